This design comes from an exercise in tuning for small area on the open sky130 flow, not from production work.
RTL that was checked went through simulation tests only; none was proved equivalent to the original.
Order is by start time. A run may have started before the one above it ended, and the first run may already hold edits.
Some runs may be left out. An edit can pass the tests and still lose a function that they never use.
The RTL of runs 1 to 7, 9 to 13, 17 and 19 to 24 was laid out without a check of its function.

==> flow/design.v <==
module fsm_engine (
    input  wire        clk,
    input  wire        rst,
    input  wire [3:0]  sensor_in,
    output reg  [2:0]  action_out
);
    typedef enum logic [1:0] {
        IDLE  = 2'b00,
        WALK  = 2'b01,
        TURN  = 2'b10,
        STOP  = 2'b11
    } state_t;
    state_t state, next_state;
    always_ff @(posedge clk or posedge rst) begin
        if (rst)
            state <= IDLE;
        else
            state <= next_state;
    end
    always_comb begin
        case (state)
            IDLE:  next_state = sensor_in[0] ? WALK : IDLE;
            WALK:  next_state = sensor_in[1] ? TURN : WALK;
            TURN:  next_state = sensor_in[2] ? STOP : TURN;
            STOP:  next_state = IDLE;
            default: next_state = IDLE;
        endcase
    end
    always_comb begin
        case (state)
            IDLE:  action_out = 3'b000;
            WALK:  action_out = 3'b001;
            TURN:  action_out = 3'b010;
            STOP:  action_out = 3'b100;
            default: action_out = 3'b000;
        endcase
    end
endmodule
module pid_controller (
    input  wire             clk,
    input  wire             rst,
    input  wire signed [15:0] ref_in,
    input  wire signed [15:0] y,
    output reg  signed [15:0] u_out
);
    parameter signed [15:0] Kp = 16'sd2;
    parameter signed [15:0] Ki = 16'sd1;
    parameter signed [15:0] Kd = 16'sd1;
    reg signed [15:0] e, e_prev, integ, deriv;
    always @(posedge clk or posedge rst) begin
        if (rst) begin
            e      <= 0;
            e_prev <= 0;
            integ  <= 0;
            deriv  <= 0;
            u_out  <= 0;
        end else begin
            e      <= ref_in - y;
            integ  <= integ + e;
            deriv  <= e - e_prev;
            u_out  <= Kp*e + Ki*integ + Kd*deriv;
            e_prev <= e;
        end
    end
endmodule
module soc_top (
    input  wire        clk,
    input  wire        rst,
    input  wire [3:0]  sensor_in,
    input  wire [15:0] y_feedback,
    output wire [15:0] actuator_out
);
    wire [2:0] action_out;
    wire [15:0] ref_val;
    fsm_engine fsm_inst (
        .clk(clk),
        .rst(rst),
        .sensor_in(sensor_in),
        .action_out(action_out)
    );
    assign ref_val = (action_out == 3'b001) ? 16'd1000 :    
                 (action_out == 3'b010) ? -16'd500 :    
                 16'd0;                                 
    pid_controller pid_inst (
        .clk(clk),
        .rst(rst),
        .ref_in(ref_val),
        .y(y_feedback),
        .u_out(actuator_out)
    );
endmodule
==> flow/run.sh <==
#!/bin/bash
# synth_recipe.tcl (not shown) runs the flow's synth.tcl, then flattens the netlist and writes it again
# the make line also repeats each setting of config.mk as NAME=value (left out here)
make -C /OpenROAD-flow-scripts/flow DESIGN_CONFIG=/design/flow/config.mk WORK_HOME=/design/flow/orfs CLKGATE_MAP_FILE= SYNTH_SCRIPT=/design/flow/synth_recipe.tcl finish
==> flow/config.mk <==
export PLATFORM = sky130hd
export DESIGN_NAME = soc_top
export DESIGN_NICKNAME = soc_top
export VERILOG_FILES = /design/flow/design.v
export SDC_FILE = /design/flow/constraint.sdc
export NUM_CORES = 4
export LEC_CHECK = 0
export CAP_MARGIN = 20
export CORE_MARGIN = 2
export CORE_UTILIZATION = 40
export SLEW_MARGIN = 20
==> flow/constraint.sdc <==
create_clock -name core_clock -period 3.0 [get_ports {clk}]
set_input_delay 0.6000 -clock core_clock [delete_from_list [all_inputs] [get_ports {clk}]]
set_output_delay 0.6000 -clock core_clock [all_outputs]
set_load 0.01 [all_outputs]
==> results of run 1 <==
worst register-to-register path, stage by stage (launching register included):
cell and delay (ns):
dfrtp_1 0.40, inv_1 0.07, fa_1 0.49, inv_1 0.04
ha_1 0.21, fa_1 0.42, a21oi_2 0.16, o21ai_1 0.12
a211oi_1 0.34, o21a_1 0.20, o21ai_1 0.08, xor2_1 0.16
metal layers:
layer  track usage, %  up-vias  share of wire, %  wire (um)
met4            8.110        0               2.7        263
met5                0        -                 0          0
met1            18.29     1739                46       4455
met2            24.39       73                47       4549
met3            2.395       21               3.8        369
li1                 -     1896                 -          -
Yosys cell counts (7+ instances only):
master / instances
xor2_1: 24
a21o_1: 16
nand2_1: 29
nand2b_1: 8
xnor2_1: 25
o21ai_1: 7
a21oi_1: 36
and3_1: 7
fa_1: 17
inv_1: 50
nand3_1: 14
ha_1: 63
o21a_1: 8
dfrtp_1: 82
nor2_1: 32
o21ai_0: 16
cells in the final DEF, fill, tap and decap left out, drive strengths merged, types with 7 or more instances in the layout:
cell type / synthesis / layout
dfrtp: 82 / 82
nor2: 32 / 32
ha: 63 / 63
o21a: 8 / 8
a21o: 16 / 16
a21oi: 40 / 40
and3: 7 / 7
a31oi: 7 / 7
xor2: 24 / 24
nand3: 14 / 14
clkdlybuf4s50: 0 / 36
nand2b: 8 / 8
nand2: 29 / 29
o21ai: 25 / 25
xnor2: 25 / 25
fa: 17 / 17
clkbuf: 3 / 10
inv: 50 / 49
logic make-up after synthesis:
kind of cell | Yosys count
compound gates | 128
fa+ha+maj | 80
mux | 1
simple gates | 122
xor+xnor | 49
buf+inv | 53
flops | 82
path summary, 6_finish.rpt:
check                                  startpoint             endpoint  slack [ns]  cells after the start
worst max-delay path            pid_inst.integ[1]   pid_inst.u_out[13]        0.18                     11
worst min-delay path                pid_inst.e[0]   pid_inst.e_prev[0]        0.42                      0
worst max register to register  pid_inst.integ[1]   pid_inst.u_out[13]        0.18                     11
worst min register to register      pid_inst.e[0]   pid_inst.e_prev[0]        0.42                      0
max in group asynchronous                     rst  pid_inst.e_prev[11]        1.99                      3
min in group asynchronous                     rst    pid_inst.integ[2]        0.67                      3
metrics by stage:
stage / area (sq um) / cells / util [%]
after CTS: 6188 / 743 / 47.29
after global routing: 6192 / 743 / 47.32
final: 6192 / 743 / 47.32
after floorplan: 5311 / 515 / -
after global placement: 5917 / 727 / 45.22
after detailed placement: 5917 / 727 / 45.22
sequential cells by signal (all words and copies together), names as in the netlist, named ones only:
register / cells
pid_inst.e_prev: 16
pid_inst.e: 16
pid_inst.u_out: 16
fsm_inst.state: 1
pid_inst.deriv: 16
pid_inst.integ: 16
cell type report:
type	instances	area, sq um	area share, %
clock inverters	6	32.53	0.5254
well taps	176	220.2	3.556
multi-input cells	380	3064	49.48
repair buffers	39	395.4	6.385
flip-flops and latches	82	2052	33.14
clock buffers	10	239.0	3.859
inverters	50	188.9	3.051
==> results.tsv, run 1 <==
metric	value	unit
# hold bufs at CTS	0	
post-route ant nets	0	
Setup violations, final	0	
#FFs+latches synth	82	
WHS	0.4165	ns
crit-path cells	inv_1 -> fa_1 -> inv_1 -> ha_1 -> fa_1 -> a21oi_2 -> o21ai_1 -> a211oi_1 -> o21a_1 -> o21ai_1 -> xor2_1	
first-pass GRT wire length	16500	um
post-cts resize count	0	
Distinct cells, synth	54	
CP max-delay cell	fa_1	
total CTS buffers	9	
RePlAce Congestion	0.8667	
Worst Path Arrival	3.04	ns
Port Buffers	36	
clock-pin slew of the registers on the worst-case setup and hold paths	0.06	ns
CP Launch Type	register	
DRC	0	
Post-synth top flop	dfrtp_1	
row cnt	42	
Via density	5.019	
initial antenna violation count	0	
htree depth	3	
Routed WL per cell	12.97	um
die area	14220	sq um
Slew headroom	64.89	%
adder-cell share of the synthesized area	21.25	%
pre-CTS WS	0.09274	ns
Critical Path RT	3.22	ns
Clk Latency, worst-skew pair	0.34	ns
Simple-Gate Fraction of Synth Area	11.83	%
Post-Syn Nets	617	
mux cell area share after synthesis	0.1885	%
core area	13090	sq um
CTS tree	done	
Die Ht	119.2	um
vias in the first global route	3732	
DIE WIDTH	119.2	um
DP HPWL	7450	um
CP Capture Type	register	
total of max-cap violations	0	
largest family of logic cells by synthesized area	adder cells	
Global Route Usage Sum	14.71	%
synthesized area	5311	sq um
Compound-Gate Fraction of Synth Area	16.28	%
RSZ-0062 raised after global routing	false	
pin count of the biggest net entering global routing	83	
clk_skew	0.006683	ns
clock buffer depth	2	
fin worst setup slack	0.1842	ns
Post-synth EDFFs	0	
Iter 0 DRT Violations	188	
Final period util	93.86	%
actual transition at the worst max-transition pin	0.5210	ns
worst min-delay path class	reg2reg	
setup TNS	0	ns
Buf/Inv on CP	2	
Final nets	664	
Remaining Overflow, GRT	0	
Final Max Tran Viols	0	
async set-or-reset flop fraction in the synthesized netlist	100.0	%
crit-path max FO	3	
status	finished clean	
f_max	0.3551	GHz
layout cells sized above 1	5.644	%
Syn Area/Cell	10.31	sq um
post-CTS setup buffer count	0	
Post-Synth XOR/XNOR Area	8.080	%
Filler cells	1220	
number of diodes	0	
Period minus WS final	2.816	ns
Ports	38	
share of the synthesized area in the top cell type	38.63	%
sequential fraction of the synthesis area	38.63	%
max incr delay on CP	0.49	ns
Area Overhead vs Synth	16.58	%
Initial DRT Pass Iterations	5	
Syn. warnings	2	
cell family with most CP delay	adder cells	
via count	3729	
WS Path Type	reg2reg	
Final Hold Viols	0	
main area contributors after synthesis	dfrtp_1 (39%), ha_1 (15%), fa_1 (6.4%), xnor2_1 (4.1%), xor2_1 (4.0%)	
Synth area leader	dfrtp_1	
Synth Instances	515	
# clock sinks	82	
final WL	9637	um
CTS Root Cell	clkbuf_16	
Starting Density	40.59	%
Power of run 1 is not shown: default switching activity piles up to over one toggle a cycle in this logic, so the estimate is an artifact.
==> run 2: changes to the inputs <==
--- a/flow/design.v
+++ b/flow/design.v
@@ -44,21 +44,64 @@
     output reg  signed [15:0] u_out
 );
-    parameter signed [15:0] Kp = 16'sd2;
-    parameter signed [15:0] Ki = 16'sd1;
-    parameter signed [15:0] Kd = 16'sd1;
-    reg signed [15:0] e, e_prev, integ, deriv;
+    reg [15:0] e, t3, t2, t1;
+    wire [15:0] e_d, t2_d, u_d;
+    wire [16:0] ce;
+    assign ce[0] = 1'b1;
+    genvar i;
+    generate
+        for (i = 0; i < 16; i = i + 1) begin : g_e
+            wire a = ref_in[i];
+            wire b = ~y[i];
+            assign e_d[i]  = a ^ b ^ ce[i];
+            assign ce[i+1] = (a & b) | (ce[i] & (a ^ b));
+        end
+    endgenerate
+    wire [16:0] ct;
+    assign t2_d[0] = t3[0];
+    assign ct[1] = 1'b1;
+    generate
+        for (i = 1; i < 16; i = i + 1) begin : g_t
+            wire a = t3[i];
+            wire b = ~e[i-1];
+            assign t2_d[i] = a ^ b ^ ct[i];
+            assign ct[i+1] = (a & b) | (ct[i] & (a ^ b));
+        end
+    endgenerate
+    wire [15:0] s, c;
+    assign s[0] = u_out[0] ^ t1[0];
+    assign c[0] = 1'b0;
+    generate
+        for (i = 1; i < 16; i = i + 1) begin : g_csa
+            wire a = u_out[i];
+            wire b = t1[i];
+            wire d = e[i-1];
+            assign s[i] = a ^ b ^ d;
+            assign c[i] = (a & b) | (d & (a ^ b));
+        end
+    endgenerate
+    wire [16:0] cu;
+    assign u_d[0] = s[0];
+    assign cu[1] = u_out[0] & t1[0];
+    generate
+        for (i = 1; i < 16; i = i + 1) begin : g_u
+            wire a = s[i];
+            wire b = c[i-1];
+            assign u_d[i] = a ^ b ^ cu[i];
+            assign cu[i+1] = (a & b) | (cu[i] & (a ^ b));
+        end
+    endgenerate
     always @(posedge clk or posedge rst) begin
         if (rst) begin
-            e      <= 0;
-            e_prev <= 0;
-            integ  <= 0;
-            deriv  <= 0;
-            u_out  <= 0;
+            e     <= 16'd0;
+            t3    <= 16'd0;
+            t2    <= 16'd0;
+            t1    <= 16'd0;
+            u_out <= 16'sd0;
         end else begin
-            e      <= ref_in - y;
-            integ  <= integ + e;
-            deriv  <= e - e_prev;
-            u_out  <= Kp*e + Ki*integ + Kd*deriv;
-            e_prev <= e;
+            e     <= e_d;
+            t3    <= e;
+            t2    <= t2_d;
+            t1    <= t2;
+            u_out <= u_d;
         end
     end
==> results.tsv, run 2 <==
metric	value	unit	change
vias in the first global route	1897		-49%
worst min-delay path class	reg2reg		
setup TNS	-38.73	ns	-38.73 ns
WHS	0.3464	ns	-0.07016 ns
# clock sinks	82		unchanged
CTS tree	done		
Global Route Usage Sum	11.50	%	-3.2 points
synthesized area	3641	sq um	-31%
clock buffer depth	2		unchanged
status	finished with violations		
most frequent cells in the layout	dfrtp_1 (82), fa_2 (38), inv_1 (35), clkdlybuf4s50_1 (33), buf_4 (17)		
total CTS buffers	9		unchanged
total of max-cap violations	0		unchanged
Final Hold Viols	0		unchanged
CP Capture Type	register		
Die Ht	99.41	um	-17%
share of the synthesized area in the top cell type	56.36	%	+18 points
most common cell after layout, fill and taps aside	dfrtp_1		
met2 usage	16.74	%	-7.7 points
initial antenna violation count	0		unchanged
Syn. warnings	2		unchanged
Port Buffers	36		unchanged
first-pass GRT wire length	8528	um	-48%
post-route ant nets	0		unchanged
core area	8763	sq um	-33%
Remaining Overflow, GRT	0		unchanged
Period minus WS final	6.025	ns	+3.209 ns
htree depth	3		unchanged
Critical Path RT	3.23	ns	about the same
Distinct cells, synth	14		-74%
RePlAce Congestion	0.7742		-11%
main area contributors after synthesis	dfrtp_1 (56%), fa_1 (29%), inv_1 (5.6%), ha_1 (3.4%), buf_4 (3.1%)		
DRC	0		unchanged
actual transition at the worst max-transition pin	0.4175	ns	-0.1034 ns
via count	1592		-57%
GR Layer Usage met3	2.881	%	+0.49 points
async set-or-reset flop fraction in the synthesized netlist	100.0	%	unchanged
Initial DRT Pass Iterations	3		-2
DIE WIDTH	99.41	um	-17%
Ports	38		unchanged
Area Overhead vs Synth	24.78	%	
crit-path max FO	2		-1
GRT Max-Usage Layer	met2		
pin count of the biggest net entering global routing	43		-48%
f_max	0.1660	GHz	-53%
met1 GRT Util	16.04	%	-2.2 points
Fail Reasons	negative setup slack		
clk_skew	0.01223	ns	+0.005550 ns
Worst Path Arrival	6.26	ns	+3.22 ns
clock-pin slew of the registers on the worst-case setup and hold paths	0.09	ns	+0.03 ns
Post-synth top flop	dfrtp_1		
Clk Latency, worst-skew pair	0.34	ns	about the same
fin worst setup slack	-3.025	ns	-3.209 ns
# hold bufs at CTS	0		unchanged
sequential fraction of the synthesis area	56.36	%	+18 points
die area	9881	sq um	-30%
Setup violations, final	27		+27
CP Launch Type	register		
layout cells sized above 1	35.46	%	+30 points
WS Path Type	reg2reg		
Synth area leader	dfrtp_1		
Final nets	361		-46%
DP HPWL	3730	um	-50%
CTS Root Cell	clkbuf_8		
Post-synth EDFFs	0		unchanged
row cnt	34		-19%
most instantiated library cell after synthesis	dfrtp_1		
Syn Area/Cell	16.11	sq um	+56%
Routed WL per cell	11.80	um	-9.0%
final WL	4602	um	-52%
Final period util	200.8	%	+110 points
Final Max Tran Viols	0		unchanged
Via density	4.082		-19%
Post-Syn Nets	310		-50%
number of diodes	0		unchanged
Iter 0 DRT Violations	26		-86%
Starting Density	41.55	%	+0.96 points
RSZ-0062 raised after global routing	true		
Synth Instances	226		-56%
Slew headroom	72.13	%	+7.2 points
top post-synthesis cells by count	dfrtp_1 (82), inv_1 (54), fa_1 (52)		
#FFs+latches synth	82		unchanged
run 2: metrics by stage:
step	utilization (%)	area (sq um)	instances	setup WS (ns)
2_1_floorplan	-	3799	226	-2.855
3_3_place_gp	49.33	4323	372	-2.944
3_5_place_dp	49.33	4323	372	-3.020
4_1_cts	51.51	4514	389	-3.049
5_1_grt	51.84	4543	390	-3.199
6_report	51.84	4543	390	-3.025
run 2: final cells by class:
cell class / count / area (sq um)
clock inverter: 7 / 58.81
multi-input combinational: 75 / 1436
timing repair buffer: 55 / 513.0
sequential: 82 / 2052
clock buffer: 9 / 123.9
fill: 742 / 4220
inverter: 54 / 224.0
tap: 108 / 135.1
run 2: path summary, 6_finish.rpt:
path | startpoint | end | depth (start not counted) | slack, ns
min in group asynchronous | rst | pid_inst.t3[0] | 2 | 0.55
setup / recovery | pid_inst.e[0] | pid_inst.u_out[15] | 17 | -3.02
hold reg to reg | pid_inst.t2[5] | pid_inst.t1[5] | 0 | 0.35
max in group asynchronous | rst | pid_inst.t2[5] | 3 | 1.86
hold / removal | pid_inst.t2[5] | pid_inst.t1[5] | 0 | 0.35
setup reg to reg | pid_inst.e[0] | pid_inst.u_out[15] | 17 | -3.02
run 2: metal layers:
layer / wire length (um) / up-vias
met5: 0 / -
met1: 2189 / 819
met2: 2158 / 33
met4: 61 / 0
met3: 192 / 4
li1: - / 736
run 2: timing repair:
action                     in CTS  in global routing
resized for setup               9                 12
buffers inserted                1                  1
setup endpoints to repair      28                 27
run 2: worst max-delay path, stage by stage, from the launching register on:
cell     delay (ns)
dfrtp_1        0.42
fa_1           0.47
ha_2           0.19
fa_2           0.34
fa_2           0.35
fa_2           0.34
fa_2           0.34
fa_2           0.34
fa_2           0.36
fa_2           0.35
fa_2           0.35
fa_2           0.34
fa_2           0.35
fa_2           0.35
fa_2           0.34
fa_2           0.33
xnor3_1        0.19
xnor2_1        0.14
run 2: cells by family after synthesis:
family                     Yosys count  share of synthesized area [%]
adders and majority gates           62                          32.03
DFF                                 82                          56.36
buffers and inverters               69                          8.660
AOI/OAI and AO/OA                    2                         0.3093
xor gates and xnor gates             7                          2.062
and+or+nand+nor                      4                         0.5842
Power of run 2 is not shown: the default activity estimate is doubtful for this run.
==> run 3: changes to the inputs <==
--- a/flow/design.v
+++ b/flow/design.v
@@ -45,50 +45,4 @@
 );
     reg [15:0] e, t3, t2, t1;
-    wire [15:0] e_d, t2_d, u_d;
-    wire [16:0] ce;
-    assign ce[0] = 1'b1;
-    genvar i;
-    generate
-        for (i = 0; i < 16; i = i + 1) begin : g_e
-            wire a = ref_in[i];
-            wire b = ~y[i];
-            assign e_d[i]  = a ^ b ^ ce[i];
-            assign ce[i+1] = (a & b) | (ce[i] & (a ^ b));
-        end
-    endgenerate
-    wire [16:0] ct;
-    assign t2_d[0] = t3[0];
-    assign ct[1] = 1'b1;
-    generate
-        for (i = 1; i < 16; i = i + 1) begin : g_t
-            wire a = t3[i];
-            wire b = ~e[i-1];
-            assign t2_d[i] = a ^ b ^ ct[i];
-            assign ct[i+1] = (a & b) | (ct[i] & (a ^ b));
-        end
-    endgenerate
-    wire [15:0] s, c;
-    assign s[0] = u_out[0] ^ t1[0];
-    assign c[0] = 1'b0;
-    generate
-        for (i = 1; i < 16; i = i + 1) begin : g_csa
-            wire a = u_out[i];
-            wire b = t1[i];
-            wire d = e[i-1];
-            assign s[i] = a ^ b ^ d;
-            assign c[i] = (a & b) | (d & (a ^ b));
-        end
-    endgenerate
-    wire [16:0] cu;
-    assign u_d[0] = s[0];
-    assign cu[1] = u_out[0] & t1[0];
-    generate
-        for (i = 1; i < 16; i = i + 1) begin : g_u
-            wire a = s[i];
-            wire b = c[i-1];
-            assign u_d[i] = a ^ b ^ cu[i];
-            assign cu[i+1] = (a & b) | (cu[i] & (a ^ b));
-        end
-    endgenerate
     always @(posedge clk or posedge rst) begin
         if (rst) begin
@@ -99,9 +53,9 @@
             u_out <= 16'sd0;
         end else begin
-            e     <= e_d;
+            e     <= ref_in - y;
             t3    <= e;
-            t2    <= t2_d;
+            t2    <= t3 - {e[14:0], 1'b0};
             t1    <= t2;
-            u_out <= u_d;
+            u_out <= u_out + t1 + {e[14:0], 1'b0};
         end
     end
==> results.tsv, run 3 <==
metric	value	unit	change
max incr delay on CP	0.47	ns	about the same
share of the synthesized area in the top cell type	43.50	%	-13 points
RePlAce Congestion	0.8432		+8.9%
Syn. warnings	2		unchanged
Setup violations, final	0		-100%
status	finished clean		
cell family with most CP delay	adder cells		
via count	3170		+99%
Synth Instances	432		+91%
Global Route Usage Sum	14.65	%	+3.1 points
Port Buffers	36		unchanged
crit-path max FO	3		+1
clock buffer depth	2		unchanged
top post-synthesis cells by count	dfrtp_1 (82), inv_1 (48), ha_1 (47)		
most frequent cells in the layout	dfrtp_1 (82), inv_1 (47), ha_1 (47), clkdlybuf4s50_1 (36), a21oi_1 (31)		
Via density	5.080		+24%
# hold bufs at CTS	0		unchanged
DRC	0		unchanged
f_max	0.3502	GHz	+110%
Final Hold Viols	0		unchanged
most instantiated library cell after synthesis	dfrtp_1		
main area contributors after synthesis	dfrtp_1 (44%), ha_1 (12%), fa_1 (6.8%), inv_1 (3.8%), a21oi_1 (3.3%)		
FF/Latch Area	2052	sq um	unchanged
Syn Area/Cell	10.92	sq um	-32%
layout cells sized above 1	6.237	%	-29 points
Post-synth top flop	dfrtp_1		
clk_skew	0.004506	ns	-0.007727 ns
Remaining Overflow, GRT	0		unchanged
CTS tree	done		
Multi-input gate area	2465	sq um	+72%
Final Max Tran Viols	0		unchanged
Final period util	95.19	%	-110 points
RSZ-0062 raised after global routing	false		
Area Overhead vs Synth	17.56	%	
clock-pin slew of the registers on the worst-case setup and hold paths	0.06	ns	-0.03 ns
setup TNS	0	ns	+38.73 ns
Die Ht	112.6	um	+13%
Iter 0 DRT Violations	178		+580%
sequential fraction of the synthesis area	43.50	%	-13 points
Post-Syn Nets	517		+67%
Initial DRT Pass Iterations	4		+1
Period minus WS final	2.856	ns	-3.169 ns
core area	11470	sq um	+31%
Critical Path RT	3.25	ns	+0.02 ns
actual transition at the worst max-transition pin	0.6704	ns	+0.2529 ns
post-CTS setup buffer count	0		-1
total CTS buffers	9		unchanged
# clock sinks	82		unchanged
Worst Path Arrival	3.10	ns	-3.16 ns
Final nets	562		+56%
Slew headroom	55.03	%	-17 points
post-cts resize count	0		-9
total of max-cap violations	0		unchanged
pin count of the biggest net entering global routing	37		-14%
Clk Latency, worst-skew pair	0.33	ns	about the same
die area	12680	sq um	+28%
final WL	8345	um	+81%
CP max-delay cell	fa_1		
Ports	38		unchanged
crit-path cells	inv_1 -> fa_1 -> inv_1 -> ha_1 -> fa_1 -> a21o_2 -> a221oi_2 -> o21bai_2 -> a311oi_2 -> xnor2_1		
DIE WIDTH	112.6	um	+13%
first-pass GRT wire length	14730	um	+73%
Post-synth EDFFs	0		unchanged
Routed WL per cell	13.37	um	+13%
#FFs+latches synth	82		unchanged
Starting Density	41.13	%	-0.41 points
number of diodes	0		unchanged
initial antenna violation count	0		unchanged
Buf/Inv on CP	2		+2
Synth area leader	dfrtp_1		
most common cell after layout, fill and taps aside	dfrtp_1		
CP Capture Type	register		
row cnt	39		+15%
Filler cells	1023		+38%
htree depth	3		unchanged
Distinct cells, synth	53		+39
CTS Root Cell	clkbuf_16		
CP Launch Type	register		
Finished Core Util	48.36	%	-3.5 points
synthesized area	4717	sq um	+30%
async set-or-reset flop fraction in the synthesized netlist	100.0	%	unchanged
WS Path Type	reg2reg		
worst min-delay path class	reg2reg		
DP HPWL	6570	um	+76%
post-route ant nets	0		unchanged
vias in the first global route	3183		+68%
run 3: layout make-up:
type / instances / share of cell area [%]
repair buffers: 39 / 6.904
flip-flops and latches: 82 / 37.00
clock inverters: 5 / 1.015
well taps: 143 / 3.227
clock buffers: 10 / 4.129
inverters: 48 / 3.272
multi-input cells: 297 / 44.45
run 3: final timing paths:
check	slack, ns	start	cells after the start	end
min reg2reg	0.34	pid_inst.t2[0]	0	pid_inst.t1[0]
max	0.14	pid_inst.e[0]	10	pid_inst.u_out[13]
max in group asynchronous	1.66	rst	3	pid_inst.u_out[15]
min	0.34	pid_inst.t2[0]	0	pid_inst.t1[0]
max reg2reg	0.14	pid_inst.e[0]	10	pid_inst.u_out[13]
min in group asynchronous	0.64	rst	2	fsm_inst.state[0]
run 3: per-layer routing:
metal / wire, um / track usage [%] / up-vias
met4: 218 / 6.829 / 0
li1: - / - / 1608
met2: 3998 / 24.11 / 57
met5: 0 / 0 / -
met1: 3791 / 18.43 / 1489
met3: 337 / 3.240 / 16
run 3: worst reg2reg max path, cell delays in order (launching register included):
cell and delay [ns]:
dfrtp_1 0.38, inv_1 0.08, fa_1 0.47, inv_1 0.04, ha_1 0.23, fa_1 0.42, a21o_2 0.23, a221oi_2 0.31
o21bai_2 0.14, a311oi_2 0.31, xnor2_1 0.16
run 3: logic make-up (layout without fill, tap and decap cells):
group           Yosys count  after routing  share of synthesized area [%]
mux                       2              2                         0.4244
flops                    82             82                          43.50
fa+ha+maj                63             63                          19.26
xor+xnor                 32             32                          5.942
buf+inv                  53            102                          4.244
compound gates          115            115                          17.43
simple gates             85             85                          9.205
run 3: metrics by stage:
| step | hold slack [ns] | setup slack [ns] | instance area [sq um] | cells |
|---|---|---|---|---|
| after floorplan | 0.3312 | 0.2857 | 4717 | 432 |
| after detailed placement | 0.3347 | 0.1810 | 5260 | 609 |
| final | 0.3435 | 0.1443 | 5545 | 624 |
| after global placement | 0.3315 | 0.1835 | 5260 | 609 |
| after global routing | 0.3511 | 0.009958 | 5545 | 624 |
| after CTS | 0.3456 | 0.1504 | 5545 | 624 |
Power of run 3 is not shown: default switching activity piles up to over one toggle a cycle in this logic, so the estimate is an artifact.
==> run 4: changes to the inputs <==
--- a/flow/config.mk
+++ b/flow/config.mk
@@ -9,3 +9,4 @@
 export CORE_MARGIN = 2
 export CORE_UTILIZATION = 40
+export CTS_BUF_LIST = sky130_fd_sc_hd__clkbuf_4
 export SLEW_MARGIN = 20
==> results.tsv, run 4 <==
metric	value	unit	change
clock buffer depth	2		unchanged
Final Hold Viols	0		unchanged
Syn Area/Cell	10.92	sq um	unchanged
Synth area leader	dfrtp_1		
DIE WIDTH	112.6	um	unchanged
Syn. warnings	2		unchanged
most common cell after layout, fill and taps aside	dfrtp_1		
clk_skew	0.01323	ns	+0.008720 ns
Distinct cells, synth	53		unchanged
layout cells sized above 1	6.445	%	+0.21 points
post-cts resize count	0		unchanged
DRC	0		unchanged
Area Overhead vs Synth	14.59	%	
core area	11470	sq um	unchanged
clock-pin slew of the registers on the worst-case setup and hold paths	0.13	ns	+0.07 ns
pin count of the biggest net entering global routing	37		unchanged
Die Ht	112.6	um	unchanged
# hold bufs at CTS	0		unchanged
RePlAce Congestion	0.8432		unchanged
Post-Syn Nets	517		unchanged
CP max-delay cell	fa_1		
Post-synth EDFFs	0		unchanged
Worst Path Arrival	3.18	ns	+0.08 ns
status	finished clean		
Clk Latency, worst-skew pair	0.43	ns	+0.10 ns
WS Path Type	reg2reg		
Iter 0 DRT Violations	136		-24%
async set-or-reset flop fraction in the synthesized netlist	100.0	%	unchanged
# clock sinks	82		unchanged
Final nets	562		unchanged
#FFs+latches synth	82		unchanged
Slew headroom	55.60	%	+0.56 points
Routed WL per cell	13.27	um	-0.78%
initial antenna violation count	1		+1
most frequent cells in the layout	dfrtp_1 (82), inv_1 (47), ha_1 (47), clkdlybuf4s50_1 (36), a21oi_1 (31)		
sequential fraction of the synthesis area	43.50	%	unchanged
worst min-delay path class	reg2reg		
DP HPWL	6570	um	unchanged
CP Launch Type	register		
Critical Path RT	3.36	ns	+0.11 ns
Via density	5.067		-0.25%
cell family with most CP delay	adder cells		
CTS Root Cell	clkbuf_4		
Remaining Overflow, GRT	0		unchanged
most instantiated library cell after synthesis	dfrtp_1		
synthesized area	4717	sq um	unchanged
die area	12680	sq um	unchanged
row cnt	39		unchanged
Final period util	94.11	%	-1.1 points
total CTS buffers	9		unchanged
top post-synthesis cells by count	dfrtp_1 (82), inv_1 (48), ha_1 (47)		
Setup violations, final	0		unchanged
htree depth	3		unchanged
total of max-cap violations	0		unchanged
Global Route Usage Sum	14.48	%	-0.17 points
Synth Instances	432		unchanged
RSZ-0062 raised after global routing	false		
max incr delay on CP	0.52	ns	+0.05 ns
Post-synth top flop	dfrtp_1		
Initial DRT Pass Iterations	4		unchanged
main area contributors after synthesis	dfrtp_1 (44%), ha_1 (12%), fa_1 (6.8%), inv_1 (3.8%), a21oi_1 (3.3%)		
CP Capture Type	register		
share of the synthesized area in the top cell type	43.50	%	unchanged
via count	3167		-0.095%
actual transition at the worst max-transition pin	0.6621	ns	-0.008384 ns
final WL	8293	um	-0.62%
post-CTS setup buffer count	0		unchanged
CTS tree	done		
post-route ant nets	0		unchanged
crit-path cells	inv_1 -> fa_1 -> inv_1 -> ha_1 -> fa_1 -> a21o_2 -> a221oi_4 -> o21bai_2 -> a311oi_2 -> xnor2_1		
setup TNS	0	ns	unchanged
Port Buffers	36		unchanged
Buf/Inv on CP	2		unchanged
Ports	38		unchanged
Period minus WS final	2.823	ns	-0.03248 ns
crit-path max FO	3		unchanged
first-pass GRT wire length	14510	um	-1.5%
Final Max Tran Viols	0		unchanged
f_max	0.3542	GHz	+1.2%
Starting Density	41.13	%	unchanged
vias in the first global route	3165		-0.57%
worst reg-to-reg setup slack	0.18	ns	+0.03 ns
[run 4: cell counts after synthesis]
No cell type changed its count.
[run 4: metal layers]
metal / track usage, % / wire length (um)
met2: 23.43 / 3903
met4: 7.886 / 261
met5: 0 / 0
met1: 18.75 / 3846
met3: 2.160 / 281
[run 4: layout make-up]
cell class / instances / area [sq um]
Fill cell: 1039 / 6062
Antenna cell: 1 / 2.502
Tap cell: 143 / 178.9
Multi-Input combinational cell: 297 / 2476
Inverter: 48 / 181.4
Sequential cell: 82 / 2052
Clock inverter: 5 / 56.30
Clock buffer: 10 / 75.07
Timing Repair Buffer: 39 / 382.9
[run 4: worst reg2reg max path: stages (launching register included)]
cell and delay (ns):
dfrtp_1 0.36, inv_1 0.06, fa_1 0.52, inv_1 0.04, ha_1 0.23, fa_1 0.42
a21o_2 0.24, a221oi_4 0.27, o21bai_2 0.14, a311oi_2 0.31, xnor2_1 0.16
[run 4: worst paths after layout]
check / from / cells past startpoint / to
max reg2reg: pid_inst.u_out[1] / 10 / pid_inst.u_out[13]
max in group asynchronous: rst / 3 / pid_inst.t3[15]
min in group asynchronous: rst / 2 / pid_inst.t1[1]
min reg2reg: pid_inst.t2[0] / 0 / pid_inst.t1[0]
max: pid_inst.u_out[1] / 10 / pid_inst.u_out[13]
min: pid_inst.t2[0] / 0 / pid_inst.t1[0]
[run 4: logic make-up after synthesis]
kind of cell / Yosys count / share of synthesized area [%]
flip-flops: 82 / 43.50
AO/OA/AOI/OAI: 115 / 17.43
multiplexers: 2 / 0.4244
adder cells (fa/ha/maj): 63 / 19.26
buffers and inverters: 53 / 4.244
AND/OR/NAND/NOR: 85 / 9.205
XOR/XNOR: 32 / 5.942
[run 4: through the flow]
step                      setup slack, ns  hold slack [ns]  instance area (sq um)  cells  utilization (%)
after floorplan                    0.2857           0.3312                   4717    432                -
after global placement             0.1835           0.3315                   5260    609            45.87
after detailed placement           0.1810           0.3347                   5260    609            45.87
after CTS                          0.1296           0.3546                   5391    624            47.02
after global routing              0.03039           0.3681                   5405    625            47.14
final                              0.1768           0.3528                   5405    625            47.14
Power of run 4 is left out for the same reason.
==> run 5: changes to the inputs <==
--- a/flow/design.v
+++ b/flow/design.v
@@ -44,18 +44,187 @@
     output reg  signed [15:0] u_out
 );
-    reg [15:0] e, t3, t2, t1;
+    reg [15:0] e, e1, e2, e3;
+    wire [15:0] e_d;
+    assign e_d = {ref_in[15], ref_in[14], ref_in[13], ref_in[12], ref_in[11], ref_in[10], ref_in[9], ref_in[8], ref_in[7], ref_in[6], ref_in[5], ref_in[4], ref_in[3], ref_in[2], ref_in[1], ref_in[0]} + {~y[15], ~y[14], ~y[13], ~y[12], ~y[11], ~y[10], ~y[9], ~y[8], ~y[7], ~y[6], ~y[5], ~y[4], ~y[3], ~y[2], ~y[1], ~y[0]} + 1'b1;
+    wire [15:0] s1, c1;
+    assign s1[0] = 1'b0 ^ 1'b1 ^ e3[0];
+    assign c1[0] = (1'b0 & 1'b1) | (e3[0] & (1'b0 ^ 1'b1));
+    assign s1[1] = e[0] ^ ~e2[0] ^ e3[1];
+    assign c1[1] = (e[0] & ~e2[0]) | (e3[1] & (e[0] ^ ~e2[0]));
+    assign s1[2] = e[1] ^ ~e2[1] ^ e3[2];
+    assign c1[2] = (e[1] & ~e2[1]) | (e3[2] & (e[1] ^ ~e2[1]));
+    assign s1[3] = e[2] ^ ~e2[2] ^ e3[3];
+    assign c1[3] = (e[2] & ~e2[2]) | (e3[3] & (e[2] ^ ~e2[2]));
+    assign s1[4] = e[3] ^ ~e2[3] ^ e3[4];
+    assign c1[4] = (e[3] & ~e2[3]) | (e3[4] & (e[3] ^ ~e2[3]));
+    assign s1[5] = e[4] ^ ~e2[4] ^ e3[5];
+    assign c1[5] = (e[4] & ~e2[4]) | (e3[5] & (e[4] ^ ~e2[4]));
+    assign s1[6] = e[5] ^ ~e2[5] ^ e3[6];
+    assign c1[6] = (e[5] & ~e2[5]) | (e3[6] & (e[5] ^ ~e2[5]));
+    assign s1[7] = e[6] ^ ~e2[6] ^ e3[7];
+    assign c1[7] = (e[6] & ~e2[6]) | (e3[7] & (e[6] ^ ~e2[6]));
+    assign s1[8] = e[7] ^ ~e2[7] ^ e3[8];
+    assign c1[8] = (e[7] & ~e2[7]) | (e3[8] & (e[7] ^ ~e2[7]));
+    assign s1[9] = e[8] ^ ~e2[8] ^ e3[9];
+    assign c1[9] = (e[8] & ~e2[8]) | (e3[9] & (e[8] ^ ~e2[8]));
+    assign s1[10] = e[9] ^ ~e2[9] ^ e3[10];
+    assign c1[10] = (e[9] & ~e2[9]) | (e3[10] & (e[9] ^ ~e2[9]));
+    assign s1[11] = e[10] ^ ~e2[10] ^ e3[11];
+    assign c1[11] = (e[10] & ~e2[10]) | (e3[11] & (e[10] ^ ~e2[10]));
+    assign s1[12] = e[11] ^ ~e2[11] ^ e3[12];
+    assign c1[12] = (e[11] & ~e2[11]) | (e3[12] & (e[11] ^ ~e2[11]));
+    assign s1[13] = e[12] ^ ~e2[12] ^ e3[13];
+    assign c1[13] = (e[12] & ~e2[12]) | (e3[13] & (e[12] ^ ~e2[12]));
+    assign s1[14] = e[13] ^ ~e2[13] ^ e3[14];
+    assign c1[14] = (e[13] & ~e2[13]) | (e3[14] & (e[13] ^ ~e2[13]));
+    assign s1[15] = e[14] ^ ~e2[14] ^ e3[15];
+    assign c1[15] = (e[14] & ~e2[14]) | (e3[15] & (e[14] ^ ~e2[14]));
+    wire [15:0] s2, c2;
+    assign s2[0] = u_out[0] ^ s1[0] ^ 1'b1;
+    assign c2[0] = (u_out[0] & s1[0]) | (1'b1 & (u_out[0] ^ s1[0]));
+    assign s2[1] = u_out[1] ^ s1[1] ^ c1[0];
+    assign c2[1] = (u_out[1] & s1[1]) | (c1[0] & (u_out[1] ^ s1[1]));
+    assign s2[2] = u_out[2] ^ s1[2] ^ c1[1];
+    assign c2[2] = (u_out[2] & s1[2]) | (c1[1] & (u_out[2] ^ s1[2]));
+    assign s2[3] = u_out[3] ^ s1[3] ^ c1[2];
+    assign c2[3] = (u_out[3] & s1[3]) | (c1[2] & (u_out[3] ^ s1[3]));
+    assign s2[4] = u_out[4] ^ s1[4] ^ c1[3];
+    assign c2[4] = (u_out[4] & s1[4]) | (c1[3] & (u_out[4] ^ s1[4]));
+    assign s2[5] = u_out[5] ^ s1[5] ^ c1[4];
+    assign c2[5] = (u_out[5] & s1[5]) | (c1[4] & (u_out[5] ^ s1[5]));
+    assign s2[6] = u_out[6] ^ s1[6] ^ c1[5];
+    assign c2[6] = (u_out[6] & s1[6]) | (c1[5] & (u_out[6] ^ s1[6]));
+    assign s2[7] = u_out[7] ^ s1[7] ^ c1[6];
+    assign c2[7] = (u_out[7] & s1[7]) | (c1[6] & (u_out[7] ^ s1[7]));
+    assign s2[8] = u_out[8] ^ s1[8] ^ c1[7];
+    assign c2[8] = (u_out[8] & s1[8]) | (c1[7] & (u_out[8] ^ s1[8]));
+    assign s2[9] = u_out[9] ^ s1[9] ^ c1[8];
+    assign c2[9] = (u_out[9] & s1[9]) | (c1[8] & (u_out[9] ^ s1[9]));
+    assign s2[10] = u_out[10] ^ s1[10] ^ c1[9];
+    assign c2[10] = (u_out[10] & s1[10]) | (c1[9] & (u_out[10] ^ s1[10]));
+    assign s2[11] = u_out[11] ^ s1[11] ^ c1[10];
+    assign c2[11] = (u_out[11] & s1[11]) | (c1[10] & (u_out[11] ^ s1[11]));
+    assign s2[12] = u_out[12] ^ s1[12] ^ c1[11];
+    assign c2[12] = (u_out[12] & s1[12]) | (c1[11] & (u_out[12] ^ s1[12]));
+    assign s2[13] = u_out[13] ^ s1[13] ^ c1[12];
+    assign c2[13] = (u_out[13] & s1[13]) | (c1[12] & (u_out[13] ^ s1[13]));
+    assign s2[14] = u_out[14] ^ s1[14] ^ c1[13];
+    assign c2[14] = (u_out[14] & s1[14]) | (c1[13] & (u_out[14] ^ s1[14]));
+    assign s2[15] = u_out[15] ^ s1[15] ^ c1[14];
+    assign c2[15] = (u_out[15] & s1[15]) | (c1[14] & (u_out[15] ^ s1[15]));
+    wire [15:0] u_d;
+    wire u_d_p0 = s2[0] ^ 1'b0;
+    wire u_d_g0 = (s2[0] & 1'b0) | (1'b0 & u_d_p0);
+    wire u_d_p1 = s2[1] ^ c2[0];
+    wire u_d_g1 = s2[1] & c2[0];
+    wire u_d_p2 = s2[2] ^ c2[1];
+    wire u_d_g2 = s2[2] & c2[1];
+    wire u_d_p3 = s2[3] ^ c2[2];
+    wire u_d_g3 = s2[3] & c2[2];
+    wire u_d_p4 = s2[4] ^ c2[3];
+    wire u_d_g4 = s2[4] & c2[3];
+    wire u_d_p5 = s2[5] ^ c2[4];
+    wire u_d_g5 = s2[5] & c2[4];
+    wire u_d_p6 = s2[6] ^ c2[5];
+    wire u_d_g6 = s2[6] & c2[5];
+    wire u_d_p7 = s2[7] ^ c2[6];
+    wire u_d_g7 = s2[7] & c2[6];
+    wire u_d_p8 = s2[8] ^ c2[7];
+    wire u_d_g8 = s2[8] & c2[7];
+    wire u_d_p9 = s2[9] ^ c2[8];
+    wire u_d_g9 = s2[9] & c2[8];
+    wire u_d_p10 = s2[10] ^ c2[9];
+    wire u_d_g10 = s2[10] & c2[9];
+    wire u_d_p11 = s2[11] ^ c2[10];
+    wire u_d_g11 = s2[11] & c2[10];
+    wire u_d_p12 = s2[12] ^ c2[11];
+    wire u_d_g12 = s2[12] & c2[11];
+    wire u_d_p13 = s2[13] ^ c2[12];
+    wire u_d_g13 = s2[13] & c2[12];
+    wire u_d_p14 = s2[14] ^ c2[13];
+    wire u_d_g14 = s2[14] & c2[13];
+    wire u_d_p15 = s2[15] ^ c2[14];
+    wire u_d_g15 = s2[15] & c2[14];
+    wire u_d_G0_1 = u_d_g1 | (u_d_p1 & u_d_g0);
+    wire u_d_P0_1 = u_d_p1 & u_d_p0;
+    wire u_d_G0_3 = u_d_g3 | (u_d_p3 & u_d_g2);
+    wire u_d_P0_3 = u_d_p3 & u_d_p2;
+    wire u_d_G0_5 = u_d_g5 | (u_d_p5 & u_d_g4);
+    wire u_d_P0_5 = u_d_p5 & u_d_p4;
+    wire u_d_G0_7 = u_d_g7 | (u_d_p7 & u_d_g6);
+    wire u_d_P0_7 = u_d_p7 & u_d_p6;
+    wire u_d_G0_9 = u_d_g9 | (u_d_p9 & u_d_g8);
+    wire u_d_P0_9 = u_d_p9 & u_d_p8;
+    wire u_d_G0_11 = u_d_g11 | (u_d_p11 & u_d_g10);
+    wire u_d_P0_11 = u_d_p11 & u_d_p10;
+    wire u_d_G0_13 = u_d_g13 | (u_d_p13 & u_d_g12);
+    wire u_d_P0_13 = u_d_p13 & u_d_p12;
+    wire u_d_G0_15 = u_d_g15 | (u_d_p15 & u_d_g14);
+    wire u_d_P0_15 = u_d_p15 & u_d_p14;
+    wire u_d_G1_3 = u_d_G0_3 | (u_d_P0_3 & u_d_G0_1);
+    wire u_d_P1_3 = u_d_P0_3 & u_d_P0_1;
+    wire u_d_G1_7 = u_d_G0_7 | (u_d_P0_7 & u_d_G0_5);
+    wire u_d_P1_7 = u_d_P0_7 & u_d_P0_5;
+    wire u_d_G1_11 = u_d_G0_11 | (u_d_P0_11 & u_d_G0_9);
+    wire u_d_P1_11 = u_d_P0_11 & u_d_P0_9;
+    wire u_d_G1_15 = u_d_G0_15 | (u_d_P0_15 & u_d_G0_13);
+    wire u_d_P1_15 = u_d_P0_15 & u_d_P0_13;
+    wire u_d_G2_7 = u_d_G1_7 | (u_d_P1_7 & u_d_G1_3);
+    wire u_d_P2_7 = u_d_P1_7 & u_d_P1_3;
+    wire u_d_G2_15 = u_d_G1_15 | (u_d_P1_15 & u_d_G1_11);
+    wire u_d_P2_15 = u_d_P1_15 & u_d_P1_11;
+    wire u_d_G3_15 = u_d_G2_15 | (u_d_P2_15 & u_d_G2_7);
+    wire u_d_P3_15 = u_d_P2_15 & u_d_P2_7;
+    wire u_d_G4_11 = u_d_G1_11 | (u_d_P1_11 & u_d_G2_7);
+    wire u_d_P4_11 = u_d_P1_11 & u_d_P2_7;
+    wire u_d_G5_5 = u_d_G0_5 | (u_d_P0_5 & u_d_G1_3);
+    wire u_d_P5_5 = u_d_P0_5 & u_d_P1_3;
+    wire u_d_G5_9 = u_d_G0_9 | (u_d_P0_9 & u_d_G2_7);
+    wire u_d_P5_9 = u_d_P0_9 & u_d_P2_7;
+    wire u_d_G5_13 = u_d_G0_13 | (u_d_P0_13 & u_d_G4_11);
+    wire u_d_P5_13 = u_d_P0_13 & u_d_P4_11;
+    wire u_d_G6_2 = u_d_g2 | (u_d_p2 & u_d_G0_1);
+    wire u_d_P6_2 = u_d_p2 & u_d_P0_1;
+    wire u_d_G6_4 = u_d_g4 | (u_d_p4 & u_d_G1_3);
+    wire u_d_P6_4 = u_d_p4 & u_d_P1_3;
+    wire u_d_G6_6 = u_d_g6 | (u_d_p6 & u_d_G5_5);
+    wire u_d_P6_6 = u_d_p6 & u_d_P5_5;
+    wire u_d_G6_8 = u_d_g8 | (u_d_p8 & u_d_G2_7);
+    wire u_d_P6_8 = u_d_p8 & u_d_P2_7;
+    wire u_d_G6_10 = u_d_g10 | (u_d_p10 & u_d_G5_9);
+    wire u_d_P6_10 = u_d_p10 & u_d_P5_9;
+    wire u_d_G6_12 = u_d_g12 | (u_d_p12 & u_d_G4_11);
+    wire u_d_P6_12 = u_d_p12 & u_d_P4_11;
+    wire u_d_G6_14 = u_d_g14 | (u_d_p14 & u_d_G5_13);
+    wire u_d_P6_14 = u_d_p14 & u_d_P5_13;
+    assign u_d[0] = u_d_p0 ^ 1'b0;
+    assign u_d[1] = u_d_p1 ^ u_d_g0;
+    assign u_d[2] = u_d_p2 ^ u_d_G0_1;
+    assign u_d[3] = u_d_p3 ^ u_d_G6_2;
+    assign u_d[4] = u_d_p4 ^ u_d_G1_3;
+    assign u_d[5] = u_d_p5 ^ u_d_G6_4;
+    assign u_d[6] = u_d_p6 ^ u_d_G5_5;
+    assign u_d[7] = u_d_p7 ^ u_d_G6_6;
+    assign u_d[8] = u_d_p8 ^ u_d_G2_7;
+    assign u_d[9] = u_d_p9 ^ u_d_G6_8;
+    assign u_d[10] = u_d_p10 ^ u_d_G5_9;
+    assign u_d[11] = u_d_p11 ^ u_d_G6_10;
+    assign u_d[12] = u_d_p12 ^ u_d_G4_11;
+    assign u_d[13] = u_d_p13 ^ u_d_G6_12;
+    assign u_d[14] = u_d_p14 ^ u_d_G5_13;
+    assign u_d[15] = u_d_p15 ^ u_d_G6_14;
     always @(posedge clk or posedge rst) begin
         if (rst) begin
             e     <= 16'd0;
-            t3    <= 16'd0;
-            t2    <= 16'd0;
-            t1    <= 16'd0;
+            e1    <= 16'd0;
+            e2    <= 16'd0;
+            e3    <= 16'd0;
             u_out <= 16'sd0;
         end else begin
-            e     <= ref_in - y;
-            t3    <= e;
-            t2    <= t3 - {e[14:0], 1'b0};
-            t1    <= t2;
-            u_out <= u_out + t1 + {e[14:0], 1'b0};
+            e     <= e_d;
+            e1    <= e;
+            e2    <= e1;
+            e3    <= e2;
+            u_out <= u_d;
         end
     end
--- a/flow/config.mk
+++ b/flow/config.mk
@@ -9,4 +9,3 @@
 export CORE_MARGIN = 2
 export CORE_UTILIZATION = 40
-export CTS_BUF_LIST = sky130_fd_sc_hd__clkbuf_4
 export SLEW_MARGIN = 20
==> results.tsv, run 5 <==
metric	value	unit	change
total CTS buffers	9		unchanged
Global Route Usage Sum	12.64	%	-1.8 points
fin worst setup slack	-0.3171	ns	-0.4939 ns
crit-path max FO	2		-1
Remaining Overflow, GRT	0		unchanged
Critical Path RT	3.23	ns	-0.13 ns
via count	2477		-22%
main area contributors after synthesis	dfrtp_1 (49%), fa_1 (17%), ha_1 (9.5%), inv_1 (8.1%), xnor2_1 (2.7%)		
sequential fraction of the synthesis area	48.54	%	+5.0 points
#FFs+latches synth	82		unchanged
FF/Latch Area	2052	sq um	unchanged
Final nets	501		-11%
Distinct cells, synth	38		-28%
Starting Density	41.14	%	about the same
layout cells sized above 1	13.19	%	+6.7 points
DIE WIDTH	106.8	um	-5.1%
die area	11410	sq um	-10%
htree depth	3		unchanged
RePlAce Congestion	0.7932		-5.9%
Post-synth top flop	dfrtp_1		
Port Buffers	36		unchanged
WS Path Type	reg2reg		
met2 wire length	3038	um	-22%
clock buffer depth	2		unchanged
clk_skew	0.008775	ns	-0.004451 ns
Ports	38		unchanged
clock-pin slew of the registers on the worst-case setup and hold paths	0.09	ns	-0.04 ns
CP Capture Type	register		
post-route ant nets	0		unchanged
Via density	4.479		-12%
initial antenna violation count	0		-1
Setup violations, final	4		+4
cell family with most CP delay	adder cells		
crit-path cells	fa_1 -> inv_1 -> fa_1 -> ha_4 -> a211oi_4 -> o31ai_1 -> a31oi_2 -> o21ai_2 -> a31o_2 -> fa_2 -> xnor2_2 -> xnor2_1		
worst min-delay path class	reg2reg		
Area after DPL	4885	sq um	-7.1%
Initial DRT Pass Iterations	4		unchanged
Iter 0 DRT Violations	62		-54%
Slew headroom	64.74	%	+9.1 points
top post-synthesis cells by count	inv_1 (91), dfrtp_1 (82), fa_1 (35)		
Max Used Layer	met4		
Post-synth EDFFs	0		unchanged
most frequent cells in the layout	inv_1 (89), dfrtp_1 (82), clkdlybuf4s50_1 (36), fa_1 (32), ha_1 (26)		
Final period util	110.6	%	+16 points
DP HPWL	4859	um	-26%
Synth area leader	dfrtp_1		
Syn. warnings	2		unchanged
# hold bufs at CTS	0		unchanged
CTS Root Cell	clkbuf_8		
Area Overhead vs Synth	23.56	%	
Syn Area/Cell	12.15	sq um	+11%
Period minus WS final	3.317	ns	+0.4939 ns
Final Max Tran Viols	0		unchanged
Multi-input gate area	1957	sq um	-21%
number of diodes	0		-1
final WL	6439	um	-22%
synthesized area	4228	sq um	-10%
Clk Latency, worst-skew pair	0.34	ns	-0.09 ns
first-pass GRT wire length	11120	um	-23%
Fail Reasons	negative setup slack		
most common cell after layout, fill and taps aside	inv_1		
CP max-delay cell	fa_1		
actual transition at the worst max-transition pin	0.5283	ns	-0.1338 ns
pin count of the biggest net entering global routing	56		+51%
CTS tree	done		
routed wl met3	188	um	-33%
total of max-cap violations	0		unchanged
Worst Path Arrival	3.55	ns	+0.37 ns
RSZ-0062 raised after global routing	true		
Filler cells	926		-11%
Final Hold Viols	0		unchanged
share of the synthesized area in the top cell type	48.54	%	+5.0 points
core area	10280	sq um	-10%
max incr delay on CP	0.53	ns	about the same
post-route cell area	5224	sq um	-3.4%
WHS	0.3402	ns	-0.01257 ns
CP Launch Type	register		
CP most frequent cell	fa_1		
Die Ht	106.8	um	-5.1%
DRC	0		unchanged
Post-Syn Nets	437		-15%
Buf/Inv on CP	1		-1
f_max	0.3015	GHz	-15%
# clock sinks	82		unchanged
Routed WL per cell	11.64	um	-12%
row cnt	37		-5.1%
vias in the first global route	2530		-20%
status	finished with violations		
most instantiated library cell after synthesis	inv_1		
async set-or-reset flop fraction in the synthesized netlist	100.0	%	unchanged
Synth Instances	348		-19%
DRT met1 WL	3101	um	-19%
run 5: kinds of logic (layout without fill, tap and decap cells):
group                      count (synthesis)  after routing  share of synthesized area, %
buffers and inverters                     92            161                         8.198
DFF                                       82             82                         48.54
adders and majority gates                 67             67                         26.04
AOI/OAI and AO/OA                         50             50                         7.754
and+or+nand+nor                           31             31                         4.055
xor gates and xnor gates                  25             25                         5.179
muxes                                      1              1                        0.2368
run 5: worst register-to-register path: cells and delay by family, from the launching register on:
family          cells  cell delay [ns]
flops               1             0.40
buf+inv             1             0.05
compound gates      5             0.89
fa+ha+maj           4             1.60
xor+xnor            2             0.26
run 5: layout make-up:
class | count | share of cell area, %
sequential | 82 | 39.28
multi-input combinational | 174 | 37.46
timing repair buffer | 54 | 9.725
inverter | 91 | 6.563
tap | 136 | 3.257
clock buffer | 10 | 2.443
clock inverter | 6 | 1.269
run 5: final timing paths:
check / slack (ns) / startpoint / depth (start not counted) / to
worst max register to register: -0.32 / pid_inst.e2[1] / 12 / pid_inst.u_out[15]
min in group asynchronous: 0.60 / rst / 2 / pid_inst.e3[14]
max in group asynchronous: 1.75 / rst / 3 / pid_inst.e1[11]
worst max-delay path: -0.32 / pid_inst.e2[1] / 12 / pid_inst.u_out[15]
worst min register to register: 0.34 / pid_inst.e1[11] / 0 / pid_inst.e2[11]
worst min-delay path: 0.34 / pid_inst.e1[11] / 0 / pid_inst.e2[11]
run 5: per-stage QoR:
stage | std cells | util, % | setup TNS, ns | setup slack (ns)
after CTS | 551 | 50.33 | -0.6710 | -0.3662
after global placement | 532 | 47.53 | -1.121 | -0.4772
after floorplan | 348 | - | -0.3288 | -0.2324
after detailed placement | 532 | 47.53 | -1.287 | -0.4974
after global routing | 553 | 50.83 | -1.250 | -0.4639
final | 553 | 50.83 | -0.6681 | -0.3171
run 5: repair_timing:
action,4_1_cts,5_1_grt
endpoints found under the setup margin,6,8
gates resized for setup,12,5
pin swaps,5,6
buffers inserted,3,2
run 5: layer usage:
layer,vias up,track usage [%]
met2,45,19.24
met1,1207,17.17
met4,0,6.308
met3,6,2.796
met5,-,0
li1,1219,-
Power of run 5 is left out for the same reason.
==> run 6: changes to the inputs <==
--- a/flow/design.v
+++ b/flow/design.v
@@ -162,56 +162,68 @@
     wire u_d_G0_15 = u_d_g15 | (u_d_p15 & u_d_g14);
     wire u_d_P0_15 = u_d_p15 & u_d_p14;
+    wire u_d_G1_2 = u_d_g2 | (u_d_p2 & u_d_G0_1);
+    wire u_d_P1_2 = u_d_p2 & u_d_P0_1;
     wire u_d_G1_3 = u_d_G0_3 | (u_d_P0_3 & u_d_G0_1);
     wire u_d_P1_3 = u_d_P0_3 & u_d_P0_1;
+    wire u_d_G1_6 = u_d_g6 | (u_d_p6 & u_d_G0_5);
+    wire u_d_P1_6 = u_d_p6 & u_d_P0_5;
     wire u_d_G1_7 = u_d_G0_7 | (u_d_P0_7 & u_d_G0_5);
     wire u_d_P1_7 = u_d_P0_7 & u_d_P0_5;
+    wire u_d_G1_10 = u_d_g10 | (u_d_p10 & u_d_G0_9);
+    wire u_d_P1_10 = u_d_p10 & u_d_P0_9;
     wire u_d_G1_11 = u_d_G0_11 | (u_d_P0_11 & u_d_G0_9);
     wire u_d_P1_11 = u_d_P0_11 & u_d_P0_9;
+    wire u_d_G1_14 = u_d_g14 | (u_d_p14 & u_d_G0_13);
+    wire u_d_P1_14 = u_d_p14 & u_d_P0_13;
     wire u_d_G1_15 = u_d_G0_15 | (u_d_P0_15 & u_d_G0_13);
     wire u_d_P1_15 = u_d_P0_15 & u_d_P0_13;
+    wire u_d_G2_4 = u_d_g4 | (u_d_p4 & u_d_G1_3);
+    wire u_d_P2_4 = u_d_p4 & u_d_P1_3;
+    wire u_d_G2_5 = u_d_G0_5 | (u_d_P0_5 & u_d_G1_3);
+    wire u_d_P2_5 = u_d_P0_5 & u_d_P1_3;
+    wire u_d_G2_6 = u_d_G1_6 | (u_d_P1_6 & u_d_G1_3);
+    wire u_d_P2_6 = u_d_P1_6 & u_d_P1_3;
     wire u_d_G2_7 = u_d_G1_7 | (u_d_P1_7 & u_d_G1_3);
     wire u_d_P2_7 = u_d_P1_7 & u_d_P1_3;
+    wire u_d_G2_12 = u_d_g12 | (u_d_p12 & u_d_G1_11);
+    wire u_d_P2_12 = u_d_p12 & u_d_P1_11;
+    wire u_d_G2_13 = u_d_G0_13 | (u_d_P0_13 & u_d_G1_11);
+    wire u_d_P2_13 = u_d_P0_13 & u_d_P1_11;
+    wire u_d_G2_14 = u_d_G1_14 | (u_d_P1_14 & u_d_G1_11);
+    wire u_d_P2_14 = u_d_P1_14 & u_d_P1_11;
     wire u_d_G2_15 = u_d_G1_15 | (u_d_P1_15 & u_d_G1_11);
     wire u_d_P2_15 = u_d_P1_15 & u_d_P1_11;
+    wire u_d_G3_8 = u_d_g8 | (u_d_p8 & u_d_G2_7);
+    wire u_d_P3_8 = u_d_p8 & u_d_P2_7;
+    wire u_d_G3_9 = u_d_G0_9 | (u_d_P0_9 & u_d_G2_7);
+    wire u_d_P3_9 = u_d_P0_9 & u_d_P2_7;
+    wire u_d_G3_10 = u_d_G1_10 | (u_d_P1_10 & u_d_G2_7);
+    wire u_d_P3_10 = u_d_P1_10 & u_d_P2_7;
+    wire u_d_G3_11 = u_d_G1_11 | (u_d_P1_11 & u_d_G2_7);
+    wire u_d_P3_11 = u_d_P1_11 & u_d_P2_7;
+    wire u_d_G3_12 = u_d_G2_12 | (u_d_P2_12 & u_d_G2_7);
+    wire u_d_P3_12 = u_d_P2_12 & u_d_P2_7;
+    wire u_d_G3_13 = u_d_G2_13 | (u_d_P2_13 & u_d_G2_7);
+    wire u_d_P3_13 = u_d_P2_13 & u_d_P2_7;
+    wire u_d_G3_14 = u_d_G2_14 | (u_d_P2_14 & u_d_G2_7);
+    wire u_d_P3_14 = u_d_P2_14 & u_d_P2_7;
     wire u_d_G3_15 = u_d_G2_15 | (u_d_P2_15 & u_d_G2_7);
     wire u_d_P3_15 = u_d_P2_15 & u_d_P2_7;
-    wire u_d_G4_11 = u_d_G1_11 | (u_d_P1_11 & u_d_G2_7);
-    wire u_d_P4_11 = u_d_P1_11 & u_d_P2_7;
-    wire u_d_G5_5 = u_d_G0_5 | (u_d_P0_5 & u_d_G1_3);
-    wire u_d_P5_5 = u_d_P0_5 & u_d_P1_3;
-    wire u_d_G5_9 = u_d_G0_9 | (u_d_P0_9 & u_d_G2_7);
-    wire u_d_P5_9 = u_d_P0_9 & u_d_P2_7;
-    wire u_d_G5_13 = u_d_G0_13 | (u_d_P0_13 & u_d_G4_11);
-    wire u_d_P5_13 = u_d_P0_13 & u_d_P4_11;
-    wire u_d_G6_2 = u_d_g2 | (u_d_p2 & u_d_G0_1);
-    wire u_d_P6_2 = u_d_p2 & u_d_P0_1;
-    wire u_d_G6_4 = u_d_g4 | (u_d_p4 & u_d_G1_3);
-    wire u_d_P6_4 = u_d_p4 & u_d_P1_3;
-    wire u_d_G6_6 = u_d_g6 | (u_d_p6 & u_d_G5_5);
-    wire u_d_P6_6 = u_d_p6 & u_d_P5_5;
-    wire u_d_G6_8 = u_d_g8 | (u_d_p8 & u_d_G2_7);
-    wire u_d_P6_8 = u_d_p8 & u_d_P2_7;
-    wire u_d_G6_10 = u_d_g10 | (u_d_p10 & u_d_G5_9);
-    wire u_d_P6_10 = u_d_p10 & u_d_P5_9;
-    wire u_d_G6_12 = u_d_g12 | (u_d_p12 & u_d_G4_11);
-    wire u_d_P6_12 = u_d_p12 & u_d_P4_11;
-    wire u_d_G6_14 = u_d_g14 | (u_d_p14 & u_d_G5_13);
-    wire u_d_P6_14 = u_d_p14 & u_d_P5_13;
     assign u_d[0] = u_d_p0 ^ 1'b0;
     assign u_d[1] = u_d_p1 ^ u_d_g0;
     assign u_d[2] = u_d_p2 ^ u_d_G0_1;
-    assign u_d[3] = u_d_p3 ^ u_d_G6_2;
+    assign u_d[3] = u_d_p3 ^ u_d_G1_2;
     assign u_d[4] = u_d_p4 ^ u_d_G1_3;
-    assign u_d[5] = u_d_p5 ^ u_d_G6_4;
-    assign u_d[6] = u_d_p6 ^ u_d_G5_5;
-    assign u_d[7] = u_d_p7 ^ u_d_G6_6;
+    assign u_d[5] = u_d_p5 ^ u_d_G2_4;
+    assign u_d[6] = u_d_p6 ^ u_d_G2_5;
+    assign u_d[7] = u_d_p7 ^ u_d_G2_6;
     assign u_d[8] = u_d_p8 ^ u_d_G2_7;
-    assign u_d[9] = u_d_p9 ^ u_d_G6_8;
-    assign u_d[10] = u_d_p10 ^ u_d_G5_9;
-    assign u_d[11] = u_d_p11 ^ u_d_G6_10;
-    assign u_d[12] = u_d_p12 ^ u_d_G4_11;
-    assign u_d[13] = u_d_p13 ^ u_d_G6_12;
-    assign u_d[14] = u_d_p14 ^ u_d_G5_13;
-    assign u_d[15] = u_d_p15 ^ u_d_G6_14;
+    assign u_d[9] = u_d_p9 ^ u_d_G3_8;
+    assign u_d[10] = u_d_p10 ^ u_d_G3_9;
+    assign u_d[11] = u_d_p11 ^ u_d_G3_10;
+    assign u_d[12] = u_d_p12 ^ u_d_G3_11;
+    assign u_d[13] = u_d_p13 ^ u_d_G3_12;
+    assign u_d[14] = u_d_p14 ^ u_d_G3_13;
+    assign u_d[15] = u_d_p15 ^ u_d_G3_14;
     always @(posedge clk or posedge rst) begin
         if (rst) begin
==> flow/flow/run.sh (new file) <==
#!/bin/bash
# Own layout flow: the standard layout (standard.sh, unchanged synthesis)
# with two changes: the port buffers are sky130_fd_sc_hd__buf_1 instead of
# the cell buffer_ports picks by default, and CTS runs without dummy loads.
set -euo pipefail
CTS="-sink_clustering_enable -repair_clock_nets -dont_use_dummy_load"
bash standard.sh "BUFFER_PORTS_ARGS=-buffer_cell sky130_fd_sc_hd__buf_1" "CTS_ARGS=$CTS" finish > make_finish.log 2>&1
==> flow/standard.sh (new file) <==
#!/bin/bash
# synth_recipe.tcl (not shown) runs the flow's synth.tcl, then flattens the netlist and writes it again
# the make line also repeats each setting of config.mk as NAME=value (left out here)
make -C /OpenROAD-flow-scripts/flow DESIGN_CONFIG=/design/flow/config.mk WORK_HOME=/design/flow/orfs CLKGATE_MAP_FILE= SYNTH_SCRIPT=/design/flow/synth_recipe.tcl "${@:-finish}"
removed: flow/run.sh
==> results.tsv, run 6 <==
metric	value	unit	change
final WL	6913	um	+7.4%
f_max	0.3304	GHz	+9.6%
Port Buffers	36		unchanged
total of max-cap violations	0		unchanged
Clk Latency, worst-skew pair	0.35	ns	about the same
Post-synth EDFFs	0		unchanged
# hold bufs at CTS	0		unchanged
worst min-delay path class	in2async		
CTS Root Cell	clkbuf_8		
CP Launch Type	register		
Critical R2R Launch	pid_inst.e3[2]		
sequential fraction of the synthesis area	48.56	%	about the same
initial antenna violation count	0		unchanged
htree depth	3		unchanged
setup TNS	-0.02690	ns	+0.6412 ns
Worst Path Arrival	3.31	ns	-0.24 ns
worst reg-to-reg setup slack	-0.03	ns	+0.29 ns
Routed WL per cell	12.71	um	+9.1%
via count	2480		+0.12%
RSZ-0062 raised after global routing	true		
clock buffer depth	2		unchanged
WS Path Type	reg2reg		
Final Max Tran Viols	0		unchanged
Starting Density	41.11	%	about the same
top post-synthesis cells by count	inv_1 (90), dfrtp_1 (82), ha_1 (33)		
Iter 0 DRT Violations	67		+8.1%
Via density	4.559		+1.8%
Setup violations, final	1		-3
worst r2r path cells	12		unchanged
Die Ht	106.8	um	about the same
clock-pin slew of the registers on the worst-case setup and hold paths	0.08	ns	about the same
Slew headroom	69.44	%	+4.7 points
async set-or-reset flop fraction in the synthesized netlist	100.0	%	unchanged
crit-path max FO	2		unchanged
Remaining Overflow, GRT	0		unchanged
DP HPWL	5195	um	+6.9%
synthesized area	4225	sq um	about the same
Synth Instances	353		+1.4%
Global Route Usage Sum	13.85	%	+1.2 points
total CTS buffers	9		unchanged
# clock sinks	82		unchanged
Final nets	496		-1.0%
met2 wire length	3527	um	+16%
routed wl met3	247	um	+31%
first-pass GRT wire length	12140	um	+9.3%
Ports	38		unchanged
pin count of the biggest net entering global routing	83		+48%
pre-CTS WS	-0.2134	ns	+0.2841 ns
CP Capture Type	register		
Synth area leader	dfrtp_1		
DRC	0		unchanged
DRT met1 WL	3024	um	-2.5%
core area	10280	sq um	unchanged
Max Used Layer	met4		
Initial DRT Pass Iterations	4		unchanged
Fail Reasons	negative setup slack		
Distinct cells, synth	41		+7.9%
most instantiated library cell after synthesis	inv_1		
status	finished with violations		
Area Overhead vs Synth	14.95	%	
share of the synthesized area in the top cell type	48.56	%	about the same
Critical Path RT	3.29	ns	+0.06 ns
Final Hold Viols	0		unchanged
Multi-input gate area	1949	sq um	-0.38%
vias in the first global route	2658		+5.1%
fin worst setup slack	-0.02690	ns	+0.2902 ns
most common cell after layout, fill and taps aside	inv_1		
layout cells sized above 1	10.78	%	-2.4 points
die area	11400	sq um	about the same
post-route ant nets	0		unchanged
Final period util	100.9	%	-9.7 points
Period minus WS final	3.027	ns	-0.2902 ns
Finished Core Util	47.26	%	-3.6 points
DIE WIDTH	106.8	um	about the same
row cnt	37		unchanged
RePlAce Congestion	0.8506		+7.2%
most frequent cells in the layout	inv_1 (85), dfrtp_1 (82), buf_1 (36), fa_1 (30), ha_1 (29)		
Syn. warnings	2		unchanged
clk_skew	0.02126	ns	+0.01248 ns
Post-Syn Nets	439		+0.46%
CTS tree	done		
main area contributors after synthesis	dfrtp_1 (49%), fa_1 (15%), ha_1 (9.8%), inv_1 (8.0%), xnor2_1 (3.3%)		
number of diodes	0		unchanged
Syn Area/Cell	11.97	sq um	-1.5%
R2R Path End	pid_inst.u_out[8]		
Filler cells	954		+3.0%
actual transition at the worst max-transition pin	0.4585	ns	-0.06981 ns
#FFs+latches synth	82		unchanged
Post-synth top flop	dfrtp_1		
FF/Latch Area	2052	sq um	unchanged
-- run 6: cell count changes after synthesis, moves of 2 or more --
cell / previous run / this run
a21oi_1: 13 / 18
fa_1: 35 / 31
nand2_1: 5 / 9
o21a_1: 4 / 1
xnor2_1: 13 / 16
a21o_2: 2 / 0
nor3_1: 2 / 4
o211ai_1: 4 / 2
or3_1: 0 / 2
or4_1: 2 / 0
xor2_1: 12 / 10
-- run 6: metal layers --
layer / GRT usage, % / up-vias
met5: 0 / -
met4: 4.638 / 0
met3: 3.708 / 12
met2: 23.07 / 46
met1: 17.57 / 1206
li1: - / 1216
-- run 6: how the worst max path moves through the flow --
stage,from,to,slack (ns),cells after the start
floorplan,pid_inst.e3[2],pid_inst.u_out[8],0.009,12
detailed placement,pid_inst.e3[2],pid_inst.u_out[8],-0.21,12
global route,pid_inst.e2[4],pid_inst.u_out[9],-0.20,11
global placement,pid_inst.e2[1],pid_inst.u_out[8],-0.16,11
CTS,pid_inst.e[2],pid_inst.u_out[8],-0.02,12
finish,pid_inst.e3[2],pid_inst.u_out[8],-0.03,12
-- run 6: logic make-up (layout without fill, tap and decap cells) --
family	Yosys count	in the layout	share of synthesized area (%)
AO/OA/AOI/OAI	56	56	8.884
adder cells (fa/ha/maj)	64	64	24.46
XOR/XNOR	27	27	5.922
AND/OR/NAND/NOR	34	34	4.175
flip-flops	82	82	48.56
buffers and inverters	90	145	7.995
-- run 6: cell type report --
cell class,count,area share (%)
multi-input combinational,181,40.13
tap,136,3.503
clock buffer,9,2.550
sequential,82,42.25
timing repair buffer,46,4.585
inverter,90,6.981
-- run 6: repair_timing --
action                                  in CTS  in global routing
cloned                                       0                  0
gates resized for setup                      9                 13
pin swaps                                    7                  7
buffers inserted                             3                  0
endpoints found under the setup margin       7                  6
-- run 6: critical path, stage by stage (launching register included) --
cell and delay (ns):
dfrtp_1 0.35, inv_2 0.04, fa_1 0.54, inv_2 0.04, fa_2 0.57, ha_4 0.21, a211oi_4 0.26, o21ai_2 0.12
a21oi_2 0.18, nor2b_1 0.06, nor2_1 0.11, fa_1 0.42, inv_1 0.06
-- run 6: metrics by stage --
stage | instances | cell area [sq um] | hold slack (ns)
3_3_place_gp | 532 | 4597 | 0.3316
3_5_place_dp | 532 | 4597 | 0.3347
4_1_cts | 544 | 4800 | 0.3271
5_1_grt | 544 | 4857 | 0.3328
6_report | 544 | 4857 | 0.2811
2_1_floorplan | 353 | 4225 | 0.3312
Power of run 6 is left out for the same reason.
==> run 7: changes to the inputs <==
==> flow/design.v (replaced) <==
module fsm_engine (
    input  wire        clk,
    input  wire        rst,
    input  wire [3:0]  sensor_in,
    output reg  [2:0]  action_out
);
    typedef enum logic [1:0] {
        IDLE  = 2'b00,
        WALK  = 2'b01,
        TURN  = 2'b10,
        STOP  = 2'b11
    } state_t;
    state_t state, next_state;
    always_ff @(posedge clk or posedge rst) begin
        if (rst)
            state <= IDLE;
        else
            state <= next_state;
    end
    always_comb begin
        case (state)
            IDLE:  next_state = sensor_in[0] ? WALK : IDLE;
            WALK:  next_state = sensor_in[1] ? TURN : WALK;
            TURN:  next_state = sensor_in[2] ? STOP : TURN;
            STOP:  next_state = IDLE;
            default: next_state = IDLE;
        endcase
    end
    always_comb begin
        case (state)
            IDLE:  action_out = 3'b000;
            WALK:  action_out = 3'b001;
            TURN:  action_out = 3'b010;
            STOP:  action_out = 3'b100;
            default: action_out = 3'b000;
        endcase
    end
endmodule
module pid_controller (
    input  wire             clk,
    input  wire             rst,
    input  wire signed [15:0] ref_in,
    input  wire signed [15:0] y,
    output reg  signed [15:0] u_out
);
    reg [15:0] ne, ne1, ne2, jb;
    wire [15:0] ne_d = y - ref_in;
    wire [15:0] jb_d = jb + ne2;
    wire [15:0] s1, c1;
    assign s1[0] = jb[0];
    assign c1[0] = 1'b0;
    assign s1[1] = ne[0] ^ ne1[0] ^ jb[1];
    assign c1[1] = (ne[0] & ne1[0]) | (jb[1] & (ne[0] ^ ne1[0]));
    assign s1[2] = ne[1] ^ ne1[1] ^ jb[2];
    assign c1[2] = (ne[1] & ne1[1]) | (jb[2] & (ne[1] ^ ne1[1]));
    assign s1[3] = ne[2] ^ ne1[2] ^ jb[3];
    assign c1[3] = (ne[2] & ne1[2]) | (jb[3] & (ne[2] ^ ne1[2]));
    assign s1[4] = ne[3] ^ ne1[3] ^ jb[4];
    assign c1[4] = (ne[3] & ne1[3]) | (jb[4] & (ne[3] ^ ne1[3]));
    assign s1[5] = ne[4] ^ ne1[4] ^ jb[5];
    assign c1[5] = (ne[4] & ne1[4]) | (jb[5] & (ne[4] ^ ne1[4]));
    assign s1[6] = ne[5] ^ ne1[5] ^ jb[6];
    assign c1[6] = (ne[5] & ne1[5]) | (jb[6] & (ne[5] ^ ne1[5]));
    assign s1[7] = ne[6] ^ ne1[6] ^ jb[7];
    assign c1[7] = (ne[6] & ne1[6]) | (jb[7] & (ne[6] ^ ne1[6]));
    assign s1[8] = ne[7] ^ ne1[7] ^ jb[8];
    assign c1[8] = (ne[7] & ne1[7]) | (jb[8] & (ne[7] ^ ne1[7]));
    assign s1[9] = ne[8] ^ ne1[8] ^ jb[9];
    assign c1[9] = (ne[8] & ne1[8]) | (jb[9] & (ne[8] ^ ne1[8]));
    assign s1[10] = ne[9] ^ ne1[9] ^ jb[10];
    assign c1[10] = (ne[9] & ne1[9]) | (jb[10] & (ne[9] ^ ne1[9]));
    assign s1[11] = ne[10] ^ ne1[10] ^ jb[11];
    assign c1[11] = (ne[10] & ne1[10]) | (jb[11] & (ne[10] ^ ne1[10]));
    assign s1[12] = ne[11] ^ ne1[11] ^ jb[12];
    assign c1[12] = (ne[11] & ne1[11]) | (jb[12] & (ne[11] ^ ne1[11]));
    assign s1[13] = ne[12] ^ ne1[12] ^ jb[13];
    assign c1[13] = (ne[12] & ne1[12]) | (jb[13] & (ne[12] ^ ne1[12]));
    assign s1[14] = ne[13] ^ ne1[13] ^ jb[14];
    assign c1[14] = (ne[13] & ne1[13]) | (jb[14] & (ne[13] ^ ne1[13]));
    assign s1[15] = ne[14] ^ ne1[14] ^ jb[15];
    assign c1[15] = (ne[14] & ne1[14]) | (jb[15] & (ne[14] ^ ne1[14]));
    wire [15:0] u_s;
    assign u_s = {s1[15], s1[14], s1[13], s1[12], s1[11], s1[10], s1[9], s1[8], s1[7], s1[6], s1[5], s1[4], s1[3], s1[2], s1[1], s1[0]} + {c1[14], c1[13], c1[12], c1[11], c1[10], c1[9], c1[8], c1[7], c1[6], c1[5], c1[4], c1[3], c1[2], c1[1], c1[0], 1'b0} + 1'b0;
    always @(posedge clk or posedge rst) begin
        if (rst) begin
            ne    <= 16'd0;
            ne1   <= 16'd0;
            ne2   <= 16'd0;
            jb    <= 16'hffff;
            u_out <= 16'sd0;
        end else begin
            ne    <= ne_d;
            ne1   <= ne;
            ne2   <= ne1;
            jb    <= jb_d;
            u_out <= ~u_s;
        end
    end
endmodule
module soc_top (
    input  wire        clk,
    input  wire        rst,
    input  wire [3:0]  sensor_in,
    input  wire [15:0] y_feedback,
    output wire [15:0] actuator_out
);
    wire [2:0] action_out;
    wire [15:0] ref_val;
    fsm_engine fsm_inst (
        .clk(clk),
        .rst(rst),
        .sensor_in(sensor_in),
        .action_out(action_out)
    );
    assign ref_val = (action_out == 3'b001) ? 16'd1000 :    
                 (action_out == 3'b010) ? -16'd500 :    
                 16'd0;                                 
    pid_controller pid_inst (
        .clk(clk),
        .rst(rst),
        .ref_in(ref_val),
        .y(y_feedback),
        .u_out(actuator_out)
    );
endmodule
==> flow/run.sh (new file) <==
#!/bin/bash
# synth_recipe.tcl (not shown) runs the flow's synth.tcl, then flattens the netlist and writes it again
# the make line also repeats each setting of config.mk as NAME=value (left out here)
make -C /OpenROAD-flow-scripts/flow DESIGN_CONFIG=/design/flow/config.mk WORK_HOME=/design/flow/orfs CLKGATE_MAP_FILE= SYNTH_SCRIPT=/design/flow/synth_recipe.tcl finish
removed: flow/flow/run.sh
removed: flow/standard.sh
==> results.tsv, run 7 <==
metric	value	unit	change
status	finished clean		
most common cell after layout, fill and taps aside	dfrtp_1		
Port Buffers	36		unchanged
f_max	0.3511	GHz	+6.3%
layout cells sized above 1	11.61	%	+0.83 points
Final nets	501		+1.0%
core area	10750	sq um	+4.6%
Distinct cells, synth	51		+24%
Global Route Usage Sum	14.57	%	+0.72 points
#FFs+latches synth	82		unchanged
synthesized area	4379	sq um	+3.6%
first-pass GRT wire length	13220	um	+8.9%
DP HPWL	5904	um	+14%
CP Capture Type	register		
Post-synth EDFFs	0		unchanged
final std cells w/o fill	562		+3.3%
pin count of the biggest net entering global routing	47		-43%
top post-synthesis cells by count	dfrtp_1 (66), ha_1 (45), a21oi_1 (27)		
htree depth	3		unchanged
die area	11800	sq um	+3.5%
Via density	5.048		+11%
row cnt	38		+2.7%
Finished Core Util	47.58	%	+0.32 points
Final Hold Viols	0		unchanged
Setup violations, final	0		-1
Iter 0 DRT Violations	188		+180%
clock-pin slew of the registers on the worst-case setup and hold paths	0.08	ns	about the same
main area contributors after synthesis	dfrtp_1 (38%), ha_1 (13%), dfstp_2 (9.6%), fa_1 (7.8%), xnor2_1 (5.0%)		
via count	2837		+14%
Worst Path Arrival	3.12	ns	-0.19 ns
Period minus WS final	2.848	ns	-0.1788 ns
final WL	7610	um	+10%
RePlAce Congestion	0.8315		-2.2%
CTS tree	done		
Syn. warnings	2		unchanged
clk_skew	0.007640	ns	-0.01362 ns
vias in the first global route	2842		+6.9%
Synth area leader	dfrtp_1		
Slew headroom	58.66	%	-11 points
# hold bufs at CTS	0		unchanged
Syn Area/Cell	11.77	sq um	-1.7%
Synth Instances	372		+5.4%
worst min-delay path class	reg2reg		
Area after DPL	4918	sq um	+7.0%
post-route cell area	5112	sq um	+5.3%
Routed WL per cell	13.54	um	+6.6%
DIE WIDTH	108.6	um	+1.7%
Area Overhead vs Synth	16.74	%	
Clk Latency, worst-skew pair	0.36	ns	about the same
actual transition at the worst max-transition pin	0.6194	ns	+0.1609 ns
Remaining Overflow, GRT	0		unchanged
Placed Cells incl. Taps	545		+2.4%
Post-Syn Nets	456		+3.9%
total CTS buffers	9		unchanged
initial antenna violation count	0		unchanged
Starting Density	40.75	%	-0.36 points
Final Max Tran Viols	0		unchanged
Critical Path RT	3.27	ns	-0.02 ns
number of diodes	0		unchanged
CP Launch Type	register		
Ports	38		unchanged
CTS Root Cell	clkbuf_8		
sequential fraction of the synthesis area	47.31	%	-1.2 points
most instantiated library cell after synthesis	dfrtp_1		
async set-or-reset flop fraction in the synthesized netlist	100.0	%	unchanged
Initial DRT Pass Iterations	4		unchanged
clock buffer depth	2		unchanged
crit-path max FO	3		+1
Die Ht	108.6	um	+1.7%
# clock sinks	82		unchanged
WS Path Type	reg2reg		
Post-synth top flop	dfrtp_1		
setup TNS	0	ns	+0.02690 ns
post-route ant nets	0		unchanged
Final period util	94.94	%	-6.0 points
most frequent cells in the layout	dfrtp_1 (66), ha_1 (45), clkdlybuf4s50_1 (36), a21oi_1 (27)		
total of max-cap violations	0		unchanged
DRC	0		unchanged
share of the synthesized area in the top cell type	37.71	%	-11 points
run 7: cell types whose count changed after synthesis, sizes merged, moves of 11 or more:
cell / before / now
nor2: 7 / 18
fa: 31 / 17
dfrtp: 82 / 66
inv: 90 / 26
ha: 33 / 45
dfstp: 0 / 16
a21oi: 18 / 29
run 7: timing repair:
| item | in CTS | in global routing |
|---|---|---|
| setup endpoints to repair | 0 | 1 |
| gates resized for setup | 0 | 3 |
| buffers inserted | 0 | 1 |
run 7: through the flow:
| step | hold slack, ns | setup slack, ns |
|---|---|---|
| 2_1_floorplan | 0.3312 | 0.3180 |
| 3_3_place_gp | 0.3345 | 0.1540 |
| 3_5_place_dp | 0.3411 | 0.1138 |
| 4_1_cts | 0.3586 | 0.09124 |
| 5_1_grt | 0.3614 | -0.01687 |
| 6_report | 0.3543 | 0.1518 |
run 7: routing by layer:
| layer | track usage [%] | routed length (um) | vias to the layer above |
|---|---|---|---|
| li1 | - | - | 1390 |
| met1 | 19.77 | 3656 | 1363 |
| met2 | 22.41 | 3437 | 71 |
| met3 | 3.945 | 369 | 13 |
| met4 | 5.495 | 145 | 0 |
| met5 | 0 | 0 | - |
run 7: path summary, 6_finish.rpt:
check                           startpoint            endpoint  slack, ns  cells after the start
hold / removal             pid_inst.ne[15]    pid_inst.ne1[15]       0.35                      0
max in group asynchronous              rst     pid_inst.jb[11]       1.68                      3
min in group asynchronous              rst           async pin       0.62                      2
setup / recovery            pid_inst.jb[1]  pid_inst.u_out[14]       0.15                     12
hold reg to reg            pid_inst.ne[15]    pid_inst.ne1[15]       0.35                      0
setup reg to reg            pid_inst.jb[1]  pid_inst.u_out[14]       0.15                     12
run 7: worst max-delay path, stage by stage (launching register included):
cell	delay (ns)
dfstp_2	0.57
inv_1	0.06
fa_1	0.41
inv_1	0.06
ha_1	0.17
inv_1	0.06
fa_1	0.41
nor2b_2	0.15
o211ai_1	0.11
a21oi_1	0.22
o21ai_2	0.10
and4b_1	0.22
a311oi_2	0.23
run 7: kinds of logic (layout without fill, tap and decap cells):
kind of cell	after synthesis	count (layout)	synth area share (%)
DFF	82	82	47.31
AOI/OAI and AO/OA	94	94	14.51
buffers and inverters	30	80	2.629
adders and majority gates	62	62	20.63
and+or+nand+nor	68	68	7.714
xor gates and xnor gates	36	36	7.200
run 7: final cells by class:
cell class	instances	area, sq um
fill	1014	5633
multi-input combinational	260	2205
sequential	82	2072
timing repair buffer	38	387.9
tap	140	175.2
clock buffer	13	158.9
inverter	26	98.84
clock inverter	3	15.01
Power of run 7 is left out for the same reason.
==> run 8: changes to the inputs <==
--- a/flow/design.v
+++ b/flow/design.v
@@ -45,5 +45,117 @@
 );
     reg [15:0] ne, ne1, ne2, jb;
-    wire [15:0] ne_d = y - ref_in;
+    wire [15:0] ne_d;
+    wire ne_d_p0 = y[0] ^ ~ref_in[0];
+    wire ne_d_g0 = (y[0] & ~ref_in[0]) | (1'b1 & ne_d_p0);
+    wire ne_d_p1 = y[1] ^ ~ref_in[1];
+    wire ne_d_g1 = y[1] & ~ref_in[1];
+    wire ne_d_p2 = y[2] ^ ~ref_in[2];
+    wire ne_d_g2 = y[2] & ~ref_in[2];
+    wire ne_d_p3 = y[3] ^ ~ref_in[3];
+    wire ne_d_g3 = y[3] & ~ref_in[3];
+    wire ne_d_p4 = y[4] ^ ~ref_in[4];
+    wire ne_d_g4 = y[4] & ~ref_in[4];
+    wire ne_d_p5 = y[5] ^ ~ref_in[5];
+    wire ne_d_g5 = y[5] & ~ref_in[5];
+    wire ne_d_p6 = y[6] ^ ~ref_in[6];
+    wire ne_d_g6 = y[6] & ~ref_in[6];
+    wire ne_d_p7 = y[7] ^ ~ref_in[7];
+    wire ne_d_g7 = y[7] & ~ref_in[7];
+    wire ne_d_p8 = y[8] ^ ~ref_in[8];
+    wire ne_d_g8 = y[8] & ~ref_in[8];
+    wire ne_d_p9 = y[9] ^ ~ref_in[9];
+    wire ne_d_g9 = y[9] & ~ref_in[9];
+    wire ne_d_p10 = y[10] ^ ~ref_in[10];
+    wire ne_d_g10 = y[10] & ~ref_in[10];
+    wire ne_d_p11 = y[11] ^ ~ref_in[11];
+    wire ne_d_g11 = y[11] & ~ref_in[11];
+    wire ne_d_p12 = y[12] ^ ~ref_in[12];
+    wire ne_d_g12 = y[12] & ~ref_in[12];
+    wire ne_d_p13 = y[13] ^ ~ref_in[13];
+    wire ne_d_g13 = y[13] & ~ref_in[13];
+    wire ne_d_p14 = y[14] ^ ~ref_in[14];
+    wire ne_d_g14 = y[14] & ~ref_in[14];
+    wire ne_d_p15 = y[15] ^ ~ref_in[15];
+    wire ne_d_g15 = y[15] & ~ref_in[15];
+    wire ne_d_G0_1 = ne_d_g1 | (ne_d_p1 & ne_d_g0);
+    wire ne_d_P0_1 = ne_d_p1 & ne_d_p0;
+    wire ne_d_G0_3 = ne_d_g3 | (ne_d_p3 & ne_d_g2);
+    wire ne_d_P0_3 = ne_d_p3 & ne_d_p2;
+    wire ne_d_G0_5 = ne_d_g5 | (ne_d_p5 & ne_d_g4);
+    wire ne_d_P0_5 = ne_d_p5 & ne_d_p4;
+    wire ne_d_G0_7 = ne_d_g7 | (ne_d_p7 & ne_d_g6);
+    wire ne_d_P0_7 = ne_d_p7 & ne_d_p6;
+    wire ne_d_G0_9 = ne_d_g9 | (ne_d_p9 & ne_d_g8);
+    wire ne_d_P0_9 = ne_d_p9 & ne_d_p8;
+    wire ne_d_G0_11 = ne_d_g11 | (ne_d_p11 & ne_d_g10);
+    wire ne_d_P0_11 = ne_d_p11 & ne_d_p10;
+    wire ne_d_G0_13 = ne_d_g13 | (ne_d_p13 & ne_d_g12);
+    wire ne_d_P0_13 = ne_d_p13 & ne_d_p12;
+    wire ne_d_G0_15 = ne_d_g15 | (ne_d_p15 & ne_d_g14);
+    wire ne_d_P0_15 = ne_d_p15 & ne_d_p14;
+    wire ne_d_G1_2 = ne_d_g2 | (ne_d_p2 & ne_d_G0_1);
+    wire ne_d_P1_2 = ne_d_p2 & ne_d_P0_1;
+    wire ne_d_G1_3 = ne_d_G0_3 | (ne_d_P0_3 & ne_d_G0_1);
+    wire ne_d_P1_3 = ne_d_P0_3 & ne_d_P0_1;
+    wire ne_d_G1_6 = ne_d_g6 | (ne_d_p6 & ne_d_G0_5);
+    wire ne_d_P1_6 = ne_d_p6 & ne_d_P0_5;
+    wire ne_d_G1_7 = ne_d_G0_7 | (ne_d_P0_7 & ne_d_G0_5);
+    wire ne_d_P1_7 = ne_d_P0_7 & ne_d_P0_5;
+    wire ne_d_G1_10 = ne_d_g10 | (ne_d_p10 & ne_d_G0_9);
+    wire ne_d_P1_10 = ne_d_p10 & ne_d_P0_9;
+    wire ne_d_G1_11 = ne_d_G0_11 | (ne_d_P0_11 & ne_d_G0_9);
+    wire ne_d_P1_11 = ne_d_P0_11 & ne_d_P0_9;
+    wire ne_d_G1_14 = ne_d_g14 | (ne_d_p14 & ne_d_G0_13);
+    wire ne_d_P1_14 = ne_d_p14 & ne_d_P0_13;
+    wire ne_d_G1_15 = ne_d_G0_15 | (ne_d_P0_15 & ne_d_G0_13);
+    wire ne_d_P1_15 = ne_d_P0_15 & ne_d_P0_13;
+    wire ne_d_G2_4 = ne_d_g4 | (ne_d_p4 & ne_d_G1_3);
+    wire ne_d_P2_4 = ne_d_p4 & ne_d_P1_3;
+    wire ne_d_G2_5 = ne_d_G0_5 | (ne_d_P0_5 & ne_d_G1_3);
+    wire ne_d_P2_5 = ne_d_P0_5 & ne_d_P1_3;
+    wire ne_d_G2_6 = ne_d_G1_6 | (ne_d_P1_6 & ne_d_G1_3);
+    wire ne_d_P2_6 = ne_d_P1_6 & ne_d_P1_3;
+    wire ne_d_G2_7 = ne_d_G1_7 | (ne_d_P1_7 & ne_d_G1_3);
+    wire ne_d_P2_7 = ne_d_P1_7 & ne_d_P1_3;
+    wire ne_d_G2_12 = ne_d_g12 | (ne_d_p12 & ne_d_G1_11);
+    wire ne_d_P2_12 = ne_d_p12 & ne_d_P1_11;
+    wire ne_d_G2_13 = ne_d_G0_13 | (ne_d_P0_13 & ne_d_G1_11);
+    wire ne_d_P2_13 = ne_d_P0_13 & ne_d_P1_11;
+    wire ne_d_G2_14 = ne_d_G1_14 | (ne_d_P1_14 & ne_d_G1_11);
+    wire ne_d_P2_14 = ne_d_P1_14 & ne_d_P1_11;
+    wire ne_d_G2_15 = ne_d_G1_15 | (ne_d_P1_15 & ne_d_G1_11);
+    wire ne_d_P2_15 = ne_d_P1_15 & ne_d_P1_11;
+    wire ne_d_G3_8 = ne_d_g8 | (ne_d_p8 & ne_d_G2_7);
+    wire ne_d_P3_8 = ne_d_p8 & ne_d_P2_7;
+    wire ne_d_G3_9 = ne_d_G0_9 | (ne_d_P0_9 & ne_d_G2_7);
+    wire ne_d_P3_9 = ne_d_P0_9 & ne_d_P2_7;
+    wire ne_d_G3_10 = ne_d_G1_10 | (ne_d_P1_10 & ne_d_G2_7);
+    wire ne_d_P3_10 = ne_d_P1_10 & ne_d_P2_7;
+    wire ne_d_G3_11 = ne_d_G1_11 | (ne_d_P1_11 & ne_d_G2_7);
+    wire ne_d_P3_11 = ne_d_P1_11 & ne_d_P2_7;
+    wire ne_d_G3_12 = ne_d_G2_12 | (ne_d_P2_12 & ne_d_G2_7);
+    wire ne_d_P3_12 = ne_d_P2_12 & ne_d_P2_7;
+    wire ne_d_G3_13 = ne_d_G2_13 | (ne_d_P2_13 & ne_d_G2_7);
+    wire ne_d_P3_13 = ne_d_P2_13 & ne_d_P2_7;
+    wire ne_d_G3_14 = ne_d_G2_14 | (ne_d_P2_14 & ne_d_G2_7);
+    wire ne_d_P3_14 = ne_d_P2_14 & ne_d_P2_7;
+    wire ne_d_G3_15 = ne_d_G2_15 | (ne_d_P2_15 & ne_d_G2_7);
+    wire ne_d_P3_15 = ne_d_P2_15 & ne_d_P2_7;
+    assign ne_d[0] = ne_d_p0 ^ 1'b1;
+    assign ne_d[1] = ne_d_p1 ^ ne_d_g0;
+    assign ne_d[2] = ne_d_p2 ^ ne_d_G0_1;
+    assign ne_d[3] = ne_d_p3 ^ ne_d_G1_2;
+    assign ne_d[4] = ne_d_p4 ^ ne_d_G1_3;
+    assign ne_d[5] = ne_d_p5 ^ ne_d_G2_4;
+    assign ne_d[6] = ne_d_p6 ^ ne_d_G2_5;
+    assign ne_d[7] = ne_d_p7 ^ ne_d_G2_6;
+    assign ne_d[8] = ne_d_p8 ^ ne_d_G2_7;
+    assign ne_d[9] = ne_d_p9 ^ ne_d_G3_8;
+    assign ne_d[10] = ne_d_p10 ^ ne_d_G3_9;
+    assign ne_d[11] = ne_d_p11 ^ ne_d_G3_10;
+    assign ne_d[12] = ne_d_p12 ^ ne_d_G3_11;
+    assign ne_d[13] = ne_d_p13 ^ ne_d_G3_12;
+    assign ne_d[14] = ne_d_p14 ^ ne_d_G3_13;
+    assign ne_d[15] = ne_d_p15 ^ ne_d_G3_14;
     wire [15:0] jb_d = jb + ne2;
     wire [15:0] s1, c1;
@@ -81,5 +193,116 @@
     assign c1[15] = (ne[14] & ne1[14]) | (jb[15] & (ne[14] ^ ne1[14]));
     wire [15:0] u_s;
-    assign u_s = {s1[15], s1[14], s1[13], s1[12], s1[11], s1[10], s1[9], s1[8], s1[7], s1[6], s1[5], s1[4], s1[3], s1[2], s1[1], s1[0]} + {c1[14], c1[13], c1[12], c1[11], c1[10], c1[9], c1[8], c1[7], c1[6], c1[5], c1[4], c1[3], c1[2], c1[1], c1[0], 1'b0} + 1'b0;
+    wire u_s_p0 = s1[0] ^ 1'b0;
+    wire u_s_g0 = (s1[0] & 1'b0) | (1'b0 & u_s_p0);
+    wire u_s_p1 = s1[1] ^ c1[0];
+    wire u_s_g1 = s1[1] & c1[0];
+    wire u_s_p2 = s1[2] ^ c1[1];
+    wire u_s_g2 = s1[2] & c1[1];
+    wire u_s_p3 = s1[3] ^ c1[2];
+    wire u_s_g3 = s1[3] & c1[2];
+    wire u_s_p4 = s1[4] ^ c1[3];
+    wire u_s_g4 = s1[4] & c1[3];
+    wire u_s_p5 = s1[5] ^ c1[4];
+    wire u_s_g5 = s1[5] & c1[4];
+    wire u_s_p6 = s1[6] ^ c1[5];
+    wire u_s_g6 = s1[6] & c1[5];
+    wire u_s_p7 = s1[7] ^ c1[6];
+    wire u_s_g7 = s1[7] & c1[6];
+    wire u_s_p8 = s1[8] ^ c1[7];
+    wire u_s_g8 = s1[8] & c1[7];
+    wire u_s_p9 = s1[9] ^ c1[8];
+    wire u_s_g9 = s1[9] & c1[8];
+    wire u_s_p10 = s1[10] ^ c1[9];
+    wire u_s_g10 = s1[10] & c1[9];
+    wire u_s_p11 = s1[11] ^ c1[10];
+    wire u_s_g11 = s1[11] & c1[10];
+    wire u_s_p12 = s1[12] ^ c1[11];
+    wire u_s_g12 = s1[12] & c1[11];
+    wire u_s_p13 = s1[13] ^ c1[12];
+    wire u_s_g13 = s1[13] & c1[12];
+    wire u_s_p14 = s1[14] ^ c1[13];
+    wire u_s_g14 = s1[14] & c1[13];
+    wire u_s_p15 = s1[15] ^ c1[14];
+    wire u_s_g15 = s1[15] & c1[14];
+    wire u_s_G0_1 = u_s_g1 | (u_s_p1 & u_s_g0);
+    wire u_s_P0_1 = u_s_p1 & u_s_p0;
+    wire u_s_G0_3 = u_s_g3 | (u_s_p3 & u_s_g2);
+    wire u_s_P0_3 = u_s_p3 & u_s_p2;
+    wire u_s_G0_5 = u_s_g5 | (u_s_p5 & u_s_g4);
+    wire u_s_P0_5 = u_s_p5 & u_s_p4;
+    wire u_s_G0_7 = u_s_g7 | (u_s_p7 & u_s_g6);
+    wire u_s_P0_7 = u_s_p7 & u_s_p6;
+    wire u_s_G0_9 = u_s_g9 | (u_s_p9 & u_s_g8);
+    wire u_s_P0_9 = u_s_p9 & u_s_p8;
+    wire u_s_G0_11 = u_s_g11 | (u_s_p11 & u_s_g10);
+    wire u_s_P0_11 = u_s_p11 & u_s_p10;
+    wire u_s_G0_13 = u_s_g13 | (u_s_p13 & u_s_g12);
+    wire u_s_P0_13 = u_s_p13 & u_s_p12;
+    wire u_s_G0_15 = u_s_g15 | (u_s_p15 & u_s_g14);
+    wire u_s_P0_15 = u_s_p15 & u_s_p14;
+    wire u_s_G1_2 = u_s_g2 | (u_s_p2 & u_s_G0_1);
+    wire u_s_P1_2 = u_s_p2 & u_s_P0_1;
+    wire u_s_G1_3 = u_s_G0_3 | (u_s_P0_3 & u_s_G0_1);
+    wire u_s_P1_3 = u_s_P0_3 & u_s_P0_1;
+    wire u_s_G1_6 = u_s_g6 | (u_s_p6 & u_s_G0_5);
+    wire u_s_P1_6 = u_s_p6 & u_s_P0_5;
+    wire u_s_G1_7 = u_s_G0_7 | (u_s_P0_7 & u_s_G0_5);
+    wire u_s_P1_7 = u_s_P0_7 & u_s_P0_5;
+    wire u_s_G1_10 = u_s_g10 | (u_s_p10 & u_s_G0_9);
+    wire u_s_P1_10 = u_s_p10 & u_s_P0_9;
+    wire u_s_G1_11 = u_s_G0_11 | (u_s_P0_11 & u_s_G0_9);
+    wire u_s_P1_11 = u_s_P0_11 & u_s_P0_9;
+    wire u_s_G1_14 = u_s_g14 | (u_s_p14 & u_s_G0_13);
+    wire u_s_P1_14 = u_s_p14 & u_s_P0_13;
+    wire u_s_G1_15 = u_s_G0_15 | (u_s_P0_15 & u_s_G0_13);
+    wire u_s_P1_15 = u_s_P0_15 & u_s_P0_13;
+    wire u_s_G2_4 = u_s_g4 | (u_s_p4 & u_s_G1_3);
+    wire u_s_P2_4 = u_s_p4 & u_s_P1_3;
+    wire u_s_G2_5 = u_s_G0_5 | (u_s_P0_5 & u_s_G1_3);
+    wire u_s_P2_5 = u_s_P0_5 & u_s_P1_3;
+    wire u_s_G2_6 = u_s_G1_6 | (u_s_P1_6 & u_s_G1_3);
+    wire u_s_P2_6 = u_s_P1_6 & u_s_P1_3;
+    wire u_s_G2_7 = u_s_G1_7 | (u_s_P1_7 & u_s_G1_3);
+    wire u_s_P2_7 = u_s_P1_7 & u_s_P1_3;
+    wire u_s_G2_12 = u_s_g12 | (u_s_p12 & u_s_G1_11);
+    wire u_s_P2_12 = u_s_p12 & u_s_P1_11;
+    wire u_s_G2_13 = u_s_G0_13 | (u_s_P0_13 & u_s_G1_11);
+    wire u_s_P2_13 = u_s_P0_13 & u_s_P1_11;
+    wire u_s_G2_14 = u_s_G1_14 | (u_s_P1_14 & u_s_G1_11);
+    wire u_s_P2_14 = u_s_P1_14 & u_s_P1_11;
+    wire u_s_G2_15 = u_s_G1_15 | (u_s_P1_15 & u_s_G1_11);
+    wire u_s_P2_15 = u_s_P1_15 & u_s_P1_11;
+    wire u_s_G3_8 = u_s_g8 | (u_s_p8 & u_s_G2_7);
+    wire u_s_P3_8 = u_s_p8 & u_s_P2_7;
+    wire u_s_G3_9 = u_s_G0_9 | (u_s_P0_9 & u_s_G2_7);
+    wire u_s_P3_9 = u_s_P0_9 & u_s_P2_7;
+    wire u_s_G3_10 = u_s_G1_10 | (u_s_P1_10 & u_s_G2_7);
+    wire u_s_P3_10 = u_s_P1_10 & u_s_P2_7;
+    wire u_s_G3_11 = u_s_G1_11 | (u_s_P1_11 & u_s_G2_7);
+    wire u_s_P3_11 = u_s_P1_11 & u_s_P2_7;
+    wire u_s_G3_12 = u_s_G2_12 | (u_s_P2_12 & u_s_G2_7);
+    wire u_s_P3_12 = u_s_P2_12 & u_s_P2_7;
+    wire u_s_G3_13 = u_s_G2_13 | (u_s_P2_13 & u_s_G2_7);
+    wire u_s_P3_13 = u_s_P2_13 & u_s_P2_7;
+    wire u_s_G3_14 = u_s_G2_14 | (u_s_P2_14 & u_s_G2_7);
+    wire u_s_P3_14 = u_s_P2_14 & u_s_P2_7;
+    wire u_s_G3_15 = u_s_G2_15 | (u_s_P2_15 & u_s_G2_7);
+    wire u_s_P3_15 = u_s_P2_15 & u_s_P2_7;
+    assign u_s[0] = u_s_p0 ^ 1'b0;
+    assign u_s[1] = u_s_p1 ^ u_s_g0;
+    assign u_s[2] = u_s_p2 ^ u_s_G0_1;
+    assign u_s[3] = u_s_p3 ^ u_s_G1_2;
+    assign u_s[4] = u_s_p4 ^ u_s_G1_3;
+    assign u_s[5] = u_s_p5 ^ u_s_G2_4;
+    assign u_s[6] = u_s_p6 ^ u_s_G2_5;
+    assign u_s[7] = u_s_p7 ^ u_s_G2_6;
+    assign u_s[8] = u_s_p8 ^ u_s_G2_7;
+    assign u_s[9] = u_s_p9 ^ u_s_G3_8;
+    assign u_s[10] = u_s_p10 ^ u_s_G3_9;
+    assign u_s[11] = u_s_p11 ^ u_s_G3_10;
+    assign u_s[12] = u_s_p12 ^ u_s_G3_11;
+    assign u_s[13] = u_s_p13 ^ u_s_G3_12;
+    assign u_s[14] = u_s_p14 ^ u_s_G3_13;
+    assign u_s[15] = u_s_p15 ^ u_s_G3_14;
     always @(posedge clk or posedge rst) begin
         if (rst) begin
==> results.tsv, run 8 <==
metric	value	unit	change
Port Buffers	36		unchanged
Post-synth top flop	dfrtp_1		
DIE WIDTH	107.3	um	-1.2%
Global Route Usage Sum	14.35	%	-0.22 points
worst reg-to-reg setup slack	0.14	ns	about the same
WS Path Type	reg2reg		
Distinct cells, synth	47		-7.8%
Syn Area/Cell	12.37	sq um	+5.1%
top post-synthesis cells by count	dfrtp_1 (66), ha_1 (46), inv_1 (31)		
async set-or-reset flop fraction in the synthesized netlist	100.0	%	unchanged
worst setup path startpoint	pid_inst.jb[2]		
Area Overhead vs Synth	19.32	%	
Finished Core Util	49.33	%	+1.7 points
Worst Path Arrival	3.08	ns	-0.04 ns
crit-path max FO	4		+1
core area	10320	sq um	-3.9%
Post-synth EDFFs	0		unchanged
Synth area leader	dfrtp_1		
Slew headroom	57.44	%	-1.2 points
via count	2605		-8.2%
max incr delay on CP	0.55	ns	-0.02 ns
clock buffer depth	2		unchanged
Clk Latency, worst-skew pair	0.36	ns	about the same
post-route ant nets	0		unchanged
actual transition at the worst max-transition pin	0.6376	ns	+0.01820 ns
first-pass GRT wire length	12630	um	-4.4%
Setup violations, final	0		unchanged
Critical R2R Launch	pid_inst.jb[2]		
worst setup path endpoint	pid_inst.u_out[8]		
Buf/Inv on CP	2		-1
Final Hold Viols	0		unchanged
Die Ht	107.3	um	-1.2%
final WL	7138	um	-6.2%
Post-Syn Nets	432		-5.3%
pin count of the biggest net entering global routing	48		+2.1%
number of diodes	0		unchanged
total CTS buffers	9		unchanged
Initial DRT Pass Iterations	4		unchanged
total of max-cap violations	0		unchanged
setup TNS	0	ns	unchanged
Routed WL per cell	13.29	um	-1.8%
row cnt	37		-2.6%
Remaining Overflow, GRT	0		unchanged
layout cells sized above 1	11.97	%	+0.36 points
status	finished clean		
Ports	38		unchanged
clk_skew	0.007721	ns	+0.00008102 ns
Synth Instances	345		-7.3%
Final period util	95.36	%	+0.42 points
f_max	0.3496	GHz	-0.44%
Via density	4.851		-3.9%
most frequent cells in the layout	dfrtp_1 (66), ha_1 (46), clkdlybuf4s50_1 (36), inv_1 (30)		
DP HPWL	5494	um	-6.9%
most common cell after layout, fill and taps aside	dfrtp_1		
RSZ-0062 raised after global routing	false		
Critical Path RT	3.22	ns	-0.05 ns
sequential fraction of the synthesis area	48.55	%	+1.2 points
CP max-delay cell	dfstp_2		
CTS tree	done		
initial antenna violation count	0		unchanged
DRC	0		unchanged
Iter 0 DRT Violations	63		-66%
# clock sinks	82		unchanged
#FFs+latches synth	82		unchanged
clock-pin slew of the registers on the worst-case setup and hold paths	0.08	ns	about the same
die area	11510	sq um	-2.4%
Final Max Tran Viols	0		unchanged
R2R Path End	pid_inst.u_out[8]		
critical path depth	10		-2
main area contributors after synthesis	dfrtp_1 (39%), ha_1 (13%), dfstp_2 (9.9%), fa_1 (8.9%), xnor2_1 (3.5%)		
CP Launch Type	register		
htree depth	3		unchanged
most instantiated library cell after synthesis	dfrtp_1		
CP Capture Type	register		
Final nets	483		-3.6%
vias in the first global route	2758		-3.0%
worst min-delay path class	reg2reg		
share of the synthesized area in the top cell type	38.70	%	+0.98 points
Period minus WS final	2.861	ns	+0.01262 ns
Starting Density	41.34	%	+0.59 points
worst r2r path cells	10		-2
cell family with most CP delay	adder cells		
synthesized area	4268	sq um	-2.5%
crit-path cells	fa_1 -> ha_1 -> inv_1 -> fa_2 -> nor2b_1 -> o31a_1 -> nor2_2 -> inv_1 -> a21oi_1 -> fa_1		
Syn. warnings	2		unchanged
RePlAce Congestion	0.8032		-3.4%
CTS Root Cell	clkbuf_8		
==> run 8: cell count changes after synthesis, moves of 3 or more <==
cell | previous run | this run
inv_1 | 26 | 31
nand2_1 | 16 | 5
a21o_1 | 11 | 5
xor2_1 | 11 | 15
nor2_1 | 18 | 21
o21ai_0 | 16 | 19
a21oi_1 | 27 | 20
nand4_1 | 6 | 2
xnor2_1 | 25 | 17
==> run 8: kinds of logic (layout without fill, tap and decap cells) <==
kind of cell / count (synthesis) / count (layout) / share of synthesized area (%)
fa+ha+maj: 65 / 65 / 22.40
compound gates: 79 / 79 / 13.10
xor+xnor: 32 / 32 / 6.567
buf+inv: 31 / 87 / 2.726
flops: 82 / 82 / 48.55
simple gates: 56 / 56 / 6.655
==> run 8: how the worst min path moves through the flow <==
| stage | start | to | slack (ns) | cells past startpoint |
|---|---|---|---|---|
| after floorplan | pid_inst.ne[15] | pid_inst.ne1[15] | 0.33 | 0 |
| after global placement | pid_inst.ne1[15] | pid_inst.ne2[15] | 0.33 | 0 |
| after detailed placement | pid_inst.ne1[15] | pid_inst.ne2[15] | 0.35 | 0 |
| after CTS | pid_inst.ne1[15] | pid_inst.ne2[15] | 0.37 | 0 |
| after global routing | pid_inst.ne1[15] | pid_inst.ne2[15] | 0.37 | 0 |
| final | pid_inst.ne1[15] | pid_inst.ne2[15] | 0.36 | 0 |
==> run 8: final cells by class <==
class,count,area [sq um]
flip-flops and latches,82,2072
fillers,917,5231
multi-input cells,232,2088
well taps,136,170.2
repair buffers,40,402.9
inverters,31,117.6
clock buffers,9,123.9
clock inverters,7,117.6
==> run 8: per-stage QoR <==
step                cells  setup WS (ns)  cell area (sq um)  hold WS (ns)
finish                537         0.1392               5092        0.3628
global route          537        0.02541               5092        0.3711
CTS                   536        0.05873               5076        0.3701
detailed placement    520        0.09083               4835        0.3498
global placement      520        0.09917               4835        0.3326
floorplan             345         0.3180               4268        0.3312
==> run 8: layer usage <==
metal	share of wire, %	global-route usage, %
met1	47	18.57
met2	46	21.70
met3	3.8	3.450
met4	3.1	8.905
met5	0	0
==> run 8: repair_timing <==
action	4_1_cts	5_1_grt
setup buffers	0	1
hold buffers	0	0
gates resized for setup	0	4
endpoints found under the setup margin	0	2
endpoints found under the hold margin	0	0
Power of run 8 is left out for the same reason.
==> run 9: changes to the inputs <==
--- a/flow/design.v
+++ b/flow/design.v
@@ -46,12 +46,14 @@
     reg [15:0] ne, ne1, ne2, jb;
     wire [15:0] ne_d;
-    wire ne_d_p0 = y[0] ^ ~ref_in[0];
-    wire ne_d_g0 = (y[0] & ~ref_in[0]) | (1'b1 & ne_d_p0);
-    wire ne_d_p1 = y[1] ^ ~ref_in[1];
-    wire ne_d_g1 = y[1] & ~ref_in[1];
-    wire ne_d_p2 = y[2] ^ ~ref_in[2];
-    wire ne_d_g2 = y[2] & ~ref_in[2];
-    wire ne_d_p3 = y[3] ^ ~ref_in[3];
-    wire ne_d_g3 = y[3] & ~ref_in[3];
+    wire [4:0] ne_d_c;
+    assign ne_d_c[0] = 1'b1;
+    assign ne_d[0] = y[0] ^ ~ref_in[0] ^ ne_d_c[0];
+    assign ne_d_c[1] = (y[0] & ~ref_in[0]) | (ne_d_c[0] & (y[0] ^ ~ref_in[0]));
+    assign ne_d[1] = y[1] ^ ~ref_in[1] ^ ne_d_c[1];
+    assign ne_d_c[2] = (y[1] & ~ref_in[1]) | (ne_d_c[1] & (y[1] ^ ~ref_in[1]));
+    assign ne_d[2] = y[2] ^ ~ref_in[2] ^ ne_d_c[2];
+    assign ne_d_c[3] = (y[2] & ~ref_in[2]) | (ne_d_c[2] & (y[2] ^ ~ref_in[2]));
+    assign ne_d[3] = y[3] ^ ~ref_in[3] ^ ne_d_c[3];
+    assign ne_d_c[4] = (y[3] & ~ref_in[3]) | (ne_d_c[3] & (y[3] ^ ~ref_in[3]));
     wire ne_d_p4 = y[4] ^ ~ref_in[4];
     wire ne_d_g4 = y[4] & ~ref_in[4];
@@ -78,38 +80,30 @@
     wire ne_d_p15 = y[15] ^ ~ref_in[15];
     wire ne_d_g15 = y[15] & ~ref_in[15];
-    wire ne_d_G0_1 = ne_d_g1 | (ne_d_p1 & ne_d_g0);
-    wire ne_d_P0_1 = ne_d_p1 & ne_d_p0;
-    wire ne_d_G0_3 = ne_d_g3 | (ne_d_p3 & ne_d_g2);
-    wire ne_d_P0_3 = ne_d_p3 & ne_d_p2;
-    wire ne_d_G0_5 = ne_d_g5 | (ne_d_p5 & ne_d_g4);
-    wire ne_d_P0_5 = ne_d_p5 & ne_d_p4;
-    wire ne_d_G0_7 = ne_d_g7 | (ne_d_p7 & ne_d_g6);
-    wire ne_d_P0_7 = ne_d_p7 & ne_d_p6;
-    wire ne_d_G0_9 = ne_d_g9 | (ne_d_p9 & ne_d_g8);
-    wire ne_d_P0_9 = ne_d_p9 & ne_d_p8;
-    wire ne_d_G0_11 = ne_d_g11 | (ne_d_p11 & ne_d_g10);
-    wire ne_d_P0_11 = ne_d_p11 & ne_d_p10;
-    wire ne_d_G0_13 = ne_d_g13 | (ne_d_p13 & ne_d_g12);
-    wire ne_d_P0_13 = ne_d_p13 & ne_d_p12;
-    wire ne_d_G0_15 = ne_d_g15 | (ne_d_p15 & ne_d_g14);
-    wire ne_d_P0_15 = ne_d_p15 & ne_d_p14;
-    wire ne_d_G1_2 = ne_d_g2 | (ne_d_p2 & ne_d_G0_1);
-    wire ne_d_P1_2 = ne_d_p2 & ne_d_P0_1;
+    wire ne_d_G0_1 = ne_d_g5 | (ne_d_p5 & ne_d_g4);
+    wire ne_d_P0_1 = ne_d_p5 & ne_d_p4;
+    wire ne_d_G0_3 = ne_d_g7 | (ne_d_p7 & ne_d_g6);
+    wire ne_d_P0_3 = ne_d_p7 & ne_d_p6;
+    wire ne_d_G0_5 = ne_d_g9 | (ne_d_p9 & ne_d_g8);
+    wire ne_d_P0_5 = ne_d_p9 & ne_d_p8;
+    wire ne_d_G0_7 = ne_d_g11 | (ne_d_p11 & ne_d_g10);
+    wire ne_d_P0_7 = ne_d_p11 & ne_d_p10;
+    wire ne_d_G0_9 = ne_d_g13 | (ne_d_p13 & ne_d_g12);
+    wire ne_d_P0_9 = ne_d_p13 & ne_d_p12;
+    wire ne_d_G0_11 = ne_d_g15 | (ne_d_p15 & ne_d_g14);
+    wire ne_d_P0_11 = ne_d_p15 & ne_d_p14;
+    wire ne_d_G1_2 = ne_d_g6 | (ne_d_p6 & ne_d_G0_1);
+    wire ne_d_P1_2 = ne_d_p6 & ne_d_P0_1;
     wire ne_d_G1_3 = ne_d_G0_3 | (ne_d_P0_3 & ne_d_G0_1);
     wire ne_d_P1_3 = ne_d_P0_3 & ne_d_P0_1;
-    wire ne_d_G1_6 = ne_d_g6 | (ne_d_p6 & ne_d_G0_5);
-    wire ne_d_P1_6 = ne_d_p6 & ne_d_P0_5;
+    wire ne_d_G1_6 = ne_d_g10 | (ne_d_p10 & ne_d_G0_5);
+    wire ne_d_P1_6 = ne_d_p10 & ne_d_P0_5;
     wire ne_d_G1_7 = ne_d_G0_7 | (ne_d_P0_7 & ne_d_G0_5);
     wire ne_d_P1_7 = ne_d_P0_7 & ne_d_P0_5;
-    wire ne_d_G1_10 = ne_d_g10 | (ne_d_p10 & ne_d_G0_9);
-    wire ne_d_P1_10 = ne_d_p10 & ne_d_P0_9;
+    wire ne_d_G1_10 = ne_d_g14 | (ne_d_p14 & ne_d_G0_9);
+    wire ne_d_P1_10 = ne_d_p14 & ne_d_P0_9;
     wire ne_d_G1_11 = ne_d_G0_11 | (ne_d_P0_11 & ne_d_G0_9);
     wire ne_d_P1_11 = ne_d_P0_11 & ne_d_P0_9;
-    wire ne_d_G1_14 = ne_d_g14 | (ne_d_p14 & ne_d_G0_13);
-    wire ne_d_P1_14 = ne_d_p14 & ne_d_P0_13;
-    wire ne_d_G1_15 = ne_d_G0_15 | (ne_d_P0_15 & ne_d_G0_13);
-    wire ne_d_P1_15 = ne_d_P0_15 & ne_d_P0_13;
-    wire ne_d_G2_4 = ne_d_g4 | (ne_d_p4 & ne_d_G1_3);
-    wire ne_d_P2_4 = ne_d_p4 & ne_d_P1_3;
+    wire ne_d_G2_4 = ne_d_g8 | (ne_d_p8 & ne_d_G1_3);
+    wire ne_d_P2_4 = ne_d_p8 & ne_d_P1_3;
     wire ne_d_G2_5 = ne_d_G0_5 | (ne_d_P0_5 & ne_d_G1_3);
     wire ne_d_P2_5 = ne_d_P0_5 & ne_d_P1_3;
@@ -118,14 +112,6 @@
     wire ne_d_G2_7 = ne_d_G1_7 | (ne_d_P1_7 & ne_d_G1_3);
     wire ne_d_P2_7 = ne_d_P1_7 & ne_d_P1_3;
-    wire ne_d_G2_12 = ne_d_g12 | (ne_d_p12 & ne_d_G1_11);
-    wire ne_d_P2_12 = ne_d_p12 & ne_d_P1_11;
-    wire ne_d_G2_13 = ne_d_G0_13 | (ne_d_P0_13 & ne_d_G1_11);
-    wire ne_d_P2_13 = ne_d_P0_13 & ne_d_P1_11;
-    wire ne_d_G2_14 = ne_d_G1_14 | (ne_d_P1_14 & ne_d_G1_11);
-    wire ne_d_P2_14 = ne_d_P1_14 & ne_d_P1_11;
-    wire ne_d_G2_15 = ne_d_G1_15 | (ne_d_P1_15 & ne_d_G1_11);
-    wire ne_d_P2_15 = ne_d_P1_15 & ne_d_P1_11;
-    wire ne_d_G3_8 = ne_d_g8 | (ne_d_p8 & ne_d_G2_7);
-    wire ne_d_P3_8 = ne_d_p8 & ne_d_P2_7;
+    wire ne_d_G3_8 = ne_d_g12 | (ne_d_p12 & ne_d_G2_7);
+    wire ne_d_P3_8 = ne_d_p12 & ne_d_P2_7;
     wire ne_d_G3_9 = ne_d_G0_9 | (ne_d_P0_9 & ne_d_G2_7);
     wire ne_d_P3_9 = ne_d_P0_9 & ne_d_P2_7;
@@ -134,28 +120,16 @@
     wire ne_d_G3_11 = ne_d_G1_11 | (ne_d_P1_11 & ne_d_G2_7);
     wire ne_d_P3_11 = ne_d_P1_11 & ne_d_P2_7;
-    wire ne_d_G3_12 = ne_d_G2_12 | (ne_d_P2_12 & ne_d_G2_7);
-    wire ne_d_P3_12 = ne_d_P2_12 & ne_d_P2_7;
-    wire ne_d_G3_13 = ne_d_G2_13 | (ne_d_P2_13 & ne_d_G2_7);
-    wire ne_d_P3_13 = ne_d_P2_13 & ne_d_P2_7;
-    wire ne_d_G3_14 = ne_d_G2_14 | (ne_d_P2_14 & ne_d_G2_7);
-    wire ne_d_P3_14 = ne_d_P2_14 & ne_d_P2_7;
-    wire ne_d_G3_15 = ne_d_G2_15 | (ne_d_P2_15 & ne_d_G2_7);
-    wire ne_d_P3_15 = ne_d_P2_15 & ne_d_P2_7;
-    assign ne_d[0] = ne_d_p0 ^ 1'b1;
-    assign ne_d[1] = ne_d_p1 ^ ne_d_g0;
-    assign ne_d[2] = ne_d_p2 ^ ne_d_G0_1;
-    assign ne_d[3] = ne_d_p3 ^ ne_d_G1_2;
-    assign ne_d[4] = ne_d_p4 ^ ne_d_G1_3;
-    assign ne_d[5] = ne_d_p5 ^ ne_d_G2_4;
-    assign ne_d[6] = ne_d_p6 ^ ne_d_G2_5;
-    assign ne_d[7] = ne_d_p7 ^ ne_d_G2_6;
-    assign ne_d[8] = ne_d_p8 ^ ne_d_G2_7;
-    assign ne_d[9] = ne_d_p9 ^ ne_d_G3_8;
-    assign ne_d[10] = ne_d_p10 ^ ne_d_G3_9;
-    assign ne_d[11] = ne_d_p11 ^ ne_d_G3_10;
-    assign ne_d[12] = ne_d_p12 ^ ne_d_G3_11;
-    assign ne_d[13] = ne_d_p13 ^ ne_d_G3_12;
-    assign ne_d[14] = ne_d_p14 ^ ne_d_G3_13;
-    assign ne_d[15] = ne_d_p15 ^ ne_d_G3_14;
+    assign ne_d[4] = ne_d_p4 ^ ne_d_c[4];
+    assign ne_d[5] = ne_d_p5 ^ (ne_d_g4 | (ne_d_p4 & ne_d_c[4]));
+    assign ne_d[6] = ne_d_p6 ^ (ne_d_G0_1 | (ne_d_P0_1 & ne_d_c[4]));
+    assign ne_d[7] = ne_d_p7 ^ (ne_d_G1_2 | (ne_d_P1_2 & ne_d_c[4]));
+    assign ne_d[8] = ne_d_p8 ^ (ne_d_G1_3 | (ne_d_P1_3 & ne_d_c[4]));
+    assign ne_d[9] = ne_d_p9 ^ (ne_d_G2_4 | (ne_d_P2_4 & ne_d_c[4]));
+    assign ne_d[10] = ne_d_p10 ^ (ne_d_G2_5 | (ne_d_P2_5 & ne_d_c[4]));
+    assign ne_d[11] = ne_d_p11 ^ (ne_d_G2_6 | (ne_d_P2_6 & ne_d_c[4]));
+    assign ne_d[12] = ne_d_p12 ^ (ne_d_G2_7 | (ne_d_P2_7 & ne_d_c[4]));
+    assign ne_d[13] = ne_d_p13 ^ (ne_d_G3_8 | (ne_d_P3_8 & ne_d_c[4]));
+    assign ne_d[14] = ne_d_p14 ^ (ne_d_G3_9 | (ne_d_P3_9 & ne_d_c[4]));
+    assign ne_d[15] = ne_d_p15 ^ (ne_d_G3_10 | (ne_d_P3_10 & ne_d_c[4]));
     wire [15:0] jb_d = jb + ne2;
     wire [15:0] s1, c1;
==> flow/flow/run.sh (new file) <==
#!/bin/bash
# Own layout flow: the standard layout (standard.sh, unchanged synthesis)
# with two changes: the port buffers are sky130_fd_sc_hd__buf_1 instead of
# the cell buffer_ports picks by default, and CTS runs without dummy loads.
set -euo pipefail
CTS="-sink_clustering_enable -repair_clock_nets -dont_use_dummy_load -buf_list \"sky130_fd_sc_hd__clkbuf_4 sky130_fd_sc_hd__clkbuf_8\""
bash standard.sh "BUFFER_PORTS_ARGS=-buffer_cell sky130_fd_sc_hd__buf_1" "CTS_ARGS=$CTS" finish > make_finish.log 2>&1
==> flow/standard.sh (new file) <==
#!/bin/bash
# synth_recipe.tcl (not shown) runs the flow's synth.tcl, then flattens the netlist and writes it again
# the make line also repeats each setting of config.mk as NAME=value (left out here)
make -C /OpenROAD-flow-scripts/flow DESIGN_CONFIG=/design/flow/config.mk WORK_HOME=/design/flow/orfs CLKGATE_MAP_FILE= SYNTH_SCRIPT=/design/flow/synth_recipe.tcl "${@:-finish}"
--- a/flow/config.mk
+++ b/flow/config.mk
@@ -8,4 +8,4 @@
 export CAP_MARGIN = 20
 export CORE_MARGIN = 2
-export CORE_UTILIZATION = 40
+export CORE_UTILIZATION = 65
 export SLEW_MARGIN = 20
removed: flow/run.sh
==> results.tsv, run 9 <==
metric	value	unit	change
async set-or-reset flop fraction in the synthesized netlist	100.0	%	unchanged
main area contributors after synthesis	dfrtp_1 (40%), ha_1 (13%), dfstp_2 (10%), fa_1 (9.1%), xnor2_1 (3.8%)		
DIE WIDTH	84.09	um	-22%
Post-Syn Nets	426		-1.4%
most instantiated library cell after synthesis	dfrtp_1		
Syn Area/Cell	12.23	sq um	-1.2%
Synth area leader	dfrtp_1		
Port Buffers	36		unchanged
RePlAce Congestion	0.7925		-1.3%
Post-synth top flop	dfrtp_1		
status	did not finish		
share of the synthesized area in the top cell type	39.62	%	+0.92 points
Synth Instances	341		-1.2%
DP HPWL	5162	um	-6.0%
Die Ht	84.09	um	-22%
failing step	clock tree synthesis (4_1_cts)		
sequential fraction of the synthesis area	49.70	%	+1.2 points
pre-CTS WS	-0.1019	ns	-0.1928 ns
Syn. warnings	2		unchanged
Ports	38		unchanged
synthesized area	4169	sq um	-2.3%
#FFs+latches synth	82		unchanged
Starting Density	66.41	%	+25 points
row cnt	29		-22%
Post-synth EDFFs	0		unchanged
Error	[ERROR STA-0564] clock_tree_synthesis positional arguments not supported.		
top post-synthesis cells by count	dfrtp_1 (66), ha_1 (44), inv_1 (33)		
Distinct cells, synth	45		-4.3%
-- run 9: changes by cell type after synthesis, sizes merged, moves of 3 or more --
| cell | change |
|---|---|
| o21ai | -3 |
| xor2 | -4 |
| nand2 | +5 |
| a21oi | -3 |
-- run 9: cell families after synthesis --
kind of cell	after synthesis	synth area share, %
flip-flops	82	49.70
AO/OA/AOI/OAI	74	11.58
adder cells (fa/ha/maj)	63	22.33
AND/OR/NAND/NOR	58	7.113
buffers and inverters	35	3.181
XOR/XNOR	29	6.092
-- run 9: through the flow --
stage / cell area [sq um] / cells / hold WS [ns]
after detailed placement: 4423 / 456 / 0.3373
after global placement: 4423 / 456 / 0.3328
after floorplan: 4169 / 341 / 0.3312
-- run 9: how the worst min path moves through the flow --
stage                           from                to  slack (ns)  cells past startpoint
global placement    pid_inst.ne1[15]  pid_inst.ne2[15]        0.33                      0
floorplan            pid_inst.ne[15]  pid_inst.ne1[15]        0.33                      0
detailed placement   pid_inst.ne[15]  pid_inst.ne1[15]        0.34                      0
==> run 10: changes to the inputs <==
--- a/flow/design.v
+++ b/flow/design.v
@@ -132,5 +132,91 @@
     assign ne_d[14] = ne_d_p14 ^ (ne_d_G3_9 | (ne_d_P3_9 & ne_d_c[4]));
     assign ne_d[15] = ne_d_p15 ^ (ne_d_G3_10 | (ne_d_P3_10 & ne_d_c[4]));
-    wire [15:0] jb_d = jb + ne2;
+    wire [15:0] jb_d;
+    wire [4:0] jb_d_c;
+    assign jb_d_c[0] = 1'b0;
+    assign jb_d[0] = jb[0] ^ ne2[0] ^ jb_d_c[0];
+    assign jb_d_c[1] = (jb[0] & ne2[0]) | (jb_d_c[0] & (jb[0] ^ ne2[0]));
+    assign jb_d[1] = jb[1] ^ ne2[1] ^ jb_d_c[1];
+    assign jb_d_c[2] = (jb[1] & ne2[1]) | (jb_d_c[1] & (jb[1] ^ ne2[1]));
+    assign jb_d[2] = jb[2] ^ ne2[2] ^ jb_d_c[2];
+    assign jb_d_c[3] = (jb[2] & ne2[2]) | (jb_d_c[2] & (jb[2] ^ ne2[2]));
+    assign jb_d[3] = jb[3] ^ ne2[3] ^ jb_d_c[3];
+    assign jb_d_c[4] = (jb[3] & ne2[3]) | (jb_d_c[3] & (jb[3] ^ ne2[3]));
+    wire jb_d_p4 = jb[4] ^ ne2[4];
+    wire jb_d_g4 = jb[4] & ne2[4];
+    wire jb_d_p5 = jb[5] ^ ne2[5];
+    wire jb_d_g5 = jb[5] & ne2[5];
+    wire jb_d_p6 = jb[6] ^ ne2[6];
+    wire jb_d_g6 = jb[6] & ne2[6];
+    wire jb_d_p7 = jb[7] ^ ne2[7];
+    wire jb_d_g7 = jb[7] & ne2[7];
+    wire jb_d_p8 = jb[8] ^ ne2[8];
+    wire jb_d_g8 = jb[8] & ne2[8];
+    wire jb_d_p9 = jb[9] ^ ne2[9];
+    wire jb_d_g9 = jb[9] & ne2[9];
+    wire jb_d_p10 = jb[10] ^ ne2[10];
+    wire jb_d_g10 = jb[10] & ne2[10];
+    wire jb_d_p11 = jb[11] ^ ne2[11];
+    wire jb_d_g11 = jb[11] & ne2[11];
+    wire jb_d_p12 = jb[12] ^ ne2[12];
+    wire jb_d_g12 = jb[12] & ne2[12];
+    wire jb_d_p13 = jb[13] ^ ne2[13];
+    wire jb_d_g13 = jb[13] & ne2[13];
+    wire jb_d_p14 = jb[14] ^ ne2[14];
+    wire jb_d_g14 = jb[14] & ne2[14];
+    wire jb_d_p15 = jb[15] ^ ne2[15];
+    wire jb_d_g15 = jb[15] & ne2[15];
+    wire jb_d_G0_1 = jb_d_g5 | (jb_d_p5 & jb_d_g4);
+    wire jb_d_P0_1 = jb_d_p5 & jb_d_p4;
+    wire jb_d_G0_3 = jb_d_g7 | (jb_d_p7 & jb_d_g6);
+    wire jb_d_P0_3 = jb_d_p7 & jb_d_p6;
+    wire jb_d_G0_5 = jb_d_g9 | (jb_d_p9 & jb_d_g8);
+    wire jb_d_P0_5 = jb_d_p9 & jb_d_p8;
+    wire jb_d_G0_7 = jb_d_g11 | (jb_d_p11 & jb_d_g10);
+    wire jb_d_P0_7 = jb_d_p11 & jb_d_p10;
+    wire jb_d_G0_9 = jb_d_g13 | (jb_d_p13 & jb_d_g12);
+    wire jb_d_P0_9 = jb_d_p13 & jb_d_p12;
+    wire jb_d_G0_11 = jb_d_g15 | (jb_d_p15 & jb_d_g14);
+    wire jb_d_P0_11 = jb_d_p15 & jb_d_p14;
+    wire jb_d_G1_2 = jb_d_g6 | (jb_d_p6 & jb_d_G0_1);
+    wire jb_d_P1_2 = jb_d_p6 & jb_d_P0_1;
+    wire jb_d_G1_3 = jb_d_G0_3 | (jb_d_P0_3 & jb_d_G0_1);
+    wire jb_d_P1_3 = jb_d_P0_3 & jb_d_P0_1;
+    wire jb_d_G1_6 = jb_d_g10 | (jb_d_p10 & jb_d_G0_5);
+    wire jb_d_P1_6 = jb_d_p10 & jb_d_P0_5;
+    wire jb_d_G1_7 = jb_d_G0_7 | (jb_d_P0_7 & jb_d_G0_5);
+    wire jb_d_P1_7 = jb_d_P0_7 & jb_d_P0_5;
+    wire jb_d_G1_10 = jb_d_g14 | (jb_d_p14 & jb_d_G0_9);
+    wire jb_d_P1_10 = jb_d_p14 & jb_d_P0_9;
+    wire jb_d_G1_11 = jb_d_G0_11 | (jb_d_P0_11 & jb_d_G0_9);
+    wire jb_d_P1_11 = jb_d_P0_11 & jb_d_P0_9;
+    wire jb_d_G2_4 = jb_d_g8 | (jb_d_p8 & jb_d_G1_3);
+    wire jb_d_P2_4 = jb_d_p8 & jb_d_P1_3;
+    wire jb_d_G2_5 = jb_d_G0_5 | (jb_d_P0_5 & jb_d_G1_3);
+    wire jb_d_P2_5 = jb_d_P0_5 & jb_d_P1_3;
+    wire jb_d_G2_6 = jb_d_G1_6 | (jb_d_P1_6 & jb_d_G1_3);
+    wire jb_d_P2_6 = jb_d_P1_6 & jb_d_P1_3;
+    wire jb_d_G2_7 = jb_d_G1_7 | (jb_d_P1_7 & jb_d_G1_3);
+    wire jb_d_P2_7 = jb_d_P1_7 & jb_d_P1_3;
+    wire jb_d_G3_8 = jb_d_g12 | (jb_d_p12 & jb_d_G2_7);
+    wire jb_d_P3_8 = jb_d_p12 & jb_d_P2_7;
+    wire jb_d_G3_9 = jb_d_G0_9 | (jb_d_P0_9 & jb_d_G2_7);
+    wire jb_d_P3_9 = jb_d_P0_9 & jb_d_P2_7;
+    wire jb_d_G3_10 = jb_d_G1_10 | (jb_d_P1_10 & jb_d_G2_7);
+    wire jb_d_P3_10 = jb_d_P1_10 & jb_d_P2_7;
+    wire jb_d_G3_11 = jb_d_G1_11 | (jb_d_P1_11 & jb_d_G2_7);
+    wire jb_d_P3_11 = jb_d_P1_11 & jb_d_P2_7;
+    assign jb_d[4] = jb_d_p4 ^ jb_d_c[4];
+    assign jb_d[5] = jb_d_p5 ^ (jb_d_g4 | (jb_d_p4 & jb_d_c[4]));
+    assign jb_d[6] = jb_d_p6 ^ (jb_d_G0_1 | (jb_d_P0_1 & jb_d_c[4]));
+    assign jb_d[7] = jb_d_p7 ^ (jb_d_G1_2 | (jb_d_P1_2 & jb_d_c[4]));
+    assign jb_d[8] = jb_d_p8 ^ (jb_d_G1_3 | (jb_d_P1_3 & jb_d_c[4]));
+    assign jb_d[9] = jb_d_p9 ^ (jb_d_G2_4 | (jb_d_P2_4 & jb_d_c[4]));
+    assign jb_d[10] = jb_d_p10 ^ (jb_d_G2_5 | (jb_d_P2_5 & jb_d_c[4]));
+    assign jb_d[11] = jb_d_p11 ^ (jb_d_G2_6 | (jb_d_P2_6 & jb_d_c[4]));
+    assign jb_d[12] = jb_d_p12 ^ (jb_d_G2_7 | (jb_d_P2_7 & jb_d_c[4]));
+    assign jb_d[13] = jb_d_p13 ^ (jb_d_G3_8 | (jb_d_P3_8 & jb_d_c[4]));
+    assign jb_d[14] = jb_d_p14 ^ (jb_d_G3_9 | (jb_d_P3_9 & jb_d_c[4]));
+    assign jb_d[15] = jb_d_p15 ^ (jb_d_G3_10 | (jb_d_P3_10 & jb_d_c[4]));
     wire [15:0] s1, c1;
     assign s1[0] = jb[0];
==> flow/flow/run.sh (replaced) <==
#!/bin/bash
# Own layout flow. It is the standard layout (standard.sh) with these
# changes:
#  - synthesis: the standard flow's own synthesis script (synth_recipe.tcl, so the same
#    passes, register names and flattening) except that ABC maps the logic
#    with flow/abc.script, an area-leaning script, in place of ORFS's
#    delay-driven abc_speed.script;
#  - the port buffers are sky130_fd_sc_hd__buf_1 (buffer_ports -buffer_cell);
#  - CTS uses sky130_fd_sc_hd__clkbuf_4 and no dummy loads.
# Every tool's output goes to a log file in this folder (make_*.log) and,
# as usual, to orfs/logs/.
set -euo pipefail
HERE=$(pwd)
sed "s#source \$::env(SCRIPTS_DIR)/synth.tcl#source $HERE/synth_orfs.tcl#" synth_recipe.tcl > synth_custom.tcl
grep -q "source $HERE/synth_orfs.tcl" synth_custom.tcl
sed "/synth_preamble.tcl/a set abc_args [lreplace \$abc_args 1 1 $HERE/flow/abc.script]" "$FLOW_HOME/scripts/synth.tcl" > synth_orfs.tcl
grep -q "flow/abc.script" synth_orfs.tcl
CTS="-sink_clustering_enable -repair_clock_nets -dont_use_dummy_load -buf_list sky130_fd_sc_hd__clkbuf_8"
bash standard.sh "SYNTH_SCRIPT=$HERE/synth_custom.tcl" \
  "BUFFER_PORTS_ARGS=-buffer_cell sky130_fd_sc_hd__buf_1" \
  "CTS_ARGS=$CTS" finish > make_finish.log 2>&1
==> flow/flow/abc.script (new file) <==
&get -n
&st
&dch
&nf
&st
&syn2
&dch
&nf
&st
&syn2
&dch
&nf
&put
buffer -c
topo
stime -c
upsize -c
dnsize -c
==> results.tsv, run 10 <==
metric	value	unit	change
status	finished with violations		
Fail Reasons	negative setup slack		
most frequent cells in the layout	dfrtp_1 (66), buf_4 (51), ha_1 (36), buf_1 (36)		
worst setup path startpoint	pid_inst.jb[0]		
Initial DRT Pass Iterations	4		
#FFs+latches synth	82		unchanged
row cnt	27		-6.9%
DP HPWL	4607	um	-11%
Post-synth top flop	dfrtp_1		
DRC	0		
clock buffer depth	2		
pin count of the biggest net entering global routing	49		
Via density	5.175		
RSZ-0062 raised after global routing	true		
Iter 0 DRT Violations	116		
Post-synth EDFFs	0		unchanged
htree depth	3		
Final Max Tran Viols	0		
main area contributors after synthesis	dfrtp_1 (44%), ha_1 (14%), fa_1 (12%), dfstp_2 (11%), o21a_1 (3.8%)		
core area	5540	sq um	
DIE WIDTH	80.07	um	-4.8%
top post-synthesis cells by count	dfrtp_1 (66), ha_1 (41), inv_1 (26)		
clk_skew	0.01216	ns	
Syn Area/Cell	13.78	sq um	+13%
initial antenna violation count	0		
Worst Path Arrival	4.06	ns	
number of diodes	0		
Die Ht	80.07	um	-4.8%
CTS tree	done		
CTS Root Cell	clkbuf_8		
Clk Latency, worst-skew pair	0.34	ns	
Final period util	126.5	%	
Distinct cells, synth	25		-44%
layout cells sized above 1	32.17	%	
sequential fraction of the synthesis area	55.09	%	+5.4 points
Slew headroom	52.25	%	
RePlAce Congestion	0.7830		-1.2%
total CTS buffers	9		
Syn. warnings	2		unchanged
share of the synthesized area in the top cell type	43.91	%	+4.3 points
Hold Crit Start	pid_inst.ne[15]		
actual transition at the worst max-transition pin	0.7152	ns	
synthesized area	3761	sq um	-9.8%
total of max-cap violations	0		
async set-or-reset flop fraction in the synthesized netlist	100.0	%	unchanged
Remaining Overflow, GRT	0		
Routed WL per cell	15.11	um	
Period minus WS final	3.796	ns	
die area	6410	sq um	
first-pass GRT wire length	11060	um	
Setup violations, final	12		
Global Route Usage Sum	23.55	%	
via count	2303		
post-route ant nets	0		
Synth Instances	273		-20%
# clock sinks	82		
Starting Density	67.89	%	+1.5 points
final WL	6722	um	
vias in the first global route	2462		
f_max	0.2635	GHz	
CP Launch Type	register		
crit-path max FO	2		
Synth area leader	dfrtp_1		
Final nets	460		
fin worst setup slack	-0.7958	ns	
Critical R2R Launch	pid_inst.jb[0]		
Critical Path RT	3.26	ns	
Final Hold Viols	0		
Post-Syn Nets	358		-16%
worst min-delay path class	reg2reg		
most common cell after layout, fill and taps aside	dfrtp_1		
WS Path Type	reg2reg		
Port Buffers	36		unchanged
Finished Core Util	84.44	%	
Area Overhead vs Synth	24.38	%	
CP Capture Type	register		
clock-pin slew of the registers on the worst-case setup and hold paths	0.06	ns	
Ports	38		unchanged
most instantiated library cell after synthesis	dfrtp_1		
# hold bufs at CTS	0		
## run 10: path summary, 6_finish.rpt
kind / to / slack, ns / cells past startpoint
max in group asynchronous: pid_inst.jb[15] / 1.89 / 3
min in group asynchronous: pid_inst.u_out[10] / 0.36 / 2
worst max-delay path: pid_inst.jb[15] / -0.80 / 16
worst min register to register: pid_inst.ne1[15] / 0.35 / 0
worst max register to register: pid_inst.jb[15] / -0.80 / 16
worst min-delay path: pid_inst.ne1[15] / 0.35 / 0
## run 10: cell families (layout without fill, tap and decap cells)
logic type | Yosys count | count (layout) | share of synthesized area (%)
adders and majority gates | 63 | 63 | 25.35
buffers and inverters | 26 | 126 | 2.595
DFF | 82 | 82 | 55.09
and+or+nand+nor | 52 | 52 | 6.520
xor gates and xnor gates | 17 | 17 | 3.959
AOI/OAI and AO/OA | 33 | 33 | 6.487
## run 10: layer usage
layer	part of all wire [%]	global-route usage [%]	vias to the layer above
li1	-	-	1100
met1	44	30.97	1137
met2	50	38.92	55
met3	4.2	6.742	11
met4	1.6	6.102	0
met5	0	0	-
## run 10: cell type report
cell class	count	area, sq um
well taps	72	90.09
multi-input cells	165	1720
flip-flops and latches	82	2072
repair buffers	91	571.8
inverters	26	100.1
fillers	291	862.1
clock buffers	9	123.9
## run 10: through the flow
stage | setup TNS (ns) | area (sq um) | hold slack, ns | worst slack (ns) | cells
floorplan | -2.235 | 3797 | 0.3312 | -0.6534 | 273
global placement | -3.672 | 4275 | 0.3334 | -0.6292 | 413
detailed placement | -4.352 | 4275 | 0.3370 | -0.6958 | 413
CTS | -4.113 | 4627 | 0.3351 | -0.6882 | 445
global route | -6.870 | 4678 | 0.3333 | -0.9286 | 445
finish | -4.651 | 4678 | 0.3497 | -0.7958 | 445
## run 10: repair_timing
item	4_1_cts	5_1_grt
endpoints found under the hold margin	0	0
endpoints found under the setup margin	13	18
resized for setup	13	14
gates cloned	0	0
pin swaps	14	14
setup buffers	24	8
## run 10: worst max-delay path: stages, from the launching register on
cell	delay, ns
dfstp_2	0.37
ha_2	0.17
fa_2	0.34
fa_2	0.36
fa_2	0.36
a21o_1	0.19
a21oi_2	0.17
nor2b_2	0.07
o21a_1	0.19
o21a_1	0.20
o21a_1	0.20
o21a_1	0.20
o311a_1	0.30
o21a_1	0.21
o21a_1	0.19
nor2_2	0.09
xnor2_1	0.12
Power of run 10 is left out for the same reason.
==> run 11: changes to the inputs <==
--- a/flow/design.v
+++ b/flow/design.v
@@ -133,5 +133,5 @@
     assign ne_d[15] = ne_d_p15 ^ (ne_d_G3_10 | (ne_d_P3_10 & ne_d_c[4]));
     wire [15:0] jb_d;
-    wire [4:0] jb_d_c;
+    wire [5:0] jb_d_c;
     assign jb_d_c[0] = 1'b0;
     assign jb_d[0] = jb[0] ^ ne2[0] ^ jb_d_c[0];
@@ -143,6 +143,6 @@
     assign jb_d[3] = jb[3] ^ ne2[3] ^ jb_d_c[3];
     assign jb_d_c[4] = (jb[3] & ne2[3]) | (jb_d_c[3] & (jb[3] ^ ne2[3]));
-    wire jb_d_p4 = jb[4] ^ ne2[4];
-    wire jb_d_g4 = jb[4] & ne2[4];
+    assign jb_d[4] = jb[4] ^ ne2[4] ^ jb_d_c[4];
+    assign jb_d_c[5] = (jb[4] & ne2[4]) | (jb_d_c[4] & (jb[4] ^ ne2[4]));
     wire jb_d_p5 = jb[5] ^ ne2[5];
     wire jb_d_g5 = jb[5] & ne2[5];
@@ -167,30 +167,26 @@
     wire jb_d_p15 = jb[15] ^ ne2[15];
     wire jb_d_g15 = jb[15] & ne2[15];
-    wire jb_d_G0_1 = jb_d_g5 | (jb_d_p5 & jb_d_g4);
-    wire jb_d_P0_1 = jb_d_p5 & jb_d_p4;
-    wire jb_d_G0_3 = jb_d_g7 | (jb_d_p7 & jb_d_g6);
-    wire jb_d_P0_3 = jb_d_p7 & jb_d_p6;
-    wire jb_d_G0_5 = jb_d_g9 | (jb_d_p9 & jb_d_g8);
-    wire jb_d_P0_5 = jb_d_p9 & jb_d_p8;
-    wire jb_d_G0_7 = jb_d_g11 | (jb_d_p11 & jb_d_g10);
-    wire jb_d_P0_7 = jb_d_p11 & jb_d_p10;
-    wire jb_d_G0_9 = jb_d_g13 | (jb_d_p13 & jb_d_g12);
-    wire jb_d_P0_9 = jb_d_p13 & jb_d_p12;
-    wire jb_d_G0_11 = jb_d_g15 | (jb_d_p15 & jb_d_g14);
-    wire jb_d_P0_11 = jb_d_p15 & jb_d_p14;
-    wire jb_d_G1_2 = jb_d_g6 | (jb_d_p6 & jb_d_G0_1);
-    wire jb_d_P1_2 = jb_d_p6 & jb_d_P0_1;
+    wire jb_d_G0_1 = jb_d_g6 | (jb_d_p6 & jb_d_g5);
+    wire jb_d_P0_1 = jb_d_p6 & jb_d_p5;
+    wire jb_d_G0_3 = jb_d_g8 | (jb_d_p8 & jb_d_g7);
+    wire jb_d_P0_3 = jb_d_p8 & jb_d_p7;
+    wire jb_d_G0_5 = jb_d_g10 | (jb_d_p10 & jb_d_g9);
+    wire jb_d_P0_5 = jb_d_p10 & jb_d_p9;
+    wire jb_d_G0_7 = jb_d_g12 | (jb_d_p12 & jb_d_g11);
+    wire jb_d_P0_7 = jb_d_p12 & jb_d_p11;
+    wire jb_d_G0_9 = jb_d_g14 | (jb_d_p14 & jb_d_g13);
+    wire jb_d_P0_9 = jb_d_p14 & jb_d_p13;
+    wire jb_d_G1_2 = jb_d_g7 | (jb_d_p7 & jb_d_G0_1);
+    wire jb_d_P1_2 = jb_d_p7 & jb_d_P0_1;
     wire jb_d_G1_3 = jb_d_G0_3 | (jb_d_P0_3 & jb_d_G0_1);
     wire jb_d_P1_3 = jb_d_P0_3 & jb_d_P0_1;
-    wire jb_d_G1_6 = jb_d_g10 | (jb_d_p10 & jb_d_G0_5);
-    wire jb_d_P1_6 = jb_d_p10 & jb_d_P0_5;
+    wire jb_d_G1_6 = jb_d_g11 | (jb_d_p11 & jb_d_G0_5);
+    wire jb_d_P1_6 = jb_d_p11 & jb_d_P0_5;
     wire jb_d_G1_7 = jb_d_G0_7 | (jb_d_P0_7 & jb_d_G0_5);
     wire jb_d_P1_7 = jb_d_P0_7 & jb_d_P0_5;
-    wire jb_d_G1_10 = jb_d_g14 | (jb_d_p14 & jb_d_G0_9);
-    wire jb_d_P1_10 = jb_d_p14 & jb_d_P0_9;
-    wire jb_d_G1_11 = jb_d_G0_11 | (jb_d_P0_11 & jb_d_G0_9);
-    wire jb_d_P1_11 = jb_d_P0_11 & jb_d_P0_9;
-    wire jb_d_G2_4 = jb_d_g8 | (jb_d_p8 & jb_d_G1_3);
-    wire jb_d_P2_4 = jb_d_p8 & jb_d_P1_3;
+    wire jb_d_G1_10 = jb_d_g15 | (jb_d_p15 & jb_d_G0_9);
+    wire jb_d_P1_10 = jb_d_p15 & jb_d_P0_9;
+    wire jb_d_G2_4 = jb_d_g9 | (jb_d_p9 & jb_d_G1_3);
+    wire jb_d_P2_4 = jb_d_p9 & jb_d_P1_3;
     wire jb_d_G2_5 = jb_d_G0_5 | (jb_d_P0_5 & jb_d_G1_3);
     wire jb_d_P2_5 = jb_d_P0_5 & jb_d_P1_3;
@@ -199,24 +195,21 @@
     wire jb_d_G2_7 = jb_d_G1_7 | (jb_d_P1_7 & jb_d_G1_3);
     wire jb_d_P2_7 = jb_d_P1_7 & jb_d_P1_3;
-    wire jb_d_G3_8 = jb_d_g12 | (jb_d_p12 & jb_d_G2_7);
-    wire jb_d_P3_8 = jb_d_p12 & jb_d_P2_7;
+    wire jb_d_G3_8 = jb_d_g13 | (jb_d_p13 & jb_d_G2_7);
+    wire jb_d_P3_8 = jb_d_p13 & jb_d_P2_7;
     wire jb_d_G3_9 = jb_d_G0_9 | (jb_d_P0_9 & jb_d_G2_7);
     wire jb_d_P3_9 = jb_d_P0_9 & jb_d_P2_7;
     wire jb_d_G3_10 = jb_d_G1_10 | (jb_d_P1_10 & jb_d_G2_7);
     wire jb_d_P3_10 = jb_d_P1_10 & jb_d_P2_7;
-    wire jb_d_G3_11 = jb_d_G1_11 | (jb_d_P1_11 & jb_d_G2_7);
-    wire jb_d_P3_11 = jb_d_P1_11 & jb_d_P2_7;
-    assign jb_d[4] = jb_d_p4 ^ jb_d_c[4];
-    assign jb_d[5] = jb_d_p5 ^ (jb_d_g4 | (jb_d_p4 & jb_d_c[4]));
-    assign jb_d[6] = jb_d_p6 ^ (jb_d_G0_1 | (jb_d_P0_1 & jb_d_c[4]));
-    assign jb_d[7] = jb_d_p7 ^ (jb_d_G1_2 | (jb_d_P1_2 & jb_d_c[4]));
-    assign jb_d[8] = jb_d_p8 ^ (jb_d_G1_3 | (jb_d_P1_3 & jb_d_c[4]));
-    assign jb_d[9] = jb_d_p9 ^ (jb_d_G2_4 | (jb_d_P2_4 & jb_d_c[4]));
-    assign jb_d[10] = jb_d_p10 ^ (jb_d_G2_5 | (jb_d_P2_5 & jb_d_c[4]));
-    assign jb_d[11] = jb_d_p11 ^ (jb_d_G2_6 | (jb_d_P2_6 & jb_d_c[4]));
-    assign jb_d[12] = jb_d_p12 ^ (jb_d_G2_7 | (jb_d_P2_7 & jb_d_c[4]));
-    assign jb_d[13] = jb_d_p13 ^ (jb_d_G3_8 | (jb_d_P3_8 & jb_d_c[4]));
-    assign jb_d[14] = jb_d_p14 ^ (jb_d_G3_9 | (jb_d_P3_9 & jb_d_c[4]));
-    assign jb_d[15] = jb_d_p15 ^ (jb_d_G3_10 | (jb_d_P3_10 & jb_d_c[4]));
+    assign jb_d[5] = jb_d_p5 ^ jb_d_c[5];
+    assign jb_d[6] = jb_d_p6 ^ (jb_d_g5 | (jb_d_p5 & jb_d_c[5]));
+    assign jb_d[7] = jb_d_p7 ^ (jb_d_G0_1 | (jb_d_P0_1 & jb_d_c[5]));
+    assign jb_d[8] = jb_d_p8 ^ (jb_d_G1_2 | (jb_d_P1_2 & jb_d_c[5]));
+    assign jb_d[9] = jb_d_p9 ^ (jb_d_G1_3 | (jb_d_P1_3 & jb_d_c[5]));
+    assign jb_d[10] = jb_d_p10 ^ (jb_d_G2_4 | (jb_d_P2_4 & jb_d_c[5]));
+    assign jb_d[11] = jb_d_p11 ^ (jb_d_G2_5 | (jb_d_P2_5 & jb_d_c[5]));
+    assign jb_d[12] = jb_d_p12 ^ (jb_d_G2_6 | (jb_d_P2_6 & jb_d_c[5]));
+    assign jb_d[13] = jb_d_p13 ^ (jb_d_G2_7 | (jb_d_P2_7 & jb_d_c[5]));
+    assign jb_d[14] = jb_d_p14 ^ (jb_d_G3_8 | (jb_d_P3_8 & jb_d_c[5]));
+    assign jb_d[15] = jb_d_p15 ^ (jb_d_G3_9 | (jb_d_P3_9 & jb_d_c[5]));
     wire [15:0] s1, c1;
     assign s1[0] = jb[0];
@@ -253,10 +246,12 @@
     assign c1[15] = (ne[14] & ne1[14]) | (jb[15] & (ne[14] ^ ne1[14]));
     wire [15:0] u_s;
-    wire u_s_p0 = s1[0] ^ 1'b0;
-    wire u_s_g0 = (s1[0] & 1'b0) | (1'b0 & u_s_p0);
-    wire u_s_p1 = s1[1] ^ c1[0];
-    wire u_s_g1 = s1[1] & c1[0];
-    wire u_s_p2 = s1[2] ^ c1[1];
-    wire u_s_g2 = s1[2] & c1[1];
+    wire [3:0] u_s_c;
+    assign u_s_c[0] = 1'b0;
+    assign u_s[0] = s1[0] ^ 1'b0 ^ u_s_c[0];
+    assign u_s_c[1] = (s1[0] & 1'b0) | (u_s_c[0] & (s1[0] ^ 1'b0));
+    assign u_s[1] = s1[1] ^ c1[0] ^ u_s_c[1];
+    assign u_s_c[2] = (s1[1] & c1[0]) | (u_s_c[1] & (s1[1] ^ c1[0]));
+    assign u_s[2] = s1[2] ^ c1[1] ^ u_s_c[2];
+    assign u_s_c[3] = (s1[2] & c1[1]) | (u_s_c[2] & (s1[2] ^ c1[1]));
     wire u_s_p3 = s1[3] ^ c1[2];
     wire u_s_g3 = s1[3] & c1[2];
@@ -285,38 +280,30 @@
     wire u_s_p15 = s1[15] ^ c1[14];
     wire u_s_g15 = s1[15] & c1[14];
-    wire u_s_G0_1 = u_s_g1 | (u_s_p1 & u_s_g0);
-    wire u_s_P0_1 = u_s_p1 & u_s_p0;
-    wire u_s_G0_3 = u_s_g3 | (u_s_p3 & u_s_g2);
-    wire u_s_P0_3 = u_s_p3 & u_s_p2;
-    wire u_s_G0_5 = u_s_g5 | (u_s_p5 & u_s_g4);
-    wire u_s_P0_5 = u_s_p5 & u_s_p4;
-    wire u_s_G0_7 = u_s_g7 | (u_s_p7 & u_s_g6);
-    wire u_s_P0_7 = u_s_p7 & u_s_p6;
-    wire u_s_G0_9 = u_s_g9 | (u_s_p9 & u_s_g8);
-    wire u_s_P0_9 = u_s_p9 & u_s_p8;
-    wire u_s_G0_11 = u_s_g11 | (u_s_p11 & u_s_g10);
-    wire u_s_P0_11 = u_s_p11 & u_s_p10;
-    wire u_s_G0_13 = u_s_g13 | (u_s_p13 & u_s_g12);
-    wire u_s_P0_13 = u_s_p13 & u_s_p12;
-    wire u_s_G0_15 = u_s_g15 | (u_s_p15 & u_s_g14);
-    wire u_s_P0_15 = u_s_p15 & u_s_p14;
-    wire u_s_G1_2 = u_s_g2 | (u_s_p2 & u_s_G0_1);
-    wire u_s_P1_2 = u_s_p2 & u_s_P0_1;
+    wire u_s_G0_1 = u_s_g4 | (u_s_p4 & u_s_g3);
+    wire u_s_P0_1 = u_s_p4 & u_s_p3;
+    wire u_s_G0_3 = u_s_g6 | (u_s_p6 & u_s_g5);
+    wire u_s_P0_3 = u_s_p6 & u_s_p5;
+    wire u_s_G0_5 = u_s_g8 | (u_s_p8 & u_s_g7);
+    wire u_s_P0_5 = u_s_p8 & u_s_p7;
+    wire u_s_G0_7 = u_s_g10 | (u_s_p10 & u_s_g9);
+    wire u_s_P0_7 = u_s_p10 & u_s_p9;
+    wire u_s_G0_9 = u_s_g12 | (u_s_p12 & u_s_g11);
+    wire u_s_P0_9 = u_s_p12 & u_s_p11;
+    wire u_s_G0_11 = u_s_g14 | (u_s_p14 & u_s_g13);
+    wire u_s_P0_11 = u_s_p14 & u_s_p13;
+    wire u_s_G1_2 = u_s_g5 | (u_s_p5 & u_s_G0_1);
+    wire u_s_P1_2 = u_s_p5 & u_s_P0_1;
     wire u_s_G1_3 = u_s_G0_3 | (u_s_P0_3 & u_s_G0_1);
     wire u_s_P1_3 = u_s_P0_3 & u_s_P0_1;
-    wire u_s_G1_6 = u_s_g6 | (u_s_p6 & u_s_G0_5);
-    wire u_s_P1_6 = u_s_p6 & u_s_P0_5;
+    wire u_s_G1_6 = u_s_g9 | (u_s_p9 & u_s_G0_5);
+    wire u_s_P1_6 = u_s_p9 & u_s_P0_5;
     wire u_s_G1_7 = u_s_G0_7 | (u_s_P0_7 & u_s_G0_5);
     wire u_s_P1_7 = u_s_P0_7 & u_s_P0_5;
-    wire u_s_G1_10 = u_s_g10 | (u_s_p10 & u_s_G0_9);
-    wire u_s_P1_10 = u_s_p10 & u_s_P0_9;
+    wire u_s_G1_10 = u_s_g13 | (u_s_p13 & u_s_G0_9);
+    wire u_s_P1_10 = u_s_p13 & u_s_P0_9;
     wire u_s_G1_11 = u_s_G0_11 | (u_s_P0_11 & u_s_G0_9);
     wire u_s_P1_11 = u_s_P0_11 & u_s_P0_9;
-    wire u_s_G1_14 = u_s_g14 | (u_s_p14 & u_s_G0_13);
-    wire u_s_P1_14 = u_s_p14 & u_s_P0_13;
-    wire u_s_G1_15 = u_s_G0_15 | (u_s_P0_15 & u_s_G0_13);
-    wire u_s_P1_15 = u_s_P0_15 & u_s_P0_13;
-    wire u_s_G2_4 = u_s_g4 | (u_s_p4 & u_s_G1_3);
-    wire u_s_P2_4 = u_s_p4 & u_s_P1_3;
+    wire u_s_G2_4 = u_s_g7 | (u_s_p7 & u_s_G1_3);
+    wire u_s_P2_4 = u_s_p7 & u_s_P1_3;
     wire u_s_G2_5 = u_s_G0_5 | (u_s_P0_5 & u_s_G1_3);
     wire u_s_P2_5 = u_s_P0_5 & u_s_P1_3;
@@ -325,14 +312,8 @@
     wire u_s_G2_7 = u_s_G1_7 | (u_s_P1_7 & u_s_G1_3);
     wire u_s_P2_7 = u_s_P1_7 & u_s_P1_3;
-    wire u_s_G2_12 = u_s_g12 | (u_s_p12 & u_s_G1_11);
-    wire u_s_P2_12 = u_s_p12 & u_s_P1_11;
-    wire u_s_G2_13 = u_s_G0_13 | (u_s_P0_13 & u_s_G1_11);
-    wire u_s_P2_13 = u_s_P0_13 & u_s_P1_11;
-    wire u_s_G2_14 = u_s_G1_14 | (u_s_P1_14 & u_s_G1_11);
-    wire u_s_P2_14 = u_s_P1_14 & u_s_P1_11;
-    wire u_s_G2_15 = u_s_G1_15 | (u_s_P1_15 & u_s_G1_11);
-    wire u_s_P2_15 = u_s_P1_15 & u_s_P1_11;
-    wire u_s_G3_8 = u_s_g8 | (u_s_p8 & u_s_G2_7);
-    wire u_s_P3_8 = u_s_p8 & u_s_P2_7;
+    wire u_s_G2_12 = u_s_g15 | (u_s_p15 & u_s_G1_11);
+    wire u_s_P2_12 = u_s_p15 & u_s_P1_11;
+    wire u_s_G3_8 = u_s_g11 | (u_s_p11 & u_s_G2_7);
+    wire u_s_P3_8 = u_s_p11 & u_s_P2_7;
     wire u_s_G3_9 = u_s_G0_9 | (u_s_P0_9 & u_s_G2_7);
     wire u_s_P3_9 = u_s_P0_9 & u_s_P2_7;
@@ -343,26 +324,17 @@
     wire u_s_G3_12 = u_s_G2_12 | (u_s_P2_12 & u_s_G2_7);
     wire u_s_P3_12 = u_s_P2_12 & u_s_P2_7;
-    wire u_s_G3_13 = u_s_G2_13 | (u_s_P2_13 & u_s_G2_7);
-    wire u_s_P3_13 = u_s_P2_13 & u_s_P2_7;
-    wire u_s_G3_14 = u_s_G2_14 | (u_s_P2_14 & u_s_G2_7);
-    wire u_s_P3_14 = u_s_P2_14 & u_s_P2_7;
-    wire u_s_G3_15 = u_s_G2_15 | (u_s_P2_15 & u_s_G2_7);
-    wire u_s_P3_15 = u_s_P2_15 & u_s_P2_7;
-    assign u_s[0] = u_s_p0 ^ 1'b0;
-    assign u_s[1] = u_s_p1 ^ u_s_g0;
-    assign u_s[2] = u_s_p2 ^ u_s_G0_1;
-    assign u_s[3] = u_s_p3 ^ u_s_G1_2;
-    assign u_s[4] = u_s_p4 ^ u_s_G1_3;
-    assign u_s[5] = u_s_p5 ^ u_s_G2_4;
-    assign u_s[6] = u_s_p6 ^ u_s_G2_5;
-    assign u_s[7] = u_s_p7 ^ u_s_G2_6;
-    assign u_s[8] = u_s_p8 ^ u_s_G2_7;
-    assign u_s[9] = u_s_p9 ^ u_s_G3_8;
-    assign u_s[10] = u_s_p10 ^ u_s_G3_9;
-    assign u_s[11] = u_s_p11 ^ u_s_G3_10;
-    assign u_s[12] = u_s_p12 ^ u_s_G3_11;
-    assign u_s[13] = u_s_p13 ^ u_s_G3_12;
-    assign u_s[14] = u_s_p14 ^ u_s_G3_13;
-    assign u_s[15] = u_s_p15 ^ u_s_G3_14;
+    assign u_s[3] = u_s_p3 ^ u_s_c[3];
+    assign u_s[4] = u_s_p4 ^ (u_s_g3 | (u_s_p3 & u_s_c[3]));
+    assign u_s[5] = u_s_p5 ^ (u_s_G0_1 | (u_s_P0_1 & u_s_c[3]));
+    assign u_s[6] = u_s_p6 ^ (u_s_G1_2 | (u_s_P1_2 & u_s_c[3]));
+    assign u_s[7] = u_s_p7 ^ (u_s_G1_3 | (u_s_P1_3 & u_s_c[3]));
+    assign u_s[8] = u_s_p8 ^ (u_s_G2_4 | (u_s_P2_4 & u_s_c[3]));
+    assign u_s[9] = u_s_p9 ^ (u_s_G2_5 | (u_s_P2_5 & u_s_c[3]));
+    assign u_s[10] = u_s_p10 ^ (u_s_G2_6 | (u_s_P2_6 & u_s_c[3]));
+    assign u_s[11] = u_s_p11 ^ (u_s_G2_7 | (u_s_P2_7 & u_s_c[3]));
+    assign u_s[12] = u_s_p12 ^ (u_s_G3_8 | (u_s_P3_8 & u_s_c[3]));
+    assign u_s[13] = u_s_p13 ^ (u_s_G3_9 | (u_s_P3_9 & u_s_c[3]));
+    assign u_s[14] = u_s_p14 ^ (u_s_G3_10 | (u_s_P3_10 & u_s_c[3]));
+    assign u_s[15] = u_s_p15 ^ (u_s_G3_11 | (u_s_P3_11 & u_s_c[3]));
     always @(posedge clk or posedge rst) begin
         if (rst) begin
==> flow/flow/run.sh (replaced) <==
#!/bin/bash
# Own layout flow: the standard layout (standard.sh, unchanged synthesis)
# with two changes: the port buffers are sky130_fd_sc_hd__buf_1 instead of
# the cell buffer_ports picks by default, and CTS runs without dummy loads.
set -euo pipefail
CTS="-sink_clustering_enable -repair_clock_nets -dont_use_dummy_load -buf_list {sky130_fd_sc_hd__clkbuf_4 sky130_fd_sc_hd__clkbuf_8} -root_buf sky130_fd_sc_hd__clkbuf_4 -sink_buffer_max_cap_derate 0.01"
bash standard.sh "BUFFER_PORTS_ARGS=-buffer_cell sky130_fd_sc_hd__buf_1" "CTS_ARGS=$CTS" finish > make_finish.log 2>&1
--- a/flow/config.mk
+++ b/flow/config.mk
@@ -8,4 +8,4 @@
 export CAP_MARGIN = 20
 export CORE_MARGIN = 2
-export CORE_UTILIZATION = 65
+export CORE_UTILIZATION = 60
 export SLEW_MARGIN = 20
removed: flow/flow/abc.script
==> results.tsv, run 11 <==
metric	value	unit	change
Simple-Gate Fraction of Synth Area	5.654	%	-0.87 points
number of diodes	0		unchanged
Critical Path RT	3.36	ns	+0.10 ns
Syn. warnings	2		unchanged
WHS	0.1259	ns	-0.2238 ns
synthesized area	3939	sq um	+4.7%
share of the synthesized area in the top cell type	41.93	%	-2.0 points
met1 GRT Util	25.90	%	-5.1 points
top post-synthesis cells by count	dfrtp_1 (66), ha_1 (41), inv_1 (25)		
die area	7228	sq um	+13%
Post-synth EDFFs	0		unchanged
Syn Area/Cell	13.58	sq um	-1.4%
post-route cell area	4384	sq um	-6.3%
Post-Syn Nets	374		+4.5%
# hold bufs at CTS	0		unchanged
GR Layer Usage met3	3.696	%	-3.0 points
Synth area leader	dfrtp_1		
htree depth	3		unchanged
Synth Instances	290		+6.2%
Starting Density	62.03	%	-5.9 points
Initial DRT Pass Iterations	5		+1
worst reg-to-reg setup slack	-0.29	ns	+0.51 ns
DIE WIDTH	85.02	um	+6.2%
worst min-delay path class	in2async		
row cnt	29		+7.4%
#FFs+latches synth	82		unchanged
Via density	5.152		-0.46%
initial antenna violation count	0		unchanged
Setup violations, final	6		-6
via count	2174		-5.6%
Area after DPL	4234	sq um	-0.97%
Distinct cells, synth	36		+44%
Clk Latency, worst-skew pair	0.41	ns	+0.07 ns
CTS Root Cell	clkbuf_4		
Final Hold Viols	0		unchanged
status	finished with violations		
Post-synth top flop	dfrtp_1		
Period minus WS final	3.290	ns	-0.5056 ns
Compound-Gate Fraction of Synth Area	8.767	%	+2.3 points
worst r2r path cells	12		-4
first-pass GRT wire length	10040	um	-9.2%
RePlAce Congestion	0.7631		-2.5%
largest family of logic cells by synthesized area	adder cells		
met2 usage	26.35	%	-13 points
clock-pin slew of the registers on the worst-case setup and hold paths	0.12	ns	+0.06 ns
pre-CTS WS	-0.3343	ns	+0.3615 ns
Final nets	431		-6.3%
CP Capture Type	register		
adder-cell share of the synthesized area	23.70	%	-1.7 points
f_max	0.3039	GHz	+15%
async set-or-reset flop fraction in the synthesized netlist	100.0	%	unchanged
most common cell after layout, fill and taps aside	dfrtp_1		
DP HPWL	4330	um	-6.0%
main area contributors after synthesis	dfrtp_1 (42%), ha_1 (13%), dfstp_2 (11%), fa_1 (11%), xnor2_1 (4.4%)		
RSZ-0062 raised after global routing	true		
WS Path Type	reg2reg		
clk_skew	0.03199	ns	+0.01983 ns
Die Ht	85.02	um	+6.2%
crit-path max FO	2		unchanged
DRC	0		unchanged
most instantiated library cell after synthesis	dfrtp_1		
R2R Path End	pid_inst.jb[15]		
Worst Path Arrival	3.65	ns	-0.41 ns
Slew headroom	73.10	%	+21 points
mux cell area share after synthesis	0	%	unchanged
GRT Max-Usage Layer	met2		
clock buffer depth	2		unchanged
fin worst setup slack	-0.2902	ns	+0.5056 ns
Ports	38		unchanged
Critical R2R Launch	pid_inst.jb[0]		
sequential fraction of the synthesis area	52.60	%	-2.5 points
setup TNS	-1.183	ns	+3.468 ns
total of max-cap violations	0		unchanged
Remaining Overflow, GRT	0		unchanged
actual transition at the worst max-transition pin	0.4030	ns	-0.3122 ns
pin count of the biggest net entering global routing	61		+24%
Area Overhead vs Synth	11.31	%	
post-route ant nets	0		unchanged
core area	6350	sq um	+15%
CP Launch Type	register		
Iter 0 DRT Violations	70		-40%
Port Buffers	36		unchanged
Fail Reasons	negative setup slack		
CTS tree	done		
vias in the first global route	2243		-8.9%
Routed WL per cell	13.43	um	-11%
Final Max Tran Viols	0		unchanged
Post-Synth XOR/XNOR Area	6.893	%	+2.9 points
Final period util	109.7	%	-17 points
Filler cells	484		+66%
Global Route Usage Sum	18.16	%	-5.4 points
total CTS buffers	9		unchanged
# clock sinks	82		unchanged
final WL	5666	um	-16%
layout cells sized above 1	17.97	%	-14 points
most frequent cells in the layout	dfrtp_1 (66), ha_1 (39), buf_1 (36), inv_1 (24), xnor2_1 (19)		
-- run 11: metal layers --
layer	up-vias	wire (um)
met2	46	2454
li1	1082	-
met1	1034	2847
met5	-	0
met4	0	133
met3	12	231
-- run 11: how the worst max path moves through the flow --
stage                    startpoint              end  slack [ns]  cells after the start
floorplan            pid_inst.jb[0]  pid_inst.jb[15]       -0.21                     12
global placement     pid_inst.jb[0]  pid_inst.jb[15]       -0.27                     12
detailed placement   pid_inst.jb[0]  pid_inst.jb[15]       -0.33                     12
CTS                  pid_inst.jb[0]  pid_inst.jb[15]       -0.33                     12
global route        pid_inst.ne2[0]  pid_inst.jb[15]       -0.38                     12
finish               pid_inst.jb[0]  pid_inst.jb[15]       -0.29                     12
-- run 11: cells by family after synthesis --
family | after synthesis
xor+xnor | 31
fa+ha+maj | 62
compound gates | 46
buf+inv | 25
simple gates | 44
flops | 82
-- run 11: through the flow --
stage	instances	utilization [%]
after floorplan	290	-
after global placement	408	66.68
after detailed placement	408	66.68
after CTS	418	67.92
after global routing	422	69.04
final	422	69.04
-- run 11: layout make-up --
cell class	instances	area (sq um)	area share, %
inverter	25	95.09	2.169
tap	77	96.34	2.197
clock buffer	9	67.56	1.541
sequential	82	2072	47.26
timing repair buffer	46	226.5	5.166
multi-input combinational	183	1827	41.67
-- run 11: worst max-delay path, cell delays in order, from the launching register on --
cell and delay (ns):
dfstp_2 0.38, ha_2 0.18, fa_2 0.34, fa_2 0.35
fa_2 0.35, fa_2 0.34, a21o_1 0.17, a21o_1 0.21
a21oi_4 0.19, a21oi_2 0.08, or3_4 0.35, a31oi_4 0.19
xnor2_2 0.12
-- run 11: repair_timing --
item                                    CTS  global route
buffers inserted                          1             4
gates resized for setup                   1             8
pin swaps                                 3             9
endpoints found under the setup margin    6             8
Power of run 11 is left out for the same reason.
==> run 12: changes to the inputs <==
==> flow/flow/run.sh (replaced) <==
#!/bin/bash
# Own layout flow: the standard layout (standard.sh, unchanged synthesis)
# with two changes: the port buffers are sky130_fd_sc_hd__buf_1 instead of
# the cell buffer_ports picks by default, and CTS runs without dummy loads.
set -euo pipefail
CTS="-sink_clustering_enable -repair_clock_nets -dont_use_dummy_load -buf_list sky130_fd_sc_hd__clkbuf_8 -root_buf sky130_fd_sc_hd__clkbuf_4"
bash standard.sh "BUFFER_PORTS_ARGS=-buffer_cell sky130_fd_sc_hd__buf_1" "CTS_ARGS=$CTS" finish > make_finish.log 2>&1
==> results.tsv, run 12 <==
metric	value	unit	change
clock buffer depth	2		unchanged
Post-synth EDFFs	0		unchanged
Syn. warnings	2		unchanged
layout cells sized above 1	17.97	%	unchanged
CP max-delay cell	dfstp_2		
actual transition at the worst max-transition pin	0.4030	ns	unchanged
Via density	5.152		unchanged
first-pass GRT wire length	10040	um	unchanged
number of diodes	0		unchanged
Routed WL per cell	13.43	um	unchanged
Worst Path Arrival	3.65	ns	about the same
Final Max Tran Viols	0		unchanged
core area	6350	sq um	unchanged
final WL	5666	um	unchanged
Remaining Overflow, GRT	0		unchanged
sequential fraction of the synthesis area	52.60	%	unchanged
vias in the first global route	2243		unchanged
fin worst setup slack	-0.2902	ns	unchanged
WHS	0.1259	ns	unchanged
most instantiated library cell after synthesis	dfrtp_1		
top post-synthesis cells by count	dfrtp_1 (66), ha_1 (41), inv_1 (25)		
worst r2r path cells	12		unchanged
Die Ht	85.02	um	unchanged
main area contributors after synthesis	dfrtp_1 (42%), ha_1 (13%), dfstp_2 (11%), fa_1 (11%), xnor2_1 (4.4%)		
htree depth	3		unchanged
DRC	0		unchanged
#FFs+latches synth	82		unchanged
Post-synth top flop	dfrtp_1		
share of the synthesized area in the top cell type	41.93	%	unchanged
worst min-delay path class	in2async		
Distinct cells, synth	36		unchanged
CP Launch Type	register		
via count	2174		unchanged
R2R Path End	pid_inst.jb[15]		
most frequent cells in the layout	dfrtp_1 (66), ha_1 (39), buf_1 (36), inv_1 (24), xnor2_1 (19)		
row cnt	29		unchanged
RePlAce Congestion	0.7631		unchanged
Buf/Inv on CP	0		unchanged
Syn Area/Cell	13.58	sq um	unchanged
cell family with most CP delay	adder cells		
status	finished with violations		
DP HPWL	4330	um	unchanged
CP most frequent cell	fa_2		
worst reg-to-reg setup slack	-0.29	ns	about the same
critical path depth	12		unchanged
WS Path Type	reg2reg		
Period minus WS final	3.290	ns	unchanged
worst setup path endpoint	pid_inst.jb[15]		
Final period util	109.7	%	unchanged
post-route ant nets	0		unchanged
Clk Latency, worst-skew pair	0.41	ns	about the same
Port Buffers	36		unchanged
synthesized area	3939	sq um	unchanged
Synth Instances	290		unchanged
f_max	0.3039	GHz	unchanged
die area	7228	sq um	unchanged
async set-or-reset flop fraction in the synthesized netlist	100.0	%	unchanged
Slew headroom	73.10	%	unchanged
Final Hold Viols	0		unchanged
clock-pin slew of the registers on the worst-case setup and hold paths	0.12	ns	about the same
initial antenna violation count	0		unchanged
crit-path cells	ha_2 -> fa_2 -> fa_2 -> fa_2 -> fa_2 -> a21o_1 -> a21o_1 -> a21oi_4 -> a21oi_2 -> or3_4 -> a31oi_4 -> xnor2_2		
crit-path max FO	2		unchanged
pin count of the biggest net entering global routing	61		unchanged
worst setup path startpoint	pid_inst.jb[0]		
Critical R2R Launch	pid_inst.jb[0]		
Fail Reasons	negative setup slack		
RSZ-0062 raised after global routing	true		
Global Route Usage Sum	18.16	%	unchanged
most common cell after layout, fill and taps aside	dfrtp_1		
CTS tree	done		
total of max-cap violations	0		unchanged
Synth area leader	dfrtp_1		
Starting Density	62.03	%	unchanged
clk_skew	0.03199	ns	unchanged
Iter 0 DRT Violations	70		unchanged
DIE WIDTH	85.02	um	unchanged
Area Overhead vs Synth	11.31	%	unchanged
CTS Root Cell	clkbuf_4		
Final nets	431		unchanged
Post-Syn Nets	374		unchanged
# clock sinks	82		unchanged
Initial DRT Pass Iterations	5		unchanged
# hold bufs at CTS	0		unchanged
Ports	38		unchanged
Setup violations, final	6		unchanged
max incr delay on CP	0.38	ns	about the same
total CTS buffers	9		unchanged
CP Capture Type	register		
Critical Path RT	3.36	ns	about the same
run 12: layout make-up:
type / count / area [sq um]
clock buffers: 9 / 67.56
inverters: 25 / 95.09
fillers: 484 / 1966
repair buffers: 46 / 226.5
flip-flops and latches: 82 / 2072
well taps: 77 / 96.34
multi-input cells: 183 / 1827
run 12: how the worst min path moves through the flow:
stage / startpoint / endpoint / slack (ns) / depth (start not counted)
after floorplan: pid_inst.ne[15] / pid_inst.ne1[15] / 0.33 / 0
after global placement: pid_inst.ne[15] / pid_inst.ne1[15] / 0.34 / 0
after detailed placement: pid_inst.ne1[15] / pid_inst.ne2[15] / 0.34 / 0
after CTS: rst / pid_inst.ne2[13] / 0.1 / 2
after global routing: rst / pid_inst.ne2[13] / 0.12 / 2
final: rst / pid_inst.ne[14] / 0.13 / 2
run 12: kinds of logic (layout without fill, tap and decap cells):
logic type | after synthesis | in the layout | share of synthesized area (%)
adder cells (fa/ha/maj) | 62 | 62 | 23.70
flip-flops | 82 | 82 | 52.60
AND/OR/NAND/NOR | 44 | 44 | 5.654
XOR/XNOR | 31 | 31 | 6.893
buffers and inverters | 25 | 80 | 2.382
AO/OA/AOI/OAI | 46 | 46 | 8.768
run 12: per-stage QoR:
step | setup WS [ns] | setup TNS (ns) | std cells | utilization, % | cell area, sq um
floorplan | -0.2058 | -0.2775 | 290 | - | 3951
global placement | -0.2719 | -0.6644 | 408 | 66.68 | 4234
detailed placement | -0.3343 | -0.8978 | 408 | 66.68 | 4234
CTS | -0.3252 | -0.9859 | 418 | 67.92 | 4313
global route | -0.3837 | -1.750 | 422 | 69.04 | 4384
finish | -0.2902 | -1.183 | 422 | 69.04 | 4384
run 12: timing repair:
action / CTS / global route
setup buffers: 1 / 4
endpoints found under the hold margin: 0 / 0
pin swaps: 3 / 9
resized for setup: 1 / 8
endpoints found under the setup margin: 6 / 8
run 12: layer usage:
layer	GRT usage, %	vias to the layer above	wire length (um)
li1	-	1082	-
met1	25.90	1034	2847
met2	26.35	46	2454
met3	3.696	12	231
met4	9.957	0	133
met5	0	-	0
Power of run 12 is left out for the same reason.
==> run 13: changes to the inputs <==
==> flow/design.v: back to that of run 10 <==
==> flow/flow/run.sh (replaced) <==
#!/bin/bash
# Own layout flow: the standard layout (standard.sh, unchanged synthesis)
# with two changes: the port buffers are sky130_fd_sc_hd__buf_1 instead of
# the cell buffer_ports picks by default, and CTS uses clkbuf_4 (root) and
# clkbuf_8 (sinks) without dummy loads.
set -euo pipefail
CTS="-sink_clustering_enable -repair_clock_nets -dont_use_dummy_load -buf_list {sky130_fd_sc_hd__clkbuf_4 sky130_fd_sc_hd__clkbuf_8} -root_buf sky130_fd_sc_hd__clkbuf_4 -sink_buffer_max_cap_derate 0.01"
bash standard.sh "BUFFER_PORTS_ARGS=-buffer_cell sky130_fd_sc_hd__buf_1" "CTS_ARGS=$CTS" finish > make_finish.log 2>&1
--- a/flow/config.mk
+++ b/flow/config.mk
@@ -6,6 +6,6 @@
 export NUM_CORES = 4
 export LEC_CHECK = 0
-export CAP_MARGIN = 20
+export CAP_MARGIN = 10
 export CORE_MARGIN = 2
 export CORE_UTILIZATION = 60
-export SLEW_MARGIN = 20
+export SLEW_MARGIN = 10
==> results.tsv, run 13 <==
metric	value	unit	change
most instantiated library cell after synthesis	dfrtp_1		
crit-path max FO	4		+2
top post-synthesis cells by count	dfrtp_1 (66), ha_1 (41), inv_1 (24)		
actual transition at the worst max-transition pin	0.5039	ns	+0.1008 ns
CP max-delay cell	dfstp_2		
vias in the first global route	2355		+5.0%
Placed Cells incl. Taps	424		+3.9%
CP Capture Type	register		
Final nets	449		+4.2%
Distinct cells, synth	39		+8.3%
Multi-input gate area	1886	sq um	+3.2%
Final period util	97.37	%	-12 points
sequential fraction of the synthesis area	52.04	%	-0.56 points
Worst Path Arrival	3.21	ns	-0.44 ns
post-route ant nets	0		unchanged
Setup violations, final	0		-6
first-pass GRT wire length	10610	um	+5.6%
Die Ht	85.46	um	+0.52%
DP HPWL	4632	um	+7.0%
Post-Synth XOR/XNOR Area	6.380	%	-0.51 points
worst setup path startpoint	pid_inst.jb[2]		
worst r2r path cells	10		-2
critical path depth	10		-2
pin count of the biggest net entering global routing	32		-48%
crit-path cells	fa_1 -> ha_1 -> inv_1 -> fa_2 -> nor2b_4 -> o2111a_1 -> or4b_4 -> a311oi_4 -> nand4b_1 -> nand4_1		
RSZ-0062 raised after global routing	true		
via count	2323		+6.9%
cell family with most CP delay	adder cells		
Initial DRT Pass Iterations	4		-1
async set-or-reset flop fraction in the synthesized netlist	100.0	%	unchanged
Syn Area/Cell	13.18	sq um	-2.9%
RePlAce Congestion	0.7711		+1.0%
f_max	0.3423	GHz	+13%
Port Buffers	36		unchanged
Simple-Gate Fraction of Synth Area	6.945	%	+1.3 points
Synth Instances	302		+4.1%
Filler cells	480		-0.83%
Routed WL per cell	13.56	um	+0.98%
Via density	5.292		+2.7%
CTS Root Cell	clkbuf_4		
Post-synth top flop	dfrtp_1		
R2R Path End	pid_inst.u_out[15]		
clock buffer depth	2		unchanged
Synth area leader	dfrtp_1		
worst reg-to-reg setup slack	0.08	ns	+0.37 ns
CP Launch Type	register		
Global Route Usage Sum	19.02	%	+0.86 points
Critical R2R Launch	pid_inst.jb[2]		
share of the synthesized area in the top cell type	41.48	%	-0.45 points
total CTS buffers	9		unchanged
max incr delay on CP	0.56	ns	+0.18 ns
DIE WIDTH	85.46	um	+0.52%
Post-synth EDFFs	0		unchanged
initial antenna violation count	0		unchanged
total of max-cap violations	0		unchanged
largest family of logic cells by synthesized area	adder cells		
Syn. warnings	2		unchanged
worst setup path endpoint	pid_inst.u_out[15]		
Remaining Overflow, GRT	0		unchanged
clock-pin slew of the registers on the worst-case setup and hold paths	0.11	ns	about the same
mux cell area share after synthesis	0	%	unchanged
adder-cell share of the synthesized area	23.95	%	+0.25 points
Period minus WS final	2.921	ns	-0.3692 ns
row cnt	29		unchanged
CTS tree	done		
WHS	0.1717	ns	+0.04580 ns
clk_skew	0.02882	ns	-0.003171 ns
Compound-Gate Fraction of Synth Area	8.422	%	-0.35 points
htree depth	3		unchanged
Final Hold Viols	0		unchanged
FF/Latch Area	2072	sq um	unchanged
Iter 0 DRT Violations	36		-49%
Final Max Tran Viols	0		unchanged
Clk Latency, worst-skew pair	0.42	ns	about the same
#FFs+latches synth	82		unchanged
core area	6386	sq um	+0.57%
Post-Syn Nets	387		+3.5%
layout cells sized above 1	15.75	%	-2.2 points
Slew headroom	66.37	%	-6.7 points
Ports	38		unchanged
# clock sinks	82		unchanged
number of diodes	0		unchanged
final WL	5952	um	+5.0%
Area Overhead vs Synth	12.04	%	
most common cell after layout, fill and taps aside	dfrtp_1		
most frequent cells in the layout	dfrtp_1 (66), ha_1 (41), buf_1 (36), inv_1 (23), fa_1 (18)		
Buf/Inv on CP	1		+1
die area	7303	sq um	+1.0%
status	finished clean		
synthesized area	3981	sq um	+1.1%
Critical Path RT	3.29	ns	-0.07 ns
DRC	0		unchanged
setup TNS	0	ns	+1.183 ns
final std cells w/o fill	439		+4.0%
WS Path Type	reg2reg		
worst min-delay path class	in2async		
main area contributors after synthesis	dfrtp_1 (41%), ha_1 (13%), fa_1 (11%), dfstp_2 (11%), xnor2_1 (3.5%)		
Starting Density	62.34	%	+0.31 points
==> run 13: cell count changes in the layout (fill, tap and decap cells not counted), sizes merged, moves of 3 or more <==
cell and change:
xnor2 -4, buf +5, a21oi +5, nand3 +3
or2 -7, nor2 +4, o21a +3, o21ai -4
==> run 13: repair_timing <==
item | in CTS | in global routing
buffers inserted | 5 | 1
endpoints found under the setup margin | 8 | 6
gates resized for setup | 7 | 5
pin swaps | 5 | 7
hold buffers | 0 | 0
==> run 13: metrics by stage <==
stage	utilization, %	worst slack [ns]	instance area, sq um
2_1_floorplan	-	0.01903	3994
3_3_place_gp	67.24	-0.09985	4294
3_5_place_dp	67.24	-0.1768	4294
4_1_cts	69.34	0.006299	4428
5_1_grt	69.85	-0.04919	4461
6_report	69.85	0.07901	4461
==> run 13: kinds of logic (layout without fill, tap and decap cells) <==
| family | count (synthesis) | after routing |
|---|---|---|
| compound gates | 51 | 51 |
| flops | 82 | 82 |
| xor+xnor | 29 | 29 |
| simple gates | 53 | 53 |
| buf+inv | 24 | 84 |
| fa+ha+maj | 63 | 63 |
==> run 13: layout make-up <==
type | count | area share, %
clock buffer | 9 | 1.515
timing repair buffer | 51 | 5.554
multi-input combinational | 196 | 42.27
sequential | 82 | 46.45
inverter | 24 | 2.048
tap | 77 | 2.160
==> run 13: worst min path at each step <==
stage                     startpoint  slack, ns                to
finish                           rst       0.17   pid_inst.ne[13]
global route                     rst       0.19  pid_inst.ne1[14]
CTS                              rst       0.17   pid_inst.ne[14]
detailed placement   pid_inst.ne[15]       0.34  pid_inst.ne1[15]
global placement    pid_inst.ne1[15]       0.33  pid_inst.ne2[15]
floorplan            pid_inst.ne[15]       0.33  pid_inst.ne1[15]
==> run 13: worst reg2reg max path, stage by stage, from the launching register on <==
cell,delay [ns]
dfstp_2,0.56
fa_1,0.39
ha_1,0.20
inv_1,0.06
fa_2,0.22
nor2b_4,0.05
o2111a_1,0.24
or4b_4,0.50
a311oi_4,0.35
nand4b_1,0.16
nand4_1,0.08
==> run 13: per-layer routing <==
layer / vias up / wire length (um) / global-route usage (%)
li1: 1151 / - / -
met1: 1120 / 2981 / 27.45
met2: 43 / 2648 / 28.05
met3: 9 / 228 / 3.891
met4: 0 / 94 / 8.658
met5: - / 0 / 0
Power of run 13 is left out for the same reason.
==> run 14: changes to the inputs <==
--- a/flow/design.v
+++ b/flow/design.v
@@ -45,39 +45,41 @@
 );
     reg [15:0] ne, ne1, ne2, jb;
+    wire walk = (ref_in == 16'd1000);
+    wire turn = (ref_in == 16'hfe0c);
     wire [15:0] ne_d;
     wire [4:0] ne_d_c;
-    assign ne_d_c[0] = 1'b1;
-    assign ne_d[0] = y[0] ^ ~ref_in[0] ^ ne_d_c[0];
-    assign ne_d_c[1] = (y[0] & ~ref_in[0]) | (ne_d_c[0] & (y[0] ^ ~ref_in[0]));
-    assign ne_d[1] = y[1] ^ ~ref_in[1] ^ ne_d_c[1];
-    assign ne_d_c[2] = (y[1] & ~ref_in[1]) | (ne_d_c[1] & (y[1] ^ ~ref_in[1]));
-    assign ne_d[2] = y[2] ^ ~ref_in[2] ^ ne_d_c[2];
-    assign ne_d_c[3] = (y[2] & ~ref_in[2]) | (ne_d_c[2] & (y[2] ^ ~ref_in[2]));
-    assign ne_d[3] = y[3] ^ ~ref_in[3] ^ ne_d_c[3];
-    assign ne_d_c[4] = (y[3] & ~ref_in[3]) | (ne_d_c[3] & (y[3] ^ ~ref_in[3]));
-    wire ne_d_p4 = y[4] ^ ~ref_in[4];
-    wire ne_d_g4 = y[4] & ~ref_in[4];
-    wire ne_d_p5 = y[5] ^ ~ref_in[5];
-    wire ne_d_g5 = y[5] & ~ref_in[5];
-    wire ne_d_p6 = y[6] ^ ~ref_in[6];
-    wire ne_d_g6 = y[6] & ~ref_in[6];
-    wire ne_d_p7 = y[7] ^ ~ref_in[7];
-    wire ne_d_g7 = y[7] & ~ref_in[7];
-    wire ne_d_p8 = y[8] ^ ~ref_in[8];
-    wire ne_d_g8 = y[8] & ~ref_in[8];
-    wire ne_d_p9 = y[9] ^ ~ref_in[9];
-    wire ne_d_g9 = y[9] & ~ref_in[9];
-    wire ne_d_p10 = y[10] ^ ~ref_in[10];
-    wire ne_d_g10 = y[10] & ~ref_in[10];
-    wire ne_d_p11 = y[11] ^ ~ref_in[11];
-    wire ne_d_g11 = y[11] & ~ref_in[11];
-    wire ne_d_p12 = y[12] ^ ~ref_in[12];
-    wire ne_d_g12 = y[12] & ~ref_in[12];
-    wire ne_d_p13 = y[13] ^ ~ref_in[13];
-    wire ne_d_g13 = y[13] & ~ref_in[13];
-    wire ne_d_p14 = y[14] ^ ~ref_in[14];
-    wire ne_d_g14 = y[14] & ~ref_in[14];
-    wire ne_d_p15 = y[15] ^ ~ref_in[15];
-    wire ne_d_g15 = y[15] & ~ref_in[15];
+    assign ne_d_c[0] = 1'b0;
+    assign ne_d[0] = y[0] ^ 1'b0 ^ ne_d_c[0];
+    assign ne_d_c[1] = (y[0] & 1'b0) | (ne_d_c[0] & (y[0] ^ 1'b0));
+    assign ne_d[1] = y[1] ^ 1'b0 ^ ne_d_c[1];
+    assign ne_d_c[2] = (y[1] & 1'b0) | (ne_d_c[1] & (y[1] ^ 1'b0));
+    assign ne_d[2] = y[2] ^ turn ^ ne_d_c[2];
+    assign ne_d_c[3] = (y[2] & turn) | (ne_d_c[2] & (y[2] ^ turn));
+    assign ne_d[3] = y[3] ^ walk ^ ne_d_c[3];
+    assign ne_d_c[4] = (y[3] & walk) | (ne_d_c[3] & (y[3] ^ walk));
+    wire ne_d_p4 = y[4] ^ (walk | turn);
+    wire ne_d_g4 = y[4] & (walk | turn);
+    wire ne_d_p5 = y[5] ^ turn;
+    wire ne_d_g5 = y[5] & turn;
+    wire ne_d_p6 = y[6] ^ turn;
+    wire ne_d_g6 = y[6] & turn;
+    wire ne_d_p7 = y[7] ^ turn;
+    wire ne_d_g7 = y[7] & turn;
+    wire ne_d_p8 = y[8] ^ turn;
+    wire ne_d_g8 = y[8] & turn;
+    wire ne_d_p9 = y[9] ^ 1'b0;
+    wire ne_d_g9 = y[9] & 1'b0;
+    wire ne_d_p10 = y[10] ^ walk;
+    wire ne_d_g10 = y[10] & walk;
+    wire ne_d_p11 = y[11] ^ walk;
+    wire ne_d_g11 = y[11] & walk;
+    wire ne_d_p12 = y[12] ^ walk;
+    wire ne_d_g12 = y[12] & walk;
+    wire ne_d_p13 = y[13] ^ walk;
+    wire ne_d_g13 = y[13] & walk;
+    wire ne_d_p14 = y[14] ^ walk;
+    wire ne_d_g14 = y[14] & walk;
+    wire ne_d_p15 = y[15] ^ walk;
+    wire ne_d_g15 = y[15] & walk;
     wire ne_d_G0_1 = ne_d_g5 | (ne_d_p5 & ne_d_g4);
     wire ne_d_P0_1 = ne_d_p5 & ne_d_p4;
@@ -253,10 +255,12 @@
     assign c1[15] = (ne[14] & ne1[14]) | (jb[15] & (ne[14] ^ ne1[14]));
     wire [15:0] u_s;
-    wire u_s_p0 = s1[0] ^ 1'b0;
-    wire u_s_g0 = (s1[0] & 1'b0) | (1'b0 & u_s_p0);
-    wire u_s_p1 = s1[1] ^ c1[0];
-    wire u_s_g1 = s1[1] & c1[0];
-    wire u_s_p2 = s1[2] ^ c1[1];
-    wire u_s_g2 = s1[2] & c1[1];
+    wire [3:0] u_s_c;
+    assign u_s_c[0] = 1'b0;
+    assign u_s[0] = s1[0] ^ 1'b0 ^ u_s_c[0];
+    assign u_s_c[1] = (s1[0] & 1'b0) | (u_s_c[0] & (s1[0] ^ 1'b0));
+    assign u_s[1] = s1[1] ^ c1[0] ^ u_s_c[1];
+    assign u_s_c[2] = (s1[1] & c1[0]) | (u_s_c[1] & (s1[1] ^ c1[0]));
+    assign u_s[2] = s1[2] ^ c1[1] ^ u_s_c[2];
+    assign u_s_c[3] = (s1[2] & c1[1]) | (u_s_c[2] & (s1[2] ^ c1[1]));
     wire u_s_p3 = s1[3] ^ c1[2];
     wire u_s_g3 = s1[3] & c1[2];
@@ -285,38 +289,30 @@
     wire u_s_p15 = s1[15] ^ c1[14];
     wire u_s_g15 = s1[15] & c1[14];
-    wire u_s_G0_1 = u_s_g1 | (u_s_p1 & u_s_g0);
-    wire u_s_P0_1 = u_s_p1 & u_s_p0;
-    wire u_s_G0_3 = u_s_g3 | (u_s_p3 & u_s_g2);
-    wire u_s_P0_3 = u_s_p3 & u_s_p2;
-    wire u_s_G0_5 = u_s_g5 | (u_s_p5 & u_s_g4);
-    wire u_s_P0_5 = u_s_p5 & u_s_p4;
-    wire u_s_G0_7 = u_s_g7 | (u_s_p7 & u_s_g6);
-    wire u_s_P0_7 = u_s_p7 & u_s_p6;
-    wire u_s_G0_9 = u_s_g9 | (u_s_p9 & u_s_g8);
-    wire u_s_P0_9 = u_s_p9 & u_s_p8;
-    wire u_s_G0_11 = u_s_g11 | (u_s_p11 & u_s_g10);
-    wire u_s_P0_11 = u_s_p11 & u_s_p10;
-    wire u_s_G0_13 = u_s_g13 | (u_s_p13 & u_s_g12);
-    wire u_s_P0_13 = u_s_p13 & u_s_p12;
-    wire u_s_G0_15 = u_s_g15 | (u_s_p15 & u_s_g14);
-    wire u_s_P0_15 = u_s_p15 & u_s_p14;
-    wire u_s_G1_2 = u_s_g2 | (u_s_p2 & u_s_G0_1);
-    wire u_s_P1_2 = u_s_p2 & u_s_P0_1;
+    wire u_s_G0_1 = u_s_g4 | (u_s_p4 & u_s_g3);
+    wire u_s_P0_1 = u_s_p4 & u_s_p3;
+    wire u_s_G0_3 = u_s_g6 | (u_s_p6 & u_s_g5);
+    wire u_s_P0_3 = u_s_p6 & u_s_p5;
+    wire u_s_G0_5 = u_s_g8 | (u_s_p8 & u_s_g7);
+    wire u_s_P0_5 = u_s_p8 & u_s_p7;
+    wire u_s_G0_7 = u_s_g10 | (u_s_p10 & u_s_g9);
+    wire u_s_P0_7 = u_s_p10 & u_s_p9;
+    wire u_s_G0_9 = u_s_g12 | (u_s_p12 & u_s_g11);
+    wire u_s_P0_9 = u_s_p12 & u_s_p11;
+    wire u_s_G0_11 = u_s_g14 | (u_s_p14 & u_s_g13);
+    wire u_s_P0_11 = u_s_p14 & u_s_p13;
+    wire u_s_G1_2 = u_s_g5 | (u_s_p5 & u_s_G0_1);
+    wire u_s_P1_2 = u_s_p5 & u_s_P0_1;
     wire u_s_G1_3 = u_s_G0_3 | (u_s_P0_3 & u_s_G0_1);
     wire u_s_P1_3 = u_s_P0_3 & u_s_P0_1;
-    wire u_s_G1_6 = u_s_g6 | (u_s_p6 & u_s_G0_5);
-    wire u_s_P1_6 = u_s_p6 & u_s_P0_5;
+    wire u_s_G1_6 = u_s_g9 | (u_s_p9 & u_s_G0_5);
+    wire u_s_P1_6 = u_s_p9 & u_s_P0_5;
     wire u_s_G1_7 = u_s_G0_7 | (u_s_P0_7 & u_s_G0_5);
     wire u_s_P1_7 = u_s_P0_7 & u_s_P0_5;
-    wire u_s_G1_10 = u_s_g10 | (u_s_p10 & u_s_G0_9);
-    wire u_s_P1_10 = u_s_p10 & u_s_P0_9;
+    wire u_s_G1_10 = u_s_g13 | (u_s_p13 & u_s_G0_9);
+    wire u_s_P1_10 = u_s_p13 & u_s_P0_9;
     wire u_s_G1_11 = u_s_G0_11 | (u_s_P0_11 & u_s_G0_9);
     wire u_s_P1_11 = u_s_P0_11 & u_s_P0_9;
-    wire u_s_G1_14 = u_s_g14 | (u_s_p14 & u_s_G0_13);
-    wire u_s_P1_14 = u_s_p14 & u_s_P0_13;
-    wire u_s_G1_15 = u_s_G0_15 | (u_s_P0_15 & u_s_G0_13);
-    wire u_s_P1_15 = u_s_P0_15 & u_s_P0_13;
-    wire u_s_G2_4 = u_s_g4 | (u_s_p4 & u_s_G1_3);
-    wire u_s_P2_4 = u_s_p4 & u_s_P1_3;
+    wire u_s_G2_4 = u_s_g7 | (u_s_p7 & u_s_G1_3);
+    wire u_s_P2_4 = u_s_p7 & u_s_P1_3;
     wire u_s_G2_5 = u_s_G0_5 | (u_s_P0_5 & u_s_G1_3);
     wire u_s_P2_5 = u_s_P0_5 & u_s_P1_3;
@@ -325,14 +321,8 @@
     wire u_s_G2_7 = u_s_G1_7 | (u_s_P1_7 & u_s_G1_3);
     wire u_s_P2_7 = u_s_P1_7 & u_s_P1_3;
-    wire u_s_G2_12 = u_s_g12 | (u_s_p12 & u_s_G1_11);
-    wire u_s_P2_12 = u_s_p12 & u_s_P1_11;
-    wire u_s_G2_13 = u_s_G0_13 | (u_s_P0_13 & u_s_G1_11);
-    wire u_s_P2_13 = u_s_P0_13 & u_s_P1_11;
-    wire u_s_G2_14 = u_s_G1_14 | (u_s_P1_14 & u_s_G1_11);
-    wire u_s_P2_14 = u_s_P1_14 & u_s_P1_11;
-    wire u_s_G2_15 = u_s_G1_15 | (u_s_P1_15 & u_s_G1_11);
-    wire u_s_P2_15 = u_s_P1_15 & u_s_P1_11;
-    wire u_s_G3_8 = u_s_g8 | (u_s_p8 & u_s_G2_7);
-    wire u_s_P3_8 = u_s_p8 & u_s_P2_7;
+    wire u_s_G2_12 = u_s_g15 | (u_s_p15 & u_s_G1_11);
+    wire u_s_P2_12 = u_s_p15 & u_s_P1_11;
+    wire u_s_G3_8 = u_s_g11 | (u_s_p11 & u_s_G2_7);
+    wire u_s_P3_8 = u_s_p11 & u_s_P2_7;
     wire u_s_G3_9 = u_s_G0_9 | (u_s_P0_9 & u_s_G2_7);
     wire u_s_P3_9 = u_s_P0_9 & u_s_P2_7;
@@ -343,26 +333,17 @@
     wire u_s_G3_12 = u_s_G2_12 | (u_s_P2_12 & u_s_G2_7);
     wire u_s_P3_12 = u_s_P2_12 & u_s_P2_7;
-    wire u_s_G3_13 = u_s_G2_13 | (u_s_P2_13 & u_s_G2_7);
-    wire u_s_P3_13 = u_s_P2_13 & u_s_P2_7;
-    wire u_s_G3_14 = u_s_G2_14 | (u_s_P2_14 & u_s_G2_7);
-    wire u_s_P3_14 = u_s_P2_14 & u_s_P2_7;
-    wire u_s_G3_15 = u_s_G2_15 | (u_s_P2_15 & u_s_G2_7);
-    wire u_s_P3_15 = u_s_P2_15 & u_s_P2_7;
-    assign u_s[0] = u_s_p0 ^ 1'b0;
-    assign u_s[1] = u_s_p1 ^ u_s_g0;
-    assign u_s[2] = u_s_p2 ^ u_s_G0_1;
-    assign u_s[3] = u_s_p3 ^ u_s_G1_2;
-    assign u_s[4] = u_s_p4 ^ u_s_G1_3;
-    assign u_s[5] = u_s_p5 ^ u_s_G2_4;
-    assign u_s[6] = u_s_p6 ^ u_s_G2_5;
-    assign u_s[7] = u_s_p7 ^ u_s_G2_6;
-    assign u_s[8] = u_s_p8 ^ u_s_G2_7;
-    assign u_s[9] = u_s_p9 ^ u_s_G3_8;
-    assign u_s[10] = u_s_p10 ^ u_s_G3_9;
-    assign u_s[11] = u_s_p11 ^ u_s_G3_10;
-    assign u_s[12] = u_s_p12 ^ u_s_G3_11;
-    assign u_s[13] = u_s_p13 ^ u_s_G3_12;
-    assign u_s[14] = u_s_p14 ^ u_s_G3_13;
-    assign u_s[15] = u_s_p15 ^ u_s_G3_14;
+    assign u_s[3] = u_s_p3 ^ u_s_c[3];
+    assign u_s[4] = u_s_p4 ^ (u_s_g3 | (u_s_p3 & u_s_c[3]));
+    assign u_s[5] = u_s_p5 ^ (u_s_G0_1 | (u_s_P0_1 & u_s_c[3]));
+    assign u_s[6] = u_s_p6 ^ (u_s_G1_2 | (u_s_P1_2 & u_s_c[3]));
+    assign u_s[7] = u_s_p7 ^ (u_s_G1_3 | (u_s_P1_3 & u_s_c[3]));
+    assign u_s[8] = u_s_p8 ^ (u_s_G2_4 | (u_s_P2_4 & u_s_c[3]));
+    assign u_s[9] = u_s_p9 ^ (u_s_G2_5 | (u_s_P2_5 & u_s_c[3]));
+    assign u_s[10] = u_s_p10 ^ (u_s_G2_6 | (u_s_P2_6 & u_s_c[3]));
+    assign u_s[11] = u_s_p11 ^ (u_s_G2_7 | (u_s_P2_7 & u_s_c[3]));
+    assign u_s[12] = u_s_p12 ^ (u_s_G3_8 | (u_s_P3_8 & u_s_c[3]));
+    assign u_s[13] = u_s_p13 ^ (u_s_G3_9 | (u_s_P3_9 & u_s_c[3]));
+    assign u_s[14] = u_s_p14 ^ (u_s_G3_10 | (u_s_P3_10 & u_s_c[3]));
+    assign u_s[15] = u_s_p15 ^ (u_s_G3_11 | (u_s_P3_11 & u_s_c[3]));
     always @(posedge clk or posedge rst) begin
         if (rst) begin
==> results.tsv, run 14 <==
metric	value	unit	change
status	finished clean		
CTS Root Cell	clkbuf_4		
Syn. warnings	2		unchanged
Area Overhead vs Synth	8.816	%	
Setup violations, final	0		unchanged
clock buffer depth	2		unchanged
DP HPWL	4717	um	+1.8%
crit-path cells	ha_1 -> fa_2 -> fa_2 -> fa_2 -> a21oi_2 -> nand4b_1 -> a21oi_2 -> o21a_4 -> a311o_1 -> xnor2_1		
Worst Path Arrival	3.20	ns	about the same
Post-Syn Nets	387		unchanged
vias in the first global route	2321		-1.4%
final WL	5931	um	-0.35%
Iter 0 DRT Violations	82		+130%
R2R Path End	pid_inst.jb[15]		
post-route cell area	4324	sq um	-3.1%
via count	2232		-3.9%
# clock sinks	82		unchanged
Slew headroom	55.66	%	-11 points
async set-or-reset flop fraction in the synthesized netlist	100.0	%	unchanged
Final nets	437		-2.7%
share of the synthesized area in the top cell type	41.56	%	+0.078 points
Routed WL per cell	13.86	um	+2.2%
number of diodes	0		unchanged
Via density	5.215		-1.4%
htree depth	3		unchanged
clock-pin slew of the registers on the worst-case setup and hold paths	0.12	ns	about the same
row cnt	29		unchanged
CP max-delay cell	dfstp_2		
# hold bufs at CTS	0		unchanged
Post-synth EDFFs	0		unchanged
CP most frequent cell	fa_2		
Post-synth top flop	dfrtp_1		
most instantiated library cell after synthesis	dfrtp_1		
Remaining Overflow, GRT	0		unchanged
RePlAce Congestion	0.7694		-0.22%
CP Launch Type	register		
Starting Density	62.23	%	-0.12 points
actual transition at the worst max-transition pin	0.6651	ns	+0.1612 ns
Buf/Inv on CP	0		-1
Synth area leader	dfrtp_1		
sequential fraction of the synthesis area	52.14	%	+0.098 points
Synth Instances	303		+0.33%
Port Buffers	36		unchanged
WS Path Type	reg2reg		
total CTS buffers	9		unchanged
clk_skew	0.02986	ns	+0.001045 ns
critical path depth	10		unchanged
fin worst setup slack	0.1321	ns	+0.05310 ns
Global Route Usage Sum	19.02	%	about the same
most frequent cells in the layout	dfrtp_1 (66), ha_1 (41), buf_1 (36), inv_1 (24), xnor2_1 (24)		
Period minus WS final	2.868	ns	-0.05310 ns
Initial DRT Pass Iterations	4		unchanged
post-route ant nets	0		unchanged
synthesized area	3974	sq um	-0.19%
worst r2r path cells	10		unchanged
RSZ-0062 raised after global routing	false		
max incr delay on CP	0.39	ns	-0.17 ns
Distinct cells, synth	39		unchanged
total of max-cap violations	0		unchanged
pre-CTS WS	-0.1154	ns	+0.06140 ns
top post-synthesis cells by count	dfrtp_1 (66), ha_1 (41), inv_1 (25)		
Final Hold Viols	0		unchanged
cell family with most CP delay	adder cells		
Final Max Tran Viols	0		unchanged
Final period util	95.60	%	-1.8 points
main area contributors after synthesis	dfrtp_1 (42%), ha_1 (13%), dfstp_2 (11%), fa_1 (11%), xnor2_1 (5.3%)		
layout cells sized above 1	11.11	%	-4.6 points
pin count of the biggest net entering global routing	44		+38%
crit-path max FO	3		-1
most common cell after layout, fill and taps aside	dfrtp_1		
worst min-delay path class	in2async		
f_max	0.3487	GHz	+1.9%
core area	6386	sq um	unchanged
Die Ht	85.38	um	about the same
die area	7290	sq um	-0.19%
DIE WIDTH	85.38	um	about the same
Area after DPL	4250	sq um	-1.0%
#FFs+latches synth	82		unchanged
first-pass GRT wire length	10570	um	-0.33%
Critical R2R Launch	pid_inst.jb[0]		
Critical Path RT	3.34	ns	+0.05 ns
DRC	0		unchanged
CTS tree	done		
worst reg-to-reg setup slack	0.13	ns	+0.05 ns
Syn Area/Cell	13.11	sq um	-0.52%
initial antenna violation count	0		unchanged
Ports	38		unchanged
CP Capture Type	register		
Clk Latency, worst-skew pair	0.40	ns	-0.02 ns
run 14: cell types whose count changed in the layout (fill, tap and decap cells not counted), moves of 4 or more:
cell / delta
o21a_1: -6
o21ai_0: +5
xor2_1: -4
buf_4: -12
xnor2_1: +8
run 14: repair_timing:
action,in CTS,in global routing
endpoints found under the setup margin,5,1
gates resized for setup,2,0
pin swaps,2,1
setup buffers,0,0
endpoints found under the hold margin,0,0
run 14: layout make-up:
class,count,area (sq um)
well taps,77,96.34
flip-flops and latches,82,2072
fillers,507,2062
clock buffers,9,67.56
multi-input cells,195,1815
inverters,25,95.09
repair buffers,40,177.7
run 14: per-stage QoR:
stage          TNS [ns]  util [%]  instances  hold WS (ns)
6_report              0     67.71        428        0.2237
5_1_grt               0     67.71        428        0.2610
4_1_cts               0     67.71        428        0.2397
3_5_place_dp    -0.1232     66.56        419        0.3373
3_3_place_gp   -0.04307     66.56        419        0.3343
2_1_floorplan         0         -        303        0.3312
run 14: worst max path at each step:
stage / from / endpoint
after floorplan: pid_inst.jb[0] / pid_inst.jb[15]
after global placement: pid_inst.jb[0] / pid_inst.jb[15]
after detailed placement: pid_inst.jb[0] / pid_inst.jb[15]
after CTS: pid_inst.jb[0] / pid_inst.jb[15]
after global routing: pid_inst.jb[0] / pid_inst.jb[15]
final: pid_inst.jb[0] / pid_inst.jb[15]
run 14: cell families (layout without fill, tap and decap cells):
group           Yosys count  count (layout)  share of synthesized area [%]
mux                       1               1                         0.2519
simple gates             47              47                          5.700
xor+xnor                 33              33                          7.273
compound gates           52              52                          8.691
buf+inv                  26              74                          2.456
fa+ha+maj                62              62                          23.49
flops                    82              82                          52.14
run 14: layer usage:
layer	routed length (um)	GRT usage [%]	vias to the layer above
li1	-	-	1117
met1	2880	26.10	1062
met2	2713	28.98	41
met3	213	4.669	12
met4	123	8.658	0
met5	0	0	-
Power of run 14 is left out for the same reason.
==> run 15: changes to the inputs <==
--- a/flow/config.mk
+++ b/flow/config.mk
@@ -6,6 +6,6 @@
 export NUM_CORES = 4
 export LEC_CHECK = 0
-export CAP_MARGIN = 10
+export CAP_MARGIN = 0
 export CORE_MARGIN = 2
 export CORE_UTILIZATION = 60
-export SLEW_MARGIN = 10
+export SLEW_MARGIN = 0
==> results.tsv, run 15 <==
metric	value	unit	change
Multi-input gate area	1815	sq um	unchanged
Starting Density	62.23	%	unchanged
die area	7290	sq um	unchanged
Post-synth top flop	dfrtp_1		
Die Ht	85.38	um	unchanged
Final Max Tran Viols	0		unchanged
DIE WIDTH	85.38	um	unchanged
status	finished clean		
f_max	0.3487	GHz	unchanged
clk_skew	0.02986	ns	unchanged
Area Overhead vs Synth	8.816	%	unchanged
Synth Instances	303		unchanged
Final period util	95.60	%	unchanged
actual transition at the worst max-transition pin	0.6651	ns	unchanged
worst reg-to-reg setup slack	0.13	ns	about the same
synthesized area	3974	sq um	unchanged
CTS tree	done		
core area	6386	sq um	unchanged
total of max-cap violations	0		unchanged
Via density	5.215		unchanged
RePlAce Congestion	0.7694		unchanged
clock-pin slew of the registers on the worst-case setup and hold paths	0.12	ns	about the same
most common cell after layout, fill and taps aside	dfrtp_1		
Slew headroom	55.66	%	unchanged
Remaining Overflow, GRT	0		unchanged
# clock sinks	82		unchanged
most instantiated library cell after synthesis	dfrtp_1		
sequential fraction of the synthesis area	52.14	%	unchanged
final WL	5931	um	unchanged
clock buffer depth	2		unchanged
Ports	38		unchanged
post-CTS setup buffer count	0		unchanged
DP HPWL	4717	um	unchanged
main area contributors after synthesis	dfrtp_1 (42%), ha_1 (13%), dfstp_2 (11%), fa_1 (11%), xnor2_1 (5.3%)		
CTS Root Cell	clkbuf_4		
vias in the first global route	2321		unchanged
top post-synthesis cells by count	dfrtp_1 (66), ha_1 (41), inv_1 (25)		
first-pass GRT wire length	10570	um	unchanged
post-route cell area	4324	sq um	unchanged
Routed WL per cell	13.86	um	unchanged
Synth area leader	dfrtp_1		
CP Capture Type	register		
WS Path Type	reg2reg		
total CTS buffers	9		unchanged
Distinct cells, synth	39		unchanged
RSZ-0062 raised after global routing	false		
#FFs+latches synth	82		unchanged
share of the synthesized area in the top cell type	41.56	%	unchanged
max incr delay on CP	0.39	ns	about the same
Final nets	437		unchanged
Global Route Usage Sum	19.02	%	unchanged
Post-Syn Nets	387		unchanged
async set-or-reset flop fraction in the synthesized netlist	100.0	%	unchanged
Post-synth EDFFs	0		unchanged
via count	2232		unchanged
# hold bufs at CTS	0		unchanged
cell family with most CP delay	adder cells		
Setup violations, final	0		unchanged
Clk Latency, worst-skew pair	0.40	ns	about the same
Initial DRT Pass Iterations	4		unchanged
Iter 0 DRT Violations	82		unchanged
Port Buffers	36		unchanged
Syn. warnings	2		unchanged
number of diodes	0		unchanged
CP max-delay cell	dfstp_2		
setup TNS	0	ns	unchanged
Filler cells	507		unchanged
FF/Latch Area	2072	sq um	unchanged
Syn Area/Cell	13.11	sq um	unchanged
htree depth	3		unchanged
Critical Path RT	3.34	ns	about the same
post-route ant nets	0		unchanged
crit-path cells	ha_1 -> fa_2 -> fa_2 -> fa_2 -> a21oi_2 -> nand4b_1 -> a21oi_2 -> o21a_4 -> a311o_1 -> xnor2_1		
worst min-delay path class	in2async		
CP Launch Type	register		
initial antenna violation count	0		unchanged
crit-path max FO	3		unchanged
Worst Path Arrival	3.20	ns	about the same
layout cells sized above 1	11.11	%	unchanged
CP most frequent cell	fa_2		
row cnt	29		unchanged
DRC	0		unchanged
Period minus WS final	2.868	ns	unchanged
Buf/Inv on CP	0		unchanged
most frequent cells in the layout	dfrtp_1 (66), ha_1 (41), buf_1 (36), inv_1 (24), xnor2_1 (24)		
Final Hold Viols	0		unchanged
pin count of the biggest net entering global routing	44		unchanged
Area after DPL	4250	sq um	unchanged
[run 15: metrics by stage]
step | worst slack [ns] | util (%) | hold slack, ns | instances
floorplan | 0.05646 | - | 0.3312 | 303
global placement | -0.04307 | 66.56 | 0.3343 | 419
detailed placement | -0.1154 | 66.56 | 0.3373 | 419
CTS | 0.03817 | 67.71 | 0.2397 | 428
global route | 0.03336 | 67.71 | 0.2610 | 428
finish | 0.1321 | 67.71 | 0.2237 | 428
[run 15: area by class of cell]
class                   instances  area share (%)
flip-flops and latches         82           47.92
multi-input cells             195           41.98
repair buffers                 40           4.109
well taps                      77           2.228
inverters                      25           2.199
clock buffers                   9           1.562
[run 15: path summary, 6_finish.rpt]
path	from	end	cells after the start
max	pid_inst.jb[0]	pid_inst.jb[15]	10
min	rst	pid_inst.u_out[14]	2
max reg2reg	pid_inst.jb[0]	pid_inst.jb[15]	10
min reg2reg	pid_inst.ne1[15]	pid_inst.ne2[15]	0
max in group asynchronous	rst	pid_inst.jb[8]	3
min in group core_clock	y_feedback[0]	pid_inst.ne[0]	1
[run 15: kinds of logic (layout without fill, tap and decap cells)]
logic type	Yosys count	after routing	synth area share, %
DFF	82	82	52.14
adders and majority gates	62	62	23.49
xor gates and xnor gates	33	33	7.273
and+or+nand+nor	47	47	5.700
AOI/OAI and AO/OA	52	52	8.691
muxes	1	1	0.2519
buffers and inverters	26	74	2.456
[run 15: what timing repair did]
item | in CTS | in global routing
setup endpoints to repair | 5 | 1
gates resized for setup | 2 | 0
pin swaps | 2 | 1
[run 15: metal layers]
metal  global-route usage, %  part of all wire [%]  vias up  routed length (um)
li1                        -                     -     1117                   -
met1                   26.10                    49     1062                2880
met2                   28.98                    46       41                2713
met3                   4.669                   3.6       12                 213
met4                   8.658                   2.1        0                 123
met5                       0                     0        -                   0
Power of run 15 is left out for the same reason.
==> run 16: changes to the inputs <==
--- a/flow/flow/run.sh
+++ b/flow/flow/run.sh
@@ -6,3 +6,3 @@
 set -euo pipefail
 CTS="-sink_clustering_enable -repair_clock_nets -dont_use_dummy_load -buf_list {sky130_fd_sc_hd__clkbuf_4 sky130_fd_sc_hd__clkbuf_8} -root_buf sky130_fd_sc_hd__clkbuf_4 -sink_buffer_max_cap_derate 0.01"
-bash standard.sh "BUFFER_PORTS_ARGS=-buffer_cell sky130_fd_sc_hd__buf_1" "CTS_ARGS=$CTS" finish > make_finish.log 2>&1
+bash standard.sh "BUFFER_PORTS_ARGS=-buffer_cell sky130_fd_sc_hd__buf_1" "CTS_ARGS=$CTS" RECOVER_POWER=100 finish > make_finish.log 2>&1
--- a/flow/config.mk
+++ b/flow/config.mk
@@ -6,6 +6,6 @@
 export NUM_CORES = 4
 export LEC_CHECK = 0
-export CAP_MARGIN = 0
+export CAP_MARGIN = 10
 export CORE_MARGIN = 2
 export CORE_UTILIZATION = 60
-export SLEW_MARGIN = 0
+export SLEW_MARGIN = 10
==> results.tsv, run 16 <==
metric	value	unit	change
status	finished with violations		
Fail Reasons	max-capacitance violations, max-slew violations		
CP most frequent cell	fa_2		
RePlAce Congestion	0.7694		unchanged
crit-path cells	ha_1 -> fa_2 -> fa_2 -> fa_2 -> a21oi_2 -> nand4b_1 -> a21oi_2 -> o21a_4 -> a311o_1 -> xnor2_1		
share of the synthesized area in the top cell type	41.56	%	unchanged
Final Hold Viols	0		unchanged
Filler cells	508		+0.20%
CTS tree	done		
CP Capture Type	register		
main area contributors after synthesis	dfrtp_1 (42%), ha_1 (13%), dfstp_2 (11%), fa_1 (11%), xnor2_1 (5.3%)		
Routed WL per cell	13.89	um	+0.24%
number of diodes	0		unchanged
post-route ant nets	0		unchanged
#FFs+latches synth	82		unchanged
Period minus WS final	2.880	ns	+0.01206 ns
Area Overhead vs Synth	8.344	%	
synthesized area	3974	sq um	unchanged
Iter 0 DRT Violations	88		+7.3%
Synth Instances	303		unchanged
async set-or-reset flop fraction in the synthesized netlist	100.0	%	unchanged
post-CTS setup buffer count	0		unchanged
cell family with most CP delay	adder cells		
total of max-cap violations	1		+1
most instantiated library cell after synthesis	dfrtp_1		
worst r2r path cells	10		unchanged
first-pass GRT wire length	10570	um	unchanged
f_max	0.3472	GHz	-0.42%
initial antenna violation count	0		unchanged
Initial DRT Pass Iterations	4		unchanged
Synth area leader	dfrtp_1		
Via density	5.234		+0.36%
Die Ht	85.38	um	unchanged
setup TNS	0	ns	unchanged
Clk Latency, worst-skew pair	0.40	ns	about the same
critical path depth	10		unchanged
Post-synth top flop	dfrtp_1		
RSZ-0062 raised after global routing	false		
hold depth	1		
Slew headroom	-8.489	%	-64 points
CP max-delay cell	dfstp_1		
WS Path Type	reg2reg		
CP Launch Type	register		
total CTS buffers	9		unchanged
# clock sinks	82		unchanged
die area	7290	sq um	unchanged
Syn. warnings	2		unchanged
Post-Syn Nets	387		unchanged
CTS Root Cell	clkbuf_4		
Syn Area/Cell	13.11	sq um	unchanged
crit-path max FO	3		unchanged
Ports	38		unchanged
sequential fraction of the synthesis area	52.14	%	unchanged
Post-synth EDFFs	0		unchanged
Global Route Usage Sum	19.02	%	unchanged
Critical Path RT	3.33	ns	about the same
via count	2240		+0.36%
clock-pin slew of the registers on the worst-case setup and hold paths	0.11	ns	about the same
top post-synthesis cells by count	dfrtp_1 (66), ha_1 (41), inv_1 (25)		
Final nets	437		unchanged
core area	6386	sq um	unchanged
clock buffer depth	2		unchanged
most common cell after layout, fill and taps aside	dfrtp_1		
clk_skew	0.02983	ns	-0.00003710 ns
Port Buffers	36		unchanged
WHS	0.2856	ns	+0.06191 ns
actual transition at the worst max-transition pin	1.618	ns	+0.9534 ns
Remaining Overflow, GRT	0		unchanged
layout cells sized above 1	9.687	%	-1.4 points
most frequent cells in the layout	dfrtp_1 (66), ha_1 (41), buf_1 (36), inv_1 (24), xnor2_1 (24)		
Buf/Inv on CP	0		unchanged
worst min-delay path class	in2reg		
htree depth	3		unchanged
max incr delay on CP	0.39	ns	about the same
Final period util	96.00	%	+0.40 points
DIE WIDTH	85.38	um	unchanged
DP HPWL	4717	um	unchanged
DRC	0		unchanged
vias in the first global route	2321		unchanged
pin count of the biggest net entering global routing	44		unchanged
row cnt	29		unchanged
Starting Density	62.23	%	unchanged
Distinct cells, synth	39		unchanged
Worst Path Arrival	3.21	ns	about the same
final WL	5945	um	+0.24%
Setup violations, final	0		unchanged
Final Max Tran Viols	41		+41
## run 16: cell counts after synthesis
No cell type changed its count.
## run 16: final timing paths
check                                 start            endpoint  slack, ns
min in group asynchronous               rst  pid_inst.u_out[14]       0.54
setup reg to reg             pid_inst.jb[0]     pid_inst.jb[15]       0.12
hold reg to reg            pid_inst.ne1[15]    pid_inst.ne2[15]       0.36
max in group asynchronous               rst      pid_inst.ne[1]       0.81
setup / recovery             pid_inst.jb[0]     pid_inst.jb[15]       0.12
hold / removal                y_feedback[0]      pid_inst.ne[0]       0.29
## run 16: cell families (layout without fill, tap and decap cells)
group / count (synthesis) / count (layout) / share of synthesized area, %
flops: 82 / 82 / 52.14
compound gates: 52 / 52 / 8.691
simple gates: 47 / 47 / 5.700
mux: 1 / 1 / 0.2519
buf+inv: 26 / 74 / 2.456
fa+ha+maj: 62 / 62 / 23.49
xor+xnor: 33 / 33 / 7.273
## run 16: timing repair
action                                  4_1_cts  5_1_grt
gates resized for setup                       2        0
hold buffers                                  0        0
pin swaps                                     2        1
endpoints found under the setup margin        5        1
## run 16: metrics by stage
| step | util, % | cell area, sq um | setup slack, ns | cells |
|---|---|---|---|---|
| after floorplan | - | 3979 | 0.05646 | 303 |
| after global placement | 66.56 | 4250 | -0.04307 | 419 |
| after detailed placement | 66.56 | 4250 | -0.1154 | 419 |
| after CTS | 67.71 | 4324 | 0.03817 | 428 |
| after global routing | 67.42 | 4305 | 0.02066 | 428 |
| final | 67.42 | 4305 | 0.1201 | 428 |
## run 16: worst reg2reg max path, stage by stage, from the launching register on
cell	delay [ns]
dfstp_1	0.39
ha_1	0.21
fa_2	0.36
fa_2	0.36
fa_2	0.36
a21oi_2	0.15
nand4b_1	0.19
a21oi_2	0.09
o21a_4	0.20
a311o_1	0.36
xnor2_1	0.16
## run 16: layout make-up
type,count,area (sq um),area share [%]
clock buffer,9,67.56,1.569
inverter,25,95.09,2.209
multi-input combinational,195,1815,42.17
sequential,82,2072,48.13
tap,77,96.34,2.238
timing repair buffer,40,158.9,3.691
## run 16: layer usage
metal | up-vias | track usage, % | wire length (um)
met5 | - | 0 | 0
met4 | 0 | 8.658 | 125
met3 | 13 | 4.669 | 212
met2 | 41 | 28.98 | 2718
met1 | 1069 | 26.10 | 2887
li1 | 1117 | - | -
Power of run 16 is left out for the same reason.
==> run 17: changes to the inputs <==
--- a/flow/design.v
+++ b/flow/design.v
@@ -48,5 +48,5 @@
     wire turn = (ref_in == 16'hfe0c);
     wire [15:0] ne_d;
-    wire [4:0] ne_d_c;
+    wire [5:0] ne_d_c;
     assign ne_d_c[0] = 1'b0;
     assign ne_d[0] = y[0] ^ 1'b0 ^ ne_d_c[0];
@@ -58,6 +58,6 @@
     assign ne_d[3] = y[3] ^ walk ^ ne_d_c[3];
     assign ne_d_c[4] = (y[3] & walk) | (ne_d_c[3] & (y[3] ^ walk));
-    wire ne_d_p4 = y[4] ^ (walk | turn);
-    wire ne_d_g4 = y[4] & (walk | turn);
+    assign ne_d[4] = y[4] ^ (walk | turn) ^ ne_d_c[4];
+    assign ne_d_c[5] = (y[4] & (walk | turn)) | (ne_d_c[4] & (y[4] ^ (walk | turn)));
     wire ne_d_p5 = y[5] ^ turn;
     wire ne_d_g5 = y[5] & turn;
@@ -82,30 +82,26 @@
     wire ne_d_p15 = y[15] ^ walk;
     wire ne_d_g15 = y[15] & walk;
-    wire ne_d_G0_1 = ne_d_g5 | (ne_d_p5 & ne_d_g4);
-    wire ne_d_P0_1 = ne_d_p5 & ne_d_p4;
-    wire ne_d_G0_3 = ne_d_g7 | (ne_d_p7 & ne_d_g6);
-    wire ne_d_P0_3 = ne_d_p7 & ne_d_p6;
-    wire ne_d_G0_5 = ne_d_g9 | (ne_d_p9 & ne_d_g8);
-    wire ne_d_P0_5 = ne_d_p9 & ne_d_p8;
-    wire ne_d_G0_7 = ne_d_g11 | (ne_d_p11 & ne_d_g10);
-    wire ne_d_P0_7 = ne_d_p11 & ne_d_p10;
-    wire ne_d_G0_9 = ne_d_g13 | (ne_d_p13 & ne_d_g12);
-    wire ne_d_P0_9 = ne_d_p13 & ne_d_p12;
-    wire ne_d_G0_11 = ne_d_g15 | (ne_d_p15 & ne_d_g14);
-    wire ne_d_P0_11 = ne_d_p15 & ne_d_p14;
-    wire ne_d_G1_2 = ne_d_g6 | (ne_d_p6 & ne_d_G0_1);
-    wire ne_d_P1_2 = ne_d_p6 & ne_d_P0_1;
+    wire ne_d_G0_1 = ne_d_g6 | (ne_d_p6 & ne_d_g5);
+    wire ne_d_P0_1 = ne_d_p6 & ne_d_p5;
+    wire ne_d_G0_3 = ne_d_g8 | (ne_d_p8 & ne_d_g7);
+    wire ne_d_P0_3 = ne_d_p8 & ne_d_p7;
+    wire ne_d_G0_5 = ne_d_g10 | (ne_d_p10 & ne_d_g9);
+    wire ne_d_P0_5 = ne_d_p10 & ne_d_p9;
+    wire ne_d_G0_7 = ne_d_g12 | (ne_d_p12 & ne_d_g11);
+    wire ne_d_P0_7 = ne_d_p12 & ne_d_p11;
+    wire ne_d_G0_9 = ne_d_g14 | (ne_d_p14 & ne_d_g13);
+    wire ne_d_P0_9 = ne_d_p14 & ne_d_p13;
+    wire ne_d_G1_2 = ne_d_g7 | (ne_d_p7 & ne_d_G0_1);
+    wire ne_d_P1_2 = ne_d_p7 & ne_d_P0_1;
     wire ne_d_G1_3 = ne_d_G0_3 | (ne_d_P0_3 & ne_d_G0_1);
     wire ne_d_P1_3 = ne_d_P0_3 & ne_d_P0_1;
-    wire ne_d_G1_6 = ne_d_g10 | (ne_d_p10 & ne_d_G0_5);
-    wire ne_d_P1_6 = ne_d_p10 & ne_d_P0_5;
+    wire ne_d_G1_6 = ne_d_g11 | (ne_d_p11 & ne_d_G0_5);
+    wire ne_d_P1_6 = ne_d_p11 & ne_d_P0_5;
     wire ne_d_G1_7 = ne_d_G0_7 | (ne_d_P0_7 & ne_d_G0_5);
     wire ne_d_P1_7 = ne_d_P0_7 & ne_d_P0_5;
-    wire ne_d_G1_10 = ne_d_g14 | (ne_d_p14 & ne_d_G0_9);
-    wire ne_d_P1_10 = ne_d_p14 & ne_d_P0_9;
-    wire ne_d_G1_11 = ne_d_G0_11 | (ne_d_P0_11 & ne_d_G0_9);
-    wire ne_d_P1_11 = ne_d_P0_11 & ne_d_P0_9;
-    wire ne_d_G2_4 = ne_d_g8 | (ne_d_p8 & ne_d_G1_3);
-    wire ne_d_P2_4 = ne_d_p8 & ne_d_P1_3;
+    wire ne_d_G1_10 = ne_d_g15 | (ne_d_p15 & ne_d_G0_9);
+    wire ne_d_P1_10 = ne_d_p15 & ne_d_P0_9;
+    wire ne_d_G2_4 = ne_d_g9 | (ne_d_p9 & ne_d_G1_3);
+    wire ne_d_P2_4 = ne_d_p9 & ne_d_P1_3;
     wire ne_d_G2_5 = ne_d_G0_5 | (ne_d_P0_5 & ne_d_G1_3);
     wire ne_d_P2_5 = ne_d_P0_5 & ne_d_P1_3;
@@ -114,24 +110,21 @@
     wire ne_d_G2_7 = ne_d_G1_7 | (ne_d_P1_7 & ne_d_G1_3);
     wire ne_d_P2_7 = ne_d_P1_7 & ne_d_P1_3;
-    wire ne_d_G3_8 = ne_d_g12 | (ne_d_p12 & ne_d_G2_7);
-    wire ne_d_P3_8 = ne_d_p12 & ne_d_P2_7;
+    wire ne_d_G3_8 = ne_d_g13 | (ne_d_p13 & ne_d_G2_7);
+    wire ne_d_P3_8 = ne_d_p13 & ne_d_P2_7;
     wire ne_d_G3_9 = ne_d_G0_9 | (ne_d_P0_9 & ne_d_G2_7);
     wire ne_d_P3_9 = ne_d_P0_9 & ne_d_P2_7;
     wire ne_d_G3_10 = ne_d_G1_10 | (ne_d_P1_10 & ne_d_G2_7);
     wire ne_d_P3_10 = ne_d_P1_10 & ne_d_P2_7;
-    wire ne_d_G3_11 = ne_d_G1_11 | (ne_d_P1_11 & ne_d_G2_7);
-    wire ne_d_P3_11 = ne_d_P1_11 & ne_d_P2_7;
-    assign ne_d[4] = ne_d_p4 ^ ne_d_c[4];
-    assign ne_d[5] = ne_d_p5 ^ (ne_d_g4 | (ne_d_p4 & ne_d_c[4]));
-    assign ne_d[6] = ne_d_p6 ^ (ne_d_G0_1 | (ne_d_P0_1 & ne_d_c[4]));
-    assign ne_d[7] = ne_d_p7 ^ (ne_d_G1_2 | (ne_d_P1_2 & ne_d_c[4]));
-    assign ne_d[8] = ne_d_p8 ^ (ne_d_G1_3 | (ne_d_P1_3 & ne_d_c[4]));
-    assign ne_d[9] = ne_d_p9 ^ (ne_d_G2_4 | (ne_d_P2_4 & ne_d_c[4]));
-    assign ne_d[10] = ne_d_p10 ^ (ne_d_G2_5 | (ne_d_P2_5 & ne_d_c[4]));
-    assign ne_d[11] = ne_d_p11 ^ (ne_d_G2_6 | (ne_d_P2_6 & ne_d_c[4]));
-    assign ne_d[12] = ne_d_p12 ^ (ne_d_G2_7 | (ne_d_P2_7 & ne_d_c[4]));
-    assign ne_d[13] = ne_d_p13 ^ (ne_d_G3_8 | (ne_d_P3_8 & ne_d_c[4]));
-    assign ne_d[14] = ne_d_p14 ^ (ne_d_G3_9 | (ne_d_P3_9 & ne_d_c[4]));
-    assign ne_d[15] = ne_d_p15 ^ (ne_d_G3_10 | (ne_d_P3_10 & ne_d_c[4]));
+    assign ne_d[5] = ne_d_p5 ^ ne_d_c[5];
+    assign ne_d[6] = ne_d_p6 ^ (ne_d_g5 | (ne_d_p5 & ne_d_c[5]));
+    assign ne_d[7] = ne_d_p7 ^ (ne_d_G0_1 | (ne_d_P0_1 & ne_d_c[5]));
+    assign ne_d[8] = ne_d_p8 ^ (ne_d_G1_2 | (ne_d_P1_2 & ne_d_c[5]));
+    assign ne_d[9] = ne_d_p9 ^ (ne_d_G1_3 | (ne_d_P1_3 & ne_d_c[5]));
+    assign ne_d[10] = ne_d_p10 ^ (ne_d_G2_4 | (ne_d_P2_4 & ne_d_c[5]));
+    assign ne_d[11] = ne_d_p11 ^ (ne_d_G2_5 | (ne_d_P2_5 & ne_d_c[5]));
+    assign ne_d[12] = ne_d_p12 ^ (ne_d_G2_6 | (ne_d_P2_6 & ne_d_c[5]));
+    assign ne_d[13] = ne_d_p13 ^ (ne_d_G2_7 | (ne_d_P2_7 & ne_d_c[5]));
+    assign ne_d[14] = ne_d_p14 ^ (ne_d_G3_8 | (ne_d_P3_8 & ne_d_c[5]));
+    assign ne_d[15] = ne_d_p15 ^ (ne_d_G3_9 | (ne_d_P3_9 & ne_d_c[5]));
     wire [15:0] jb_d;
     wire [4:0] jb_d_c;
@@ -181,44 +174,40 @@
     wire jb_d_G0_11 = jb_d_g15 | (jb_d_p15 & jb_d_g14);
     wire jb_d_P0_11 = jb_d_p15 & jb_d_p14;
-    wire jb_d_G1_2 = jb_d_g6 | (jb_d_p6 & jb_d_G0_1);
-    wire jb_d_P1_2 = jb_d_p6 & jb_d_P0_1;
     wire jb_d_G1_3 = jb_d_G0_3 | (jb_d_P0_3 & jb_d_G0_1);
     wire jb_d_P1_3 = jb_d_P0_3 & jb_d_P0_1;
-    wire jb_d_G1_6 = jb_d_g10 | (jb_d_p10 & jb_d_G0_5);
-    wire jb_d_P1_6 = jb_d_p10 & jb_d_P0_5;
     wire jb_d_G1_7 = jb_d_G0_7 | (jb_d_P0_7 & jb_d_G0_5);
     wire jb_d_P1_7 = jb_d_P0_7 & jb_d_P0_5;
-    wire jb_d_G1_10 = jb_d_g14 | (jb_d_p14 & jb_d_G0_9);
-    wire jb_d_P1_10 = jb_d_p14 & jb_d_P0_9;
     wire jb_d_G1_11 = jb_d_G0_11 | (jb_d_P0_11 & jb_d_G0_9);
     wire jb_d_P1_11 = jb_d_P0_11 & jb_d_P0_9;
-    wire jb_d_G2_4 = jb_d_g8 | (jb_d_p8 & jb_d_G1_3);
-    wire jb_d_P2_4 = jb_d_p8 & jb_d_P1_3;
-    wire jb_d_G2_5 = jb_d_G0_5 | (jb_d_P0_5 & jb_d_G1_3);
-    wire jb_d_P2_5 = jb_d_P0_5 & jb_d_P1_3;
-    wire jb_d_G2_6 = jb_d_G1_6 | (jb_d_P1_6 & jb_d_G1_3);
-    wire jb_d_P2_6 = jb_d_P1_6 & jb_d_P1_3;
     wire jb_d_G2_7 = jb_d_G1_7 | (jb_d_P1_7 & jb_d_G1_3);
     wire jb_d_P2_7 = jb_d_P1_7 & jb_d_P1_3;
-    wire jb_d_G3_8 = jb_d_g12 | (jb_d_p12 & jb_d_G2_7);
-    wire jb_d_P3_8 = jb_d_p12 & jb_d_P2_7;
-    wire jb_d_G3_9 = jb_d_G0_9 | (jb_d_P0_9 & jb_d_G2_7);
-    wire jb_d_P3_9 = jb_d_P0_9 & jb_d_P2_7;
-    wire jb_d_G3_10 = jb_d_G1_10 | (jb_d_P1_10 & jb_d_G2_7);
-    wire jb_d_P3_10 = jb_d_P1_10 & jb_d_P2_7;
     wire jb_d_G3_11 = jb_d_G1_11 | (jb_d_P1_11 & jb_d_G2_7);
     wire jb_d_P3_11 = jb_d_P1_11 & jb_d_P2_7;
+    wire jb_d_G4_5 = jb_d_G0_5 | (jb_d_P0_5 & jb_d_G1_3);
+    wire jb_d_P4_5 = jb_d_P0_5 & jb_d_P1_3;
+    wire jb_d_G4_9 = jb_d_G0_9 | (jb_d_P0_9 & jb_d_G2_7);
+    wire jb_d_P4_9 = jb_d_P0_9 & jb_d_P2_7;
+    wire jb_d_G5_2 = jb_d_g6 | (jb_d_p6 & jb_d_G0_1);
+    wire jb_d_P5_2 = jb_d_p6 & jb_d_P0_1;
+    wire jb_d_G5_4 = jb_d_g8 | (jb_d_p8 & jb_d_G1_3);
+    wire jb_d_P5_4 = jb_d_p8 & jb_d_P1_3;
+    wire jb_d_G5_6 = jb_d_g10 | (jb_d_p10 & jb_d_G4_5);
+    wire jb_d_P5_6 = jb_d_p10 & jb_d_P4_5;
+    wire jb_d_G5_8 = jb_d_g12 | (jb_d_p12 & jb_d_G2_7);
+    wire jb_d_P5_8 = jb_d_p12 & jb_d_P2_7;
+    wire jb_d_G5_10 = jb_d_g14 | (jb_d_p14 & jb_d_G4_9);
+    wire jb_d_P5_10 = jb_d_p14 & jb_d_P4_9;
     assign jb_d[4] = jb_d_p4 ^ jb_d_c[4];
     assign jb_d[5] = jb_d_p5 ^ (jb_d_g4 | (jb_d_p4 & jb_d_c[4]));
     assign jb_d[6] = jb_d_p6 ^ (jb_d_G0_1 | (jb_d_P0_1 & jb_d_c[4]));
-    assign jb_d[7] = jb_d_p7 ^ (jb_d_G1_2 | (jb_d_P1_2 & jb_d_c[4]));
+    assign jb_d[7] = jb_d_p7 ^ (jb_d_G5_2 | (jb_d_P5_2 & jb_d_c[4]));
     assign jb_d[8] = jb_d_p8 ^ (jb_d_G1_3 | (jb_d_P1_3 & jb_d_c[4]));
-    assign jb_d[9] = jb_d_p9 ^ (jb_d_G2_4 | (jb_d_P2_4 & jb_d_c[4]));
-    assign jb_d[10] = jb_d_p10 ^ (jb_d_G2_5 | (jb_d_P2_5 & jb_d_c[4]));
-    assign jb_d[11] = jb_d_p11 ^ (jb_d_G2_6 | (jb_d_P2_6 & jb_d_c[4]));
+    assign jb_d[9] = jb_d_p9 ^ (jb_d_G5_4 | (jb_d_P5_4 & jb_d_c[4]));
+    assign jb_d[10] = jb_d_p10 ^ (jb_d_G4_5 | (jb_d_P4_5 & jb_d_c[4]));
+    assign jb_d[11] = jb_d_p11 ^ (jb_d_G5_6 | (jb_d_P5_6 & jb_d_c[4]));
     assign jb_d[12] = jb_d_p12 ^ (jb_d_G2_7 | (jb_d_P2_7 & jb_d_c[4]));
-    assign jb_d[13] = jb_d_p13 ^ (jb_d_G3_8 | (jb_d_P3_8 & jb_d_c[4]));
-    assign jb_d[14] = jb_d_p14 ^ (jb_d_G3_9 | (jb_d_P3_9 & jb_d_c[4]));
-    assign jb_d[15] = jb_d_p15 ^ (jb_d_G3_10 | (jb_d_P3_10 & jb_d_c[4]));
+    assign jb_d[13] = jb_d_p13 ^ (jb_d_G5_8 | (jb_d_P5_8 & jb_d_c[4]));
+    assign jb_d[14] = jb_d_p14 ^ (jb_d_G4_9 | (jb_d_P4_9 & jb_d_c[4]));
+    assign jb_d[15] = jb_d_p15 ^ (jb_d_G5_10 | (jb_d_P5_10 & jb_d_c[4]));
     wire [15:0] s1, c1;
     assign s1[0] = jb[0];
@@ -301,48 +290,42 @@
     wire u_s_G0_11 = u_s_g14 | (u_s_p14 & u_s_g13);
     wire u_s_P0_11 = u_s_p14 & u_s_p13;
-    wire u_s_G1_2 = u_s_g5 | (u_s_p5 & u_s_G0_1);
-    wire u_s_P1_2 = u_s_p5 & u_s_P0_1;
     wire u_s_G1_3 = u_s_G0_3 | (u_s_P0_3 & u_s_G0_1);
     wire u_s_P1_3 = u_s_P0_3 & u_s_P0_1;
-    wire u_s_G1_6 = u_s_g9 | (u_s_p9 & u_s_G0_5);
-    wire u_s_P1_6 = u_s_p9 & u_s_P0_5;
     wire u_s_G1_7 = u_s_G0_7 | (u_s_P0_7 & u_s_G0_5);
     wire u_s_P1_7 = u_s_P0_7 & u_s_P0_5;
-    wire u_s_G1_10 = u_s_g13 | (u_s_p13 & u_s_G0_9);
-    wire u_s_P1_10 = u_s_p13 & u_s_P0_9;
     wire u_s_G1_11 = u_s_G0_11 | (u_s_P0_11 & u_s_G0_9);
     wire u_s_P1_11 = u_s_P0_11 & u_s_P0_9;
-    wire u_s_G2_4 = u_s_g7 | (u_s_p7 & u_s_G1_3);
-    wire u_s_P2_4 = u_s_p7 & u_s_P1_3;
-    wire u_s_G2_5 = u_s_G0_5 | (u_s_P0_5 & u_s_G1_3);
-    wire u_s_P2_5 = u_s_P0_5 & u_s_P1_3;
-    wire u_s_G2_6 = u_s_G1_6 | (u_s_P1_6 & u_s_G1_3);
-    wire u_s_P2_6 = u_s_P1_6 & u_s_P1_3;
     wire u_s_G2_7 = u_s_G1_7 | (u_s_P1_7 & u_s_G1_3);
     wire u_s_P2_7 = u_s_P1_7 & u_s_P1_3;
-    wire u_s_G2_12 = u_s_g15 | (u_s_p15 & u_s_G1_11);
-    wire u_s_P2_12 = u_s_p15 & u_s_P1_11;
-    wire u_s_G3_8 = u_s_g11 | (u_s_p11 & u_s_G2_7);
-    wire u_s_P3_8 = u_s_p11 & u_s_P2_7;
-    wire u_s_G3_9 = u_s_G0_9 | (u_s_P0_9 & u_s_G2_7);
-    wire u_s_P3_9 = u_s_P0_9 & u_s_P2_7;
-    wire u_s_G3_10 = u_s_G1_10 | (u_s_P1_10 & u_s_G2_7);
-    wire u_s_P3_10 = u_s_P1_10 & u_s_P2_7;
     wire u_s_G3_11 = u_s_G1_11 | (u_s_P1_11 & u_s_G2_7);
     wire u_s_P3_11 = u_s_P1_11 & u_s_P2_7;
-    wire u_s_G3_12 = u_s_G2_12 | (u_s_P2_12 & u_s_G2_7);
-    wire u_s_P3_12 = u_s_P2_12 & u_s_P2_7;
+    wire u_s_G4_5 = u_s_G0_5 | (u_s_P0_5 & u_s_G1_3);
+    wire u_s_P4_5 = u_s_P0_5 & u_s_P1_3;
+    wire u_s_G4_9 = u_s_G0_9 | (u_s_P0_9 & u_s_G2_7);
+    wire u_s_P4_9 = u_s_P0_9 & u_s_P2_7;
+    wire u_s_G5_2 = u_s_g5 | (u_s_p5 & u_s_G0_1);
+    wire u_s_P5_2 = u_s_p5 & u_s_P0_1;
+    wire u_s_G5_4 = u_s_g7 | (u_s_p7 & u_s_G1_3);
+    wire u_s_P5_4 = u_s_p7 & u_s_P1_3;
+    wire u_s_G5_6 = u_s_g9 | (u_s_p9 & u_s_G4_5);
+    wire u_s_P5_6 = u_s_p9 & u_s_P4_5;
+    wire u_s_G5_8 = u_s_g11 | (u_s_p11 & u_s_G2_7);
+    wire u_s_P5_8 = u_s_p11 & u_s_P2_7;
+    wire u_s_G5_10 = u_s_g13 | (u_s_p13 & u_s_G4_9);
+    wire u_s_P5_10 = u_s_p13 & u_s_P4_9;
+    wire u_s_G5_12 = u_s_g15 | (u_s_p15 & u_s_G3_11);
+    wire u_s_P5_12 = u_s_p15 & u_s_P3_11;
     assign u_s[3] = u_s_p3 ^ u_s_c[3];
     assign u_s[4] = u_s_p4 ^ (u_s_g3 | (u_s_p3 & u_s_c[3]));
     assign u_s[5] = u_s_p5 ^ (u_s_G0_1 | (u_s_P0_1 & u_s_c[3]));
-    assign u_s[6] = u_s_p6 ^ (u_s_G1_2 | (u_s_P1_2 & u_s_c[3]));
+    assign u_s[6] = u_s_p6 ^ (u_s_G5_2 | (u_s_P5_2 & u_s_c[3]));
     assign u_s[7] = u_s_p7 ^ (u_s_G1_3 | (u_s_P1_3 & u_s_c[3]));
-    assign u_s[8] = u_s_p8 ^ (u_s_G2_4 | (u_s_P2_4 & u_s_c[3]));
-    assign u_s[9] = u_s_p9 ^ (u_s_G2_5 | (u_s_P2_5 & u_s_c[3]));
-    assign u_s[10] = u_s_p10 ^ (u_s_G2_6 | (u_s_P2_6 & u_s_c[3]));
+    assign u_s[8] = u_s_p8 ^ (u_s_G5_4 | (u_s_P5_4 & u_s_c[3]));
+    assign u_s[9] = u_s_p9 ^ (u_s_G4_5 | (u_s_P4_5 & u_s_c[3]));
+    assign u_s[10] = u_s_p10 ^ (u_s_G5_6 | (u_s_P5_6 & u_s_c[3]));
     assign u_s[11] = u_s_p11 ^ (u_s_G2_7 | (u_s_P2_7 & u_s_c[3]));
-    assign u_s[12] = u_s_p12 ^ (u_s_G3_8 | (u_s_P3_8 & u_s_c[3]));
-    assign u_s[13] = u_s_p13 ^ (u_s_G3_9 | (u_s_P3_9 & u_s_c[3]));
-    assign u_s[14] = u_s_p14 ^ (u_s_G3_10 | (u_s_P3_10 & u_s_c[3]));
+    assign u_s[12] = u_s_p12 ^ (u_s_G5_8 | (u_s_P5_8 & u_s_c[3]));
+    assign u_s[13] = u_s_p13 ^ (u_s_G4_9 | (u_s_P4_9 & u_s_c[3]));
+    assign u_s[14] = u_s_p14 ^ (u_s_G5_10 | (u_s_P5_10 & u_s_c[3]));
     assign u_s[15] = u_s_p15 ^ (u_s_G3_11 | (u_s_P3_11 & u_s_c[3]));
     always @(posedge clk or posedge rst) begin
--- a/flow/flow/run.sh
+++ b/flow/flow/run.sh
@@ -6,3 +6,3 @@
 set -euo pipefail
 CTS="-sink_clustering_enable -repair_clock_nets -dont_use_dummy_load -buf_list {sky130_fd_sc_hd__clkbuf_4 sky130_fd_sc_hd__clkbuf_8} -root_buf sky130_fd_sc_hd__clkbuf_4 -sink_buffer_max_cap_derate 0.01"
-bash standard.sh "BUFFER_PORTS_ARGS=-buffer_cell sky130_fd_sc_hd__buf_1" "CTS_ARGS=$CTS" RECOVER_POWER=100 finish > make_finish.log 2>&1
+bash standard.sh "BUFFER_PORTS_ARGS=-buffer_cell sky130_fd_sc_hd__buf_1" "CTS_ARGS=$CTS" finish > make_finish.log 2>&1
==> results.tsv, run 17 <==
metric	value	unit	change
Fail Reasons	negative setup slack		
CP Capture Type	register		
Port Buffers	36		unchanged
Simple-Gate Fraction of Synth Area	5.506	%	-0.19 points
CTS tree	done		
first-pass GRT wire length	10290	um	-2.6%
clock-pin slew of the registers on the worst-case setup and hold paths	0.12	ns	about the same
Final Max Tran Viols	0		-100%
share of the synthesized area in the top cell type	42.25	%	+0.69 points
DRT met1 WL	2730	um	-5.4%
Post-Syn Nets	377		-2.6%
layout cells sized above 1	16.95	%	+7.3 points
Syn Area/Cell	13.34	sq um	+1.7%
Via density	5.101		-2.5%
CP most frequent cell	fa_2		
initial antenna violation count	0		unchanged
Slew headroom	77.52	%	+86 points
Routed WL per cell	13.23	um	-4.7%
total CTS buffers	9		unchanged
max incr delay on CP	0.41	ns	+0.02 ns
routed wl met3	265	um	+25%
Synth area leader	dfrtp_1		
# hold bufs at CTS	0		unchanged
Max Used Layer	met4		
worst min-delay path class	in2async		
most common cell after layout, fill and taps aside	dfrtp_1		
Filler cells	495		-2.6%
actual transition at the worst max-transition pin	0.3352	ns	-1.283 ns
die area	7176	sq um	-1.6%
adder-cell share of the synthesized area	24.07	%	+0.58 points
clock buffer depth	2		unchanged
final WL	5623	um	-5.4%
main area contributors after synthesis	dfrtp_1 (42%), ha_1 (13%), fa_1 (11%), dfstp_2 (11%), xnor2_1 (5.2%)		
Final period util	101.8	%	+5.8 points
sequential fraction of the synthesis area	53.01	%	+0.87 points
Worst Path Arrival	3.37	ns	+0.16 ns
via count	2168		-3.2%
RePlAce Congestion	0.7931		+3.1%
R2R Path End	pid_inst.jb[15]		
Starting Density	61.91	%	-0.32 points
# clock sinks	82		unchanged
#FFs+latches synth	82		unchanged
Critical Path RT	3.32	ns	about the same
largest family of logic cells by synthesized area	adder cells		
number of diodes	0		unchanged
worst reg-to-reg setup slack	-0.05	ns	-0.17 ns
Syn. warnings	2		unchanged
RSZ-0062 raised after global routing	true		
core area	6314	sq um	-1.1%
Area after DPL	4213	sq um	-0.88%
Setup violations, final	2		+2
pin count of the biggest net entering global routing	66		+50%
htree depth	3		unchanged
total of max-cap violations	0		-1
Initial DRT Pass Iterations	4		unchanged
f_max	0.3275	GHz	-5.7%
worst r2r path cells	13		+3
Area Overhead vs Synth	12.10	%	
Compound-Gate Fraction of Synth Area	6.914	%	-1.8 points
synthesized area	3909	sq um	-1.6%
crit-path cells	ha_4 -> inv_2 -> fa_2 -> inv_2 -> fa_2 -> fa_2 -> a21oi_2 -> nor2b_2 -> a31o_2 -> o41a_1 -> a41o_1 -> o41ai_2 -> xnor2_1		
Post-synth top flop	dfrtp_1		
fin worst setup slack	-0.05360	ns	-0.1736 ns
cell family with most CP delay	compound AO/OA/AOI/OAI gates		
mux cell area share after synthesis	0	%	-0.25 points
Post-Synth XOR/XNOR Area	7.618	%	+0.35 points
async set-or-reset flop fraction in the synthesized netlist	100.0	%	unchanged
vias in the first global route	2281		-1.7%
clk_skew	0.02780	ns	-0.002027 ns
DP HPWL	4393	um	-6.9%
status	finished with violations		
CTS Root Cell	clkbuf_4		
Buf/Inv on CP	2		+2
post-route cell area	4382	sq um	+1.8%
Period minus WS final	3.054	ns	+0.1736 ns
post-route ant nets	0		unchanged
met2 wire length	2582	um	-5.0%
Post-synth EDFFs	0		unchanged
Synth Instances	293		-3.3%
Ports	38		unchanged
most frequent cells in the layout	dfrtp_1 (66), ha_1 (38), buf_1 (36), inv_1 (27), xnor2_1 (22)		
CP max-delay cell	dfrtp_1		
row cnt	29		unchanged
crit-path max FO	2		-1
most instantiated library cell after synthesis	dfrtp_1		
Final Hold Viols	0		unchanged
Clk Latency, worst-skew pair	0.40	ns	about the same
top post-synthesis cells by count	dfrtp_1 (66), ha_1 (40), inv_1 (30)		
DRC	0		unchanged
Critical R2R Launch	pid_inst.ne2[0]		
DIE WIDTH	84.71	um	-0.78%
Iter 0 DRT Violations	85		-3.4%
Final nets	434		-0.69%
Global Route Usage Sum	18.52	%	-0.50 points
Remaining Overflow, GRT	0		unchanged
WS Path Type	reg2reg		
worst setup path startpoint	pid_inst.ne2[0]		
CP Launch Type	register		
Die Ht	84.71	um	-0.78%
Distinct cells, synth	30		-23%
run 17: per-stage QoR:
| stage | setup TNS, ns | util (%) | setup slack [ns] | instances | hold slack, ns |
|---|---|---|---|---|---|
| finish | -0.08107 | 69.40 | -0.05360 | 425 | 0.1019 |
| global route | -0.4485 | 69.40 | -0.1769 | 425 | 0.09527 |
| CTS | -0.1638 | 68.47 | -0.08673 | 423 | 0.08402 |
| detailed placement | -0.4645 | 66.73 | -0.1761 | 412 | 0.3434 |
| global placement | -0.2303 | 66.73 | -0.1370 | 412 | 0.3349 |
| floorplan | 0 | - | 0.002877 | 293 | 0.3312 |
run 17: what timing repair did:
action | in CTS | in global routing
endpoints found under the setup margin | 6 | 9
buffers inserted | 2 | 2
pin swaps | 4 | 3
resized for setup | 6 | 11
run 17: area by class of cell:
class	instances	area [sq um]	area share (%)
repair buffers	46	222.7	5.083
flip-flops and latches	82	2072	47.29
clock buffers	9	67.56	1.542
inverters	30	113.9	2.599
multi-input cells	181	1809	41.29
well taps	77	96.34	2.199
run 17: worst max-delay path by stage:
| stage | cells after the start | to |
|---|---|---|
| after floorplan | 13 | pid_inst.jb[15] |
| after global placement | 13 | pid_inst.jb[15] |
| after detailed placement | 13 | pid_inst.jb[15] |
| after CTS | 13 | pid_inst.jb[15] |
| after global routing | 13 | pid_inst.jb[15] |
| final | 13 | pid_inst.jb[15] |
run 17: layer usage:
metal	vias to the layer above	GRT usage, %
met1	1040	26.20
met5	-	0
met4	0	4.329
met2	47	28.70
li1	1077	-
met3	4	5.605
run 17: worst register-to-register path: cells and delay by family, from the launching register on:
kind / cells / cell delay [ns]
adder cells (fa/ha/maj): 4 / 1.04
AO/OA/AOI/OAI: 5 / 1.20
XOR/XNOR: 1 / 0.17
buffers and inverters: 2 / 0.09
AND/OR/NAND/NOR: 1 / 0.06
flip-flops: 1 / 0.41
run 17: logic make-up after synthesis:
logic type / count (synthesis)
xor gates and xnor gates: 34
DFF: 82
and+or+nand+nor: 44
adders and majority gates: 62
AOI/OAI and AO/OA: 41
buffers and inverters: 30
Power of run 17 is left out for the same reason.
==> run 18: changes to the inputs <==
==> flow/design.v: back to that of run 14 <==
--- a/flow/config.mk
+++ b/flow/config.mk
@@ -9,3 +9,4 @@
 export CORE_MARGIN = 2
 export CORE_UTILIZATION = 60
+export PLACE_DENSITY = 0.8
 export SLEW_MARGIN = 10
==> results.tsv, run 18 <==
metric	value	unit	change
status	finished clean		
Filler cells	476		-3.8%
post-route ant nets	0		unchanged
Synth Instances	303		+3.4%
actual transition at the worst max-transition pin	0.6481	ns	+0.3129 ns
vias in the first global route	2189		-4.0%
clk_skew	0.01136	ns	-0.01644 ns
pre-CTS WS	-0.1114	ns	+0.06466 ns
Port Buffers	36		unchanged
Synth area leader	dfrtp_1		
fin worst setup slack	0.1000	ns	+0.1536 ns
total CTS buffers	9		unchanged
Remaining Overflow, GRT	0		unchanged
DRC	0		unchanged
htree depth	3		unchanged
Syn. warnings	2		unchanged
number of diodes	0		unchanged
crit-path max FO	3		+1
final WL	5920	um	+5.3%
#FFs+latches synth	82		unchanged
async set-or-reset flop fraction in the synthesized netlist	100.0	%	unchanged
DIE WIDTH	85.38	um	+0.79%
clock-pin slew of the registers on the worst-case setup and hold paths	0.11	ns	about the same
Post-synth EDFFs	0		unchanged
pin count of the biggest net entering global routing	47		-29%
clock buffer depth	2		unchanged
Worst Path Arrival	3.23	ns	-0.14 ns
die area	7290	sq um	+1.6%
Via density	5.276		+3.4%
Slew headroom	56.74	%	-21 points
Final nets	437		+0.69%
sequential fraction of the synthesis area	52.14	%	-0.87 points
Starting Density	62.23	%	+0.32 points
DP HPWL	4637	um	+5.6%
via count	2258		+4.2%
post-route cell area	4324	sq um	-1.3%
Post-synth top flop	dfrtp_1		
total of max-cap violations	0		unchanged
layout cells sized above 1	11.11	%	-5.8 points
Period minus WS final	2.900	ns	-0.1536 ns
share of the synthesized area in the top cell type	41.56	%	-0.69 points
Initial DRT Pass Iterations	4		unchanged
Syn Area/Cell	13.11	sq um	-1.7%
most frequent cells in the layout	dfrtp_1 (66), ha_1 (41), buf_1 (36), inv_1 (24), xnor2_1 (24)		
Area after DPL	4243	sq um	+0.71%
Iter 0 DRT Violations	68		-20%
initial antenna violation count	0		unchanged
Finished Core Util	67.71	%	-1.7 points
CTS Root Cell	clkbuf_4		
WS Path Type	reg2reg		
row cnt	29		unchanged
Ports	38		unchanged
Final period util	96.67	%	-5.1 points
Routed WL per cell	13.83	um	+4.5%
Final Max Tran Viols	0		unchanged
worst min-delay path class	in2async		
Distinct cells, synth	39		+30%
Area Overhead vs Synth	8.816	%	
f_max	0.3448	GHz	+5.3%
RSZ-0062 raised after global routing	false		
RePlAce Congestion	0.7970		+0.49%
Final Hold Viols	0		unchanged
final std cells w/o fill	428		+0.71%
CP Capture Type	register		
# clock sinks	82		unchanged
Global Route Usage Sum	18.35	%	-0.17 points
synthesized area	3974	sq um	+1.7%
CP Launch Type	register		
Clk Latency, worst-skew pair	0.40	ns	about the same
main area contributors after synthesis	dfrtp_1 (42%), ha_1 (13%), dfstp_2 (11%), fa_1 (11%), xnor2_1 (5.3%)		
most instantiated library cell after synthesis	dfrtp_1		
most common cell after layout, fill and taps aside	dfrtp_1		
core area	6386	sq um	+1.1%
CTS tree	done		
Placed Cells incl. Taps	418		+1.5%
Setup violations, final	0		-2
Die Ht	85.38	um	+0.79%
first-pass GRT wire length	10090	um	-2.0%
top post-synthesis cells by count	dfrtp_1 (66), ha_1 (41), inv_1 (25)		
Post-Syn Nets	387		+2.7%
Critical Path RT	3.33	ns	about the same
-- run 18: path summary, 6_finish.rpt --
path	from	end	slack, ns	cells after the start
max	pid_inst.jb[0]	pid_inst.jb[15]	0.10	10
min	rst	pid_inst.u_out[6]	0.24	2
max reg2reg	pid_inst.jb[0]	pid_inst.jb[15]	0.10	10
min reg2reg	pid_inst.ne[15]	pid_inst.ne1[15]	0.36	0
max in group asynchronous	rst	pid_inst.jb[6]	2.07	3
min in group core_clock	y_feedback[1]	pid_inst.ne[1]	0.29	1
-- run 18: timing repair --
| item | CTS | global route |
|---|---|---|
| hold buffers | 0 | 0 |
| buffers inserted | 0 | 1 |
| gates cloned | 0 | 0 |
| endpoints found under the hold margin | 0 | 0 |
| endpoints found under the setup margin | 3 | 2 |
| pin swaps | 1 | 3 |
| resized for setup | 2 | 0 |
-- run 18: kinds of logic (layout without fill, tap and decap cells) --
kind of cell	after synthesis	after routing	synth area share, %
simple gates	47	47	5.700
fa+ha+maj	62	62	23.49
flops	82	82	52.14
mux	1	1	0.2519
compound gates	52	52	8.691
buf+inv	26	74	2.456
xor+xnor	33	33	7.273
-- run 18: per-layer routing --
layer / GRT usage [%] / routed length [um]
met3: 3.502 / 210
met4: 8.225 / 90
met2: 27.84 / 2749
met5: 0 / 0
met1: 26.03 / 2868
-- run 18: area by class of cell --
class	count	area (sq um)	area share, %
repair buffers	40	177.7	4.109
inverters	25	95.09	2.199
multi-input cells	195	1815	41.98
flip-flops and latches	82	2072	47.92
clock buffers	9	67.56	1.562
well taps	77	96.34	2.228
-- run 18: through the flow --
stage	hold slack [ns]	TNS, ns
floorplan	0.3312	0
global placement	0.3350	-0.04387
detailed placement	0.3427	-0.1292
CTS	0.2305	0
global route	0.2599	0
finish	0.2397	0
-- run 18: critical path, stage by stage, from the launching register on --
cell	delay (ns)
dfstp_2	0.38
ha_1	0.20
fa_2	0.34
fa_2	0.36
fa_2	0.40
a21oi_2	0.14
nand4b_1	0.20
a21oi_2	0.10
o21a_4	0.20
a311o_1	0.35
xnor2_1	0.17
Power of run 18 is left out for the same reason.
==> run 19: changes to the inputs <==
--- a/flow/design.v
+++ b/flow/design.v
@@ -48,5 +48,5 @@
     wire turn = (ref_in == 16'hfe0c);
     wire [15:0] ne_d;
-    wire [4:0] ne_d_c;
+    wire [5:0] ne_d_c;
     assign ne_d_c[0] = 1'b0;
     assign ne_d[0] = y[0] ^ 1'b0 ^ ne_d_c[0];
@@ -58,6 +58,6 @@
     assign ne_d[3] = y[3] ^ walk ^ ne_d_c[3];
     assign ne_d_c[4] = (y[3] & walk) | (ne_d_c[3] & (y[3] ^ walk));
-    wire ne_d_p4 = y[4] ^ (walk | turn);
-    wire ne_d_g4 = y[4] & (walk | turn);
+    assign ne_d[4] = y[4] ^ (walk | turn) ^ ne_d_c[4];
+    assign ne_d_c[5] = (y[4] & (walk | turn)) | (ne_d_c[4] & (y[4] ^ (walk | turn)));
     wire ne_d_p5 = y[5] ^ turn;
     wire ne_d_g5 = y[5] & turn;
@@ -82,30 +82,26 @@
     wire ne_d_p15 = y[15] ^ walk;
     wire ne_d_g15 = y[15] & walk;
-    wire ne_d_G0_1 = ne_d_g5 | (ne_d_p5 & ne_d_g4);
-    wire ne_d_P0_1 = ne_d_p5 & ne_d_p4;
-    wire ne_d_G0_3 = ne_d_g7 | (ne_d_p7 & ne_d_g6);
-    wire ne_d_P0_3 = ne_d_p7 & ne_d_p6;
-    wire ne_d_G0_5 = ne_d_g9 | (ne_d_p9 & ne_d_g8);
-    wire ne_d_P0_5 = ne_d_p9 & ne_d_p8;
-    wire ne_d_G0_7 = ne_d_g11 | (ne_d_p11 & ne_d_g10);
-    wire ne_d_P0_7 = ne_d_p11 & ne_d_p10;
-    wire ne_d_G0_9 = ne_d_g13 | (ne_d_p13 & ne_d_g12);
-    wire ne_d_P0_9 = ne_d_p13 & ne_d_p12;
-    wire ne_d_G0_11 = ne_d_g15 | (ne_d_p15 & ne_d_g14);
-    wire ne_d_P0_11 = ne_d_p15 & ne_d_p14;
-    wire ne_d_G1_2 = ne_d_g6 | (ne_d_p6 & ne_d_G0_1);
-    wire ne_d_P1_2 = ne_d_p6 & ne_d_P0_1;
+    wire ne_d_G0_1 = ne_d_g6 | (ne_d_p6 & ne_d_g5);
+    wire ne_d_P0_1 = ne_d_p6 & ne_d_p5;
+    wire ne_d_G0_3 = ne_d_g8 | (ne_d_p8 & ne_d_g7);
+    wire ne_d_P0_3 = ne_d_p8 & ne_d_p7;
+    wire ne_d_G0_5 = ne_d_g10 | (ne_d_p10 & ne_d_g9);
+    wire ne_d_P0_5 = ne_d_p10 & ne_d_p9;
+    wire ne_d_G0_7 = ne_d_g12 | (ne_d_p12 & ne_d_g11);
+    wire ne_d_P0_7 = ne_d_p12 & ne_d_p11;
+    wire ne_d_G0_9 = ne_d_g14 | (ne_d_p14 & ne_d_g13);
+    wire ne_d_P0_9 = ne_d_p14 & ne_d_p13;
+    wire ne_d_G1_2 = ne_d_g7 | (ne_d_p7 & ne_d_G0_1);
+    wire ne_d_P1_2 = ne_d_p7 & ne_d_P0_1;
     wire ne_d_G1_3 = ne_d_G0_3 | (ne_d_P0_3 & ne_d_G0_1);
     wire ne_d_P1_3 = ne_d_P0_3 & ne_d_P0_1;
-    wire ne_d_G1_6 = ne_d_g10 | (ne_d_p10 & ne_d_G0_5);
-    wire ne_d_P1_6 = ne_d_p10 & ne_d_P0_5;
+    wire ne_d_G1_6 = ne_d_g11 | (ne_d_p11 & ne_d_G0_5);
+    wire ne_d_P1_6 = ne_d_p11 & ne_d_P0_5;
     wire ne_d_G1_7 = ne_d_G0_7 | (ne_d_P0_7 & ne_d_G0_5);
     wire ne_d_P1_7 = ne_d_P0_7 & ne_d_P0_5;
-    wire ne_d_G1_10 = ne_d_g14 | (ne_d_p14 & ne_d_G0_9);
-    wire ne_d_P1_10 = ne_d_p14 & ne_d_P0_9;
-    wire ne_d_G1_11 = ne_d_G0_11 | (ne_d_P0_11 & ne_d_G0_9);
-    wire ne_d_P1_11 = ne_d_P0_11 & ne_d_P0_9;
-    wire ne_d_G2_4 = ne_d_g8 | (ne_d_p8 & ne_d_G1_3);
-    wire ne_d_P2_4 = ne_d_p8 & ne_d_P1_3;
+    wire ne_d_G1_10 = ne_d_g15 | (ne_d_p15 & ne_d_G0_9);
+    wire ne_d_P1_10 = ne_d_p15 & ne_d_P0_9;
+    wire ne_d_G2_4 = ne_d_g9 | (ne_d_p9 & ne_d_G1_3);
+    wire ne_d_P2_4 = ne_d_p9 & ne_d_P1_3;
     wire ne_d_G2_5 = ne_d_G0_5 | (ne_d_P0_5 & ne_d_G1_3);
     wire ne_d_P2_5 = ne_d_P0_5 & ne_d_P1_3;
@@ -114,24 +110,21 @@
     wire ne_d_G2_7 = ne_d_G1_7 | (ne_d_P1_7 & ne_d_G1_3);
     wire ne_d_P2_7 = ne_d_P1_7 & ne_d_P1_3;
-    wire ne_d_G3_8 = ne_d_g12 | (ne_d_p12 & ne_d_G2_7);
-    wire ne_d_P3_8 = ne_d_p12 & ne_d_P2_7;
+    wire ne_d_G3_8 = ne_d_g13 | (ne_d_p13 & ne_d_G2_7);
+    wire ne_d_P3_8 = ne_d_p13 & ne_d_P2_7;
     wire ne_d_G3_9 = ne_d_G0_9 | (ne_d_P0_9 & ne_d_G2_7);
     wire ne_d_P3_9 = ne_d_P0_9 & ne_d_P2_7;
     wire ne_d_G3_10 = ne_d_G1_10 | (ne_d_P1_10 & ne_d_G2_7);
     wire ne_d_P3_10 = ne_d_P1_10 & ne_d_P2_7;
-    wire ne_d_G3_11 = ne_d_G1_11 | (ne_d_P1_11 & ne_d_G2_7);
-    wire ne_d_P3_11 = ne_d_P1_11 & ne_d_P2_7;
-    assign ne_d[4] = ne_d_p4 ^ ne_d_c[4];
-    assign ne_d[5] = ne_d_p5 ^ (ne_d_g4 | (ne_d_p4 & ne_d_c[4]));
-    assign ne_d[6] = ne_d_p6 ^ (ne_d_G0_1 | (ne_d_P0_1 & ne_d_c[4]));
-    assign ne_d[7] = ne_d_p7 ^ (ne_d_G1_2 | (ne_d_P1_2 & ne_d_c[4]));
-    assign ne_d[8] = ne_d_p8 ^ (ne_d_G1_3 | (ne_d_P1_3 & ne_d_c[4]));
-    assign ne_d[9] = ne_d_p9 ^ (ne_d_G2_4 | (ne_d_P2_4 & ne_d_c[4]));
-    assign ne_d[10] = ne_d_p10 ^ (ne_d_G2_5 | (ne_d_P2_5 & ne_d_c[4]));
-    assign ne_d[11] = ne_d_p11 ^ (ne_d_G2_6 | (ne_d_P2_6 & ne_d_c[4]));
-    assign ne_d[12] = ne_d_p12 ^ (ne_d_G2_7 | (ne_d_P2_7 & ne_d_c[4]));
-    assign ne_d[13] = ne_d_p13 ^ (ne_d_G3_8 | (ne_d_P3_8 & ne_d_c[4]));
-    assign ne_d[14] = ne_d_p14 ^ (ne_d_G3_9 | (ne_d_P3_9 & ne_d_c[4]));
-    assign ne_d[15] = ne_d_p15 ^ (ne_d_G3_10 | (ne_d_P3_10 & ne_d_c[4]));
+    assign ne_d[5] = ne_d_p5 ^ ne_d_c[5];
+    assign ne_d[6] = ne_d_p6 ^ (ne_d_g5 | (ne_d_p5 & ne_d_c[5]));
+    assign ne_d[7] = ne_d_p7 ^ (ne_d_G0_1 | (ne_d_P0_1 & ne_d_c[5]));
+    assign ne_d[8] = ne_d_p8 ^ (ne_d_G1_2 | (ne_d_P1_2 & ne_d_c[5]));
+    assign ne_d[9] = ne_d_p9 ^ (ne_d_G1_3 | (ne_d_P1_3 & ne_d_c[5]));
+    assign ne_d[10] = ne_d_p10 ^ (ne_d_G2_4 | (ne_d_P2_4 & ne_d_c[5]));
+    assign ne_d[11] = ne_d_p11 ^ (ne_d_G2_5 | (ne_d_P2_5 & ne_d_c[5]));
+    assign ne_d[12] = ne_d_p12 ^ (ne_d_G2_6 | (ne_d_P2_6 & ne_d_c[5]));
+    assign ne_d[13] = ne_d_p13 ^ (ne_d_G2_7 | (ne_d_P2_7 & ne_d_c[5]));
+    assign ne_d[14] = ne_d_p14 ^ (ne_d_G3_8 | (ne_d_P3_8 & ne_d_c[5]));
+    assign ne_d[15] = ne_d_p15 ^ (ne_d_G3_9 | (ne_d_P3_9 & ne_d_c[5]));
     wire [15:0] jb_d;
     wire [4:0] jb_d_c;
--- a/flow/config.mk
+++ b/flow/config.mk
@@ -9,4 +9,3 @@
 export CORE_MARGIN = 2
 export CORE_UTILIZATION = 60
-export PLACE_DENSITY = 0.8
 export SLEW_MARGIN = 10
==> results.tsv, run 19 <==
metric	value	unit	change
synthesized area	4009	sq um	+0.88%
# clock sinks	82		unchanged
pin count of the biggest net entering global routing	48		+2.1%
Final Hold Viols	0		unchanged
total CTS buffers	9		unchanged
Iter 0 DRT Violations	68		unchanged
final WL	5951	um	+0.52%
Syn Area/Cell	13.19	sq um	+0.55%
R2R Path End	pid_inst.jb[14]		
Critical Path RT	3.34	ns	about the same
actual transition at the worst max-transition pin	0.6003	ns	-0.04786 ns
worst min-delay path class	in2async		
async set-or-reset flop fraction in the synthesized netlist	100.0	%	unchanged
Period minus WS final	2.942	ns	+0.04218 ns
worst reg-to-reg setup slack	0.06	ns	-0.04 ns
first-pass GRT wire length	10830	um	+7.4%
Port Buffers	36		unchanged
Remaining Overflow, GRT	0		unchanged
final std cells w/o fill	434		+1.4%
Placed Cells incl. Taps	423		+1.2%
Area Overhead vs Synth	9.988	%	
Synth Instances	304		+0.33%
Global Route Usage Sum	19.42	%	+1.1 points
CP Capture Type	register		
initial antenna violation count	0		unchanged
adder-cell share of the synthesized area	23.47	%	about the same
Synth area leader	dfrtp_1		
share of the synthesized area in the top cell type	41.20	%	-0.36 points
main area contributors after synthesis	dfrtp_1 (41%), ha_1 (12%), fa_1 (11%), dfstp_2 (10%), xnor2_1 (4.2%)		
WHS	0.2114	ns	-0.02836 ns
post-route ant nets	0		unchanged
mux cell area share after synthesis	0.2497	%	-0.0022 points
via count	2358		+4.4%
vias in the first global route	2391		+9.2%
DIE WIDTH	85.74	um	+0.42%
row cnt	29		unchanged
clock-pin slew of the registers on the worst-case setup and hold paths	0.12	ns	about the same
Post-Synth XOR/XNOR Area	6.554	%	-0.72 points
clock buffer depth	2		unchanged
sequential fraction of the synthesis area	51.69	%	-0.46 points
Setup violations, final	0		unchanged
Simple-Gate Fraction of Synth Area	6.554	%	+0.86 points
Die Ht	85.74	um	+0.42%
#FFs+latches synth	82		unchanged
Via density	5.433		+3.0%
Final nets	443		+1.4%
most common cell after layout, fill and taps aside	dfrtp_1		
Distinct cells, synth	42		+7.7%
number of diodes	0		unchanged
Slew headroom	59.94	%	+3.2 points
pre-CTS WS	-0.07986	ns	+0.03156 ns
DRC	0		unchanged
htree depth	3		unchanged
worst setup path endpoint	pid_inst.jb[14]		
clk_skew	0.03257	ns	+0.02121 ns
Clk Latency, worst-skew pair	0.41	ns	about the same
Critical R2R Launch	pid_inst.jb[0]		
f_max	0.3399	GHz	-1.4%
Starting Density	62.42	%	+0.19 points
most frequent cells in the layout	dfrtp_1 (66), ha_1 (39), buf_1 (36), inv_1 (22)		
RSZ-0062 raised after global routing	true		
largest family of logic cells by synthesized area	adder cells		
top post-synthesis cells by count	dfrtp_1 (66), ha_1 (40), inv_1 (23)		
RePlAce Congestion	0.8193		+2.8%
DP HPWL	4654	um	+0.36%
core area	6422	sq um	+0.57%
crit-path max FO	5		+2
Routed WL per cell	13.71	um	-0.87%
Final period util	98.07	%	+1.4 points
Post-synth EDFFs	0		unchanged
Syn. warnings	2		unchanged
Worst Path Arrival	3.29	ns	+0.06 ns
worst setup path startpoint	pid_inst.jb[0]		
status	finished clean		
worst r2r path cells	10		unchanged
Compound-Gate Fraction of Synth Area	9.332	%	+0.64 points
CP Launch Type	register		
most instantiated library cell after synthesis	dfrtp_1		
WS Path Type	reg2reg		
layout cells sized above 1	13.45	%	+2.3 points
Ports	38		unchanged
Final Max Tran Viols	0		unchanged
die area	7351	sq um	+0.85%
Post-synth top flop	dfrtp_1		
Initial DRT Pass Iterations	18		+14
CTS tree	done		
CTS Root Cell	clkbuf_4		
total of max-cap violations	0		unchanged
# hold bufs at CTS	0		unchanged
Post-Syn Nets	388		+0.26%
fin worst setup slack	0.05786	ns	-0.04218 ns
==> run 19: how the worst min path moves through the flow <==
| stage | depth (start not counted) | to | slack, ns | from |
|---|---|---|---|---|
| final | 2 | pid_inst.ne2[4] | 0.21 | rst |
| after global routing | 2 | pid_inst.ne2[4] | 0.23 | rst |
| after CTS | 2 | pid_inst.ne2[4] | 0.21 | rst |
| after detailed placement | 0 | pid_inst.ne1[15] | 0.34 | pid_inst.ne[15] |
| after global placement | 0 | pid_inst.ne1[15] | 0.33 | pid_inst.ne[15] |
| after floorplan | 0 | pid_inst.ne1[15] | 0.33 | pid_inst.ne[15] |
==> run 19: final cells by class <==
class	instances	area, sq um
Tap cell	77	96.34
Inverter	23	87.58
Timing Repair Buffer	44	207.7
Sequential cell	82	2072
Clock buffer	9	67.56
Fill cell	476	2013
Multi-Input combinational cell	199	1878
==> run 19: through the flow <==
step | TNS [ns] | util (%) | cell area (sq um)
floorplan | 0 | - | 4014
global placement | -0.2145 | 67.02 | 4304
detailed placement | -0.2673 | 67.02 | 4304
CTS | 0 | 68.23 | 4382
global route | -0.07727 | 68.65 | 4409
finish | 0 | 68.65 | 4409
==> run 19: cell families after synthesis <==
family | Yosys count
xor gates and xnor gates | 30
DFF | 82
adders and majority gates | 62
buffers and inverters | 23
muxes | 1
and+or+nand+nor | 52
AOI/OAI and AO/OA | 54
==> run 19: metal layers <==
metal / track usage (%) / vias up / wire length (um)
li1: - / 1142 / -
met1: 26.86 / 1147 / 2884
met3: 4.909 / 12 / 210
met5: 0 / - / 0
met2: 29.83 / 57 / 2720
met4: 7.792 / 0 / 135
==> run 19: what timing repair did <==
action / in CTS / in global routing
gates cloned: 0 / 0
endpoints found under the setup margin: 4 / 5
pin swaps: 2 / 10
setup buffers: 0 / 2
gates resized for setup: 3 / 3
==> run 19: critical path, stage by stage (launching register included) <==
cell	delay, ns
dfstp_2	0.38
ha_2	0.17
fa_2	0.34
fa_2	0.40
fa_2	0.35
a21oi_2	0.14
nand4b_1	0.18
a21boi_2	0.08
a221o_2	0.41
o31ai_4	0.30
xnor2_2	0.15
Power of run 19 is left out for the same reason.
==> run 20: changes to the inputs <==
--- a/flow/design.v
+++ b/flow/design.v
@@ -48,5 +48,5 @@
     wire turn = (ref_in == 16'hfe0c);
     wire [15:0] ne_d;
-    wire [5:0] ne_d_c;
+    wire [4:0] ne_d_c;
     assign ne_d_c[0] = 1'b0;
     assign ne_d[0] = y[0] ^ 1'b0 ^ ne_d_c[0];
@@ -58,6 +58,6 @@
     assign ne_d[3] = y[3] ^ walk ^ ne_d_c[3];
     assign ne_d_c[4] = (y[3] & walk) | (ne_d_c[3] & (y[3] ^ walk));
-    assign ne_d[4] = y[4] ^ (walk | turn) ^ ne_d_c[4];
-    assign ne_d_c[5] = (y[4] & (walk | turn)) | (ne_d_c[4] & (y[4] ^ (walk | turn)));
+    wire ne_d_p4 = y[4] ^ (walk | turn);
+    wire ne_d_g4 = y[4] & (walk | turn);
     wire ne_d_p5 = y[5] ^ turn;
     wire ne_d_g5 = y[5] & turn;
@@ -82,26 +82,30 @@
     wire ne_d_p15 = y[15] ^ walk;
     wire ne_d_g15 = y[15] & walk;
-    wire ne_d_G0_1 = ne_d_g6 | (ne_d_p6 & ne_d_g5);
-    wire ne_d_P0_1 = ne_d_p6 & ne_d_p5;
-    wire ne_d_G0_3 = ne_d_g8 | (ne_d_p8 & ne_d_g7);
-    wire ne_d_P0_3 = ne_d_p8 & ne_d_p7;
-    wire ne_d_G0_5 = ne_d_g10 | (ne_d_p10 & ne_d_g9);
-    wire ne_d_P0_5 = ne_d_p10 & ne_d_p9;
-    wire ne_d_G0_7 = ne_d_g12 | (ne_d_p12 & ne_d_g11);
-    wire ne_d_P0_7 = ne_d_p12 & ne_d_p11;
-    wire ne_d_G0_9 = ne_d_g14 | (ne_d_p14 & ne_d_g13);
-    wire ne_d_P0_9 = ne_d_p14 & ne_d_p13;
-    wire ne_d_G1_2 = ne_d_g7 | (ne_d_p7 & ne_d_G0_1);
-    wire ne_d_P1_2 = ne_d_p7 & ne_d_P0_1;
+    wire ne_d_G0_1 = ne_d_g5 | (ne_d_p5 & ne_d_g4);
+    wire ne_d_P0_1 = ne_d_p5 & ne_d_p4;
+    wire ne_d_G0_3 = ne_d_g7 | (ne_d_p7 & ne_d_g6);
+    wire ne_d_P0_3 = ne_d_p7 & ne_d_p6;
+    wire ne_d_G0_5 = ne_d_g9 | (ne_d_p9 & ne_d_g8);
+    wire ne_d_P0_5 = ne_d_p9 & ne_d_p8;
+    wire ne_d_G0_7 = ne_d_g11 | (ne_d_p11 & ne_d_g10);
+    wire ne_d_P0_7 = ne_d_p11 & ne_d_p10;
+    wire ne_d_G0_9 = ne_d_g13 | (ne_d_p13 & ne_d_g12);
+    wire ne_d_P0_9 = ne_d_p13 & ne_d_p12;
+    wire ne_d_G0_11 = ne_d_g15 | (ne_d_p15 & ne_d_g14);
+    wire ne_d_P0_11 = ne_d_p15 & ne_d_p14;
+    wire ne_d_G1_2 = ne_d_g6 | (ne_d_p6 & ne_d_G0_1);
+    wire ne_d_P1_2 = ne_d_p6 & ne_d_P0_1;
     wire ne_d_G1_3 = ne_d_G0_3 | (ne_d_P0_3 & ne_d_G0_1);
     wire ne_d_P1_3 = ne_d_P0_3 & ne_d_P0_1;
-    wire ne_d_G1_6 = ne_d_g11 | (ne_d_p11 & ne_d_G0_5);
-    wire ne_d_P1_6 = ne_d_p11 & ne_d_P0_5;
+    wire ne_d_G1_6 = ne_d_g10 | (ne_d_p10 & ne_d_G0_5);
+    wire ne_d_P1_6 = ne_d_p10 & ne_d_P0_5;
     wire ne_d_G1_7 = ne_d_G0_7 | (ne_d_P0_7 & ne_d_G0_5);
     wire ne_d_P1_7 = ne_d_P0_7 & ne_d_P0_5;
-    wire ne_d_G1_10 = ne_d_g15 | (ne_d_p15 & ne_d_G0_9);
-    wire ne_d_P1_10 = ne_d_p15 & ne_d_P0_9;
-    wire ne_d_G2_4 = ne_d_g9 | (ne_d_p9 & ne_d_G1_3);
-    wire ne_d_P2_4 = ne_d_p9 & ne_d_P1_3;
+    wire ne_d_G1_10 = ne_d_g14 | (ne_d_p14 & ne_d_G0_9);
+    wire ne_d_P1_10 = ne_d_p14 & ne_d_P0_9;
+    wire ne_d_G1_11 = ne_d_G0_11 | (ne_d_P0_11 & ne_d_G0_9);
+    wire ne_d_P1_11 = ne_d_P0_11 & ne_d_P0_9;
+    wire ne_d_G2_4 = ne_d_g8 | (ne_d_p8 & ne_d_G1_3);
+    wire ne_d_P2_4 = ne_d_p8 & ne_d_P1_3;
     wire ne_d_G2_5 = ne_d_G0_5 | (ne_d_P0_5 & ne_d_G1_3);
     wire ne_d_P2_5 = ne_d_P0_5 & ne_d_P1_3;
@@ -110,21 +114,24 @@
     wire ne_d_G2_7 = ne_d_G1_7 | (ne_d_P1_7 & ne_d_G1_3);
     wire ne_d_P2_7 = ne_d_P1_7 & ne_d_P1_3;
-    wire ne_d_G3_8 = ne_d_g13 | (ne_d_p13 & ne_d_G2_7);
-    wire ne_d_P3_8 = ne_d_p13 & ne_d_P2_7;
+    wire ne_d_G3_8 = ne_d_g12 | (ne_d_p12 & ne_d_G2_7);
+    wire ne_d_P3_8 = ne_d_p12 & ne_d_P2_7;
     wire ne_d_G3_9 = ne_d_G0_9 | (ne_d_P0_9 & ne_d_G2_7);
     wire ne_d_P3_9 = ne_d_P0_9 & ne_d_P2_7;
     wire ne_d_G3_10 = ne_d_G1_10 | (ne_d_P1_10 & ne_d_G2_7);
     wire ne_d_P3_10 = ne_d_P1_10 & ne_d_P2_7;
-    assign ne_d[5] = ne_d_p5 ^ ne_d_c[5];
-    assign ne_d[6] = ne_d_p6 ^ (ne_d_g5 | (ne_d_p5 & ne_d_c[5]));
-    assign ne_d[7] = ne_d_p7 ^ (ne_d_G0_1 | (ne_d_P0_1 & ne_d_c[5]));
-    assign ne_d[8] = ne_d_p8 ^ (ne_d_G1_2 | (ne_d_P1_2 & ne_d_c[5]));
-    assign ne_d[9] = ne_d_p9 ^ (ne_d_G1_3 | (ne_d_P1_3 & ne_d_c[5]));
-    assign ne_d[10] = ne_d_p10 ^ (ne_d_G2_4 | (ne_d_P2_4 & ne_d_c[5]));
-    assign ne_d[11] = ne_d_p11 ^ (ne_d_G2_5 | (ne_d_P2_5 & ne_d_c[5]));
-    assign ne_d[12] = ne_d_p12 ^ (ne_d_G2_6 | (ne_d_P2_6 & ne_d_c[5]));
-    assign ne_d[13] = ne_d_p13 ^ (ne_d_G2_7 | (ne_d_P2_7 & ne_d_c[5]));
-    assign ne_d[14] = ne_d_p14 ^ (ne_d_G3_8 | (ne_d_P3_8 & ne_d_c[5]));
-    assign ne_d[15] = ne_d_p15 ^ (ne_d_G3_9 | (ne_d_P3_9 & ne_d_c[5]));
+    wire ne_d_G3_11 = ne_d_G1_11 | (ne_d_P1_11 & ne_d_G2_7);
+    wire ne_d_P3_11 = ne_d_P1_11 & ne_d_P2_7;
+    assign ne_d[4] = ne_d_p4 ^ ne_d_c[4];
+    assign ne_d[5] = ne_d_p5 ^ (ne_d_g4 | (ne_d_p4 & ne_d_c[4]));
+    assign ne_d[6] = ne_d_p6 ^ (ne_d_G0_1 | (ne_d_P0_1 & ne_d_c[4]));
+    assign ne_d[7] = ne_d_p7 ^ (ne_d_G1_2 | (ne_d_P1_2 & ne_d_c[4]));
+    assign ne_d[8] = ne_d_p8 ^ (ne_d_G1_3 | (ne_d_P1_3 & ne_d_c[4]));
+    assign ne_d[9] = ne_d_p9 ^ (ne_d_G2_4 | (ne_d_P2_4 & ne_d_c[4]));
+    assign ne_d[10] = ne_d_p10 ^ (ne_d_G2_5 | (ne_d_P2_5 & ne_d_c[4]));
+    assign ne_d[11] = ne_d_p11 ^ (ne_d_G2_6 | (ne_d_P2_6 & ne_d_c[4]));
+    assign ne_d[12] = ne_d_p12 ^ (ne_d_G2_7 | (ne_d_P2_7 & ne_d_c[4]));
+    assign ne_d[13] = ne_d_p13 ^ (ne_d_G3_8 | (ne_d_P3_8 & ne_d_c[4]));
+    assign ne_d[14] = ne_d_p14 ^ (ne_d_G3_9 | (ne_d_P3_9 & ne_d_c[4]));
+    assign ne_d[15] = ne_d_p15 ^ (ne_d_G3_10 | (ne_d_P3_10 & ne_d_c[4]));
     wire [15:0] jb_d;
     wire [4:0] jb_d_c;
@@ -248,5 +255,5 @@
     assign c1[15] = (ne[14] & ne1[14]) | (jb[15] & (ne[14] ^ ne1[14]));
     wire [15:0] u_s;
-    wire [3:0] u_s_c;
+    wire [2:0] u_s_c;
     assign u_s_c[0] = 1'b0;
     assign u_s[0] = s1[0] ^ 1'b0 ^ u_s_c[0];
@@ -254,6 +261,6 @@
     assign u_s[1] = s1[1] ^ c1[0] ^ u_s_c[1];
     assign u_s_c[2] = (s1[1] & c1[0]) | (u_s_c[1] & (s1[1] ^ c1[0]));
-    assign u_s[2] = s1[2] ^ c1[1] ^ u_s_c[2];
-    assign u_s_c[3] = (s1[2] & c1[1]) | (u_s_c[2] & (s1[2] ^ c1[1]));
+    wire u_s_p2 = s1[2] ^ c1[1];
+    wire u_s_g2 = s1[2] & c1[1];
     wire u_s_p3 = s1[3] ^ c1[2];
     wire u_s_g3 = s1[3] & c1[2];
@@ -282,30 +289,32 @@
     wire u_s_p15 = s1[15] ^ c1[14];
     wire u_s_g15 = s1[15] & c1[14];
-    wire u_s_G0_1 = u_s_g4 | (u_s_p4 & u_s_g3);
-    wire u_s_P0_1 = u_s_p4 & u_s_p3;
-    wire u_s_G0_3 = u_s_g6 | (u_s_p6 & u_s_g5);
-    wire u_s_P0_3 = u_s_p6 & u_s_p5;
-    wire u_s_G0_5 = u_s_g8 | (u_s_p8 & u_s_g7);
-    wire u_s_P0_5 = u_s_p8 & u_s_p7;
-    wire u_s_G0_7 = u_s_g10 | (u_s_p10 & u_s_g9);
-    wire u_s_P0_7 = u_s_p10 & u_s_p9;
-    wire u_s_G0_9 = u_s_g12 | (u_s_p12 & u_s_g11);
-    wire u_s_P0_9 = u_s_p12 & u_s_p11;
-    wire u_s_G0_11 = u_s_g14 | (u_s_p14 & u_s_g13);
-    wire u_s_P0_11 = u_s_p14 & u_s_p13;
-    wire u_s_G1_2 = u_s_g5 | (u_s_p5 & u_s_G0_1);
-    wire u_s_P1_2 = u_s_p5 & u_s_P0_1;
+    wire u_s_G0_1 = u_s_g3 | (u_s_p3 & u_s_g2);
+    wire u_s_P0_1 = u_s_p3 & u_s_p2;
+    wire u_s_G0_3 = u_s_g5 | (u_s_p5 & u_s_g4);
+    wire u_s_P0_3 = u_s_p5 & u_s_p4;
+    wire u_s_G0_5 = u_s_g7 | (u_s_p7 & u_s_g6);
+    wire u_s_P0_5 = u_s_p7 & u_s_p6;
+    wire u_s_G0_7 = u_s_g9 | (u_s_p9 & u_s_g8);
+    wire u_s_P0_7 = u_s_p9 & u_s_p8;
+    wire u_s_G0_9 = u_s_g11 | (u_s_p11 & u_s_g10);
+    wire u_s_P0_9 = u_s_p11 & u_s_p10;
+    wire u_s_G0_11 = u_s_g13 | (u_s_p13 & u_s_g12);
+    wire u_s_P0_11 = u_s_p13 & u_s_p12;
+    wire u_s_G0_13 = u_s_g15 | (u_s_p15 & u_s_g14);
+    wire u_s_P0_13 = u_s_p15 & u_s_p14;
+    wire u_s_G1_2 = u_s_g4 | (u_s_p4 & u_s_G0_1);
+    wire u_s_P1_2 = u_s_p4 & u_s_P0_1;
     wire u_s_G1_3 = u_s_G0_3 | (u_s_P0_3 & u_s_G0_1);
     wire u_s_P1_3 = u_s_P0_3 & u_s_P0_1;
-    wire u_s_G1_6 = u_s_g9 | (u_s_p9 & u_s_G0_5);
-    wire u_s_P1_6 = u_s_p9 & u_s_P0_5;
+    wire u_s_G1_6 = u_s_g8 | (u_s_p8 & u_s_G0_5);
+    wire u_s_P1_6 = u_s_p8 & u_s_P0_5;
     wire u_s_G1_7 = u_s_G0_7 | (u_s_P0_7 & u_s_G0_5);
     wire u_s_P1_7 = u_s_P0_7 & u_s_P0_5;
-    wire u_s_G1_10 = u_s_g13 | (u_s_p13 & u_s_G0_9);
-    wire u_s_P1_10 = u_s_p13 & u_s_P0_9;
+    wire u_s_G1_10 = u_s_g12 | (u_s_p12 & u_s_G0_9);
+    wire u_s_P1_10 = u_s_p12 & u_s_P0_9;
     wire u_s_G1_11 = u_s_G0_11 | (u_s_P0_11 & u_s_G0_9);
     wire u_s_P1_11 = u_s_P0_11 & u_s_P0_9;
-    wire u_s_G2_4 = u_s_g7 | (u_s_p7 & u_s_G1_3);
-    wire u_s_P2_4 = u_s_p7 & u_s_P1_3;
+    wire u_s_G2_4 = u_s_g6 | (u_s_p6 & u_s_G1_3);
+    wire u_s_P2_4 = u_s_p6 & u_s_P1_3;
     wire u_s_G2_5 = u_s_G0_5 | (u_s_P0_5 & u_s_G1_3);
     wire u_s_P2_5 = u_s_P0_5 & u_s_P1_3;
@@ -314,8 +323,10 @@
     wire u_s_G2_7 = u_s_G1_7 | (u_s_P1_7 & u_s_G1_3);
     wire u_s_P2_7 = u_s_P1_7 & u_s_P1_3;
-    wire u_s_G2_12 = u_s_g15 | (u_s_p15 & u_s_G1_11);
-    wire u_s_P2_12 = u_s_p15 & u_s_P1_11;
-    wire u_s_G3_8 = u_s_g11 | (u_s_p11 & u_s_G2_7);
-    wire u_s_P3_8 = u_s_p11 & u_s_P2_7;
+    wire u_s_G2_12 = u_s_g14 | (u_s_p14 & u_s_G1_11);
+    wire u_s_P2_12 = u_s_p14 & u_s_P1_11;
+    wire u_s_G2_13 = u_s_G0_13 | (u_s_P0_13 & u_s_G1_11);
+    wire u_s_P2_13 = u_s_P0_13 & u_s_P1_11;
+    wire u_s_G3_8 = u_s_g10 | (u_s_p10 & u_s_G2_7);
+    wire u_s_P3_8 = u_s_p10 & u_s_P2_7;
     wire u_s_G3_9 = u_s_G0_9 | (u_s_P0_9 & u_s_G2_7);
     wire u_s_P3_9 = u_s_P0_9 & u_s_P2_7;
@@ -326,17 +337,20 @@
     wire u_s_G3_12 = u_s_G2_12 | (u_s_P2_12 & u_s_G2_7);
     wire u_s_P3_12 = u_s_P2_12 & u_s_P2_7;
-    assign u_s[3] = u_s_p3 ^ u_s_c[3];
-    assign u_s[4] = u_s_p4 ^ (u_s_g3 | (u_s_p3 & u_s_c[3]));
-    assign u_s[5] = u_s_p5 ^ (u_s_G0_1 | (u_s_P0_1 & u_s_c[3]));
-    assign u_s[6] = u_s_p6 ^ (u_s_G1_2 | (u_s_P1_2 & u_s_c[3]));
-    assign u_s[7] = u_s_p7 ^ (u_s_G1_3 | (u_s_P1_3 & u_s_c[3]));
-    assign u_s[8] = u_s_p8 ^ (u_s_G2_4 | (u_s_P2_4 & u_s_c[3]));
-    assign u_s[9] = u_s_p9 ^ (u_s_G2_5 | (u_s_P2_5 & u_s_c[3]));
-    assign u_s[10] = u_s_p10 ^ (u_s_G2_6 | (u_s_P2_6 & u_s_c[3]));
-    assign u_s[11] = u_s_p11 ^ (u_s_G2_7 | (u_s_P2_7 & u_s_c[3]));
-    assign u_s[12] = u_s_p12 ^ (u_s_G3_8 | (u_s_P3_8 & u_s_c[3]));
-    assign u_s[13] = u_s_p13 ^ (u_s_G3_9 | (u_s_P3_9 & u_s_c[3]));
-    assign u_s[14] = u_s_p14 ^ (u_s_G3_10 | (u_s_P3_10 & u_s_c[3]));
-    assign u_s[15] = u_s_p15 ^ (u_s_G3_11 | (u_s_P3_11 & u_s_c[3]));
+    wire u_s_G3_13 = u_s_G2_13 | (u_s_P2_13 & u_s_G2_7);
+    wire u_s_P3_13 = u_s_P2_13 & u_s_P2_7;
+    assign u_s[2] = u_s_p2 ^ u_s_c[2];
+    assign u_s[3] = u_s_p3 ^ (u_s_g2 | (u_s_p2 & u_s_c[2]));
+    assign u_s[4] = u_s_p4 ^ (u_s_G0_1 | (u_s_P0_1 & u_s_c[2]));
+    assign u_s[5] = u_s_p5 ^ (u_s_G1_2 | (u_s_P1_2 & u_s_c[2]));
+    assign u_s[6] = u_s_p6 ^ (u_s_G1_3 | (u_s_P1_3 & u_s_c[2]));
+    assign u_s[7] = u_s_p7 ^ (u_s_G2_4 | (u_s_P2_4 & u_s_c[2]));
+    assign u_s[8] = u_s_p8 ^ (u_s_G2_5 | (u_s_P2_5 & u_s_c[2]));
+    assign u_s[9] = u_s_p9 ^ (u_s_G2_6 | (u_s_P2_6 & u_s_c[2]));
+    assign u_s[10] = u_s_p10 ^ (u_s_G2_7 | (u_s_P2_7 & u_s_c[2]));
+    assign u_s[11] = u_s_p11 ^ (u_s_G3_8 | (u_s_P3_8 & u_s_c[2]));
+    assign u_s[12] = u_s_p12 ^ (u_s_G3_9 | (u_s_P3_9 & u_s_c[2]));
+    assign u_s[13] = u_s_p13 ^ (u_s_G3_10 | (u_s_P3_10 & u_s_c[2]));
+    assign u_s[14] = u_s_p14 ^ (u_s_G3_11 | (u_s_P3_11 & u_s_c[2]));
+    assign u_s[15] = u_s_p15 ^ (u_s_G3_12 | (u_s_P3_12 & u_s_c[2]));
     always @(posedge clk or posedge rst) begin
         if (rst) begin
==> results.tsv, run 20 <==
metric	value	unit	change
status	finished clean		
worst reg-to-reg setup slack	0.06	ns	about the same
Slew headroom	62.02	%	+2.1 points
Buf/Inv on CP	0		unchanged
Critical Path RT	3.34	ns	about the same
CP Capture Type	register		
main area contributors after synthesis	dfrtp_1 (42%), ha_1 (13%), fa_1 (12%), dfstp_2 (11%), xnor2_1 (4.4%)		
Clk Latency, worst-skew pair	0.41	ns	about the same
crit-path max FO	3		-2
htree depth	3		unchanged
mux cell area share after synthesis	0	%	-0.25 points
core area	6386	sq um	-0.57%
Distinct cells, synth	37		-12%
die area	7297	sq um	-0.75%
Final Max Tran Viols	0		unchanged
vias in the first global route	2225		-6.9%
worst setup path startpoint	pid_inst.jb[0]		
CP max-delay cell	fa_2		
f_max	0.3405	GHz	+0.19%
R2R Path End	pid_inst.jb[15]		
most frequent cells in the layout	dfrtp_1 (66), ha_1 (40), buf_1 (36), inv_1 (28), fa_1 (21)		
share of the synthesized area in the top cell type	41.52	%	+0.32 points
RSZ-0062 raised after global routing	true		
worst r2r path cells	10		unchanged
# hold bufs at CTS	0		unchanged
CP most frequent cell	fa_2		
Initial DRT Pass Iterations	4		-14
Ports	38		unchanged
Syn. warnings	2		unchanged
initial antenna violation count	0		unchanged
Starting Density	62.28	%	-0.14 points
actual transition at the worst max-transition pin	0.5690	ns	-0.03123 ns
DRC	0		unchanged
Compound-Gate Fraction of Synth Area	8.273	%	-1.1 points
Global Route Usage Sum	18.10	%	-1.3 points
layout cells sized above 1	10.95	%	-2.5 points
CTS Root Cell	clkbuf_4		
most common cell after layout, fill and taps aside	dfrtp_1		
CTS tree	done		
DIE WIDTH	85.42	um	-0.37%
async set-or-reset flop fraction in the synthesized netlist	100.0	%	unchanged
Routed WL per cell	13.33	um	-2.8%
Final period util	97.89	%	-0.18 points
crit-path cells	ha_1 -> fa_2 -> fa_2 -> fa_2 -> a21oi_2 -> nand4b_1 -> a21oi_1 -> o21a_1 -> a311o_1 -> xnor2_1		
Remaining Overflow, GRT	0		unchanged
total CTS buffers	9		unchanged
via count	2209		-6.3%
Period minus WS final	2.937	ns	-0.005536 ns
Worst Path Arrival	3.28	ns	about the same
total of max-cap violations	0		unchanged
sequential fraction of the synthesis area	52.09	%	+0.41 points
most instantiated library cell after synthesis	dfrtp_1		
number of diodes	0		unchanged
Post-Syn Nets	385		-0.77%
Port Buffers	36		unchanged
Final Hold Viols	0		unchanged
Filler cells	460		-3.4%
Syn Area/Cell	13.30	sq um	+0.88%
final WL	5652	um	-5.0%
post-route ant nets	0		unchanged
clock-pin slew of the registers on the worst-case setup and hold paths	0.12	ns	about the same
Post-Synth XOR/XNOR Area	6.826	%	+0.27 points
Final nets	435		-1.8%
max incr delay on CP	0.40	ns	about the same
Setup violations, final	0		unchanged
FF/Latch Area	2072	sq um	unchanged
Die Ht	85.42	um	-0.37%
cell family with most CP delay	adder cells		
Post-synth EDFFs	0		unchanged
Post-synth top flop	dfrtp_1		
final std cells w/o fill	424		-2.3%
Simple-Gate Fraction of Synth Area	5.411	%	-1.1 points
first-pass GRT wire length	10120	um	-6.6%
row cnt	29		unchanged
largest family of logic cells by synthesized area	adder cells		
Synth area leader	dfrtp_1		
worst min-delay path class	in2async		
top post-synthesis cells by count	dfrtp_1 (66), ha_1 (40), inv_1 (29)		
pin count of the biggest net entering global routing	50		+4.2%
Iter 0 DRT Violations	34		-50%
clk_skew	0.02106	ns	-0.01151 ns
# clock sinks	82		unchanged
Placed Cells incl. Taps	415		-1.9%
WS Path Type	reg2reg		
clock buffer depth	2		unchanged
adder-cell share of the synthesized area	24.66	%	+1.2 points
Critical R2R Launch	pid_inst.jb[0]		
#FFs+latches synth	82		unchanged
Synth Instances	299		-1.6%
Multi-input gate area	1812	sq um	-3.5%
DP HPWL	4432	um	-4.8%
Via density	5.210		-4.1%
CP Launch Type	register		
Area Overhead vs Synth	8.808	%	
RePlAce Congestion	0.7357		-10%
synthesized area	3978	sq um	-0.78%
post-CTS setup buffer count	0		unchanged
==> run 20: worst max path at each step <==
| stage | endpoint | cells after the start |
|---|---|---|
| finish | pid_inst.jb[15] | 10 |
| global route | pid_inst.jb[15] | 10 |
| CTS | pid_inst.jb[15] | 10 |
| detailed placement | pid_inst.jb[15] | 10 |
| global placement | pid_inst.jb[15] | 10 |
| floorplan | pid_inst.jb[15] | 10 |
==> run 20: worst register-to-register path: cells and delay by family, from the launching register on <==
kind            cells  cell delay (ns)
flops               1             0.38
simple gates        1             0.18
fa+ha+maj           4             1.36
compound gates      4             0.80
xor+xnor            1             0.15
==> run 20: final cells by class <==
class,instances,share of cell area [%]
timing repair buffer,39,3.932
tap,77,2.226
clock buffer,9,1.561
inverter,29,2.544
sequential,82,47.88
multi-input combinational,188,41.86
==> run 20: cells by family after synthesis <==
family	count (synthesis)
xor+xnor	31
flops	82
buf+inv	29
fa+ha+maj	64
compound gates	51
simple gates	42
==> run 20: layer usage <==
layer / track usage [%] / vias to the layer above / wire length, um
met3: 3.891 / 10 / 220
met1: 26.76 / 1055 / 2837
met5: 0 / - / 0
met4: 8.514 / 0 / 114
met2: 25.78 / 45 / 2480
li1: - / 1099 / -
==> run 20: what timing repair did <==
item / 4_1_cts / 5_1_grt
hold endpoints to repair: 0 / 0
gates resized for setup: 2 / 1
endpoints found under the setup margin: 3 / 3
pin swaps: 3 / 1
==> run 20: metrics by stage <==
stage,utilization (%),setup TNS [ns],setup slack (ns),instance area [sq um],hold WS (ns)
global route,67.77,-0.07449,-0.06439,4328,0.2310
CTS,67.71,0,0.01791,4324,0.2000
floorplan,-,0,0.04552,3983,0.3312
global placement,66.56,-0.04609,-0.04609,4250,0.3331
finish,67.77,0,0.06340,4328,0.1976
detailed placement,66.56,-0.1442,-0.1307,4250,0.3347
Power of run 20 is left out for the same reason.
==> run 21: changes to the inputs <==
--- a/flow/design.v
+++ b/flow/design.v
@@ -181,44 +181,40 @@
     wire jb_d_G0_11 = jb_d_g15 | (jb_d_p15 & jb_d_g14);
     wire jb_d_P0_11 = jb_d_p15 & jb_d_p14;
-    wire jb_d_G1_2 = jb_d_g6 | (jb_d_p6 & jb_d_G0_1);
-    wire jb_d_P1_2 = jb_d_p6 & jb_d_P0_1;
     wire jb_d_G1_3 = jb_d_G0_3 | (jb_d_P0_3 & jb_d_G0_1);
     wire jb_d_P1_3 = jb_d_P0_3 & jb_d_P0_1;
-    wire jb_d_G1_6 = jb_d_g10 | (jb_d_p10 & jb_d_G0_5);
-    wire jb_d_P1_6 = jb_d_p10 & jb_d_P0_5;
     wire jb_d_G1_7 = jb_d_G0_7 | (jb_d_P0_7 & jb_d_G0_5);
     wire jb_d_P1_7 = jb_d_P0_7 & jb_d_P0_5;
-    wire jb_d_G1_10 = jb_d_g14 | (jb_d_p14 & jb_d_G0_9);
-    wire jb_d_P1_10 = jb_d_p14 & jb_d_P0_9;
     wire jb_d_G1_11 = jb_d_G0_11 | (jb_d_P0_11 & jb_d_G0_9);
     wire jb_d_P1_11 = jb_d_P0_11 & jb_d_P0_9;
-    wire jb_d_G2_4 = jb_d_g8 | (jb_d_p8 & jb_d_G1_3);
-    wire jb_d_P2_4 = jb_d_p8 & jb_d_P1_3;
-    wire jb_d_G2_5 = jb_d_G0_5 | (jb_d_P0_5 & jb_d_G1_3);
-    wire jb_d_P2_5 = jb_d_P0_5 & jb_d_P1_3;
-    wire jb_d_G2_6 = jb_d_G1_6 | (jb_d_P1_6 & jb_d_G1_3);
-    wire jb_d_P2_6 = jb_d_P1_6 & jb_d_P1_3;
     wire jb_d_G2_7 = jb_d_G1_7 | (jb_d_P1_7 & jb_d_G1_3);
     wire jb_d_P2_7 = jb_d_P1_7 & jb_d_P1_3;
-    wire jb_d_G3_8 = jb_d_g12 | (jb_d_p12 & jb_d_G2_7);
-    wire jb_d_P3_8 = jb_d_p12 & jb_d_P2_7;
-    wire jb_d_G3_9 = jb_d_G0_9 | (jb_d_P0_9 & jb_d_G2_7);
-    wire jb_d_P3_9 = jb_d_P0_9 & jb_d_P2_7;
-    wire jb_d_G3_10 = jb_d_G1_10 | (jb_d_P1_10 & jb_d_G2_7);
-    wire jb_d_P3_10 = jb_d_P1_10 & jb_d_P2_7;
     wire jb_d_G3_11 = jb_d_G1_11 | (jb_d_P1_11 & jb_d_G2_7);
     wire jb_d_P3_11 = jb_d_P1_11 & jb_d_P2_7;
+    wire jb_d_G4_5 = jb_d_G0_5 | (jb_d_P0_5 & jb_d_G1_3);
+    wire jb_d_P4_5 = jb_d_P0_5 & jb_d_P1_3;
+    wire jb_d_G4_9 = jb_d_G0_9 | (jb_d_P0_9 & jb_d_G2_7);
+    wire jb_d_P4_9 = jb_d_P0_9 & jb_d_P2_7;
+    wire jb_d_G5_2 = jb_d_g6 | (jb_d_p6 & jb_d_G0_1);
+    wire jb_d_P5_2 = jb_d_p6 & jb_d_P0_1;
+    wire jb_d_G5_4 = jb_d_g8 | (jb_d_p8 & jb_d_G1_3);
+    wire jb_d_P5_4 = jb_d_p8 & jb_d_P1_3;
+    wire jb_d_G5_6 = jb_d_g10 | (jb_d_p10 & jb_d_G4_5);
+    wire jb_d_P5_6 = jb_d_p10 & jb_d_P4_5;
+    wire jb_d_G5_8 = jb_d_g12 | (jb_d_p12 & jb_d_G2_7);
+    wire jb_d_P5_8 = jb_d_p12 & jb_d_P2_7;
+    wire jb_d_G5_10 = jb_d_g14 | (jb_d_p14 & jb_d_G4_9);
+    wire jb_d_P5_10 = jb_d_p14 & jb_d_P4_9;
     assign jb_d[4] = jb_d_p4 ^ jb_d_c[4];
     assign jb_d[5] = jb_d_p5 ^ (jb_d_g4 | (jb_d_p4 & jb_d_c[4]));
     assign jb_d[6] = jb_d_p6 ^ (jb_d_G0_1 | (jb_d_P0_1 & jb_d_c[4]));
-    assign jb_d[7] = jb_d_p7 ^ (jb_d_G1_2 | (jb_d_P1_2 & jb_d_c[4]));
+    assign jb_d[7] = jb_d_p7 ^ (jb_d_G5_2 | (jb_d_P5_2 & jb_d_c[4]));
     assign jb_d[8] = jb_d_p8 ^ (jb_d_G1_3 | (jb_d_P1_3 & jb_d_c[4]));
-    assign jb_d[9] = jb_d_p9 ^ (jb_d_G2_4 | (jb_d_P2_4 & jb_d_c[4]));
-    assign jb_d[10] = jb_d_p10 ^ (jb_d_G2_5 | (jb_d_P2_5 & jb_d_c[4]));
-    assign jb_d[11] = jb_d_p11 ^ (jb_d_G2_6 | (jb_d_P2_6 & jb_d_c[4]));
+    assign jb_d[9] = jb_d_p9 ^ (jb_d_G5_4 | (jb_d_P5_4 & jb_d_c[4]));
+    assign jb_d[10] = jb_d_p10 ^ (jb_d_G4_5 | (jb_d_P4_5 & jb_d_c[4]));
+    assign jb_d[11] = jb_d_p11 ^ (jb_d_G5_6 | (jb_d_P5_6 & jb_d_c[4]));
     assign jb_d[12] = jb_d_p12 ^ (jb_d_G2_7 | (jb_d_P2_7 & jb_d_c[4]));
-    assign jb_d[13] = jb_d_p13 ^ (jb_d_G3_8 | (jb_d_P3_8 & jb_d_c[4]));
-    assign jb_d[14] = jb_d_p14 ^ (jb_d_G3_9 | (jb_d_P3_9 & jb_d_c[4]));
-    assign jb_d[15] = jb_d_p15 ^ (jb_d_G3_10 | (jb_d_P3_10 & jb_d_c[4]));
+    assign jb_d[13] = jb_d_p13 ^ (jb_d_G5_8 | (jb_d_P5_8 & jb_d_c[4]));
+    assign jb_d[14] = jb_d_p14 ^ (jb_d_G4_9 | (jb_d_P4_9 & jb_d_c[4]));
+    assign jb_d[15] = jb_d_p15 ^ (jb_d_G5_10 | (jb_d_P5_10 & jb_d_c[4]));
     wire [15:0] s1, c1;
     assign s1[0] = jb[0];
@@ -255,5 +251,5 @@
     assign c1[15] = (ne[14] & ne1[14]) | (jb[15] & (ne[14] ^ ne1[14]));
     wire [15:0] u_s;
-    wire [2:0] u_s_c;
+    wire [3:0] u_s_c;
     assign u_s_c[0] = 1'b0;
     assign u_s[0] = s1[0] ^ 1'b0 ^ u_s_c[0];
@@ -261,6 +257,6 @@
     assign u_s[1] = s1[1] ^ c1[0] ^ u_s_c[1];
     assign u_s_c[2] = (s1[1] & c1[0]) | (u_s_c[1] & (s1[1] ^ c1[0]));
-    wire u_s_p2 = s1[2] ^ c1[1];
-    wire u_s_g2 = s1[2] & c1[1];
+    assign u_s[2] = s1[2] ^ c1[1] ^ u_s_c[2];
+    assign u_s_c[3] = (s1[2] & c1[1]) | (u_s_c[2] & (s1[2] ^ c1[1]));
     wire u_s_p3 = s1[3] ^ c1[2];
     wire u_s_g3 = s1[3] & c1[2];
@@ -289,32 +285,30 @@
     wire u_s_p15 = s1[15] ^ c1[14];
     wire u_s_g15 = s1[15] & c1[14];
-    wire u_s_G0_1 = u_s_g3 | (u_s_p3 & u_s_g2);
-    wire u_s_P0_1 = u_s_p3 & u_s_p2;
-    wire u_s_G0_3 = u_s_g5 | (u_s_p5 & u_s_g4);
-    wire u_s_P0_3 = u_s_p5 & u_s_p4;
-    wire u_s_G0_5 = u_s_g7 | (u_s_p7 & u_s_g6);
-    wire u_s_P0_5 = u_s_p7 & u_s_p6;
-    wire u_s_G0_7 = u_s_g9 | (u_s_p9 & u_s_g8);
-    wire u_s_P0_7 = u_s_p9 & u_s_p8;
-    wire u_s_G0_9 = u_s_g11 | (u_s_p11 & u_s_g10);
-    wire u_s_P0_9 = u_s_p11 & u_s_p10;
-    wire u_s_G0_11 = u_s_g13 | (u_s_p13 & u_s_g12);
-    wire u_s_P0_11 = u_s_p13 & u_s_p12;
-    wire u_s_G0_13 = u_s_g15 | (u_s_p15 & u_s_g14);
-    wire u_s_P0_13 = u_s_p15 & u_s_p14;
-    wire u_s_G1_2 = u_s_g4 | (u_s_p4 & u_s_G0_1);
-    wire u_s_P1_2 = u_s_p4 & u_s_P0_1;
+    wire u_s_G0_1 = u_s_g4 | (u_s_p4 & u_s_g3);
+    wire u_s_P0_1 = u_s_p4 & u_s_p3;
+    wire u_s_G0_3 = u_s_g6 | (u_s_p6 & u_s_g5);
+    wire u_s_P0_3 = u_s_p6 & u_s_p5;
+    wire u_s_G0_5 = u_s_g8 | (u_s_p8 & u_s_g7);
+    wire u_s_P0_5 = u_s_p8 & u_s_p7;
+    wire u_s_G0_7 = u_s_g10 | (u_s_p10 & u_s_g9);
+    wire u_s_P0_7 = u_s_p10 & u_s_p9;
+    wire u_s_G0_9 = u_s_g12 | (u_s_p12 & u_s_g11);
+    wire u_s_P0_9 = u_s_p12 & u_s_p11;
+    wire u_s_G0_11 = u_s_g14 | (u_s_p14 & u_s_g13);
+    wire u_s_P0_11 = u_s_p14 & u_s_p13;
+    wire u_s_G1_2 = u_s_g5 | (u_s_p5 & u_s_G0_1);
+    wire u_s_P1_2 = u_s_p5 & u_s_P0_1;
     wire u_s_G1_3 = u_s_G0_3 | (u_s_P0_3 & u_s_G0_1);
     wire u_s_P1_3 = u_s_P0_3 & u_s_P0_1;
-    wire u_s_G1_6 = u_s_g8 | (u_s_p8 & u_s_G0_5);
-    wire u_s_P1_6 = u_s_p8 & u_s_P0_5;
+    wire u_s_G1_6 = u_s_g9 | (u_s_p9 & u_s_G0_5);
+    wire u_s_P1_6 = u_s_p9 & u_s_P0_5;
     wire u_s_G1_7 = u_s_G0_7 | (u_s_P0_7 & u_s_G0_5);
     wire u_s_P1_7 = u_s_P0_7 & u_s_P0_5;
-    wire u_s_G1_10 = u_s_g12 | (u_s_p12 & u_s_G0_9);
-    wire u_s_P1_10 = u_s_p12 & u_s_P0_9;
+    wire u_s_G1_10 = u_s_g13 | (u_s_p13 & u_s_G0_9);
+    wire u_s_P1_10 = u_s_p13 & u_s_P0_9;
     wire u_s_G1_11 = u_s_G0_11 | (u_s_P0_11 & u_s_G0_9);
     wire u_s_P1_11 = u_s_P0_11 & u_s_P0_9;
-    wire u_s_G2_4 = u_s_g6 | (u_s_p6 & u_s_G1_3);
-    wire u_s_P2_4 = u_s_p6 & u_s_P1_3;
+    wire u_s_G2_4 = u_s_g7 | (u_s_p7 & u_s_G1_3);
+    wire u_s_P2_4 = u_s_p7 & u_s_P1_3;
     wire u_s_G2_5 = u_s_G0_5 | (u_s_P0_5 & u_s_G1_3);
     wire u_s_P2_5 = u_s_P0_5 & u_s_P1_3;
@@ -323,10 +317,8 @@
     wire u_s_G2_7 = u_s_G1_7 | (u_s_P1_7 & u_s_G1_3);
     wire u_s_P2_7 = u_s_P1_7 & u_s_P1_3;
-    wire u_s_G2_12 = u_s_g14 | (u_s_p14 & u_s_G1_11);
-    wire u_s_P2_12 = u_s_p14 & u_s_P1_11;
-    wire u_s_G2_13 = u_s_G0_13 | (u_s_P0_13 & u_s_G1_11);
-    wire u_s_P2_13 = u_s_P0_13 & u_s_P1_11;
-    wire u_s_G3_8 = u_s_g10 | (u_s_p10 & u_s_G2_7);
-    wire u_s_P3_8 = u_s_p10 & u_s_P2_7;
+    wire u_s_G2_12 = u_s_g15 | (u_s_p15 & u_s_G1_11);
+    wire u_s_P2_12 = u_s_p15 & u_s_P1_11;
+    wire u_s_G3_8 = u_s_g11 | (u_s_p11 & u_s_G2_7);
+    wire u_s_P3_8 = u_s_p11 & u_s_P2_7;
     wire u_s_G3_9 = u_s_G0_9 | (u_s_P0_9 & u_s_G2_7);
     wire u_s_P3_9 = u_s_P0_9 & u_s_P2_7;
@@ -337,20 +329,17 @@
     wire u_s_G3_12 = u_s_G2_12 | (u_s_P2_12 & u_s_G2_7);
     wire u_s_P3_12 = u_s_P2_12 & u_s_P2_7;
-    wire u_s_G3_13 = u_s_G2_13 | (u_s_P2_13 & u_s_G2_7);
-    wire u_s_P3_13 = u_s_P2_13 & u_s_P2_7;
-    assign u_s[2] = u_s_p2 ^ u_s_c[2];
-    assign u_s[3] = u_s_p3 ^ (u_s_g2 | (u_s_p2 & u_s_c[2]));
-    assign u_s[4] = u_s_p4 ^ (u_s_G0_1 | (u_s_P0_1 & u_s_c[2]));
-    assign u_s[5] = u_s_p5 ^ (u_s_G1_2 | (u_s_P1_2 & u_s_c[2]));
-    assign u_s[6] = u_s_p6 ^ (u_s_G1_3 | (u_s_P1_3 & u_s_c[2]));
-    assign u_s[7] = u_s_p7 ^ (u_s_G2_4 | (u_s_P2_4 & u_s_c[2]));
-    assign u_s[8] = u_s_p8 ^ (u_s_G2_5 | (u_s_P2_5 & u_s_c[2]));
-    assign u_s[9] = u_s_p9 ^ (u_s_G2_6 | (u_s_P2_6 & u_s_c[2]));
-    assign u_s[10] = u_s_p10 ^ (u_s_G2_7 | (u_s_P2_7 & u_s_c[2]));
-    assign u_s[11] = u_s_p11 ^ (u_s_G3_8 | (u_s_P3_8 & u_s_c[2]));
-    assign u_s[12] = u_s_p12 ^ (u_s_G3_9 | (u_s_P3_9 & u_s_c[2]));
-    assign u_s[13] = u_s_p13 ^ (u_s_G3_10 | (u_s_P3_10 & u_s_c[2]));
-    assign u_s[14] = u_s_p14 ^ (u_s_G3_11 | (u_s_P3_11 & u_s_c[2]));
-    assign u_s[15] = u_s_p15 ^ (u_s_G3_12 | (u_s_P3_12 & u_s_c[2]));
+    assign u_s[3] = u_s_p3 ^ u_s_c[3];
+    assign u_s[4] = u_s_p4 ^ (u_s_g3 | (u_s_p3 & u_s_c[3]));
+    assign u_s[5] = u_s_p5 ^ (u_s_G0_1 | (u_s_P0_1 & u_s_c[3]));
+    assign u_s[6] = u_s_p6 ^ (u_s_G1_2 | (u_s_P1_2 & u_s_c[3]));
+    assign u_s[7] = u_s_p7 ^ (u_s_G1_3 | (u_s_P1_3 & u_s_c[3]));
+    assign u_s[8] = u_s_p8 ^ (u_s_G2_4 | (u_s_P2_4 & u_s_c[3]));
+    assign u_s[9] = u_s_p9 ^ (u_s_G2_5 | (u_s_P2_5 & u_s_c[3]));
+    assign u_s[10] = u_s_p10 ^ (u_s_G2_6 | (u_s_P2_6 & u_s_c[3]));
+    assign u_s[11] = u_s_p11 ^ (u_s_G2_7 | (u_s_P2_7 & u_s_c[3]));
+    assign u_s[12] = u_s_p12 ^ (u_s_G3_8 | (u_s_P3_8 & u_s_c[3]));
+    assign u_s[13] = u_s_p13 ^ (u_s_G3_9 | (u_s_P3_9 & u_s_c[3]));
+    assign u_s[14] = u_s_p14 ^ (u_s_G3_10 | (u_s_P3_10 & u_s_c[3]));
+    assign u_s[15] = u_s_p15 ^ (u_s_G3_11 | (u_s_P3_11 & u_s_c[3]));
     always @(posedge clk or posedge rst) begin
         if (rst) begin
==> results.tsv, run 21 <==
metric	value	unit	change
status	finished clean		
clk_skew	0.03363	ns	+0.01257 ns
row cnt	29		unchanged
first-pass GRT wire length	10980	um	+8.5%
Distinct cells, synth	40		+8.1%
clock-pin slew of the registers on the worst-case setup and hold paths	0.13	ns	about the same
# hold bufs at CTS	0		unchanged
clock buffer depth	2		unchanged
WS Path Type	reg2reg		
pin count of the biggest net entering global routing	44		-12%
Synth area leader	dfrtp_1		
final WL	6026	um	+6.6%
# clock sinks	82		unchanged
CP Capture Type	register		
Synth Instances	303		+1.3%
DRC	0		unchanged
Post-synth EDFFs	0		unchanged
Final Hold Viols	0		unchanged
Ports	38		unchanged
worst r2r path cells	10		unchanged
total CTS buffers	9		unchanged
Placed Cells incl. Taps	421		+1.4%
R2R Path End	pid_inst.jb[15]		
DP HPWL	4717	um	+6.4%
Buf/Inv on CP	0		unchanged
layout cells sized above 1	12.43	%	+1.5 points
Setup violations, final	0		unchanged
Initial DRT Pass Iterations	18		+14
share of the synthesized area in the top cell type	41.10	%	-0.43 points
Post-Syn Nets	387		+0.52%
synthesized area	4019	sq um	+1.0%
f_max	0.3560	GHz	+4.6%
total of max-cap violations	0		unchanged
Port Buffers	36		unchanged
most frequent cells in the layout	dfrtp_1 (66), ha_1 (41), buf_1 (36), inv_1 (20), xnor2_1 (19)		
Critical R2R Launch	pid_inst.jb[0]		
actual transition at the worst max-transition pin	0.7254	ns	+0.1564 ns
most instantiated library cell after synthesis	dfrtp_1		
CP max-delay cell	fa_2		
number of diodes	0		unchanged
Worst Path Arrival	3.15	ns	-0.13 ns
Iter 0 DRT Violations	93		+170%
#FFs+latches synth	82		unchanged
max incr delay on CP	0.40	ns	about the same
worst reg-to-reg setup slack	0.19	ns	+0.13 ns
Starting Density	62.58	%	+0.29 points
sequential fraction of the synthesis area	51.56	%	-0.54 points
DIE WIDTH	85.84	um	+0.49%
Critical Path RT	3.34	ns	about the same
final std cells w/o fill	431		+1.7%
CP Launch Type	register		
vias in the first global route	2348		+5.5%
Area Overhead vs Synth	9.184	%	
Routed WL per cell	13.98	um	+4.9%
async set-or-reset flop fraction in the synthesized netlist	100.0	%	unchanged
die area	7369	sq um	+0.99%
Syn. warnings	2		unchanged
top post-synthesis cells by count	dfrtp_1 (66), ha_1 (41), fa_1 (21), inv_1 (21), xnor2_1 (19)		
crit-path cells	ha_1 -> fa_2 -> fa_2 -> fa_2 -> a21oi_2 -> nand4b_1 -> and4bb_1 -> o21bai_2 -> o31a_1 -> xnor2_1		
Slew headroom	51.58	%	-10 points
Final nets	440		+1.1%
Period minus WS final	2.809	ns	-0.1279 ns
Final period util	93.62	%	-4.3 points
CTS Root Cell	clkbuf_4		
RSZ-0062 raised after global routing	false		
post-route ant nets	0		unchanged
Final Max Tran Viols	0		unchanged
core area	6422	sq um	+0.57%
cell family with most CP delay	adder cells		
Clk Latency, worst-skew pair	0.43	ns	+0.02 ns
htree depth	3		unchanged
Die Ht	85.84	um	+0.49%
initial antenna violation count	0		unchanged
CTS tree	done		
Syn Area/Cell	13.26	sq um	-0.30%
Post-synth top flop	dfrtp_1		
worst min-delay path class	in2async		
most common cell after layout, fill and taps aside	dfrtp_1		
CP most frequent cell	fa_2		
Via density	5.353		+2.7%
crit-path max FO	3		unchanged
RePlAce Congestion	0.7649		+4.0%
Remaining Overflow, GRT	0		unchanged
via count	2307		+4.4%
main area contributors after synthesis	dfrtp_1 (41%), ha_1 (13%), dfstp_2 (10%), fa_1 (10%), xnor2_1 (4.1%)		
Global Route Usage Sum	19.77	%	+1.7 points
==> run 21: layer usage <==
layer | global-route usage (%) | routed length, um | vias to the layer above
met5 | 0 | 0 | -
met4 | 6.061 | 104 | 0
met3 | 6.930 | 254 | 10
met2 | 29.33 | 2768 | 48
met1 | 27.84 | 2899 | 1107
li1 | - | - | 1142
==> run 21: metrics by stage <==
step	TNS [ns]	hold WS, ns	worst slack [ns]	utilization (%)	cell area [sq um]
2_1_floorplan	0	0.3312	0.05766	-	4019
3_3_place_gp	-0.1855	0.3355	-0.09062	66.98	4302
3_5_place_dp	-0.3316	0.3362	-0.1308	66.98	4302
4_1_cts	0	0.2329	0.03662	68.21	4380
5_1_grt	0	0.2515	0.02054	68.32	4388
6_report	0	0.2444	0.1913	68.32	4388
==> run 21: repair_timing <==
action,4_1_cts,5_1_grt
setup endpoints to repair,6,5
gates resized for setup,4,0
setup buffers,0,1
pin swaps,0,5
==> run 21: worst max-delay path by stage <==
| stage | startpoint | to | slack [ns] | cells after the start |
|---|---|---|---|---|
| 6_report | pid_inst.jb[0] | pid_inst.jb[15] | 0.19 | 10 |
| 5_1_grt | pid_inst.jb[0] | pid_inst.jb[15] | 0.02 | 10 |
| 4_1_cts | pid_inst.jb[0] | pid_inst.jb[15] | 0.04 | 10 |
| 3_5_place_dp | pid_inst.jb[0] | pid_inst.jb[15] | -0.13 | 10 |
| 3_3_place_gp | pid_inst.jb[0] | pid_inst.jb[15] | -0.09 | 10 |
| 2_1_floorplan | pid_inst.jb[0] | pid_inst.jb[15] | 0.06 | 10 |
==> run 21: kinds of logic (layout without fill, tap and decap cells) <==
family                   Yosys count  after routing  synth area share, %
AND/OR/NAND/NOR                   47             47                5.854
XOR/XNOR                          34             34                7.410
buffers and inverters             21             72                1.962
flip-flops                        82             82                51.56
adder cells (fa/ha/maj)           62             62                23.23
AO/OA/AOI/OAI                     57             57                9.994
==> run 21: area by class of cell <==
cell class | count | area, sq um
Timing Repair Buffer | 42 | 192.7
Sequential cell | 82 | 2072
Clock buffer | 9 | 67.56
Multi-Input combinational cell | 200 | 1879
Inverter | 21 | 80.08
Tap cell | 77 | 96.34
Fill cell | 501 | 2034
==> run 21: worst register-to-register path: stages (launching register included) <==
cell and delay [ns]:
dfstp_2 0.39, ha_1 0.20, fa_2 0.35, fa_2 0.36, fa_2 0.40, a21oi_2 0.14, nand4b_1 0.17, and4bb_1 0.23
o21bai_2 0.09, o31a_1 0.25, xnor2_1 0.15
Power of run 21 is left out for the same reason.
==> run 22: changes to the inputs <==
--- a/flow/design.v
+++ b/flow/design.v
@@ -181,40 +181,44 @@
     wire jb_d_G0_11 = jb_d_g15 | (jb_d_p15 & jb_d_g14);
     wire jb_d_P0_11 = jb_d_p15 & jb_d_p14;
+    wire jb_d_G1_2 = jb_d_g6 | (jb_d_p6 & jb_d_G0_1);
+    wire jb_d_P1_2 = jb_d_p6 & jb_d_P0_1;
     wire jb_d_G1_3 = jb_d_G0_3 | (jb_d_P0_3 & jb_d_G0_1);
     wire jb_d_P1_3 = jb_d_P0_3 & jb_d_P0_1;
+    wire jb_d_G1_6 = jb_d_g10 | (jb_d_p10 & jb_d_G0_5);
+    wire jb_d_P1_6 = jb_d_p10 & jb_d_P0_5;
     wire jb_d_G1_7 = jb_d_G0_7 | (jb_d_P0_7 & jb_d_G0_5);
     wire jb_d_P1_7 = jb_d_P0_7 & jb_d_P0_5;
+    wire jb_d_G1_10 = jb_d_g14 | (jb_d_p14 & jb_d_G0_9);
+    wire jb_d_P1_10 = jb_d_p14 & jb_d_P0_9;
     wire jb_d_G1_11 = jb_d_G0_11 | (jb_d_P0_11 & jb_d_G0_9);
     wire jb_d_P1_11 = jb_d_P0_11 & jb_d_P0_9;
+    wire jb_d_G2_4 = jb_d_g8 | (jb_d_p8 & jb_d_G1_3);
+    wire jb_d_P2_4 = jb_d_p8 & jb_d_P1_3;
+    wire jb_d_G2_5 = jb_d_G0_5 | (jb_d_P0_5 & jb_d_G1_3);
+    wire jb_d_P2_5 = jb_d_P0_5 & jb_d_P1_3;
+    wire jb_d_G2_6 = jb_d_G1_6 | (jb_d_P1_6 & jb_d_G1_3);
+    wire jb_d_P2_6 = jb_d_P1_6 & jb_d_P1_3;
     wire jb_d_G2_7 = jb_d_G1_7 | (jb_d_P1_7 & jb_d_G1_3);
     wire jb_d_P2_7 = jb_d_P1_7 & jb_d_P1_3;
+    wire jb_d_G3_8 = jb_d_g12 | (jb_d_p12 & jb_d_G2_7);
+    wire jb_d_P3_8 = jb_d_p12 & jb_d_P2_7;
+    wire jb_d_G3_9 = jb_d_G0_9 | (jb_d_P0_9 & jb_d_G2_7);
+    wire jb_d_P3_9 = jb_d_P0_9 & jb_d_P2_7;
+    wire jb_d_G3_10 = jb_d_G1_10 | (jb_d_P1_10 & jb_d_G2_7);
+    wire jb_d_P3_10 = jb_d_P1_10 & jb_d_P2_7;
     wire jb_d_G3_11 = jb_d_G1_11 | (jb_d_P1_11 & jb_d_G2_7);
     wire jb_d_P3_11 = jb_d_P1_11 & jb_d_P2_7;
-    wire jb_d_G4_5 = jb_d_G0_5 | (jb_d_P0_5 & jb_d_G1_3);
-    wire jb_d_P4_5 = jb_d_P0_5 & jb_d_P1_3;
-    wire jb_d_G4_9 = jb_d_G0_9 | (jb_d_P0_9 & jb_d_G2_7);
-    wire jb_d_P4_9 = jb_d_P0_9 & jb_d_P2_7;
-    wire jb_d_G5_2 = jb_d_g6 | (jb_d_p6 & jb_d_G0_1);
-    wire jb_d_P5_2 = jb_d_p6 & jb_d_P0_1;
-    wire jb_d_G5_4 = jb_d_g8 | (jb_d_p8 & jb_d_G1_3);
-    wire jb_d_P5_4 = jb_d_p8 & jb_d_P1_3;
-    wire jb_d_G5_6 = jb_d_g10 | (jb_d_p10 & jb_d_G4_5);
-    wire jb_d_P5_6 = jb_d_p10 & jb_d_P4_5;
-    wire jb_d_G5_8 = jb_d_g12 | (jb_d_p12 & jb_d_G2_7);
-    wire jb_d_P5_8 = jb_d_p12 & jb_d_P2_7;
-    wire jb_d_G5_10 = jb_d_g14 | (jb_d_p14 & jb_d_G4_9);
-    wire jb_d_P5_10 = jb_d_p14 & jb_d_P4_9;
     assign jb_d[4] = jb_d_p4 ^ jb_d_c[4];
     assign jb_d[5] = jb_d_p5 ^ (jb_d_g4 | (jb_d_p4 & jb_d_c[4]));
     assign jb_d[6] = jb_d_p6 ^ (jb_d_G0_1 | (jb_d_P0_1 & jb_d_c[4]));
-    assign jb_d[7] = jb_d_p7 ^ (jb_d_G5_2 | (jb_d_P5_2 & jb_d_c[4]));
+    assign jb_d[7] = jb_d_p7 ^ (jb_d_G1_2 | (jb_d_P1_2 & jb_d_c[4]));
     assign jb_d[8] = jb_d_p8 ^ (jb_d_G1_3 | (jb_d_P1_3 & jb_d_c[4]));
-    assign jb_d[9] = jb_d_p9 ^ (jb_d_G5_4 | (jb_d_P5_4 & jb_d_c[4]));
-    assign jb_d[10] = jb_d_p10 ^ (jb_d_G4_5 | (jb_d_P4_5 & jb_d_c[4]));
-    assign jb_d[11] = jb_d_p11 ^ (jb_d_G5_6 | (jb_d_P5_6 & jb_d_c[4]));
+    assign jb_d[9] = jb_d_p9 ^ (jb_d_G2_4 | (jb_d_P2_4 & jb_d_c[4]));
+    assign jb_d[10] = jb_d_p10 ^ (jb_d_G2_5 | (jb_d_P2_5 & jb_d_c[4]));
+    assign jb_d[11] = jb_d_p11 ^ (jb_d_G2_6 | (jb_d_P2_6 & jb_d_c[4]));
     assign jb_d[12] = jb_d_p12 ^ (jb_d_G2_7 | (jb_d_P2_7 & jb_d_c[4]));
-    assign jb_d[13] = jb_d_p13 ^ (jb_d_G5_8 | (jb_d_P5_8 & jb_d_c[4]));
-    assign jb_d[14] = jb_d_p14 ^ (jb_d_G4_9 | (jb_d_P4_9 & jb_d_c[4]));
-    assign jb_d[15] = jb_d_p15 ^ (jb_d_G5_10 | (jb_d_P5_10 & jb_d_c[4]));
+    assign jb_d[13] = jb_d_p13 ^ (jb_d_G3_8 | (jb_d_P3_8 & jb_d_c[4]));
+    assign jb_d[14] = jb_d_p14 ^ (jb_d_G3_9 | (jb_d_P3_9 & jb_d_c[4]));
+    assign jb_d[15] = jb_d_p15 ^ (jb_d_G3_10 | (jb_d_P3_10 & jb_d_c[4]));
     wire [15:0] s1, c1;
     assign s1[0] = jb[0];
@@ -297,48 +301,42 @@
     wire u_s_G0_11 = u_s_g14 | (u_s_p14 & u_s_g13);
     wire u_s_P0_11 = u_s_p14 & u_s_p13;
-    wire u_s_G1_2 = u_s_g5 | (u_s_p5 & u_s_G0_1);
-    wire u_s_P1_2 = u_s_p5 & u_s_P0_1;
     wire u_s_G1_3 = u_s_G0_3 | (u_s_P0_3 & u_s_G0_1);
     wire u_s_P1_3 = u_s_P0_3 & u_s_P0_1;
-    wire u_s_G1_6 = u_s_g9 | (u_s_p9 & u_s_G0_5);
-    wire u_s_P1_6 = u_s_p9 & u_s_P0_5;
     wire u_s_G1_7 = u_s_G0_7 | (u_s_P0_7 & u_s_G0_5);
     wire u_s_P1_7 = u_s_P0_7 & u_s_P0_5;
-    wire u_s_G1_10 = u_s_g13 | (u_s_p13 & u_s_G0_9);
-    wire u_s_P1_10 = u_s_p13 & u_s_P0_9;
     wire u_s_G1_11 = u_s_G0_11 | (u_s_P0_11 & u_s_G0_9);
     wire u_s_P1_11 = u_s_P0_11 & u_s_P0_9;
-    wire u_s_G2_4 = u_s_g7 | (u_s_p7 & u_s_G1_3);
-    wire u_s_P2_4 = u_s_p7 & u_s_P1_3;
-    wire u_s_G2_5 = u_s_G0_5 | (u_s_P0_5 & u_s_G1_3);
-    wire u_s_P2_5 = u_s_P0_5 & u_s_P1_3;
-    wire u_s_G2_6 = u_s_G1_6 | (u_s_P1_6 & u_s_G1_3);
-    wire u_s_P2_6 = u_s_P1_6 & u_s_P1_3;
     wire u_s_G2_7 = u_s_G1_7 | (u_s_P1_7 & u_s_G1_3);
     wire u_s_P2_7 = u_s_P1_7 & u_s_P1_3;
-    wire u_s_G2_12 = u_s_g15 | (u_s_p15 & u_s_G1_11);
-    wire u_s_P2_12 = u_s_p15 & u_s_P1_11;
-    wire u_s_G3_8 = u_s_g11 | (u_s_p11 & u_s_G2_7);
-    wire u_s_P3_8 = u_s_p11 & u_s_P2_7;
-    wire u_s_G3_9 = u_s_G0_9 | (u_s_P0_9 & u_s_G2_7);
-    wire u_s_P3_9 = u_s_P0_9 & u_s_P2_7;
-    wire u_s_G3_10 = u_s_G1_10 | (u_s_P1_10 & u_s_G2_7);
-    wire u_s_P3_10 = u_s_P1_10 & u_s_P2_7;
     wire u_s_G3_11 = u_s_G1_11 | (u_s_P1_11 & u_s_G2_7);
     wire u_s_P3_11 = u_s_P1_11 & u_s_P2_7;
-    wire u_s_G3_12 = u_s_G2_12 | (u_s_P2_12 & u_s_G2_7);
-    wire u_s_P3_12 = u_s_P2_12 & u_s_P2_7;
+    wire u_s_G4_5 = u_s_G0_5 | (u_s_P0_5 & u_s_G1_3);
+    wire u_s_P4_5 = u_s_P0_5 & u_s_P1_3;
+    wire u_s_G4_9 = u_s_G0_9 | (u_s_P0_9 & u_s_G2_7);
+    wire u_s_P4_9 = u_s_P0_9 & u_s_P2_7;
+    wire u_s_G5_2 = u_s_g5 | (u_s_p5 & u_s_G0_1);
+    wire u_s_P5_2 = u_s_p5 & u_s_P0_1;
+    wire u_s_G5_4 = u_s_g7 | (u_s_p7 & u_s_G1_3);
+    wire u_s_P5_4 = u_s_p7 & u_s_P1_3;
+    wire u_s_G5_6 = u_s_g9 | (u_s_p9 & u_s_G4_5);
+    wire u_s_P5_6 = u_s_p9 & u_s_P4_5;
+    wire u_s_G5_8 = u_s_g11 | (u_s_p11 & u_s_G2_7);
+    wire u_s_P5_8 = u_s_p11 & u_s_P2_7;
+    wire u_s_G5_10 = u_s_g13 | (u_s_p13 & u_s_G4_9);
+    wire u_s_P5_10 = u_s_p13 & u_s_P4_9;
+    wire u_s_G5_12 = u_s_g15 | (u_s_p15 & u_s_G3_11);
+    wire u_s_P5_12 = u_s_p15 & u_s_P3_11;
     assign u_s[3] = u_s_p3 ^ u_s_c[3];
     assign u_s[4] = u_s_p4 ^ (u_s_g3 | (u_s_p3 & u_s_c[3]));
     assign u_s[5] = u_s_p5 ^ (u_s_G0_1 | (u_s_P0_1 & u_s_c[3]));
-    assign u_s[6] = u_s_p6 ^ (u_s_G1_2 | (u_s_P1_2 & u_s_c[3]));
+    assign u_s[6] = u_s_p6 ^ (u_s_G5_2 | (u_s_P5_2 & u_s_c[3]));
     assign u_s[7] = u_s_p7 ^ (u_s_G1_3 | (u_s_P1_3 & u_s_c[3]));
-    assign u_s[8] = u_s_p8 ^ (u_s_G2_4 | (u_s_P2_4 & u_s_c[3]));
-    assign u_s[9] = u_s_p9 ^ (u_s_G2_5 | (u_s_P2_5 & u_s_c[3]));
-    assign u_s[10] = u_s_p10 ^ (u_s_G2_6 | (u_s_P2_6 & u_s_c[3]));
+    assign u_s[8] = u_s_p8 ^ (u_s_G5_4 | (u_s_P5_4 & u_s_c[3]));
+    assign u_s[9] = u_s_p9 ^ (u_s_G4_5 | (u_s_P4_5 & u_s_c[3]));
+    assign u_s[10] = u_s_p10 ^ (u_s_G5_6 | (u_s_P5_6 & u_s_c[3]));
     assign u_s[11] = u_s_p11 ^ (u_s_G2_7 | (u_s_P2_7 & u_s_c[3]));
-    assign u_s[12] = u_s_p12 ^ (u_s_G3_8 | (u_s_P3_8 & u_s_c[3]));
-    assign u_s[13] = u_s_p13 ^ (u_s_G3_9 | (u_s_P3_9 & u_s_c[3]));
-    assign u_s[14] = u_s_p14 ^ (u_s_G3_10 | (u_s_P3_10 & u_s_c[3]));
+    assign u_s[12] = u_s_p12 ^ (u_s_G5_8 | (u_s_P5_8 & u_s_c[3]));
+    assign u_s[13] = u_s_p13 ^ (u_s_G4_9 | (u_s_P4_9 & u_s_c[3]));
+    assign u_s[14] = u_s_p14 ^ (u_s_G5_10 | (u_s_P5_10 & u_s_c[3]));
     assign u_s[15] = u_s_p15 ^ (u_s_G3_11 | (u_s_P3_11 & u_s_c[3]));
     always @(posedge clk or posedge rst) begin
==> results.tsv, run 22 <==
metric	value	unit	change
Routed WL per cell	13.34	um	-4.6%
Global Route Usage Sum	19.04	%	-0.74 points
post-CTS setup buffer count	0		unchanged
pre-CTS WS	0.01682	ns	+0.1477 ns
CP max-delay cell	fa_1		
Clk Latency, worst-skew pair	0.42	ns	about the same
Die Ht	86.14	um	+0.34%
# hold bufs at CTS	0		unchanged
Synth area leader	dfrtp_1		
CTS tree	done		
total of max-cap violations	0		unchanged
Distinct cells, synth	46		+15%
Initial DRT Pass Iterations	4		-14
pin count of the biggest net entering global routing	50		+14%
post-cts resize count	0		-4
met2 usage	30.09	%	+0.76 points
Iter 0 DRT Violations	66		-29%
Starting Density	63.02	%	+0.45 points
GRT Max-Usage Layer	met2		
cell family with most CP delay	adder cells		
Filler cells	508		+1.4%
Synth Instances	302		-0.33%
WS Path Type	reg2reg		
Syn. warnings	2		unchanged
Slew headroom	48.92	%	-2.7 points
Period minus WS final	2.834	ns	+0.02501 ns
Buf/Inv on CP	2		+2
Remaining Overflow, GRT	0		unchanged
# clock sinks	82		unchanged
sequential fraction of the synthesis area	51.19	%	-0.37 points
Setup violations, final	0		unchanged
core area	6422	sq um	unchanged
Final Max Tran Viols	0		unchanged
Post-synth EDFFs	0		unchanged
CP Launch Type	register		
via count	2276		-1.3%
top post-synthesis cells by count	dfrtp_1 (66), ha_1 (41), inv_1 (26)		
Final period util	94.46	%	+0.83 points
total CTS buffers	9		unchanged
DRC	0		unchanged
Finished Core Util	68.65	%	+0.33 points
status	finished clean		
die area	7419	sq um	+0.69%
clk_skew	0.03065	ns	-0.002979 ns
max incr delay on CP	0.45	ns	+0.05 ns
most frequent cells in the layout	dfrtp_1 (66), ha_1 (41), buf_1 (36), inv_1 (25), fa_1 (20)		
most instantiated library cell after synthesis	dfrtp_1		
Area Overhead vs Synth	8.934	%	
setup TNS	0	ns	unchanged
Via density	5.293		-1.1%
htree depth	3		unchanged
RePlAce Congestion	0.7484		-2.2%
CP Capture Type	register		
layout cells sized above 1	13.03	%	+0.60 points
synthesized area	4048	sq um	+0.72%
Post-synth top flop	dfrtp_1		
main area contributors after synthesis	dfrtp_1 (41%), ha_1 (13%), dfstp_2 (10%), fa_1 (10%), xnor2_1 (4.1%)		
Final nets	439		-0.23%
most common cell after layout, fill and taps aside	dfrtp_1		
row cnt	29		unchanged
CTS Root Cell	clkbuf_4		
f_max	0.3529	GHz	-0.88%
DIE WIDTH	86.14	um	+0.34%
RSZ-0062 raised after global routing	false		
initial antenna violation count	0		unchanged
Syn Area/Cell	13.40	sq um	+1.0%
worst min-delay path class	in2async		
clock-pin slew of the registers on the worst-case setup and hold paths	0.12	ns	about the same
Worst Path Arrival	3.20	ns	+0.05 ns
final WL	5736	um	-4.8%
share of the synthesized area in the top cell type	40.80	%	-0.29 points
Port Buffers	36		unchanged
Critical Path RT	3.36	ns	+0.02 ns
crit-path cells	ha_1 -> inv_1 -> fa_1 -> inv_1 -> fa_2 -> fa_1 -> a21o_1 -> nand4_1 -> and2_4 -> a21oi_2 -> o21a_1 -> o32a_1		
#FFs+latches synth	82		unchanged
post-route ant nets	0		unchanged
met1 GRT Util	25.82	%	-2.0 points
crit-path max FO	4		+1
fin worst setup slack	0.1663	ns	-0.02501 ns
first-pass GRT wire length	10780	um	-1.8%
Post-Syn Nets	386		-0.26%
actual transition at the worst max-transition pin	0.7653	ns	+0.03990 ns
number of diodes	0		unchanged
clock buffer depth	2		unchanged
async set-or-reset flop fraction in the synthesized netlist	100.0	%	unchanged
Final Hold Viols	0		unchanged
Ports	38		unchanged
DP HPWL	4636	um	-1.7%
vias in the first global route	2423		+3.2%
GR Layer Usage met3	4.139	%	-2.8 points
-- run 22: cell type report --
cell class                 instances  area, sq um  share of cell area (%)
clock buffer                       9        67.56                   1.532
inverter                          26        98.84                   2.242
tap                               77        96.34                   2.185
sequential                        82         2072                   46.99
timing repair buffer              42        180.2                   4.086
multi-input combinational        194         1894                   42.96
-- run 22: kinds of logic after synthesis --
family,Yosys count,synth area share [%]
buffers and inverters,26,2.411
xor gates and xnor gates,32,6.924
AOI/OAI and AO/OA,49,9.273
DFF,82,51.19
and+or+nand+nor,51,7.141
adders and majority gates,62,23.06
-- run 22: path summary, 6_finish.rpt --
path,depth (start not counted),slack (ns),start,endpoint
worst max-delay path,12,0.17,pid_inst.jb[0],pid_inst.jb[14]
worst min register to register,0,0.37,pid_inst.ne1[15],pid_inst.ne2[15]
min in group core_clock,1,0.29,y_feedback[1],pid_inst.ne[1]
worst min-delay path,2,0.27,rst,pid_inst.ne[9]
max in group asynchronous,3,2.00,rst,pid_inst.jb[15]
worst max register to register,12,0.17,pid_inst.jb[0],pid_inst.jb[14]
-- run 22: per-layer routing --
layer	vias up	part of all wire, %
met4	0	2.0
met5	-	0
met2	36	47
met3	10	2.9
li1	1141	-
met1	1089	48
-- run 22: worst reg2reg max path, stage by stage (launching register included) --
cell	delay, ns
dfstp_2	0.38
ha_1	0.18
inv_1	0.07
fa_1	0.16
inv_1	0.06
fa_2	0.41
fa_1	0.45
a21o_1	0.21
nand4_1	0.12
and2_4	0.18
a21oi_2	0.07
o21a_1	0.20
o32a_1	0.28
-- run 22: stage by stage --
stage | cells | instance area (sq um) | hold slack, ns
after floorplan | 302 | 4048 | 0.3312
after CTS | 430 | 4393 | 0.2709
after global placement | 421 | 4325 | 0.3320
final | 430 | 4409 | 0.2689
after global routing | 430 | 4409 | 0.2669
after detailed placement | 421 | 4325 | 0.3451
Power of run 22 is left out for the same reason.
==> run 23: changes to the inputs <==
--- a/flow/design.v
+++ b/flow/design.v
@@ -181,44 +181,40 @@
     wire jb_d_G0_11 = jb_d_g15 | (jb_d_p15 & jb_d_g14);
     wire jb_d_P0_11 = jb_d_p15 & jb_d_p14;
-    wire jb_d_G1_2 = jb_d_g6 | (jb_d_p6 & jb_d_G0_1);
-    wire jb_d_P1_2 = jb_d_p6 & jb_d_P0_1;
     wire jb_d_G1_3 = jb_d_G0_3 | (jb_d_P0_3 & jb_d_G0_1);
     wire jb_d_P1_3 = jb_d_P0_3 & jb_d_P0_1;
-    wire jb_d_G1_6 = jb_d_g10 | (jb_d_p10 & jb_d_G0_5);
-    wire jb_d_P1_6 = jb_d_p10 & jb_d_P0_5;
     wire jb_d_G1_7 = jb_d_G0_7 | (jb_d_P0_7 & jb_d_G0_5);
     wire jb_d_P1_7 = jb_d_P0_7 & jb_d_P0_5;
-    wire jb_d_G1_10 = jb_d_g14 | (jb_d_p14 & jb_d_G0_9);
-    wire jb_d_P1_10 = jb_d_p14 & jb_d_P0_9;
     wire jb_d_G1_11 = jb_d_G0_11 | (jb_d_P0_11 & jb_d_G0_9);
     wire jb_d_P1_11 = jb_d_P0_11 & jb_d_P0_9;
-    wire jb_d_G2_4 = jb_d_g8 | (jb_d_p8 & jb_d_G1_3);
-    wire jb_d_P2_4 = jb_d_p8 & jb_d_P1_3;
-    wire jb_d_G2_5 = jb_d_G0_5 | (jb_d_P0_5 & jb_d_G1_3);
-    wire jb_d_P2_5 = jb_d_P0_5 & jb_d_P1_3;
-    wire jb_d_G2_6 = jb_d_G1_6 | (jb_d_P1_6 & jb_d_G1_3);
-    wire jb_d_P2_6 = jb_d_P1_6 & jb_d_P1_3;
     wire jb_d_G2_7 = jb_d_G1_7 | (jb_d_P1_7 & jb_d_G1_3);
     wire jb_d_P2_7 = jb_d_P1_7 & jb_d_P1_3;
-    wire jb_d_G3_8 = jb_d_g12 | (jb_d_p12 & jb_d_G2_7);
-    wire jb_d_P3_8 = jb_d_p12 & jb_d_P2_7;
-    wire jb_d_G3_9 = jb_d_G0_9 | (jb_d_P0_9 & jb_d_G2_7);
-    wire jb_d_P3_9 = jb_d_P0_9 & jb_d_P2_7;
-    wire jb_d_G3_10 = jb_d_G1_10 | (jb_d_P1_10 & jb_d_G2_7);
-    wire jb_d_P3_10 = jb_d_P1_10 & jb_d_P2_7;
     wire jb_d_G3_11 = jb_d_G1_11 | (jb_d_P1_11 & jb_d_G2_7);
     wire jb_d_P3_11 = jb_d_P1_11 & jb_d_P2_7;
+    wire jb_d_G4_5 = jb_d_G0_5 | (jb_d_P0_5 & jb_d_G1_3);
+    wire jb_d_P4_5 = jb_d_P0_5 & jb_d_P1_3;
+    wire jb_d_G4_9 = jb_d_G0_9 | (jb_d_P0_9 & jb_d_G2_7);
+    wire jb_d_P4_9 = jb_d_P0_9 & jb_d_P2_7;
+    wire jb_d_G5_2 = jb_d_g6 | (jb_d_p6 & jb_d_G0_1);
+    wire jb_d_P5_2 = jb_d_p6 & jb_d_P0_1;
+    wire jb_d_G5_4 = jb_d_g8 | (jb_d_p8 & jb_d_G1_3);
+    wire jb_d_P5_4 = jb_d_p8 & jb_d_P1_3;
+    wire jb_d_G5_6 = jb_d_g10 | (jb_d_p10 & jb_d_G4_5);
+    wire jb_d_P5_6 = jb_d_p10 & jb_d_P4_5;
+    wire jb_d_G5_8 = jb_d_g12 | (jb_d_p12 & jb_d_G2_7);
+    wire jb_d_P5_8 = jb_d_p12 & jb_d_P2_7;
+    wire jb_d_G5_10 = jb_d_g14 | (jb_d_p14 & jb_d_G4_9);
+    wire jb_d_P5_10 = jb_d_p14 & jb_d_P4_9;
     assign jb_d[4] = jb_d_p4 ^ jb_d_c[4];
     assign jb_d[5] = jb_d_p5 ^ (jb_d_g4 | (jb_d_p4 & jb_d_c[4]));
     assign jb_d[6] = jb_d_p6 ^ (jb_d_G0_1 | (jb_d_P0_1 & jb_d_c[4]));
-    assign jb_d[7] = jb_d_p7 ^ (jb_d_G1_2 | (jb_d_P1_2 & jb_d_c[4]));
+    assign jb_d[7] = jb_d_p7 ^ (jb_d_G5_2 | (jb_d_P5_2 & jb_d_c[4]));
     assign jb_d[8] = jb_d_p8 ^ (jb_d_G1_3 | (jb_d_P1_3 & jb_d_c[4]));
-    assign jb_d[9] = jb_d_p9 ^ (jb_d_G2_4 | (jb_d_P2_4 & jb_d_c[4]));
-    assign jb_d[10] = jb_d_p10 ^ (jb_d_G2_5 | (jb_d_P2_5 & jb_d_c[4]));
-    assign jb_d[11] = jb_d_p11 ^ (jb_d_G2_6 | (jb_d_P2_6 & jb_d_c[4]));
+    assign jb_d[9] = jb_d_p9 ^ (jb_d_G5_4 | (jb_d_P5_4 & jb_d_c[4]));
+    assign jb_d[10] = jb_d_p10 ^ (jb_d_G4_5 | (jb_d_P4_5 & jb_d_c[4]));
+    assign jb_d[11] = jb_d_p11 ^ (jb_d_G5_6 | (jb_d_P5_6 & jb_d_c[4]));
     assign jb_d[12] = jb_d_p12 ^ (jb_d_G2_7 | (jb_d_P2_7 & jb_d_c[4]));
-    assign jb_d[13] = jb_d_p13 ^ (jb_d_G3_8 | (jb_d_P3_8 & jb_d_c[4]));
-    assign jb_d[14] = jb_d_p14 ^ (jb_d_G3_9 | (jb_d_P3_9 & jb_d_c[4]));
-    assign jb_d[15] = jb_d_p15 ^ (jb_d_G3_10 | (jb_d_P3_10 & jb_d_c[4]));
+    assign jb_d[13] = jb_d_p13 ^ (jb_d_G5_8 | (jb_d_P5_8 & jb_d_c[4]));
+    assign jb_d[14] = jb_d_p14 ^ (jb_d_G4_9 | (jb_d_P4_9 & jb_d_c[4]));
+    assign jb_d[15] = jb_d_p15 ^ (jb_d_G5_10 | (jb_d_P5_10 & jb_d_c[4]));
     wire [15:0] s1, c1;
     assign s1[0] = jb[0];
==> results.tsv, run 23 <==
metric	value	unit	change
initial antenna violation count	0		unchanged
Post-Syn Nets	414		+7.3%
Die Ht	87.30	um	+1.3%
Distinct cells, synth	48		+4.3%
row cnt	30		+3.4%
worst reg-to-reg setup slack	0.13	ns	-0.04 ns
most frequent cells in the layout	dfrtp_1 (66), ha_1 (40), buf_1 (36), inv_1 (24), xnor2_1 (20)		
Post-synth EDFFs	0		unchanged
Finished Core Util	67.11	%	-1.5 points
CP Capture Type	register		
Clk Latency, worst-skew pair	0.42	ns	about the same
Setup violations, final	0		unchanged
Synth Instances	330		+9.3%
post-CTS setup buffer count	0		unchanged
pre-CTS WS	-0.04859	ns	-0.06541 ns
sequential fraction of the synthesis area	49.77	%	-1.4 points
crit-path max FO	2		-2
worst setup path endpoint	pid_inst.jb[15]		
# hold bufs at CTS	0		unchanged
top post-synthesis cells by count	dfrtp_1 (66), ha_1 (41), inv_1 (27)		
Slew headroom	58.03	%	+9.1 points
total CTS buffers	9		unchanged
worst r2r path cells	11		-1
WS Path Type	reg2reg		
Filler cells	542		+6.7%
Remaining Overflow, GRT	0		unchanged
Starting Density	61.61	%	-1.4 points
R2R Path End	pid_inst.jb[15]		
Global Route Usage Sum	19.06	%	+0.025 points
Final Max Tran Viols	0		unchanged
post-route ant nets	0		unchanged
clock buffer depth	2		unchanged
Worst Path Arrival	3.22	ns	+0.02 ns
share of the synthesized area in the top cell type	39.68	%	-1.1 points
clock-pin slew of the registers on the worst-case setup and hold paths	0.12	ns	about the same
Period minus WS final	2.874	ns	+0.04038 ns
WHS	0.2142	ns	-0.05468 ns
actual transition at the worst max-transition pin	0.6289	ns	-0.1364 ns
vias in the first global route	2465		+1.7%
CP Launch Type	register		
Critical R2R Launch	pid_inst.jb[0]		
Final nets	467		+6.4%
Initial DRT Pass Iterations	4		unchanged
RSZ-0062 raised after global routing	true		
Syn Area/Cell	12.61	sq um	-5.9%
Post-synth top flop	dfrtp_1		
Via density	5.386		+1.8%
clk_skew	0.04275	ns	+0.01210 ns
synthesized area	4163	sq um	+2.8%
via count	2483		+9.1%
die area	7620	sq um	+2.7%
#FFs+latches synth	82		unchanged
Area Overhead vs Synth	8.927	%	about the same
layout cells sized above 1	13.91	%	+0.88 points
most common cell after layout, fill and taps aside	dfrtp_1		
worst min-delay path class	in2async		
most instantiated library cell after synthesis	dfrtp_1		
total of max-cap violations	0		unchanged
first-pass GRT wire length	11070	um	+2.6%
Syn. warnings	2		unchanged
Port Buffers	36		unchanged
number of diodes	0		unchanged
RePlAce Congestion	0.8228		+9.9%
async set-or-reset flop fraction in the synthesized netlist	100.0	%	unchanged
pin count of the biggest net entering global routing	48		-4.0%
worst setup path startpoint	pid_inst.jb[0]		
status	finished clean		
CTS Root Cell	clkbuf_4		
DIE WIDTH	87.30	um	+1.3%
setup TNS	0	ns	unchanged
CTS tree	done		
Final Hold Viols	0		unchanged
Iter 0 DRT Violations	53		-20%
final WL	6214	um	+8.3%
Synth area leader	dfrtp_1		
Final period util	95.80	%	+1.3 points
Routed WL per cell	13.48	um	+1.0%
htree depth	3		unchanged
core area	6756	sq um	+5.2%
fin worst setup slack	0.1259	ns	-0.04038 ns
Critical Path RT	3.35	ns	about the same
Ports	38		unchanged
DRC	0		unchanged
# clock sinks	82		unchanged
DP HPWL	4843	um	+4.5%
f_max	0.3479	GHz	-1.4%
main area contributors after synthesis	dfrtp_1 (40%), ha_1 (12%), dfstp_2 (10%), fa_1 (10%), xnor2_1 (4.2%)		
run 23: logic make-up after synthesis:
logic type | count (synthesis) | synth area share, %
flops | 82 | 49.77
buf+inv | 27 | 2.435
xor+xnor | 27 | 5.681
simple gates | 64 | 7.785
compound gates | 68 | 11.90
fa+ha+maj | 62 | 22.42
run 23: area by class of cell:
type                       instances  area, sq um  area share [%]
timing repair buffer              42        192.7           4.249
tap                               80        100.1           2.208
clock buffer                       9        67.56           1.490
sequential                        82         2072           45.70
inverter                          27        102.6           2.263
multi-input combinational        221         1999           44.09
run 23: per-stage QoR:
step                area (sq um)  std cells
floorplan                   4168        330
global placement            4462        452
detailed placement          4462        452
CTS                         4529        461
global route                4534        461
finish                      4534        461
run 23: worst min path at each step:
stage / startpoint / endpoint / slack [ns]
after global routing: rst / pid_inst.ne2[2] / 0.22
after floorplan: pid_inst.ne[15] / pid_inst.ne1[15] / 0.33
after CTS: rst / pid_inst.u_out[1] / 0.21
final: rst / pid_inst.ne1[3] / 0.21
after global placement: pid_inst.ne[15] / pid_inst.ne1[15] / 0.34
after detailed placement: pid_inst.ne[15] / pid_inst.ne1[15] / 0.34
run 23: per-layer routing:
layer | GRT usage, % | part of all wire, % | vias to the layer above
met2 | 27.07 | 45 | 48
met4 | 7.972 | 1.4 | 0
li1 | - | - | 1246
met1 | 28.28 | 50 | 1181
met3 | 4.360 | 3.4 | 8
met5 | 0 | 0 | -
run 23: what timing repair did:
item | in CTS | in global routing
endpoints found under the setup margin | 1 | 2
cloned | 0 | 0
pin swaps | 4 | 7
gates resized for setup | 0 | 5
run 23: worst max-delay path, stage by stage (launching register included):
cell      delay, ns
dfstp_2        0.39
ha_2           0.17
inv_2          0.05
fa_2           0.19
inv_2          0.04
fa_2           0.36
fa_2           0.37
a211o_1        0.31
a21oi_4        0.21
o211ai_4       0.08
or4_1          0.45
and3b_1        0.17
Power of run 23 is left out for the same reason.
==> run 24: changes to the inputs <==
--- a/flow/design.v
+++ b/flow/design.v
@@ -94,44 +94,40 @@
     wire ne_d_G0_11 = ne_d_g15 | (ne_d_p15 & ne_d_g14);
     wire ne_d_P0_11 = ne_d_p15 & ne_d_p14;
-    wire ne_d_G1_2 = ne_d_g6 | (ne_d_p6 & ne_d_G0_1);
-    wire ne_d_P1_2 = ne_d_p6 & ne_d_P0_1;
     wire ne_d_G1_3 = ne_d_G0_3 | (ne_d_P0_3 & ne_d_G0_1);
     wire ne_d_P1_3 = ne_d_P0_3 & ne_d_P0_1;
-    wire ne_d_G1_6 = ne_d_g10 | (ne_d_p10 & ne_d_G0_5);
-    wire ne_d_P1_6 = ne_d_p10 & ne_d_P0_5;
     wire ne_d_G1_7 = ne_d_G0_7 | (ne_d_P0_7 & ne_d_G0_5);
     wire ne_d_P1_7 = ne_d_P0_7 & ne_d_P0_5;
-    wire ne_d_G1_10 = ne_d_g14 | (ne_d_p14 & ne_d_G0_9);
-    wire ne_d_P1_10 = ne_d_p14 & ne_d_P0_9;
     wire ne_d_G1_11 = ne_d_G0_11 | (ne_d_P0_11 & ne_d_G0_9);
     wire ne_d_P1_11 = ne_d_P0_11 & ne_d_P0_9;
-    wire ne_d_G2_4 = ne_d_g8 | (ne_d_p8 & ne_d_G1_3);
-    wire ne_d_P2_4 = ne_d_p8 & ne_d_P1_3;
-    wire ne_d_G2_5 = ne_d_G0_5 | (ne_d_P0_5 & ne_d_G1_3);
-    wire ne_d_P2_5 = ne_d_P0_5 & ne_d_P1_3;
-    wire ne_d_G2_6 = ne_d_G1_6 | (ne_d_P1_6 & ne_d_G1_3);
-    wire ne_d_P2_6 = ne_d_P1_6 & ne_d_P1_3;
     wire ne_d_G2_7 = ne_d_G1_7 | (ne_d_P1_7 & ne_d_G1_3);
     wire ne_d_P2_7 = ne_d_P1_7 & ne_d_P1_3;
-    wire ne_d_G3_8 = ne_d_g12 | (ne_d_p12 & ne_d_G2_7);
-    wire ne_d_P3_8 = ne_d_p12 & ne_d_P2_7;
-    wire ne_d_G3_9 = ne_d_G0_9 | (ne_d_P0_9 & ne_d_G2_7);
-    wire ne_d_P3_9 = ne_d_P0_9 & ne_d_P2_7;
-    wire ne_d_G3_10 = ne_d_G1_10 | (ne_d_P1_10 & ne_d_G2_7);
-    wire ne_d_P3_10 = ne_d_P1_10 & ne_d_P2_7;
     wire ne_d_G3_11 = ne_d_G1_11 | (ne_d_P1_11 & ne_d_G2_7);
     wire ne_d_P3_11 = ne_d_P1_11 & ne_d_P2_7;
+    wire ne_d_G4_5 = ne_d_G0_5 | (ne_d_P0_5 & ne_d_G1_3);
+    wire ne_d_P4_5 = ne_d_P0_5 & ne_d_P1_3;
+    wire ne_d_G4_9 = ne_d_G0_9 | (ne_d_P0_9 & ne_d_G2_7);
+    wire ne_d_P4_9 = ne_d_P0_9 & ne_d_P2_7;
+    wire ne_d_G5_2 = ne_d_g6 | (ne_d_p6 & ne_d_G0_1);
+    wire ne_d_P5_2 = ne_d_p6 & ne_d_P0_1;
+    wire ne_d_G5_4 = ne_d_g8 | (ne_d_p8 & ne_d_G1_3);
+    wire ne_d_P5_4 = ne_d_p8 & ne_d_P1_3;
+    wire ne_d_G5_6 = ne_d_g10 | (ne_d_p10 & ne_d_G4_5);
+    wire ne_d_P5_6 = ne_d_p10 & ne_d_P4_5;
+    wire ne_d_G5_8 = ne_d_g12 | (ne_d_p12 & ne_d_G2_7);
+    wire ne_d_P5_8 = ne_d_p12 & ne_d_P2_7;
+    wire ne_d_G5_10 = ne_d_g14 | (ne_d_p14 & ne_d_G4_9);
+    wire ne_d_P5_10 = ne_d_p14 & ne_d_P4_9;
     assign ne_d[4] = ne_d_p4 ^ ne_d_c[4];
     assign ne_d[5] = ne_d_p5 ^ (ne_d_g4 | (ne_d_p4 & ne_d_c[4]));
     assign ne_d[6] = ne_d_p6 ^ (ne_d_G0_1 | (ne_d_P0_1 & ne_d_c[4]));
-    assign ne_d[7] = ne_d_p7 ^ (ne_d_G1_2 | (ne_d_P1_2 & ne_d_c[4]));
+    assign ne_d[7] = ne_d_p7 ^ (ne_d_G5_2 | (ne_d_P5_2 & ne_d_c[4]));
     assign ne_d[8] = ne_d_p8 ^ (ne_d_G1_3 | (ne_d_P1_3 & ne_d_c[4]));
-    assign ne_d[9] = ne_d_p9 ^ (ne_d_G2_4 | (ne_d_P2_4 & ne_d_c[4]));
-    assign ne_d[10] = ne_d_p10 ^ (ne_d_G2_5 | (ne_d_P2_5 & ne_d_c[4]));
-    assign ne_d[11] = ne_d_p11 ^ (ne_d_G2_6 | (ne_d_P2_6 & ne_d_c[4]));
+    assign ne_d[9] = ne_d_p9 ^ (ne_d_G5_4 | (ne_d_P5_4 & ne_d_c[4]));
+    assign ne_d[10] = ne_d_p10 ^ (ne_d_G4_5 | (ne_d_P4_5 & ne_d_c[4]));
+    assign ne_d[11] = ne_d_p11 ^ (ne_d_G5_6 | (ne_d_P5_6 & ne_d_c[4]));
     assign ne_d[12] = ne_d_p12 ^ (ne_d_G2_7 | (ne_d_P2_7 & ne_d_c[4]));
-    assign ne_d[13] = ne_d_p13 ^ (ne_d_G3_8 | (ne_d_P3_8 & ne_d_c[4]));
-    assign ne_d[14] = ne_d_p14 ^ (ne_d_G3_9 | (ne_d_P3_9 & ne_d_c[4]));
-    assign ne_d[15] = ne_d_p15 ^ (ne_d_G3_10 | (ne_d_P3_10 & ne_d_c[4]));
+    assign ne_d[13] = ne_d_p13 ^ (ne_d_G5_8 | (ne_d_P5_8 & ne_d_c[4]));
+    assign ne_d[14] = ne_d_p14 ^ (ne_d_G4_9 | (ne_d_P4_9 & ne_d_c[4]));
+    assign ne_d[15] = ne_d_p15 ^ (ne_d_G5_10 | (ne_d_P5_10 & ne_d_c[4]));
     wire [15:0] jb_d;
     wire [4:0] jb_d_c;
@@ -181,40 +177,44 @@
     wire jb_d_G0_11 = jb_d_g15 | (jb_d_p15 & jb_d_g14);
     wire jb_d_P0_11 = jb_d_p15 & jb_d_p14;
+    wire jb_d_G1_2 = jb_d_g6 | (jb_d_p6 & jb_d_G0_1);
+    wire jb_d_P1_2 = jb_d_p6 & jb_d_P0_1;
     wire jb_d_G1_3 = jb_d_G0_3 | (jb_d_P0_3 & jb_d_G0_1);
     wire jb_d_P1_3 = jb_d_P0_3 & jb_d_P0_1;
+    wire jb_d_G1_6 = jb_d_g10 | (jb_d_p10 & jb_d_G0_5);
+    wire jb_d_P1_6 = jb_d_p10 & jb_d_P0_5;
     wire jb_d_G1_7 = jb_d_G0_7 | (jb_d_P0_7 & jb_d_G0_5);
     wire jb_d_P1_7 = jb_d_P0_7 & jb_d_P0_5;
+    wire jb_d_G1_10 = jb_d_g14 | (jb_d_p14 & jb_d_G0_9);
+    wire jb_d_P1_10 = jb_d_p14 & jb_d_P0_9;
     wire jb_d_G1_11 = jb_d_G0_11 | (jb_d_P0_11 & jb_d_G0_9);
     wire jb_d_P1_11 = jb_d_P0_11 & jb_d_P0_9;
+    wire jb_d_G2_4 = jb_d_g8 | (jb_d_p8 & jb_d_G1_3);
+    wire jb_d_P2_4 = jb_d_p8 & jb_d_P1_3;
+    wire jb_d_G2_5 = jb_d_G0_5 | (jb_d_P0_5 & jb_d_G1_3);
+    wire jb_d_P2_5 = jb_d_P0_5 & jb_d_P1_3;
+    wire jb_d_G2_6 = jb_d_G1_6 | (jb_d_P1_6 & jb_d_G1_3);
+    wire jb_d_P2_6 = jb_d_P1_6 & jb_d_P1_3;
     wire jb_d_G2_7 = jb_d_G1_7 | (jb_d_P1_7 & jb_d_G1_3);
     wire jb_d_P2_7 = jb_d_P1_7 & jb_d_P1_3;
+    wire jb_d_G3_8 = jb_d_g12 | (jb_d_p12 & jb_d_G2_7);
+    wire jb_d_P3_8 = jb_d_p12 & jb_d_P2_7;
+    wire jb_d_G3_9 = jb_d_G0_9 | (jb_d_P0_9 & jb_d_G2_7);
+    wire jb_d_P3_9 = jb_d_P0_9 & jb_d_P2_7;
+    wire jb_d_G3_10 = jb_d_G1_10 | (jb_d_P1_10 & jb_d_G2_7);
+    wire jb_d_P3_10 = jb_d_P1_10 & jb_d_P2_7;
     wire jb_d_G3_11 = jb_d_G1_11 | (jb_d_P1_11 & jb_d_G2_7);
     wire jb_d_P3_11 = jb_d_P1_11 & jb_d_P2_7;
-    wire jb_d_G4_5 = jb_d_G0_5 | (jb_d_P0_5 & jb_d_G1_3);
-    wire jb_d_P4_5 = jb_d_P0_5 & jb_d_P1_3;
-    wire jb_d_G4_9 = jb_d_G0_9 | (jb_d_P0_9 & jb_d_G2_7);
-    wire jb_d_P4_9 = jb_d_P0_9 & jb_d_P2_7;
-    wire jb_d_G5_2 = jb_d_g6 | (jb_d_p6 & jb_d_G0_1);
-    wire jb_d_P5_2 = jb_d_p6 & jb_d_P0_1;
-    wire jb_d_G5_4 = jb_d_g8 | (jb_d_p8 & jb_d_G1_3);
-    wire jb_d_P5_4 = jb_d_p8 & jb_d_P1_3;
-    wire jb_d_G5_6 = jb_d_g10 | (jb_d_p10 & jb_d_G4_5);
-    wire jb_d_P5_6 = jb_d_p10 & jb_d_P4_5;
-    wire jb_d_G5_8 = jb_d_g12 | (jb_d_p12 & jb_d_G2_7);
-    wire jb_d_P5_8 = jb_d_p12 & jb_d_P2_7;
-    wire jb_d_G5_10 = jb_d_g14 | (jb_d_p14 & jb_d_G4_9);
-    wire jb_d_P5_10 = jb_d_p14 & jb_d_P4_9;
     assign jb_d[4] = jb_d_p4 ^ jb_d_c[4];
     assign jb_d[5] = jb_d_p5 ^ (jb_d_g4 | (jb_d_p4 & jb_d_c[4]));
     assign jb_d[6] = jb_d_p6 ^ (jb_d_G0_1 | (jb_d_P0_1 & jb_d_c[4]));
-    assign jb_d[7] = jb_d_p7 ^ (jb_d_G5_2 | (jb_d_P5_2 & jb_d_c[4]));
+    assign jb_d[7] = jb_d_p7 ^ (jb_d_G1_2 | (jb_d_P1_2 & jb_d_c[4]));
     assign jb_d[8] = jb_d_p8 ^ (jb_d_G1_3 | (jb_d_P1_3 & jb_d_c[4]));
-    assign jb_d[9] = jb_d_p9 ^ (jb_d_G5_4 | (jb_d_P5_4 & jb_d_c[4]));
-    assign jb_d[10] = jb_d_p10 ^ (jb_d_G4_5 | (jb_d_P4_5 & jb_d_c[4]));
-    assign jb_d[11] = jb_d_p11 ^ (jb_d_G5_6 | (jb_d_P5_6 & jb_d_c[4]));
+    assign jb_d[9] = jb_d_p9 ^ (jb_d_G2_4 | (jb_d_P2_4 & jb_d_c[4]));
+    assign jb_d[10] = jb_d_p10 ^ (jb_d_G2_5 | (jb_d_P2_5 & jb_d_c[4]));
+    assign jb_d[11] = jb_d_p11 ^ (jb_d_G2_6 | (jb_d_P2_6 & jb_d_c[4]));
     assign jb_d[12] = jb_d_p12 ^ (jb_d_G2_7 | (jb_d_P2_7 & jb_d_c[4]));
-    assign jb_d[13] = jb_d_p13 ^ (jb_d_G5_8 | (jb_d_P5_8 & jb_d_c[4]));
-    assign jb_d[14] = jb_d_p14 ^ (jb_d_G4_9 | (jb_d_P4_9 & jb_d_c[4]));
-    assign jb_d[15] = jb_d_p15 ^ (jb_d_G5_10 | (jb_d_P5_10 & jb_d_c[4]));
+    assign jb_d[13] = jb_d_p13 ^ (jb_d_G3_8 | (jb_d_P3_8 & jb_d_c[4]));
+    assign jb_d[14] = jb_d_p14 ^ (jb_d_G3_9 | (jb_d_P3_9 & jb_d_c[4]));
+    assign jb_d[15] = jb_d_p15 ^ (jb_d_G3_10 | (jb_d_P3_10 & jb_d_c[4]));
     wire [15:0] s1, c1;
     assign s1[0] = jb[0];
@@ -297,42 +297,48 @@
     wire u_s_G0_11 = u_s_g14 | (u_s_p14 & u_s_g13);
     wire u_s_P0_11 = u_s_p14 & u_s_p13;
+    wire u_s_G1_2 = u_s_g5 | (u_s_p5 & u_s_G0_1);
+    wire u_s_P1_2 = u_s_p5 & u_s_P0_1;
     wire u_s_G1_3 = u_s_G0_3 | (u_s_P0_3 & u_s_G0_1);
     wire u_s_P1_3 = u_s_P0_3 & u_s_P0_1;
+    wire u_s_G1_6 = u_s_g9 | (u_s_p9 & u_s_G0_5);
+    wire u_s_P1_6 = u_s_p9 & u_s_P0_5;
     wire u_s_G1_7 = u_s_G0_7 | (u_s_P0_7 & u_s_G0_5);
     wire u_s_P1_7 = u_s_P0_7 & u_s_P0_5;
+    wire u_s_G1_10 = u_s_g13 | (u_s_p13 & u_s_G0_9);
+    wire u_s_P1_10 = u_s_p13 & u_s_P0_9;
     wire u_s_G1_11 = u_s_G0_11 | (u_s_P0_11 & u_s_G0_9);
     wire u_s_P1_11 = u_s_P0_11 & u_s_P0_9;
+    wire u_s_G2_4 = u_s_g7 | (u_s_p7 & u_s_G1_3);
+    wire u_s_P2_4 = u_s_p7 & u_s_P1_3;
+    wire u_s_G2_5 = u_s_G0_5 | (u_s_P0_5 & u_s_G1_3);
+    wire u_s_P2_5 = u_s_P0_5 & u_s_P1_3;
+    wire u_s_G2_6 = u_s_G1_6 | (u_s_P1_6 & u_s_G1_3);
+    wire u_s_P2_6 = u_s_P1_6 & u_s_P1_3;
     wire u_s_G2_7 = u_s_G1_7 | (u_s_P1_7 & u_s_G1_3);
     wire u_s_P2_7 = u_s_P1_7 & u_s_P1_3;
+    wire u_s_G2_12 = u_s_g15 | (u_s_p15 & u_s_G1_11);
+    wire u_s_P2_12 = u_s_p15 & u_s_P1_11;
+    wire u_s_G3_8 = u_s_g11 | (u_s_p11 & u_s_G2_7);
+    wire u_s_P3_8 = u_s_p11 & u_s_P2_7;
+    wire u_s_G3_9 = u_s_G0_9 | (u_s_P0_9 & u_s_G2_7);
+    wire u_s_P3_9 = u_s_P0_9 & u_s_P2_7;
+    wire u_s_G3_10 = u_s_G1_10 | (u_s_P1_10 & u_s_G2_7);
+    wire u_s_P3_10 = u_s_P1_10 & u_s_P2_7;
     wire u_s_G3_11 = u_s_G1_11 | (u_s_P1_11 & u_s_G2_7);
     wire u_s_P3_11 = u_s_P1_11 & u_s_P2_7;
-    wire u_s_G4_5 = u_s_G0_5 | (u_s_P0_5 & u_s_G1_3);
-    wire u_s_P4_5 = u_s_P0_5 & u_s_P1_3;
-    wire u_s_G4_9 = u_s_G0_9 | (u_s_P0_9 & u_s_G2_7);
-    wire u_s_P4_9 = u_s_P0_9 & u_s_P2_7;
-    wire u_s_G5_2 = u_s_g5 | (u_s_p5 & u_s_G0_1);
-    wire u_s_P5_2 = u_s_p5 & u_s_P0_1;
-    wire u_s_G5_4 = u_s_g7 | (u_s_p7 & u_s_G1_3);
-    wire u_s_P5_4 = u_s_p7 & u_s_P1_3;
-    wire u_s_G5_6 = u_s_g9 | (u_s_p9 & u_s_G4_5);
-    wire u_s_P5_6 = u_s_p9 & u_s_P4_5;
-    wire u_s_G5_8 = u_s_g11 | (u_s_p11 & u_s_G2_7);
-    wire u_s_P5_8 = u_s_p11 & u_s_P2_7;
-    wire u_s_G5_10 = u_s_g13 | (u_s_p13 & u_s_G4_9);
-    wire u_s_P5_10 = u_s_p13 & u_s_P4_9;
-    wire u_s_G5_12 = u_s_g15 | (u_s_p15 & u_s_G3_11);
-    wire u_s_P5_12 = u_s_p15 & u_s_P3_11;
+    wire u_s_G3_12 = u_s_G2_12 | (u_s_P2_12 & u_s_G2_7);
+    wire u_s_P3_12 = u_s_P2_12 & u_s_P2_7;
     assign u_s[3] = u_s_p3 ^ u_s_c[3];
     assign u_s[4] = u_s_p4 ^ (u_s_g3 | (u_s_p3 & u_s_c[3]));
     assign u_s[5] = u_s_p5 ^ (u_s_G0_1 | (u_s_P0_1 & u_s_c[3]));
-    assign u_s[6] = u_s_p6 ^ (u_s_G5_2 | (u_s_P5_2 & u_s_c[3]));
+    assign u_s[6] = u_s_p6 ^ (u_s_G1_2 | (u_s_P1_2 & u_s_c[3]));
     assign u_s[7] = u_s_p7 ^ (u_s_G1_3 | (u_s_P1_3 & u_s_c[3]));
-    assign u_s[8] = u_s_p8 ^ (u_s_G5_4 | (u_s_P5_4 & u_s_c[3]));
-    assign u_s[9] = u_s_p9 ^ (u_s_G4_5 | (u_s_P4_5 & u_s_c[3]));
-    assign u_s[10] = u_s_p10 ^ (u_s_G5_6 | (u_s_P5_6 & u_s_c[3]));
+    assign u_s[8] = u_s_p8 ^ (u_s_G2_4 | (u_s_P2_4 & u_s_c[3]));
+    assign u_s[9] = u_s_p9 ^ (u_s_G2_5 | (u_s_P2_5 & u_s_c[3]));
+    assign u_s[10] = u_s_p10 ^ (u_s_G2_6 | (u_s_P2_6 & u_s_c[3]));
     assign u_s[11] = u_s_p11 ^ (u_s_G2_7 | (u_s_P2_7 & u_s_c[3]));
-    assign u_s[12] = u_s_p12 ^ (u_s_G5_8 | (u_s_P5_8 & u_s_c[3]));
-    assign u_s[13] = u_s_p13 ^ (u_s_G4_9 | (u_s_P4_9 & u_s_c[3]));
-    assign u_s[14] = u_s_p14 ^ (u_s_G5_10 | (u_s_P5_10 & u_s_c[3]));
+    assign u_s[12] = u_s_p12 ^ (u_s_G3_8 | (u_s_P3_8 & u_s_c[3]));
+    assign u_s[13] = u_s_p13 ^ (u_s_G3_9 | (u_s_P3_9 & u_s_c[3]));
+    assign u_s[14] = u_s_p14 ^ (u_s_G3_10 | (u_s_P3_10 & u_s_c[3]));
     assign u_s[15] = u_s_p15 ^ (u_s_G3_11 | (u_s_P3_11 & u_s_c[3]));
     always @(posedge clk or posedge rst) begin
==> results.tsv, run 24 <==
metric	value	unit	change
htree depth	3		unchanged
setup TNS	0	ns	unchanged
Syn Area/Cell	13.18	sq um	+4.5%
Final nets	435		-6.9%
die area	7347	sq um	-3.6%
Ports	38		unchanged
clk_skew	0.03173	ns	-0.01102 ns
WS Path Type	reg2reg		
CP Capture Type	register		
Iter 0 DRT Violations	74		+40%
status	finished clean		
via count	2230		-10%
# hold bufs at CTS	0		unchanged
Post-synth EDFFs	0		unchanged
Hold Crit Start	y_feedback[1]		
number of diodes	0		unchanged
initial antenna violation count	0		unchanged
Initial DRT Pass Iterations	4		unchanged
Area Overhead vs Synth	8.994	%	about the same
#FFs+latches synth	82		unchanged
Final Hold Viols	0		unchanged
Hold Path Sink	pid_inst.ne[1]		
Area after DPL	4278	sq um	-4.1%
Placed Cells incl. Taps	420		-7.1%
R2R Path End	pid_inst.jb[10]		
core area	6386	sq um	-5.5%
Via density	5.186		-3.7%
share of the synthesized area in the top cell type	41.22	%	+1.5 points
CTS Root Cell	clkbuf_4		
Die Ht	85.72	um	-1.8%
Global Route Usage Sum	18.16	%	-0.90 points
Slew headroom	43.74	%	-14 points
Final period util	94.11	%	-1.7 points
worst r2r path cells	11		unchanged
sequential fraction of the synthesis area	51.72	%	+1.9 points
WHS	0.3063	ns	+0.09213 ns
Critical Path RT	3.34	ns	about the same
vias in the first global route	2277		-7.6%
top post-synthesis cells by count	dfrtp_1 (66), ha_1 (37), inv_1 (24), xnor2_1 (24), fa_1 (21)		
final std cells w/o fill	430		-6.7%
Final Max Tran Viols	0		unchanged
Period minus WS final	2.823	ns	-0.05070 ns
post-route cell area	4367	sq um	-3.7%
Post-Syn Nets	384		-7.2%
Starting Density	62.74	%	+1.1 points
DRC	0		unchanged
most instantiated library cell after synthesis	dfrtp_1		
most common cell after layout, fill and taps aside	dfrtp_1		
first-pass GRT wire length	10210	um	-7.7%
Routed WL per cell	13.31	um	-1.3%
Synth Instances	304		-7.9%
Critical R2R Launch	pid_inst.jb[0]		
Worst Path Arrival	3.16	ns	-0.06 ns
hold depth	1		
post-route ant nets	0		unchanged
f_max	0.3542	GHz	+1.8%
total CTS buffers	9		unchanged
Clk Latency, worst-skew pair	0.41	ns	about the same
Post-synth top flop	dfrtp_1		
CP Launch Type	register		
# clock sinks	82		unchanged
total of max-cap violations	0		unchanged
final WL	5722	um	-7.9%
row cnt	29		-3.3%
Remaining Overflow, GRT	0		unchanged
crit-path max FO	3		+1
actual transition at the worst max-transition pin	0.8440	ns	+0.2151 ns
DIE WIDTH	85.72	um	-1.8%
main area contributors after synthesis	dfrtp_1 (41%), ha_1 (12%), dfstp_2 (10%), fa_1 (10%), xnor2_1 (5.2%)		
Synth area leader	dfrtp_1		
clock-pin slew of the registers on the worst-case setup and hold paths	0.10	ns	-0.02 ns
synthesized area	4006	sq um	-3.8%
pin count of the biggest net entering global routing	51		+6.3%
Syn. warnings	2		unchanged
CTS tree	done		
worst min-delay path class	in2reg		
DP HPWL	4516	um	-6.8%
Setup violations, final	0		unchanged
Port Buffers	36		unchanged
most frequent cells in the layout	dfrtp_1 (66), ha_1 (36), buf_1 (36), xnor2_1 (24), inv_1 (23)		
clock buffer depth	2		unchanged
RePlAce Congestion	0.7755		-5.7%
async set-or-reset flop fraction in the synthesized netlist	100.0	%	unchanged
worst reg-to-reg setup slack	0.18	ns	+0.05 ns
RSZ-0062 raised after global routing	false		
Distinct cells, synth	40		-17%
layout cells sized above 1	12.46	%	-1.4 points
-- run 24: worst max-delay path by stage --
stage | to | cells after the start | startpoint
final | pid_inst.jb[10] | 11 | pid_inst.jb[0]
after global routing | pid_inst.u_out[15] | 8 | pid_inst.jb[3]
after CTS | pid_inst.jb[10] | 11 | pid_inst.jb[0]
after detailed placement | pid_inst.jb[15] | 10 | pid_inst.jb[0]
after global placement | pid_inst.jb[15] | 10 | pid_inst.jb[0]
after floorplan | pid_inst.jb[15] | 10 | pid_inst.jb[0]
-- run 24: repair_timing --
action	CTS	global route
gates resized for setup	2	3
setup buffers	0	1
endpoints found under the setup margin	6	5
pin swaps	4	7
cloned	0	0
-- run 24: layer usage --
metal  up-vias  track usage, %  share of wire, %
met3         8           3.850               3.7
met1      1053           25.54                50
met5         -               0                 0
met4         0           9.235               1.8
met2        44           26.99                45
li1       1125               -                 -
-- run 24: final cells by class --
class | instances | area, sq um
multi-input cells | 197 | 1854
well taps | 77 | 96.34
repair buffers | 41 | 185.2
flip-flops and latches | 82 | 2072
inverters | 24 | 91.34
clock buffers | 9 | 67.56
fillers | 496 | 2019
-- run 24: cells by family (layout without fill, tap and decap cells) --
logic type	Yosys count	after routing	synth area share (%)
xor+xnor	37	37	8.089
simple gates	50	50	6.059
flops	82	82	51.72
compound gates	51	51	9.494
buf+inv	25	74	2.342
mux	1	1	0.2499
fa+ha+maj	58	58	22.05
-- run 24: per-stage QoR --
stage	setup WS, ns	util (%)
final	0.1766	68.38
after floorplan	0.02671	-
after global placement	-0.07989	66.99
after detailed placement	-0.1471	66.99
after CTS	0.009433	68.12
after global routing	0.02122	68.38
-- run 24: critical path, cell delays in order (launching register included) --
cell,delay (ns)
dfstp_2,0.38
ha_2,0.19
fa_2,0.36
fa_2,0.36
fa_2,0.39
a21o_1,0.19
a31oi_1,0.18
o21a_1,0.20
buf_4,0.14
nor2b_1,0.05
o21ai_1,0.18
o31a_1,0.16
Power of run 24 is left out for the same reason.
==> run 25: changes to the inputs <==
==> flow/design.v: back to that of run 14 <==
--- a/flow/config.mk
+++ b/flow/config.mk
@@ -8,4 +8,4 @@
 export CAP_MARGIN = 10
 export CORE_MARGIN = 2
-export CORE_UTILIZATION = 60
+export CORE_UTILIZATION = 55
 export SLEW_MARGIN = 10
==> results.tsv, run 25 <==
metric	value	unit	change
DP HPWL	4606	um	+2.0%
Placed Cells incl. Taps	440		+4.8%
DRC	0		unchanged
vias in the first global route	2243		-1.5%
CTS Root Cell	clkbuf_4		
worst min-delay path class	in2async		
Clk Latency, worst-skew pair	0.41	ns	about the same
share of the synthesized area in the top cell type	41.56	%	+0.34 points
status	finished clean		
Critical Path RT	3.34	ns	about the same
Post-Syn Nets	387		+0.78%
CP Capture Type	register		
final WL	5889	um	+2.9%
Port Buffers	36		unchanged
Initial DRT Pass Iterations	4		unchanged
async set-or-reset flop fraction in the synthesized netlist	100.0	%	unchanged
layout cells sized above 1	11.61	%	-0.85 points
most common cell after layout, fill and taps aside	dfrtp_1		
pin count of the biggest net entering global routing	49		-3.9%
FF/Latch Area	2072	sq um	unchanged
Setup violations, final	0		unchanged
Routed WL per cell	13.12	um	-1.4%
Starting Density	57.54	%	-5.2 points
Die Ht	89	um	+3.8%
Critical R2R Launch	pid_inst.ne2[0]		
worst reg-to-reg setup slack	0.16	ns	-0.02 ns
Syn Area/Cell	13.11	sq um	-0.48%
clk_skew	0.02672	ns	-0.005016 ns
most frequent cells in the layout	dfrtp_1 (66), ha_1 (41), buf_1 (36), inv_1 (24), xnor2_1 (24)		
Synth area leader	dfrtp_1		
CP Launch Type	register		
Filler cells	589		+19%
crit-path max FO	3		unchanged
sequential fraction of the synthesis area	52.14	%	+0.42 points
core area	6907	sq um	+8.2%
Ports	38		unchanged
row cnt	30		+3.4%
Slew headroom	60.86	%	+17 points
#FFs+latches synth	82		unchanged
R2R Path End	pid_inst.jb[15]		
Syn. warnings	2		unchanged
Remaining Overflow, GRT	0		unchanged
actual transition at the worst max-transition pin	0.5864	ns	-0.2576 ns
main area contributors after synthesis	dfrtp_1 (42%), ha_1 (13%), dfstp_2 (11%), fa_1 (11%), xnor2_1 (5.3%)		
total CTS buffers	9		unchanged
Final period util	94.82	%	+0.70 points
die area	7921	sq um	+7.8%
Final Max Tran Viols	0		unchanged
Global Route Usage Sum	17.79	%	-0.37 points
clock buffer depth	2		unchanged
post-route ant nets	0		unchanged
via count	2251		+0.94%
WS Path Type	reg2reg		
Multi-input gate area	1815	sq um	-2.1%
Worst Path Arrival	3.19	ns	+0.03 ns
# clock sinks	82		unchanged
number of diodes	0		unchanged
worst r2r path cells	10		-1
f_max	0.3516	GHz	-0.74%
clock-pin slew of the registers on the worst-case setup and hold paths	0.12	ns	+0.02 ns
Post-synth top flop	dfrtp_1		
htree depth	3		unchanged
top post-synthesis cells by count	dfrtp_1 (66), ha_1 (41), inv_1 (25)		
initial antenna violation count	0		unchanged
Iter 0 DRT Violations	91		+23%
synthesized area	3974	sq um	-0.81%
Post-synth EDFFs	0		unchanged
Final nets	439		+0.92%
Distinct cells, synth	39		-2.5%
Via density	5.013		-3.3%
most instantiated library cell after synthesis	dfrtp_1		
CTS tree	done		
# hold bufs at CTS	0		unchanged
Synth Instances	303		-0.33%
final std cells w/o fill	449		+4.4%
total of max-cap violations	0		unchanged
WHS	0.2127	ns	-0.09361 ns
first-pass GRT wire length	10420	um	+2.0%
Area Overhead vs Synth	9.792	%	
RSZ-0062 raised after global routing	true		
DIE WIDTH	89	um	+3.8%
Period minus WS final	2.845	ns	+0.02110 ns
Final Hold Viols	0		unchanged
RePlAce Congestion	0.7631		-1.6%
-- run 25: changes by cell type in the layout (fill, tap and decap cells not counted), moves of 3 or more --
cell     change
a21oi_2      +3
ha_1         +5
nor2_1       +4
nor2b_1      +5
nor3_1       -4
o21a_1       -3
o21ai_0      +6
o21ai_2      -3
or2_1        -4
xor2_1       -4
-- run 25: final cells by class --
cell class              instances  share of cell area (%)
clock buffers                   9                   1.549
repair buffers                 42                   4.416
multi-input cells             195                   41.61
well taps                      96                   2.753
inverters                      25                   2.180
flip-flops and latches         82                   47.49
-- run 25: critical path: stages (launching register included) --
cell and delay, ns:
dfrtp_1 0.39, ha_1 0.19, fa_2 0.35, fa_2 0.35
fa_2 0.35, a21oi_2 0.15, nand4b_1 0.19, a21oi_2 0.09
o21a_4 0.20, a311o_1 0.35, xnor2_1 0.17
-- run 25: routing by layer --
layer  vias up  wire (um)  share of wire [%]  GRT usage [%]
met1      1081       2963                 50          25.92
met3         9        194                3.3          3.786
met5         -          0                  0              0
met2        36       2641                 45          25.78
li1       1125          -                  -              -
met4         0         90                1.5          8.141
-- run 25: worst max-delay path by stage --
stage	endpoint	from	depth (start not counted)	slack (ns)
after global placement	pid_inst.jb[15]	pid_inst.jb[0]	10	-0.05
final	pid_inst.jb[15]	pid_inst.ne2[0]	10	0.16
after detailed placement	pid_inst.jb[15]	pid_inst.jb[0]	10	-0.11
after global routing	pid_inst.jb[15]	pid_inst.ne2[0]	10	-0.001
after floorplan	pid_inst.jb[15]	pid_inst.jb[0]	10	0.06
after CTS	pid_inst.jb[15]	pid_inst.ne2[0]	10	0.002
-- run 25: kinds of logic (layout without fill, tap and decap cells) --
kind of cell | after synthesis | count (layout) | share of synthesized area [%]
simple gates | 47 | 47 | 5.700
buf+inv | 26 | 76 | 2.456
mux | 1 | 1 | 0.2519
fa+ha+maj | 62 | 62 | 23.49
compound gates | 52 | 52 | 8.691
flops | 82 | 82 | 52.14
xor+xnor | 33 | 33 | 7.273
-- run 25: per-stage QoR --
step	instance area, sq um	utilization [%]	TNS, ns	worst slack, ns
2_1_floorplan	3979	-	0	0.05646
3_3_place_gp	4289	62.10	-0.05147	-0.05147
3_5_place_dp	4289	62.10	-0.1457	-0.1093
4_1_cts	4363	63.17	0	0.001965
5_1_grt	4363	63.17	-0.001331	-0.001331
6_report	4363	63.17	0	0.1555
-- run 25: what timing repair did --
item | in CTS | in global routing
resized for setup | 2 | 1
endpoints found under the hold margin | 0 | 0
pin swaps | 1 | 4
buffers inserted | 0 | 0
endpoints found under the setup margin | 4 | 5
Power of run 25 is left out for the same reason.

==> separate check: timing with driven ports <==
The flow's constraints put no driver on any port. The routed layouts listed below were extracted and timed again, unchanged, in two steps. Step 1: set_driving_cell puts a clkbuf_16 on clk and a buf_2 on each other input, an assumption about the parent block. Step 2 also shifts input and output timing later by t, the mid clock arrival at the registers, as if the neighbouring blocks saw the same clock. Three values: no drivers, after step 1, after step 2; two values: the first two.
| run | t, ns | slack for setup (ns) | latest minus earliest clock arrival (ns) | worst data-port slew with drivers (ns) | cell pins on the clock port's net |
|---|---|---|---|---|---|
| run 1 | 0.372 | 0.184 / 0.184 / 0.105 | 0.007 / 0.007 | 0.03 | 1 |
| run 2 | 0.368 | -3.025 / -3.025 / -3.025 | 0.014 / 0.014 | 0.04 | 1 |
| run 3 | 0.365 | 0.144 / 0.144 / 0.144 | 0.005 / 0.005 | 0.03 | 1 |
| run 4 | 0.457 | 0.177 / 0.177 / 0.177 | 0.014 / 0.014 | 0.03 | 1 |
| run 5 | 0.371 | -0.317 / -0.317 / -0.317 | 0.011 / 0.012 | 0.03 | 1 |
| run 6 | 0.364 | -0.027 / -0.027 / -0.027 | 0.021 / 0.021 | 0.04 | 1 |
| run 7 | 0.384 | 0.152 / 0.152 / 0.152 | 0.008 / 0.008 | 0.03 | 1 |
| run 8 | 0.385 | 0.139 / 0.139 / 0.139 | 0.008 / 0.008 | 0.03 | 1 |
| run 10 | 0.364 | -0.796 / -0.796 / -0.796 | 0.012 / 0.013 | 0.03 | 1 |
| run 11 | 0.424 | -0.290 / -0.290 / -0.290 | 0.033 / 0.033 | 0.03 | 1 |
| run 12 | 0.424 | -0.290 / -0.290 / -0.290 | 0.033 / 0.033 | 0.03 | 1 |
| run 13 | 0.428 | 0.079 / 0.079 / 0.079 | 0.029 / 0.029 | 0.03 | 1 |
| run 14 | 0.417 | 0.132 / 0.132 / 0.132 | 0.030 / 0.030 | 0.03 | 1 |
| run 15 | 0.417 | 0.132 / 0.132 / 0.132 | 0.030 / 0.030 | 0.03 | 1 |
| run 16 | 0.415 | 0.120 / 0.120 / 0.120 | 0.030 / 0.030 | 0.03 | 1 |
| run 17 | 0.416 | -0.054 / -0.054 / -0.054 | 0.028 / 0.028 | 0.03 | 1 |
| run 18 | 0.422 | 0.100 / 0.100 / 0.100 | 0.012 / 0.011 | 0.03 | 1 |
| run 19 | 0.423 | 0.058 / 0.058 / 0.058 | 0.033 / 0.033 | 0.03 | 1 |
| run 20 | 0.428 | 0.063 / 0.063 / 0.063 | 0.021 / 0.022 | 0.03 | 1 |
| run 21 | 0.437 | 0.191 / 0.191 / 0.191 | 0.034 / 0.034 | 0.03 | 1 |
| run 22 | 0.431 | 0.166 / 0.166 / 0.166 | 0.031 / 0.031 | 0.03 | 1 |
| run 23 | 0.424 | 0.126 / 0.126 / 0.126 | 0.043 / 0.043 | 0.03 | 1 |
| run 24 | 0.416 | 0.177 / 0.177 / 0.177 | 0.032 / 0.031 | 0.03 | 1 |
| run 25 | 0.424 | 0.155 / 0.155 / 0.155 | 0.028 / 0.027 | 0.03 | 1 |
The setup slack of run 1, which loses most, moves by 0.000 ns with the drivers and by -0.079 ns with both steps.
